Context: an optimization exercise on an open-source flow, tuned for small area and a short achievable clock period. The choices shown serve that exercise and are no tape-out recipe. At most, simulation tests tie the RTL to the original design; equivalence was not proved. Runs are listed by start time; runs that overlapped did not see each other's results, and the first one shown may already differ from the original design. The series may have gaps, and a smaller design here may also do less where the tests do not look. Function not checked in runs 3, 4, 9, 10 and 15 to 18: the RTL went through the layout flow alone. No activity file was given, so power comes from the tool's default toggle rates.

--- flow/constraint.sdc ---
create_clock -name core_clock -period 80.0 [get_ports {clk}]
set_input_delay 16.0000 -clock core_clock [delete_from_list [all_inputs] [get_ports {clk}]]
set_output_delay 16.0000 -clock core_clock [all_outputs]
set_load 0.01 [all_outputs]
--- flow/run.sh ---
#!/bin/bash
# synth_recipe.tcl (not shown) runs the flow's synth.tcl, then flattens the netlist and writes it again
# the make line also repeats each setting of config.mk as NAME=value (left out here)
make -C /OpenROAD-flow-scripts/flow DESIGN_CONFIG=/design/flow/config.mk WORK_HOME=/design/flow/orfs CLKGATE_MAP_FILE= SYNTH_SCRIPT=/design/flow/synth_recipe.tcl finish
--- flow/design.v ---
module clkdiv(
    input               clk,
    input               rst,  
    output reg [31:0]   div_res
);
    always @(posedge clk) begin      
        if(rst == 1'b1) begin
            div_res <= 32'b0;
        end else begin
            div_res <= div_res + 32'b1;   
        end
    end
endmodule
module random_generator (
    input wire clk,                    
    input wire reset,                  
    output reg [15:0] random_number    
);
    reg [15:0] lfsr;
    always @(posedge clk or posedge reset) begin
        if (reset) begin
            lfsr <= 16'hACE1;
            random_number <= 16'h0000;
        end else begin
        lfsr <= {lfsr[14:0], lfsr[15] ^ lfsr[13] ^ lfsr[12] ^ lfsr[10]};
        random_number <= lfsr;
        end
    end
endmodule
module ps2_recorder (
    input clk,
    input reset,
    input ps2_clk,
    input ps2_data,
    output reg [31:0] record,
    output wire finished
);
    reg [1:0] sync_reg;       
    reg [10:0] shift_reg;     
    reg [3:0] bit_count;       
    wire ps2_clk_falling;     
    reg [2:0] count;          
    assign finished = (count == 3'b011);  
    always @(posedge clk or posedge reset) begin
        if (reset)
            sync_reg <= 2'b11;
        else
            sync_reg <= {sync_reg[0], ps2_clk};
    end
    assign ps2_clk_falling = (sync_reg == 2'b10);
    always @(posedge clk or posedge reset) begin
        if (reset) begin
            bit_count <= 0;
            shift_reg <= 11'h7FF;
            record <= 0;
            count <= 0;
        end
        else if (ps2_clk_falling) begin   
            shift_reg <= {ps2_data, shift_reg[10:1]};
            if (bit_count == 4'd10) begin   
                bit_count <= 0;             
                record <= {record[23:0], shift_reg[9:2]};
                if (count < 3'b011) begin
                    count <= count + 1;
                end else begin
                    count <= 1;
                end
            end
            else begin
                bit_count <= bit_count + 1;  
            end
        end
    end
endmodule
module ps2_mouse_driver (
    input clk,               
    input reset,             
    input ps2_clk,           
    input ps2_data,          
    output reg [11:0] x_pos,  
    output reg [11:0] y_pos,  
    output reg [31:0] seg_data,  
    output reg left_btn,     
    output reg right_btn     
);
    localparam MAX_X = 12'd639;  
    localparam MAX_Y = 12'd479;   
    localparam INIT_X = 12'd320;  
    localparam INIT_Y = 12'd240;   
    wire [31:0] record;  
    wire finished;  
    ps2_recorder recorder (
        .clk(clk),
        .reset(reset),
        .ps2_clk(ps2_clk),
        .ps2_data(ps2_data),
        .record(record),
        .finished(finished)
    );
    reg prev_finished;  
    always @(posedge clk or posedge reset) begin
        if (reset) begin
            x_pos <= INIT_X;
            y_pos <= INIT_Y;
            left_btn <= 0;
            right_btn <= 0;
            prev_finished <= 0;
        end else begin
            if (finished && !prev_finished) begin
                left_btn <= record[16];           
                right_btn <= record[17];          
                if (x_pos + $signed({{4{record[15]}}, record[15:8]}) > MAX_X && record[15] == 0) begin
                    x_pos <= MAX_X;  
                end else if (x_pos + $signed({{4{record[15]}}, record[15:8]}) > MAX_X && record[15] == 1) begin
                    x_pos <= 0;  
                end else begin
                    x_pos <= x_pos + $signed({{4{record[15]}}, record[15:8]});
                end
                if (y_pos + $signed({{4{record[7]}}, record[7:0]}) > MAX_Y && record[7] == 0) begin
                    y_pos <= MAX_Y;  
                end else if (y_pos + $signed({{4{record[7]}}, record[7:0]}) > MAX_Y && record[7] == 1) begin
                    y_pos <= 0;  
                end else begin
                    y_pos <= y_pos + $signed({{4{record[7]}}, record[7:0]});
                end
                if ($signed(x_pos) > MAX_X) x_pos <= MAX_X;
                if ($signed(y_pos) > MAX_Y) y_pos <= MAX_Y;
                if ($signed(x_pos) < 0) x_pos <= 0;
                if ($signed(y_pos) < 0) y_pos <= 0;
            end
            prev_finished <= finished;  
        end
    end
endmodule
module mouse_monitor (
    input clk,
    input [11:0] x_pos,  
    input [11:0] y_pos,  
    input left_btn,  
    input right_btn,  
    output reg [11:0] mouse_click_mole,  
    output reg mouse_click,  
    output reg mouse_right_click  
);
    wire prev_left_btn = 1'b0;
    wire prev_right_btn = 1'b0;
    always @(posedge clk) begin
        if (left_btn && !prev_left_btn) begin
            mouse_click_mole[0] <= (x_pos >= 106 && x_pos <= 151 && y_pos >= 273 && y_pos <= 307);
            mouse_click_mole[1] <= (x_pos >= 230 && x_pos <= 274 && y_pos >= 270 && y_pos <= 305);
            mouse_click_mole[2] <= (x_pos >= 350 && x_pos <= 392 && y_pos >= 271 && y_pos <= 306);
            mouse_click_mole[3] <= (x_pos >= 470 && x_pos <= 513 && y_pos >= 270 && y_pos <= 306);
            mouse_click_mole[4] <= (x_pos >= 94 && x_pos <= 140 && y_pos >= 320 && y_pos <= 352);
            mouse_click_mole[5] <= (x_pos >= 224 && x_pos <= 269 && y_pos >= 320 && y_pos <= 352);
            mouse_click_mole[6] <= (x_pos >= 353 && x_pos <= 400 && y_pos >= 320 && y_pos <= 352);
            mouse_click_mole[7] <= (x_pos >= 480 && x_pos <= 528 && y_pos >= 320 && y_pos <= 352);
            mouse_click_mole[8] <= (x_pos >= 78 && x_pos <= 125 && y_pos >= 374 && y_pos <= 408);
            mouse_click_mole[9] <= (x_pos >= 218 && x_pos <= 271 && y_pos >= 374 && y_pos <= 408);
            mouse_click_mole[10] <= (x_pos >= 357 && x_pos <= 408 && y_pos >= 374 && y_pos <= 408);
            mouse_click_mole[11] <= (x_pos >= 496 && x_pos <= 550 && y_pos >= 374 && y_pos <= 408);
            mouse_click <= 1;
        end else begin
            mouse_click_mole <= 0;
            mouse_click <= 0;
        end
        if (right_btn && !prev_right_btn) begin
            mouse_right_click <= 1;
        end else begin
            mouse_right_click <= 0;
        end
    end
endmodule
module buzzer_controller(
    input wire clk,         
    input wire [15:0] score,  
    input wire mouse_click,  
    input wire is_win,
    input wire is_lose,
    input wire [2:0] live,  
    input wire enabled,  
    input wire reset,  
    output reg [5:0] note  
);
    reg is_playing;  
    reg prev_is_win;  
    reg prev_is_lose;  
    reg [2:0] prev_live;  
    reg [15:0] prev_score;  
    reg [151:0] current_notelist;  
    reg [151:0] current_notelist_length;  
    reg [31:0] current_playtime;  
    wire [31:0] div_res;
    clkdiv u_clkdiv (
        .clk(clk),
        .rst(reset),
        .div_res(div_res)
    );
    wire tick = (div_res[10:0] == 11'h3FF);
    always @(posedge clk) begin
        if (reset) begin
            is_playing <= 0;
            note <= 8'd0;
            current_playtime <= 32'd0;
            prev_is_win <= is_win;
            prev_is_lose <= is_lose;
            prev_live <= live;
            prev_score <= score;
        end else if (tick) begin
        if (enabled) begin
            if (is_playing) begin
                current_playtime <= current_playtime + 1;
                if (current_playtime >= current_notelist_length[7:0]) begin  
                    current_notelist_length <= current_notelist_length >> 8;  
                    current_notelist <= current_notelist >> 8;
                    current_playtime <= 32'd0;  
                    if (current_notelist_length == 0) begin
                        is_playing <= 0;  
                        note <= 8'd0;
                    end else begin
                        note <= current_notelist[7:0];  
                    end
                end
            end else if (is_win && !prev_is_win) begin
                is_playing <= 1;
                current_notelist <= {
                    8'd18,   
                    8'd18,   
                    8'd18,   
                    8'd16,   
                    8'd16,   
                    8'd9,    
                    8'd12,   
                    8'd16,   
                    8'd9,    
                    8'd12,   
                    8'd16,   
                    8'd14,   
                    8'd14,   
                    8'd7,    
                    8'd10,   
                    8'd14,   
                    8'd7,    
                    8'd10,   
                    8'd14    
                };
                current_notelist_length <= {
                    8'd200,
                    8'd200,   
                    8'd200,
                    8'd200,
                    8'd200,
                    8'd100,
                    8'd100,
                    8'd100,
                    8'd100,
                    8'd100,
                    8'd100,
                    8'd200,
                    8'd200,
                    8'd100,
                    8'd100,
                    8'd100,
                    8'd100,
                    8'd100,
                    8'd100
                };
                current_playtime <= 32'd0;
            end else if (is_lose && !prev_is_lose) begin
                is_playing <= 1;
                current_notelist <= {
                    8'd4,    
                    8'd3,   
                    8'd7,   
                    8'd6,   
                    8'd0,
                    8'd10,  
                    8'd8,  
                    8'd10   
                };
                current_notelist_length <= {
                    8'd150,
                    8'd150,
                    8'd150,
                    8'd150,
                    8'd110,
                    8'd200,
                    8'd100,
                    8'd100
                };
                current_playtime <= 32'd0;
            end else if (score > prev_score) begin
                is_playing <= 1;
                current_notelist <= {
                    8'd26,  
                    8'd20,  
                    8'd17,  
                    8'd13   
                };
                current_notelist_length <= {
                    8'd30,   
                    8'd30,   
                    8'd30,   
                    8'd30    
                };
                current_playtime <= 32'd0;
            end else if (live < prev_live) begin
                is_playing <= 1;
                current_notelist <= {
                    8'd12,  
                    8'd18,  
                    8'd26,  
                    8'd30,  
                    8'd34,  
                    8'd36   
                };
                current_notelist_length <= {
                    8'd50,  
                    8'd30,   
                    8'd30,   
                    8'd20,   
                    8'd20,   
                    8'd20    
                };
                current_playtime <= 32'd0;
            end else if (mouse_click) begin
                is_playing <= 1;
                current_notelist <= { 
                    8'd15,  
                    8'd16,  
                    8'd17,  
                    8'd19   
                };
                current_notelist_length <= {
                    8'd30,  
                    8'd20,  
                    8'd20,  
                    8'd30   
                };
                current_playtime <= 32'd0;
            end else begin
                is_playing <= 0;
                note <= 8'd0;
            end
        end else begin
            is_playing <= 0;
            note <= 8'd0;
            current_playtime <= 32'd0;
        end
        prev_is_win <= is_win;  
        prev_is_lose <= is_lose;  
        prev_live <= live;  
        prev_score <= score;  
        end
    end
endmodule
module buzzer_driver(
    input clk,         
    input [5:0] note,  
    output reg beep    
);
    reg [31:0] cnt;
    reg [31:0] period;
    always @(*) begin
        case(note)
            6'd0:  period = 32'd0;         
            6'd1:  period = 32'd95556;     
            6'd2:  period = 32'd90194;     
            6'd3:  period = 32'd85131;     
            6'd4:  period = 32'd80385;     
            6'd5:  period = 32'd75922;     
            6'd6:  period = 32'd71714;     
            6'd7:  period = 32'd67742;     
            6'd8:  period = 32'd63992;     
            6'd9:  period = 32'd60456;     
            6'd10: period = 32'd57122;     
            6'd11: period = 32'd53984;     
            6'd12: period = 32'd51036;     
            6'd13: period = 32'd48267;     
            6'd14: period = 32'd45668;     
            6'd15: period = 32'd43232;     
            6'd16: period = 32'd40945;     
            6'd17: period = 32'd38796;     
            6'd18: period = 32'd36777;     
            6'd19: period = 32'd34880;     
            6'd20: period = 32'd33096;     
            6'd21: period = 32'd31420;     
            6'd22: period = 32'd29844;     
            6'd23: period = 32'd28362;     
            6'd24: period = 32'd26968;     
            6'd25: period = 32'd23889;     
            6'd26: period = 32'd22544;     
            6'd27: period = 32'd21284;     
            6'd28: period = 32'd20096;     
            6'd29: period = 32'd18960;     
            6'd30: period = 32'd17896;     
            6'd31: period = 32'd16896;     
            6'd32: period = 32'd15944;     
            6'd33: period = 32'd15048;     
            6'd34: period = 32'd14204;     
            6'd35: period = 32'd13408;     
            6'd36: period = 32'd12654;     
            6'd37: period = 32'd11944;     
            6'd38: period = 32'd11272;     
            6'd39: period = 32'd10642;     
            6'd40: period = 32'd10048;     
            6'd41: period = 32'd9480;      
            6'd42: period = 32'd8948;      
            6'd43: period = 32'd8450;      
            6'd44: period = 32'd7972;      
            6'd45: period = 32'd7524;      
            6'd46: period = 32'd7102;      
            6'd47: period = 32'd6704;      
            6'd48: period = 32'd6327;      
            6'd49: period = 32'd5972;      
            6'd50: period = 32'd5636;      
            6'd51: period = 32'd5318;      
            6'd52: period = 32'd5018;      
            6'd53: period = 32'd4736;      
            6'd54: period = 32'd4474;      
            6'd55: period = 32'd4225;      
            6'd56: period = 32'd3986;      
            6'd57: period = 32'd3762;      
            6'd58: period = 32'd3551;      
            6'd59: period = 32'd3352;      
            6'd60: period = 32'd3164;      
            6'd61: period = 32'd2986;      
            6'd62: period = 32'd2820;      
            6'd63: period = 32'd0;         
            default: period = 32'd0;
        endcase
    end
    always @(posedge clk) begin
        if(period == 0) begin
            cnt <= 0;
            beep <= 0;
        end else if(cnt >= period) begin
            cnt <= 0;
            beep <= ~beep;
        end else begin
            cnt <= cnt + 1;
        end
    end
endmodule
module game(
    input clk,         
    input reset,       
    input is_pause,       
    input [11:0] x_pos,  
    input [11:0] y_pos,  
    input left_btn,  
    input right_btn,  
    output [5:0] note,  
    output [31:0] seg_data,  
    output [11:0] mole_up_o,  
    output is_start_o  
);
    wire [11:0] mouse_click_mole;  
    wire mouse_click;  
    wire mouse_right_click;  
    wire [15:0] random_number;  
    reg is_start;  
    reg [15:0] score;  
    reg [31:0] time_left;  
    reg [11:0] mole_up;  
    reg [3:0] level;  
    reg [2:0] live;  
    wire is_win = (level > 9);  
    wire is_lose = (live == 0);  
    always @(posedge clk or posedge reset) begin
        if (reset) begin
            is_start <= 0;
            score <= 0;
            time_left <= 0;  
            mole_up <= 0;  
            level <= 1;  
            live <= 5;  
        end else if (!is_start) begin
            if (mouse_click) begin
                is_start <= 1;  
            end
        end else if (is_pause) begin
        end else if (is_win || is_lose) begin
            if (mouse_right_click) begin
                is_start <= 0;  
                score <= 0;  
                time_left <= 0;  
                mole_up <= 0;  
                level <= 1;  
                live <= 5;  
            end
        end else begin
            if (time_left > 0) begin
                time_left <= time_left - 1;  
            end else begin
                if (|mole_up) begin
                    live <= live - 1;  
                    mole_up <= 0;  
                    time_left <= {(random_number % 50 + 25) / level, 8'b0};  
                end else begin
                    mole_up[random_number % 12] <= 1;  
                    time_left <= {(random_number % 200 + 100) / level, 8'b0};  
                end
            end
            if (|(mouse_click_mole & mole_up)) begin
                score <= score + level * time_left[17:8];
                mole_up <= 0;  
                time_left <= {(random_number % 50 + 25) / level, 8'b0};  
                if (score >= 500 * level) begin
                    level <= level + 1;  
                end
            end
        end
    end
    buzzer_controller buzzer_controller_inst (
        .clk(clk),
        .score(score),
        .mouse_click(mouse_click),
        .is_win(is_win),
        .is_lose(is_lose),
        .live(live),
        .enabled(1),  
        .reset(reset),
        .note(note)
    );
    mouse_monitor mouse_monitor_inst (
        .clk(clk),
        .x_pos(x_pos),
        .y_pos(y_pos),
        .left_btn(left_btn),
        .right_btn(right_btn),
        .mouse_click_mole(mouse_click_mole),
        .mouse_click(mouse_click),
        .mouse_right_click(mouse_right_click)
    );
    random_generator random_generator_inst (
        .clk(clk),
        .reset(reset),
        .random_number(random_number)
    );
    assign mole_up_o = mole_up;
    assign is_start_o = is_start;
    assign seg_data = {
        level,
        1'b0, live,
        8'b0,
        score
    };
endmodule
module whac_core (
    input  wire        clk,
    input  wire        rst,         
    input  wire        pause,       
    input  wire        ps2_clk,
    input  wire        ps2_data,
    output wire [11:0] x_pos,
    output wire [11:0] y_pos,
    output wire        left_btn,
    output wire        right_btn,
    output wire [11:0] mole_up,
    output wire        is_start,
    output wire [3:0]  level,
    output wire [2:0]  live,
    output wire [15:0] score,
    output wire [5:0]  note,
    output wire        beep
);
    ps2_mouse_driver mouse_driver (
        .clk(clk),
        .reset(rst),
        .ps2_clk(ps2_clk),
        .ps2_data(ps2_data),
        .x_pos(x_pos),
        .y_pos(y_pos),
        .seg_data(),
        .left_btn(left_btn),
        .right_btn(right_btn)
    );
    buzzer_driver buzzer (
        .clk(clk),
        .note(note),
        .beep(beep)
    );
    wire [31:0] seg_data;
    game game_logic (
        .clk(clk),
        .reset(rst),
        .is_pause(pause),
        .x_pos(x_pos),
        .y_pos(y_pos),
        .seg_data(seg_data),
        .left_btn(left_btn),
        .right_btn(right_btn),
        .note(note),
        .mole_up_o(mole_up),
        .is_start_o(is_start)
    );
    assign level = seg_data[31:28];
    assign live  = seg_data[26:24];
    assign score = seg_data[15:0];
endmodule
--- flow/config.mk ---
export PLATFORM = sky130hd
export DESIGN_NAME = whac_core
export DESIGN_NICKNAME = whac_core
export VERILOG_FILES = /design/flow/design.v
export SDC_FILE = /design/flow/constraint.sdc
export NUM_CORES = 4
export LEC_CHECK = 0
export CAP_MARGIN = 20
export CORE_MARGIN = 2
export CORE_UTILIZATION = 40
export SLEW_MARGIN = 20
==> summary.md, run 1 <==
| Metric | Value |
|---|---|
| Status | `complete, no violations` |
| Fin cells | `10736` |
| Post-synth ARST share | `36.7%` |
| Vias in the first global route | `61429` |
| Number of port buffers | `73` |
| Core Area | `159000 µm²` |
| CTS root buffer | `clkbuf_16` |
| Most common cell after layout, fill and taps aside | `nor2_1` |
| Register-to-Register Setup Slack | `4.82 ns` |
| Setup WS post-layout | `4.82 ns` |
| EDFF count, synth | `153` |
| Pin count of the biggest net entering global routing | `75` |
| Clock slew at reported path FFs | `0.07 ns` |
| HPWL after DPL | `164000 µm` |
| Commonest non-fill, non-tap cells in the layout | `839 x nor2_1, 718 x nand2_1, 547 x a21oi_1, 440 x o21ai_0, 402 x ha_1` |
| CP most frequent cell | `o21a_1` |
| Worst r2r src | `game_logic.random_generator_inst.random_number[12]` |
| Skew final | `0.0788 ns` |
| Seq cells post-synth | `422` |
| Endpoint class of the critical path | `register` |
| Drt pass-1 iters | `8` |
| Top Usage Layer GRT | `met2` |
| Cell taking the most area after synthesis | `ha_1` |
| First-pass GRT wire length | `334000 µm` |
| CTS Sinks | `422` |
| HP Start | `game_logic.random_generator_inst.lfsr[7]` |
| Skew-Pair Late Insertion Delay | `0.65 ns` |
| Largest register FFs | `67` |
| Biggest register | `game_logic.buzzer_controller_inst.current_notelist_length` |
| WL final | `210000 µm` |
| Total gr overflow | `0` |
| Initial antenna violation count | `2` |
| Cells after synthesis | `8495` |
| Main synth FF type | `edfxtp_1` |
| Met1 GRT Util | `35.0%` |
| Synth Cell Area | `64000 µm²` |
| TritonCTS clock tree | `done` |
| CP Launch Type | `register` |
| Io pins | `74` |
| Detailed-route via count | `66715` |
| Worst Hold Class | `reg2reg` |
| Final period utilization | `94.0%` |
| Fmax | `13.3 MHz` |
| Hold depth | `0` |
| Worst EP arrival | `75.67 ns` |
| Layout area overhead | `10.6%` |
| RePlAce Congestion | `0.961` |
| Max Cap Violations | `0` |
| CTS Buf Count | `47` |
| CP Class | `reg2reg` |
| Top cells by area, synth | `ha_1 7.9%, edfxtp_1 7.2%, nor2_1 5.0%` |
| Final min period | `75.18 ns` |
| Slew @ Worst Pin | `1.22 ns` |
| Worst r2r dst | `game_logic.time_left[8]` |
| Clock Path Buffers | `3` |
| Avg Cell Area, Syn | `7.53 µm²` |
| Slowest CP cell | `or4_4` |
| Max-slew violation count | `0` |
| Final hold violation count | `0` |
| Site Rows | `146` |
| Worst slack at placement | `-1.41 ns` |
| Layout cell share with drive strength beyond 1 | `12.2%` |
| Wire length per cell | `19.6 µm` |
| Hold Path Sink | `game_logic.random_generator_inst.random_number[7]` |
| Final net count | `9058` |
| Sequential element share of the synthesized area | `16.9%` |
| Inst Count DP | `10570` |
| GRT Overall Usage | `24.3%` |
| Met2 usage | `39.5%` |
| Area share of the largest cell type after synthesis | `7.88%` |
| Final core occ | `44.6%` |
| Die Y | `404 µm` |
| Initial drt markers | `5901` |
| Met3 Track Usage GR | `2.29%` |
| H-tree Lvls | `2` |
| Chip Width | `404 µm` |
| Final setup viols | `0` |
| Hold Slack | `0.355 ns` |
| Crit path largest cell delay | `0.60 ns` |
| Registers with the most flip-flops | `game_logic.buzzer_controller_inst.current_notelist_length: 67 flops, game_logic.buzzer_controller_inst.current_notelist: 65 flops` |
| Relative slew slack | `16.3%` |
| Initial Util | `40.3%` |
| Post-DRT Antenna Nets | `0` |
| Req. time, crit path | `80.50 ns` |
| Netlist cell types | `180` |
| Via/cell ratio | `6.21` |
| Register-to-Register Path Depth | `358` |
| DIE AREA | `163000 µm²` |
| Drt drc | `0` |
| Synth warn | `9` |
| Crit Path Max Fanout | `19` |
==> synth_stat cells (all sizes together), types with 137 or more instances <==
cell type    n
edfxtp     153
a21oi      578
nand3      277
nor2       856
nand4      138
ha         403
o21ai      511
inv        345
and2       200
nor3       368
nor4       137
o21a       220
a21o       149
nand2      727
xnor2      355
xor2       213
clkbuf     175
==> worst max path at each step <==
| stage | from | to | slack, ns | depth (start not counted) |
|---|---|---|---|---|
| after global routing | game_logic.random_generator_inst.random_number[12] | game_logic.time_left[8] | -0.41 | 364 |
| after detailed placement | game_logic.random_generator_inst.random_number[12] | game_logic.time_left[8] | -1.41 | 346 |
| after floorplan | game_logic.random_generator_inst.random_number[13] | game_logic.time_left[8] | 0.45 | 382 |
| final | game_logic.random_generator_inst.random_number[12] | game_logic.time_left[8] | 4.82 | 358 |
| after global placement | game_logic.random_generator_inst.random_number[12] | game_logic.time_left[8] | -2.75 | 290 |
| after CTS | game_logic.random_generator_inst.random_number[12] | game_logic.time_left[8] | 0.09 | 352 |
==> area by class of cell <==
| class | instances | area, µm² |
|---|---|---|
| fillers | 16027 | 87800 |
| multi-input cells | 7455 | 51600 |
| flip-flops and latches | 422 | 10800 |
| repair buffers | 345 | 2790 |
| well taps | 2072 | 2590 |
| clock buffers | 68 | 1410 |
| inverters | 353 | 1340 |
| clock inverters | 20 | 282 |
| diodes | 1 | 2.50 |
==> through the flow <==
step	area [µm²]	TNS, ns
floorplan	64000	0
global placement	67500	-2.75
detailed placement	67500	-1.41
CTS	69400	0
global route	70800	-0.414
finish	70800	0
==> timing repair <==
item,in CTS,in global routing
hold buffers,0,0
cloned,0,3
pin swaps,1,36
setup buffers,3,69
setup endpoints to repair,1,3
gates resized for setup,24,165
==> kinds of logic after synthesis <==
family	share of synthesized area (%)
AND/OR/NAND/NOR	28.9
AO/OA/AOI/OAI	29.1
buffers and inverters	4.23
XOR/XNOR	7.89
adder cells (fa/ha/maj)	8.81
flip-flops	16.9
multiplexers	4.15
other	0.00586
==> routing by layer <==
metal | part of all wire (%) | wire (µm)
met5 | 0.0062 | 13
met4 | 2.0 | 4150
met3 | 5.3 | 11200
met2 | 45 | 94400
met1 | 48 | 101000
==> worst max-delay path, delay by kind of cell (launching register included) <==
kind                     cells  cell delay [ns]
buffers and inverters       16             2.30
multiplexers                16             4.01
flip-flops                   1             0.37
AO/OA/AOI/OAI              158            29.67
adder cells (fa/ha/maj)     34             9.79
AND/OR/NAND/NOR            134            28.77
Power of run 1 is not shown: default switching activity piles up to over one toggle a cycle in this logic, so the estimate is an artifact.
==> run 2: changes to the inputs <==
==> flow/design.v (replaced) <==
module whac_core (
    input  wire        clk,
    input  wire        rst,
    input  wire        pause,
    input  wire        ps2_clk,
    input  wire        ps2_data,
    output wire [11:0] x_pos,
    output wire [11:0] y_pos,
    output wire        left_btn,
    output wire        right_btn,
    output wire [11:0] mole_up,
    output wire        is_start,
    output wire [3:0]  level,
    output wire [2:0]  live,
    output wire [15:0] score,
    output wire [5:0]  note,
    output wire        beep
);
    function [17:0] add;
        input [17:0] a, b;
        input ci;
        integer k;
        reg c;
        begin
            c = ci;
            for (k = 0; k < 18; k = k + 1) begin
                add[k] = a[k] ^ b[k] ^ c;
                c = (a[k] & b[k]) | (c & (a[k] ^ b[k]));
            end
        end
    endfunction
    function ge;
        input [17:0] a, b;
        integer k;
        reg c;
        begin
            c = 1'b1;
            for (k = 0; k < 18; k = k + 1)
                c = (a[k] & ~b[k]) | (c & ~(a[k] ^ b[k]));
            ge = c;
        end
    endfunction
    reg [1:0] sync;
    reg [3:0] bc;           
    reg [1:0] cnt;          
    reg [9:0] sh;           
    reg [7:0] bx;           
    reg [1:0] bb;           
    reg       upd;          
    wire fall = sync[1] & ~sync[0];
    wire last = bc[3] & bc[1];           
    wire done = fall & last;
    always @(posedge clk or posedge rst) begin
        if (rst) begin
            sync <= 2'b11;
            bc <= 4'd0;
            cnt <= 2'd0;
        end else begin
            sync <= {sync[0], ps2_clk};
            if (fall) begin
                bc <= last ? 4'd0 : bc + 4'd1;
                if (last) cnt <= cnt[1] ? 2'd0 : cnt + 2'd1;
            end
        end
    end
    always @(posedge clk) begin
        if (fall) sh <= {ps2_data, sh[9:1]};
        if (done & (cnt == 2'd0)) bb <= sh[2:1];
        if (done & (cnt == 2'd1)) bx <= sh[8:1];
        upd <= done & cnt[1];
    end
    reg [9:0] xp;
    reg [8:0] yp;
    reg lb, rb;
    wire [7:0] dy = sh[7:0];    
    wire [10:0] sx = add({8'd0, xp}, {{10{bx[7]}}, bx}, 1'b0);
    wire [10:0] sy = add({9'd0, yp}, {{10{dy[7]}}, dy}, 1'b0);
    wire [9:0] nx = sx[10] ? 10'd0 : ge({8'd0, sx[9:0]}, 18'd640) ? 10'd639 : sx[9:0];
    wire [8:0] ny = sy[10] ? 9'd0 : ge({8'd0, sy[9:0]}, 18'd480) ? 9'd479 : sy[8:0];
    always @(posedge clk or posedge rst) begin
        if (rst) begin
            xp <= 10'd320;
            yp <= 9'd240;
            lb <= 1'b0;
            rb <= 1'b0;
        end else if (upd) begin
            xp <= nx;
            yp <= ny;
            lb <= bb[0];
            rb <= bb[1];
        end
    end
    assign x_pos = {2'b00, xp};
    assign y_pos = {3'b000, yp};
    assign left_btn = lb;
    assign right_btn = rb;
    function inb;
        input [9:0] x;
        input [8:0] y;
        input [9:0] x0, x1;
        input [8:0] y0, y1;
        inb = ge({8'd0, x}, {8'd0, x0}) & ge({8'd0, x1}, {8'd0, x}) &
              ge({9'd0, y}, {9'd0, y0}) & ge({9'd0, y1}, {9'd0, y});
    endfunction
    wire [11:0] inbox;
    assign inbox[0]  = inb(xp, yp, 106, 151, 273, 307);
    assign inbox[1]  = inb(xp, yp, 230, 274, 270, 305);
    assign inbox[2]  = inb(xp, yp, 350, 392, 271, 306);
    assign inbox[3]  = inb(xp, yp, 470, 513, 270, 306);
    assign inbox[4]  = inb(xp, yp, 94,  140, 320, 352);
    assign inbox[5]  = inb(xp, yp, 224, 269, 320, 352);
    assign inbox[6]  = inb(xp, yp, 353, 400, 320, 352);
    assign inbox[7]  = inb(xp, yp, 480, 528, 320, 352);
    assign inbox[8]  = inb(xp, yp, 78,  125, 374, 408);
    assign inbox[9]  = inb(xp, yp, 218, 271, 374, 408);
    assign inbox[10] = inb(xp, yp, 357, 408, 374, 408);
    assign inbox[11] = inb(xp, yp, 496, 550, 374, 408);
    reg [15:0] rnd;
    reg [4:0] w;
    reg [1:0] u;
    wire fb = rnd[15] ^ rnd[13] ^ rnd[12] ^ rnd[10];
    wire [4:0] wn;     
    assign wn[0] = (~w[4] & ~w[3] & rnd[2]) | (~w[4] & ~w[2] & rnd[2] & ~rnd[15]) | (w[3] & w[0] & ~rnd[2] & rnd[15]) | (w[3] & w[1] & ~rnd[2] & rnd[15]) | (w[3] & w[2] & ~rnd[2] & rnd[15]) | (w[3] & w[2] & w[0] & ~rnd[2]) | (w[3] & w[2] & w[1] & ~rnd[2]) | (w[4] & ~rnd[2] & ~rnd[15]) | (w[4] & w[3] & rnd[2] & rnd[15]) | (w[4] & ~w[3] & ~w[2] & ~rnd[2]) | (w[4] & w[2] & w[1] & rnd[2] & rnd[15]) | (w[4] & w[2] & ~w[1] & ~w[0] & ~rnd[2]) | (w[4] & w[2] & w[0] & rnd[2] & rnd[15]);
    assign wn[1] = (~w[4] & ~w[3] & w[0]) | (w[3] & w[1] & ~w[0] & ~rnd[2] & rnd[15]) | (w[3] & w[2] & ~w[0] & ~rnd[2] & rnd[15]) | (w[3] & w[2] & w[1] & ~w[0] & ~rnd[2]) | (w[4] & ~w[0] & ~rnd[2]) | (w[4] & w[3] & rnd[15]) | (~w[2] & w[0] & rnd[2]) | (w[0] & rnd[2] & ~rnd[15]) | (w[4] & w[2] & w[1] & ~w[0] & rnd[15]) | (~w[4] & w[0] & rnd[2]) | (w[3] & ~w[2] & w[0] & ~rnd[15]);
    assign wn[2] = (~w[4] & ~w[3] & w[1]) | (w[1] & w[0]) | (w[4] & ~w[1] & ~w[0] & ~rnd[2]) | (w[4] & w[3] & rnd[15]) | (w[1] & rnd[2] & ~rnd[15]) | (~w[2] & w[1] & rnd[2]) | (w[3] & w[2] & ~w[1] & ~w[0] & ~rnd[2] & rnd[15]) | (~w[4] & w[1] & rnd[2]) | (w[3] & ~w[2] & w[1] & ~rnd[15]);
    assign wn[3] = (~w[4] & ~w[3] & ~w[2] & rnd[15]) | (~w[4] & ~w[3] & w[2] & ~rnd[15]) | (~w[4] & ~w[2] & ~w[1] & ~w[0] & ~rnd[2] & rnd[15]) | (w[2] & ~w[1] & ~w[0] & ~rnd[2] & ~rnd[15]) | (~w[3] & ~w[2] & ~w[1] & ~w[0] & ~rnd[2] & rnd[15]) | (w[4] & ~w[2] & rnd[2] & ~rnd[15]) | (w[4] & ~w[2] & w[0] & ~rnd[15]) | (w[4] & ~w[2] & w[1] & ~rnd[15]) | (w[4] & w[2] & ~w[1] & ~w[0] & rnd[2] & rnd[15]) | (w[3] & w[2] & rnd[2] & rnd[15]) | (w[3] & w[2] & w[1] & rnd[15]) | (w[3] & w[2] & w[0] & rnd[15]);
    assign wn[4] = (~w[4] & ~w[3] & w[2] & rnd[15]) | (~w[4] & w[3] & ~w[2] & ~w[1] & ~w[0] & ~rnd[2]) | (w[3] & ~w[2] & ~rnd[15]) | (w[4] & ~w[2] & w[0] & rnd[15]) | (w[4] & ~w[2] & w[1] & rnd[15]) | (w[3] & ~w[1] & ~w[0] & ~rnd[2] & ~rnd[15]) | (w[4] & w[2] & w[0] & ~rnd[15]) | (w[4] & w[2] & w[1] & ~rnd[15]) | (~w[3] & w[2] & ~w[1] & ~w[0] & rnd[15]) | (w[4] & w[2] & rnd[2] & ~rnd[15]) | (w[4] & ~w[3] & ~w[2] & rnd[2] & rnd[15]);
    wire [1:0] un;     
    assign un[0] = (u[1] & ~rnd[1] & ~rnd[15]) | (~u[1] & ~u[0] & rnd[1] & ~rnd[15]) | (u[1] & rnd[1] & rnd[15]) | (u[0] & ~rnd[1] & rnd[15]);
    assign un[1] = (~u[1] & ~u[0] & ~rnd[1] & rnd[15]) | (u[1] & rnd[1] & ~rnd[15]) | (u[0] & ~rnd[1] & ~rnd[15]) | (u[0] & rnd[1] & rnd[15]);
    wire kp, kn;
    assign kp = (w[3] & w[2] & rnd[2] & ~rnd[15]) | (w[3] & w[2] & w[0] & ~rnd[15]) | (w[3] & w[2] & w[1] & ~rnd[15]) | (w[4] & ~rnd[15]) | (w[4] & w[3]) | (w[4] & w[2] & w[0]) | (w[4] & w[2] & w[1]);
    assign kn = (~w[4] & ~w[3] & rnd[15]) | (~w[4] & ~w[2] & ~w[1] & ~w[0] & ~rnd[2] & rnd[15]);
    reg [1:0] t3;
    reg [2:0] t5, t7;
    reg [3:0] t9;
    wire [1:0] t3n;
    wire [2:0] t5n, t7n;
    wire [3:0] t9n;
    assign t3n[0] = (~t3[1] & ~t3[0] & ~fb & ~rnd[15] & kn) | (t3[1] & ~fb & ~rnd[15] & kp) | (~t3[1] & ~t3[0] & ~fb & rnd[15] & ~kp & ~kn) | (t3[1] & ~fb & rnd[15] & kn) | (t3[1] & fb & ~rnd[15] & ~kp & ~kn) | (~t3[1] & ~t3[0] & fb & ~rnd[15] & kp) | (~t3[1] & ~t3[0] & fb & rnd[15] & kn) | (t3[1] & fb & rnd[15] & kp) | (t3[0] & ~fb & ~rnd[15] & ~kp & ~kn) | (t3[0] & fb & ~rnd[15] & kn) | (t3[0] & fb & rnd[15] & ~kp & ~kn) | (t3[0] & ~fb & rnd[15] & kp);
    assign t3n[1] = (~t3[1] & ~t3[0] & ~fb & ~rnd[15] & ~kp & ~kn) | (t3[1] & ~fb & ~rnd[15] & kn) | (t3[1] & ~fb & rnd[15] & ~kp & ~kn) | (~t3[1] & ~t3[0] & ~fb & rnd[15] & kp) | (~t3[1] & ~t3[0] & fb & ~rnd[15] & kn) | (t3[1] & fb & ~rnd[15] & kp) | (~t3[1] & ~t3[0] & fb & rnd[15] & ~kp & ~kn) | (t3[1] & fb & rnd[15] & kn) | (t3[0] & fb & ~rnd[15] & ~kp & ~kn) | (t3[0] & ~fb & ~rnd[15] & kp) | (t3[0] & ~fb & rnd[15] & kn) | (t3[0] & fb & rnd[15] & kp);
    assign t5n[0] = (t5[2] & ~fb & ~rnd[15]) | (~t5[2] & ~t5[1] & fb & ~rnd[15]) | (t5[1] & ~t5[0] & ~fb & rnd[15]) | (t5[2] & fb & rnd[15]) | (t5[1] & t5[0] & ~fb & ~rnd[15]) | (~t5[1] & t5[0] & ~fb & rnd[15]) | (t5[1] & t5[0] & fb & rnd[15]);
    assign t5n[1] = (t5[2] & ~fb) | (t5[0] & fb & ~rnd[15]) | (t5[1] & ~t5[0] & ~fb & rnd[15]) | (t5[2] & rnd[15]) | (~t5[1] & t5[0] & ~rnd[15]) | (~t5[1] & t5[0] & fb);
    assign t5n[2] = (t5[1] & ~t5[0] & ~fb & ~rnd[15]) | (~t5[2] & ~t5[1] & ~t5[0] & ~fb & rnd[15]) | (t5[2] & fb & ~rnd[15]) | (t5[1] & ~t5[0] & fb & rnd[15]);
    assign t7n[0] = (~t7[2] & ~t7[1] & ~t7[0] & ~fb & ~rnd[15] & ~kn) | (~t7[2] & ~t7[1] & ~t7[0] & ~fb & kp) | (~t7[2] & ~t7[1] & fb & ~rnd[15] & kn) | (~t7[2] & ~t7[1] & fb & rnd[15] & ~kp & ~kn) | (~t7[2] & ~t7[1] & ~fb & ~rnd[15] & kp) | (~t7[2] & t7[0] & ~fb & rnd[15] & kn) | (~t7[2] & ~t7[0] & ~fb & ~rnd[15] & kp) | (~t7[2] & t7[1] & ~fb & rnd[15] & kn) | (~t7[2] & t7[1] & fb & ~rnd[15] & ~kp & ~kn) | (~t7[2] & t7[1] & fb & rnd[15] & kp) | (t7[1] & t7[0] & ~fb & kn) | (t7[1] & t7[0] & ~fb & rnd[15] & ~kp) | (t7[2] & t7[1] & ~fb & ~rnd[15] & ~kp & ~kn) | (t7[2] & ~t7[1] & ~fb & ~rnd[15] & kn) | (t7[2] & ~t7[1] & ~fb & rnd[15] & ~kp & ~kn) | (t7[2] & t7[1] & ~fb & rnd[15] & kp) | (t7[2] & t7[1] & fb & kn) | (t7[2] & ~t7[1] & fb & ~rnd[15] & kp) | (t7[2] & t7[1] & fb & rnd[15] & ~kp) | (t7[2] & fb & rnd[15] & kn) | (t7[1] & t7[0] & fb & kp) | (t7[2] & t7[0] & ~fb & ~rnd[15] & ~kp) | (~t7[2] & t7[0] & fb & rnd[15] & kp) | (t7[2] & t7[0] & ~fb & rnd[15] & kp) | (~t7[2] & ~t7[1] & t7[0] & fb & ~kp & ~kn);
    assign t7n[1] = (~t7[2] & ~t7[1] & t7[0] & ~fb & ~rnd[15] & kp) | (t7[0] & fb & rnd[15] & kn) | (t7[1] & t7[0] & fb & kn) | (t7[1] & t7[0] & fb & rnd[15] & ~kp) | (t7[2] & t7[0] & rnd[15] & kn) | (t7[2] & t7[0] & fb & ~kp) | (t7[2] & t7[0] & fb & rnd[15]) | (~t7[2] & ~t7[0] & fb & kp) | (t7[2] & ~t7[0] & ~fb & kp) | (~t7[2] & ~t7[0] & ~fb & kn) | (~t7[2] & t7[1] & ~t7[0] & ~fb & ~kp) | (~t7[2] & ~t7[1] & ~t7[0] & fb & ~rnd[15]) | (t7[2] & ~t7[1] & ~t7[0] & ~fb & ~kn) | (~t7[2] & ~t7[1] & ~t7[0] & rnd[15] & ~kp & ~kn) | (~t7[1] & ~t7[0] & ~fb & ~rnd[15] & kn) | (~t7[2] & t7[1] & ~t7[0] & rnd[15] & kp) | (t7[2] & t7[1] & ~fb & ~rnd[15] & ~kn) | (t7[2] & ~t7[1] & ~t7[0] & ~rnd[15] & kp) | (~t7[2] & ~t7[0] & fb & ~rnd[15] & ~kn);
    assign t7n[2] = (~t7[2] & ~t7[1] & ~t7[0] & ~fb & rnd[15] & kn) | (~t7[2] & ~t7[1] & ~t7[0] & ~rnd[15] & ~kp & ~kn) | (~t7[2] & ~t7[1] & ~t7[0] & rnd[15] & kp) | (~t7[1] & t7[0] & ~rnd[15] & kn) | (~t7[1] & t7[0] & rnd[15] & ~kp & ~kn) | (~t7[1] & t7[0] & fb & ~rnd[15] & kp) | (~t7[2] & t7[1] & ~t7[0] & ~fb & ~rnd[15] & kn) | (~t7[2] & t7[1] & ~t7[0] & ~fb & rnd[15] & ~kp & ~kn) | (~t7[2] & t7[1] & ~t7[0] & ~rnd[15] & kp) | (~t7[1] & ~t7[0] & ~fb & ~rnd[15] & ~kp & ~kn) | (t7[2] & t7[1] & rnd[15] & kn) | (~t7[1] & ~t7[0] & ~fb & rnd[15] & kp) | (t7[2] & t7[1] & fb & ~rnd[15] & ~kp & ~kn) | (t7[2] & ~t7[1] & fb & ~rnd[15] & kn) | (t7[2] & ~t7[1] & fb & rnd[15] & ~kp & ~kn) | (t7[1] & fb & rnd[15] & kn) | (t7[2] & t7[1] & fb & rnd[15] & kp) | (t7[1] & t7[0] & ~rnd[15] & ~kp & ~kn) | (t7[2] & t7[0] & ~rnd[15] & kp) | (t7[1] & t7[0] & rnd[15] & kp) | (t7[1] & t7[0] & rnd[15] & kn) | (t7[1] & ~t7[0] & ~fb & ~rnd[15] & kp);
    assign t9n[0] = (~t9[3] & ~t9[2] & ~fb & ~rnd[15] & kn) | (~t9[2] & ~t9[1] & ~t9[0] & ~fb & rnd[15] & ~kn) | (t9[3] & ~fb & rnd[15]) | (t9[3] & fb & ~rnd[15] & ~kn) | (~t9[2] & ~t9[1] & ~t9[0] & fb & ~rnd[15] & kp) | (~t9[3] & ~t9[2] & fb & rnd[15] & kn) | (~t9[2] & t9[0] & ~fb & ~rnd[15] & ~kp) | (~t9[2] & ~t9[1] & ~fb & rnd[15] & kp) | (~t9[2] & t9[0] & fb & rnd[15] & ~kp) | (~t9[2] & t9[1] & ~fb & ~rnd[15]) | (~t9[2] & t9[1] & fb & rnd[15]) | (t9[2] & ~t9[1] & ~t9[0] & ~fb & ~rnd[15] & ~kn) | (t9[2] & fb & ~rnd[15] & kn) | (t9[2] & t9[1] & ~fb & rnd[15] & ~kp) | (t9[2] & t9[1] & fb & ~rnd[15]) | (t9[2] & ~t9[1] & ~t9[0] & fb & rnd[15] & ~kn) | (t9[2] & ~t9[1] & ~fb & ~rnd[15] & kp) | (t9[2] & t9[0] & fb & ~rnd[15] & ~kp) | (t9[2] & t9[1] & t9[0] & ~fb & rnd[15]) | (t9[2] & t9[0] & ~fb & rnd[15] & kn) | (t9[2] & ~t9[1] & fb & rnd[15] & kp);
    assign t9n[1] = (t9[3] & ~rnd[15] & ~kp & ~kn) | (~t9[3] & ~t9[2] & ~t9[1] & ~t9[0] & ~rnd[15] & kp) | (t9[3] & ~fb & rnd[15] & kn) | (t9[3] & ~fb & rnd[15] & kp) | (~t9[3] & ~t9[2] & ~t9[0] & fb & ~rnd[15] & kn) | (t9[3] & fb & ~kp & ~kn) | (~t9[3] & ~t9[2] & ~t9[1] & ~t9[0] & fb & kp) | (~t9[2] & t9[0] & fb & ~rnd[15] & ~kp & ~kn) | (t9[2] & t9[1] & ~t9[0] & ~fb & rnd[15] & kn) | (t9[2] & t9[1] & t9[0] & ~fb & rnd[15] & ~kp & ~kn) | (t9[0] & ~fb & ~rnd[15] & kn) | (t9[0] & fb & rnd[15] & kn) | (t9[2] & t9[0] & ~rnd[15] & kn) | (~t9[2] & t9[0] & rnd[15] & kn) | (t9[2] & t9[1] & t9[0] & ~rnd[15] & kp) | (t9[1] & t9[0] & fb & rnd[15] & kp) | (~t9[1] & t9[0] & ~fb & rnd[15] & kp) | (~t9[2] & t9[1] & t9[0] & ~fb & kp) | (t9[2] & ~t9[0] & ~fb & ~rnd[15] & ~kp & ~kn) | (t9[2] & ~t9[1] & ~t9[0] & rnd[15] & ~kp & ~kn) | (t9[2] & t9[1] & ~t9[0] & fb & ~kp & ~kn) | (~t9[2] & t9[1] & ~t9[0] & rnd[15] & ~kp & ~kn) | (t9[2] & t9[0] & fb & rnd[15] & kp) | (t9[2] & t9[0] & ~fb & ~rnd[15] & kp) | (t9[1] & ~t9[0] & ~fb & ~rnd[15] & ~kp & ~kn) | (~t9[3] & ~t9[2] & ~t9[0] & fb & ~rnd[15] & kp) | (t9[2] & ~t9[1] & ~t9[0] & fb & ~rnd[15] & kp) | (~t9[3] & ~t9[1] & ~t9[0] & ~fb & rnd[15] & ~kp & ~kn);
    assign t9n[2] = (~t9[2] & ~t9[1] & t9[0] & fb & ~rnd[15] & kn) | (t9[2] & ~t9[1] & ~t9[0] & ~fb & ~kn) | (t9[2] & ~t9[1] & ~t9[0] & rnd[15] & ~kn) | (t9[2] & ~t9[1] & ~fb & kp) | (t9[2] & ~t9[1] & rnd[15] & kp) | (~t9[1] & ~t9[0] & fb & kp) | (t9[3] & ~kp & ~kn) | (t9[2] & t9[1] & ~rnd[15] & kn) | (~t9[2] & t9[1] & ~t9[0] & kn) | (t9[1] & t9[0] & rnd[15] & kn) | (~t9[2] & t9[1] & t9[0] & ~kp & ~kn) | (~t9[3] & ~t9[1] & ~t9[0] & kp) | (t9[1] & t9[0] & fb & ~kp & ~kn) | (t9[1] & t9[0] & ~fb & ~rnd[15] & ~kp) | (t9[3] & ~rnd[15] & kp) | (t9[3] & ~fb & rnd[15] & kn) | (t9[1] & ~t9[0] & fb & kn) | (~t9[1] & t9[0] & ~fb & rnd[15] & kp) | (~t9[2] & t9[1] & t9[0] & fb & ~rnd[15] & kp) | (~t9[1] & ~t9[0] & ~fb & rnd[15] & ~kp & ~kn) | (~t9[2] & t9[1] & ~t9[0] & fb & ~rnd[15] & ~kp);
    assign t9n[3] = (~t9[3] & ~t9[2] & ~t9[1] & ~t9[0] & ~fb & ~rnd[15] & ~kp & ~kn) | (t9[3] & ~fb & ~rnd[15] & kn) | (t9[2] & ~t9[1] & ~t9[0] & ~fb & rnd[15] & kn) | (t9[2] & t9[1] & ~t9[0] & ~fb & rnd[15] & kp) | (t9[2] & ~t9[1] & ~t9[0] & fb & ~rnd[15] & ~kp & ~kn) | (~t9[3] & ~t9[2] & ~t9[1] & ~t9[0] & fb & rnd[15] & ~kp & ~kn) | (t9[3] & fb & rnd[15] & kn) | (~t9[2] & ~t9[1] & t9[0] & ~fb & ~rnd[15] & kp) | (~t9[2] & t9[1] & t9[0] & fb & ~rnd[15] & kn) | (t9[2] & ~t9[1] & t9[0] & fb & ~rnd[15] & kp) | (t9[2] & ~t9[1] & t9[0] & ~fb & rnd[15] & ~kp & ~kn) | (~t9[2] & ~t9[1] & t9[0] & fb & rnd[15] & kp);
    always @(posedge clk or posedge rst) begin
        if (rst) begin
            rnd <= 16'hD670;    
            w <= 5'd12;
            u <= 2'd2;
            t3 <= 2'd1;         
            t5 <= 3'd1;
            t7 <= 3'd0;
            t9 <= 4'd7;
        end else begin
            rnd <= {rnd[14:0], fb};
            w <= wn;
            u <= un;
            t3 <= t3n;
            t5 <= t5n;
            t7 <= t7n;
            t9 <= t9n;
        end
    end
    reg        started;
    reg [13:0] sc;
    reg [7:0]  tl;          
    reg [8:0]  rr;
    reg        gdec;        
    reg [11:0] mole;
    reg [3:0]  lvl;
    reg [2:0]  lives;
    reg        mclk, rclk, hit;
    wire is_win = lvl[3] & (lvl[2] | lvl[1]);
    wire is_lose = (lives == 3'd0);
    wire mole_any = |mole;
    wire [3:0] d = gdec ? lvl - 4'd1 : lvl;
    wire unz = ge({9'd0, rr}, {14'd0, d});    
    wire tnz = (|tl) | unz;                   
    wire run = started & ~pause;
    wire play = run & ~is_win & ~is_lose;
    wire restart = run & (is_win | is_lose) & rclk;
    wire hitp = play & hit;
    wire timeout = play & ~tnz;
    wire gapload = timeout & mole_any | hitp;
    wire appear = timeout & ~mole_any;
    wire [13:0] thr;        
    assign thr[0] = 1'b0;
    assign thr[1] = 1'b0;
    assign thr[2] = (lvl[0]);
    assign thr[3] = (lvl[1]);
    assign thr[4] = (~lvl[2] & lvl[0]) | (lvl[2] & ~lvl[0]);
    assign thr[5] = (~lvl[3] & ~lvl[2] & ~lvl[1]) | (lvl[2] & lvl[1]) | (~lvl[2] & ~lvl[0]);
    assign thr[6] = (~lvl[3] & ~lvl[1]) | (~lvl[2] & lvl[1]);
    assign thr[7] = 1'b1;
    assign thr[8] = 1'b1;
    assign thr[9] = (~lvl[0]);
    assign thr[10] = (lvl[1] & lvl[0]) | (~lvl[1] & ~lvl[0]);
    assign thr[11] = (lvl[2] & lvl[0]) | (lvl[2] & lvl[1]) | (lvl[3] & ~lvl[0]);
    assign thr[12] = (lvl[3] & lvl[0]);
    assign thr[13] = 1'b0;
    wire lvup = ge({4'd0, sc}, {4'd0, thr});
    wire [7:0] m200 = {w, rnd[2:0]};
    wire [4:0] w4;          
    assign w4[0] = (~w[3] & w[2] & w[1] & w[0]) | (w[3] & ~w[2]) | (w[3] & ~w[1] & ~w[0]) | (w[4] & w[1] & w[0]) | (w[4] & w[2]);
    assign w4[1] = (~w[4] & w[2] & w[1] & w[0]) | (~w[4] & w[3]) | (w[4] & ~w[3] & ~w[2] & ~w[0]) | (w[4] & ~w[2] & ~w[1] & w[0]);
    assign w4[2] = (~w[4] & ~w[3] & ~w[2] & w[0]) | (~w[4] & ~w[3] & ~w[1] & w[0]) | (w[3] & ~w[0]) | (w[4] & ~w[0]);
    assign w4[3] = (~w[4] & ~w[3] & ~w[2] & w[1]) | (w[3] & ~w[2] & ~w[1] & w[0]) | (w[3] & w[2] & w[1] & w[0]) | (w[4] & ~w[3] & ~w[2] & ~w[1] & ~w[0]) | (w[4] & w[2] & ~w[1] & w[0]) | (~w[3] & w[2] & w[1] & ~w[0]) | (w[3] & ~w[2] & w[1] & ~w[0]);
    assign w4[4] = (~w[4] & ~w[3] & w[2] & ~w[1]) | (~w[4] & ~w[3] & w[2] & ~w[0]) | (w[3] & ~w[2] & w[1] & w[0]) | (w[4] & ~w[2] & ~w[1] & w[0]) | (w[4] & w[3]) | (w[4] & ~w[2] & w[1] & ~w[0]) | (w[4] & w[2] & w[1] & w[0]) | (w[3] & w[2] & ~w[1] & ~w[0]);
    wire [5:0] g1 = add({13'd0, w4}, {16'd0, rnd[2:1]}, 1'b0);
    wire [4:0] g2 = ge({12'd0, g1}, 18'd25) ? g1[4:0] - 5'd25 : g1[4:0];
    wire [6:0] v_gap = add({12'd0, g2, rnd[0]}, 18'd25, 1'b0);     
    wire [2:0] s = rnd[2:0];
    reg  [3:0] vrem;
    always @(*) begin
        case (lvl)
            4'd2: vrem = {3'd0, s[0]};
            4'd3: vrem = {2'd0, t3};
            4'd4: vrem = {2'd0, s[1:0]};
            4'd5: vrem = {1'd0, t5};
            4'd6: vrem = {2'd0, t3} + ((s[0] ^ t3[0]) ? 4'd3 : 4'd0);
            4'd7: vrem = {1'd0, t7};
            4'd8: vrem = {1'd0, ~s[2], s[1:0]};
            4'd9: vrem = t9;
            default: vrem = 4'd0;
        endcase
    end
    wire [8:0] v_app = add({10'd0, m200}, 18'd100, 1'b0);
    wire [8:0] lq = add({9'd0, v_app}, ~{14'd0, vrem}, 1'b1);    
    reg [11:0] mole_n;
    wire [3:0] hole = {u, rnd[1:0]};
    always @(*) begin
        mole_n = mole;
        if (restart | hitp | (timeout & mole_any)) mole_n = 12'd0;
        else if (appear) mole_n = 12'd1 << hole;
    end
    always @(posedge clk or posedge rst) begin
        if (rst) begin
            started <= 1'b0;
            sc <= 14'd0;
            tl <= 8'd0;
            rr <= 9'd0;
            gdec <= 1'b0;
            mole <= 12'd0;
            lvl <= 4'd1;
            lives <= 3'd5;
        end else begin
            mole <= mole_n;
            if (!started) begin
                if (mclk) started <= 1'b1;
            end else if (restart) begin
                started <= 1'b0;
                sc <= 14'd0;
                tl <= 8'd0;
                rr <= 9'd0;
                gdec <= 1'b0;
                lvl <= 4'd1;
                lives <= 3'd5;
            end else if (play) begin
                if (appear) begin
                    tl <= 8'd0;
                    rr <= lq;
                    gdec <= 1'b0;
                end else if (gapload) begin
                    tl <= 8'd0;
                    rr <= {2'b00, v_gap};
                    gdec <= hitp & lvup;
                end else if (tl != 8'd0) begin
                    tl <= tl - 8'd1;
                end else begin
                    tl <= 8'hFF;
                    rr <= add({9'd0, rr}, ~{14'd0, d}, 1'b1);
                end
                if (timeout & mole_any) lives <= lives - 3'd1;
                if (hitp) begin
                    sc <= add({4'd0, sc}, {9'd0, rr}, 1'b0);
                    if (lvup) lvl <= lvl + 4'd1;
                end
            end
        end
    end
    always @(posedge clk) begin
        mclk <= lb;
        rclk <= rb;
        hit <= lb & |(inbox & mole_n);
    end
    assign mole_up = mole;
    assign is_start = started;
    assign level = lvl;
    assign live = lives;
    assign score = {2'b00, sc};
    reg [10:0] div;
    reg        playing;
    reg [5:0]  p;
    reg [7:0]  pt;
    reg [5:0]  note_r;
    reg        pwin, plose;
    reg [2:0]  plive;
    reg [13:0] psc;
    wire [7:0]  m_len;
    wire [5:0]  m_note;
    wire [0:0]  m_end;
    wire [16:0] per;
    localparam [5:0] B_WIN = 6'd0;
    localparam [5:0] B_LOSE = 6'd20;
    localparam [5:0] B_SCORE = 6'd29;
    localparam [5:0] B_LIVE = 6'd34;
    localparam [5:0] B_CLICK = 6'd41;
    assign m_len[0] = 1'b0;
    assign m_len[1] = (p[5] & ~p[3] & ~p[2] & ~p[1] & ~p[0]) | (p[5] & ~p[3] & p[2] & p[0]) | (p[5] & p[2] & p[1]) | (p[5] & p[3] & ~p[2] & ~p[1] & p[0]) | (p[5] & p[3] & p[2] & ~p[0]) | (p[4] & p[2] & p[1] & p[0]) | (p[4] & p[3] & ~p[2]) | (p[4] & p[3] & p[0]) | (p[4] & p[3] & p[1]);
    assign m_len[2] = (~p[3] & p[2] & ~p[1]) | (p[4] & p[2] & p[0]) | (p[4] & p[3] & p[1]) | (p[3] & ~p[2] & p[0]) | (~p[5] & ~p[4] & ~p[2]) | (p[5] & ~p[2] & p[1]) | (~p[5] & ~p[4] & ~p[1]) | (p[5] & p[2] & ~p[0]) | (p[4] & p[3] & ~p[2]) | (p[5] & ~p[3] & ~p[0]);
    assign m_len[3] = (~p[5] & p[2] & p[1]) | (p[5] & ~p[3] & ~p[2] & ~p[1] & ~p[0]) | (p[5] & ~p[3] & p[2] & ~p[1] & p[0]) | (p[2] & p[1] & ~p[0]) | (p[5] & p[3] & ~p[2] & ~p[1] & p[0]) | (p[5] & p[3] & p[2] & ~p[0]) | (p[4] & ~p[3] & ~p[2] & ~p[1]) | (p[4] & p[3] & p[2] & p[0]) | (p[4] & ~p[3] & p[1] & ~p[0]);
    assign m_len[4] = (p[4] & p[3] & ~p[2]) | (p[5] & ~p[3] & ~p[0]) | (p[5] & p[1]) | (p[5] & ~p[3] & p[2]) | (p[5] & p[3] & ~p[2] & p[0]) | (p[5] & p[2] & ~p[0]) | (p[4] & p[3] & p[0]) | (p[4] & p[3] & p[1]);
    assign m_len[5] = (~p[5] & ~p[4] & ~p[2]) | (p[5] & p[2] & p[1] & p[0]) | (~p[5] & ~p[4] & ~p[1]) | (p[4] & ~p[3] & p[2] & p[0]) | (p[4] & ~p[3] & p[2] & ~p[1]);
    assign m_len[6] = (~p[5] & ~p[4]) | (~p[5] & ~p[3] & p[2]) | (p[4] & ~p[3] & ~p[0]) | (~p[5] & ~p[3] & ~p[1]);
    assign m_len[7] = (~p[5] & ~p[4] & p[2] & p[1]) | (p[4] & ~p[2] & ~p[1]) | (p[4] & p[3] & ~p[2]) | (p[4] & ~p[3] & p[1] & ~p[0]);
    assign m_note[0] = (~p[5] & ~p[4] & ~p[2] & p[1] & ~p[0]) | (~p[5] & ~p[4] & p[2] & ~p[1] & p[0]) | (p[5] & p[3] & ~p[2] & ~p[1] & p[0]) | (p[5] & p[3] & p[2] & ~p[0]) | (p[4] & p[3] & ~p[1] & p[0]) | (p[4] & p[3] & p[1] & ~p[0]) | (p[5] & p[3] & p[1] & ~p[0]);
    assign m_note[1] = (~p[5] & ~p[4] & ~p[3]) | (~p[3] & ~p[1] & ~p[0]) | (p[5] & p[3] & ~p[2] & ~p[1] & p[0]) | (p[5] & p[2] & ~p[0]) | (p[4] & ~p[2] & ~p[1]) | (p[4] & ~p[2] & ~p[0]) | (p[4] & ~p[3] & ~p[0]) | (p[5] & ~p[3] & p[2] & ~p[1]) | (p[5] & ~p[3] & ~p[2] & p[1] & p[0]);
    assign m_note[2] = (~p[5] & ~p[4] & ~p[3] & ~p[2] & ~p[0]) | (~p[5] & ~p[4] & ~p[3] & p[1]) | (p[5] & p[2] & ~p[1] & ~p[0]) | (~p[5] & ~p[4] & ~p[3] & p[2] & p[0]) | (~p[5] & p[3] & ~p[2] & ~p[1] & p[0]) | (~p[4] & p[3] & p[2] & ~p[1] & ~p[0]) | (p[4] & p[3] & ~p[2] & ~p[1]) | (p[4] & p[3] & p[0]) | (p[5] & p[2] & p[1] & p[0]) | (p[5] & ~p[3] & ~p[2] & p[1] & ~p[0]);
    assign m_note[3] = (~p[5] & ~p[4] & p[3] & ~p[2] & p[1] & ~p[0]) | (~p[4] & ~p[3] & ~p[1] & ~p[0]) | (~p[5] & ~p[3] & p[2] & ~p[0]) | (p[5] & ~p[3] & p[2] & p[0]) | (p[4] & p[2] & ~p[1] & p[0]) | (~p[4] & p[2] & ~p[1] & ~p[0]) | (~p[5] & ~p[4] & ~p[3] & ~p[2] & p[0]) | (~p[5] & ~p[4] & p[3] & ~p[1] & p[0]) | (~p[5] & ~p[4] & ~p[3] & p[1] & p[0]);
    assign m_note[4] = (~p[5] & ~p[4] & p[3] & ~p[2] & ~p[1] & ~p[0]) | (p[5] & ~p[3] & ~p[1] & ~p[0]) | (p[5] & ~p[3] & p[2] & ~p[1]) | (p[5] & p[3] & ~p[2] & p[0]) | (p[5] & p[3] & p[1]) | (~p[4] & p[3] & p[1] & p[0]) | (p[3] & p[2] & p[1]) | (p[4] & ~p[3] & ~p[2] & ~p[1]) | (p[4] & ~p[3] & ~p[2] & ~p[0]) | (p[5] & p[2] & p[1] & ~p[0]);
    assign m_note[5] = (p[5] & ~p[3] & ~p[2] & p[1]);
    assign m_end[0] = (p[5] & ~p[3] & ~p[2] & ~p[1] & p[0]) | (p[5] & p[3] & ~p[2] & ~p[1] & ~p[0]) | (p[4] & ~p[3] & ~p[2] & p[1] & p[0]) | (p[4] & p[3] & p[2] & ~p[1] & ~p[0]) | (p[5] & p[3] & p[2] & p[0]);
    assign per[0] = (~note_r[5] & ~note_r[4] & ~note_r[3] & ~note_r[1]) | (note_r[2] & ~note_r[1] & note_r[0]) | (note_r[4] & ~note_r[3] & ~note_r[2] & ~note_r[0]) | (~note_r[4] & ~note_r[3] & ~note_r[2] & note_r[0]);
    assign per[1] = (note_r[2] & ~note_r[1] & note_r[0]) | (~note_r[5] & ~note_r[4] & ~note_r[3] & note_r[1]) | (note_r[5] & note_r[2]) | (~note_r[4] & note_r[3] & ~note_r[2] & note_r[1]);
    assign per[2] = (note_r[5]) | (~note_r[4] & note_r[3] & note_r[2] & ~note_r[0]) | (~note_r[3] & note_r[2] & note_r[0]) | (~note_r[3] & ~note_r[1] & note_r[0]);
    assign per[3] = (note_r[5]) | (note_r[3] & ~note_r[1]) | (~note_r[1] & note_r[0]) | (note_r[4] & note_r[2]) | (~note_r[4] & ~note_r[3] & note_r[0]) | (note_r[4] & ~note_r[3] & note_r[1] & ~note_r[0]);
    assign per[4] = (~note_r[2] & ~note_r[1] & ~note_r[0]) | (note_r[4] & note_r[3] & ~note_r[2]) | (note_r[3] & ~note_r[1] & ~note_r[0]) | (~note_r[3] & note_r[2] & note_r[0]) | (note_r[5] & ~note_r[2]);
    assign per[5] = (note_r[5]) | (~note_r[4] & note_r[3] & note_r[1]) | (note_r[3] & ~note_r[2] & ~note_r[1]) | (note_r[2] & note_r[1] & ~note_r[0]) | (~note_r[3] & ~note_r[2] & ~note_r[0]);
    assign per[6] = (note_r[5]) | (note_r[4] & note_r[1] & note_r[0]) | (note_r[3] & note_r[2] & note_r[1]) | (~note_r[2] & ~note_r[1] & ~note_r[0]) | (note_r[4] & note_r[2]) | (note_r[3] & ~note_r[1] & ~note_r[0]);
    assign per[7] = (~note_r[2] & ~note_r[1] & ~note_r[0]) | (note_r[2] & note_r[0]) | (note_r[4] & note_r[3] & note_r[2]) | (note_r[4] & ~note_r[2] & ~note_r[1]) | (~note_r[4] & ~note_r[3] & note_r[0]) | (note_r[4] & ~note_r[3] & note_r[1] & ~note_r[0]);
    assign per[8] = (note_r[5]) | (note_r[3] & ~note_r[1] & ~note_r[0]) | (note_r[4] & note_r[2]) | (note_r[4] & ~note_r[1]) | (~note_r[4] & ~note_r[2] & ~note_r[0]) | (note_r[4] & ~note_r[3] & ~note_r[0]);
    assign per[9] = (~note_r[3] & ~note_r[2] & ~note_r[0]) | (~note_r[4] & note_r[3] & note_r[2] & ~note_r[0]) | (note_r[4] & ~note_r[2] & ~note_r[1]) | (~note_r[5] & ~note_r[4] & ~note_r[3] & ~note_r[1]) | (~note_r[4] & ~note_r[2] & note_r[1] & ~note_r[0]);
    assign per[10] = (~note_r[4] & ~note_r[2] & note_r[1]) | (note_r[3] & note_r[2] & ~note_r[1]) | (~note_r[1] & note_r[0]) | (~note_r[3] & ~note_r[2] & ~note_r[0]) | (note_r[4] & note_r[3] & note_r[2]);
    assign per[11] = (~note_r[5] & ~note_r[4] & ~note_r[3]) | (~note_r[5] & ~note_r[2] & ~note_r[0]) | (note_r[3] & note_r[0]) | (note_r[1] & note_r[0]);
    assign per[12] = (note_r[2] & ~note_r[1] & note_r[0]) | (~note_r[4] & note_r[1] & ~note_r[0]) | (note_r[4] & ~note_r[2] & ~note_r[1]) | (~note_r[4] & ~note_r[3] & ~note_r[1]) | (note_r[3] & ~note_r[2] & ~note_r[0]);
    assign per[13] = (~note_r[4] & ~note_r[3] & ~note_r[1]) | (~note_r[4] & note_r[3] & note_r[2] & note_r[1]) | (note_r[3] & note_r[0]) | (note_r[5]) | (note_r[3] & ~note_r[2] & ~note_r[1]);
    assign per[14] = (note_r[3] & ~note_r[1] & ~note_r[0]) | (note_r[3] & ~note_r[2]) | (note_r[4] & note_r[3]) | (~note_r[4] & ~note_r[2] & note_r[0]);
    assign per[15] = (~note_r[4] & note_r[3]) | (note_r[4] & ~note_r[3]);
    assign per[16] = (~note_r[5] & ~note_r[4] & ~note_r[3]);
    wire tick = (div == 11'h3FF);
    wire ev_win = is_win & ~pwin;
    wire ev_lose = is_lose & ~plose;
    wire ev_score = ~ge({4'd0, psc}, {4'd0, sc});           
    wire ev_live = ~ge({15'd0, lives}, {15'd0, plive});     
    wire pt_hit = (pt == m_len);
    always @(posedge clk or posedge rst) begin
        if (rst) begin
            div <= 11'd0;
            playing <= 1'b0;
            note_r <= 6'd0;
            pwin <= 1'b0;
            plose <= 1'b0;
            plive <= 3'd5;
            psc <= 14'd0;
        end else begin
            div <= div + 11'd1;
            if (tick) begin
                if (playing) begin
                    if (pt_hit) begin
                        if (m_end) begin
                            playing <= 1'b0;
                            note_r <= 6'd0;
                        end else begin
                            note_r <= m_note;
                        end
                    end
                end else if (ev_win | ev_lose | ev_score | ev_live | mclk) begin
                    playing <= 1'b1;
                end
                pwin <= is_win;
                plose <= is_lose;
                plive <= lives;
                psc <= sc;
            end
        end
    end
    always @(posedge clk) begin
        if (tick) begin
            if (playing) begin
                if (pt_hit) begin
                    pt <= 8'd0;
                    p <= p + 6'd1;
                end else begin
                    pt <= pt + 8'd1;
                end
            end else begin
                pt <= 8'd0;
                if (ev_win) p <= B_WIN;
                else if (ev_lose) p <= B_LOSE;
                else if (ev_score) p <= B_SCORE;
                else if (ev_live) p <= B_LIVE;
                else p <= B_CLICK;
            end
        end
    end
    assign note = note_r;
    reg [16:0] cnt_b;
    reg        beep_r;
    always @(posedge clk) begin
        if (note_r == 6'd0) begin
            cnt_b <= 17'd0;
            beep_r <= 1'b0;
        end else if (ge({1'b0, cnt_b}, {1'b0, per})) begin
            cnt_b <= 17'd0;
            beep_r <= ~beep_r;
        end else begin
            cnt_b <= cnt_b + 17'd1;
        end
    end
    assign beep = beep_r;
endmodule
==> run 2 against run 1 <==
Against the previous run: count of clock-buffer cells in the layout is 37 lower; critical path depth is 350 lower; synthesized cell count is 80% lower; global-route usage is 4.7 points lower; routed wire length is 82% lower; first-iteration DRC count is 85% lower.
==> summary.md, run 2 <==
| Metric | Value |
|---|---|
| WL final | `37800 µm` |
| Number of port buffers | `66` |
| CP Launch Type | `input port` |
| Hold Buf Count CTS | `0` |
| Sequential power share | `44.1%` |
| Clock slew at reported path FFs | `0.06 ns` |
| Layout cell share with drive strength beyond 1 | `8.36%` |
| Pint | `202 µW` |
| First-pass GRT wire length | `62500 µm` |
| Skew final | `0.00830 ns` |
| Total power | `276 µW` |
| Io pins | `74` |
| Initial antenna violation count | `0` |
| RePlAce Congestion | `0.870` |
| Sw Pwr | `74.1 µW` |
| Post-synth ARST share | `73.2%` |
| Sequential element share of the synthesized area | `35.9%` |
| DIE AREA | `38600 µm²` |
| Combinational Power Share | `12.8%` |
| Drt pass-1 iters | `5` |
| CTS root buffer | `clkbuf_16` |
| HPWL after DPL | `26600 µm` |
| Most common cell after layout, fill and taps aside | `nor2_1` |
| Initial drt markers | `889` |
| Setup bufs post-CTS | `0` |
| Commonest non-fill, non-tap cells in the layout | `168 x nor2_1, 147 x nand2_1, 125 x inv_1, 124 x dfrtp_1, 115 x a21oi_1` |
| Final period utilization | `23.0%` |
| CTS Buf Count | `26` |
| Wire length per cell | `17.4 µm` |
| Core Area | `36500 µm²` |
| Crit Path Max Fanout | `9` |
| Die Y | `196 µm` |
| Final core occ | `45.5%` |
| Req. time, crit path | `80.41 ns` |
| Crit path largest cell delay | `0.51 ns` |
| Final setup viols | `0` |
| Max Cap Violations | `0` |
| Skew-Pair Late Insertion Delay | `0.54 ns` |
| Top cells by area, synth | `dfrtp_1 21%, ha_1 7.9%, edfxtp_1 6.9%` |
| Antenna diode count | `0` |
| H-tree Lvls | `1` |
| Total gr overflow | `0` |
| Registers with the most flip-flops | `cnt_b: 17 flops, rnd: 16 flops` |
| Synth Cell Area | `14800 µm²` |
| Drt drc | `0` |
| TritonCTS clock tree | `done` |
| Top cells by count, synth | `169 x nor2_1, 147 x nand2_1, 126 x inv_1` |
| Final min period | `18.41 ns` |
| Cell taking the most area after synthesis | `dfrtp_1` |
| Fmax | `54.3 MHz` |
| Crit path cell chain | `clkdlybuf4s50_1, or4bb_1, nor4_1, and3_1, nor2_1, or2_2, a31oi_1, o21ai_1` |
| Status | `complete, no violations` |
| Most common cell in the synthesized netlist | `nor2_1` |
| Switching portion of total power | `26.9%` |
| Detailed-route via count | `12467` |
| Chip Width | `196 µm` |
| Pin count of the biggest net entering global routing | `72` |
| Post-DRT Antenna Nets | `0` |
| Final net count | `1822` |
| Initial Util | `40.6%` |
| Main synth FF type | `dfrtp_1` |
| EDFF count, synth | `34` |
| Setup TNS | `0 ns` |
| CTS Sinks | `209` |
| Max-slew violation count | `0` |
| Netlist cell types | `87` |
| Cells after synthesis | `1684` |
| Largest register FFs | `17` |
| Synth warn | `1` |
| Final hold violation count | `0` |
| Endpoint class of the critical path | `register` |
| Via/cell ratio | `5.72` |
| Relative slew slack | `32.6%` |
| Biggest register | `cnt_b` |
| Clock power frac | `43.1%` |
| Area share of the largest cell type after synthesis | `20.9%` |
| Power density over cell area | `16.6 nW/µm²` |
| Worst Hold Class | `reg2reg` |
| Avg Cell Area, Syn | `8.80 µm²` |
| Worst EP arrival | `18.83 ns` |
| Vias in the first global route | `11661` |
| Slowest CP cell | `or4bb_1` |
| Static Leak | `6.80 nW` |
| RSZ-0062 raised after global routing | `no` |
| Register-to-Register Setup Slack | `75.14 ns` |
| GRT Overall Usage | `19.6%` |
| Site Rows | `70` |
| Slew @ Worst Pin | `1.01 ns` |
| Seq cells post-synth | `209` |
| Worst VDD drop | `0.0163 mV` |
| Clock Path Buffers | `3` |
| Layout area overhead | `12.2%` |
| CP Class | `in2reg` |
| Post_cts resized | `0` |
[run 2: final cells by class]
| type | instances | area, µm² |
|---|---|---|
| clock inverters | 17 | 168 |
| flip-flops and latches | 209 | 5330 |
| multi-input cells | 1245 | 8600 |
| fillers | 3543 | 19900 |
| well taps | 468 | 586 |
| inverters | 129 | 489 |
| clock buffers | 31 | 691 |
| repair buffers | 80 | 773 |
[run 2: metal layers]
layer,share of wire [%],global-route usage [%],up-vias
met5,0,0,-
met4,2.3,5.22,0
met3,3.9,2.07,59
met2,48,32.5,261
met1,46,27.5,6053
li1,-,-,6094
[run 2: final timing paths]
kind                              from      to  depth (start not counted)
worst min register to register  rnd[3]  rnd[4]                          0
max in group asynchronous          rst   bc[1]                          4
worst min-delay path            rnd[3]  rnd[4]                          0
min in group asynchronous          rst  div[6]                          2
worst max register to register  lvl[0]   rr[6]                         16
worst max-delay path             pause   rr[6]                          8
[run 2: critical path: cells and delay by family]
family / cells / cell delay [ns]
simple gates: 5 / 2.09
compound gates: 2 / 0.24
buf+inv: 1 / 0.50
[run 2: logic make-up (layout without fill, tap and decap cells)]
| logic type | Yosys count | after routing | share of synthesized area [%] |
|---|---|---|---|
| adders and majority gates | 128 | 128 | 12.4 |
| and+or+nand+nor | 547 | 547 | 17.9 |
| AOI/OAI and AO/OA | 452 | 452 | 20.2 |
| xor gates and xnor gates | 64 | 64 | 3.78 |
| buffers and inverters | 236 | 257 | 6.21 |
| muxes | 47 | 47 | 3.45 |
| other | 1 | 7 | 0.0253 |
| DFF | 209 | 209 | 35.9 |
[run 2: power by group through the flow]
stage	logic (mW)	clock network [mW]	registers, mW
floorplan	0.0258	0	0.122
global placement	0.0347	0	0.123
detailed placement	0.0353	0	0.123
CTS	0.0357	0.122	0.122
global route	0.0408	0.127	0.123
finish	0.0353	0.119	0.122
[run 2: per-stage QoR]
stage / instances / cell area [µm²] / hold slack (ns) / worst slack [ns]
after floorplan: 1690 / 14800 / 0.331 / 59.93
after global placement: 2130 / 15800 / 0.344 / 61.16
after detailed placement: 2130 / 15800 / 0.340 / 61.11
after CTS: 2178 / 16600 / 0.358 / 61.68
after global routing: 2179 / 16600 / 0.358 / 61.48
final: 2179 / 16600 / 0.354 / 61.59
==> run 3: changes to the inputs <==
--- a/flow/design.v
+++ b/flow/design.v
@@ -1,6 +1,6 @@
 module whac_core (
     input  wire        clk,
-    input  wire        rst,
+    input  wire        rst,         
     input  wire        pause,
     input  wire        ps2_clk,
     input  wire        ps2_data,
@@ -50,7 +50,7 @@
     wire fall = sync[1] & ~sync[0];
     wire last = bc[3] & bc[1];           
     wire done = fall & last;
-    always @(posedge clk or posedge rst) begin
+    always @(posedge clk) begin
         if (rst) begin
             sync <= 2'b11;
             bc <= 4'd0;
@@ -77,7 +77,7 @@
     wire [10:0] sy = add({9'd0, yp}, {{10{dy[7]}}, dy}, 1'b0);
     wire [9:0] nx = sx[10] ? 10'd0 : ge({8'd0, sx[9:0]}, 18'd640) ? 10'd639 : sx[9:0];
     wire [8:0] ny = sy[10] ? 9'd0 : ge({8'd0, sy[9:0]}, 18'd480) ? 9'd479 : sy[8:0];
-    always @(posedge clk or posedge rst) begin
+    always @(posedge clk) begin
         if (rst) begin
             xp <= 10'd320;
             yp <= 9'd240;
@@ -128,44 +128,15 @@
     wire [1:0] un;     
     assign un[0] = (u[1] & ~rnd[1] & ~rnd[15]) | (~u[1] & ~u[0] & rnd[1] & ~rnd[15]) | (u[1] & rnd[1] & rnd[15]) | (u[0] & ~rnd[1] & rnd[15]);
     assign un[1] = (~u[1] & ~u[0] & ~rnd[1] & rnd[15]) | (u[1] & rnd[1] & ~rnd[15]) | (u[0] & ~rnd[1] & ~rnd[15]) | (u[0] & rnd[1] & rnd[15]);
-    wire kp, kn;
-    assign kp = (w[3] & w[2] & rnd[2] & ~rnd[15]) | (w[3] & w[2] & w[0] & ~rnd[15]) | (w[3] & w[2] & w[1] & ~rnd[15]) | (w[4] & ~rnd[15]) | (w[4] & w[3]) | (w[4] & w[2] & w[0]) | (w[4] & w[2] & w[1]);
-    assign kn = (~w[4] & ~w[3] & rnd[15]) | (~w[4] & ~w[2] & ~w[1] & ~w[0] & ~rnd[2] & rnd[15]);
-    reg [1:0] t3;
-    reg [2:0] t5, t7;
-    reg [3:0] t9;
-    wire [1:0] t3n;
-    wire [2:0] t5n, t7n;
-    wire [3:0] t9n;
-    assign t3n[0] = (~t3[1] & ~t3[0] & ~fb & ~rnd[15] & kn) | (t3[1] & ~fb & ~rnd[15] & kp) | (~t3[1] & ~t3[0] & ~fb & rnd[15] & ~kp & ~kn) | (t3[1] & ~fb & rnd[15] & kn) | (t3[1] & fb & ~rnd[15] & ~kp & ~kn) | (~t3[1] & ~t3[0] & fb & ~rnd[15] & kp) | (~t3[1] & ~t3[0] & fb & rnd[15] & kn) | (t3[1] & fb & rnd[15] & kp) | (t3[0] & ~fb & ~rnd[15] & ~kp & ~kn) | (t3[0] & fb & ~rnd[15] & kn) | (t3[0] & fb & rnd[15] & ~kp & ~kn) | (t3[0] & ~fb & rnd[15] & kp);
-    assign t3n[1] = (~t3[1] & ~t3[0] & ~fb & ~rnd[15] & ~kp & ~kn) | (t3[1] & ~fb & ~rnd[15] & kn) | (t3[1] & ~fb & rnd[15] & ~kp & ~kn) | (~t3[1] & ~t3[0] & ~fb & rnd[15] & kp) | (~t3[1] & ~t3[0] & fb & ~rnd[15] & kn) | (t3[1] & fb & ~rnd[15] & kp) | (~t3[1] & ~t3[0] & fb & rnd[15] & ~kp & ~kn) | (t3[1] & fb & rnd[15] & kn) | (t3[0] & fb & ~rnd[15] & ~kp & ~kn) | (t3[0] & ~fb & ~rnd[15] & kp) | (t3[0] & ~fb & rnd[15] & kn) | (t3[0] & fb & rnd[15] & kp);
-    assign t5n[0] = (t5[2] & ~fb & ~rnd[15]) | (~t5[2] & ~t5[1] & fb & ~rnd[15]) | (t5[1] & ~t5[0] & ~fb & rnd[15]) | (t5[2] & fb & rnd[15]) | (t5[1] & t5[0] & ~fb & ~rnd[15]) | (~t5[1] & t5[0] & ~fb & rnd[15]) | (t5[1] & t5[0] & fb & rnd[15]);
-    assign t5n[1] = (t5[2] & ~fb) | (t5[0] & fb & ~rnd[15]) | (t5[1] & ~t5[0] & ~fb & rnd[15]) | (t5[2] & rnd[15]) | (~t5[1] & t5[0] & ~rnd[15]) | (~t5[1] & t5[0] & fb);
-    assign t5n[2] = (t5[1] & ~t5[0] & ~fb & ~rnd[15]) | (~t5[2] & ~t5[1] & ~t5[0] & ~fb & rnd[15]) | (t5[2] & fb & ~rnd[15]) | (t5[1] & ~t5[0] & fb & rnd[15]);
-    assign t7n[0] = (~t7[2] & ~t7[1] & ~t7[0] & ~fb & ~rnd[15] & ~kn) | (~t7[2] & ~t7[1] & ~t7[0] & ~fb & kp) | (~t7[2] & ~t7[1] & fb & ~rnd[15] & kn) | (~t7[2] & ~t7[1] & fb & rnd[15] & ~kp & ~kn) | (~t7[2] & ~t7[1] & ~fb & ~rnd[15] & kp) | (~t7[2] & t7[0] & ~fb & rnd[15] & kn) | (~t7[2] & ~t7[0] & ~fb & ~rnd[15] & kp) | (~t7[2] & t7[1] & ~fb & rnd[15] & kn) | (~t7[2] & t7[1] & fb & ~rnd[15] & ~kp & ~kn) | (~t7[2] & t7[1] & fb & rnd[15] & kp) | (t7[1] & t7[0] & ~fb & kn) | (t7[1] & t7[0] & ~fb & rnd[15] & ~kp) | (t7[2] & t7[1] & ~fb & ~rnd[15] & ~kp & ~kn) | (t7[2] & ~t7[1] & ~fb & ~rnd[15] & kn) | (t7[2] & ~t7[1] & ~fb & rnd[15] & ~kp & ~kn) | (t7[2] & t7[1] & ~fb & rnd[15] & kp) | (t7[2] & t7[1] & fb & kn) | (t7[2] & ~t7[1] & fb & ~rnd[15] & kp) | (t7[2] & t7[1] & fb & rnd[15] & ~kp) | (t7[2] & fb & rnd[15] & kn) | (t7[1] & t7[0] & fb & kp) | (t7[2] & t7[0] & ~fb & ~rnd[15] & ~kp) | (~t7[2] & t7[0] & fb & rnd[15] & kp) | (t7[2] & t7[0] & ~fb & rnd[15] & kp) | (~t7[2] & ~t7[1] & t7[0] & fb & ~kp & ~kn);
-    assign t7n[1] = (~t7[2] & ~t7[1] & t7[0] & ~fb & ~rnd[15] & kp) | (t7[0] & fb & rnd[15] & kn) | (t7[1] & t7[0] & fb & kn) | (t7[1] & t7[0] & fb & rnd[15] & ~kp) | (t7[2] & t7[0] & rnd[15] & kn) | (t7[2] & t7[0] & fb & ~kp) | (t7[2] & t7[0] & fb & rnd[15]) | (~t7[2] & ~t7[0] & fb & kp) | (t7[2] & ~t7[0] & ~fb & kp) | (~t7[2] & ~t7[0] & ~fb & kn) | (~t7[2] & t7[1] & ~t7[0] & ~fb & ~kp) | (~t7[2] & ~t7[1] & ~t7[0] & fb & ~rnd[15]) | (t7[2] & ~t7[1] & ~t7[0] & ~fb & ~kn) | (~t7[2] & ~t7[1] & ~t7[0] & rnd[15] & ~kp & ~kn) | (~t7[1] & ~t7[0] & ~fb & ~rnd[15] & kn) | (~t7[2] & t7[1] & ~t7[0] & rnd[15] & kp) | (t7[2] & t7[1] & ~fb & ~rnd[15] & ~kn) | (t7[2] & ~t7[1] & ~t7[0] & ~rnd[15] & kp) | (~t7[2] & ~t7[0] & fb & ~rnd[15] & ~kn);
-    assign t7n[2] = (~t7[2] & ~t7[1] & ~t7[0] & ~fb & rnd[15] & kn) | (~t7[2] & ~t7[1] & ~t7[0] & ~rnd[15] & ~kp & ~kn) | (~t7[2] & ~t7[1] & ~t7[0] & rnd[15] & kp) | (~t7[1] & t7[0] & ~rnd[15] & kn) | (~t7[1] & t7[0] & rnd[15] & ~kp & ~kn) | (~t7[1] & t7[0] & fb & ~rnd[15] & kp) | (~t7[2] & t7[1] & ~t7[0] & ~fb & ~rnd[15] & kn) | (~t7[2] & t7[1] & ~t7[0] & ~fb & rnd[15] & ~kp & ~kn) | (~t7[2] & t7[1] & ~t7[0] & ~rnd[15] & kp) | (~t7[1] & ~t7[0] & ~fb & ~rnd[15] & ~kp & ~kn) | (t7[2] & t7[1] & rnd[15] & kn) | (~t7[1] & ~t7[0] & ~fb & rnd[15] & kp) | (t7[2] & t7[1] & fb & ~rnd[15] & ~kp & ~kn) | (t7[2] & ~t7[1] & fb & ~rnd[15] & kn) | (t7[2] & ~t7[1] & fb & rnd[15] & ~kp & ~kn) | (t7[1] & fb & rnd[15] & kn) | (t7[2] & t7[1] & fb & rnd[15] & kp) | (t7[1] & t7[0] & ~rnd[15] & ~kp & ~kn) | (t7[2] & t7[0] & ~rnd[15] & kp) | (t7[1] & t7[0] & rnd[15] & kp) | (t7[1] & t7[0] & rnd[15] & kn) | (t7[1] & ~t7[0] & ~fb & ~rnd[15] & kp);
-    assign t9n[0] = (~t9[3] & ~t9[2] & ~fb & ~rnd[15] & kn) | (~t9[2] & ~t9[1] & ~t9[0] & ~fb & rnd[15] & ~kn) | (t9[3] & ~fb & rnd[15]) | (t9[3] & fb & ~rnd[15] & ~kn) | (~t9[2] & ~t9[1] & ~t9[0] & fb & ~rnd[15] & kp) | (~t9[3] & ~t9[2] & fb & rnd[15] & kn) | (~t9[2] & t9[0] & ~fb & ~rnd[15] & ~kp) | (~t9[2] & ~t9[1] & ~fb & rnd[15] & kp) | (~t9[2] & t9[0] & fb & rnd[15] & ~kp) | (~t9[2] & t9[1] & ~fb & ~rnd[15]) | (~t9[2] & t9[1] & fb & rnd[15]) | (t9[2] & ~t9[1] & ~t9[0] & ~fb & ~rnd[15] & ~kn) | (t9[2] & fb & ~rnd[15] & kn) | (t9[2] & t9[1] & ~fb & rnd[15] & ~kp) | (t9[2] & t9[1] & fb & ~rnd[15]) | (t9[2] & ~t9[1] & ~t9[0] & fb & rnd[15] & ~kn) | (t9[2] & ~t9[1] & ~fb & ~rnd[15] & kp) | (t9[2] & t9[0] & fb & ~rnd[15] & ~kp) | (t9[2] & t9[1] & t9[0] & ~fb & rnd[15]) | (t9[2] & t9[0] & ~fb & rnd[15] & kn) | (t9[2] & ~t9[1] & fb & rnd[15] & kp);
-    assign t9n[1] = (t9[3] & ~rnd[15] & ~kp & ~kn) | (~t9[3] & ~t9[2] & ~t9[1] & ~t9[0] & ~rnd[15] & kp) | (t9[3] & ~fb & rnd[15] & kn) | (t9[3] & ~fb & rnd[15] & kp) | (~t9[3] & ~t9[2] & ~t9[0] & fb & ~rnd[15] & kn) | (t9[3] & fb & ~kp & ~kn) | (~t9[3] & ~t9[2] & ~t9[1] & ~t9[0] & fb & kp) | (~t9[2] & t9[0] & fb & ~rnd[15] & ~kp & ~kn) | (t9[2] & t9[1] & ~t9[0] & ~fb & rnd[15] & kn) | (t9[2] & t9[1] & t9[0] & ~fb & rnd[15] & ~kp & ~kn) | (t9[0] & ~fb & ~rnd[15] & kn) | (t9[0] & fb & rnd[15] & kn) | (t9[2] & t9[0] & ~rnd[15] & kn) | (~t9[2] & t9[0] & rnd[15] & kn) | (t9[2] & t9[1] & t9[0] & ~rnd[15] & kp) | (t9[1] & t9[0] & fb & rnd[15] & kp) | (~t9[1] & t9[0] & ~fb & rnd[15] & kp) | (~t9[2] & t9[1] & t9[0] & ~fb & kp) | (t9[2] & ~t9[0] & ~fb & ~rnd[15] & ~kp & ~kn) | (t9[2] & ~t9[1] & ~t9[0] & rnd[15] & ~kp & ~kn) | (t9[2] & t9[1] & ~t9[0] & fb & ~kp & ~kn) | (~t9[2] & t9[1] & ~t9[0] & rnd[15] & ~kp & ~kn) | (t9[2] & t9[0] & fb & rnd[15] & kp) | (t9[2] & t9[0] & ~fb & ~rnd[15] & kp) | (t9[1] & ~t9[0] & ~fb & ~rnd[15] & ~kp & ~kn) | (~t9[3] & ~t9[2] & ~t9[0] & fb & ~rnd[15] & kp) | (t9[2] & ~t9[1] & ~t9[0] & fb & ~rnd[15] & kp) | (~t9[3] & ~t9[1] & ~t9[0] & ~fb & rnd[15] & ~kp & ~kn);
-    assign t9n[2] = (~t9[2] & ~t9[1] & t9[0] & fb & ~rnd[15] & kn) | (t9[2] & ~t9[1] & ~t9[0] & ~fb & ~kn) | (t9[2] & ~t9[1] & ~t9[0] & rnd[15] & ~kn) | (t9[2] & ~t9[1] & ~fb & kp) | (t9[2] & ~t9[1] & rnd[15] & kp) | (~t9[1] & ~t9[0] & fb & kp) | (t9[3] & ~kp & ~kn) | (t9[2] & t9[1] & ~rnd[15] & kn) | (~t9[2] & t9[1] & ~t9[0] & kn) | (t9[1] & t9[0] & rnd[15] & kn) | (~t9[2] & t9[1] & t9[0] & ~kp & ~kn) | (~t9[3] & ~t9[1] & ~t9[0] & kp) | (t9[1] & t9[0] & fb & ~kp & ~kn) | (t9[1] & t9[0] & ~fb & ~rnd[15] & ~kp) | (t9[3] & ~rnd[15] & kp) | (t9[3] & ~fb & rnd[15] & kn) | (t9[1] & ~t9[0] & fb & kn) | (~t9[1] & t9[0] & ~fb & rnd[15] & kp) | (~t9[2] & t9[1] & t9[0] & fb & ~rnd[15] & kp) | (~t9[1] & ~t9[0] & ~fb & rnd[15] & ~kp & ~kn) | (~t9[2] & t9[1] & ~t9[0] & fb & ~rnd[15] & ~kp);
-    assign t9n[3] = (~t9[3] & ~t9[2] & ~t9[1] & ~t9[0] & ~fb & ~rnd[15] & ~kp & ~kn) | (t9[3] & ~fb & ~rnd[15] & kn) | (t9[2] & ~t9[1] & ~t9[0] & ~fb & rnd[15] & kn) | (t9[2] & t9[1] & ~t9[0] & ~fb & rnd[15] & kp) | (t9[2] & ~t9[1] & ~t9[0] & fb & ~rnd[15] & ~kp & ~kn) | (~t9[3] & ~t9[2] & ~t9[1] & ~t9[0] & fb & rnd[15] & ~kp & ~kn) | (t9[3] & fb & rnd[15] & kn) | (~t9[2] & ~t9[1] & t9[0] & ~fb & ~rnd[15] & kp) | (~t9[2] & t9[1] & t9[0] & fb & ~rnd[15] & kn) | (t9[2] & ~t9[1] & t9[0] & fb & ~rnd[15] & kp) | (t9[2] & ~t9[1] & t9[0] & ~fb & rnd[15] & ~kp & ~kn) | (~t9[2] & ~t9[1] & t9[0] & fb & rnd[15] & kp);
-    always @(posedge clk or posedge rst) begin
+    always @(posedge clk) begin
         if (rst) begin
             rnd <= 16'hD670;    
             w <= 5'd12;
             u <= 2'd2;
-            t3 <= 2'd1;         
-            t5 <= 3'd1;
-            t7 <= 3'd0;
-            t9 <= 4'd7;
         end else begin
             rnd <= {rnd[14:0], fb};
             w <= wn;
             u <= un;
-            t3 <= t3n;
-            t5 <= t5n;
-            t7 <= t7n;
-            t9 <= t9n;
         end
     end
     reg        started;
@@ -217,20 +188,26 @@
     wire [4:0] g2 = ge({12'd0, g1}, 18'd25) ? g1[4:0] - 5'd25 : g1[4:0];
     wire [6:0] v_gap = add({12'd0, g2, rnd[0]}, 18'd25, 1'b0);     
     wire [2:0] s = rnd[2:0];
-    reg  [3:0] vrem;
+    wire [1:0] a3, b3;
+    wire [2:0] a5, b5, a6, b6, a7, b7;
+    wire [3:0] a9, b9;
+    reg  [3:0] ra, rb_;
     always @(*) begin
         case (lvl)
-            4'd2: vrem = {3'd0, s[0]};
-            4'd3: vrem = {2'd0, t3};
-            4'd4: vrem = {2'd0, s[1:0]};
-            4'd5: vrem = {1'd0, t5};
-            4'd6: vrem = {2'd0, t3} + ((s[0] ^ t3[0]) ? 4'd3 : 4'd0);
-            4'd7: vrem = {1'd0, t7};
-            4'd8: vrem = {1'd0, ~s[2], s[1:0]};
-            4'd9: vrem = t9;
-            default: vrem = 4'd0;
+            4'd2: begin ra = 4'd0; rb_ = {3'd0, s[0]}; end
+            4'd3: begin ra = {2'd0, a3}; rb_ = {2'd0, b3}; end
+            4'd4: begin ra = 4'd0; rb_ = {2'd0, s[1:0]}; end
+            4'd5: begin ra = {1'd0, a5}; rb_ = {1'd0, b5}; end
+            4'd6: begin ra = {1'd0, a6}; rb_ = {1'd0, b6}; end
+            4'd7: begin ra = {1'd0, a7}; rb_ = {1'd0, b7}; end
+            4'd8: begin ra = 4'd4; rb_ = {1'd0, s}; end
+            4'd9: begin ra = a9; rb_ = b9; end
+            default: begin ra = 4'd0; rb_ = 4'd0; end
         endcase
     end
+    wire [4:0] ry = add({14'd0, ra}, {14'd0, rb_}, 1'b0);
+    wire [4:0] rz = add({13'd0, ry}, ~{14'd0, lvl}, 1'b1);
+    wire [3:0] vrem = ge({13'd0, ry}, {14'd0, lvl}) ? rz[3:0] : ry[3:0];
     wire [8:0] v_app = add({10'd0, m200}, 18'd100, 1'b0);
     wire [8:0] lq = add({9'd0, v_app}, ~{14'd0, vrem}, 1'b1);    
     reg [11:0] mole_n;
@@ -240,7 +217,7 @@
         if (restart | hitp | (timeout & mole_any)) mole_n = 12'd0;
         else if (appear) mole_n = 12'd1 << hole;
     end
-    always @(posedge clk or posedge rst) begin
+    always @(posedge clk) begin
         if (rst) begin
             started <= 1'b0;
             sc <= 14'd0;
@@ -350,7 +327,7 @@
     wire ev_score = ~ge({4'd0, psc}, {4'd0, sc});           
     wire ev_live = ~ge({15'd0, lives}, {15'd0, plive});     
     wire pt_hit = (pt == m_len);
-    always @(posedge clk or posedge rst) begin
+    always @(posedge clk) begin
         if (rst) begin
             div <= 11'd0;
             playing <= 1'b0;
==> flow/flow/run.sh (new file) <==
#!/bin/bash
set -euo pipefail
export BUFFER_PORTS_ARGS="-buffer_cell sky130_fd_sc_hd__buf_2"
bash standard.sh > standard.log 2>&1
==> flow/standard.sh (new file) <==
#!/bin/bash
# synth_recipe.tcl (not shown) runs the flow's synth.tcl, then flattens the netlist and writes it again
# the make line also repeats each setting of config.mk as NAME=value (left out here)
make -C /OpenROAD-flow-scripts/flow DESIGN_CONFIG=/design/flow/config.mk WORK_HOME=/design/flow/orfs CLKGATE_MAP_FILE= SYNTH_SCRIPT=/design/flow/synth_recipe.tcl "${@:-finish}"
removed: flow/run.sh
==> run 3 against run 2 <==
Against the previous run: synthesized area is 13% lower; total power is 15% lower; routed wire length is 14% lower; sequential share of layout area is 1.3 points lower; critical path type unchanged; critical endpoint is now gdec; highest routed layer unchanged.
==> summary.md, run 3 <==
| Metric | Value |
|---|---|
| Clock Path Buffers | `2` |
| Initial antenna violation count | `0` |
| CP Class | `in2reg` |
| Io pins | `74` |
| HPWL after DPL | `23400 µm` |
| TritonCTS clock tree | `done` |
| Crit path cell chain | `buf_2, inv_1, nand2_1, or3_1, o32ai_1` |
| Relative slew slack | `33.3%` |
| Post-DRT Antenna Nets | `0` |
| Endpoint class of the critical path | `register` |
| Req. time, crit path | `80.31 ns` |
| Number of port buffers | `66` |
| Setup WS post-layout | `61.82 ns` |
| Final setup viols | `0` |
| Static Leak | `5.57 nW` |
| Sequential element share of the synthesized area | `33.4%` |
| Final period utilization | `22.7%` |
| Wire length per cell | `16.5 µm` |
| Slowest CP cell | `nand2_1` |
| Hold Slack | `0.385 ns` |
| CP Launch Type | `input port` |
| Die Y | `183 µm` |
| Synth warn | `31` |
| Fmax | `55.0 MHz` |
| Final core occ | `44.2%` |
| RePlAce Congestion | `0.885` |
| CTS Sinks | `197` |
| Vias in the first global route | `10402` |
| Pin count of the biggest net entering global routing | `47` |
| GRT Overall Usage | `19.7%` |
| Setup bufs post-CTS | `0` |
| Skew-Pair Late Insertion Delay | `0.45 ns` |
| Register-to-Register Path Depth | `28` |
| Hold depth | `0` |
| Drt pass-1 iters | `5` |
| Chip Width | `183 µm` |
| Filler cells | `3193` |
| Post-synth ARST share | `0%` |
| Final net count | `1681` |
| First-pass GRT wire length | `53600 µm` |
| DIE AREA | `33600 µm²` |
| Avg Cell Area, Syn | `8.32 µm²` |
| Top cells by count, synth | `163 x dfxtp_1, 156 x nor2_1, 153 x nand2_1` |
| Area share of the largest cell type after synthesis | `25.4%` |
| Synth Cell Area | `12800 µm²` |
| Setup TNS | `0 ns` |
| Final hold violation count | `0` |
| Clock slew at reported path FFs | `0.08 ns` |
| Netlist cell types | `89` |
| EDFF count, synth | `34` |
| Most common cell in the synthesized netlist | `dfxtp_1` |
| CTS root buffer | `clkbuf_16` |
| Worst Hold Class | `reg2reg` |
| CP startpoint | `rst` |
| Core Area | `31600 µm²` |
| Post_cts resized | `0` |
| Crit path largest cell delay | `0.76 ns` |
| Commonest non-fill, non-tap cells in the layout | `163 x dfxtp_1, 155 x nor2_1, 153 x nand2_1, 114 x a21oi_1, 112 x inv_1` |
| Worst EP arrival | `18.48 ns` |
| Via/cell ratio | `5.61` |
| Initial Util | `40.7%` |
| Register-to-Register Setup Slack | `74.27 ns` |
| Power density over cell area | `16.8 nW/µm²` |
| Hold Buf Count CTS | `0` |
| Top cells by area, synth | `dfxtp_1 25%, ha_1 9.1%, edfxtp_1 7.9%` |
| Final min period | `18.18 ns` |
| Largest register FFs | `17` |
| Worst r2r dst | `rr[7]` |
| Worst slack at placement | `61.31 ns` |
| Inst Count DP | `1930` |
| Main synth FF type | `dfxtp_1` |
| Layout area overhead | `8.67%` |
| Seq cells post-synth | `197` |
| RSZ-0062 raised after global routing | `no` |
| Worst VDD drop | `0.0170 mV` |
| Registers with the most flip-flops | `cnt_b: 17 flops, rnd: 16 flops` |
| Slew @ Worst Pin | `1.00 ns` |
| Layout cell share with drive strength beyond 1 | `9.03%` |
| Initial drt markers | `827` |
| Fin cells | `1964` |
| Worst r2r src | `lvl[0]` |
| Antenna diode count | `0` |
| WL final | `32400 µm` |
| Cells after synthesis | `1544` |
| H-tree Lvls | `4` |
| Drt drc | `0` |
| Skew final | `0.0174 ns` |
| Most common cell after layout, fill and taps aside | `dfxtp_1` |
| Status | `complete, no violations` |
| Max Cap Violations | `0` |
| Cell taking the most area after synthesis | `dfxtp_1` |
| CTS Buf Count | `17` |
| Crit Path Max Fanout | `46` |
| Max-slew violation count | `0` |
| HP Start | `rb` |
| Total gr overflow | `0` |
| Site Rows | `65` |
| Detailed-route via count | `11013` |
| Hold Path Sink | `rclk` |
| Biggest register | `cnt_b` |
## run 3: report_power, final
part	internal (mW)	switching, mW
registers	0.103	0.00668
logic	0.0178	0.0239
clock network	0.0413	0.0427
## run 3: worst max path at each step
stage	end	slack, ns	cells past startpoint
2_1_floorplan	rr[0]	62.42	7
3_3_place_gp	rr[5]	61.38	7
3_5_place_dp	rr[5]	61.31	7
4_1_cts	rr[5]	61.78	7
5_1_grt	gdec	61.54	5
6_report	gdec	61.82	5
## run 3: kinds of logic after synthesis
logic type | Yosys count | synth area share [%]
compound gates | 392 | 20.1
xor+xnor | 56 | 3.82
fa+ha+maj | 128 | 14.4
buf+inv | 212 | 6.59
flops | 197 | 33.4
mux | 13 | 1.04
other cells | 1 | 0.0292
simple gates | 545 | 20.6
## run 3: cell type report
| class | instances | area (µm²) | share of cell area, % |
|---|---|---|---|
| Multi-Input combinational cell | 1141 | 7750 | 55.5 |
| Sequential cell | 197 | 4280 | 30.7 |
| Tap cell | 402 | 503 | 3.60 |
| Inverter | 116 | 435 | 3.12 |
| Clock buffer | 17 | 425 | 3.05 |
| Timing Repair Buffer | 76 | 420 | 3.01 |
| Clock inverter | 15 | 141 | 1.01 |
## run 3: through the flow
| step | cell area [µm²] | power (mW) |
|---|---|---|
| after floorplan | 12900 | 0.142 |
| after global placement | 13300 | 0.153 |
| after detailed placement | 13400 | 0.153 |
| after CTS | 13900 | 0.238 |
| after global routing | 14000 | 0.249 |
| final | 14000 | 0.235 |
## run 3: critical path: cells and delay by family
kind / cells / cell delay, ns
AO/OA/AOI/OAI: 1 / 0.15
AND/OR/NAND/NOR: 2 / 1.18
buffers and inverters: 2 / 1.12
## run 3: routing by layer
metal / routed length, µm / GRT usage [%] / up-vias
met3: 1550 / 3.59 / 29
met5: 0 / 0 / -
met2: 14900 / 31.8 / 259
li1: - / - / 5469
met4: 522 / 6.05 / 0
met1: 15400 / 26.7 / 5256
==> run 4: changes to the inputs <==
--- a/flow/design.v
+++ b/flow/design.v
@@ -40,6 +40,8 @@
             ge = c;
         end
     endfunction
+    reg rst_q;
+    always @(posedge clk) rst_q <= rst;
     reg [1:0] sync;
     reg [3:0] bc;           
     reg [1:0] cnt;          
@@ -51,12 +53,14 @@
     wire last = bc[3] & bc[1];           
     wire done = fall & last;
     always @(posedge clk) begin
-        if (rst) begin
-            sync <= 2'b11;
+        if (rst) sync <= 2'b11;
+        else sync <= {sync[0], ps2_clk};
+    end
+    always @(posedge clk) begin
+        if (rst_q) begin
             bc <= 4'd0;
             cnt <= 2'd0;
         end else begin
-            sync <= {sync[0], ps2_clk};
             if (fall) begin
                 bc <= last ? 4'd0 : bc + 4'd1;
                 if (last) cnt <= cnt[1] ? 2'd0 : cnt + 2'd1;
@@ -78,7 +82,7 @@
     wire [9:0] nx = sx[10] ? 10'd0 : ge({8'd0, sx[9:0]}, 18'd640) ? 10'd639 : sx[9:0];
     wire [8:0] ny = sy[10] ? 9'd0 : ge({8'd0, sy[9:0]}, 18'd480) ? 9'd479 : sy[8:0];
     always @(posedge clk) begin
-        if (rst) begin
+        if (rst_q) begin
             xp <= 10'd320;
             yp <= 9'd240;
             lb <= 1'b0;
@@ -129,10 +133,10 @@
     assign un[0] = (u[1] & ~rnd[1] & ~rnd[15]) | (~u[1] & ~u[0] & rnd[1] & ~rnd[15]) | (u[1] & rnd[1] & rnd[15]) | (u[0] & ~rnd[1] & rnd[15]);
     assign un[1] = (~u[1] & ~u[0] & ~rnd[1] & rnd[15]) | (u[1] & rnd[1] & ~rnd[15]) | (u[0] & ~rnd[1] & ~rnd[15]) | (u[0] & rnd[1] & rnd[15]);
     always @(posedge clk) begin
-        if (rst) begin
-            rnd <= 16'hD670;    
-            w <= 5'd12;
-            u <= 2'd2;
+        if (rst_q) begin
+            rnd <= 16'hACE1;
+            w <= 5'd7;          
+            u <= 2'd0;          
         end else begin
             rnd <= {rnd[14:0], fb};
             w <= wn;
@@ -150,15 +154,14 @@
     reg        mclk, rclk, hit;
     wire is_win = lvl[3] & (lvl[2] | lvl[1]);
     wire is_lose = (lives == 3'd0);
+    wire frozen = is_win | is_lose;
     wire mole_any = |mole;
     wire [3:0] d = gdec ? lvl - 4'd1 : lvl;
     wire unz = ge({9'd0, rr}, {14'd0, d});    
     wire tnz = (|tl) | unz;                   
-    wire run = started & ~pause;
-    wire play = run & ~is_win & ~is_lose;
-    wire restart = run & (is_win | is_lose) & rclk;
-    wire hitp = play & hit;
-    wire timeout = play & ~tnz;
+    wire act = started & ~pause;              
+    wire timeout = ~frozen & ~tnz;
+    wire hitp = ~frozen & hit;
     wire gapload = timeout & mole_any | hitp;
     wire appear = timeout & ~mole_any;
     wire [13:0] thr;        
@@ -191,6 +194,36 @@
     wire [1:0] a3, b3;
     wire [2:0] a5, b5, a6, b6, a7, b7;
     wire [3:0] a9, b9;
+    assign a3[0] = (~w[4] & ~w[3] & ~w[2] & ~w[1] & ~w[0]) | (~w[4] & ~w[3] & ~w[2] & w[1] & w[0]) | (~w[4] & ~w[3] & w[2] & w[1] & ~w[0]) | (w[3] & ~w[2] & ~w[1] & w[0]) | (w[3] & w[2] & ~w[1] & ~w[0]) | (w[4] & w[3]) | (w[4] & ~w[2] & w[1] & ~w[0]) | (w[4] & w[2] & ~w[1] & w[0]) | (w[3] & w[2] & w[1] & w[0]);
+    assign a3[1] = (~w[4] & ~w[3] & ~w[2] & w[1] & ~w[0]) | (~w[4] & ~w[3] & w[2] & ~w[1] & w[0]) | (~w[4] & w[3] & ~w[2] & ~w[1] & ~w[0]) | (w[3] & ~w[2] & w[1] & w[0]) | (w[4] & ~w[2] & ~w[1] & w[0]) | (w[4] & w[2] & ~w[1] & ~w[0]) | (w[3] & w[2] & w[1] & ~w[0]) | (w[4] & w[2] & w[1] & w[0]);
+    assign b3[0] = (~s[2] & ~s[1] & s[0]) | (s[2] & ~s[1] & ~s[0]) | (s[2] & s[1] & s[0]);
+    assign b3[1] = (~s[2] & s[1] & ~s[0]) | (s[2] & ~s[1] & s[0]);
+    assign a5[0] = (~w[3] & ~w[2] & ~w[1] & w[0]) | (~w[4] & ~w[3] & w[1] & ~w[0]) | (~w[4] & ~w[3] & w[2] & w[1]) | (w[3] & ~w[2] & w[1] & w[0]) | (w[4] & ~w[3] & ~w[2] & ~w[1]) | (w[3] & w[2] & ~w[1] & ~w[0]) | (w[4] & ~w[1] & w[0]) | (w[4] & w[2] & w[1] & ~w[0]);
+    assign a5[1] = (~w[4] & ~w[2] & ~w[1] & w[0]) | (~w[4] & ~w[3] & w[2] & ~w[0]) | (w[3] & ~w[2] & w[0]) | (w[4] & ~w[2] & ~w[1] & ~w[0]) | (w[4] & ~w[2] & w[1] & w[0]) | (w[4] & w[2] & ~w[1] & w[0]) | (~w[4] & w[2] & w[1] & ~w[0]);
+    assign a5[2] = (w[4] & ~w[2] & w[1] & ~w[0]) | (~w[4] & w[3] & ~w[2] & ~w[1] & ~w[0]) | (~w[4] & ~w[3] & ~w[2] & w[1] & w[0]) | (w[3] & w[2] & ~w[1] & w[0]) | (w[4] & w[2] & w[1] & w[0]);
+    assign b5[0] = (~s[2] & s[0]) | (s[2] & s[1] & ~s[0]);
+    assign b5[1] = (~s[2] & s[1]) | (s[1] & s[0]);
+    assign b5[2] = (s[2] & ~s[1] & ~s[0]);
+    assign a6[0] = 1'b0;
+    assign a6[1] = (~w[4] & ~w[3] & ~w[2] & w[1] & ~w[0]) | (~w[4] & ~w[3] & w[2] & ~w[1] & w[0]) | (~w[4] & w[3] & ~w[2] & ~w[1] & ~w[0]) | (w[3] & ~w[2] & w[1] & w[0]) | (w[4] & ~w[2] & ~w[1] & w[0]) | (w[4] & w[2] & ~w[1] & ~w[0]) | (w[3] & w[2] & w[1] & ~w[0]) | (w[4] & w[2] & w[1] & w[0]);
+    assign a6[2] = (~w[4] & ~w[3] & ~w[2] & ~w[1] & ~w[0]) | (~w[4] & ~w[3] & ~w[2] & w[1] & w[0]) | (~w[4] & ~w[3] & w[2] & w[1] & ~w[0]) | (w[3] & ~w[2] & ~w[1] & w[0]) | (w[3] & w[2] & ~w[1] & ~w[0]) | (w[4] & w[3]) | (w[4] & ~w[2] & w[1] & ~w[0]) | (w[4] & w[2] & ~w[1] & w[0]) | (w[3] & w[2] & w[1] & w[0]);
+    assign b6[0] = (s[0]);
+    assign b6[1] = (~s[2] & s[1]);
+    assign b6[2] = (s[2] & ~s[1]);
+    assign a7[0] = (~w[4] & ~w[3] & ~w[2] & w[0]) | (~w[3] & w[2] & w[1] & ~w[0]) | (w[3] & ~w[2] & ~w[0]) | (w[4] & w[2] & ~w[0]) | (w[3] & w[2] & w[0]) | (~w[3] & ~w[2] & ~w[1] & w[0]);
+    assign a7[1] = (~w[4] & ~w[3] & ~w[2] & ~w[1]) | (~w[4] & ~w[3] & ~w[1] & ~w[0]) | (~w[4] & w[2] & w[1] & w[0]) | (~w[4] & ~w[2] & ~w[1] & ~w[0]) | (w[3] & w[1] & w[0]) | (w[4] & w[1] & ~w[0]) | (w[4] & w[2] & ~w[1] & w[0]) | (w[3] & w[2] & w[1]);
+    assign a7[2] = (~w[4] & ~w[2] & w[1]) | (~w[4] & ~w[3] & w[2] & ~w[1] & ~w[0]) | (w[3] & ~w[2] & w[0]) | (w[4] & ~w[2] & ~w[1]) | (w[4] & w[2] & w[1] & w[0]) | (w[4] & ~w[2] & ~w[0]);
+    assign b7[0] = (~s[2] & s[0]) | (~s[1] & s[0]);
+    assign b7[1] = (~s[2] & s[1]) | (s[1] & ~s[0]);
+    assign b7[2] = (s[2] & ~s[1]) | (s[2] & ~s[0]);
+    assign a9[0] = (~w[3] & ~w[2] & ~w[1] & ~w[0]) | (~w[4] & ~w[3] & w[1] & w[0]) | (~w[3] & w[2] & w[0]) | (w[3] & ~w[2] & ~w[1] & w[0]) | (w[3] & w[2] & ~w[0]) | (w[4] & ~w[3] & ~w[2] & ~w[0]);
+    assign a9[1] = (~w[4] & ~w[3] & w[1] & w[0]) | (~w[4] & w[2] & ~w[1] & ~w[0]) | (~w[4] & w[3] & ~w[1] & ~w[0]) | (w[3] & w[2] & ~w[1]) | (w[4] & ~w[3] & ~w[2] & ~w[1]) | (w[4] & ~w[1] & w[0]) | (w[4] & w[2] & w[1] & ~w[0]);
+    assign a9[2] = (~w[4] & ~w[3] & ~w[2] & w[1] & w[0]) | (w[3] & w[2]) | (w[4] & w[3]) | (~w[4] & w[2] & ~w[0]) | (w[4] & w[2] & w[0]) | (w[2] & ~w[1] & w[0]) | (w[2] & w[1] & ~w[0]);
+    assign a9[3] = (~w[4] & ~w[3] & ~w[2] & w[1] & ~w[0]) | (w[3] & ~w[2] & w[1] & w[0]) | (w[4] & w[2] & ~w[1] & ~w[0]);
+    assign b9[0] = (s[0]);
+    assign b9[1] = (s[1]);
+    assign b9[2] = (s[2]);
+    assign b9[3] = 1'b0;
     reg  [3:0] ra, rb_;
     always @(*) begin
         case (lvl)
@@ -210,15 +243,15 @@
     wire [3:0] vrem = ge({13'd0, ry}, {14'd0, lvl}) ? rz[3:0] : ry[3:0];
     wire [8:0] v_app = add({10'd0, m200}, 18'd100, 1'b0);
     wire [8:0] lq = add({9'd0, v_app}, ~{14'd0, vrem}, 1'b1);    
-    reg [11:0] mole_n;
+    reg [11:0] mole_a;      
     wire [3:0] hole = {u, rnd[1:0]};
     always @(*) begin
-        mole_n = mole;
-        if (restart | hitp | (timeout & mole_any)) mole_n = 12'd0;
-        else if (appear) mole_n = 12'd1 << hole;
+        mole_a = mole;
+        if ((frozen & rclk) | hitp | (timeout & mole_any)) mole_a = 12'd0;
+        else if (appear) mole_a = 12'd1 << hole;
     end
     always @(posedge clk) begin
-        if (rst) begin
+        if (rst_q) begin
             started <= 1'b0;
             sc <= 14'd0;
             tl <= 8'd0;
@@ -227,19 +260,21 @@
             mole <= 12'd0;
             lvl <= 4'd1;
             lives <= 3'd5;
-        end else begin
-            mole <= mole_n;
-            if (!started) begin
-                if (mclk) started <= 1'b1;
-            end else if (restart) begin
-                started <= 1'b0;
-                sc <= 14'd0;
-                tl <= 8'd0;
-                rr <= 9'd0;
-                gdec <= 1'b0;
-                lvl <= 4'd1;
-                lives <= 3'd5;
-            end else if (play) begin
+        end else if (!started) begin
+            if (mclk) started <= 1'b1;
+        end else if (!pause) begin
+            mole <= mole_a;
+            if (frozen) begin
+                if (rclk) begin
+                    started <= 1'b0;
+                    sc <= 14'd0;
+                    tl <= 8'd0;
+                    rr <= 9'd0;
+                    gdec <= 1'b0;
+                    lvl <= 4'd1;
+                    lives <= 3'd5;
+                end
+            end else begin
                 if (appear) begin
                     tl <= 8'd0;
                     rr <= lq;
@@ -265,7 +300,7 @@
     always @(posedge clk) begin
         mclk <= lb;
         rclk <= rb;
-        hit <= lb & |(inbox & mole_n);
+        hit <= lb & (act ? |(inbox & mole_a) : |(inbox & mole));
     end
     assign mole_up = mole;
     assign is_start = started;
@@ -280,30 +315,25 @@
     reg        pwin, plose;
     reg [2:0]  plive;
     reg [13:0] psc;
-    wire [7:0]  m_len;
+    wire [2:0]  m_lc;       
     wire [5:0]  m_note;
     wire [0:0]  m_end;
     wire [16:0] per;
     localparam [5:0] B_WIN = 6'd0;
-    localparam [5:0] B_LOSE = 6'd20;
-    localparam [5:0] B_SCORE = 6'd29;
-    localparam [5:0] B_LIVE = 6'd34;
-    localparam [5:0] B_CLICK = 6'd41;
-    assign m_len[0] = 1'b0;
-    assign m_len[1] = (p[5] & ~p[3] & ~p[2] & ~p[1] & ~p[0]) | (p[5] & ~p[3] & p[2] & p[0]) | (p[5] & p[2] & p[1]) | (p[5] & p[3] & ~p[2] & ~p[1] & p[0]) | (p[5] & p[3] & p[2] & ~p[0]) | (p[4] & p[2] & p[1] & p[0]) | (p[4] & p[3] & ~p[2]) | (p[4] & p[3] & p[0]) | (p[4] & p[3] & p[1]);
-    assign m_len[2] = (~p[3] & p[2] & ~p[1]) | (p[4] & p[2] & p[0]) | (p[4] & p[3] & p[1]) | (p[3] & ~p[2] & p[0]) | (~p[5] & ~p[4] & ~p[2]) | (p[5] & ~p[2] & p[1]) | (~p[5] & ~p[4] & ~p[1]) | (p[5] & p[2] & ~p[0]) | (p[4] & p[3] & ~p[2]) | (p[5] & ~p[3] & ~p[0]);
-    assign m_len[3] = (~p[5] & p[2] & p[1]) | (p[5] & ~p[3] & ~p[2] & ~p[1] & ~p[0]) | (p[5] & ~p[3] & p[2] & ~p[1] & p[0]) | (p[2] & p[1] & ~p[0]) | (p[5] & p[3] & ~p[2] & ~p[1] & p[0]) | (p[5] & p[3] & p[2] & ~p[0]) | (p[4] & ~p[3] & ~p[2] & ~p[1]) | (p[4] & p[3] & p[2] & p[0]) | (p[4] & ~p[3] & p[1] & ~p[0]);
-    assign m_len[4] = (p[4] & p[3] & ~p[2]) | (p[5] & ~p[3] & ~p[0]) | (p[5] & p[1]) | (p[5] & ~p[3] & p[2]) | (p[5] & p[3] & ~p[2] & p[0]) | (p[5] & p[2] & ~p[0]) | (p[4] & p[3] & p[0]) | (p[4] & p[3] & p[1]);
-    assign m_len[5] = (~p[5] & ~p[4] & ~p[2]) | (p[5] & p[2] & p[1] & p[0]) | (~p[5] & ~p[4] & ~p[1]) | (p[4] & ~p[3] & p[2] & p[0]) | (p[4] & ~p[3] & p[2] & ~p[1]);
-    assign m_len[6] = (~p[5] & ~p[4]) | (~p[5] & ~p[3] & p[2]) | (p[4] & ~p[3] & ~p[0]) | (~p[5] & ~p[3] & ~p[1]);
-    assign m_len[7] = (~p[5] & ~p[4] & p[2] & p[1]) | (p[4] & ~p[2] & ~p[1]) | (p[4] & p[3] & ~p[2]) | (p[4] & ~p[3] & p[1] & ~p[0]);
-    assign m_note[0] = (~p[5] & ~p[4] & ~p[2] & p[1] & ~p[0]) | (~p[5] & ~p[4] & p[2] & ~p[1] & p[0]) | (p[5] & p[3] & ~p[2] & ~p[1] & p[0]) | (p[5] & p[3] & p[2] & ~p[0]) | (p[4] & p[3] & ~p[1] & p[0]) | (p[4] & p[3] & p[1] & ~p[0]) | (p[5] & p[3] & p[1] & ~p[0]);
-    assign m_note[1] = (~p[5] & ~p[4] & ~p[3]) | (~p[3] & ~p[1] & ~p[0]) | (p[5] & p[3] & ~p[2] & ~p[1] & p[0]) | (p[5] & p[2] & ~p[0]) | (p[4] & ~p[2] & ~p[1]) | (p[4] & ~p[2] & ~p[0]) | (p[4] & ~p[3] & ~p[0]) | (p[5] & ~p[3] & p[2] & ~p[1]) | (p[5] & ~p[3] & ~p[2] & p[1] & p[0]);
-    assign m_note[2] = (~p[5] & ~p[4] & ~p[3] & ~p[2] & ~p[0]) | (~p[5] & ~p[4] & ~p[3] & p[1]) | (p[5] & p[2] & ~p[1] & ~p[0]) | (~p[5] & ~p[4] & ~p[3] & p[2] & p[0]) | (~p[5] & p[3] & ~p[2] & ~p[1] & p[0]) | (~p[4] & p[3] & p[2] & ~p[1] & ~p[0]) | (p[4] & p[3] & ~p[2] & ~p[1]) | (p[4] & p[3] & p[0]) | (p[5] & p[2] & p[1] & p[0]) | (p[5] & ~p[3] & ~p[2] & p[1] & ~p[0]);
-    assign m_note[3] = (~p[5] & ~p[4] & p[3] & ~p[2] & p[1] & ~p[0]) | (~p[4] & ~p[3] & ~p[1] & ~p[0]) | (~p[5] & ~p[3] & p[2] & ~p[0]) | (p[5] & ~p[3] & p[2] & p[0]) | (p[4] & p[2] & ~p[1] & p[0]) | (~p[4] & p[2] & ~p[1] & ~p[0]) | (~p[5] & ~p[4] & ~p[3] & ~p[2] & p[0]) | (~p[5] & ~p[4] & p[3] & ~p[1] & p[0]) | (~p[5] & ~p[4] & ~p[3] & p[1] & p[0]);
-    assign m_note[4] = (~p[5] & ~p[4] & p[3] & ~p[2] & ~p[1] & ~p[0]) | (p[5] & ~p[3] & ~p[1] & ~p[0]) | (p[5] & ~p[3] & p[2] & ~p[1]) | (p[5] & p[3] & ~p[2] & p[0]) | (p[5] & p[3] & p[1]) | (~p[4] & p[3] & p[1] & p[0]) | (p[3] & p[2] & p[1]) | (p[4] & ~p[3] & ~p[2] & ~p[1]) | (p[4] & ~p[3] & ~p[2] & ~p[0]) | (p[5] & p[2] & p[1] & ~p[0]);
-    assign m_note[5] = (p[5] & ~p[3] & ~p[2] & p[1]);
-    assign m_end[0] = (p[5] & ~p[3] & ~p[2] & ~p[1] & p[0]) | (p[5] & p[3] & ~p[2] & ~p[1] & ~p[0]) | (p[4] & ~p[3] & ~p[2] & p[1] & p[0]) | (p[4] & p[3] & p[2] & ~p[1] & ~p[0]) | (p[5] & p[3] & p[2] & p[0]);
+    localparam [5:0] B_CLICK = 6'd23;
+    localparam [5:0] B_SCORE = 6'd28;
+    localparam [5:0] B_LIVE = 6'd36;
+    localparam [5:0] B_LOSE = 6'd43;
+    assign m_lc[0] = (~p[5] & ~p[4] & p[2] & p[1]) | (~p[5] & p[4] & ~p[3] & ~p[0]) | (~p[5] & p[4] & ~p[2] & ~p[1]) | (p[5] & ~p[4] & ~p[1] & p[0]) | (p[5] & p[2] & p[1] & ~p[0]) | (p[5] & ~p[3] & p[2] & ~p[1]);
+    assign m_lc[1] = (~p[5] & p[2] & p[1]) | (p[5] & p[3] & ~p[2] & ~p[1]) | (p[4] & ~p[3] & ~p[1]) | (p[4] & p[1] & ~p[0]) | (p[4] & p[2]) | (p[2] & p[1] & p[0]) | (p[5] & p[3] & ~p[1] & p[0]);
+    assign m_lc[2] = (~p[5] & ~p[4]) | (p[5] & p[3] & p[2]) | (p[4] & ~p[3] & ~p[0]) | (p[4] & ~p[3] & ~p[1]) | (~p[4] & p[3] & p[1] & p[0]);
+    assign m_note[0] = (~p[5] & p[2] & ~p[1] & p[0]) | (p[5] & p[4] & ~p[1]) | (p[4] & ~p[3] & p[2]) | (p[4] & p[3] & ~p[1] & ~p[0]) | (~p[5] & p[3] & ~p[2] & p[1] & ~p[0]) | (~p[4] & ~p[3] & ~p[2] & p[1] & ~p[0]);
+    assign m_note[1] = (p[4] & p[2] & p[1] & p[0]) | (p[5] & p[3] & ~p[2] & ~p[1] & ~p[0]) | (p[5] & p[2] & p[0]) | (~p[5] & ~p[4] & ~p[3]) | (p[4] & ~p[3] & ~p[1]) | (~p[5] & p[4] & ~p[2] & p[1] & ~p[0]) | (~p[4] & ~p[3] & p[1]) | (p[5] & p[3] & p[1] & p[0]);
+    assign m_note[2] = (~p[5] & ~p[4] & ~p[3] & ~p[2] & ~p[0]) | (p[5] & ~p[3] & p[2] & ~p[0]) | (~p[4] & p[3] & ~p[2] & ~p[1] & p[0]) | (~p[5] & p[3] & p[2] & ~p[1] & ~p[0]) | (p[5] & p[3] & p[2] & p[1] & p[0]) | (p[5] & p[4] & ~p[0]) | (p[4] & p[3] & p[1] & ~p[0]) | (~p[5] & ~p[4] & ~p[3] & p[1]) | (~p[5] & ~p[3] & p[2] & ~p[1] & p[0]);
+    assign m_note[3] = (~p[5] & p[3] & ~p[2] & p[1] & ~p[0]) | (p[4] & p[3] & p[2] & p[1] & p[0]) | (~p[4] & p[3] & p[2] & ~p[1]) | (~p[4] & ~p[3] & p[2] & p[1]) | (~p[4] & ~p[2] & ~p[1] & p[0]) | (~p[5] & p[2] & ~p[1] & ~p[0]) | (p[5] & ~p[4] & ~p[2] & p[0]) | (~p[4] & ~p[3] & ~p[2] & p[0]) | (~p[5] & ~p[4] & ~p[3] & ~p[2] & ~p[1]);
+    assign m_note[4] = (p[3] & ~p[2] & ~p[1] & ~p[0]) | (~p[5] & ~p[4] & p[3] & p[1] & p[0]) | (~p[5] & p[3] & p[2] & p[1]) | (~p[5] & p[4] & ~p[3] & ~p[0]) | (~p[5] & p[4] & ~p[1] & p[0]) | (p[5] & ~p[4] & ~p[3] & p[1]) | (p[4] & p[2] & p[1]);
+    assign m_note[5] = (p[5] & ~p[3] & p[2] & ~p[1]);
+    assign m_end[0] = (p[5] & ~p[4] & ~p[3] & ~p[2]) | (p[4] & ~p[2] & p[1] & p[0]) | (p[5] & p[3] & ~p[2] & p[1] & ~p[0]);
     assign per[0] = (~note_r[5] & ~note_r[4] & ~note_r[3] & ~note_r[1]) | (note_r[2] & ~note_r[1] & note_r[0]) | (note_r[4] & ~note_r[3] & ~note_r[2] & ~note_r[0]) | (~note_r[4] & ~note_r[3] & ~note_r[2] & note_r[0]);
     assign per[1] = (note_r[2] & ~note_r[1] & note_r[0]) | (~note_r[5] & ~note_r[4] & ~note_r[3] & note_r[1]) | (note_r[5] & note_r[2]) | (~note_r[4] & note_r[3] & ~note_r[2] & note_r[1]);
     assign per[2] = (note_r[5]) | (~note_r[4] & note_r[3] & note_r[2] & ~note_r[0]) | (~note_r[3] & note_r[2] & note_r[0]) | (~note_r[3] & ~note_r[1] & note_r[0]);
@@ -326,10 +356,18 @@
     wire ev_lose = is_lose & ~plose;
     wire ev_score = ~ge({4'd0, psc}, {4'd0, sc});           
     wire ev_live = ~ge({15'd0, lives}, {15'd0, plive});     
-    wire pt_hit = (pt == m_len);
+    wire pt_hit;
+    assign pt_hit = ((m_lc == 3'd0) & (pt == 8'd0)) |
+        ((m_lc == 3'd1) & (pt == 8'd20)) |
+        ((m_lc == 3'd2) & (pt == 8'd30)) |
+        ((m_lc == 3'd3) & (pt == 8'd50)) |
+        ((m_lc == 3'd4) & (pt == 8'd100)) |
+        ((m_lc == 3'd5) & (pt == 8'd110)) |
+        ((m_lc == 3'd6) & (pt == 8'd150)) |
+        ((m_lc == 3'd7) & (pt == 8'd200));
     always @(posedge clk) begin
-        if (rst) begin
-            div <= 11'd0;
+        if (rst_q) begin
+            div <= 11'd1;
             playing <= 1'b0;
             note_r <= 6'd0;
             pwin <= 1'b0;
==> run 4 against run 3 <==
Against the previous run: final area rose by 5.8%; via count rose by 9.2%; clock power down 2%; synthesized area up 6.4%; hold slack got worse by 0.013 ns; cell count is 11% higher; flip-flop and latch count is 1 higher; combinational power is essentially flat; critical endpoint is now rr[2].
==> summary.md, run 4 <==
| Metric | Value |
|---|---|
| Power density over cell area | `15.6 nW/µm²` |
| Io pins | `74` |
| Crit Path Max Fanout | `19` |
| Area share of the largest cell type after synthesis | `24.0%` |
| Site Rows | `67` |
| Simple-gate share of the synthesized area | `21.3%` |
| GRT Overall Usage | `19.0%` |
| Total gr overflow | `0` |
| Sequential power share | `46.3%` |
| Top cells by area, synth | `dfxtp_1 24%, ha_1 9.2%, edfxtp_1 7.5%` |
| Initial drt markers | `878` |
| CP Class | `in2reg` |
| Initial Util | `40.7%` |
| CP most frequent cell | `nor2_1` |
| DIE AREA | `35700 µm²` |
| Status | `complete, no violations` |
| Relative slew slack | `31.4%` |
| Pint | `160 µW` |
| RePlAce Congestion | `0.871` |
| Antenna diode count | `0` |
| Drt pass-1 iters | `5` |
| Setup TNS | `0 ns` |
| Skew final | `0.0127 ns` |
| Fin cells | `2172` |
| Static Leak | `5.85 nW` |
| Main synth FF type | `dfxtp_1` |
| Synth Area in XOR/XNOR | `3.33%` |
| WL final | `33800 µm` |
| Compound-gate portion of the synthesized area | `21.3%` |
| Slowest CP cell | `nor2_1` |
| Clock power frac | `35.6%` |
| Slew @ Worst Pin | `1.03 ns` |
| CP Launch Type | `input port` |
| Max Cap Violations | `0` |
| Registers with the most flip-flops | `cnt_b: 17 flops, rnd: 16 flops` |
| Netlist cell types | `88` |
| Largest family of logic cells by synthesized area | `compound AO/OA/AOI/OAI gates` |
| Final net count | `1853` |
| Fmax | `56.8 MHz` |
| CTS root buffer | `clkbuf_16` |
| Clock Path Buffers | `2` |
| Post-synthesis mux area share | `1.43%` |
| Final period utilization | `22.0%` |
| Drt drc | `0` |
| EDFF count, synth | `34` |
| Final min period | `17.60 ns` |
| H-tree Lvls | `4` |
| CTS Sinks | `198` |
| Synth Cell Area | `13700 µm²` |
| Switching portion of total power | `30.4%` |
| Chip Width | `189 µm` |
| Most common cell after layout, fill and taps aside | `nor2_1` |
| Core Area | `33600 µm²` |
| Post-DRT Antenna Nets | `0` |
| Max-slew violation count | `0` |
| Worst VDD drop | `0.0147 mV` |
| Cell taking the most area after synthesis | `dfxtp_1` |
| Hold Buf Count CTS | `0` |
| Clock slew at reported path FFs | `0.07 ns` |
| Wire length per cell | `15.6 µm` |
| Post_cts resized | `0` |
| Req. time, crit path | `80.37 ns` |
| Layout area overhead | `8.02%` |
| Seq cells post-synth | `198` |
| Via/cell ratio | `5.54` |
| Hold Slack | `0.372 ns` |
| Post-synthesis adder-cell area fraction | `14.5%` |
| Detailed-route via count | `12026` |
| Vias in the first global route | `11335` |
| HPWL after DPL | `24400 µm` |
| Largest register FFs | `17` |
| Die Y | `189 µm` |
| Sequential element share of the synthesized area | `31.5%` |
| RSZ-0062 raised after global routing | `no` |
| Commonest non-fill, non-tap cells in the layout | `199 x nor2_1, 163 x a21oi_1, 163 x dfxtp_1, 157 x nand2_1, 120 x inv_1` |
| Initial antenna violation count | `0` |
| TritonCTS clock tree | `done` |
| Endpoint class of the critical path | `register` |
| Worst Hold Class | `reg2reg` |
| Layout cell share with drive strength beyond 1 | `7.83%` |
| CTS Buf Count | `17` |
| Worst EP arrival | `17.98 ns` |
| Post-synth ARST share | `0%` |
| Pin count of the biggest net entering global routing | `65` |
| Crit path largest cell delay | `0.50 ns` |
| Crit path cell chain | `buf_2, nor2b_1, buf_4, o21a_1, o31ai_2, nor2_1, a21boi_0, a21oi_1, nor2_1` |
| Setup bufs post-CTS | `0` |
| Cells after synthesis | `1714` |
| Inst Count DP | `2140` |
| Most common cell in the synthesized netlist | `nor2_1` |
| Combinational Power Share | `18.2%` |
| Biggest register | `cnt_b` |
| Sw Pwr | `70.2 µW` |
| Skew-Pair Late Insertion Delay | `0.44 ns` |
| Synth warn | `1` |
| Final hold violation count | `0` |
| Avg Cell Area, Syn | `7.97 µm²` |
| Number of port buffers | `66` |
| Top cells by count, synth | `199 x nor2_1, 164 x dfxtp_1, 163 x a21oi_1` |
| First-pass GRT wire length | `56500 µm` |
| Final setup viols | `0` |
## run 4: worst max-delay path: cells and delay by family
family                 cells  cell delay (ns)
AO/OA/AOI/OAI              4             0.89
buffers and inverters      2             0.36
AND/OR/NAND/NOR            3             0.71
## run 4: final timing paths
kind,startpoint,end,slack (ns),cells after the start
worst max-delay path,pause,rr[2],62.40,9
worst min-delay path,rb,rclk,0.37,0
worst max register to register,w[2],rr[8],73.07,31
worst min register to register,rb,rclk,0.37,0
## run 4: layout make-up
class	instances	area (µm²)
Clock inverter	11	92.6
Timing Repair Buffer	75	398
Tap cell	448	561
Multi-Input combinational cell	1294	8480
Fill cell	3335	18900
Inverter	125	469
Sequential cell	198	4310
Clock buffer	21	452
## run 4: per-stage QoR
| stage | worst slack, ns | utilization (%) | power [mW] | cell area [µm²] |
|---|---|---|---|---|
| 6_report | 62.40 | 43.9 | 0.231 | 14800 |
| 5_1_grt | 62.28 | 43.9 | 0.244 | 14800 |
| 4_1_cts | 62.46 | 43.9 | 0.233 | 14800 |
| 3_5_place_dp | 62.00 | 42.3 | 0.150 | 14200 |
| 3_3_place_gp | 62.06 | 42.3 | 0.150 | 14200 |
| 2_1_floorplan | 62.48 | - | 0.140 | 13700 |
## run 4: logic make-up after synthesis
kind of cell    count (synthesis)
simple gates                  614
compound gates                465
buf+inv                       228
flops                         198
fa+ha+maj                     137
xor+xnor                       52
mux                            19
other cells                     1
## run 4: layer usage
layer	GRT usage (%)	part of all wire, %	up-vias
li1	-	-	6066
met1	25.2	47	5595
met2	31.5	47	317
met3	3.52	4.4	48
met4	6.04	2.2	0
met5	0	0	-
## run 4: power by group through the flow
stage | combinational (mW) | sequential [mW] | clock (mW)
global placement | 0.0411 | 0.109 | 0
CTS | 0.0419 | 0.107 | 0.0845
global route | 0.0480 | 0.107 | 0.0883
detailed placement | 0.0414 | 0.109 | 0
finish | 0.0419 | 0.107 | 0.0821
floorplan | 0.0337 | 0.106 | 0
==> run 5: changes to the inputs <==
--- a/flow/design.v
+++ b/flow/design.v
@@ -42,6 +42,20 @@
     endfunction
     reg rst_q;
     always @(posedge clk) rst_q <= rst;
+    function [10:0] db11;    
+        input [10:0] q;
+        db11 = {q[9:0], q[10] ^ q[8] ^ (q[9:0] == 10'd0)};
+    endfunction
+    function [7:0] db8;      
+        input [7:0] q;
+        db8 = {q[6:0], q[7] ^ q[5] ^ q[4] ^ q[3] ^ (q[6:0] == 7'd0)};
+    endfunction
+    function [3:0] db4;      
+        input [3:0] q;
+        db4 = {q[2:0], q[3] ^ q[2] ^ (q[2:0] == 3'd0)};
+    endfunction
+    localparam [10:0] DIV1 = 11'd1, DIV1023 = 11'd2032;
+    localparam [3:0] BC10 = 4'd11;
     reg [1:0] sync;
     reg [3:0] bc;           
     reg [1:0] cnt;          
@@ -50,7 +64,7 @@
     reg [1:0] bb;           
     reg       upd;          
     wire fall = sync[1] & ~sync[0];
-    wire last = bc[3] & bc[1];           
+    wire last = (bc == BC10);
     wire done = fall & last;
     always @(posedge clk) begin
         if (rst) sync <= 2'b11;
@@ -62,7 +76,7 @@
             cnt <= 2'd0;
         end else begin
             if (fall) begin
-                bc <= last ? 4'd0 : bc + 4'd1;
+                bc <= last ? 4'd0 : db4(bc);
                 if (last) cnt <= cnt[1] ? 2'd0 : cnt + 2'd1;
             end
         end
@@ -132,14 +146,20 @@
     wire [1:0] un;     
     assign un[0] = (u[1] & ~rnd[1] & ~rnd[15]) | (~u[1] & ~u[0] & rnd[1] & ~rnd[15]) | (u[1] & rnd[1] & rnd[15]) | (u[0] & ~rnd[1] & rnd[15]);
     assign un[1] = (~u[1] & ~u[0] & ~rnd[1] & rnd[15]) | (u[1] & rnd[1] & ~rnd[15]) | (u[0] & ~rnd[1] & ~rnd[15]) | (u[0] & rnd[1] & rnd[15]);
+    reg  [6:0] v_gap;
+    wire [7:0] gz = add({10'd0, v_gap, fb}, rnd[15] ? ~18'd61 : ~18'd25, 1'b1);    
+    wire [6:0] gn = gz[7] ? gz[6:0] + 7'd50 : ge({10'd0, gz}, 18'd75) ? gz[6:0] - 7'd50 :
+                    ge({10'd0, gz}, 18'd25) ? gz[6:0] : gz[6:0] + 7'd50;
     always @(posedge clk) begin
         if (rst_q) begin
             rnd <= 16'hACE1;
             w <= 5'd7;          
+            v_gap <= 7'd32;     
             u <= 2'd0;          
         end else begin
             rnd <= {rnd[14:0], fb};
             w <= wn;
+            v_gap <= gn;
             u <= un;
         end
     end
@@ -181,15 +201,6 @@
     assign thr[13] = 1'b0;
     wire lvup = ge({4'd0, sc}, {4'd0, thr});
     wire [7:0] m200 = {w, rnd[2:0]};
-    wire [4:0] w4;          
-    assign w4[0] = (~w[3] & w[2] & w[1] & w[0]) | (w[3] & ~w[2]) | (w[3] & ~w[1] & ~w[0]) | (w[4] & w[1] & w[0]) | (w[4] & w[2]);
-    assign w4[1] = (~w[4] & w[2] & w[1] & w[0]) | (~w[4] & w[3]) | (w[4] & ~w[3] & ~w[2] & ~w[0]) | (w[4] & ~w[2] & ~w[1] & w[0]);
-    assign w4[2] = (~w[4] & ~w[3] & ~w[2] & w[0]) | (~w[4] & ~w[3] & ~w[1] & w[0]) | (w[3] & ~w[0]) | (w[4] & ~w[0]);
-    assign w4[3] = (~w[4] & ~w[3] & ~w[2] & w[1]) | (w[3] & ~w[2] & ~w[1] & w[0]) | (w[3] & w[2] & w[1] & w[0]) | (w[4] & ~w[3] & ~w[2] & ~w[1] & ~w[0]) | (w[4] & w[2] & ~w[1] & w[0]) | (~w[3] & w[2] & w[1] & ~w[0]) | (w[3] & ~w[2] & w[1] & ~w[0]);
-    assign w4[4] = (~w[4] & ~w[3] & w[2] & ~w[1]) | (~w[4] & ~w[3] & w[2] & ~w[0]) | (w[3] & ~w[2] & w[1] & w[0]) | (w[4] & ~w[2] & ~w[1] & w[0]) | (w[4] & w[3]) | (w[4] & ~w[2] & w[1] & ~w[0]) | (w[4] & w[2] & w[1] & w[0]) | (w[3] & w[2] & ~w[1] & ~w[0]);
-    wire [5:0] g1 = add({13'd0, w4}, {16'd0, rnd[2:1]}, 1'b0);
-    wire [4:0] g2 = ge({12'd0, g1}, 18'd25) ? g1[4:0] - 5'd25 : g1[4:0];
-    wire [6:0] v_gap = add({12'd0, g2, rnd[0]}, 18'd25, 1'b0);     
     wire [2:0] s = rnd[2:0];
     wire [1:0] a3, b3;
     wire [2:0] a5, b5, a6, b6, a7, b7;
@@ -245,18 +256,19 @@
     wire [8:0] lq = add({9'd0, v_app}, ~{14'd0, vrem}, 1'b1);    
     reg [11:0] mole_a;      
     wire [3:0] hole = {u, rnd[1:0]};
+    wire clear_a = (frozen & rclk) | hitp | (timeout & mole_any);
     always @(*) begin
         mole_a = mole;
-        if ((frozen & rclk) | hitp | (timeout & mole_any)) mole_a = 12'd0;
+        if (clear_a) mole_a = 12'd0;
         else if (appear) mole_a = 12'd1 << hole;
     end
+    wire hit_h = |(inbox & mole);                     
+    wire [11:0] ibh = inbox >> hole;
+    wire hit_a = ~clear_a & (appear ? ibh[0] : hit_h);
     always @(posedge clk) begin
         if (rst_q) begin
             started <= 1'b0;
             sc <= 14'd0;
-            tl <= 8'd0;
-            rr <= 9'd0;
-            gdec <= 1'b0;
             mole <= 12'd0;
             lvl <= 4'd1;
             lives <= 3'd5;
@@ -268,27 +280,10 @@
                 if (rclk) begin
                     started <= 1'b0;
                     sc <= 14'd0;
-                    tl <= 8'd0;
-                    rr <= 9'd0;
-                    gdec <= 1'b0;
                     lvl <= 4'd1;
                     lives <= 3'd5;
                 end
             end else begin
-                if (appear) begin
-                    tl <= 8'd0;
-                    rr <= lq;
-                    gdec <= 1'b0;
-                end else if (gapload) begin
-                    tl <= 8'd0;
-                    rr <= {2'b00, v_gap};
-                    gdec <= hitp & lvup;
-                end else if (tl != 8'd0) begin
-                    tl <= tl - 8'd1;
-                end else begin
-                    tl <= 8'hFF;
-                    rr <= add({9'd0, rr}, ~{14'd0, d}, 1'b1);
-                end
                 if (timeout & mole_any) lives <= lives - 3'd1;
                 if (hitp) begin
                     sc <= add({4'd0, sc}, {9'd0, rr}, 1'b0);
@@ -298,19 +293,39 @@
         end
     end
     always @(posedge clk) begin
+        if (!started) begin
+            tl <= 8'd0;
+            rr <= 9'd0;
+            gdec <= 1'b0;
+        end else if (!pause & !frozen) begin
+            if (appear) begin
+                tl <= 8'd0;
+                rr <= lq;
+                gdec <= 1'b0;
+            end else if (gapload) begin
+                tl <= 8'd0;
+                rr <= {2'b00, v_gap};
+                gdec <= hitp & lvup;
+            end else begin
+                tl <= db8(tl);
+                if (tl == 8'd0) rr <= add({9'd0, rr}, ~{14'd0, d}, 1'b1);
+            end
+        end
+    end
+    always @(posedge clk) begin
         mclk <= lb;
         rclk <= rb;
-        hit <= lb & (act ? |(inbox & mole_a) : |(inbox & mole));
+        hit <= lb & (act ? hit_a : hit_h);
     end
     assign mole_up = mole;
     assign is_start = started;
     assign level = lvl;
     assign live = lives;
     assign score = {2'b00, sc};
-    reg [10:0] div;
+    reg [10:0] div;         
     reg        playing;
     reg [5:0]  p;
-    reg [7:0]  pt;
+    reg [7:0]  pt;          
     reg [5:0]  note_r;
     reg        pwin, plose;
     reg [2:0]  plive;
@@ -351,23 +366,23 @@
     assign per[14] = (note_r[3] & ~note_r[1] & ~note_r[0]) | (note_r[3] & ~note_r[2]) | (note_r[4] & note_r[3]) | (~note_r[4] & ~note_r[2] & note_r[0]);
     assign per[15] = (~note_r[4] & note_r[3]) | (note_r[4] & ~note_r[3]);
     assign per[16] = (~note_r[5] & ~note_r[4] & ~note_r[3]);
-    wire tick = (div == 11'h3FF);
+    wire tick = (div == DIV1023);
     wire ev_win = is_win & ~pwin;
     wire ev_lose = is_lose & ~plose;
     wire ev_score = ~ge({4'd0, psc}, {4'd0, sc});           
     wire ev_live = ~ge({15'd0, lives}, {15'd0, plive});     
     wire pt_hit;
     assign pt_hit = ((m_lc == 3'd0) & (pt == 8'd0)) |
-        ((m_lc == 3'd1) & (pt == 8'd20)) |
-        ((m_lc == 3'd2) & (pt == 8'd30)) |
-        ((m_lc == 3'd3) & (pt == 8'd50)) |
-        ((m_lc == 3'd4) & (pt == 8'd100)) |
-        ((m_lc == 3'd5) & (pt == 8'd110)) |
-        ((m_lc == 3'd6) & (pt == 8'd150)) |
-        ((m_lc == 3'd7) & (pt == 8'd200));
+        ((m_lc == 3'd1) & (pt == 8'd92)) |
+        ((m_lc == 3'd2) & (pt == 8'd50)) |
+        ((m_lc == 3'd3) & (pt == 8'd130)) |
+        ((m_lc == 3'd4) & (pt == 8'd136)) |
+        ((m_lc == 3'd5) & (pt == 8'd177)) |
+        ((m_lc == 3'd6) & (pt == 8'd169)) |
+        ((m_lc == 3'd7) & (pt == 8'd14));
     always @(posedge clk) begin
         if (rst_q) begin
-            div <= 11'd1;
+            div <= DIV1;
             playing <= 1'b0;
             note_r <= 6'd0;
             pwin <= 1'b0;
@@ -375,7 +390,7 @@
             plive <= 3'd5;
             psc <= 14'd0;
         end else begin
-            div <= div + 11'd1;
+            div <= db11(div);
             if (tick) begin
                 if (playing) begin
                     if (pt_hit) begin
@@ -403,7 +418,7 @@
                     pt <= 8'd0;
                     p <= p + 6'd1;
                 end else begin
-                    pt <= pt + 8'd1;
+                    pt <= db8(pt);
                 end
             end else begin
                 pt <= 8'd0;
==> run 5 against run 4 <==
Against the previous run: fmax shrank 0.20%; final area grew 1.9%; via count grew 0.13%; setup slack lost 0.035 ns; routed wire length grew 2.9%; largest cell class unchanged; highest routed layer unchanged.
==> summary.md, run 5 <==
| Metric | Value |
|---|---|
| Status | `complete, no violations` |
| Sequential power share | `40.7%` |
| Vias in the first global route | `10894` |
| Power density over cell area | `18.9 nW/µm²` |
| CTS root buffer | `clkbuf_16` |
| Pint | `200 µW` |
| Combinational Power Share | `19.3%` |
| Core Area | `33600 µm²` |
| Final period utilization | `22.1%` |
| Initial drt markers | `955` |
| Hold Buf Count CTS | `0` |
| Register-to-Register Setup Slack | `72.91 ns` |
| Skew-Pair Late Insertion Delay | `0.52 ns` |
| Die Y | `189 µm` |
| Commonest non-fill, non-tap cells in the layout | `172 x nor2_1, 170 x dfxtp_1, 165 x nand2_1, 158 x a21oi_1, 120 x inv_1` |
| Worst Hold Class | `reg2reg` |
| Slew @ Worst Pin | `0.967 ns` |
| CP Class | `reg2out` |
| GRT Overall Usage | `19.3%` |
| Cells after synthesis | `1697` |
| Initial Util | `40.8%` |
| Total power | `284 µW` |
| Clock slew at reported path FFs | `0.06 ns` |
| Clock power frac | `40.0%` |
| Sequential element share of the synthesized area | `32.4%` |
| Initial antenna violation count | `1` |
| Top cells by count, synth | `172 x nor2_1, 171 x dfxtp_1, 165 x nand2_1` |
| CTS Sinks | `205` |
| Post-DRT Antenna Nets | `0` |
| WL final | `34800 µm` |
| Post_cts resized | `0` |
| Largest register FFs | `17` |
| Most common cell after layout, fill and taps aside | `nor2_1` |
| Switching portion of total power | `29.6%` |
| Antenna diode count | `0` |
| Layout area overhead | `9.72%` |
| Max-slew violation count | `0` |
| Max Cap Violations | `0` |
| RePlAce Congestion | `0.878` |
| Wire length per cell | `16.1 µm` |
| Detailed-route via count | `12042` |
| Final hold violation count | `0` |
| Final min period | `17.64 ns` |
| Crit path largest cell delay | `0.87 ns` |
| Worst EP arrival | `1.64 ns` |
| Relative slew slack | `35.4%` |
| EDFF count, synth | `34` |
| Layout cell share with drive strength beyond 1 | `8.47%` |
| Skew final | `0.0124 ns` |
| Synth warn | `1` |
| TritonCTS clock tree | `done` |
| Clock Path Buffers | `3` |
| H-tree Lvls | `1` |
| First-pass GRT wire length | `57500 µm` |
| HPWL after DPL | `24900 µm` |
| Final setup viols | `0` |
| Via/cell ratio | `5.58` |
| Filler cells | `3362` |
| Netlist cell types | `81` |
| Registers with the most flip-flops | `cnt_b: 17 flops, rnd: 16 flops` |
| Area share of the largest cell type after synthesis | `25.0%` |
| Io pins | `74` |
| Worst Path Buf+Inv | `1` |
| Post-synth ARST share | `0%` |
| Pin count of the biggest net entering global routing | `83` |
| Number of port buffers | `66` |
| Top cells by area, synth | `dfxtp_1 25%, ha_1 8.9%, edfxtp_1 7.4%` |
| Final net count | `1833` |
| Endpoint class of the critical path | `output port` |
| Cell taking the most area after synthesis | `dfxtp_1` |
| Synth Cell Area | `13700 µm²` |
| Chip Width | `189 µm` |
| Drt drc | `0` |
| Avg Cell Area, Syn | `8.08 µm²` |
| Drt pass-1 iters | `7` |
| Final core occ | `44.8%` |
| Most common cell in the synthesized netlist | `nor2_1` |
| Fmax | `56.7 MHz` |
| Site Rows | `67` |
| Slowest CP cell | `dfxtp_1` |
| Crit path cell chain | `buf_2` |
| Biggest register | `cnt_b` |
| Worst VDD drop | `0.0157 mV` |
| Main synth FF type | `dfxtp_1` |
| Crit Path Max Fanout | `27` |
| Sw Pwr | `84.0 µW` |
| Req. time, crit path | `64.00 ns` |
| Seq cells post-synth | `205` |
| Cell family with the largest share of critical-path delay | `flip-flops` |
| Static Leak | `5.95 nW` |
| DIE AREA | `35800 µm²` |
| Setup TNS | `0 ns` |
| Setup bufs post-CTS | `0` |
| RSZ-0062 raised after global routing | `no` |
| CTS Buf Count | `24` |
| CP Launch Type | `register` |
| Total gr overflow | `0` |
-- run 5: routing by layer --
layer / GRT usage, % / up-vias / routed length, µm
li1: - / 5978 / -
met2: 31.2 / 337 / 16000
met4: 3.52 / 0 / 467
met5: 0 / - / 0
met1: 27.9 / 5688 / 16600
met3: 1.98 / 39 / 1740
-- run 5: cell type report --
class	count	area [µm²]	share of cell area, %
clock buffers	32	652	4.33
clock inverters	12	161	1.07
inverters	127	477	3.17
multi-input cells	1264	8370	55.6
flip-flops and latches	205	4450	29.6
well taps	448	561	3.73
repair buffers	72	375	2.50
-- run 5: cells by family after synthesis --
kind of cell             synth area share (%)
AO/OA/AOI/OAI                            21.0
other                                  0.0273
buffers and inverters                    6.83
XOR/XNOR                                 2.75
AND/OR/NAND/NOR                          20.6
flip-flops                               32.4
multiplexers                             2.10
adder cells (fa/ha/maj)                  14.3
-- run 5: power groups by stage --
stage / registers (mW) / clock network (mW) / logic, mW
after detailed placement: 0.118 / 0 / 0.0542
after floorplan: 0.112 / 0 / 0.0480
after CTS: 0.115 / 0.117 / 0.0545
after global routing: 0.116 / 0.121 / 0.0620
after global placement: 0.118 / 0 / 0.0534
final: 0.116 / 0.114 / 0.0549
-- run 5: per-stage QoR --
| stage | setup WS (ns) | std cells | instance area [µm²] | hold slack, ns |
|---|---|---|---|---|
| final | 62.36 | 2160 | 15000 | 0.385 |
| after global routing | 62.26 | 2160 | 15000 | 0.396 |
| after CTS | 62.36 | 2160 | 15000 | 0.388 |
| after detailed placement | 62.17 | 2116 | 14200 | 0.369 |
| after global placement | 62.24 | 2116 | 14200 | 0.366 |
| after floorplan | 62.72 | 1703 | 13700 | 0.389 |
-- run 5: path summary, 6_finish.rpt --
path | startpoint | to | cells after the start
hold reg to reg | rb | rclk | 0
setup / recovery | note_r[2] | note[2] | 1
hold / removal | rb | rclk | 0
setup reg to reg | w[4] | rr[8] | 30
==> run 6: changes to the inputs <==
--- a/flow/config.mk
+++ b/flow/config.mk
@@ -8,4 +8,5 @@
 export CAP_MARGIN = 20
 export CORE_MARGIN = 2
 export CORE_UTILIZATION = 40
+export CTS_BUF_LIST = sky130_fd_sc_hd__clkbuf_4 sky130_fd_sc_hd__clkbuf_8
 export SLEW_MARGIN = 20
==> run 6 against run 5 <==
Against the previous run: via count up 0.74%; cell count up 1.3%; clock power about the same; critical endpoint unchanged; first-iteration DRC count down 4.9%; highest routed layer unchanged.
==> summary.md, run 6 <==
| Metric | Value |
|---|---|
| Worst r2r src | `w[4]` |
| Hold Path Sink | `rclk` |
| Req. time, crit path | `64.00 ns` |
| Cells after synthesis | `1697` |
| Largest register FFs | `17` |
| Synth warn | `1` |
| Chip Width | `189 µm` |
| Cell taking the most area after synthesis | `dfxtp_1` |
| Cell family with the largest share of critical-path delay | `flip-flops` |
| Skew-Pair Late Insertion Delay | `0.53 ns` |
| Hold depth | `0` |
| Final core occ | `44.9%` |
| Clock slew at reported path FFs | `0.06 ns` |
| Endpoint class of the critical path | `output port` |
| Avg Cell Area, Syn | `8.08 µm²` |
| Post-DRT Antenna Nets | `0` |
| Seq cells post-synth | `205` |
| First-pass GRT wire length | `58100 µm` |
| Most common cell after layout, fill and taps aside | `nor2_1` |
| Vias in the first global route | `11073` |
| Wire length per cell | `16.1 µm` |
| Critical path depth | `1` |
| Registers with the most flip-flops | `cnt_b: 17 flops, rnd: 16 flops` |
| Crit path cell chain | `buf_2` |
| Power density over cell area | `18.8 nW/µm²` |
| Fmax | `56.7 MHz` |
| Pin count of the biggest net entering global routing | `83` |
| Final net count | `1849` |
| Total gr overflow | `0` |
| Filler cells | `3402` |
| Worst Path Buf+Inv | `1` |
| CP Launch Type | `register` |
| Post-synth ARST share | `0%` |
| Detailed-route via count | `12131` |
| Worst EP arrival | `1.65 ns` |
| Final period utilization | `22.1%` |
| CTS Sinks | `205` |
| Setup TNS | `0 ns` |
| Number of port buffers | `66` |
| Final setup viols | `0` |
| Netlist cell types | `81` |
| Initial drt markers | `908` |
| Top cells by count, synth | `172 x nor2_1, 171 x dfxtp_1, 165 x nand2_1` |
| TritonCTS clock tree | `done` |
| Antenna diode count | `0` |
| CTS root buffer | `clkbuf_8` |
| Worst r2r dst | `rr[8]` |
| Main synth FF type | `dfxtp_1` |
| Max Cap Violations | `0` |
| Register-to-Register Setup Slack | `72.92 ns` |
| RSZ-0062 raised after global routing | `no` |
| Layout area overhead | `10.1%` |
| Slowest CP cell | `dfxtp_1` |
| Crit path largest cell delay | `0.86 ns` |
| Commonest non-fill, non-tap cells in the layout | `172 x nor2_1, 170 x dfxtp_1, 165 x nand2_1, 158 x a21oi_1, 120 x inv_1` |
| Most common cell in the synthesized netlist | `nor2_1` |
| DIE AREA | `35800 µm²` |
| Die Y | `189 µm` |
| Sequential element share of the synthesized area | `32.4%` |
| Clock Path Buffers | `3` |
| Hold Buf Count CTS | `0` |
| CP Class | `reg2out` |
| H-tree Lvls | `2` |
| Initial Util | `40.8%` |
| WL final | `35100 µm` |
| Core Area | `33600 µm²` |
| Via/cell ratio | `5.55` |
| Drt pass-1 iters | `5` |
| Setup bufs post-CTS | `0` |
| Skew final | `0.0205 ns` |
| Area share of the largest cell type after synthesis | `25.0%` |
| Status | `complete, no violations` |
| Register-to-Register Path Depth | `30` |
| Crit Path Max Fanout | `27` |
| Top cells by area, synth | `dfxtp_1 25%, ha_1 8.9%, edfxtp_1 7.4%` |
| Drt drc | `0` |
| Initial antenna violation count | `1` |
| Post_cts resized | `0` |
| Biggest register | `cnt_b` |
| CTS Buf Count | `40` |
| Layout cell share with drive strength beyond 1 | `10.5%` |
| HP Start | `rb` |
| Worst VDD drop | `0.0106 mV` |
| Final hold violation count | `0` |
| Site Rows | `67` |
| Synth Cell Area | `13700 µm²` |
| HPWL after DPL | `24900 µm` |
| CP startpoint | `note_r[2]` |
| EDFF count, synth | `34` |
| Slew @ Worst Pin | `0.967 ns` |
| GRT Overall Usage | `19.6%` |
| Worst Hold Class | `reg2reg` |
| Relative slew slack | `35.4%` |
| Final min period | `17.65 ns` |
| Max-slew violation count | `0` |
| Io pins | `74` |
| Static Leak | `6.02 nW` |
| RePlAce Congestion | `0.878` |
-- run 6: cell counts after synthesis --
Identical to the previous run, type by type.
-- run 6: routing by layer --
metal  track usage [%]  part of all wire [%]  up-vias
met4              4.39                   1.5        0
li1                  -                     -     6006
met1              27.8                    47     5723
met2              31.5                    46      355
met5                 0                     0        -
met3              2.63                   5.0       47
-- run 6: worst max-delay path by stage --
stage	to	slack [ns]
after floorplan	lvl[2]	62.72
final	note[2]	62.35
after global placement	rr[8]	62.24
after detailed placement	lvl[2]	62.17
after global routing	note[2]	62.24
after CTS	note[2]	62.33
-- run 6: worst register-to-register path, delay by kind of cell, from the launching register on --
family	cells	cell delay (ns)
flip-flops	1	0.95
AND/OR/NAND/NOR	5	0.97
XOR/XNOR	1	0.20
buffers and inverters	4	0.78
AO/OA/AOI/OAI	9	1.08
adder cells (fa/ha/maj)	11	3.00
-- run 6: where the power goes --
group          total, mW  switching [mW]  internal, mW  leakage [nW]
clock              0.114          0.0448        0.0690         0.467
combinational     0.0551          0.0330        0.0221          3.85
sequential         0.116         0.00758         0.108          1.71
total              0.285          0.0854         0.199          6.02
-- run 6: layout make-up --
class | instances | area, µm² | area share (%)
clock buffer | 60 | 744 | 4.93
multi-input combinational | 1264 | 8370 | 55.4
clock inverter | 11 | 128 | 0.845
inverter | 127 | 477 | 3.16
sequential | 205 | 4450 | 29.5
timing repair buffer | 72 | 375 | 2.49
tap | 448 | 561 | 3.71
-- run 6: per-stage QoR --
step / cell area (µm²) / hold WS, ns / cells / setup slack [ns] / total power [mW]
after floorplan: 13700 / 0.389 / 1703 / 62.72 / 0.160
after global placement: 14200 / 0.366 / 2116 / 62.24 / 0.171
after detailed placement: 14200 / 0.369 / 2116 / 62.17 / 0.172
after CTS: 15100 / 0.377 / 2187 / 62.33 / 0.288
after global routing: 15100 / 0.390 / 2187 / 62.24 / 0.301
final: 15100 / 0.379 / 2187 / 62.35 / 0.285
-- run 6: cells by family (layout without fill, tap and decap cells) --
group	after synthesis	in the layout	share of synthesized area, %
adder cells (fa/ha/maj)	135	135	14.3
AO/OA/AOI/OAI	461	461	21.0
flip-flops	205	205	32.4
multiplexers	27	27	2.10
buffers and inverters	234	270	6.83
AND/OR/NAND/NOR	591	591	20.6
XOR/XNOR	43	43	2.75
other	1	7	0.0273
==> run 7: changes to the inputs <==
--- a/flow/config.mk
+++ b/flow/config.mk
@@ -8,5 +8,6 @@
 export CAP_MARGIN = 20
 export CORE_MARGIN = 2
 export CORE_UTILIZATION = 40
-export CTS_BUF_LIST = sky130_fd_sc_hd__clkbuf_4 sky130_fd_sc_hd__clkbuf_8
+export CTS_CLUSTER_DIAMETER = 120
+export CTS_CLUSTER_SIZE = 30
 export SLEW_MARGIN = 20
==> run 7 against run 6 <==
Against the previous run: combinational power about the same; hold slack better by 0.0044 ns; fmax up 0.13%; count of clock-buffer cells in the layout down 46; clock skew up 0.0075 ns; clock power down 45%; setup slack better by 0.023 ns; first-iteration DRC count up 7.4%; via count down 1.9%; routed wire length down 2.1%; synthesized area unchanged; sequential share of layout area up 1.1 points; critical endpoint unchanged.
==> summary.md, run 7 <==
| Metric | Value |
|---|---|
| Area after DPL | `14200 µm²` |
| Initial Util | `40.8%` |
| Number of port buffers | `66` |
| Vias in the first global route | `10737` |
| Skew final | `0.0281 ns` |
| Synth warn | `1` |
| CP startpoint | `note_r[2]` |
| Most common cell after layout, fill and taps aside | `nor2_1` |
| Core Area | `33600 µm²` |
| Wire length per cell | `16.1 µm` |
| Sequential element share of the synthesized area | `32.4%` |
| CP Class | `reg2out` |
| First-pass GRT wire length | `56900 µm` |
| Hold Slack | `0.383 ns` |
| Post-synth ARST share | `0%` |
| Hold Buf Count CTS | `0` |
| Total gr overflow | `0` |
| Post_cts resized | `0` |
| EDFF count, synth | `34` |
| Drt drc | `0` |
| Die Y | `189 µm` |
| TritonCTS clock tree | `done` |
| Final hold violation count | `0` |
| Setup TNS | `0 ns` |
| Commonest non-fill, non-tap cells in the layout | `172 x nor2_1, 170 x dfxtp_1, 165 x nand2_1, 158 x a21oi_1, 120 x inv_1` |
| Static Leak | `5.71 nW` |
| Top cells by area, synth | `dfxtp_1 25%, ha_1 8.9%, edfxtp_1 7.4%` |
| Io pins | `74` |
| Clock Path Buffers | `3` |
| Register-to-Register Path Depth | `30` |
| Clock slew at reported path FFs | `0.12 ns` |
| Power density over cell area | `16.1 nW/µm²` |
| Slowest CP cell | `dfxtp_1` |
| Worst Hold Class | `reg2reg` |
| Cell family with the largest share of critical-path delay | `flip-flops` |
| Registers with the most flip-flops | `cnt_b: 17 flops, rnd: 16 flops` |
| Worst setup endpoint | `note[2]` |
| Avg Cell Area, Syn | `8.08 µm²` |
| Max Cap Violations | `0` |
| CTS Sinks | `205` |
| WL final | `34400 µm` |
| Final min period | `17.63 ns` |
| Total power | `234 µW` |
| Detailed-route via count | `11898` |
| Crit path cell chain | `buf_2` |
| Relative slew slack | `35.7%` |
| Pin count of the biggest net entering global routing | `83` |
| HP Start | `rb` |
| Worst r2r src | `w[4]` |
| Antenna diode count | `0` |
| Max-slew violation count | `0` |
| Endpoint class of the critical path | `output port` |
| Worst r2r dst | `rr[8]` |
| Post-DRT Antenna Nets | `0` |
| Via/cell ratio | `5.58` |
| Setup bufs post-CTS | `0` |
| RePlAce Congestion | `0.878` |
| H-tree Lvls | `1` |
| RSZ-0062 raised after global routing | `no` |
| Crit path largest cell delay | `0.89 ns` |
| HPWL after DPL | `24900 µm` |
| Skew-Pair Late Insertion Delay | `0.49 ns` |
| Netlist cell types | `81` |
| Final net count | `1820` |
| Largest register FFs | `17` |
| Seq cells post-synth | `205` |
| Initial drt markers | `975` |
| CTS Buf Count | `11` |
| Inst Count DP | `2116` |
| Fin cells | `2133` |
| Fmax | `56.7 MHz` |
| Worst EP arrival | `1.63 ns` |
| Most common cell in the synthesized netlist | `nor2_1` |
| Cells after synthesis | `1697` |
| Biggest register | `cnt_b` |
| Cell taking the most area after synthesis | `dfxtp_1` |
| Layout area overhead | `6.16%` |
| Slew @ Worst Pin | `0.963 ns` |
| Final period utilization | `22.0%` |
| Layout cell share with drive strength beyond 1 | `7.54%` |
| Chip Width | `189 µm` |
| Area share of the largest cell type after synthesis | `25.0%` |
| Site Rows | `67` |
| Main synth FF type | `dfxtp_1` |
| Worst Path Buf+Inv | `1` |
| Crit Path Max Fanout | `27` |
| Fin area | `14600 µm²` |
| Initial antenna violation count | `1` |
| Final setup viols | `0` |
| DIE AREA | `35800 µm²` |
| Drt pass-1 iters | `5` |
| Critical path depth | `1` |
| Top cells by count, synth | `172 x nor2_1, 171 x dfxtp_1, 165 x nand2_1` |
| GRT Overall Usage | `19.0%` |
| Worst VDD drop | `0.0196 mV` |
| CP Launch Type | `register` |
| Req. time, crit path | `64.00 ns` |
| Status | `complete, no violations` |
| Register-to-Register Setup Slack | `72.90 ns` |
| CTS root buffer | `clkbuf_16` |
| Synth Cell Area | `13700 µm²` |
[run 7: cell counts after synthesis]
No cell type changed its count.
[run 7: cell families (layout without fill, tap and decap cells)]
| kind of cell | after synthesis | in the layout | share of synthesized area [%] |
|---|---|---|---|
| compound gates | 461 | 461 | 21.0 |
| mux | 27 | 27 | 2.10 |
| buf+inv | 234 | 216 | 6.83 |
| simple gates | 591 | 591 | 20.6 |
| other cells | 1 | 7 | 0.0273 |
| xor+xnor | 43 | 43 | 2.75 |
| fa+ha+maj | 135 | 135 | 14.3 |
| flops | 205 | 205 | 32.4 |
[run 7: per-layer routing]
metal	vias to the layer above	part of all wire (%)	GRT usage, %
met4	0	1.0	2.58
met3	28	3.8	1.69
met2	262	46	30.8
met1	5678	49	28.0
met5	-	0	0
li1	5930	-	-
[run 7: area by class of cell]
type                       count  area, µm²
clock buffer                  14        287
timing repair buffer          72        375
tap                          448        561
fill                        3410      19100
multi-input combinational   1264       8370
clock inverter                 3       38.8
inverter                     127        477
sequential                   205       4450
[run 7: worst min path at each step]
stage                         end  depth (start not counted)
final                        rclk                          0
after global routing         rclk                          0
after CTS                    rclk                          0
after detailed placement     rclk                          0
after global placement       rclk                          0
after floorplan           rnd[10]                          1
[run 7: through the flow]
stage / utilization, % / setup slack [ns]
finish: 43.3 / 62.37
global route: 43.3 / 62.27
CTS: 43.3 / 62.38
detailed placement: 42.3 / 62.17
global placement: 42.3 / 62.24
floorplan: - / 62.72
[run 7: report_power, final]
| group | internal [mW] | switching (mW) |
|---|---|---|
| Sequential | 0.108 | 0.00760 |
| Clock | 0.0269 | 0.0364 |
| Combinational | 0.0221 | 0.0329 |
==> run 8: changes to the inputs <==
--- a/flow/config.mk
+++ b/flow/config.mk
@@ -8,6 +8,6 @@
 export CAP_MARGIN = 20
 export CORE_MARGIN = 2
 export CORE_UTILIZATION = 40
-export CTS_CLUSTER_DIAMETER = 120
-export CTS_CLUSTER_SIZE = 30
+export CTS_CLUSTER_DIAMETER = 150
+export CTS_CLUSTER_SIZE = 25
 export SLEW_MARGIN = 20
==> run 8 against run 7 <==
Against the previous run: still clean; synthesized area unchanged; final area increased by 0.27%; combinational power about the same; count of clock-buffer cells in the layout increased by 3; fmax about the same; clock power increased by 6.2%; clock skew decreased by 0.0030 ns; synthesized cell count unchanged; non-clock buffer count unchanged; first-iteration DRC count decreased by 4.4%; cell count about the same; routed wire length increased by 0.20%; critical path type unchanged.
==> summary.md, run 8 <==
| Metric | Value |
|---|---|
| Power density over cell area | `16.3 nW/µm²` |
| Largest family of logic cells by synthesized area | `compound AO/OA/AOI/OAI gates` |
| Skew final | `0.0251 ns` |
| Pin count of the biggest net entering global routing | `83` |
| Worst Path Buf+Inv | `1` |
| Cell taking the most area after synthesis | `dfxtp_1` |
| Fin area | `14600 µm²` |
| Combinational Power Share | `23.1%` |
| Req. time, crit path | `64.00 ns` |
| Worst slack at placement | `62.17 ns` |
| Setup TNS | `0 ns` |
| Registers with the most flip-flops | `cnt_b: 17 flops, rnd: 16 flops` |
| Worst EP arrival | `1.62 ns` |
| Area share of the largest cell type after synthesis | `25.0%` |
| Crit path largest cell delay | `0.88 ns` |
| H-tree Lvls | `1` |
| Max Cap Violations | `0` |
| Vias in the first global route | `10756` |
| Netlist cell types | `81` |
| Status | `complete, no violations` |
| HPWL after DPL | `24900 µm` |
| Total gr overflow | `0` |
| Slowest CP cell | `dfxtp_1` |
| Via/cell ratio | `5.58` |
| Sequential element share of the synthesized area | `32.4%` |
| Clock Path Buffers | `3` |
| Filler cells | `3417` |
| Top cells by area, synth | `dfxtp_1 25%, ha_1 8.9%, edfxtp_1 7.4%` |
| Post-synth ARST share | `0%` |
| Register Area | `4450 µm²` |
| Final setup viols | `0` |
| Site Rows | `67` |
| Most common cell in the synthesized netlist | `nor2_1` |
| Hold Buf Count CTS | `0` |
| DIE AREA | `35800 µm²` |
| Post-synthesis adder-cell area fraction | `14.3%` |
| Final hold violation count | `0` |
| Setup WS post-layout | `62.38 ns` |
| Post-DRT Antenna Nets | `0` |
| Initial Util | `40.8%` |
| Core Area | `33600 µm²` |
| Avg Cell Area, Syn | `8.08 µm²` |
| Number of port buffers | `66` |
| Worst Hold Class | `reg2reg` |
| Skew-Pair Late Insertion Delay | `0.48 ns` |
| WL final | `34400 µm` |
| Pint | `161 µW` |
| Post-synthesis mux area share | `2.10%` |
| Initial antenna violation count | `1` |
| Area after DPL | `14200 µm²` |
| Top cells by count, synth | `172 x nor2_1, 171 x dfxtp_1, 165 x nand2_1` |
| Synth Area in XOR/XNOR | `2.75%` |
| Antenna diode count | `0` |
| Simple-gate share of the synthesized area | `20.6%` |
| Clock power frac | `28.3%` |
| Final min period | `17.62 ns` |
| Seq cells post-synth | `205` |
| First-pass GRT wire length | `56900 µm` |
| Commonest non-fill, non-tap cells in the layout | `172 x nor2_1, 170 x dfxtp_1, 165 x nand2_1, 158 x a21oi_1, 120 x inv_1` |
| EDFF count, synth | `34` |
| Chip Width | `189 µm` |
| Cells after synthesis | `1697` |
| RePlAce Congestion | `0.878` |
| Crit path cell chain | `buf_2` |
| Layout cell share with drive strength beyond 1 | `7.59%` |
| CTS Sinks | `205` |
| Synth warn | `1` |
| Die Y | `189 µm` |
| CP Launch Type | `register` |
| Synth Cell Area | `13700 µm²` |
| Crit Path Max Fanout | `27` |
| Sw Pwr | `76.7 µW` |
| Initial drt markers | `932` |
| Layout area overhead | `6.45%` |
| Final net count | `1821` |
| Post_cts resized | `0` |
| Worst VDD drop | `0.0121 mV` |
| Io pins | `74` |
| Detailed-route via count | `11921` |
| CP Class | `reg2out` |
| Sequential power share | `48.6%` |
| Relative slew slack | `35.7%` |
| CTS Buf Count | `12` |
| Biggest register | `cnt_b` |
| Cell family with the largest share of critical-path delay | `flip-flops` |
| Multi-input gate area | `8370 µm²` |
| Total power | `237 µW` |
| Final period utilization | `22.0%` |
| Most common cell after layout, fill and taps aside | `nor2_1` |
| Hold Slack | `0.379 ns` |
| Static Leak | `5.73 nW` |
| TritonCTS clock tree | `done` |
| Clock slew at reported path FFs | `0.10 ns` |
| Setup bufs post-CTS | `0` |
| CTS root buffer | `clkbuf_16` |
| Slew @ Worst Pin | `0.963 ns` |
| Largest register FFs | `17` |
| Switching portion of total power | `32.3%` |
| Wire length per cell | `16.1 µm` |
| Drt drc | `0` |
| Max-slew violation count | `0` |
| Endpoint class of the critical path | `output port` |
| Main synth FF type | `dfxtp_1` |
| Compound-gate portion of the synthesized area | `21.0%` |
| Drt pass-1 iters | `5` |
| Fmax | `56.8 MHz` |
| RSZ-0062 raised after global routing | `no` |
| GRT Overall Usage | `19.0%` |
run 8: cell counts after synthesis:
No cell type changed its count.
run 8: kinds of logic after synthesis:
logic type | Yosys count
buffers and inverters | 234
adder cells (fa/ha/maj) | 135
AO/OA/AOI/OAI | 461
AND/OR/NAND/NOR | 591
multiplexers | 27
flip-flops | 205
XOR/XNOR | 43
other | 1
run 8: per-layer routing:
| layer | vias up | track usage, % | wire (µm) |
|---|---|---|---|
| met3 | 30 | 1.46 | 1370 |
| met5 | - | 0 | 0 |
| met2 | 289 | 31.0 | 16000 |
| li1 | 5937 | - | - |
| met4 | 0 | 2.82 | 361 |
| met1 | 5665 | 28.0 | 16700 |
run 8: path summary, 6_finish.rpt:
check	startpoint	to	slack (ns)	cells after the start
worst max-delay path	note_r[2]	note[2]	62.38	1
worst min-delay path	rb	rclk	0.38	0
worst max register to register	w[4]	rr[8]	72.93	30
worst min register to register	rb	rclk	0.38	0
run 8: power by group through the flow:
stage	Clock (mW)	Sequential (mW)	Combinational [mW]
after floorplan	0	0.112	0.0480
after global placement	0	0.118	0.0534
after detailed placement	0	0.118	0.0542
after CTS	0.0704	0.115	0.0545
after global routing	0.0739	0.116	0.0620
final	0.0671	0.115	0.0549
run 8: layout make-up:
type	instances	share of cell area [%]
sequential	205	30.5
timing repair buffer	72	2.57
multi-input combinational	1264	57.3
clock buffer	17	2.33
tap	448	3.84
inverter	127	3.27
clock inverter	2	0.171
run 8: stage by stage:
step	utilization, %	std cells
3_5_place_dp	42.3	2116
2_1_floorplan	-	1703
6_report	43.4	2135
5_1_grt	43.4	2135
3_3_place_gp	42.3	2116
4_1_cts	43.4	2135
==> run 9: changes to the inputs <==
--- a/flow/design.v
+++ b/flow/design.v
@@ -252,8 +252,8 @@
     wire [4:0] ry = add({14'd0, ra}, {14'd0, rb_}, 1'b0);
     wire [4:0] rz = add({13'd0, ry}, ~{14'd0, lvl}, 1'b1);
     wire [3:0] vrem = ge({13'd0, ry}, {14'd0, lvl}) ? rz[3:0] : ry[3:0];
-    wire [8:0] v_app = add({10'd0, m200}, 18'd100, 1'b0);
-    wire [8:0] lq = add({9'd0, v_app}, ~{14'd0, vrem}, 1'b1);    
+    wire [6:0] k100 = 7'd100 - {3'd0, vrem};                      
+    wire [8:0] lq = add({10'd0, m200}, {11'd0, k100}, 1'b0);      
     reg [11:0] mole_a;      
     wire [3:0] hole = {u, rnd[1:0]};
     wire clear_a = (frozen & rclk) | hitp | (timeout & mole_any);
--- a/flow/config.mk
+++ b/flow/config.mk
@@ -5,6 +5,7 @@
 export SDC_FILE = /design/flow/constraint.sdc
 export NUM_CORES = 4
 export LEC_CHECK = 0
+export ABC_AREA = 1
 export CAP_MARGIN = 20
 export CORE_MARGIN = 2
 export CORE_UTILIZATION = 40
==> run 9 against run 8 <==
Against the previous run: synthesized cell count is 7.4% higher; die area is 2.3% lower; sequential share of layout area is 0.35 points higher.
==> summary.md, run 9 <==
| Metric | Value |
|---|---|
| TritonCTS clock tree | `done` |
| Slowest CP cell | `dfxtp_1` |
| Filler cells | `3387` |
| WL final | `36100 µm` |
| First-pass GRT wire length | `60600 µm` |
| Post-DRT Antenna Nets | `0` |
| Largest register FFs | `17` |
| CP Class | `reg2out` |
| Synth Cell Area | `13400 µm²` |
| Skew final | `0.0361 ns` |
| Area share of the largest cell type after synthesis | `25.6%` |
| Worst setup endpoint | `level[0]` |
| Site Rows | `66` |
| Final min period | `17.44 ns` |
| Initial antenna violation count | `0` |
| Worst Hold Class | `reg2reg` |
| H-tree Lvls | `1` |
| CTS root buffer | `clkbuf_16` |
| Status | `complete, no violations` |
| Drt drc | `0` |
| Main synth FF type | `dfxtp_1` |
| Total gr overflow | `0` |
| GRT Overall Usage | `20.6%` |
| RePlAce Congestion | `0.940` |
| Crit Path Max Fanout | `12` |
| Fmax | `57.3 MHz` |
| Io pins | `74` |
| Vias in the first global route | `11786` |
| Critical path depth | `1` |
| Number of port buffers | `66` |
| Clock slew at reported path FFs | `0.11 ns` |
| Worst r2r src | `w[1]` |
| Seq cells post-synth | `205` |
| Register-to-Register Path Depth | `30` |
| Detailed-route via count | `12228` |
| Hold Buf Count CTS | `0` |
| Final period utilization | `21.8%` |
| HPWL after DPL | `27400 µm` |
| Pin count of the biggest net entering global routing | `66` |
| Skew-Pair Late Insertion Delay | `0.49 ns` |
| EDFF count, synth | `34` |
| Layout cell share with drive strength beyond 1 | `6.68%` |
| Core Area | `32800 µm²` |
| Registers with the most flip-flops | `cnt_b: 17 flops, rnd: 16 flops` |
| Die Y | `187 µm` |
| CP Launch Type | `register` |
| DIE AREA | `35000 µm²` |
| Fin cells | `2297` |
| CP startpoint | `lvl[0]` |
| Post_cts resized | `0` |
| Cell family with the largest share of critical-path delay | `flip-flops` |
| Top cells by area, synth | `dfxtp_1 26%, ha_1 8.2%, inv_1 8.0%` |
| Biggest register | `cnt_b` |
| Final net count | `1982` |
| Static Leak | `6.23 nW` |
| Avg Cell Area, Syn | `7.34 µm²` |
| Slew @ Worst Pin | `0.793 ns` |
| Setup TNS | `0 ns` |
| Endpoint class of the critical path | `output port` |
| Power density over cell area | `16.3 nW/µm²` |
| Sequential element share of the synthesized area | `33.2%` |
| Max Cap Violations | `0` |
| Setup bufs post-CTS | `0` |
| CTS Sinks | `205` |
| Netlist cell types | `57` |
| Post-synth ARST share | `0%` |
| Total power | `235 µW` |
| Cells after synthesis | `1823` |
| Register-to-Register Setup Slack | `72.24 ns` |
| Crit path largest cell delay | `0.67 ns` |
| Final core occ | `44.0%` |
| Initial Util | `40.8%` |
| Crit path cell chain | `buf_2` |
| Initial drt markers | `972` |
| Antenna diode count | `0` |
| CTS Buf Count | `12` |
| Worst Path Buf+Inv | `1` |
| Via/cell ratio | `5.32` |
| Clock Path Buffers | `3` |
| Req. time, crit path | `64.00 ns` |
| Max-slew violation count | `0` |
| Drt pass-1 iters | `6` |
| Inst Count DP | `2278` |
| Relative slew slack | `45.8%` |
| Layout area overhead | `7.71%` |
| Final setup viols | `0` |
| Worst EP arrival | `1.44 ns` |
| Wire length per cell | `15.7 µm` |
| Chip Width | `187 µm` |
| RSZ-0062 raised after global routing | `no` |
| Worst r2r dst | `rr[7]` |
| Final hold violation count | `0` |
| Worst VDD drop | `0.0128 mV` |
| Synth warn | `1` |
| Cell taking the most area after synthesis | `dfxtp_1` |
| Top cells by count, synth | `285 x inv_1, 285 x nand2_1, 222 x nor2_1` |
| Commonest non-fill, non-tap cells in the layout | `285 x inv_1, 285 x nand2_1, 222 x nor2_1, 170 x dfxtp_1, 133 x o21ai_0` |
[run 9: metrics by stage]
stage               hold WS (ns)  instance area, µm²  setup slack [ns]
global placement           0.392               14100             62.23
global route               0.416               14400             62.49
finish                     0.408               14400             62.56
floorplan                  0.388               13400             62.88
detailed placement         0.396               14100             62.19
CTS                        0.412               14400             62.57
[run 9: logic make-up (layout without fill, tap and decap cells)]
logic type	after synthesis	in the layout	synth area share [%]
other	1	7	0.0280
buffers and inverters	362	388	10.5
flip-flops	205	205	33.2
AO/OA/AOI/OAI	411	411	18.4
XOR/XNOR	31	31	2.03
adder cells (fa/ha/maj)	127	127	14.1
AND/OR/NAND/NOR	685	685	21.7
multiplexers	1	1	0.0841
[run 9: worst min-delay path by stage]
stage / from / cells after the start / slack (ns) / end
3_3_place_gp: rnd[11] / 2 / 0.39 / rnd[12]
5_1_grt: rnd[7] / 2 / 0.42 / rnd[8]
4_1_cts: rnd[7] / 2 / 0.41 / rnd[8]
3_5_place_dp: rnd[7] / 2 / 0.40 / rnd[8]
2_1_floorplan: rnd[11] / 2 / 0.39 / rnd[12]
6_report: rnd[7] / 2 / 0.41 / rnd[8]
[run 9: area by class of cell]
class	instances	area (µm²)	share of cell area, %
repair buffers	71	368	2.55
clock buffers	17	340	2.36
well taps	442	553	3.83
flip-flops and latches	205	4450	30.8
inverters	298	1120	7.79
multi-input cells	1262	7570	52.5
clock inverters	2	25.0	0.174
[run 9: report_power, final]
group | switching [mW] | internal [mW] | total, mW | leakage (nW)
combinational | 0.0353 | 0.0182 | 0.0535 | 4.37
sequential | 0.00556 | 0.108 | 0.114 | 1.69
clock | 0.0367 | 0.0307 | 0.0674 | 0.176
[run 9: routing by layer]
metal  wire length (µm)  GRT usage (%)
met5                  0              0
met4                792           5.53
met3               2120           2.83
met2              16600           34.4
met1              16500           28.1
==> run 10: changes to the inputs <==
--- a/flow/config.mk
+++ b/flow/config.mk
@@ -8,7 +8,8 @@
 export ABC_AREA = 1
 export CAP_MARGIN = 20
 export CORE_MARGIN = 2
-export CORE_UTILIZATION = 40
+export CORE_UTILIZATION = 60
 export CTS_CLUSTER_DIAMETER = 150
 export CTS_CLUSTER_SIZE = 25
+export PLACE_DENSITY = 0.7
 export SLEW_MARGIN = 20
==> run 10 against run 9 <==
Against the previous run: via count about the same; first-iteration DRC count increased by 7.6%; fmax increased by 0.38%; routed wire length decreased by 7.8%; clock power decreased by 2%; final area decreased by 1.5%; setup slack improved by 0.067 ns; core utilization increased by 21 points; count of clock-buffer cells in the layout decreased by 1; clock skew decreased by 0.0047 ns; highest routed layer unchanged.
==> summary.md, run 10 <==
| Metric | Value |
|---|---|
| Skew final | `0.0314 ns` |
| Clock Path Buffers | `3` |
| Biggest register | `cnt_b` |
| Synth Area in XOR/XNOR | `2.03%` |
| H-tree Lvls | `1` |
| CTS root buffer | `clkbuf_16` |
| Max-slew violation count | `0` |
| CTS Sinks | `205` |
| Chip Width | `153 µm` |
| Relative slew slack | `43.5%` |
| Sequential element share of the synthesized area | `33.2%` |
| Die Y | `153 µm` |
| Largest family of logic cells by synthesized area | `simple AND/OR/NAND/NOR gates` |
| Req. time, crit path | `64.00 ns` |
| Final period utilization | `21.7%` |
| Compound-gate portion of the synthesized area | `18.4%` |
| Synth Cell Area | `13400 µm²` |
| Crit path largest cell delay | `0.66 ns` |
| Worst slack at placement | `62.21 ns` |
| DIE AREA | `23500 µm²` |
| RSZ-0062 raised after global routing | `no` |
| Post-synthesis mux area share | `0.0841%` |
| Worst Hold Class | `reg2reg` |
| EDFF count, synth | `34` |
| Final net count | `1981` |
| Power density over cell area | `16.4 nW/µm²` |
| Main synth FF type | `dfxtp_1` |
| Met3 Track Usage GR | `4.34%` |
| Post-DRT Antenna Nets | `0` |
| Fmax | `57.6 MHz` |
| Total gr overflow | `0` |
| Registers with the most flip-flops | `cnt_b: 17 flops, rnd: 16 flops` |
| Top cells by count, synth | `285 x inv_1, 285 x nand2_1, 222 x nor2_1` |
| Max Cap Violations | `0` |
| Critical path depth | `1` |
| Initial drt markers | `1046` |
| Simple-gate share of the synthesized area | `21.7%` |
| Post-synthesis adder-cell area fraction | `14.1%` |
| Cells after synthesis | `1823` |
| Worst EP arrival | `1.37 ns` |
| Drt pass-1 iters | `5` |
| Layout cell share with drive strength beyond 1 | `6.59%` |
| Crit Path Max Fanout | `12` |
| CTS Buf Count | `12` |
| Skew-Pair Late Insertion Delay | `0.49 ns` |
| HPWL after DPL | `25300 µm` |
| Initial antenna violation count | `0` |
| Inst Count DP | `2115` |
| Slew @ Worst Pin | `0.827 ns` |
| Post-synth ARST share | `0%` |
| Site Rows | `54` |
| WL final | `33300 µm` |
| Met1 GRT Util | `38.4%` |
| Core Area | `21900 µm²` |
| Met2 usage | `47.0%` |
| GRT Overall Usage | `28.1%` |
| Cell taking the most area after synthesis | `dfxtp_1` |
| Endpoint class of the critical path | `output port` |
| Top Usage Layer GRT | `met2` |
| Crit path cell chain | `buf_2` |
| Antenna diode count | `0` |
| Number of port buffers | `66` |
| Commonest non-fill, non-tap cells in the layout | `285 x inv_1, 285 x nand2_1, 222 x nor2_1, 170 x dfxtp_1, 133 x o21ai_0` |
| Final core occ | `64.9%` |
| Register-to-Register Path Depth | `33` |
| Avg Cell Area, Syn | `7.34 µm²` |
| CP Launch Type | `register` |
| Area share of the largest cell type after synthesis | `25.6%` |
| Hold Buf Count CTS | `0` |
| CP Class | `reg2out` |
| Clock slew at reported path FFs | `0.11 ns` |
| Cell family with the largest share of critical-path delay | `flip-flops` |
| Via/cell ratio | `5.74` |
| Post_cts resized | `0` |
| Vias in the first global route | `11412` |
| Synth warn | `1` |
| Worst VDD drop | `0.0201 mV` |
| RePlAce Congestion | `0.956` |
| Final hold violation count | `0` |
| Setup bufs post-CTS | `0` |
| Worst Path Buf+Inv | `1` |
| Filler cells | `1939` |
| Pin count of the biggest net entering global routing | `67` |
| Detailed-route via count | `12234` |
| Hold Slack | `0.367 ns` |
| Seq cells post-synth | `205` |
| Setup TNS | `0 ns` |
| Wire length per cell | `15.6 µm` |
| Largest register FFs | `17` |
| Top cells by area, synth | `dfxtp_1 26%, ha_1 8.2%, inv_1 8.0%` |
| Slowest CP cell | `dfxtp_1` |
| Status | `complete, no violations` |
| Final min period | `17.37 ns` |
| Netlist cell types | `57` |
| Static Leak | `6.23 nW` |
| Final setup viols | `0` |
| Fin cells | `2132` |
| Hold depth | `0` |
| Drt drc | `0` |
| Io pins | `74` |
| Layout area overhead | `6.07%` |
| Initial Util | `61.2%` |
| First-pass GRT wire length | `55700 µm` |
| Setup WS post-layout | `62.63 ns` |
| TritonCTS clock tree | `done` |
==> run 10: worst paths after layout <==
path | slack (ns) | endpoint | from
worst max-delay path | 62.63 | level[0] | lvl[0]
worst min register to register | 0.37 | rclk | rb
worst max register to register | 72.30 | rr[7] | w[0]
worst min-delay path | 0.37 | rclk | rb
==> run 10: cell families (layout without fill, tap and decap cells) <==
kind of cell,after synthesis,in the layout
multiplexers,1,1
flip-flops,205,205
AND/OR/NAND/NOR,685,685
AO/OA/AOI/OAI,411,411
other,1,7
XOR/XNOR,31,31
adder cells (fa/ha/maj),127,127
buffers and inverters,362,385
==> run 10: layout make-up <==
type	instances	area (µm²)	share of cell area [%]
multi-input combinational	1262	7570	53.3
sequential	205	4450	31.3
inverter	298	1120	7.91
timing repair buffer	70	360	2.54
tap	280	350	2.47
clock buffer	16	337	2.37
clock inverter	1	20.0	0.141
==> run 10: power breakdown <==
group,switching (mW),internal (mW),leakage (nW)
combinational,0.0349,0.0182,4.36
sequential,0.00571,0.108,1.69
clock,0.0356,0.0305,0.174
total,0.0763,0.157,6.23
==> run 10: layer usage <==
layer,vias up,wire length (µm)
li1,6092,-
met1,5620,14800
met2,455,15500
met3,67,2230
met4,0,717
met5,-,0
==> run 10: stage by stage <==
step	power (mW)	cell area, µm²
after floorplan	0.155	13400
after global placement	0.168	13800
after detailed placement	0.168	13800
after CTS	0.233	14200
after global routing	0.245	14200
final	0.233	14200
==> run 11: changes to the inputs <==
--- a/flow/design.v
+++ b/flow/design.v
@@ -134,35 +134,42 @@
     assign inbox[10] = inb(xp, yp, 357, 408, 374, 408);
     assign inbox[11] = inb(xp, yp, 496, 550, 374, 408);
     reg [15:0] rnd;
-    reg [4:0] w;
+    reg [4:0] r25;
     reg [1:0] u;
     wire fb = rnd[15] ^ rnd[13] ^ rnd[12] ^ rnd[10];
-    wire [4:0] wn;     
-    assign wn[0] = (~w[4] & ~w[3] & rnd[2]) | (~w[4] & ~w[2] & rnd[2] & ~rnd[15]) | (w[3] & w[0] & ~rnd[2] & rnd[15]) | (w[3] & w[1] & ~rnd[2] & rnd[15]) | (w[3] & w[2] & ~rnd[2] & rnd[15]) | (w[3] & w[2] & w[0] & ~rnd[2]) | (w[3] & w[2] & w[1] & ~rnd[2]) | (w[4] & ~rnd[2] & ~rnd[15]) | (w[4] & w[3] & rnd[2] & rnd[15]) | (w[4] & ~w[3] & ~w[2] & ~rnd[2]) | (w[4] & w[2] & w[1] & rnd[2] & rnd[15]) | (w[4] & w[2] & ~w[1] & ~w[0] & ~rnd[2]) | (w[4] & w[2] & w[0] & rnd[2] & rnd[15]);
-    assign wn[1] = (~w[4] & ~w[3] & w[0]) | (w[3] & w[1] & ~w[0] & ~rnd[2] & rnd[15]) | (w[3] & w[2] & ~w[0] & ~rnd[2] & rnd[15]) | (w[3] & w[2] & w[1] & ~w[0] & ~rnd[2]) | (w[4] & ~w[0] & ~rnd[2]) | (w[4] & w[3] & rnd[15]) | (~w[2] & w[0] & rnd[2]) | (w[0] & rnd[2] & ~rnd[15]) | (w[4] & w[2] & w[1] & ~w[0] & rnd[15]) | (~w[4] & w[0] & rnd[2]) | (w[3] & ~w[2] & w[0] & ~rnd[15]);
-    assign wn[2] = (~w[4] & ~w[3] & w[1]) | (w[1] & w[0]) | (w[4] & ~w[1] & ~w[0] & ~rnd[2]) | (w[4] & w[3] & rnd[15]) | (w[1] & rnd[2] & ~rnd[15]) | (~w[2] & w[1] & rnd[2]) | (w[3] & w[2] & ~w[1] & ~w[0] & ~rnd[2] & rnd[15]) | (~w[4] & w[1] & rnd[2]) | (w[3] & ~w[2] & w[1] & ~rnd[15]);
-    assign wn[3] = (~w[4] & ~w[3] & ~w[2] & rnd[15]) | (~w[4] & ~w[3] & w[2] & ~rnd[15]) | (~w[4] & ~w[2] & ~w[1] & ~w[0] & ~rnd[2] & rnd[15]) | (w[2] & ~w[1] & ~w[0] & ~rnd[2] & ~rnd[15]) | (~w[3] & ~w[2] & ~w[1] & ~w[0] & ~rnd[2] & rnd[15]) | (w[4] & ~w[2] & rnd[2] & ~rnd[15]) | (w[4] & ~w[2] & w[0] & ~rnd[15]) | (w[4] & ~w[2] & w[1] & ~rnd[15]) | (w[4] & w[2] & ~w[1] & ~w[0] & rnd[2] & rnd[15]) | (w[3] & w[2] & rnd[2] & rnd[15]) | (w[3] & w[2] & w[1] & rnd[15]) | (w[3] & w[2] & w[0] & rnd[15]);
-    assign wn[4] = (~w[4] & ~w[3] & w[2] & rnd[15]) | (~w[4] & w[3] & ~w[2] & ~w[1] & ~w[0] & ~rnd[2]) | (w[3] & ~w[2] & ~rnd[15]) | (w[4] & ~w[2] & w[0] & rnd[15]) | (w[4] & ~w[2] & w[1] & rnd[15]) | (w[3] & ~w[1] & ~w[0] & ~rnd[2] & ~rnd[15]) | (w[4] & w[2] & w[0] & ~rnd[15]) | (w[4] & w[2] & w[1] & ~rnd[15]) | (~w[3] & w[2] & ~w[1] & ~w[0] & rnd[15]) | (w[4] & w[2] & rnd[2] & ~rnd[15]) | (w[4] & ~w[3] & ~w[2] & rnd[2] & rnd[15]);
+    wire [4:0] r25n;   
+    assign r25n[0] = (~r25[4] & ~r25[3] & ~r25[2] & fb) | (~r25[4] & ~r25[3] & fb & ~rnd[15]) | (~r25[4] & r25[2] & r25[1] & ~fb & rnd[15]) | (~r25[4] & r25[3] & ~fb & rnd[15]) | (~r25[4] & ~r25[2] & fb & ~rnd[15]) | (r25[3] & r25[2] & r25[0] & ~fb) | (r25[3] & r25[2] & r25[1] & ~fb) | (r25[4] & ~r25[3] & ~r25[2] & ~r25[1] & ~fb) | (r25[4] & ~fb & ~rnd[15]) | (r25[4] & r25[3] & fb & rnd[15]) | (r25[4] & r25[2] & fb & rnd[15]) | (r25[4] & r25[1] & fb & rnd[15]) | (~r25[4] & ~r25[3] & ~r25[1] & ~r25[0] & fb);
+    assign r25n[1] = (~r25[4] & ~r25[3] & ~r25[2] & ~r25[0] & rnd[15]) | (~r25[4] & ~r25[3] & ~r25[1] & ~r25[0] & rnd[15]) | (~r25[4] & ~r25[3] & r25[0] & ~rnd[15]) | (~r25[4] & ~r25[0] & fb & rnd[15]) | (r25[3] & r25[0] & ~fb & rnd[15]) | (r25[0] & fb & ~rnd[15]) | (r25[4] & ~r25[0] & ~fb & ~rnd[15]) | (~r25[3] & ~r25[2] & ~r25[1] & ~r25[0] & fb & rnd[15]) | (r25[4] & r25[0] & ~fb & rnd[15]) | (r25[3] & r25[2] & r25[1] & ~r25[0] & ~fb & ~rnd[15]) | (r25[3] & ~r25[2] & r25[0] & ~rnd[15]) | (r25[4] & r25[2] & r25[0] & fb) | (r25[4] & r25[1] & r25[0] & fb) | (r25[2] & r25[1] & r25[0] & ~fb & rnd[15]);
+    assign r25n[2] = (~r25[1] & ~r25[0] & rnd[15]) | (~r25[4] & ~r25[3] & ~r25[2] & r25[1] & r25[0]) | (~r25[4] & ~r25[3] & r25[1] & ~rnd[15]) | (~r25[4] & r25[1] & r25[0] & fb) | (r25[3] & ~r25[1] & ~fb & rnd[15]) | (r25[4] & ~r25[1] & ~r25[0] & ~fb) | (r25[1] & fb & ~rnd[15]) | (r25[4] & ~r25[1] & ~fb & rnd[15]) | (r25[1] & r25[0] & ~rnd[15]) | (r25[4] & r25[2] & ~r25[1] & rnd[15]) | (r25[3] & ~r25[2] & r25[1] & ~rnd[15]);
+    assign r25n[3] = (~r25[4] & ~r25[3] & ~r25[2] & ~r25[1] & ~r25[0] & rnd[15]) | (~r25[4] & ~r25[3] & r25[2] & ~rnd[15]) | (r25[3] & ~r25[2] & r25[0] & fb & rnd[15]) | (r25[3] & ~r25[2] & r25[1] & rnd[15]) | (r25[3] & r25[2] & ~r25[1] & ~r25[0] & rnd[15]) | (r25[4] & ~r25[2] & fb & ~rnd[15]) | (r25[4] & r25[3] & rnd[15]) | (r25[4] & ~r25[2] & r25[0] & ~rnd[15]) | (r25[4] & ~r25[2] & ~r25[1] & r25[0] & fb) | (r25[4] & ~r25[2] & r25[1] & ~rnd[15]) | (r25[2] & ~r25[1] & ~r25[0] & ~fb & ~rnd[15]) | (r25[4] & r25[2] & r25[1] & rnd[15]) | (~r25[4] & r25[2] & ~r25[1] & r25[0] & ~fb & rnd[15]);
+    assign r25n[4] = (~r25[4] & ~r25[3] & ~r25[2] & r25[1] & rnd[15]) | (~r25[4] & ~r25[3] & r25[2] & ~r25[1] & ~r25[0] & rnd[15]) | (r25[3] & ~r25[2] & ~rnd[15]) | (r25[3] & ~r25[1] & ~r25[0] & ~fb & ~rnd[15]) | (r25[3] & r25[2] & r25[0] & fb & rnd[15]) | (r25[4] & ~r25[3] & ~r25[2] & ~r25[1] & rnd[15]) | (r25[4] & r25[2] & fb & ~rnd[15]) | (r25[4] & r25[2] & r25[0] & ~rnd[15]) | (r25[4] & r25[2] & r25[1] & ~rnd[15]) | (r25[3] & r25[2] & r25[1] & rnd[15]) | (~r25[4] & ~r25[3] & ~r25[2] & r25[0] & rnd[15]) | (~r25[4] & ~r25[3] & ~r25[1] & r25[0] & ~fb & rnd[15]);
     wire [1:0] un;     
     assign un[0] = (u[1] & ~rnd[1] & ~rnd[15]) | (~u[1] & ~u[0] & rnd[1] & ~rnd[15]) | (u[1] & rnd[1] & rnd[15]) | (u[0] & ~rnd[1] & rnd[15]);
     assign un[1] = (~u[1] & ~u[0] & ~rnd[1] & rnd[15]) | (u[1] & rnd[1] & ~rnd[15]) | (u[0] & ~rnd[1] & ~rnd[15]) | (u[0] & rnd[1] & rnd[15]);
-    reg  [6:0] v_gap;
-    wire [7:0] gz = add({10'd0, v_gap, fb}, rnd[15] ? ~18'd61 : ~18'd25, 1'b1);    
-    wire [6:0] gn = gz[7] ? gz[6:0] + 7'd50 : ge({10'd0, gz}, 18'd75) ? gz[6:0] - 7'd50 :
-                    ge({10'd0, gz}, 18'd25) ? gz[6:0] : gz[6:0] + 7'd50;
     always @(posedge clk) begin
         if (rst_q) begin
             rnd <= 16'hACE1;
-            w <= 5'd7;          
-            v_gap <= 7'd32;     
+            r25 <= 5'd7;        
             u <= 2'd0;          
         end else begin
             rnd <= {rnd[14:0], fb};
-            w <= wn;
-            v_gap <= gn;
+            r25 <= r25n;
             u <= un;
         end
     end
+    wire [2:0] s = rnd[2:0];
+    wire [2:0] k8 = s - r25[2:0];
+    wire [7:0] k25;         
+    assign k25[0] = (k8[0]);
+    assign k25[1] = (k8[1]);
+    assign k25[2] = (k8[2]);
+    assign k25[3] = (k8[0]);
+    assign k25[4] = (~k8[1] & k8[0]) | (k8[1] & ~k8[0]);
+    assign k25[5] = (~k8[2] & k8[1] & ~k8[0]) | (k8[2] & ~k8[1]) | (k8[2] & k8[0]);
+    assign k25[6] = (~k8[2] & k8[1] & k8[0]) | (k8[2] & ~k8[1]);
+    assign k25[7] = (k8[2] & k8[1]);
+    wire [7:0] m200 = add({13'd0, r25}, {10'd0, k25}, 1'b0);           
+    wire [6:0] v_gap = add({13'd0, r25}, (rnd[0] ^ r25[0]) ? 18'd50 : 18'd25, 1'b0);   
     reg        started;
     reg [13:0] sc;
     reg [7:0]  tl;          
@@ -200,48 +207,43 @@
     assign thr[12] = (lvl[3] & lvl[0]);
     assign thr[13] = 1'b0;
     wire lvup = ge({4'd0, sc}, {4'd0, thr});
-    wire [7:0] m200 = {w, rnd[2:0]};
-    wire [2:0] s = rnd[2:0];
     wire [1:0] a3, b3;
-    wire [2:0] a5, b5, a6, b6, a7, b7;
+    wire [2:0] a5, a6, b6, a7, b7;
     wire [3:0] a9, b9;
-    assign a3[0] = (~w[4] & ~w[3] & ~w[2] & ~w[1] & ~w[0]) | (~w[4] & ~w[3] & ~w[2] & w[1] & w[0]) | (~w[4] & ~w[3] & w[2] & w[1] & ~w[0]) | (w[3] & ~w[2] & ~w[1] & w[0]) | (w[3] & w[2] & ~w[1] & ~w[0]) | (w[4] & w[3]) | (w[4] & ~w[2] & w[1] & ~w[0]) | (w[4] & w[2] & ~w[1] & w[0]) | (w[3] & w[2] & w[1] & w[0]);
-    assign a3[1] = (~w[4] & ~w[3] & ~w[2] & w[1] & ~w[0]) | (~w[4] & ~w[3] & w[2] & ~w[1] & w[0]) | (~w[4] & w[3] & ~w[2] & ~w[1] & ~w[0]) | (w[3] & ~w[2] & w[1] & w[0]) | (w[4] & ~w[2] & ~w[1] & w[0]) | (w[4] & w[2] & ~w[1] & ~w[0]) | (w[3] & w[2] & w[1] & ~w[0]) | (w[4] & w[2] & w[1] & w[0]);
-    assign b3[0] = (~s[2] & ~s[1] & s[0]) | (s[2] & ~s[1] & ~s[0]) | (s[2] & s[1] & s[0]);
-    assign b3[1] = (~s[2] & s[1] & ~s[0]) | (s[2] & ~s[1] & s[0]);
-    assign a5[0] = (~w[3] & ~w[2] & ~w[1] & w[0]) | (~w[4] & ~w[3] & w[1] & ~w[0]) | (~w[4] & ~w[3] & w[2] & w[1]) | (w[3] & ~w[2] & w[1] & w[0]) | (w[4] & ~w[3] & ~w[2] & ~w[1]) | (w[3] & w[2] & ~w[1] & ~w[0]) | (w[4] & ~w[1] & w[0]) | (w[4] & w[2] & w[1] & ~w[0]);
-    assign a5[1] = (~w[4] & ~w[2] & ~w[1] & w[0]) | (~w[4] & ~w[3] & w[2] & ~w[0]) | (w[3] & ~w[2] & w[0]) | (w[4] & ~w[2] & ~w[1] & ~w[0]) | (w[4] & ~w[2] & w[1] & w[0]) | (w[4] & w[2] & ~w[1] & w[0]) | (~w[4] & w[2] & w[1] & ~w[0]);
-    assign a5[2] = (w[4] & ~w[2] & w[1] & ~w[0]) | (~w[4] & w[3] & ~w[2] & ~w[1] & ~w[0]) | (~w[4] & ~w[3] & ~w[2] & w[1] & w[0]) | (w[3] & w[2] & ~w[1] & w[0]) | (w[4] & w[2] & w[1] & w[0]);
-    assign b5[0] = (~s[2] & s[0]) | (s[2] & s[1] & ~s[0]);
-    assign b5[1] = (~s[2] & s[1]) | (s[1] & s[0]);
-    assign b5[2] = (s[2] & ~s[1] & ~s[0]);
-    assign a6[0] = 1'b0;
-    assign a6[1] = (~w[4] & ~w[3] & ~w[2] & w[1] & ~w[0]) | (~w[4] & ~w[3] & w[2] & ~w[1] & w[0]) | (~w[4] & w[3] & ~w[2] & ~w[1] & ~w[0]) | (w[3] & ~w[2] & w[1] & w[0]) | (w[4] & ~w[2] & ~w[1] & w[0]) | (w[4] & w[2] & ~w[1] & ~w[0]) | (w[3] & w[2] & w[1] & ~w[0]) | (w[4] & w[2] & w[1] & w[0]);
-    assign a6[2] = (~w[4] & ~w[3] & ~w[2] & ~w[1] & ~w[0]) | (~w[4] & ~w[3] & ~w[2] & w[1] & w[0]) | (~w[4] & ~w[3] & w[2] & w[1] & ~w[0]) | (w[3] & ~w[2] & ~w[1] & w[0]) | (w[3] & w[2] & ~w[1] & ~w[0]) | (w[4] & w[3]) | (w[4] & ~w[2] & w[1] & ~w[0]) | (w[4] & w[2] & ~w[1] & w[0]) | (w[3] & w[2] & w[1] & w[0]);
-    assign b6[0] = (s[0]);
-    assign b6[1] = (~s[2] & s[1]);
-    assign b6[2] = (s[2] & ~s[1]);
-    assign a7[0] = (~w[4] & ~w[3] & ~w[2] & w[0]) | (~w[3] & w[2] & w[1] & ~w[0]) | (w[3] & ~w[2] & ~w[0]) | (w[4] & w[2] & ~w[0]) | (w[3] & w[2] & w[0]) | (~w[3] & ~w[2] & ~w[1] & w[0]);
-    assign a7[1] = (~w[4] & ~w[3] & ~w[2] & ~w[1]) | (~w[4] & ~w[3] & ~w[1] & ~w[0]) | (~w[4] & w[2] & w[1] & w[0]) | (~w[4] & ~w[2] & ~w[1] & ~w[0]) | (w[3] & w[1] & w[0]) | (w[4] & w[1] & ~w[0]) | (w[4] & w[2] & ~w[1] & w[0]) | (w[3] & w[2] & w[1]);
-    assign a7[2] = (~w[4] & ~w[2] & w[1]) | (~w[4] & ~w[3] & w[2] & ~w[1] & ~w[0]) | (w[3] & ~w[2] & w[0]) | (w[4] & ~w[2] & ~w[1]) | (w[4] & w[2] & w[1] & w[0]) | (w[4] & ~w[2] & ~w[0]);
-    assign b7[0] = (~s[2] & s[0]) | (~s[1] & s[0]);
-    assign b7[1] = (~s[2] & s[1]) | (s[1] & ~s[0]);
-    assign b7[2] = (s[2] & ~s[1]) | (s[2] & ~s[0]);
-    assign a9[0] = (~w[3] & ~w[2] & ~w[1] & ~w[0]) | (~w[4] & ~w[3] & w[1] & w[0]) | (~w[3] & w[2] & w[0]) | (w[3] & ~w[2] & ~w[1] & w[0]) | (w[3] & w[2] & ~w[0]) | (w[4] & ~w[3] & ~w[2] & ~w[0]);
-    assign a9[1] = (~w[4] & ~w[3] & w[1] & w[0]) | (~w[4] & w[2] & ~w[1] & ~w[0]) | (~w[4] & w[3] & ~w[1] & ~w[0]) | (w[3] & w[2] & ~w[1]) | (w[4] & ~w[3] & ~w[2] & ~w[1]) | (w[4] & ~w[1] & w[0]) | (w[4] & w[2] & w[1] & ~w[0]);
-    assign a9[2] = (~w[4] & ~w[3] & ~w[2] & w[1] & w[0]) | (w[3] & w[2]) | (w[4] & w[3]) | (~w[4] & w[2] & ~w[0]) | (w[4] & w[2] & w[0]) | (w[2] & ~w[1] & w[0]) | (w[2] & w[1] & ~w[0]);
-    assign a9[3] = (~w[4] & ~w[3] & ~w[2] & w[1] & ~w[0]) | (w[3] & ~w[2] & w[1] & w[0]) | (w[4] & w[2] & ~w[1] & ~w[0]);
-    assign b9[0] = (s[0]);
-    assign b9[1] = (s[1]);
-    assign b9[2] = (s[2]);
-    assign b9[3] = 1'b0;
+    assign a3[0] = (~r25[4] & ~r25[3] & ~r25[2] & ~r25[1] & ~r25[0]) | (~r25[4] & ~r25[3] & ~r25[2] & r25[1] & r25[0]) | (~r25[4] & ~r25[3] & r25[2] & r25[1] & ~r25[0]) | (r25[3] & ~r25[2] & ~r25[1] & r25[0]) | (r25[3] & r25[2] & ~r25[1] & ~r25[0]) | (r25[4] & r25[3]) | (r25[4] & ~r25[2] & r25[1] & ~r25[0]) | (r25[4] & r25[2] & ~r25[1] & r25[0]) | (r25[3] & r25[2] & r25[1] & r25[0]);
+    assign a3[1] = (~r25[4] & ~r25[3] & ~r25[2] & ~r25[1] & r25[0]) | (~r25[4] & ~r25[3] & r25[2] & ~r25[1] & ~r25[0]) | (~r25[4] & ~r25[3] & r25[2] & r25[1] & r25[0]) | (r25[3] & ~r25[2] & r25[1] & ~r25[0]) | (r25[4] & ~r25[3] & ~r25[2] & ~r25[1] & ~r25[0]) | (r25[4] & ~r25[2] & r25[1] & r25[0]) | (r25[3] & r25[2] & ~r25[1] & r25[0]) | (r25[4] & r25[2] & r25[1] & ~r25[0]);
+    assign b3[0] = (~k8[2] & ~k8[1] & k8[0]) | (k8[2] & ~k8[1] & ~k8[0]) | (k8[2] & k8[1] & k8[0]);
+    assign b3[1] = (~k8[2] & k8[1] & ~k8[0]) | (k8[2] & ~k8[1] & k8[0]);
+    assign a5[0] = (~r25[4] & ~r25[3] & ~r25[2] & r25[0]) | (~r25[4] & ~r25[3] & r25[2] & r25[1] & ~r25[0]) | (~r25[4] & r25[3] & ~r25[2] & ~r25[1] & ~r25[0]) | (r25[3] & r25[2] & ~r25[1] & r25[0]) | (r25[4] & ~r25[3] & ~r25[2] & ~r25[0]) | (r25[4] & r25[2] & r25[0]) | (~r25[4] & ~r25[2] & r25[1] & r25[0]);
+    assign a5[1] = (~r25[4] & r25[3] & ~r25[1] & ~r25[0]) | (r25[3] & r25[2] & ~r25[1]) | (r25[4] & ~r25[2] & ~r25[1] & r25[0]) | (r25[4] & r25[1] & ~r25[0]) | (~r25[4] & ~r25[3] & ~r25[2] & r25[1]) | (~r25[3] & r25[2] & r25[1] & r25[0]);
+    assign a5[2] = (r25[4] & ~r25[2] & r25[1] & r25[0]) | (r25[4] & r25[3]) | (r25[3] & ~r25[2] & ~r25[1] & r25[0]) | (~r25[4] & ~r25[3] & r25[2] & ~r25[1] & ~r25[0]) | (r25[3] & r25[2] & r25[1] & ~r25[0]);
+    assign a6[0] = (r25[0]);
+    assign a6[1] = (~r25[4] & ~r25[3] & r25[2] & ~r25[1]) | (r25[3] & ~r25[2] & r25[1]) | (r25[4] & ~r25[3] & ~r25[2] & ~r25[1]) | (r25[4] & r25[2] & r25[1]);
+    assign a6[2] = (~r25[4] & ~r25[3] & ~r25[2] & ~r25[1]) | (~r25[4] & ~r25[3] & r25[2] & r25[1]) | (r25[3] & r25[2] & ~r25[1]) | (r25[4] & r25[3]) | (r25[4] & ~r25[2] & r25[1]);
+    assign b6[0] = (k8[0]);
+    assign b6[1] = (~k8[2] & k8[1]);
+    assign b6[2] = (k8[2] & ~k8[1]);
+    assign a7[0] = (~r25[4] & ~r25[3] & ~r25[2] & r25[0]) | (~r25[3] & r25[2] & r25[1] & ~r25[0]) | (r25[3] & ~r25[2] & ~r25[0]) | (r25[4] & r25[2] & ~r25[0]) | (r25[3] & r25[2] & r25[0]) | (~r25[3] & ~r25[2] & ~r25[1] & r25[0]);
+    assign a7[1] = (~r25[4] & ~r25[3] & ~r25[2] & ~r25[1]) | (~r25[4] & ~r25[3] & ~r25[1] & ~r25[0]) | (~r25[4] & r25[2] & r25[1] & r25[0]) | (~r25[4] & ~r25[2] & ~r25[1] & ~r25[0]) | (r25[3] & r25[1] & r25[0]) | (r25[4] & r25[1] & ~r25[0]) | (r25[4] & r25[2] & ~r25[1] & r25[0]) | (r25[3] & r25[2] & r25[1]);
+    assign a7[2] = (~r25[4] & ~r25[2] & r25[1]) | (~r25[4] & ~r25[3] & r25[2] & ~r25[1] & ~r25[0]) | (r25[3] & ~r25[2] & r25[0]) | (r25[4] & ~r25[2] & ~r25[1]) | (r25[4] & r25[2] & r25[1] & r25[0]) | (r25[4] & ~r25[2] & ~r25[0]);
+    assign b7[0] = (~k8[2] & k8[1]) | (k8[1] & ~k8[0]);
+    assign b7[1] = (k8[2] & ~k8[1]) | (k8[2] & ~k8[0]);
+    assign b7[2] = (~k8[2] & k8[0]) | (~k8[1] & k8[0]);
+    assign a9[0] = (~r25[4] & ~r25[3] & ~r25[0]) | (r25[3] & r25[0]) | (r25[4] & r25[3]) | (r25[4] & r25[2] & ~r25[0]) | (r25[4] & r25[1] & ~r25[0]);
+    assign a9[1] = (~r25[4] & ~r25[3] & ~r25[1] & r25[0]) | (~r25[4] & r25[1] & ~r25[0]) | (r25[3] & r25[1]) | (r25[4] & r25[3]) | (r25[4] & r25[1] & r25[0]) | (r25[4] & r25[2] & ~r25[1] & ~r25[0]);
+    assign a9[2] = (~r25[4] & ~r25[3] & ~r25[2] & r25[1] & r25[0]) | (r25[3] & r25[2]) | (r25[4] & r25[3]) | (~r25[4] & r25[2] & ~r25[0]) | (r25[4] & r25[2] & r25[0]) | (r25[2] & ~r25[1] & r25[0]) | (r25[2] & r25[1] & ~r25[0]);
+    assign a9[3] = (r25[4] & ~r25[3] & ~r25[2] & ~r25[1] & ~r25[0]) | (~r25[4] & ~r25[3] & r25[2] & r25[1] & r25[0]);
+    assign b9[0] = (~k8[2] & k8[0]) | (~k8[2] & k8[1]) | (k8[2] & ~k8[1] & ~k8[0]);
+    assign b9[1] = (~k8[2] & k8[0]) | (k8[2] & k8[1] & ~k8[0]);
+    assign b9[2] = (~k8[2] & ~k8[1] & k8[0]) | (k8[1] & ~k8[0]) | (k8[2] & k8[1]);
+    assign b9[3] = (k8[2] & ~k8[1] & k8[0]);
     reg  [3:0] ra, rb_;
     always @(*) begin
         case (lvl)
             4'd2: begin ra = 4'd0; rb_ = {3'd0, s[0]}; end
             4'd3: begin ra = {2'd0, a3}; rb_ = {2'd0, b3}; end
             4'd4: begin ra = 4'd0; rb_ = {2'd0, s[1:0]}; end
-            4'd5: begin ra = {1'd0, a5}; rb_ = {1'd0, b5}; end
+            4'd5: begin ra = {1'd0, a5}; rb_ = 4'd0; end
             4'd6: begin ra = {1'd0, a6}; rb_ = {1'd0, b6}; end
             4'd7: begin ra = {1'd0, a7}; rb_ = {1'd0, b7}; end
             4'd8: begin ra = 4'd4; rb_ = {1'd0, s}; end
--- a/flow/config.mk
+++ b/flow/config.mk
@@ -8,8 +8,7 @@
 export ABC_AREA = 1
 export CAP_MARGIN = 20
 export CORE_MARGIN = 2
-export CORE_UTILIZATION = 60
+export CORE_UTILIZATION = 40
 export CTS_CLUSTER_DIAMETER = 150
 export CTS_CLUSTER_SIZE = 25
-export PLACE_DENSITY = 0.7
 export SLEW_MARGIN = 20
==> run 11 against run 10 <==
Against the previous run: still clean; hold slack gained 0.024 ns; first-iteration DRC count shrank 11%; cell count grew 6.8%; core utilization shrank 21 points; total power grew 23%; synthesized area shrank 1.4%; sequential power shrank 4%; final area grew 1.6%; die area grew 47%; non-clock buffer count grew 1; sequential share of layout area shrank 1.5 points.
==> summary.md, run 11 <==
| Metric | Value |
|---|---|
| HPWL after DPL | `26400 µm` |
| Site Rows | `66` |
| CTS Sinks | `198` |
| Post_cts resized | `0` |
| Worst slack at placement | `61.78 ns` |
| Cells after synthesis | `1790` |
| CTS root buffer | `clkbuf_16` |
| Static Leak | `6.21 nW` |
| Synth warn | `1` |
| Synth Cell Area | `13200 µm²` |
| RePlAce Congestion | `0.933` |
| Number of port buffers | `66` |
| Post-synth ARST share | `0%` |
| RSZ-0062 raised after global routing | `no` |
| Netlist cell types | `58` |
| Fmax | `56.1 MHz` |
| Fin cells | `2276` |
| Antenna diode count | `0` |
| CP Launch Type | `input port` |
| First-pass GRT wire length | `58400 µm` |
| Main synth FF type | `dfxtp_1` |
| Fin area | `14400 µm²` |
| EDFF count, synth | `34` |
| Vias in the first global route | `11517` |
| Hold depth | `0` |
| Worst VDD drop | `0.0179 mV` |
| Layout area overhead | `9.34%` |
| Setup TNS | `0 ns` |
| Final period utilization | `22.3%` |
| Initial Util | `40.6%` |
| Most common cell after layout, fill and taps aside | `nand2_1` |
| Post-DRT Antenna Nets | `0` |
| Area share of the largest cell type after synthesis | `24.9%` |
| Largest register FFs | `17` |
| Power density over cell area | `19.9 nW/µm²` |
| Clock Path Buffers | `2` |
| Biggest register | `cnt_b` |
| Commonest non-fill, non-tap cells in the layout | `282 x nand2_1, 275 x inv_1, 218 x nor2_1, 163 x dfxtp_1, 133 x o21ai_0` |
| Endpoint class of the critical path | `register` |
| Worst EP arrival | `18.16 ns` |
| Drt drc | `0` |
| Wire length per cell | `15.3 µm` |
| Final setup viols | `0` |
| Inst Count DP | `2244` |
| Via/cell ratio | `5.29` |
| Final min period | `17.82 ns` |
| CTS Buf Count | `17` |
| Worst Hold Class | `reg2reg` |
| Detailed-route via count | `12033` |
| Initial antenna violation count | `0` |
| Relative slew slack | `32.6%` |
| Skew final | `0.0253 ns` |
| Initial drt markers | `926` |
| TritonCTS clock tree | `done` |
| Chip Width | `186 µm` |
| Slew @ Worst Pin | `1.01 ns` |
| Setup bufs post-CTS | `0` |
| Die Y | `186 µm` |
| Skew-Pair Late Insertion Delay | `0.46 ns` |
| WL final | `34800 µm` |
| Max-slew violation count | `0` |
| Cell taking the most area after synthesis | `dfxtp_1` |
| Top cells by count, synth | `282 x nand2_1, 275 x inv_1, 218 x nor2_1` |
| Final hold violation count | `0` |
| Hold Buf Count CTS | `0` |
| Clock slew at reported path FFs | `0.08 ns` |
| CP Class | `in2reg` |
| Core Area | `32500 µm²` |
| Registers with the most flip-flops | `cnt_b: 17 flops, rnd: 16 flops` |
| Total gr overflow | `0` |
| DIE AREA | `34500 µm²` |
| Req. time, crit path | `80.34 ns` |
| GRT Overall Usage | `21.0%` |
| Most common cell in the synthesized netlist | `nand2_1` |
| Area after DPL | `13900 µm²` |
| Avg Cell Area, Syn | `7.38 µm²` |
| Top cells by area, synth | `dfxtp_1 25%, ha_1 8.2%, nand2_1 8.0%` |
| H-tree Lvls | `4` |
| Pin count of the biggest net entering global routing | `72` |
| Final net count | `1957` |
| Crit Path Max Fanout | `17` |
| Seq cells post-synth | `198` |
| Final core occ | `44.4%` |
| Max Cap Violations | `0` |
| Status | `complete, no violations` |
| Sequential element share of the synthesized area | `32.6%` |
| Setup WS post-layout | `62.18 ns` |
| Register-to-Register Path Depth | `35` |
| Io pins | `74` |
| Drt pass-1 iters | `5` |
| Layout cell share with drive strength beyond 1 | `8.02%` |
## run 11: cell types whose count changed in the layout (fill, tap and decap cells not counted), moves of 5 or more
cell       change
fa_1           +6
inv_8          +5
clkinv_1       -5
o211ai_1       -6
dfxtp_1        -7
inv_1         -10
nor3_1         +8
o2111ai_1      -5
## run 11: final timing paths
| kind | startpoint | to | slack (ns) |
|---|---|---|---|
| worst max-delay path | pause | lvl[2] | 62.18 |
| worst min-delay path | rb | rclk | 0.39 |
| worst max register to register | r25[1] | rr[7] | 71.72 |
| worst min register to register | rb | rclk | 0.39 |
## run 11: area by class of cell
| class | count | area [µm²] |
|---|---|---|
| flip-flops and latches | 198 | 4310 |
| well taps | 442 | 553 |
| multi-input cells | 1248 | 7560 |
| repair buffers | 71 | 368 |
| inverters | 285 | 1070 |
| clock buffers | 17 | 425 |
| fillers | 3394 | 18100 |
| clock inverters | 15 | 153 |
## run 11: metal layers
layer  track usage (%)  vias to the layer above  wire, µm
met5                 0                        -         0
met1              27.8                     5587     16000
li1                  -                     6010         -
met3              3.78                       55      1800
met4              7.72                        0       769
met2              34.2                      381     16200
## run 11: kinds of logic (layout without fill, tap and decap cells)
group,Yosys count,in the layout,share of synthesized area (%)
adders and majority gates,131,131,15.0
buffers and inverters,350,388,10.4
xor gates and xnor gates,27,27,1.79
DFF,198,198,32.6
muxes,2,2,0.171
AOI/OAI and AO/OA,401,401,18.2
and+or+nand+nor,680,680,21.8
other,1,7,0.0284
## run 11: critical path, cell delays in order
cell,delay (ns)
buf_2,0.12
nor2_1,0.10
inv_1,0.14
nor2_1,0.66
inv_1,0.38
nor2_1,0.28
nor2_1,0.09
inv_1,0.09
nand2_1,0.07
o21ai_0,0.16
a21oi_1,0.06
## run 11: metrics by stage
stage	power [mW]	hold WS, ns
after global placement	0.202	0.384
after detailed placement	0.202	0.383
after floorplan	0.176	0.388
after CTS	0.289	0.395
after global routing	0.306	0.402
final	0.287	0.391
## run 11: power breakdown
group,internal [mW],switching (mW)
registers,0.103,0.00568
logic,0.0340,0.0579
clock network,0.0418,0.0444
total,0.179,0.108
==> run 12: changes to the inputs <==
--- a/flow/design.v
+++ b/flow/design.v
@@ -59,7 +59,7 @@
     reg [1:0] sync;
     reg [3:0] bc;           
     reg [1:0] cnt;          
-    reg [9:0] sh;           
+    reg [8:0] sh;           
     reg [7:0] bx;           
     reg [1:0] bb;           
     reg       upd;          
@@ -82,9 +82,9 @@
         end
     end
     always @(posedge clk) begin
-        if (fall) sh <= {ps2_data, sh[9:1]};
-        if (done & (cnt == 2'd0)) bb <= sh[2:1];
-        if (done & (cnt == 2'd1)) bx <= sh[8:1];
+        if (fall & ~last) sh <= {ps2_data, sh[8:1]};
+        if (done & (cnt == 2'd0)) bb <= sh[1:0];
+        if (done & (cnt == 2'd1)) bx <= sh[7:0];
         upd <= done & cnt[1];
     end
     reg [9:0] xp;
@@ -336,21 +336,21 @@
     wire [5:0]  m_note;
     wire [0:0]  m_end;
     wire [16:0] per;
-    localparam [5:0] B_WIN = 6'd0;
+    localparam [5:0] B_LOSE = 6'd0;
+    localparam [5:0] B_LIVE = 6'd13;
     localparam [5:0] B_CLICK = 6'd23;
-    localparam [5:0] B_SCORE = 6'd28;
-    localparam [5:0] B_LIVE = 6'd36;
-    localparam [5:0] B_LOSE = 6'd43;
-    assign m_lc[0] = (~p[5] & ~p[4] & p[2] & p[1]) | (~p[5] & p[4] & ~p[3] & ~p[0]) | (~p[5] & p[4] & ~p[2] & ~p[1]) | (p[5] & ~p[4] & ~p[1] & p[0]) | (p[5] & p[2] & p[1] & ~p[0]) | (p[5] & ~p[3] & p[2] & ~p[1]);
-    assign m_lc[1] = (~p[5] & p[2] & p[1]) | (p[5] & p[3] & ~p[2] & ~p[1]) | (p[4] & ~p[3] & ~p[1]) | (p[4] & p[1] & ~p[0]) | (p[4] & p[2]) | (p[2] & p[1] & p[0]) | (p[5] & p[3] & ~p[1] & p[0]);
-    assign m_lc[2] = (~p[5] & ~p[4]) | (p[5] & p[3] & p[2]) | (p[4] & ~p[3] & ~p[0]) | (p[4] & ~p[3] & ~p[1]) | (~p[4] & p[3] & p[1] & p[0]);
-    assign m_note[0] = (~p[5] & p[2] & ~p[1] & p[0]) | (p[5] & p[4] & ~p[1]) | (p[4] & ~p[3] & p[2]) | (p[4] & p[3] & ~p[1] & ~p[0]) | (~p[5] & p[3] & ~p[2] & p[1] & ~p[0]) | (~p[4] & ~p[3] & ~p[2] & p[1] & ~p[0]);
-    assign m_note[1] = (p[4] & p[2] & p[1] & p[0]) | (p[5] & p[3] & ~p[2] & ~p[1] & ~p[0]) | (p[5] & p[2] & p[0]) | (~p[5] & ~p[4] & ~p[3]) | (p[4] & ~p[3] & ~p[1]) | (~p[5] & p[4] & ~p[2] & p[1] & ~p[0]) | (~p[4] & ~p[3] & p[1]) | (p[5] & p[3] & p[1] & p[0]);
-    assign m_note[2] = (~p[5] & ~p[4] & ~p[3] & ~p[2] & ~p[0]) | (p[5] & ~p[3] & p[2] & ~p[0]) | (~p[4] & p[3] & ~p[2] & ~p[1] & p[0]) | (~p[5] & p[3] & p[2] & ~p[1] & ~p[0]) | (p[5] & p[3] & p[2] & p[1] & p[0]) | (p[5] & p[4] & ~p[0]) | (p[4] & p[3] & p[1] & ~p[0]) | (~p[5] & ~p[4] & ~p[3] & p[1]) | (~p[5] & ~p[3] & p[2] & ~p[1] & p[0]);
-    assign m_note[3] = (~p[5] & p[3] & ~p[2] & p[1] & ~p[0]) | (p[4] & p[3] & p[2] & p[1] & p[0]) | (~p[4] & p[3] & p[2] & ~p[1]) | (~p[4] & ~p[3] & p[2] & p[1]) | (~p[4] & ~p[2] & ~p[1] & p[0]) | (~p[5] & p[2] & ~p[1] & ~p[0]) | (p[5] & ~p[4] & ~p[2] & p[0]) | (~p[4] & ~p[3] & ~p[2] & p[0]) | (~p[5] & ~p[4] & ~p[3] & ~p[2] & ~p[1]);
-    assign m_note[4] = (p[3] & ~p[2] & ~p[1] & ~p[0]) | (~p[5] & ~p[4] & p[3] & p[1] & p[0]) | (~p[5] & p[3] & p[2] & p[1]) | (~p[5] & p[4] & ~p[3] & ~p[0]) | (~p[5] & p[4] & ~p[1] & p[0]) | (p[5] & ~p[4] & ~p[3] & p[1]) | (p[4] & p[2] & p[1]);
-    assign m_note[5] = (p[5] & ~p[3] & p[2] & ~p[1]);
-    assign m_end[0] = (p[5] & ~p[4] & ~p[3] & ~p[2]) | (p[4] & ~p[2] & p[1] & p[0]) | (p[5] & p[3] & ~p[2] & p[1] & ~p[0]);
+    localparam [5:0] B_WIN = 6'd32;
+    localparam [5:0] B_SCORE = 6'd55;
+    assign m_lc[0] = (~p[4] & ~p[2]) | (p[5] & ~p[4]) | (~p[2] & p[1] & p[0]) | (p[5] & ~p[3] & ~p[2]);
+    assign m_lc[1] = (~p[5] & ~p[3] & p[2]) | (~p[5] & ~p[3] & ~p[1]) | (p[5] & ~p[4] & ~p[2]) | (p[4] & p[2]) | (p[5] & p[3] & ~p[1]) | (~p[3] & p[2] & ~p[1]) | (p[4] & p[3] & p[1] & ~p[0]) | (~p[4] & ~p[2] & p[0]);
+    assign m_lc[2] = (~p[4] & ~p[3] & p[2]) | (~p[3] & p[1] & ~p[0]) | (p[5] & ~p[4]) | (p[5] & ~p[3] & ~p[1]) | (~p[4] & ~p[3] & ~p[1]);
+    assign m_note[0] = (p[5] & ~p[4] & ~p[2] & p[1] & ~p[0]) | (~p[3] & p[2] & ~p[1] & p[0]) | (~p[5] & ~p[3] & p[2] & p[1] & ~p[0]) | (p[5] & p[2] & ~p[1] & p[0]) | (p[4] & p[2]) | (p[4] & p[3] & ~p[1] & ~p[0]) | (~p[5] & p[4] & p[3] & ~p[0]);
+    assign m_note[1] = (~p[3] & p[2] & ~p[1]) | (p[4] & ~p[3] & ~p[1]) | (p[5] & ~p[4] & ~p[3]) | (~p[5] & p[4] & p[2]) | (~p[4] & ~p[3] & ~p[0]) | (~p[5] & ~p[4] & p[3] & p[1]) | (p[4] & p[3] & p[1] & ~p[0]) | (p[5] & ~p[3] & ~p[0]);
+    assign m_note[2] = (~p[5] & p[2] & ~p[1]) | (p[5] & ~p[4] & ~p[3] & ~p[2] & ~p[0]) | (p[5] & ~p[4] & ~p[3] & p[1]) | (p[3] & p[2] & ~p[1] & ~p[0]) | (~p[5] & p[4] & p[1] & ~p[0]) | (~p[5] & ~p[4] & p[2] & p[0]) | (p[5] & ~p[3] & p[2] & p[0]) | (p[5] & p[3] & ~p[2] & ~p[1] & p[0]);
+    assign m_note[3] = (p[3] & ~p[2] & p[1] & ~p[0]) | (~p[5] & ~p[3] & ~p[2] & ~p[0]) | (~p[4] & ~p[2] & ~p[1] & p[0]) | (p[5] & ~p[3] & p[2] & p[1]) | (p[5] & p[2] & ~p[1] & ~p[0]) | (p[5] & p[3] & p[2] & ~p[1]) | (~p[4] & ~p[3] & ~p[2] & ~p[1]) | (p[5] & ~p[4] & ~p[3] & p[1] & p[0]) | (~p[5] & p[3] & p[2] & p[1] & p[0]);
+    assign m_note[4] = (p[4] & ~p[1]) | (p[5] & p[3] & ~p[2] & ~p[1] & ~p[0]) | (~p[4] & p[3] & p[1] & p[0]) | (p[5] & p[4] & ~p[0]) | (p[5] & p[3] & p[2] & p[1]) | (~p[5] & p[4] & p[2]);
+    assign m_note[5] = (~p[5] & p[3] & p[2] & ~p[1]) | (~p[5] & p[3] & p[2] & ~p[0]);
+    assign m_end[0] = (p[4] & ~p[2] & p[1] & p[0]) | (~p[5] & ~p[4] & p[3] & ~p[2]);
     assign per[0] = (~note_r[5] & ~note_r[4] & ~note_r[3] & ~note_r[1]) | (note_r[2] & ~note_r[1] & note_r[0]) | (note_r[4] & ~note_r[3] & ~note_r[2] & ~note_r[0]) | (~note_r[4] & ~note_r[3] & ~note_r[2] & note_r[0]);
     assign per[1] = (note_r[2] & ~note_r[1] & note_r[0]) | (~note_r[5] & ~note_r[4] & ~note_r[3] & note_r[1]) | (note_r[5] & note_r[2]) | (~note_r[4] & note_r[3] & ~note_r[2] & note_r[1]);
     assign per[2] = (note_r[5]) | (~note_r[4] & note_r[3] & note_r[2] & ~note_r[0]) | (~note_r[3] & note_r[2] & note_r[0]) | (~note_r[3] & ~note_r[1] & note_r[0]);
@@ -374,14 +374,14 @@
     wire ev_score = ~ge({4'd0, psc}, {4'd0, sc});           
     wire ev_live = ~ge({15'd0, lives}, {15'd0, plive});     
     wire pt_hit;
-    assign pt_hit = ((m_lc == 3'd0) & (pt == 8'd0)) |
-        ((m_lc == 3'd1) & (pt == 8'd92)) |
+    assign pt_hit = ((m_lc == 3'd1) & (pt == 8'd0)) |
+        ((m_lc == 3'd0) & (pt == 8'd92)) |
         ((m_lc == 3'd2) & (pt == 8'd50)) |
-        ((m_lc == 3'd3) & (pt == 8'd130)) |
-        ((m_lc == 3'd4) & (pt == 8'd136)) |
-        ((m_lc == 3'd5) & (pt == 8'd177)) |
+        ((m_lc == 3'd4) & (pt == 8'd130)) |
+        ((m_lc == 3'd7) & (pt == 8'd136)) |
+        ((m_lc == 3'd3) & (pt == 8'd177)) |
         ((m_lc == 3'd6) & (pt == 8'd169)) |
-        ((m_lc == 3'd7) & (pt == 8'd14));
+        ((m_lc == 3'd5) & (pt == 8'd14));
     always @(posedge clk) begin
         if (rst_q) begin
             div <= DIV1;
==> flow/flow/run.sh (replaced) <==
#!/bin/bash
set -euo pipefail
export BUFFER_PORTS_ARGS="-buffer_cell sky130_fd_sc_hd__buf_2"
export SETUP_SLACK_MARGIN=62.8
bash standard.sh > standard.log 2>&1
--- a/flow/config.mk
+++ b/flow/config.mk
@@ -8,7 +8,8 @@
 export ABC_AREA = 1
 export CAP_MARGIN = 20
 export CORE_MARGIN = 2
-export CORE_UTILIZATION = 40
+export CORE_UTILIZATION = 60
 export CTS_CLUSTER_DIAMETER = 150
 export CTS_CLUSTER_SIZE = 25
+export PLACE_DENSITY = 0.7
 export SLEW_MARGIN = 20
==> run 12 against run 11 <==
Against the previous run: still clean; core utilization rose by 22 points; flip-flop and latch count fell by 1; synthesized cell count fell by 0.45%; sequential power barely moved; sequential share of layout area rose by 0.10 points; combinational power fell by 2%; fmax rose by 3.9%; setup slack improved by 0.67 ns; via count rose by 0.61%; clock power rose by 3.8%; critical endpoint is now x_pos[6].
==> summary.md, run 12 <==
| Metric | Value |
|---|---|
| Power density over cell area | `20.0 nW/µm²` |
| Clock Path Buffers | `2` |
| Worst Hold Class | `reg2reg` |
| RSZ-0062 raised after global routing | `yes` |
| First-pass GRT wire length | `55900 µm` |
| Worst Path Buf+Inv | `1` |
| Hold Slack | `0.386 ns` |
| Avg Cell Area, Syn | `7.40 µm²` |
| Worst EP arrival | `1.15 ns` |
| Most common cell after layout, fill and taps aside | `inv_1` |
| Layout cell share with drive strength beyond 1 | `9.30%` |
| GRT Overall Usage | `28.9%` |
| Cell taking the most area after synthesis | `dfxtp_1` |
| WL final | `33400 µm` |
| Total power | `287 µW` |
| Most common cell in the synthesized netlist | `inv_1` |
| Chip Width | `152 µm` |
| Initial drt markers | `1200` |
| Post-synth ARST share | `0%` |
| Worst r2r src | `r25[1]` |
| CP Class | `reg2out` |
| Crit path cell chain | `buf_2` |
| H-tree Lvls | `4` |
| Crit path largest cell delay | `0.51 ns` |
| Final hold violation count | `0` |
| DIE AREA | `23200 µm²` |
| Io pins | `74` |
| Register-to-Register Setup Slack | `71.42 ns` |
| Skew-Pair Late Insertion Delay | `0.45 ns` |
| Synth warn | `1` |
| Main synth FF type | `dfxtp_1` |
| Commonest non-fill, non-tap cells in the layout | `275 x inv_1, 264 x nand2_1, 228 x nor2_1, 148 x dfxtp_1, 133 x o21ai_0` |
| CP Launch Type | `register` |
| Hold Path Sink | `rclk` |
| Crit Path Max Fanout | `7` |
| Biggest register | `cnt_b` |
| Slowest CP cell | `dfxtp_1` |
| TritonCTS clock tree | `done` |
| Relative slew slack | `46.1%` |
| HPWL after DPL | `24900 µm` |
| Via/cell ratio | `5.71` |
| Registers with the most flip-flops | `cnt_b: 17 flops, rnd: 16 flops` |
| Detailed-route via count | `12107` |
| Wire length per cell | `15.8 µm` |
| Total gr overflow | `0` |
| Worst VDD drop | `0.0167 mV` |
| Seq cells post-synth | `197` |
| Drt drc | `0` |
| Pin count of the biggest net entering global routing | `44` |
| Area share of the largest cell type after synthesis | `24.9%` |
| CTS Buf Count | `17` |
| Skew final | `0.0173 ns` |
| Final min period | `17.15 ns` |
| Slew @ Worst Pin | `0.801 ns` |
| Initial Util | `60.8%` |
| Endpoint class of the critical path | `output port` |
| CTS root buffer | `clkbuf_16` |
| Clock slew at reported path FFs | `0.08 ns` |
| Req. time, crit path | `64.00 ns` |
| HP Start | `rb` |
| CTS Sinks | `197` |
| Hold depth | `0` |
| Setup TNS | `0 ns` |
| Site Rows | `54` |
| Cell family with the largest share of critical-path delay | `flip-flops` |
| Drt pass-1 iters | `7` |
| Top cells by count, synth | `277 x inv_1, 264 x nand2_1, 230 x nor2_1` |
| EDFF count, synth | `33` |
| Post-DRT Antenna Nets | `0` |
| Max-slew violation count | `0` |
| Static Leak | `6.25 nW` |
| Number of port buffers | `66` |
| Register-to-Register Path Depth | `32` |
| Layout area overhead | `8.85%` |
| Top cells by area, synth | `dfxtp_1 25%, ha_1 8.2%, inv_1 7.9%` |
| Sequential element share of the synthesized area | `32.4%` |
| Status | `complete, no violations` |
| Netlist cell types | `60` |
| RePlAce Congestion | `0.954` |
| Synth Cell Area | `13200 µm²` |
| Cells after synthesis | `1782` |
| Worst r2r dst | `rr[7]` |
| Vias in the first global route | `11598` |
| Die Y | `152 µm` |
| Final net count | `1961` |
| Largest register FFs | `17` |
| Final period utilization | `21.4%` |
| CP startpoint | `xp[6]` |
| Initial antenna violation count | `0` |
| Fmax | `58.3 MHz` |
| Core Area | `21700 µm²` |
| Final setup viols | `0` |
| Max Cap Violations | `0` |
run 12: area by class of cell:
type,count,area (µm²)
antenna,1,2.50
clock buffer,17,425
clock inverter,15,183
fill,1911,7330
inverter,287,1080
multi-input combinational,1243,7590
sequential,197,4300
tap,280,350
timing repair buffer,79,428
run 12: kinds of logic (layout without fill, tap and decap cells):
family	Yosys count	count (layout)	share of synthesized area, %
compound gates	395	395	17.6
xor+xnor	31	31	2.06
fa+ha+maj	131	131	15.0
buf+inv	349	398	10.4
flops	197	197	32.4
mux	2	2	0.171
other cells	1	8	0.0284
simple gates	676	677	22.3
run 12: power by group:
group / switching [mW] / internal [mW] / total [mW]
clock network: 0.0445 / 0.0450 / 0.0896
logic: 0.0570 / 0.0331 / 0.0901
registers: 0.00515 / 0.103 / 0.108
run 12: worst max-delay path by stage:
stage / end / cells after the start
floorplan: lvl[2] / 10
global placement: lvl[2] / 11
detailed placement: lvl[2] / 11
CTS: lvl[2] / 11
global route: lvl[2] / 11
finish: x_pos[6] / 1
run 12: through the flow:
step	instance area (µm²)	setup slack, ns	utilization (%)	cells
after floorplan	13200	62.87	-	1788
after global placement	13700	62.08	63.0	2079
after detailed placement	13700	62.02	63.0	2079
after CTS	14300	62.71	65.9	2111
after global routing	14400	62.67	66.2	2118
final	14400	62.85	66.2	2119
run 12: metal layers:
layer	wire length [µm]	track usage, %	share of wire [%]	up-vias
met5	0	0	0	-
met4	1030	11.8	3.1	0
met3	1810	3.90	5.4	92
met2	15700	47.6	47	449
met1	14900	38.6	45	5570
li1	-	-	-	5996
run 12: what timing repair did:
item / 4_1_cts / 5_1_grt
resized for setup: 11 / 10
cloned: 0 / 1
setup buffers: 0 / 6
hold buffers: 0 / 0
endpoints found under the setup margin: 23 / 11
pin swaps: 1 / 1
==> run 13: changes to the inputs <==
==> flow/flow/run.sh (replaced) <==
#!/bin/bash
set -euo pipefail
export BUFFER_PORTS_ARGS="-buffer_cell sky130_fd_sc_hd__buf_2"
export SETUP_SLACK_MARGIN=62.5
bash standard.sh > standard.log 2>&1
==> run 13 against run 12 <==
Against the previous run: via count is 0.63% lower; routed wire length is 1.2% lower; still clean; cell count is 0.42% lower; non-clock buffer count is 7 lower; total power is 2.5% lower; hold slack worse by 0.015 ns; fmax is 1.3% lower; register-to-register slack better by 0.02 ns.
==> summary.md, run 13 <==
| Metric | Value |
|---|---|
| Status | `complete, no violations` |
| Register-to-Register Path Depth | `36` |
| Cells after synthesis | `1782` |
| Hold Buf Count CTS | `0` |
| Biggest register | `cnt_b` |
| Post_cts resized | `0` |
| Most common cell after layout, fill and taps aside | `inv_1` |
| Chip Width | `152 µm` |
| Initial Util | `60.8%` |
| Layout cell share with drive strength beyond 1 | `7.76%` |
| Register-to-Register Setup Slack | `71.44 ns` |
| Registers with the most flip-flops | `cnt_b: 17 flops, rnd: 16 flops` |
| Avg Cell Area, Syn | `7.40 µm²` |
| Antenna diode count | `0` |
| Seq cells post-synth | `197` |
| Total power | `280 µW` |
| Clock Path Buffers | `2` |
| RePlAce Congestion | `0.979` |
| Fmax | `57.5 MHz` |
| Synth warn | `1` |
| Vias in the first global route | `11491` |
| Cell family with the largest share of critical-path delay | `flip-flops` |
| Skew-Pair Late Insertion Delay | `0.44 ns` |
| Endpoint class of the critical path | `output port` |
| CP Class | `reg2out` |
| RSZ-0062 raised after global routing | `no` |
| Filler cells | `1912` |
| H-tree Lvls | `4` |
| Cell taking the most area after synthesis | `dfxtp_1` |
| Worst EP arrival | `1.38 ns` |
| Slew @ Worst Pin | `0.830 ns` |
| First-pass GRT wire length | `55400 µm` |
| Req. time, crit path | `64.00 ns` |
| Top cells by count, synth | `277 x inv_1, 264 x nand2_1, 230 x nor2_1` |
| Crit path cell chain | `buf_2` |
| WL final | `33000 µm` |
| Pint | `177 µW` |
| Sw Pwr | `103 µW` |
| Worst r2r dst | `rr[7]` |
| Final period utilization | `21.7%` |
| Worst VDD drop | `0.0176 mV` |
| Combinational Power Share | `31.2%` |
| Worst r2r src | `r25[1]` |
| Sequential element share of the synthesized area | `32.4%` |
| Synth Cell Area | `13200 µm²` |
| Post-DRT Antenna Nets | `0` |
| TritonCTS clock tree | `done` |
| Max Cap Violations | `0` |
| Max-slew violation count | `0` |
| HP Start | `rb` |
| Top cells by area, synth | `dfxtp_1 25%, ha_1 8.2%, inv_1 7.9%` |
| Io pins | `74` |
| Setup TNS | `0 ns` |
| Netlist cell types | `60` |
| Main synth FF type | `dfxtp_1` |
| HPWL after DPL | `24600 µm` |
| CTS Sinks | `197` |
| Total gr overflow | `0` |
| Core Area | `21700 µm²` |
| CTS Buf Count | `17` |
| Pin count of the biggest net entering global routing | `75` |
| Initial drt markers | `963` |
| Post-synth ARST share | `0%` |
| Layout area overhead | `7.80%` |
| Clock slew at reported path FFs | `0.08 ns` |
| Relative slew slack | `44.7%` |
| Drt pass-1 iters | `6` |
| DIE AREA | `23200 µm²` |
| EDFF count, synth | `33` |
| Switching portion of total power | `36.9%` |
| Skew final | `0.0181 ns` |
| Site Rows | `54` |
| Commonest non-fill, non-tap cells in the layout | `277 x inv_1, 264 x nand2_1, 230 x nor2_1, 163 x dfxtp_1, 133 x o21ai_0` |
| Hold depth | `0` |
| Clock power frac | `30.3%` |
| Final setup viols | `0` |
| Initial antenna violation count | `0` |
| Final min period | `17.38 ns` |
| Crit Path Max Fanout | `16` |
| Die Y | `152 µm` |
| Crit path largest cell delay | `0.70 ns` |
| Drt drc | `0` |
| Setup bufs post-CTS | `0` |
| CP Launch Type | `register` |
| CTS root buffer | `clkbuf_16` |
| CP startpoint | `xp[7]` |
| Most common cell in the synthesized netlist | `inv_1` |
| Largest register FFs | `17` |
| Via/cell ratio | `5.70` |
| Power density over cell area | `19.7 nW/µm²` |
| Static Leak | `6.19 nW` |
| Final net count | `1953` |
| Wire length per cell | `15.6 µm` |
| Hold Path Sink | `rclk` |
| Sequential power share | `38.5%` |
| Final hold violation count | `0` |
| Number of port buffers | `66` |
| Slowest CP cell | `dfxtp_1` |
| Worst Path Buf+Inv | `1` |
| Worst Hold Class | `reg2reg` |
| GRT Overall Usage | `28.5%` |
| Detailed-route via count | `12031` |
| Area share of the largest cell type after synthesis | `24.9%` |
-- run 13: changes by cell type in the layout (fill, tap and decap cells not counted), moves of 4 or more --
cell / before / now
inv_6: 1 / 5
dfxtp_1: 148 / 163
buf_4: 13 / 6
dfxtp_2: 15 / 1
-- run 13: power by group through the flow --
stage | sequential [mW] | combinational, mW | clock, mW
floorplan | 0.107 | 0.0681 | 0
global placement | 0.110 | 0.0852 | 0
detailed placement | 0.110 | 0.0855 | 0
CTS | 0.108 | 0.0861 | 0.0862
global route | 0.108 | 0.0994 | 0.0901
finish | 0.108 | 0.0874 | 0.0849
-- run 13: cell type report --
type                    instances  area, µm²  area share [%]
clock buffers                  19        433            3.04
clock inverters                13        133           0.933
inverters                     287       1080            7.59
multi-input cells            1242       7570            53.3
flip-flops and latches        197       4280            30.1
well taps                     280        350            2.46
repair buffers                 72        375            2.64
-- run 13: per-stage QoR --
stage / std cells / hold WS [ns] / area [µm²] / setup WS (ns) / utilization, %
after global placement: 2078 / 0.354 / 13600 / 62.25 / 62.9
final: 2110 / 0.370 / 14200 / 62.62 / 65.6
after detailed placement: 2078 / 0.353 / 13600 / 62.13 / 62.9
after CTS: 2110 / 0.370 / 14200 / 62.60 / 65.5
after global routing: 2110 / 0.380 / 14200 / 62.51 / 65.6
after floorplan: 1788 / 0.388 / 13200 / 62.80 / -
-- run 13: kinds of logic after synthesis --
| family | after synthesis | synth area share (%) |
|---|---|---|
| and+or+nand+nor | 676 | 22.3 |
| AOI/OAI and AO/OA | 395 | 17.6 |
| buffers and inverters | 349 | 10.4 |
| DFF | 197 | 32.4 |
| adders and majority gates | 131 | 15.0 |
| xor gates and xnor gates | 31 | 2.06 |
| muxes | 2 | 0.171 |
| other | 1 | 0.0284 |
-- run 13: per-layer routing --
layer	vias to the layer above	track usage (%)	share of wire [%]
li1	5979	-	-
met1	5522	37.6	44
met2	451	48.5	48
met3	79	3.70	5.5
met4	0	9.92	2.6
met5	-	0	0
-- run 13: worst max path at each step --
| stage | end | cells after the start |
|---|---|---|
| after floorplan | lvl[2] | 10 |
| after global placement | rr[8] | 7 |
| after detailed placement | rr[8] | 7 |
| after CTS | rr[8] | 7 |
| after global routing | lvl[2] | 12 |
| final | x_pos[7] | 1 |
==> run 14: changes to the inputs <==
==> flow/flow/run.sh (replaced) <==
#!/bin/bash
set -euo pipefail
export BUFFER_PORTS_ARGS="-buffer_cell sky130_fd_sc_hd__buf_2"
bash standard.sh > standard.log 2>&1
==> run 14 against run 13 <==
Against the previous run: still clean on timing, DRC and antenna; sequential power is essentially flat; synthesized area stayed put; non-clock buffer count unchanged; routed wire length unchanged; hold slack stayed put; via count is the same; register-to-register slack is essentially flat; global-route usage unchanged; first-iteration DRC count stayed put; count of clock-buffer cells in the layout did not move; clock skew did not move; largest cell class unchanged.
==> summary.md, run 14 <==
| Metric | Value |
|---|---|
| Post-DRT Antenna Nets | `0` |
| Post-synthesis adder-cell area fraction | `15.0%` |
| Sequential element share of the synthesized area | `32.4%` |
| Setup bufs post-CTS | `0` |
| Commonest non-fill, non-tap cells in the layout | `277 x inv_1, 264 x nand2_1, 230 x nor2_1, 163 x dfxtp_1, 133 x o21ai_0` |
| WL final | `33000 µm` |
| Max Cap Violations | `0` |
| Cell taking the most area after synthesis | `dfxtp_1` |
| Setup TNS | `0 ns` |
| Layout area overhead | `7.80%` |
| Main synth FF type | `dfxtp_1` |
| Largest family of logic cells by synthesized area | `simple AND/OR/NAND/NOR gates` |
| CTS root buffer | `clkbuf_16` |
| Status | `complete, no violations` |
| Total power | `280 µW` |
| Final net count | `1953` |
| Initial Util | `60.8%` |
| H-tree Lvls | `4` |
| Fmax | `57.5 MHz` |
| Worst slack at placement | `62.13 ns` |
| Slew @ Worst Pin | `0.830 ns` |
| CP Class | `reg2out` |
| Worst EP arrival | `1.38 ns` |
| Area after DPL | `13600 µm²` |
| RePlAce Congestion | `0.979` |
| Worst Hold Class | `reg2reg` |
| Final period utilization | `21.7%` |
| Final core occ | `65.6%` |
| Most common cell in the synthesized netlist | `inv_1` |
| Wire length per cell | `15.6 µm` |
| Io pins | `74` |
| Register-to-Register Path Depth | `36` |
| GRT Overall Usage | `28.5%` |
| Simple-gate share of the synthesized area | `22.3%` |
| Post-synth ARST share | `0%` |
| Biggest register | `cnt_b` |
| Critical path depth | `1` |
| CTS Buf Count | `17` |
| Power density over cell area | `19.7 nW/µm²` |
| Total gr overflow | `0` |
| Crit path cell chain | `buf_2` |
| Top cells by area, synth | `dfxtp_1 25%, ha_1 8.2%, inv_1 7.9%` |
| EDFF count, synth | `33` |
| Skew final | `0.0181 ns` |
| Req. time, crit path | `64.00 ns` |
| HPWL after DPL | `24600 µm` |
| Clock slew at reported path FFs | `0.08 ns` |
| RSZ-0062 raised after global routing | `no` |
| Synth Cell Area | `13200 µm²` |
| CTS Sinks | `197` |
| First-pass GRT wire length | `55400 µm` |
| Avg Cell Area, Syn | `7.40 µm²` |
| Synth Area in XOR/XNOR | `2.06%` |
| Setup WS post-layout | `62.62 ns` |
| Crit Path Max Fanout | `16` |
| Hold depth | `0` |
| Final hold violation count | `0` |
| Max-slew violation count | `0` |
| Fin cells | `2110` |
| Final min period | `17.38 ns` |
| Compound-gate portion of the synthesized area | `17.6%` |
| Number of port buffers | `66` |
| Antenna diode count | `0` |
| Drt drc | `0` |
| Cell family with the largest share of critical-path delay | `flip-flops` |
| Inst Count DP | `2078` |
| Top cells by count, synth | `277 x inv_1, 264 x nand2_1, 230 x nor2_1` |
| CP Launch Type | `register` |
| Cells after synthesis | `1782` |
| Hold Slack | `0.370 ns` |
| DIE AREA | `23200 µm²` |
| TritonCTS clock tree | `done` |
| Crit path largest cell delay | `0.70 ns` |
| Synth warn | `1` |
| Static Leak | `6.19 nW` |
| Via/cell ratio | `5.70` |
| Seq cells post-synth | `197` |
| Skew-Pair Late Insertion Delay | `0.44 ns` |
| Endpoint class of the critical path | `output port` |
| Registers with the most flip-flops | `cnt_b: 17 flops, rnd: 16 flops` |
| Area share of the largest cell type after synthesis | `24.9%` |
| Drt pass-1 iters | `6` |
| Core Area | `21700 µm²` |
| Vias in the first global route | `11491` |
| Clock Path Buffers | `2` |
| Worst VDD drop | `0.0176 mV` |
| Filler cells | `1912` |
| Initial antenna violation count | `0` |
| Die Y | `152 µm` |
| Worst Path Buf+Inv | `1` |
| Slowest CP cell | `dfxtp_1` |
| Detailed-route via count | `12031` |
| Chip Width | `152 µm` |
| Pin count of the biggest net entering global routing | `75` |
| Post-synthesis mux area share | `0.171%` |
| Post_cts resized | `0` |
| Final setup viols | `0` |
| Largest register FFs | `17` |
| Initial drt markers | `963` |
| Relative slew slack | `44.7%` |
| Netlist cell types | `60` |
| Most common cell after layout, fill and taps aside | `inv_1` |
| Hold Buf Count CTS | `0` |
| Fin area | `14200 µm²` |
| Site Rows | `54` |
| Layout cell share with drive strength beyond 1 | `7.76%` |
==> run 14: cell counts after synthesis <==
No cell type changed its count.
==> run 14: path summary, 6_finish.rpt <==
| kind | slack (ns) | start | end |
|---|---|---|---|
| max reg2reg | 71.44 | r25[1] | rr[7] |
| min reg2reg | 0.37 | rb | rclk |
| min | 0.37 | rb | rclk |
| max | 62.62 | xp[7] | x_pos[7] |
==> run 14: logic make-up after synthesis <==
logic type / Yosys count
AND/OR/NAND/NOR: 676
AO/OA/AOI/OAI: 395
buffers and inverters: 349
flip-flops: 197
adder cells (fa/ha/maj): 131
XOR/XNOR: 31
multiplexers: 2
other: 1
==> run 14: final cells by class <==
type | count | area [µm²] | area share, %
multi-input cells | 1242 | 7570 | 53.3
flip-flops and latches | 197 | 4280 | 30.1
inverters | 287 | 1080 | 7.59
clock buffers | 19 | 433 | 3.04
repair buffers | 72 | 375 | 2.64
well taps | 280 | 350 | 2.46
clock inverters | 13 | 133 | 0.933
==> run 14: report_power, final <==
part,switching [mW],internal [mW]
Combinational,0.0549,0.0325
Sequential,0.00515,0.103
Clock,0.0433,0.0416
Total,0.103,0.177
==> run 14: routing by layer <==
layer	vias to the layer above	track usage (%)	wire, µm
met5	-	0	0
met4	0	9.92	852
met3	79	3.70	1820
met2	451	48.5	15800
met1	5522	37.6	14500
li1	5979	-	-
==> run 15: changes to the inputs <==
--- a/flow/design.v
+++ b/flow/design.v
@@ -112,27 +112,29 @@
     assign y_pos = {3'b000, yp};
     assign left_btn = lb;
     assign right_btn = rb;
-    function inb;
-        input [9:0] x;
-        input [8:0] y;
-        input [9:0] x0, x1;
-        input [8:0] y0, y1;
-        inb = ge({8'd0, x}, {8'd0, x0}) & ge({8'd0, x1}, {8'd0, x}) &
-              ge({9'd0, y}, {9'd0, y0}) & ge({9'd0, y1}, {9'd0, y});
-    endfunction
     wire [11:0] inbox;
-    assign inbox[0]  = inb(xp, yp, 106, 151, 273, 307);
-    assign inbox[1]  = inb(xp, yp, 230, 274, 270, 305);
-    assign inbox[2]  = inb(xp, yp, 350, 392, 271, 306);
-    assign inbox[3]  = inb(xp, yp, 470, 513, 270, 306);
-    assign inbox[4]  = inb(xp, yp, 94,  140, 320, 352);
-    assign inbox[5]  = inb(xp, yp, 224, 269, 320, 352);
-    assign inbox[6]  = inb(xp, yp, 353, 400, 320, 352);
-    assign inbox[7]  = inb(xp, yp, 480, 528, 320, 352);
-    assign inbox[8]  = inb(xp, yp, 78,  125, 374, 408);
-    assign inbox[9]  = inb(xp, yp, 218, 271, 374, 408);
-    assign inbox[10] = inb(xp, yp, 357, 408, 374, 408);
-    assign inbox[11] = inb(xp, yp, 496, 550, 374, 408);
+    wire yA0 = ge({9'd0, yp}, 18'd273) & ge(18'd307, {9'd0, yp});
+    wire yA1 = ge({9'd0, yp}, 18'd270) & ge(18'd305, {9'd0, yp});
+    wire yA2 = ge({9'd0, yp}, 18'd271) & ge(18'd306, {9'd0, yp});
+    wire yA3 = ge({9'd0, yp}, 18'd270) & ge(18'd306, {9'd0, yp});
+    wire yB  = ge({9'd0, yp}, 18'd320) & ge(18'd352, {9'd0, yp});
+    wire yC  = ge({9'd0, yp}, 18'd374) & ge(18'd408, {9'd0, yp});
+    function inx;
+        input [9:0] x, x0, x1;
+        inx = ge({8'd0, x}, {8'd0, x0}) & ge({8'd0, x1}, {8'd0, x});
+    endfunction
+    assign inbox[0]  = inx(xp, 106, 151) & yA0;
+    assign inbox[1]  = inx(xp, 230, 274) & yA1;
+    assign inbox[2]  = inx(xp, 350, 392) & yA2;
+    assign inbox[3]  = inx(xp, 470, 513) & yA3;
+    assign inbox[4]  = inx(xp, 94,  140) & yB;
+    assign inbox[5]  = inx(xp, 224, 269) & yB;
+    assign inbox[6]  = inx(xp, 353, 400) & yB;
+    assign inbox[7]  = inx(xp, 480, 528) & yB;
+    assign inbox[8]  = inx(xp, 78,  125) & yC;
+    assign inbox[9]  = inx(xp, 218, 271) & yC;
+    assign inbox[10] = inx(xp, 357, 408) & yC;
+    assign inbox[11] = inx(xp, 496, 550) & yC;
     reg [15:0] rnd;
     reg [4:0] r25;
     reg [1:0] u;
==> run 15 against run 14 <==
Against the previous run: still clean; sequential share of layout area up 0.20 points; register-to-register slack improved by 0.31 ns; flip-flop and latch count did not move; critical path depth grew 10; clock power is 0.6% lower.
==> summary.md, run 15 <==
| Metric | Value |
|---|---|
| Area share of the largest cell type after synthesis | `25.2%` |
| Initial Util | `61.7%` |
| HPWL after DPL | `24100 µm` |
| Max Cap Violations | `0` |
| Largest register FFs | `17` |
| CP most frequent cell | `nor2_1` |
| Worst EP arrival | `18.03 ns` |
| Chip Width | `151 µm` |
| Final hold violation count | `0` |
| Setup TNS | `0 ns` |
| Sequential element share of the synthesized area | `32.8%` |
| Registers with the most flip-flops | `cnt_b: 17 flops, rnd: 16 flops` |
| Synth Cell Area | `13100 µm²` |
| Total power | `264 µW` |
| Most common cell in the synthesized netlist | `nand2_1` |
| Via/cell ratio | `5.71` |
| CP Launch Type | `input port` |
| Final min period | `17.71 ns` |
| Relative slew slack | `42.3%` |
| Req. time, crit path | `80.32 ns` |
| Power density over cell area | `18.7 nW/µm²` |
| Final net count | `1944` |
| Crit path largest cell delay | `0.47 ns` |
| Io pins | `74` |
| Setup bufs post-CTS | `0` |
| Detailed-route via count | `11978` |
| Slew @ Worst Pin | `0.865 ns` |
| Hold Slack | `0.411 ns` |
| Drt pass-1 iters | `7` |
| TritonCTS clock tree | `done` |
| WL final | `32100 µm` |
| Synth warn | `1` |
| Worst VDD drop | `0.0159 mV` |
| Site Rows | `53` |
| Static Leak | `6.19 nW` |
| Total gr overflow | `0` |
| Pin count of the biggest net entering global routing | `73` |
| Cells after synthesis | `1768` |
| Worst Path Buf+Inv | `4` |
| CTS Sinks | `197` |
| Skew final | `0.0203 ns` |
| Drt drc | `0` |
| Final period utilization | `22.1%` |
| Avg Cell Area, Syn | `7.38 µm²` |
| Wire length per cell | `15.3 µm` |
| CP Class | `in2reg` |
| Number of port buffers | `66` |
| Initial antenna violation count | `0` |
| Top cells by area, synth | `dfxtp_1 25%, ha_1 8.2%, nand2_1 8.0%` |
| Endpoint class of the critical path | `register` |
| Cell taking the most area after synthesis | `dfxtp_1` |
| Commonest non-fill, non-tap cells in the layout | `277 x nand2_1, 276 x inv_1, 206 x nor2_1, 163 x dfxtp_1, 143 x o21ai_0` |
| Core Area | `21200 µm²` |
| Vias in the first global route | `11161` |
| EDFF count, synth | `33` |
| GRT Overall Usage | `29.0%` |
| Final core occ | `66.8%` |
| CTS root buffer | `clkbuf_16` |
| CTS Buf Count | `17` |
| Cell family with the largest share of critical-path delay | `simple AND/OR/NAND/NOR gates` |
| Clock slew at reported path FFs | `0.08 ns` |
| Layout cell share with drive strength beyond 1 | `7.85%` |
| H-tree Lvls | `4` |
| RSZ-0062 raised after global routing | `no` |
| Clock Path Buffers | `2` |
| RePlAce Congestion | `0.949` |
| Initial drt markers | `919` |
| Post_cts resized | `0` |
| Hold Buf Count CTS | `0` |
| Biggest register | `cnt_b` |
| Crit path cell chain | `buf_2, nor2_1, inv_1, nor2_2, clkinv_1, nor2_1, nor2_1, inv_1, nand2_1, o21ai_0, a21oi_1` |
| Post-synth ARST share | `0%` |
| Post-DRT Antenna Nets | `0` |
| Crit Path Max Fanout | `17` |
| Layout area overhead | `8.23%` |
| Main synth FF type | `dfxtp_1` |
| Netlist cell types | `60` |
| First-pass GRT wire length | `54000 µm` |
| DIE AREA | `22900 µm²` |
| Fmax | `56.5 MHz` |
| Most common cell after layout, fill and taps aside | `nand2_1` |
| Top cells by count, synth | `277 x nand2_1, 276 x inv_1, 206 x nor2_1` |
| Final setup viols | `0` |
| Die Y | `151 µm` |
| Worst Hold Class | `reg2reg` |
| Status | `complete, no violations` |
| Max-slew violation count | `0` |
| Slowest CP cell | `nor2_2` |
| Skew-Pair Late Insertion Delay | `0.44 ns` |
| Seq cells post-synth | `197` |
[run 15: power breakdown]
part           switching [mW]  internal (mW)  total (mW)
Sequential            0.00470          0.102       0.107
Combinational          0.0454         0.0270      0.0724
Clock                  0.0424         0.0419      0.0844
Total                  0.0925          0.171       0.264
[run 15: final cells by class]
class                      instances  area (µm²)
antenna                            1        2.50
clock buffer                      18         429
clock inverter                    14         156
fill                            1881        7030
inverter                         289        1090
multi-input combinational       1232        7460
sequential                       197        4280
tap                              275         344
timing repair buffer              71         368
[run 15: layer usage]
layer  GRT usage [%]  up-vias  routed length (µm)
li1                -     5947                   -
met1            40.0     5521               14500
met2            47.6      464               14900
met3            4.91       46                2180
met4            7.57        0                 557
met5               0        -                   0
[run 15: metrics by stage]
| step | cells | area (µm²) | setup slack, ns |
|---|---|---|---|
| 4_1_cts | 2096 | 14100 | 62.37 |
| 2_1_floorplan | 1774 | 13100 | 62.65 |
| 6_report | 2097 | 14100 | 62.29 |
| 5_1_grt | 2096 | 14100 | 62.11 |
| 3_3_place_gp | 2064 | 13500 | 61.97 |
| 3_5_place_dp | 2064 | 13500 | 61.93 |
[run 15: worst paths after layout]
kind | depth (start not counted) | start | to | slack (ns)
max | 11 | pause | lvl[2] | 62.29
min | 1 | rnd[9] | rnd[10] | 0.41
min reg2reg | 1 | rnd[9] | rnd[10] | 0.41
max reg2reg | 36 | r25[0] | rr[7] | 71.75
[run 15: worst register-to-register path: cells and delay by family (launching register included)]
kind	cells	cell delay (ns)
AOI/OAI and AO/OA	3	0.42
adders and majority gates	15	4.72
buffers and inverters	10	0.61
DFF	1	0.77
muxes	1	0.38
and+or+nand+nor	7	1.25
[run 15: kinds of logic after synthesis]
kind of cell	synth area share, %
AND/OR/NAND/NOR	21.9
multiplexers	0.173
adder cells (fa/ha/maj)	15.1
flip-flops	32.8
other	0.0287
XOR/XNOR	2.01
AO/OA/AOI/OAI	17.7
buffers and inverters	10.3
==> run 16: changes to the inputs <==
--- a/flow/config.mk
+++ b/flow/config.mk
@@ -9,7 +9,8 @@
 export CAP_MARGIN = 20
 export CORE_MARGIN = 2
 export CORE_UTILIZATION = 60
-export CTS_CLUSTER_DIAMETER = 150
-export CTS_CLUSTER_SIZE = 25
+export CTS_BUF_LIST = sky130_fd_sc_hd__clkbuf_8
+export CTS_CLUSTER_DIAMETER = 120
+export CTS_CLUSTER_SIZE = 20
 export PLACE_DENSITY = 0.7
 export SLEW_MARGIN = 20
==> run 16 against run 15 <==
Against the previous run: via count up 0.14%; register-to-register slack about the same; sequential share of layout area grew 0.42 points; still clean on timing, DRC and antenna; clock power decreased by 25%.
==> summary.md, run 16 <==
| Metric | Value |
|---|---|
| Status | `complete, no violations` |
| DIE AREA | `22900 µm²` |
| WL final | `32000 µm` |
| CP most frequent cell | `nor2_1` |
| Drt pass-1 iters | `6` |
| H-tree Lvls | `4` |
| Wire length per cell | `15.3 µm` |
| Worst r2r src | `r25[0]` |
| CTS Buf Count | `17` |
| CTS root buffer | `clkbuf_8` |
| Area share of the largest cell type after synthesis | `25.2%` |
| Skew final | `0.0295 ns` |
| First-pass GRT wire length | `53700 µm` |
| Core Area | `21200 µm²` |
| Drt drc | `0` |
| Relative slew slack | `42.6%` |
| Io pins | `74` |
| Vias in the first global route | `11068` |
| Max Cap Violations | `0` |
| Registers with the most flip-flops | `cnt_b: 17 flops, rnd: 16 flops` |
| Final period utilization | `22.1%` |
| Clock Path Buffers | `2` |
| Crit path cell chain | `buf_2, nor2_1, inv_1, nor2_2, clkinv_1, nor2_1, nor2_1, inv_1, nand2_1, o21ai_0, a21oi_1` |
| Critical path depth | `11` |
| Detailed-route via count | `11995` |
| Setup bufs post-CTS | `0` |
| Area after DPL | `13500 µm²` |
| Fmax | `56.7 MHz` |
| Die Y | `151 µm` |
| Final net count | `1944` |
| Slowest CP cell | `nor2_2` |
| Layout area overhead | `6.76%` |
| Static Leak | `6.11 nW` |
| Worst Path Buf+Inv | `4` |
| Via/cell ratio | `5.72` |
| Fin cells | `2097` |
| Layout cell share with drive strength beyond 1 | `7.85%` |
| Final hold violation count | `0` |
| Total gr overflow | `0` |
| Most common cell in the synthesized netlist | `nand2_1` |
| Crit Path Max Fanout | `17` |
| Cell taking the most area after synthesis | `dfxtp_1` |
| Worst Hold Class | `reg2reg` |
| Cell family with the largest share of critical-path delay | `simple AND/OR/NAND/NOR gates` |
| TritonCTS clock tree | `done` |
| Top cells by count, synth | `277 x nand2_1, 276 x inv_1, 206 x nor2_1` |
| Site Rows | `53` |
| RePlAce Congestion | `0.949` |
| Main synth FF type | `dfxtp_1` |
| Post_cts resized | `0` |
| Number of port buffers | `66` |
| HPWL after DPL | `24100 µm` |
| Worst setup endpoint | `lvl[2]` |
| Synth Cell Area | `13100 µm²` |
| GRT Overall Usage | `28.9%` |
| Avg Cell Area, Syn | `7.38 µm²` |
| Chip Width | `151 µm` |
| Setup TNS | `0 ns` |
| Largest register FFs | `17` |
| Worst VDD drop | `0.0146 mV` |
| Initial drt markers | `856` |
| Initial antenna violation count | `0` |
| Req. time, crit path | `80.38 ns` |
| Register-to-Register Path Depth | `36` |
| CTS Sinks | `197` |
| Final setup viols | `0` |
| Final min period | `17.65 ns` |
| RSZ-0062 raised after global routing | `no` |
| Initial Util | `61.7%` |
| Worst EP arrival | `18.03 ns` |
| Hold Buf Count CTS | `0` |
| Max-slew violation count | `0` |
| Endpoint class of the critical path | `register` |
| Seq cells post-synth | `197` |
| Worst r2r dst | `rr[7]` |
| Synth warn | `1` |
| Inst Count DP | `2064` |
| Sequential element share of the synthesized area | `32.8%` |
| Slew @ Worst Pin | `0.861 ns` |
| Skew-Pair Late Insertion Delay | `0.49 ns` |
| Register-to-Register Setup Slack | `71.76 ns` |
| Pin count of the biggest net entering global routing | `73` |
| Post-DRT Antenna Nets | `0` |
| CP startpoint | `pause` |
| Biggest register | `cnt_b` |
| Power density over cell area | `17.4 nW/µm²` |
| CP Class | `in2reg` |
| Fin area | `13900 µm²` |
| CP Launch Type | `input port` |
| Post-synth ARST share | `0%` |
| Cells after synthesis | `1768` |
| EDFF count, synth | `33` |
| Commonest non-fill, non-tap cells in the layout | `277 x inv_1, 277 x nand2_1, 206 x nor2_1, 163 x dfxtp_1, 143 x o21ai_0` |
| Crit path largest cell delay | `0.47 ns` |
| Clock slew at reported path FFs | `0.11 ns` |
| Netlist cell types | `60` |
| Top cells by area, synth | `dfxtp_1 25%, ha_1 8.2%, nand2_1 8.0%` |
## run 16: layout make-up
class / count / area, µm²
Inverter: 289 / 1090
Clock buffer: 17 / 234
Fill cell: 1916 / 7220
Timing Repair Buffer: 71 / 368
Antenna cell: 1 / 2.50
Tap cell: 275 / 344
Multi-Input combinational cell: 1232 / 7460
Sequential cell: 197 / 4280
Clock inverter: 15 / 160
## run 16: power breakdown
part	internal (mW)	switching [mW]	total (mW)
clock network	0.0234	0.0400	0.0634
logic	0.0270	0.0454	0.0724
registers	0.102	0.00470	0.107
total	0.153	0.0901	0.243
## run 16: worst reg2reg max path: cells and delay by family (launching register included)
family / cells / cell delay [ns]
flops: 1 / 0.79
compound gates: 3 / 0.42
mux: 1 / 0.38
simple gates: 7 / 1.26
buf+inv: 10 / 0.61
fa+ha+maj: 15 / 4.72
## run 16: cell families after synthesis
family                     count (synthesis)  share of synthesized area, %
muxes                                      2                         0.173
AOI/OAI and AO/OA                        393                          17.7
adders and majority gates                131                          15.1
buffers and inverters                    345                          10.3
DFF                                      197                          32.8
other                                      1                        0.0287
and+or+nand+nor                          669                          21.9
xor gates and xnor gates                  30                          2.01
## run 16: how the worst min path moves through the flow
stage / from / end / slack (ns) / cells past startpoint
finish: rnd[3] / rnd[4] / 0.41 / 2
global route: rnd[8] / rnd[9] / 0.42 / 2
CTS: rnd[9] / rnd[10] / 0.42 / 1
detailed placement: rb / rclk / 0.39 / 0
global placement: rb / rclk / 0.39 / 0
floorplan: rnd[11] / rnd[12] / 0.39 / 2
## run 16: routing by layer
| metal | GRT usage, % | vias up | routed length, µm |
|---|---|---|---|
| met5 | 0 | - | 0 |
| met4 | 8.22 | 0 | 601 |
| met3 | 4.49 | 47 | 2040 |
| met2 | 47.1 | 458 | 14700 |
| met1 | 39.9 | 5543 | 14700 |
| li1 | - | 5947 | - |
## run 16: through the flow
stage                     utilization, %  power, mW  hold slack, ns  worst slack, ns
after CTS                           65.8      0.244           0.419            62.42
final                               65.9      0.243           0.415            62.35
after global routing                65.8      0.259           0.425            62.17
after floorplan                        -      0.163           0.388            62.65
after detailed placement            64.0      0.181           0.395            61.93
after global placement              64.0      0.180           0.391            61.97
==> run 17: changes to the inputs <==
==> flow/flow/run.sh (replaced) <==
#!/bin/bash
set -euo pipefail
export BUFFER_PORTS_ARGS="-buffer_cell sky130_fd_sc_hd__buf_2"
export SETUP_SLACK_MARGIN=63.0
bash standard.sh > standard.log 2>&1
--- a/flow/config.mk
+++ b/flow/config.mk
@@ -9,8 +9,7 @@
 export CAP_MARGIN = 20
 export CORE_MARGIN = 2
 export CORE_UTILIZATION = 60
-export CTS_BUF_LIST = sky130_fd_sc_hd__clkbuf_8
-export CTS_CLUSTER_DIAMETER = 120
-export CTS_CLUSTER_SIZE = 20
+export CTS_CLUSTER_DIAMETER = 150
+export CTS_CLUSTER_SIZE = 25
 export PLACE_DENSITY = 0.7
 export SLEW_MARGIN = 20
==> run 17 against run 16 <==
Against the previous run: fmax grew 4.0%; non-clock buffer count grew 26; global-route usage grew 0.29 points; final area grew 4.1%; via count grew 1.1%; largest cell class unchanged; largest power group unchanged; highest routed layer unchanged.
==> summary.md, run 17 <==
| Metric | Value |
|---|---|
| Layout cell share with drive strength beyond 1 | `12.5%` |
| Total gr overflow | `0` |
| Via/cell ratio | `5.71` |
| CTS root buffer | `clkbuf_16` |
| Biggest register | `cnt_b` |
| Worst Path Buf+Inv | `1` |
| Sequential element share of the synthesized area | `32.8%` |
| Final net count | `1970` |
| Worst Hold Class | `reg2reg` |
| Cell family with the largest share of critical-path delay | `flip-flops` |
| Clock Path Buffers | `2` |
| Final core occ | `68.5%` |
| CTS Buf Count | `17` |
| TritonCTS clock tree | `done` |
| Core Area | `21200 µm²` |
| Multi-input gate area | `7490 µm²` |
| Final hold violation count | `0` |
| Register Area | `4430 µm²` |
| EDFF count, synth | `33` |
| Number of port buffers | `66` |
| Initial drt markers | `951` |
| CP Class | `reg2out` |
| Max Cap Violations | `0` |
| HPWL after DPL | `24100 µm` |
| Pin count of the biggest net entering global routing | `73` |
| Antenna diode count | `0` |
| Avg Cell Area, Syn | `7.38 µm²` |
| Final min period | `16.97 ns` |
| Cells after synthesis | `1768` |
| Register-to-Register Setup Slack | `71.60 ns` |
| Worst VDD drop | `0.0180 mV` |
| Register-to-Register Path Depth | `35` |
| Critical path depth | `1` |
| Skew final | `0.0160 ns` |
| Netlist cell types | `60` |
| Drt drc | `0` |
| Worst slack at placement | `62.13 ns` |
| DIE AREA | `22900 µm²` |
| Final setup viols | `0` |
| Crit path largest cell delay | `0.39 ns` |
| Total power | `264 µW` |
| Slowest CP cell | `dfxtp_4` |
| Worst r2r dst | `rr[7]` |
| Status | `complete, no violations` |
| Layout area overhead | `11.1%` |
| Relative slew slack | `46.4%` |
| Crit Path Max Fanout | `8` |
| Synth Cell Area | `13100 µm²` |
| Worst EP arrival | `0.97 ns` |
| Static Leak | `6.36 nW` |
| Seq cells post-synth | `197` |
| CP startpoint | `xp[3]` |
| Most common cell in the synthesized netlist | `nand2_1` |
| First-pass GRT wire length | `53800 µm` |
| Cell taking the most area after synthesis | `dfxtp_1` |
| Fmax | `58.9 MHz` |
| WL final | `33200 µm` |
| Skew-Pair Late Insertion Delay | `0.45 ns` |
| Req. time, crit path | `64.00 ns` |
| Crit path cell chain | `buf_2` |
| Top cells by area, synth | `dfxtp_1 25%, ha_1 8.2%, nand2_1 8.0%` |
| Post-DRT Antenna Nets | `0` |
| Io pins | `74` |
| Commonest non-fill, non-tap cells in the layout | `277 x nand2_1, 275 x inv_1, 204 x nor2_1, 142 x o21ai_0, 119 x a21oi_1` |
| Drt pass-1 iters | `5` |
| Top cells by count, synth | `277 x nand2_1, 276 x inv_1, 206 x nor2_1` |
| Post-synth ARST share | `0%` |
| Vias in the first global route | `11122` |
| Wire length per cell | `15.6 µm` |
| Clock slew at reported path FFs | `0.07 ns` |
| Worst r2r src | `r25[1]` |
| Power density over cell area | `18.2 nW/µm²` |
| Filler cells | `1800` |
| Site Rows | `53` |
| CP Launch Type | `register` |
| RePlAce Congestion | `1.01` |
| Initial Util | `61.7%` |
| RSZ-0062 raised after global routing | `no` |
| Detailed-route via count | `12124` |
| GRT Overall Usage | `29.2%` |
| Chip Width | `151 µm` |
| Setup WS post-layout | `63.03 ns` |
| Area share of the largest cell type after synthesis | `25.2%` |
| Endpoint class of the critical path | `output port` |
| Main synth FF type | `dfxtp_1` |
| CTS Sinks | `197` |
| Registers with the most flip-flops | `cnt_b: 17 flops, rnd: 16 flops` |
| Slew @ Worst Pin | `0.804 ns` |
| Max-slew violation count | `0` |
| Worst setup endpoint | `x_pos[3]` |
| Die Y | `151 µm` |
| Synth warn | `1` |
| Most common cell after layout, fill and taps aside | `nand2_1` |
| H-tree Lvls | `4` |
| Largest register FFs | `17` |
| Final period utilization | `21.2%` |
| Setup TNS | `0 ns` |
| Initial antenna violation count | `0` |
## run 17: changes by cell type in the layout (fill, tap and decap cells not counted), sizes merged
cell,previous run,this run
inv,288,287
diode,1,0
clkinvlp,1,0
clkbuf,17,19
buf,71,97
## run 17: logic make-up after synthesis
kind of cell / share of synthesized area, %
XOR/XNOR: 2.01
multiplexers: 0.173
buffers and inverters: 10.3
flip-flops: 32.8
AO/OA/AOI/OAI: 17.7
other: 0.0287
AND/OR/NAND/NOR: 21.9
adder cells (fa/ha/maj): 15.1
## run 17: layer usage
metal / track usage (%) / part of all wire [%]
met5: 0 / 0
met4: 8.79 / 2.3
met3: 4.52 / 6.1
met2: 48.6 / 47
met1: 39.3 / 44
## run 17: per-stage QoR
step | instance area [µm²] | std cells | hold WS (ns)
global route | 14500 | 2122 | 0.401
CTS | 14300 | 2107 | 0.407
detailed placement | 13600 | 2063 | 0.395
global placement | 13600 | 2063 | 0.393
floorplan | 13100 | 1774 | 0.388
finish | 14500 | 2122 | 0.391
## run 17: power breakdown
group	switching, mW	internal [mW]
logic	0.0457	0.0271
registers	0.00573	0.101
clock network	0.0427	0.0417
total	0.0941	0.170
## run 17: worst min-delay path by stage
stage / to / depth (start not counted) / slack, ns / startpoint
2_1_floorplan: rnd[12] / 2 / 0.39 / rnd[11]
3_3_place_gp: rnd[15] / 1 / 0.39 / rnd[14]
3_5_place_dp: rclk / 0 / 0.39 / rb
4_1_cts: rnd[5] / 1 / 0.41 / rnd[4]
5_1_grt: rclk / 0 / 0.40 / rb
6_report: rclk / 0 / 0.39 / rb
## run 17: area by class of cell
| class | count | area share, % |
|---|---|---|
| clock buffers | 19 | 2.99 |
| clock inverters | 13 | 0.941 |
| inverters | 289 | 7.55 |
| multi-input cells | 1232 | 51.7 |
| flip-flops and latches | 197 | 30.6 |
| well taps | 275 | 2.37 |
| repair buffers | 97 | 3.90 |
## run 17: timing repair
action,CTS,global route
pin swaps,1,0
resized for setup,74,21
hold buffers,0,0
buffers inserted,12,15
endpoints found under the setup margin,60,31
==> run 18: changes to the inputs <==
==> flow/flow/run.sh (replaced) <==
#!/bin/bash
set -euo pipefail
export BUFFER_PORTS_ARGS="-buffer_cell sky130_fd_sc_hd__buf_2"
export SETUP_SLACK_MARGIN=62.8
bash standard.sh > standard.log 2>&1
==> run 18 against run 17 <==
Against the previous run: synthesized area did not move; clock power rose by 7.3%; hold slack got worse by 0.0079 ns; via count fell by 1.5%; routed wire length fell by 1.9%; synthesized cell count did not move; clock skew fell by 0.00092 ns; final area fell by 2.0%; critical path type unchanged; largest cell class unchanged.
==> summary.md, run 18 <==
| Metric | Value |
|---|---|
| Status | `complete, no violations` |
| Hold Buf Count CTS | `0` |
| Crit Path Max Fanout | `8` |
| Register-to-Register Path Depth | `36` |
| Worst VDD drop | `0.0168 mV` |
| Main synth FF type | `dfxtp_1` |
| CTS root buffer | `clkbuf_16` |
| Setup WS post-layout | `62.83 ns` |
| Via/cell ratio | `5.70` |
| Worst r2r src | `r25[0]` |
| Final setup viols | `0` |
| Final period utilization | `21.5%` |
| First-pass GRT wire length | `53600 µm` |
| Sequential power share | `40.0%` |
| Skew-Pair Late Insertion Delay | `0.45 ns` |
| Req. time, crit path | `64.00 ns` |
| Final net count | `1944` |
| Post-DRT Antenna Nets | `0` |
| Post-synthesis adder-cell area fraction | `15.1%` |
| Chip Width | `151 µm` |
| Inst Count DP | `2063` |
| CP Class | `reg2out` |
| Post-synth ARST share | `0%` |
| Total gr overflow | `0` |
| Drt drc | `0` |
| Fin cells | `2096` |
| Fmax | `58.3 MHz` |
| Cell family with the largest share of critical-path delay | `flip-flops` |
| Slowest CP cell | `dfxtp_1` |
| Crit path largest cell delay | `0.53 ns` |
| Static Leak | `6.23 nW` |
| Post-synthesis mux area share | `0.173%` |
| RSZ-0062 raised after global routing | `no` |
| Sw Pwr | `96.3 µW` |
| Antenna diode count | `0` |
| Netlist cell types | `60` |
| Crit path cell chain | `buf_2` |
| Number of port buffers | `66` |
| Clock Path Buffers | `2` |
| Register-to-Register Setup Slack | `71.62 ns` |
| Registers with the most flip-flops | `cnt_b: 17 flops, rnd: 16 flops` |
| Power density over cell area | `19.1 nW/µm²` |
| Top cells by count, synth | `277 x nand2_1, 276 x inv_1, 206 x nor2_1` |
| Die Y | `151 µm` |
| EDFF count, synth | `33` |
| TritonCTS clock tree | `done` |
| Commonest non-fill, non-tap cells in the layout | `277 x nand2_1, 275 x inv_1, 205 x nor2_1, 151 x dfxtp_1, 143 x o21ai_0` |
| Layout area overhead | `8.84%` |
| Vias in the first global route | `11292` |
| Setup TNS | `0 ns` |
| Combinational Power Share | `26.6%` |
| CTS Buf Count | `17` |
| Core Area | `21200 µm²` |
| Synth Cell Area | `13100 µm²` |
| DIE AREA | `22900 µm²` |
| Site Rows | `53` |
| Layout cell share with drive strength beyond 1 | `8.79%` |
| Area after DPL | `13500 µm²` |
| H-tree Lvls | `4` |
| Hold Path Sink | `rclk` |
| Initial antenna violation count | `0` |
| CP Launch Type | `register` |
| Final min period | `17.17 ns` |
| Seq cells post-synth | `197` |
| HPWL after DPL | `24400 µm` |
| Worst r2r dst | `rr[7]` |
| Simple-gate share of the synthesized area | `21.9%` |
| Synth warn | `1` |
| Relative slew slack | `48.1%` |
| Cell taking the most area after synthesis | `dfxtp_1` |
| Worst slack at placement | `62.18 ns` |
| Initial Util | `61.7%` |
| Final hold violation count | `0` |
| Endpoint class of the critical path | `output port` |
| WL final | `32500 µm` |
| Synth Area in XOR/XNOR | `2.01%` |
| Worst Path Buf+Inv | `1` |
| Largest register FFs | `17` |
| Biggest register | `cnt_b` |
| Clock slew at reported path FFs | `0.08 ns` |
| Fin area | `14200 µm²` |
| Slew @ Worst Pin | `0.778 ns` |
| Total power | `271 µW` |
| Worst EP arrival | `1.17 ns` |
| Hold depth | `0` |
| Max-slew violation count | `0` |
| Max Cap Violations | `0` |
| Skew final | `0.0151 ns` |
| Area share of the largest cell type after synthesis | `25.2%` |
| Drt pass-1 iters | `5` |
| Largest family of logic cells by synthesized area | `simple AND/OR/NAND/NOR gates` |
| Filler cells | `1815` |
| GRT Overall Usage | `29.1%` |
| Pint | `175 µW` |
| Pin count of the biggest net entering global routing | `73` |
| Wire length per cell | `15.5 µm` |
| Initial drt markers | `939` |
| Most common cell after layout, fill and taps aside | `nand2_1` |
| Compound-gate portion of the synthesized area | `17.7%` |
| Detailed-route via count | `11940` |
| CTS Sinks | `197` |
| HP Start | `rb` |
| Switching portion of total power | `35.6%` |
| Io pins | `74` |
| Top cells by area, synth | `dfxtp_1 25%, ha_1 8.2%, nand2_1 8.0%` |
| Clock power frac | `33.5%` |
| Cells after synthesis | `1768` |
| Most common cell in the synthesized netlist | `nand2_1` |
| Sequential element share of the synthesized area | `32.8%` |
| RePlAce Congestion | `0.966` |
| Avg Cell Area, Syn | `7.38 µm²` |
| Worst Hold Class | `reg2reg` |
## run 18: cell types whose count changed in the layout (fill, tap and decap cells not counted), moves of 2 or more
cell and change:
nor2_4 -2, dfxtp_1 +46, buf_4 -27, clkinv_8 +2, clkbuf_1 -2, inv_12 +3
dfxtp_2 -12, dfxtp_4 -34, clkinv_4 -4, inv_6 -3
## run 18: per-layer routing
layer	wire, µm	vias to the layer above	track usage, %
met1	14300	5451	38.4
met5	0	-	0
met2	15200	449	48.6
met4	975	0	10.8
li1	-	5954	-
met3	2090	86	4.31
## run 18: through the flow
stage	hold slack, ns	util [%]
finish	0.383	67.1
floorplan	0.388	-
global placement	0.364	64.0
CTS	0.386	67.1
detailed placement	0.370	64.0
global route	0.398	67.1
## run 18: what timing repair did
item | in CTS | in global routing
endpoints found under the setup margin | 12 | 8
buffers inserted | 1 | 0
gates resized for setup | 9 | 6
pin swaps | 1 | 0
## run 18: how the worst max path moves through the flow
| stage | start | endpoint | slack [ns] | cells after the start |
|---|---|---|---|---|
| 6_report | yp[5] | y_pos[5] | 62.83 | 1 |
| 3_3_place_gp | pause | rr[0] | 62.27 | 6 |
| 4_1_cts | lvl[3] | level[3] | 62.81 | 1 |
| 2_1_floorplan | pause | lvl[2] | 62.81 | 10 |
| 3_5_place_dp | pause | rr[0] | 62.18 | 6 |
| 5_1_grt | note_r[3] | note[3] | 62.80 | 1 |
## run 18: logic make-up after synthesis
group	after synthesis
and+or+nand+nor	669
AOI/OAI and AO/OA	393
buffers and inverters	345
DFF	197
adders and majority gates	131
xor gates and xnor gates	30
muxes	2
other	1
## run 18: area by class of cell
| type | count | area (µm²) | share of cell area, % |
|---|---|---|---|
| Clock buffer | 18 | 450 | 3.17 |
| Clock inverter | 14 | 183 | 1.29 |
| Inverter | 289 | 1090 | 7.68 |
| Multi-Input combinational cell | 1232 | 7480 | 52.6 |
| Sequential cell | 197 | 4290 | 30.2 |
| Tap cell | 275 | 344 | 2.42 |
| Timing Repair Buffer | 71 | 368 | 2.59 |
## run 18: power groups by stage
stage          Clock [mW]  Combinational, mW  Sequential, mW
3_5_place_dp            0             0.0709           0.110
5_1_grt            0.0953             0.0830           0.109
3_3_place_gp            0             0.0707           0.111
2_1_floorplan           0             0.0563           0.106
6_report           0.0906             0.0720           0.108
4_1_cts            0.0919             0.0717           0.108
==> run 19: changes to the inputs <==
--- a/flow/design.v
+++ b/flow/design.v
@@ -36,7 +36,7 @@
         begin
             c = 1'b1;
             for (k = 0; k < 18; k = k + 1)
-                c = (a[k] & ~b[k]) | (c & ~(a[k] ^ b[k]));
+                c = (a[k] & ~b[k]) | (c & (a[k] | ~b[k]));
             ge = c;
         end
     endfunction
==> run 19 against run 18 <==
Against the previous run: still clean; flip-flop and latch count unchanged; sequential power about the same; setup slack improved by 0.013 ns; first-iteration DRC count increased by 4.5%; routed wire length increased by 2.1%; non-clock buffer count unchanged; fmax about the same; clock skew decreased by 0.0042 ns; cell count increased by 1.3%; register-to-register slack improved by 0.05 ns; highest routed layer unchanged.
==> summary.md, run 19 <==
| Metric | Value |
|---|---|
| Final hold violation count | `0` |
| Worst r2r dst | `rr[7]` |
| Detailed-route via count | `12168` |
| Cell taking the most area after synthesis | `dfxtp_1` |
| Netlist cell types | `60` |
| Hold depth | `0` |
| Worst EP arrival | `1.15 ns` |
| Filler cells | `1926` |
| Crit path cell chain | `buf_2` |
| Antenna diode count | `0` |
| Most common cell in the synthesized netlist | `nand2_1` |
| Register-to-Register Path Depth | `37` |
| First-pass GRT wire length | `56200 µm` |
| Final period utilization | `21.4%` |
| Multi-input gate area | `7490 µm²` |
| Total gr overflow | `0` |
| Drt drc | `0` |
| Via/cell ratio | `5.73` |
| Most common cell after layout, fill and taps aside | `nand2_1` |
| Drt pass-1 iters | `5` |
| Skew-Pair Late Insertion Delay | `0.44 ns` |
| WL final | `33200 µm` |
| CP Class | `reg2out` |
| CTS Buf Count | `17` |
| HP Start | `rb` |
| Slew @ Worst Pin | `0.941 ns` |
| Layout area overhead | `8.00%` |
| Crit Path Max Fanout | `13` |
| Fin cells | `2124` |
| Post_cts resized | `13` |
| Worst Path Buf+Inv | `1` |
| Fmax | `58.3 MHz` |
| Final min period | `17.15 ns` |
| Vias in the first global route | `11454` |
| Commonest non-fill, non-tap cells in the layout | `275 x nand2_1, 270 x inv_1, 219 x nor2_1, 147 x dfxtp_1, 139 x o21ai_0` |
| Number of port buffers | `66` |
| Final net count | `1937` |
| Worst slack at placement | `62.11 ns` |
| Inst Count DP | `2092` |
| Endpoint class of the critical path | `output port` |
| Largest register FFs | `17` |
| Synth Cell Area | `13100 µm²` |
| Initial Util | `60.6%` |
| Core Area | `21700 µm²` |
| Main synth FF type | `dfxtp_1` |
| Crit path largest cell delay | `0.52 ns` |
| Biggest register | `cnt_b` |
| H-tree Lvls | `4` |
| Clock slew at reported path FFs | `0.08 ns` |
| Pin count of the biggest net entering global routing | `77` |
| HPWL after DPL | `24900 µm` |
| Setup WS post-layout | `62.85 ns` |
| Area share of the largest cell type after synthesis | `25.0%` |
| Status | `complete, no violations` |
| Register Area | `4300 µm²` |
| RePlAce Congestion | `0.962` |
| Worst r2r src | `r25[1]` |
| CTS root buffer | `clkbuf_16` |
| Req. time, crit path | `64.00 ns` |
| Max-slew violation count | `0` |
| Avg Cell Area, Syn | `7.31 µm²` |
| Skew final | `0.0109 ns` |
| Clock Path Buffers | `2` |
| Critical path depth | `1` |
| CTS Sinks | `197` |
| Power density over cell area | `19.8 nW/µm²` |
| Initial drt markers | `981` |
| Setup TNS | `0 ns` |
| CP Launch Type | `register` |
| Io pins | `74` |
| Top cells by area, synth | `dfxtp_1 25%, nand2_1 7.9%, inv_1 7.7%` |
| Cell family with the largest share of critical-path delay | `flip-flops` |
| Final setup viols | `0` |
| Registers with the most flip-flops | `cnt_b: 17 flops, rnd: 16 flops` |
| DIE AREA | `23100 µm²` |
| Initial antenna violation count | `0` |
| Site Rows | `54` |
| Post-DRT Antenna Nets | `0` |
| GRT Overall Usage | `28.9%` |
| Sequential element share of the synthesized area | `32.5%` |
| CP startpoint | `note_r[3]` |
| EDFF count, synth | `33` |
| Die Y | `152 µm` |
| Seq cells post-synth | `197` |
| Worst VDD drop | `0.0204 mV` |
| Cells after synthesis | `1798` |
| Post-synth ARST share | `0%` |
| Chip Width | `152 µm` |
| Worst Hold Class | `reg2reg` |
| Layout cell share with drive strength beyond 1 | `10.8%` |
| Synth warn | `1` |
| TritonCTS clock tree | `done` |
| Static Leak | `5.99 nW` |
| Wire length per cell | `15.6 µm` |
| Worst setup endpoint | `note[3]` |
| Relative slew slack | `35.6%` |
| RSZ-0062 raised after global routing | `no` |
| Final core occ | `65.4%` |
| Top cells by count, synth | `275 x nand2_1, 270 x inv_1, 220 x nor2_1` |
| Register-to-Register Setup Slack | `71.67 ns` |
| Max Cap Violations | `0` |
| Setup bufs post-CTS | `0` |
| Hold Buf Count CTS | `0` |
| Slowest CP cell | `dfxtp_2` |
run 19: cell count changes after synthesis, moves of 9 or more:
| cell | before | now |
|---|---|---|
| nor2_1 | 206 | 220 |
| nor2_4 | 0 | 12 |
| ha_1 | 86 | 56 |
| inv_2 | 3 | 12 |
| nand3_2 | 0 | 12 |
run 19: metal layers:
layer	share of wire (%)	up-vias	GRT usage (%)
li1	-	6026	-
met1	43	5626	38.0
met2	49	457	49.4
met3	5.8	59	4.34
met4	2.1	0	8.68
met5	0	-	0
run 19: layout make-up:
cell class	count	share of cell area [%]
Clock buffer	18	3.09
Tap cell	280	2.47
Sequential cell	197	30.3
Clock inverter	14	1.12
Inverter	289	7.66
Multi-Input combinational cell	1255	52.8
Timing Repair Buffer	71	2.59
run 19: cells by family after synthesis:
family	count (synthesis)	share of synthesized area, %
AND/OR/NAND/NOR	713	24.4
other	1	0.0285
flip-flops	197	32.5
adder cells (fa/ha/maj)	102	12.3
XOR/XNOR	26	1.73
AO/OA/AOI/OAI	407	18.3
buffers and inverters	352	10.7
run 19: report_power, final:
group	total, mW	switching, mW	internal, mW	leakage (nW)
sequential	0.108	0.00550	0.103	1.64
combinational	0.0864	0.0558	0.0306	4.07
clock	0.0862	0.0433	0.0429	0.289
total	0.281	0.105	0.176	5.99
run 19: how the worst min path moves through the flow:
| stage | end | slack (ns) |
|---|---|---|
| 2_1_floorplan | rnd[12] | 0.39 |
| 3_3_place_gp | rclk | 0.36 |
| 3_5_place_dp | rclk | 0.37 |
| 4_1_cts | rclk | 0.38 |
| 5_1_grt | rclk | 0.38 |
| 6_report | rclk | 0.38 |
run 19: through the flow:
stage                     hold slack, ns  instance area [µm²]  total power, mW
after floorplan                    0.388                13200            0.172
after global placement             0.355                13600            0.194
after detailed placement           0.368                13600            0.195
after CTS                          0.380                14200            0.281
after global routing               0.384                14200            0.299
final                              0.381                14200            0.281
run 19: worst register-to-register path: cells and delay by family (launching register included):
| family | cells | cell delay [ns] |
|---|---|---|
| adders and majority gates | 14 | 4.46 |
| and+or+nand+nor | 7 | 1.04 |
| buffers and inverters | 10 | 1.02 |
| DFF | 1 | 0.85 |
| AOI/OAI and AO/OA | 6 | 0.84 |
==> run 20: changes to the inputs <==
==> flow/flow/run.sh (replaced) <==
#!/bin/bash
set -euo pipefail
export BUFFER_PORTS_ARGS="-buffer_cell sky130_fd_sc_hd__buf_2"
export SETUP_SLACK_MARGIN=62.7
bash standard.sh > standard.log 2>&1
==> run 20 against run 19 <==
Against the previous run: synthesized cell count unchanged; non-clock buffer count unchanged; setup slack got worse by 0.058 ns; clock power about the same; flip-flop and latch count unchanged; highest routed layer unchanged; final area about the same; fmax decreased by 0.34%; still clean.
==> summary.md, run 20 <==
| Metric | Value |
|---|---|
| First-pass GRT wire length | `56200 µm` |
| Seq cells post-synth | `197` |
| Cell taking the most area after synthesis | `dfxtp_1` |
| Worst Path Buf+Inv | `1` |
| CP Launch Type | `register` |
| Final net count | `1937` |
| Filler cells | `1924` |
| Drt drc | `0` |
| Post-DRT Antenna Nets | `0` |
| Antenna diode count | `0` |
| Initial Util | `60.6%` |
| Multi-input gate area | `7490 µm²` |
| RePlAce Congestion | `0.962` |
| Sequential element share of the synthesized area | `32.5%` |
| Initial drt markers | `946` |
| Combinational Power Share | `30.7%` |
| Worst slack at placement | `62.11 ns` |
| Status | `complete, no violations` |
| Detailed-route via count | `12130` |
| Skew-Pair Late Insertion Delay | `0.44 ns` |
| Total gr overflow | `0` |
| H-tree Lvls | `4` |
| Most common cell in the synthesized netlist | `nand2_1` |
| Number of port buffers | `66` |
| Pin count of the biggest net entering global routing | `77` |
| Clock Path Buffers | `2` |
| Most common cell after layout, fill and taps aside | `nand2_1` |
| Cells after synthesis | `1798` |
| Final setup viols | `0` |
| Fin area | `14200 µm²` |
| Io pins | `74` |
| Clock power frac | `30.8%` |
| Via/cell ratio | `5.71` |
| Die Y | `152 µm` |
| Static Leak | `5.99 nW` |
| Clock slew at reported path FFs | `0.08 ns` |
| Relative slew slack | `37.7%` |
| Drt pass-1 iters | `7` |
| WL final | `33100 µm` |
| HPWL after DPL | `24900 µm` |
| TritonCTS clock tree | `done` |
| Crit path cell chain | `buf_2` |
| Main synth FF type | `dfxtp_1` |
| Layout cell share with drive strength beyond 1 | `10.4%` |
| Synth warn | `1` |
| Switching portion of total power | `37.2%` |
| Avg Cell Area, Syn | `7.31 µm²` |
| Worst Hold Class | `reg2reg` |
| Top cells by area, synth | `dfxtp_1 25%, nand2_1 7.9%, inv_1 7.7%` |
| Max Cap Violations | `0` |
| CTS root buffer | `clkbuf_16` |
| Chip Width | `152 µm` |
| Final period utilization | `21.5%` |
| CP Class | `reg2out` |
| Skew final | `0.0102 ns` |
| Area after DPL | `13600 µm²` |
| Power density over cell area | `19.8 nW/µm²` |
| Endpoint class of the critical path | `output port` |
| Netlist cell types | `60` |
| Post-synth ARST share | `0%` |
| Req. time, crit path | `64.00 ns` |
| Wire length per cell | `15.6 µm` |
| Hold Buf Count CTS | `0` |
| Sequential power share | `38.5%` |
| Final hold violation count | `0` |
| EDFF count, synth | `33` |
| Layout area overhead | `7.90%` |
| Worst EP arrival | `1.21 ns` |
| Biggest register | `cnt_b` |
| Crit path largest cell delay | `0.56 ns` |
| Site Rows | `54` |
| CTS Sinks | `197` |
| Slew @ Worst Pin | `0.912 ns` |
| Synth Cell Area | `13100 µm²` |
| GRT Overall Usage | `28.9%` |
| Fmax | `58.1 MHz` |
| Commonest non-fill, non-tap cells in the layout | `275 x nand2_1, 270 x inv_1, 219 x nor2_1, 155 x dfxtp_1, 139 x o21ai_0` |
| Top cells by count, synth | `275 x nand2_1, 270 x inv_1, 220 x nor2_1` |
| Cell family with the largest share of critical-path delay | `flip-flops` |
| Slowest CP cell | `dfxtp_1` |
| Sw Pwr | `104 µW` |
| Max-slew violation count | `0` |
| Area share of the largest cell type after synthesis | `25.0%` |
| Setup bufs post-CTS | `0` |
| Registers with the most flip-flops | `cnt_b: 17 flops, rnd: 16 flops` |
| Final min period | `17.21 ns` |
| Vias in the first global route | `11441` |
| CTS Buf Count | `17` |
| Register Area | `4290 µm²` |
| Initial antenna violation count | `0` |
| Crit Path Max Fanout | `8` |
| RSZ-0062 raised after global routing | `no` |
| DIE AREA | `23100 µm²` |
| Setup TNS | `0 ns` |
| Worst VDD drop | `0.0202 mV` |
| Setup WS post-layout | `62.79 ns` |
| Core Area | `21700 µm²` |
| Largest register FFs | `17` |
| Pint | `176 µW` |
-- run 20: per-stage QoR --
stage | total power, mW | instances | util [%] | hold slack, ns
after floorplan | 0.172 | 1804 | - | 0.388
after global placement | 0.194 | 2092 | 62.5 | 0.355
after detailed placement | 0.195 | 2092 | 62.5 | 0.368
after CTS | 0.281 | 2124 | 65.3 | 0.380
after global routing | 0.299 | 2124 | 65.4 | 0.384
final | 0.281 | 2124 | 65.4 | 0.379
-- run 20: worst paths after layout --
kind              startpoint       end  slack, ns  depth (start not counted)
setup reg to reg      r25[1]     rr[7]      71.71                         37
hold reg to reg           rb      rclk       0.38                          0
hold / removal            rb      rclk       0.38                          0
setup / recovery       xp[6]  x_pos[6]      62.79                          1
-- run 20: timing repair --
action | in CTS | in global routing
endpoints found under the hold margin | 0 | 0
gates resized for setup | 3 | 7
setup endpoints to repair | 13 | 11
-- run 20: final cells by class --
cell class / count / share of cell area [%]
Multi-Input combinational cell: 1255 / 52.8
Sequential cell: 197 / 30.2
Inverter: 289 / 7.67
Clock buffer: 18 / 3.10
Timing Repair Buffer: 71 / 2.59
Tap cell: 280 / 2.47
Clock inverter: 14 / 1.12
-- run 20: per-layer routing --
metal | wire, µm | vias up | track usage (%) | share of wire [%]
met5 | 0 | - | 0 | 0
met4 | 735 | 0 | 8.68 | 2.2
met3 | 2020 | 62 | 4.34 | 6.1
met2 | 16000 | 485 | 49.3 | 48
met1 | 14300 | 5556 | 38.0 | 43
li1 | - | 6027 | - | -
-- run 20: power groups by stage --
stage               clock network (mW)  logic, mW  registers, mW
CTS                             0.0875     0.0852          0.108
finish                          0.0864     0.0862          0.108
global placement                     0     0.0837          0.110
global route                    0.0918     0.0987          0.108
detailed placement                   0     0.0845          0.110
floorplan                            0     0.0657          0.107
-- run 20: logic make-up after synthesis --
kind of cell               after synthesis  share of synthesized area [%]
DFF                                    197                           32.5
xor gates and xnor gates                26                           1.73
adders and majority gates              102                           12.3
and+or+nand+nor                        713                           24.4
AOI/OAI and AO/OA                      407                           18.3
buffers and inverters                  352                           10.7
other                                    1                         0.0285
==> run 21: changes to the inputs <==
==> flow/flow/run.sh (replaced) <==
#!/bin/bash
set -euo pipefail
export BUFFER_PORTS_ARGS="-buffer_cell sky130_fd_sc_hd__buf_2"
export SETUP_SLACK_MARGIN=62.8
bash standard.sh > standard.log 2>&1
--- a/flow/config.mk
+++ b/flow/config.mk
@@ -8,8 +8,8 @@
 export ABC_AREA = 1
 export CAP_MARGIN = 20
 export CORE_MARGIN = 2
-export CORE_UTILIZATION = 60
+export CORE_UTILIZATION = 75
 export CTS_CLUSTER_DIAMETER = 150
 export CTS_CLUSTER_SIZE = 25
-export PLACE_DENSITY = 0.7
+export PLACE_DENSITY = 0.85
 export SLEW_MARGIN = 20
==> run 21 against run 20 <==
Against the previous run: still clean; total power is 0.82% higher; clock power down 0.9%; routed wire length grew 2.1%; cell count shrank 2.6%; synthesized cell count unchanged; global-route usage increased by 8.3 points; highest routed layer unchanged.
==> summary.md, run 21 <==
| Metric | Value |
|---|---|
| Clock Path Buffers | `2` |
| Worst r2r src | `r25[0]` |
| Seq cells post-synth | `197` |
| Avg Cell Area, Syn | `7.31 µm²` |
| RePlAce Congestion | `1.02` |
| Initial drt markers | `1546` |
| Register-to-Register Setup Slack | `71.58 ns` |
| Setup TNS | `0 ns` |
| CTS Sinks | `197` |
| Slowest CP cell | `dfxtp_1` |
| Worst Path Buf+Inv | `1` |
| Clock slew at reported path FFs | `0.07 ns` |
| Post-synth ARST share | `0%` |
| Cells after synthesis | `1798` |
| Top cells by area, synth | `dfxtp_1 25%, nand2_1 7.9%, inv_1 7.7%` |
| Register Area | `4300 µm²` |
| Total gr overflow | `0` |
| Skew-Pair Late Insertion Delay | `0.44 ns` |
| Post-synthesis adder-cell area fraction | `12.3%` |
| Largest register FFs | `17` |
| Most common cell after layout, fill and taps aside | `nand2_1` |
| Top cells by count, synth | `275 x nand2_1, 270 x inv_1, 220 x nor2_1` |
| CP Launch Type | `register` |
| Drt pass-1 iters | `9` |
| Hold Buf Count CTS | `0` |
| HPWL after DPL | `24400 µm` |
| DIE AREA | `18600 µm²` |
| Endpoint class of the critical path | `output port` |
| Req. time, crit path | `64.00 ns` |
| Post-DRT Antenna Nets | `0` |
| Max Cap Violations | `0` |
| Synth warn | `1` |
| Site Rows | `48` |
| Area share of the largest cell type after synthesis | `25.0%` |
| Via/cell ratio | `6.11` |
| Cell taking the most area after synthesis | `dfxtp_1` |
| GRT Overall Usage | `37.1%` |
| Crit path largest cell delay | `0.52 ns` |
| Largest family of logic cells by synthesized area | `simple AND/OR/NAND/NOR gates` |
| Chip Width | `136 µm` |
| Final setup viols | `0` |
| Wire length per cell | `16.4 µm` |
| Layout area overhead | `7.46%` |
| Biggest register | `cnt_b` |
| Worst Hold Class | `reg2reg` |
| Multi-input gate area | `7500 µm²` |
| Crit path cell chain | `buf_2` |
| Post-synthesis mux area share | `0%` |
| CTS Buf Count | `17` |
| Worst VDD drop | `0.0209 mV` |
| Simple-gate share of the synthesized area | `24.4%` |
| Filler cells | `1148` |
| WL final | `33800 µm` |
| Netlist cell types | `60` |
| Final period utilization | `21.4%` |
| Vias in the first global route | `12112` |
| Synth Area in XOR/XNOR | `1.73%` |
| Register-to-Register Path Depth | `37` |
| Pin count of the biggest net entering global routing | `78` |
| Die Y | `136 µm` |
| Main synth FF type | `dfxtp_1` |
| Synth Cell Area | `13100 µm²` |
| CP Class | `reg2out` |
| Sequential element share of the synthesized area | `32.5%` |
| Compound-gate portion of the synthesized area | `18.3%` |
| Static Leak | `5.99 nW` |
| Status | `complete, no violations` |
| Detailed-route via count | `12640` |
| Final net count | `1936` |
| Initial antenna violation count | `0` |
| Final hold violation count | `0` |
| Worst setup endpoint | `y_pos[8]` |
| First-pass GRT wire length | `55900 µm` |
| Cell family with the largest share of critical-path delay | `flip-flops` |
| Worst EP arrival | `1.16 ns` |
| TritonCTS clock tree | `done` |
| EDFF count, synth | `33` |
| Initial Util | `76.2%` |
| Drt drc | `0` |
| Registers with the most flip-flops | `cnt_b: 17 flops, rnd: 16 flops` |
| Number of port buffers | `66` |
| CP startpoint | `yp[8]` |
| H-tree Lvls | `4` |
| Max-slew violation count | `0` |
| Crit Path Max Fanout | `7` |
| Most common cell in the synthesized netlist | `nand2_1` |
| Antenna diode count | `0` |
| Total power | `283 µW` |
| Core Area | `17200 µm²` |
| Io pins | `74` |
| Final min period | `17.16 ns` |
| Fmax | `58.3 MHz` |
| Worst r2r dst | `rr[7]` |
| CTS root buffer | `clkbuf_16` |
| Critical path depth | `1` |
| Power density over cell area | `20.0 nW/µm²` |
| Skew final | `0.0112 ns` |
| Layout cell share with drive strength beyond 1 | `10.9%` |
| Setup bufs post-CTS | `0` |
| Slew @ Worst Pin | `0.941 ns` |
| Relative slew slack | `35.7%` |
| Commonest non-fill, non-tap cells in the layout | `275 x nand2_1, 270 x inv_1, 219 x nor2_1, 147 x dfxtp_1, 139 x o21ai_0` |
| RSZ-0062 raised after global routing | `no` |
## run 21: cell counts after synthesis
No cell type changed its count.
## run 21: power by group
part	total, mW	internal [mW]	leakage [nW]	switching [mW]
clock network	0.0856	0.0428	0.292	0.0427
logic	0.0877	0.0315	4.06	0.0562
registers	0.110	0.103	1.64	0.00697
total	0.283	0.177	5.99	0.106
## run 21: worst min-delay path by stage
stage | cells past startpoint | slack (ns) | endpoint | start
global placement | 2 | 0.39 | rnd[8] | rnd[7]
floorplan | 2 | 0.39 | rnd[12] | rnd[11]
global route | 0 | 0.42 | rclk | rb
finish | 1 | 0.41 | rnd[10] | rnd[9]
detailed placement | 1 | 0.39 | rnd[10] | rnd[9]
CTS | 1 | 0.41 | rnd[10] | rnd[9]
## run 21: cell families after synthesis
family	count (synthesis)
buf+inv	352
other cells	1
compound gates	407
fa+ha+maj	102
xor+xnor	26
flops	197
simple gates	713
## run 21: repair_timing
| item | 4_1_cts | 5_1_grt |
|---|---|---|
| endpoints found under the setup margin | 23 | 18 |
| gates resized for setup | 12 | 9 |
| cloned | 0 | 0 |
## run 21: final cells by class
class	count	share of cell area [%]
clock buffer	18	3.11
sequential	197	30.4
timing repair buffer	70	2.55
clock inverter	14	1.12
tap	225	1.99
inverter	289	7.70
multi-input combinational	1255	53.1
## run 21: metal layers
metal  wire length [µm]  GRT usage [%]
met5                  0              0
met4               1290           17.7
met3               2710           6.82
met2              16400           63.5
met1              13400           45.2
## run 21: through the flow
stage | setup slack, ns | std cells | cell area (µm²) | hold slack, ns | utilization, %
6_report | 62.84 | 2068 | 14100 | 0.411 | 81.9
3_3_place_gp | 62.25 | 2036 | 13500 | 0.392 | 78.3
5_1_grt | 62.81 | 2068 | 14100 | 0.421 | 81.9
3_5_place_dp | 62.10 | 2036 | 13500 | 0.394 | 78.3
2_1_floorplan | 62.90 | 1804 | 13200 | 0.388 | -
4_1_cts | 62.72 | 2068 | 14100 | 0.411 | 81.8
==> run 22: changes to the inputs <==
==> flow/flow/run.sh (replaced) <==
#!/bin/bash
set -euo pipefail
rm -rf scripts_abc
cp -r "$FLOW_HOME/scripts" scripts_abc
printf 'strash\ndch\nmap -a\ntopo\n' > scripts_abc/abc_area.script
export SCRIPTS_DIR="$PWD/scripts_abc"
export BUFFER_PORTS_ARGS="-buffer_cell sky130_fd_sc_hd__buf_2"
export SETUP_SLACK_MARGIN=62.8
bash standard.sh > standard.log 2>&1
--- a/flow/config.mk
+++ b/flow/config.mk
@@ -8,8 +8,8 @@
 export ABC_AREA = 1
 export CAP_MARGIN = 20
 export CORE_MARGIN = 2
-export CORE_UTILIZATION = 75
+export CORE_UTILIZATION = 60
 export CTS_CLUSTER_DIAMETER = 150
 export CTS_CLUSTER_SIZE = 25
-export PLACE_DENSITY = 0.85
+export PLACE_DENSITY = 0.7
 export SLEW_MARGIN = 20
==> run 22 against run 21 <==
Against the previous run: final area shrank 2.2%; critical path depth grew 4; non-clock buffer count grew 2; highest routed layer unchanged; synthesized area shrank 5.6%; clock skew is essentially flat; clock power grew 6.5%; critical path type is now in2reg.
==> summary.md, run 22 <==
| Metric | Value |
|---|---|
| Hold depth | `2` |
| CP Launch Type | `input port` |
| Final setup viols | `0` |
| First-pass GRT wire length | `54000 µm` |
| Switching portion of total power | `37.0%` |
| Max Cap Violations | `0` |
| Top cells by area, synth | `dfxtp_1 26%, nor2_1 8.3%, edfxtp_1 8.0%` |
| CP Class | `in2reg` |
| Chip Width | `148 µm` |
| Site Rows | `52` |
| Vias in the first global route | `11288` |
| Filler cells | `1715` |
| Skew final | `0.0115 ns` |
| Avg Cell Area, Syn | `7.59 µm²` |
| Initial drt markers | `1006` |
| Req. time, crit path | `80.35 ns` |
| Antenna diode count | `0` |
| Most common cell after layout, fill and taps aside | `nor2_1` |
| Total gr overflow | `0` |
| Biggest register | `cnt_b` |
| Pin count of the biggest net entering global routing | `68` |
| Endpoint class of the critical path | `register` |
| Worst VDD drop | `0.0192 mV` |
| RePlAce Congestion | `0.977` |
| Worst r2r src | `r25[1]` |
| Number of port buffers | `66` |
| Initial Util | `61.3%` |
| EDFF count, synth | `33` |
| Post-DRT Antenna Nets | `0` |
| RSZ-0062 raised after global routing | `no` |
| Seq cells post-synth | `197` |
| Hold Buf Count CTS | `0` |
| H-tree Lvls | `4` |
| Slowest CP cell | `or4_2` |
| HPWL after DPL | `24500 µm` |
| Hold Path Sink | `rnd[12]` |
| Cell taking the most area after synthesis | `dfxtp_1` |
| Fin cells | `2006` |
| Fmax | `58.3 MHz` |
| Crit path cell chain | `buf_2, nor2_1, clkinvlp_4, or4_2, a21oi_1` |
| Core Area | `20200 µm²` |
| Clock Path Buffers | `2` |
| Status | `complete, no violations` |
| Netlist cell types | `49` |
| Io pins | `74` |
| Skew-Pair Late Insertion Delay | `0.44 ns` |
| Commonest non-fill, non-tap cells in the layout | `271 x nor2_1, 260 x clkinv_1, 161 x nand2_1, 152 x dfxtp_1, 134 x a21oi_1` |
| Crit Path Max Fanout | `12` |
| CTS root buffer | `clkbuf_16` |
| Setup TNS | `0 ns` |
| CTS Buf Count | `17` |
| Final net count | `1829` |
| Final min period | `17.17 ns` |
| Registers with the most flip-flops | `cnt_b: 17 flops, rnd: 16 flops` |
| Relative slew slack | `31.5%` |
| CTS Sinks | `197` |
| Combinational Power Share | `30.0%` |
| Top cells by count, synth | `273 x nor2_1, 263 x clkinv_1, 164 x dfxtp_1` |
| DIE AREA | `21800 µm²` |
| Drt drc | `0` |
| Crit path largest cell delay | `0.67 ns` |
| Sequential element share of the synthesized area | `34.5%` |
| Clock slew at reported path FFs | `0.08 ns` |
| Final period utilization | `21.5%` |
| Cells after synthesis | `1633` |
| Inst Count DP | `1973` |
| Largest register FFs | `17` |
| Register-to-Register Setup Slack | `71.18 ns` |
| Pint | `180 µW` |
| Layout area overhead | `11.3%` |
| Worst EP arrival | `17.52 ns` |
| Wire length per cell | `16.4 µm` |
| Via/cell ratio | `5.98` |
| Slew @ Worst Pin | `1.02 ns` |
| Synth Cell Area | `12400 µm²` |
| Post-synth ARST share | `0%` |
| GRT Overall Usage | `30.1%` |
| Synth warn | `1` |
| Detailed-route via count | `11988` |
| Sw Pwr | `106 µW` |
| Layout cell share with drive strength beyond 1 | `8.29%` |
| Most common cell in the synthesized netlist | `nor2_1` |
| Sequential power share | `38.2%` |
| Worst Hold Class | `reg2reg` |
| Power density over cell area | `20.7 nW/µm²` |
| Worst r2r dst | `rr[7]` |
| Die Y | `148 µm` |
| TritonCTS clock tree | `done` |
| HP Start | `rnd[11]` |
| Clock power frac | `31.9%` |
| Area share of the largest cell type after synthesis | `26.5%` |
| Drt pass-1 iters | `5` |
| Max-slew violation count | `0` |
| WL final | `32900 µm` |
| Initial antenna violation count | `0` |
| Main synth FF type | `dfxtp_1` |
| Static Leak | `4.96 nW` |
| Register-to-Register Path Depth | `34` |
| Final hold violation count | `0` |
## run 22: per-layer routing
layer / GRT usage [%] / wire length [µm] / vias up
li1: - / - / 5848
met1: 38.4 / 13800 / 5486
met2: 50.9 / 15600 / 543
met3: 4.85 / 2230 / 111
met4: 13.1 / 1240 / 0
met5: 0 / 0 / -
## run 22: cells by family after synthesis
family | Yosys count | synth area share [%]
AND/OR/NAND/NOR | 594 | 20.1
adder cells (fa/ha/maj) | 113 | 13.9
AO/OA/AOI/OAI | 436 | 21.6
other | 1 | 0.0302
buffers and inverters | 270 | 8.38
flip-flops | 197 | 34.5
XOR/XNOR | 22 | 1.55
## run 22: how the worst max path moves through the flow
stage,to,startpoint,depth (start not counted)
2_1_floorplan,lvl[1],pause,8
3_3_place_gp,gdec,pause,5
3_5_place_dp,lvl[1],pause,9
4_1_cts,x_pos[5],xp[5],1
5_1_grt,gdec,pause,5
6_report,gdec,pause,5
## run 22: cell type report
type / count / area [µm²] / area share [%]
well taps: 270 / 338 / 2.45
clock buffers: 17 / 425 / 3.08
clock inverters: 15 / 223 / 1.61
inverters: 263 / 997 / 7.22
repair buffers: 72 / 375 / 2.72
multi-input cells: 1172 / 7160 / 51.9
flip-flops and latches: 197 / 4290 / 31.1
## run 22: timing repair
action | CTS | global route
hold endpoints to repair | 0 | 0
pin swaps | 0 | 1
resized for setup | 9 | 5
setup endpoints to repair | 9 | 13
setup buffers | 0 | 1
## run 22: power by group through the flow
stage / Sequential, mW / Clock, mW / Combinational, mW
after floorplan: 0.109 / 0 / 0.0639
after global placement: 0.111 / 0 / 0.0836
after detailed placement: 0.111 / 0 / 0.0830
after CTS: 0.109 / 0.0925 / 0.0841
after global routing: 0.110 / 0.0960 / 0.0986
final: 0.109 / 0.0912 / 0.0859
## run 22: worst max-delay path, delay by kind of cell
family	cells	cell delay (ns)
AO/OA/AOI/OAI	1	0.14
buffers and inverters	2	0.47
AND/OR/NAND/NOR	2	0.90
## run 22: per-stage QoR
stage	hold WS (ns)	total power, mW	setup WS, ns	util [%]	instance area [µm²]
after floorplan	0.383	0.173	62.78	-	12500
after global placement	0.392	0.195	62.46	64.8	13100
after detailed placement	0.391	0.194	62.44	64.8	13100
after CTS	0.404	0.286	62.83	68.1	13800
after global routing	0.410	0.304	62.80	68.2	13800
final	0.402	0.286	62.83	68.2	13800
==> run 23: changes to the inputs <==
==> flow/flow/run.sh (replaced) <==
#!/bin/bash
set -euo pipefail
rm -rf scripts_abc
cp -r "$FLOW_HOME/scripts" scripts_abc
printf 'strash\ndch\nmap -a\ntopo\nstrash\ndch\nmap -a\ntopo\n' > scripts_abc/abc_area.script
export SCRIPTS_DIR="$PWD/scripts_abc"
export BUFFER_PORTS_ARGS="-buffer_cell sky130_fd_sc_hd__buf_2"
export SETUP_SLACK_MARGIN=62.8
bash standard.sh > standard.log 2>&1
==> run 23 against run 22 <==
Against the previous run: highest routed layer unchanged; fmax barely moved; clock power about the same; largest power group unchanged; global-route usage increased by 0.42 points; critical path type is now reg2out.
==> summary.md, run 23 <==
| Metric | Value |
|---|---|
| Core Area | `20200 µm²` |
| Drt drc | `0` |
| Die Y | `147 µm` |
| Final net count | `1804` |
| EDFF count, synth | `33` |
| WL final | `32600 µm` |
| Worst EP arrival | `1.15 ns` |
| Initial drt markers | `969` |
| CP Class | `reg2out` |
| Slew @ Worst Pin | `0.817 ns` |
| Crit path cell chain | `buf_2` |
| Static Leak | `4.89 nW` |
| Number of port buffers | `66` |
| HPWL after DPL | `24500 µm` |
| DIE AREA | `21600 µm²` |
| Final min period | `17.15 ns` |
| Post-synth ARST share | `0%` |
| Skew-Pair Late Insertion Delay | `0.44 ns` |
| Final setup viols | `0` |
| Setup TNS | `0 ns` |
| Worst Hold Class | `reg2reg` |
| Cell taking the most area after synthesis | `dfxtp_1` |
| Max-slew violation count | `0` |
| Site Rows | `52` |
| Netlist cell types | `46` |
| Post_cts resized | `8` |
| CTS Buf Count | `17` |
| Clock slew at reported path FFs | `0.08 ns` |
| Synth Cell Area | `12300 µm²` |
| CP Launch Type | `register` |
| Antenna diode count | `0` |
| Main synth FF type | `dfxtp_1` |
| Biggest register | `cnt_b` |
| Largest register FFs | `17` |
| Final period utilization | `21.4%` |
| Pin count of the biggest net entering global routing | `77` |
| Detailed-route via count | `11943` |
| Initial antenna violation count | `0` |
| Setup WS post-layout | `62.85 ns` |
| Status | `complete, no violations` |
| Avg Cell Area, Syn | `7.61 µm²` |
| GRT Overall Usage | `30.6%` |
| Relative slew slack | `44.9%` |
| Commonest non-fill, non-tap cells in the layout | `262 x clkinv_1, 237 x nor2_1, 153 x o21ai_0, 150 x dfxtp_1, 149 x nand2_1` |
| Final hold violation count | `0` |
| RSZ-0062 raised after global routing | `yes` |
| RePlAce Congestion | `0.972` |
| Top cells by count, synth | `268 x clkinv_1, 241 x nor2_1, 164 x dfxtp_1` |
| Wire length per cell | `16.5 µm` |
| Max Cap Violations | `0` |
| First-pass GRT wire length | `54500 µm` |
| CTS root buffer | `clkbuf_16` |
| Sequential element share of the synthesized area | `34.8%` |
| Fmax | `58.3 MHz` |
| Cell family with the largest share of critical-path delay | `flip-flops` |
| Layout area overhead | `11.0%` |
| Drt pass-1 iters | `6` |
| Post-DRT Antenna Nets | `0` |
| Vias in the first global route | `11093` |
| Total gr overflow | `0` |
| Cells after synthesis | `1612` |
| CTS Sinks | `197` |
| Area share of the largest cell type after synthesis | `26.8%` |
| Endpoint class of the critical path | `output port` |
| Hold Buf Count CTS | `0` |
| Registers with the most flip-flops | `cnt_b: 17 flops, rnd: 16 flops` |
| Req. time, crit path | `64.00 ns` |
| Via/cell ratio | `6.03` |
| Inst Count DP | `1949` |
| Worst slack at placement | `62.31 ns` |
| Chip Width | `147 µm` |
| Crit path largest cell delay | `0.50 ns` |
| Skew final | `0.0109 ns` |
| Slowest CP cell | `dfxtp_2` |
| Layout cell share with drive strength beyond 1 | `8.42%` |
| Synth warn | `1` |
| Top cells by area, synth | `dfxtp_1 27%, clkinv_1 8.2%, edfxtp_1 8.1%` |
| Most common cell after layout, fill and taps aside | `clkinv_1` |
| Crit Path Max Fanout | `14` |
| Setup bufs post-CTS | `0` |
| H-tree Lvls | `4` |
| Io pins | `74` |
| Seq cells post-synth | `197` |
| TritonCTS clock tree | `done` |
| Worst VDD drop | `0.0215 mV` |
| Worst Path Buf+Inv | `1` |
| Fin cells | `1981` |
| Most common cell in the synthesized netlist | `clkinv_1` |
| Initial Util | `60.8%` |
| Power density over cell area | `20.8 nW/µm²` |
| Clock Path Buffers | `2` |
## run 23: metal layers
layer	part of all wire, %	global-route usage (%)	vias to the layer above
li1	-	-	5803
met1	43	41.0	5575
met2	47	50.7	485
met3	6.9	4.47	80
met4	2.7	11.1	0
met5	0	0	-
## run 23: kinds of logic (layout without fill, tap and decap cells)
| logic type | Yosys count | after routing | share of synthesized area, % |
|---|---|---|---|
| AOI/OAI and AO/OA | 474 | 474 | 23.1 |
| DFF | 197 | 197 | 34.8 |
| other | 1 | 7 | 0.0306 |
| xor gates and xnor gates | 16 | 16 | 1.14 |
| and+or+nand+nor | 545 | 545 | 19.0 |
| adders and majority gates | 104 | 104 | 13.3 |
| buffers and inverters | 275 | 368 | 8.63 |
## run 23: metrics by stage
stage	area (µm²)	total power [mW]	util [%]	hold WS, ns
CTS	13600	0.282	67.5	0.394
global placement	13000	0.193	64.3	0.388
detailed placement	13000	0.192	64.3	0.384
finish	13600	0.283	67.5	0.406
global route	13600	0.298	67.5	0.407
floorplan	12300	0.168	-	0.383
## run 23: final timing paths
path / startpoint / to / slack (ns) / cells after the start
worst max register to register: r25[1] / rr[7] / 71.13 / 33
worst min-delay path: rnd[6] / rnd[7] / 0.41 / 1
worst max-delay path: lvl[0] / level[0] / 62.85 / 1
worst min register to register: rnd[6] / rnd[7] / 0.41 / 1
## run 23: cell type report
class                   count  area (µm²)
flip-flops and latches    197        4290
well taps                 270         338
multi-input cells        1146        7000
clock inverters            14         200
fillers                  1751        6550
clock buffers              18         429
repair buffers             68         345
inverters                 268        1020
## run 23: power by group
group / switching [mW] / leakage (nW) / internal [mW] / total (mW)
Combinational: 0.0524 / 2.92 / 0.0311 / 0.0835
Sequential: 0.00602 / 1.67 / 0.103 / 0.109
Clock: 0.0427 / 0.305 / 0.0483 / 0.0909
==> run 24: changes to the inputs <==
==> flow/flow/run.sh (replaced) <==
#!/bin/bash
set -euo pipefail
rm -rf scripts_abc
cp -r "$FLOW_HOME/scripts" scripts_abc
printf 'strash\ndch\nmap -a\ntopo\nstrash\ndch\nmap -a\ntopo\nstrash\ndch\nmap -a\ntopo\n' > scripts_abc/abc_area.script
export SCRIPTS_DIR="$PWD/scripts_abc"
export BUFFER_PORTS_ARGS="-buffer_cell sky130_fd_sc_hd__buf_2"
export SETUP_SLACK_MARGIN=62.8
bash standard.sh > standard.log 2>&1
==> run 24 against run 23 <==
Against the previous run: register-to-register slack improved by 0.18 ns; sequential power barely moved; clock power fell by 4.5%; via count fell by 0.76%; critical path type unchanged; routed wire length fell by 0.74%; core utilization rose by 0.16 points; total power fell by 7.3%; non-clock buffer count rose by 4; final area barely moved; setup slack got worse by 0.042 ns; die area fell by 0.24%.
==> summary.md, run 24 <==
| Metric | Value |
|---|---|
| Status | `complete, no violations` |
| GRT Overall Usage | `29.8%` |
| Max-slew violation count | `0` |
| Final hold violation count | `0` |
| Top cells by count, synth | `271 x clkinv_1, 254 x nor2_1, 164 x dfxtp_1` |
| Biggest register | `cnt_b` |
| Initial Util | `60.9%` |
| Most common cell in the synthesized netlist | `clkinv_1` |
| Worst Path Buf+Inv | `1` |
| RePlAce Congestion | `0.975` |
| Fmax | `58.2 MHz` |
| Layout cell share with drive strength beyond 1 | `9.19%` |
| Hold Buf Count CTS | `0` |
| Initial antenna violation count | `0` |
| Avg Cell Area, Syn | `7.68 µm²` |
| Detailed-route via count | `11852` |
| Largest register FFs | `17` |
| Layout area overhead | `11.2%` |
| Skew final | `0.0107 ns` |
| Site Rows | `52` |
| Top cells by area, synth | `dfxtp_1 27%, clkinv_1 8.3%, edfxtp_1 8.1%` |
| Cells after synthesis | `1594` |
| Final core occ | `67.7%` |
| CP Class | `reg2out` |
| Skew-Pair Late Insertion Delay | `0.44 ns` |
| Netlist cell types | `49` |
| Hold depth | `0` |
| WL final | `32400 µm` |
| Register-to-Register Setup Slack | `71.31 ns` |
| Commonest non-fill, non-tap cells in the layout | `266 x clkinv_1, 250 x nor2_1, 149 x dfxtp_1, 137 x a21oi_1, 135 x nand2_1` |
| Clock slew at reported path FFs | `0.08 ns` |
| HPWL after DPL | `23800 µm` |
| Most common cell after layout, fill and taps aside | `clkinv_1` |
| Slew @ Worst Pin | `0.911 ns` |
| Setup TNS | `0 ns` |
| CTS Buf Count | `17` |
| Synth Cell Area | `12200 µm²` |
| Drt drc | `0` |
| Registers with the most flip-flops | `cnt_b: 17 flops, rnd: 16 flops` |
| Chip Width | `147 µm` |
| Worst EP arrival | `1.19 ns` |
| Total gr overflow | `0` |
| Clock Path Buffers | `2` |
| Final period utilization | `21.5%` |
| Antenna diode count | `0` |
| First-pass GRT wire length | `52900 µm` |
| Vias in the first global route | `10893` |
| CP Launch Type | `register` |
| Worst Hold Class | `reg2reg` |
| Synth warn | `1` |
| Static Leak | `4.94 nW` |
| Relative slew slack | `39.1%` |
| EDFF count, synth | `33` |
| Final min period | `17.19 ns` |
| Initial drt markers | `1020` |
| RSZ-0062 raised after global routing | `no` |
| TritonCTS clock tree | `done` |
| HP Start | `lb` |
| Area share of the largest cell type after synthesis | `26.8%` |
| Register-to-Register Path Depth | `32` |
| Power density over cell area | `19.3 nW/µm²` |
| Cell taking the most area after synthesis | `dfxtp_1` |
| H-tree Lvls | `4` |
| Crit path largest cell delay | `0.55 ns` |
| Wire length per cell | `16.5 µm` |
| Via/cell ratio | `6.02` |
| Pin count of the biggest net entering global routing | `77` |
| Worst VDD drop | `0.0168 mV` |
| Worst r2r dst | `rr[7]` |
| Number of port buffers | `66` |
| Post-DRT Antenna Nets | `0` |
| DIE AREA | `21600 µm²` |
| Sequential element share of the synthesized area | `34.9%` |
| Hold Path Sink | `mclk` |
| Worst r2r src | `r25[1]` |
| Final setup viols | `0` |
| Final net count | `1791` |
| Main synth FF type | `dfxtp_1` |
| Max Cap Violations | `0` |
| Endpoint class of the critical path | `output port` |
| Io pins | `74` |
| Crit Path Max Fanout | `8` |
| CTS Sinks | `197` |
| Crit path cell chain | `buf_2` |
| CTS root buffer | `clkbuf_16` |
| Req. time, crit path | `64.00 ns` |
| Post-synth ARST share | `0%` |
| Core Area | `20100 µm²` |
| Drt pass-1 iters | `6` |
| Slowest CP cell | `dfxtp_1` |
| Cell family with the largest share of critical-path delay | `flip-flops` |
| Die Y | `147 µm` |
| Seq cells post-synth | `197` |
## run 24: changes by cell type in the layout (fill, tap and decap cells not counted), sizes merged, moves of 5 or more
cell    previous run  this run
a211oi            18        23
xor2               8        13
o31ai              1         8
nor3              54        45
a21oi            144       137
nor4              25        18
o21ai            155       134
nand3             41        48
o211ai            22        15
nor2             241       255
nand2            149       135
o221ai             4         9
## run 24: report_power, final
group / switching, mW / internal [mW]
Sequential: 0.00438 / 0.102
Clock: 0.0437 / 0.0431
Combinational: 0.0441 / 0.0248
Total: 0.0921 / 0.170
## run 24: repair_timing
item,in CTS,in global routing
endpoints found under the setup margin,8,13
gates cloned,0,1
gates resized for setup,8,9
setup buffers,0,2
pin swaps,0,1
## run 24: how the worst max path moves through the flow
stage,startpoint,to,depth (start not counted)
detailed placement,pause,lvl[0],10
CTS,xp[4],x_pos[4],1
finish,note_r[5],note[5],1
global placement,pause,lvl[0],10
floorplan,pause,lvl[0],9
global route,note_r[2],note[2],1
## run 24: cell families after synthesis
kind of cell	Yosys count	share of synthesized area, %
adders and majority gates	102	13.2
DFF	197	34.9
other	1	0.0306
buffers and inverters	278	8.74
and+or+nand+nor	534	18.5
AOI/OAI and AO/OA	465	23.4
xor gates and xnor gates	17	1.22
## run 24: stage by stage
| step | cell area [µm²] | hold WS (ns) | cells | worst slack, ns | total power, mW |
|---|---|---|---|---|---|
| after floorplan | 12300 | 0.383 | 1600 | 62.80 | 0.158 |
| after global placement | 12900 | 0.360 | 1933 | 62.44 | 0.177 |
| after detailed placement | 12900 | 0.367 | 1933 | 62.37 | 0.176 |
| after CTS | 13600 | 0.381 | 1965 | 62.80 | 0.263 |
| after global routing | 13600 | 0.394 | 1968 | 62.80 | 0.276 |
| final | 13600 | 0.385 | 1968 | 62.81 | 0.262 |
## run 24: metal layers
layer | up-vias | track usage [%] | routed length, µm
met5 | - | 0 | 0
met1 | 5483 | 39.6 | 14000
li1 | 5757 | - | -
met2 | 550 | 50.4 | 15400
met3 | 62 | 4.32 | 2300
met4 | 0 | 9.76 | 733
## run 24: cell type report
cell class,count,area [µm²]
Clock buffer,18,439
Clock inverter,14,163
Fill cell,1708,6490
Inverter,271,1020
Multi-Input combinational cell,1126,6970
Sequential cell,197,4290
Tap cell,270,338
Timing Repair Buffer,72,388
==> run 25: changes to the inputs <==
==> flow/flow/run.sh (replaced) <==
#!/bin/bash
set -euo pipefail
rm -rf scripts_abc
cp -r "$FLOW_HOME/scripts" scripts_abc
printf 'strash\ndch\nmap -a\ntopo\nstrash\ndch\nmap -a\ntopo\n' > scripts_abc/abc_area.script
export SCRIPTS_DIR="$PWD/scripts_abc"
export BUFFER_PORTS_ARGS="-buffer_cell sky130_fd_sc_hd__buf_1"
export SETUP_SLACK_MARGIN=62.8
bash standard.sh > standard.log 2>&1
==> run 25 against run 24 <==
Against the previous run: non-clock buffer count is 4 lower; first-iteration DRC count is 3.1% lower; sequential power hardly changed; setup slack gained 0.030 ns; via count decreased by 0.12%; final area is 0.35% lower; critical endpoint is now is_start; largest cell class unchanged; largest power group unchanged; highest routed layer unchanged.
==> summary.md, run 25 <==
| Metric | Value |
|---|---|
| Cells after synthesis | `1612` |
| Avg Cell Area, Syn | `7.61 µm²` |
| Largest register FFs | `17` |
| Register-to-Register Setup Slack | `71.02 ns` |
| Setup bufs post-CTS | `0` |
| Vias in the first global route | `11188` |
| Clock slew at reported path FFs | `0.08 ns` |
| Worst VDD drop | `0.0203 mV` |
| Netlist cell types | `46` |
| Max Cap Violations | `0` |
| Worst r2r src | `r25[1]` |
| Layout cell share with drive strength beyond 1 | `4.73%` |
| Most common cell after layout, fill and taps aside | `clkinv_1` |
| Endpoint class of the critical path | `output port` |
| CP Launch Type | `register` |
| Slowest CP cell | `dfxtp_1` |
| Clock Path Buffers | `2` |
| Synth warn | `1` |
| HP Start | `rnd[3]` |
| Sequential element share of the synthesized area | `34.8%` |
| Top cells by area, synth | `dfxtp_1 27%, clkinv_1 8.2%, edfxtp_1 8.1%` |
| Biggest register | `cnt_b` |
| Final min period | `17.16 ns` |
| Synth Cell Area | `12300 µm²` |
| Static Leak | `4.64 nW` |
| Die Y | `147 µm` |
| Number of port buffers | `66` |
| Skew-Pair Late Insertion Delay | `0.45 ns` |
| Drt drc | `0` |
| Area share of the largest cell type after synthesis | `26.8%` |
| Inst Count DP | `1949` |
| Final hold violation count | `0` |
| Wire length on met3 | `2030 µm` |
| Setup TNS | `0 ns` |
| RSZ-0062 raised after global routing | `yes` |
| Hold Slack | `0.401 ns` |
| Final period utilization | `21.5%` |
| WL final | `32300 µm` |
| Wire length per cell | `16.3 µm` |
| HPWL after DPL | `24200 µm` |
| Cell taking the most area after synthesis | `dfxtp_1` |
| RePlAce Congestion | `0.949` |
| Initial antenna violation count | `0` |
| Fmax | `58.3 MHz` |
| Fin cells | `1981` |
| DIE AREA | `21600 µm²` |
| Worst EP arrival | `1.16 ns` |
| Main synth FF type | `dfxtp_1` |
| Switching portion of total power | `36.8%` |
| CTS root buffer | `clkbuf_16` |
| Req. time, crit path | `64.00 ns` |
| Via/cell ratio | `5.98` |
| Hold Path Sink | `rnd[4]` |
| Power density over cell area | `20.9 nW/µm²` |
| Site Rows | `52` |
| Slew @ Worst Pin | `0.818 ns` |
| Seq cells post-synth | `197` |
| Crit Path Max Fanout | `8` |
| Final net count | `1804` |
| Post-DRT Antenna Nets | `0` |
| Area after DPL | `12900 µm²` |
| H-tree Lvls | `4` |
| Top cells by count, synth | `268 x clkinv_1, 241 x nor2_1, 164 x dfxtp_1` |
| Sequential power share | `38.3%` |
| Layout area overhead | `10.5%` |
| Core Area | `20200 µm²` |
| Hold depth | `2` |
| Commonest non-fill, non-tap cells in the layout | `262 x clkinv_1, 237 x nor2_1, 153 x o21ai_0, 149 x nand2_1, 148 x dfxtp_1` |
| Drt pass-1 iters | `5` |
| Hold Buf Count CTS | `0` |
| Fin area | `13600 µm²` |
| Met2 WL | `15100 µm` |
| Crit path cell chain | `buf_1` |
| CTS Buf Count | `17` |
| Cell family with the largest share of critical-path delay | `flip-flops` |
| CP Class | `reg2out` |
| Worst r2r dst | `rr[7]` |
| Max Used Layer | `met4` |
| Relative slew slack | `45.4%` |
| Total gr overflow | `0` |
| GRT Overall Usage | `30.6%` |
| Register-to-Register Path Depth | `33` |
| Worst Path Buf+Inv | `1` |
| Status | `complete, no violations` |
| Combinational Power Share | `29.5%` |
| Worst Hold Class | `reg2reg` |
| Met1 wire length | `14400 µm` |
| Registers with the most flip-flops | `cnt_b: 17 flops, rnd: 16 flops` |
| First-pass GRT wire length | `54500 µm` |
| TritonCTS clock tree | `done` |
| Detailed-route via count | `11838` |
| Io pins | `74` |
| Max-slew violation count | `0` |
| Initial Util | `60.8%` |
| Crit path largest cell delay | `0.52 ns` |
| Antenna diode count | `0` |
| Total power | `283 µW` |
| Skew final | `0.0128 ns` |
| Final setup viols | `0` |
| EDFF count, synth | `33` |
| Post-synth ARST share | `0%` |
| Initial drt markers | `988` |
| CTS Sinks | `197` |
| Sw Pwr | `104 µW` |
| Clock power frac | `32.1%` |
| Pin count of the biggest net entering global routing | `76` |
| Chip Width | `147 µm` |
| Pint | `179 µW` |
| Most common cell in the synthesized netlist | `clkinv_1` |
[run 25: power groups by stage]
| stage | sequential, mW | combinational [mW] | clock [mW] |
|---|---|---|---|
| floorplan | 0.109 | 0.0592 | 0 |
| global placement | 0.111 | 0.0818 | 0 |
| detailed placement | 0.111 | 0.0814 | 0 |
| CTS | 0.108 | 0.0823 | 0.0924 |
| global route | 0.109 | 0.0945 | 0.0960 |
| finish | 0.109 | 0.0836 | 0.0910 |
[run 25: logic make-up after synthesis]
group	count (synthesis)	share of synthesized area (%)
xor+xnor	16	1.14
simple gates	545	19.0
other cells	1	0.0306
compound gates	474	23.1
fa+ha+maj	104	13.3
buf+inv	275	8.63
flops	197	34.8
[run 25: metrics by stage]
step	worst slack [ns]	utilization, %
final	62.84	67.2
after global routing	62.78	67.2
after CTS	62.80	67.1
after detailed placement	62.33	63.9
after global placement	62.38	63.9
after floorplan	62.79	-
[run 25: worst max-delay path by stage]
stage               startpoint  cells after the start        to  slack, ns
floorplan                pause                      8    lvl[1]      62.79
global placement         pause                     10    lvl[0]      62.38
detailed placement       pause                     10    lvl[0]      62.33
CTS                     lvl[0]                      1  level[0]      62.80
global route             pause                     10    lvl[0]      62.78
finish                 started                      1  is_start      62.84
[run 25: area by class of cell]
type	instances	area (µm²)
Inverter	268	1020
Fill cell	1804	6610
Clock buffer	18	450
Timing Repair Buffer	68	263
Tap cell	270	338
Clock inverter	14	184
Sequential cell	197	4300
Multi-Input combinational cell	1146	7010
[run 25: routing by layer]
metal	vias to the layer above	track usage, %
met5	-	0
met4	0	10.8
li1	5804	-
met1	5469	41.4
met2	488	50.5
met3	77	4.29
[run 25: timing repair]
| action | in CTS | in global routing |
|---|---|---|
| gates cloned | 0 | 0 |
| setup endpoints to repair | 11 | 20 |
| hold endpoints to repair | 0 | 0 |
| resized for setup | 9 | 14 |

[static timing again, ports no longer ideal]
How much do the figures lean on ideal ports? The routed layouts below were timed once more, with nothing changed but the port constraints.
Step 1 assumes that a clkbuf_16 drives the clock port and a buf_2 every other input.
Step 2 times the ports against the registers' clock, not the clock port: input delays grow and output delays shrink by t, the midpoint of the rising clock arrivals with the driver on.
Three values: ideal, step 1, step 2; two values: the first two.
run | shift t [ns] | setup slack, ns | worst hold slack (ns)
run 1 | 0.692 | 4.823 / 4.823 / 4.823 | 0.355 / 0.355 / 0.355
run 2 | 0.584 | 61.586 / 61.598 / 61.014 | 0.354 / 0.354 / 0.354
run 3 | 0.493 | 61.823 / 61.850 / 61.357 | 0.385 / 0.385 / 0.385
run 4 | 0.484 | 62.395 / 62.420 / 61.935 | 0.372 / 0.372 / 0.372
run 5 | 0.562 | 62.360 / 62.310 / 62.081 | 0.385 / 0.385 / 0.385
run 6 | 0.573 | 62.351 / 62.304 / 62.079 | 0.379 / 0.379 / 0.379
run 7 | 0.518 | 62.373 / 62.328 / 62.076 | 0.383 / 0.383 / 0.383
run 8 | 0.516 | 62.381 / 62.335 / 62.100 | 0.379 / 0.379 / 0.379
run 9 | 0.530 | 62.559 / 62.505 / 62.242 | 0.408 / 0.408 / 0.408
run 10 | 0.517 | 62.625 / 62.578 / 62.197 | 0.367 / 0.367 / 0.367
run 11 | 0.498 | 62.182 / 62.208 / 61.710 | 0.391 / 0.391 / 0.391
run 12 | 0.490 | 62.847 / 62.797 / 62.376 | 0.386 / 0.386 / 0.386
run 13 | 0.478 | 62.618 / 62.573 / 62.270 | 0.370 / 0.370 / 0.370
run 14 | 0.478 | 62.618 / 62.573 / 62.270 | 0.370 / 0.370 / 0.370
run 15 | 0.481 | 62.290 / 62.285 / 61.804 | 0.411 / 0.411 / 0.411
run 16 | 0.524 | 62.351 / 62.337 / 61.813 | 0.415 / 0.415 / 0.415
run 17 | 0.490 | 63.034 / 62.980 / 62.621 | 0.391 / 0.391 / 0.391
run 18 | 0.484 | 62.833 / 62.786 / 62.498 | 0.383 / 0.383 / 0.383
run 19 | 0.481 | 62.846 / 62.798 / 62.481 | 0.381 / 0.381 / 0.381
run 20 | 0.483 | 62.788 / 62.740 / 62.488 | 0.379 / 0.379 / 0.379
run 21 | 0.482 | 62.841 / 62.797 / 62.418 | 0.411 / 0.411 / 0.411
run 22 | 0.485 | 62.833 / 62.786 / 62.377 | 0.402 / 0.402 / 0.402
run 23 | 0.487 | 62.849 / 62.798 / 62.453 | 0.406 / 0.406 / 0.406
run 24 | 0.484 | 62.807 / 62.758 / 62.505 | 0.385 / 0.385 / 0.385
run 25 | 0.493 | 62.837 / 62.786 / 62.474 | 0.401 / 0.401 / 0.401
After both steps every run listed still meets setup and hold. For run 2, which loses most, drivers alone change the setup slack by +0.012 ns; drivers and shift together by -0.572 ns.
